Background: an optimization exercise with open tools, aiming at small area and a short achievable clock period. Do not read the settings as production practice.
RTL that was checked went through simulation tests only; none was proved equivalent to the original.
The runs stand in the order in which they began. Some may have run side by side, so a run need not build on the results above it, and the first need not be the original design.
Not every run is shown, and edits may drop behaviour that the tests do not exercise.
No functional check of the RTL was part of runs 2 to 7, 14 to 17, 20 to 22, 32 to 34 and 43.
The flow treats the clock pin as an ideal source, which a real chip does not have.
No activity file was given, so power comes from the tool's default toggle rates.

File: run.sh
#!/bin/bash
# synth_recipe.tcl (not shown) runs the flow's synth.tcl, then flattens the netlist and writes it again
# the make line also repeats each setting of config.mk as NAME=value (left out here)
make -C /OpenROAD-flow-scripts/flow DESIGN_CONFIG=/design/flow/config.mk WORK_HOME=/design/flow/orfs CLKGATE_MAP_FILE= SYNTH_SCRIPT=/design/flow/synth_recipe.tcl finish
File: config.mk
export PLATFORM = sky130hd
export DESIGN_NAME = FP16_add
export DESIGN_NICKNAME = FP16_add
export VERILOG_FILES = /design/flow/design.v
export SDC_FILE = /design/flow/constraint.sdc
export NUM_CORES = 4
export LEC_CHECK = 0
export CAP_MARGIN = 20
export CORE_MARGIN = 2
export CORE_UTILIZATION = 40
export PLACE_DENSITY = 0.6
export SLEW_MARGIN = 20
File: constraint.sdc
create_clock -name core_clock -period 4.0 [get_ports {clk}]
set_input_delay 0.8000 -clock core_clock [delete_from_list [all_inputs] [get_ports {clk}]]
set_output_delay 0.8000 -clock core_clock [all_outputs]
set_load 0.01 [all_outputs]
File: design.v
`timescale 1ns / 1ps
module FP16_add(
    input wire [15:0]data1,
    input wire [15:0]data2,
    input wire clk,
    input wire rst,
    input wire input_valid,
    output reg [15:0]data_o,
    output reg output_update
    );
    reg pre_over;        
    reg overflow1;
    reg sign_high;
    reg sign_low;
    reg [4:0]exp_high;
    reg [4:0]exp_low;
    reg [22:0]rm_high;
    reg [22:0]rm_low;
    reg align_over;      
    reg overflow2;
    reg sign_high2;
    reg sign_low2;
    reg [4:0]exp_high2;
    reg [4:0]exp_low2;
    reg [22:0]rm_high2;
    reg [22:0]rm_low2;
    reg cal_over;        
    reg overflow3;
    reg sign_cache;
    reg [5:0]exp_cache;
    reg [22:0]rm_cache;
    reg norpre_over;      
    reg overflow4;
    reg sign_new;
    reg [6:0]exp_new;
    reg [11:0]rm_new;
    reg ifround;
    reg norround_over;    
    reg overflow5;
    reg sign_new2;
    reg [6:0]exp_new2;
    reg [11:0]rm_new2;
    reg norcarry_over;       
    reg overflow6;
    reg sign_new3;
    reg [6:0]exp_new3;
    reg [11:0]rm_new3;
    always @ (posedge clk or posedge rst)   begin
        if(rst) begin                    
            pre_over <= 1'b0;
            overflow1 <= 1'b0;
            sign_high <= 1'b0;
            sign_low <= 1'b0;
            exp_high <= 4'd0;
            exp_low <= 4'd0;
            rm_high <= 23'd0;
            rm_low <= 23'd0;
        end
        else if(input_valid)    begin            
            pre_over <= 1'b1;
            if((&data1) || (&data2))    begin
                overflow1 <= 1'b1;
                sign_high <= sign_high;
                sign_low <= sign_low;
                exp_high <= exp_high;
                exp_low <= exp_low;
                rm_high <= rm_high;
                rm_low <= rm_low;
            end
            else begin
                overflow1 <= 1'b0;
                if(data1[14:10] > data2[14:10]) begin
                    exp_high <= data1[14:10];
                    exp_low <= data2[14:10];
                    sign_high <= data1[15];
                    sign_low <= data2[15];
                    rm_high <= {2'b01,data1[9:0],11'd0};
                    if(|data2[14:10])
                        rm_low <= {2'd1,data2[9:0],11'd0};
                    else
                        rm_low <= 23'd0;
                end
                else if(data1[14:10] < data2[14:10])    begin
                    exp_high <= data2[14:10];
                    exp_low <= data1[14:10];
                    sign_high <= data2[15];
                    sign_low <= data1[15];
                    rm_high <= {2'b01,data2[9:0],11'd0};
                    if(|data1[14:10])
                        rm_low <= {2'd1,data1[9:0],11'd0};
                    else
                        rm_low <= 23'd0;
                end
                else if(data1[9:0] > data2[9:0])    begin
                    exp_high <= data1[14:10];
                    exp_low <= data2[14:10];
                    sign_high <= data1[15];
                    sign_low <= data2[15];
                    rm_high <= {2'd1,data1[9:0],11'd0};
                    rm_low <= {2'd1,data2[9:0],11'd0};
                end
                else    begin
                    exp_high <= data2[14:10];
                    exp_low <= data1[14:10];
                    sign_high <= data2[15];
                    sign_low <= data1[15];
                    if(|data1[14:10])   begin
                        rm_high <= {2'b01,data2[9:0],11'd0};
                        rm_low <= {2'b01,data1[9:0],11'd0};
                    end
                    else    begin
                        rm_high <= 23'd0;
                        rm_low <= 23'd0;
                    end
                end
            end
        end
        else    begin                
            pre_over <= 1'b0;
            overflow1 <= overflow1;
            sign_high <= sign_high;
            sign_low <= sign_low;
            exp_high <= exp_high;
            exp_low <= exp_low;
            rm_high <= rm_high;
            rm_low <= rm_low;
        end
    end
    always@(posedge clk or posedge rst) begin
        if(rst) begin                            
            align_over <= 1'b0;
            overflow2 <= 1'b0;
            sign_high2 <= 1'b0;
            sign_low2 <= 1'b0;
            exp_high2 <= 5'd0;
            exp_low2 <= 5'd0;
            rm_high2 <= 23'd0;
            rm_low2 <= 23'd0;
        end
        else if(pre_over)   begin                
            align_over <= 1'b1;
            overflow2 <= overflow1;
            if(overflow1)   begin
                sign_high2 <= sign_high2;
                sign_low2 <= sign_low2;
                exp_high2 <= exp_high2;
                exp_low2 <= exp_low2;
                rm_high2 <= rm_high2;
                rm_low2 <= rm_low2;
            end
            else begin
                sign_high2 <= sign_high;
                sign_low2 <= sign_low;
                exp_high2 <= exp_high;
                exp_low2 <= exp_low;
                rm_high2 <= rm_high;
                case(exp_high - exp_low)
                    5'd0 : rm_low2 <= rm_low;
                    5'd1 : rm_low2 <= rm_low >> 1;
                    5'd2 : rm_low2 <= rm_low >> 2;
                    5'd3 : rm_low2 <= rm_low >> 3;
                    5'd4 : rm_low2 <= rm_low >> 4;
                    5'd5 : rm_low2 <= rm_low >> 5;
                    5'd6 : rm_low2 <= rm_low >> 6;
                    5'd7 : rm_low2 <= rm_low >> 7;
                    5'd8 : rm_low2 <= rm_low >> 8;
                    5'd9 : rm_low2 <= rm_low >> 9;
                    5'd10 : rm_low2 <= rm_low >> 10;
                    5'd11 : rm_low2 <= rm_low >> 11;
                    5'd12 : rm_low2 <= rm_low >> 12;
                    default  : rm_low2 <= 23'd0;
                endcase 
            end
        end
        else    begin                        
            align_over <= 1'b0;
            overflow2 <= overflow2;
            sign_high2 <= sign_high2;
            sign_low2 <= sign_low2;
            exp_high2 <= exp_high2;
            exp_low2 <= exp_low2;
            rm_high2 <= rm_high2;
            rm_low2 <= rm_low2;
        end
    end
    always @(posedge clk or posedge rst)    begin
        if(rst) begin                            
            cal_over <= 1'b0;
            overflow3 <= 1'b0;
            sign_cache <= 1'b0;
            exp_cache <= 6'd0;
            rm_cache <= 23'd0;
        end
        else if(align_over) begin                
            cal_over <= 1'b1;
            overflow3 <= overflow2;
            if(overflow2)   begin
                sign_cache <= sign_cache;
                exp_cache <= exp_cache;
                rm_cache <= rm_cache;
            end
            else    begin
                sign_cache <= sign_high2;
                exp_cache <= exp_high2;
                if(sign_high2 ^ sign_low2)
                    rm_cache <= rm_high2 - rm_low2;
                else
                    rm_cache <= rm_high2 + rm_low2;
            end
        end
        else    begin                            
            cal_over <= 1'b0;
            overflow3 <= overflow3;
            sign_cache <= sign_cache;
            exp_cache <= exp_cache;
            rm_cache <= rm_cache;
        end
    end
    always @(posedge clk or posedge rst)    begin
        if(rst) begin                            
            norpre_over <= 1'b0;
            overflow4 <= 1'b0;
            exp_new <= 7'd0;
            rm_new <= 12'd0;
            sign_new <= 1'b0;
            ifround <= 1'b0;          
        end
        else if(cal_over)   begin                
            norpre_over <= 1'b1;
            overflow4 <= overflow3;
            if(overflow3)   begin
                sign_new <= sign_new;
                exp_new <= exp_new;
                rm_new <= rm_new;
                ifround <= ifround;
            end
            else    begin
                sign_new <= sign_cache;
                casex(rm_cache)
                    23'b1xx_xxxx_xxxx_xxxx_xxxx_xxxx : begin
                        exp_new <= exp_cache + 7'd1;
                        rm_new <= {1'b0,rm_cache[22:12]};
                        ifround <= rm_cache[11] & (rm_cache[12] | (|rm_cache[10:0]));
                    end
                    23'b01x_xxxx_xxxx_xxxx_xxxx_xxxx : begin
                        exp_new <= exp_cache;
                        rm_new <= {1'b0,rm_cache[21:11]};
                        ifround <= rm_cache[10] & (rm_cache[11] | (|rm_cache[9:0]));
                    end
                    23'b001_xxxx_xxxx_xxxx_xxxx_xxxx : begin
                        exp_new <= exp_cache - 7'd1;
                        rm_new <= {1'b0,rm_cache[20:10]};
                        ifround <= rm_cache[9] & (rm_cache[10] | (|rm_cache[8:0]));
                    end
                    23'b000_1xxx_xxxx_xxxx_xxxx_xxxx : begin
                        exp_new <= exp_cache - 7'd2;
                        rm_new <= {1'b0,rm_cache[19:9]};
                        ifround <= rm_cache[8] & (rm_cache[9] | (|rm_cache[7:0]));
                    end
                    23'b000_01xx_xxxx_xxxx_xxxx_xxxx : begin
                        exp_new <= exp_cache - 7'd3;
                        rm_new <= {1'b0,rm_cache[18:8]};
                        ifround <= rm_cache[7] & (rm_cache[8] | (|rm_cache[6:0]));
                    end
                    23'b000_001x_xxxx_xxxx_xxxx_xxxx : begin
                        exp_new <= exp_cache - 7'd4;
                        rm_new <= {1'b0,rm_cache[17:7]};
                        ifround <= rm_cache[6] & (rm_cache[7] | (|rm_cache[5:0]));
                    end
                    23'b000_0001_xxxx_xxxx_xxxx_xxxx : begin
                        exp_new <= exp_cache - 7'd5;
                        rm_new <= {1'b0,rm_cache[16:6]};
                        ifround <= rm_cache[5] & (rm_cache[6] | (|rm_cache[4:0]));
                    end
                    23'b000_0000_1xxx_xxxx_xxxx_xxxx : begin
                        exp_new <= exp_cache - 7'd6;
                        rm_new <= {1'b0,rm_cache[15:5]};
                        ifround <= rm_cache[4] & (rm_cache[5] | (|rm_cache[3:0]));
                    end
                    23'b000_0000_01xx_xxxx_xxxx_xxxx : begin
                        exp_new <= exp_cache - 7'd7;
                        rm_new <= {1'b0,rm_cache[14:4]};
                        ifround <= rm_cache[3] & (rm_cache[4] | (|rm_cache[2:0]));
                    end
                    23'b000_0000_001x_xxxx_xxxx_xxxx : begin
                        exp_new <= exp_cache - 7'd8;
                        rm_new <= {1'b0,rm_cache[13:3]};
                        ifround <= rm_cache[2] & (rm_cache[3] | (|rm_cache[1:0]));
                    end
                    23'b000_0000_0001_xxxx_xxxx_xxxx : begin
                        exp_new <= exp_cache - 7'd9;
                        rm_new <= {1'b0,rm_cache[12:2]};
                        ifround <= rm_cache[1] & (rm_cache[2] | rm_cache[0]);
                    end
                    23'b000_0000_0000_1xxx_xxxx_xxxx : begin
                        exp_new <= exp_cache - 7'd10;
                        rm_new <= {1'b0,rm_cache[11:1]};
                        ifround <= rm_cache[0] & rm_cache[1];
                    end
                    default : begin
                        exp_new <= 12'd0;
                        rm_new <= 7'd0;
                        ifround <= 1'b0;
                    end
                endcase
            end
        end
        else    begin                
            norpre_over <= 1'b0;
            overflow4 <= 1'b0;
            sign_new <= sign_new;
            exp_new <= exp_new;
            rm_new <= rm_new;
            ifround <= ifround;
        end
    end
    always@(posedge clk or posedge rst) begin
        if(rst) begin            
            norround_over <= 1'b0;
            overflow5 <= 1'b0;
            rm_new2 <= 12'd0;
            sign_new2 <= 1'b0;
            exp_new2 <= 7'd0;
        end
        else if(norpre_over)    begin        
            norround_over <= 1'b1;
            overflow5 <= overflow4;
            if(overflow4)   begin
                rm_new2 <= rm_new2;
                sign_new2 <= sign_new2;
                exp_new2 <= exp_new2;
            end
            else    begin
                rm_new2 <= ifround ? rm_new + 12'd1 : rm_new;
                sign_new2 <= sign_new;
                exp_new2 <= exp_new;
            end
        end
        else    begin            
            norround_over <= 1'b0;
            overflow5 <= overflow5;
            rm_new2 <= rm_new2;
            sign_new2 <= sign_new2;
            exp_new2 <= exp_new2;
        end
    end
    always @ (posedge clk or posedge rst)   begin
        if(rst) begin        
            norcarry_over <= 1'b0;
            overflow6 <= 1'b0;
            sign_new3 <= 1'b0;
            exp_new3 <= 7'd0;
            rm_new3 <= 12'd0;
        end
        else if(norround_over)  begin        
            norcarry_over <= 1'b1;
            overflow6 <= overflow5;
            if(overflow5)   begin
                sign_new3 <= sign_new3;
                exp_new3 <= exp_new3;
                rm_new3 <= rm_new3;
            end
            else begin
                sign_new3 <= sign_new2;
                if(rm_new2[11]) begin
                    exp_new3 <= exp_new2 + 7'd1;
                    rm_new3 <= rm_new2 >> 1;
                end
                else begin
                    exp_new3 <= exp_new2;
                    rm_new3 <= rm_new2;
                end
            end
        end
        else    begin                    
            norcarry_over <= 1'b0;
            overflow6 <= overflow6;
            sign_new3 <= sign_new3;
            exp_new3 <= exp_new3;
            rm_new3 <= rm_new3;
        end
    end
    always @(posedge clk or posedge rst)    begin
        if(rst) begin            
            data_o <= 16'd0;
            output_update <= 1'b0;
        end
        else if(norcarry_over)  begin            
            output_update <= 1'b1;
            if(overflow6 | (exp_new3[6:5] == 2'b01))
                data_o <= 16'hffff;
            else if( ~(|rm_new3[11:0]) | (exp_new3[6]))
                data_o <= 16'h0000;
            else
                data_o <= {sign_new3,exp_new3[4:0],rm_new3[9:0]};
        end
        else    begin                
            data_o <= data_o;
            output_update <= 1'b0;
        end
    end
endmodule
==> reports/results.ini, run 1 <==
[die]
row_count = 64
die_w_um = 181
io_pins = 52
fp.dieH_um = 181
initial_core_util_pct = 40.8
die-area_um2 = 32700
core_area_um2 = 30700

[global_routing]
grtUsageTotal_pct = 19.2
grt_pass1_wl_um = 52600
antenna_found_initial = 0
grt_max_degree = 89
grt_pass1_vias = 10200
overflow = 0

[clock_tree]
clock_latency_ns = 0.45
cts_tree = yes
numCtsBuffers = 17
clkSinkCount = 191
clk_pin_slew_ns = 0.08
cts-root-buf = clkbuf_16
htreeDepth = 4
clockBufferDepth = 2

[yosys]
synth_ff_type = dfrtp_1
yosys.area.top_type = dfrtp_1
synth-seq-cells = 191
syn_inst = 1433
syn_area_um2 = 12500
synth_area_leaders = dfrtp_1 38%, nand2_1 6.1%, o21ai_0 5.3%, ha_1 4.9%, a21oi_1 2.9%
syn-num-nets = 1518
synth_edf_count = 0
ys_seq_area_share_pct = 38.2
yosys_warnings = 1
synth_cell_type_count = 83
yosysTopAreaCellShare_pct = 38.2
synthArstFlopShare_pct = 100
synth.avg_cell_area_um2 = 8.72

[timing]
max_freq_ghz = 0.272
rsz0062_at_grt = no
hold_violations = 0
tns_ns = 0
skew_ns = 0.0131
fin_crit_sh_pct = 92.1
slew_viol_final = 0
period_needed_ns = 3.68
worstMarginPinSlew_ns = 1.14
timing.final.setup_violations = 0
relSlewSlack_pct = 23.2

[hold_path]
whs_endpoint = norpre_over$_DFF_PP0_
whs_path_depth = 0
min-delay-start = cal_over$_DFF_PP0_
hp-class = reg -> reg

[detailed_routing]
drtIter0Drc = 1188
drc_errors = 0
num_vias = 10700
avgViaCountPerCell = 5.84
totalWireLength_um = 31200
drtPass1Iterations = 7
wl_per_cell_um = 17.0
ant_nets = 0

[placed_design]
portBuffers = 51
placed_cells = 1802
dpl.hpwl_um = 22500
finalWeightedCongestion = 0.861

[setup_path]
path_max_fanout = 10
r2r-start = rm_low2[0]$_DFFE_PP0P_
endpoint_kind = register
r2r_slack_ns = 0.32
regToRegEndpoint = rm_cache[21]$_DFFE_PP0P_
critical_path_class = reg -> reg
cp-start-kind = register
crit_arrival_ns = 4.00
crit_required_ns = 4.32
worstRegToRegCells = 14

[layout]
layoutNonFillerInstCount = 1833
mostFrequentLayoutCell = nand2_1
antenna_cells = 0
nets = 1510
area_growth_pct = 11.8
final_cell_mix = 203 x nand2_1, 191 x dfrtp_1, 133 x o21ai_0
drive_gt1_share_pct = 9.12

[pwr]
p_seq_share_pct = 31.8
p_switching_mw = 4.70
p_sw_share_pct = 44.6
powerDensity_nw_per_um2 = 754
total_leakage_power_nw = 5.85
vdd_drop_max_v = 0.000424
clockPowerShare_pct = 16.4
p_int_mw = 5.84
comb_power_share_pct = 51.8

[outcome]
outcome = finished clean

[job]
cap_violations = 0

power groups by stage:
| stage | Clock (mW) | Combinational [mW] | Sequential [mW] |
|---|---|---|---|
| 6_report | 1.72 | 5.46 | 3.35 |
| 5_1_grt | 1.86 | 6.13 | 3.46 |
| 4_1_cts | 1.78 | 5.44 | 3.35 |
| 3_5_place_dp | 0 | 5.41 | 3.39 |
| 3_3_place_gp | 0 | 5.36 | 3.37 |
| 2_1_floorplan | 0 | 4.42 | 2.95 |
worst max-delay path, stage by stage (launching register included):
cell,delay [ns]
dfrtp_1,0.47
inv_1,0.19
ha_1,0.39
nor3b_4,0.26
and3_1,0.25
nand2_1,0.11
o21ai_0,0.20
xor2_1,0.22
ha_1,0.35
a21o_1,0.21
a211o_1,0.31
nor2_1,0.09
nor4b_2,0.27
or4_1,0.16
nand3_1,0.07
cell families after synthesis:
kind of cell,share of synthesized area [%]
fa+ha+maj,5.07
compound gates,23.3
flops,38.2
xor+xnor,4.12
buf+inv,5.27
simple gates,18.5
mux,5.44
worst max-delay path by stage:
stage | slack, ns | startpoint | depth (start not counted) | end
3_5_place_dp | 0.27 | rm_low2[0]$_DFFE_PP0P_ | 14 | rm_cache[21]$_DFFE_PP0P_
3_3_place_gp | 0.40 | data2[7] | 12 | rm_low[14]$_DFFE_PP0P_
4_1_cts | 0.24 | rm_low2[0]$_DFFE_PP0P_ | 14 | rm_cache[21]$_DFFE_PP0P_
5_1_grt | 0.06 | rm_low2[0]$_DFFE_PP0P_ | 14 | rm_cache[21]$_DFFE_PP0P_
6_report | 0.32 | rm_low2[0]$_DFFE_PP0P_ | 14 | rm_cache[21]$_DFFE_PP0P_
2_1_floorplan | 0.62 | rm_low2[0]$_DFFE_PP0P_ | 16 | rm_cache[21]$_DFFE_PP0P_
flip-flops by register name, indices dropped and copies added, names as in the netlist, 5 cells and up:
signal / cells
exp_high: 5
rm_cache: 23
data_o: 16
rm_new3: 11
exp_new2: 7
rm_new: 11
exp_new3: 7
exp_high2: 5
exp_low: 5
exp_cache: 5
exp_new: 7
rm_high: 11
rm_low: 11
rm_low2: 22
rm_high2: 11
rm_new2: 12
Yosys cell counts, drive strengths merged (9+ instances only):
| cell type | number |
|---|---|
| nand4 | 32 |
| clkbuf | 99 |
| nand2b | 20 |
| nand2 | 204 |
| xor2 | 23 |
| nor3 | 35 |
| a22o | 17 |
| a31oi | 12 |
| buf | 16 |
| a21o | 24 |
| a21oi | 74 |
| a221oi | 33 |
| nand3 | 22 |
| and2 | 9 |
| mux2i | 33 |
| a22oi | 40 |
| mux2 | 31 |
| nor2 | 78 |
| a222oi | 33 |
| dfrtp | 191 |
| o21ai | 134 |
| nor2b | 11 |
| inv | 53 |
| nor4 | 15 |
| ha | 49 |
| nor3b | 11 |
| xnor2 | 35 |
routing by layer:
| metal | vias up | part of all wire (%) | track usage, % |
|---|---|---|---|
| met2 | 339 | 49 | 32.1 |
| li1 | 5233 | - | - |
| met5 | - | 0 | 0 |
| met1 | 5080 | 45 | 26.0 |
| met3 | 44 | 4.6 | 2.44 |
| met4 | 0 | 1.9 | 6.19 |
cell type report:
cell class	count	area [um^2]
fillers	2922	16700
multi-input cells	1074	7090
flip-flops and latches	191	4780
repair buffers	88	813
well taps	396	495
clock buffers	17	425
inverters	53	203
clock inverters	14	173
timing repair:
action                                 in CTS  in global routing
hold buffers                                0                  0
setup endpoints to repair                   0                  1
gates resized for setup                     0                  1
endpoints found under the hold margin       0                  0
setup buffers                               0                  0
per-stage QoR:
step / utilization (%) / instance area (um^2) / power, mW / setup WS (ns) / hold slack, ns
after floorplan: - / 12500 / 7.37 / 0.617 / 0.352
after global placement: 43.5 / 13400 / 8.73 / 0.396 / 0.375
after detailed placement: 43.5 / 13400 / 8.80 / 0.275 / 0.383
after CTS: 45.5 / 13900 / 10.6 / 0.242 / 0.401
after global routing: 45.6 / 14000 / 11.5 / 0.0616 / 0.415
final: 45.6 / 14000 / 10.5 / 0.317 / 0.396
==> run 2: changes to the inputs <==
==> design.v (replaced) <==
module FP16_add #(
    parameter C0 = 0,    
    parameter C1 = 1,    
    parameter C2 = 0,    
    parameter C3 = 1,    
    parameter C4 = 0,    
    parameter C5 = 1     
)(
    input wire [15:0]data1,
    input wire [15:0]data2,
    input wire clk,
    input wire rst,
    input wire input_valid,
    output reg [15:0]data_o,
    output reg output_update
    );
    localparam NS = C0 + C1 + C2 + C3 + C4 + C5;
    reg [NS-1:0] vld;
    always @(posedge clk or posedge rst) begin
        if (rst) vld <= {NS{1'b0}};
        else     vld <= {vld[NS-2:0], input_valid};
    end
    always @(*) output_update = vld[NS-1];
    wire [15:0] a, b;
    generate if (C0) begin : g0
        reg [15:0] ra, rb;
        always @(posedge clk) begin ra <= data1; rb <= data2; end
        assign a = ra; assign b = rb;
    end else begin : n0
        assign a = data1; assign b = data2;
    end endgenerate
    wire ovf_0 = (&a) | (&b);
    wire gt = a[14:0] > b[14:0];
    wire [4:0] ea = a[14:10], eb = b[14:10];
    wire eq0 = ~(|ea) & ~(|eb);
    wire [4:0] dab = ea - eb, dba = eb - ea;
    wire [4:0] d_0 = gt ? dab : dba;
    wire [4:0] eh_0 = gt ? ea : eb;
    wire [9:0] fh_0 = gt ? a[9:0] : b[9:0];
    wire [9:0] fl_0 = gt ? b[9:0] : a[9:0];
    wire sh_0 = gt ? a[15] : b[15];
    wire sub_0 = a[15] ^ b[15];
    wire lh_0 = (gt ? |eb : |ea) | eq0;    
    wire zall_0 = eq0 & ~gt;
    wire [1:0] kill_0 = {ovf_0, zall_0};
    wire [4:0] d_1, eh_1; wire [9:0] fh_1, fl_1; wire sh_1, sub_1, lh_1; wire [1:0] kill_1;
    generate if (C1) begin : g1
        reg [4:0] r_d, r_eh; reg [9:0] r_fh, r_fl; reg r_sh, r_sub, r_lh; reg [1:0] r_kill;
        always @(posedge clk) begin
            r_d <= d_0; r_eh <= eh_0; r_fh <= fh_0; r_fl <= fl_0;
            r_sh <= sh_0; r_sub <= sub_0; r_lh <= lh_0; r_kill <= kill_0;
        end
        assign d_1 = r_d; assign eh_1 = r_eh; assign fh_1 = r_fh; assign fl_1 = r_fl;
        assign sh_1 = r_sh; assign sub_1 = r_sub; assign lh_1 = r_lh; assign kill_1 = r_kill;
    end else begin : n1
        assign d_1 = d_0; assign eh_1 = eh_0; assign fh_1 = fh_0; assign fl_1 = fl_0;
        assign sh_1 = sh_0; assign sub_1 = sub_0; assign lh_1 = lh_0; assign kill_1 = kill_0;
    end endgenerate
    wire [22:0] low23 = {2'b01, fl_1, 11'd0} >> d_1;
    wire big = (d_1 > 5'd12) | ~lh_1;
    wire [12:0] al_1 = big ? 13'd0 : low23[21:9];
    wire st_1 = big ? 1'b0 : |low23[8:0];
    wire [12:0] al_2; wire st_2; wire [4:0] eh_2; wire [9:0] fh_2; wire sh_2, sub_2; wire [1:0] kill_2;
    generate if (C2) begin : g2
        reg [12:0] r_al; reg r_st; reg [4:0] r_eh; reg [9:0] r_fh; reg r_sh, r_sub; reg [1:0] r_kill;
        always @(posedge clk) begin
            r_al <= al_1; r_st <= st_1; r_eh <= eh_1; r_fh <= fh_1;
            r_sh <= sh_1; r_sub <= sub_1; r_kill <= kill_1;
        end
        assign al_2 = r_al; assign st_2 = r_st; assign eh_2 = r_eh; assign fh_2 = r_fh;
        assign sh_2 = r_sh; assign sub_2 = r_sub; assign kill_2 = r_kill;
    end else begin : n2
        assign al_2 = al_1; assign st_2 = st_1; assign eh_2 = eh_1; assign fh_2 = fh_1;
        assign sh_2 = sh_1; assign sub_2 = sub_1; assign kill_2 = kill_1;
    end endgenerate
    wire [14:0] hf = {2'b01, fh_2, 3'd0};
    wire [14:0] lf = {1'b0, al_2, st_2};
    wire [14:0] s_2 = sub_2 ? hf - lf : hf + lf;
    wire [14:0] s_3; wire [4:0] eh_3; wire sh_3; wire [1:0] kill_3;
    generate if (C3) begin : g3
        reg [14:0] r_s; reg [4:0] r_eh; reg r_sh; reg [1:0] r_kill;
        always @(posedge clk) begin
            r_s <= s_2; r_eh <= eh_2; r_sh <= sh_2; r_kill <= kill_2;
        end
        assign s_3 = r_s; assign eh_3 = r_eh; assign sh_3 = r_sh; assign kill_3 = r_kill;
    end else begin : n3
        assign s_3 = s_2; assign eh_3 = eh_2; assign sh_3 = sh_2; assign kill_3 = kill_2;
    end endgenerate
    reg [3:0] lz;
    integer i;
    always @(*) begin
        lz = 4'd12;
        for (i = 3; i <= 14; i = i + 1)
            if (s_3[i]) lz = 14 - i;
    end
    wire zero_3 = ~(|s_3[14:3]);
    wire [14:0] n_3 = s_3 << lz;
    wire [10:0] m_3 = n_3[14:4];
    wire rnd_3 = n_3[3] & (n_3[4] | (|n_3[2:0]));
    wire [6:0] e_3 = {2'b00, eh_3} + 7'd1 - {3'd0, lz};
    wire [1:0] kill3 = {kill_3[1], kill_3[0] | zero_3};
    wire [10:0] m_4; wire rnd_4; wire [6:0] e_4; wire sh_4; wire [1:0] kill_4;
    generate if (C4) begin : g4
        reg [10:0] r_m; reg r_rnd; reg [6:0] r_e; reg r_sh; reg [1:0] r_kill;
        always @(posedge clk) begin
            r_m <= m_3; r_rnd <= rnd_3; r_e <= e_3; r_sh <= sh_3; r_kill <= kill3;
        end
        assign m_4 = r_m; assign rnd_4 = r_rnd; assign e_4 = r_e; assign sh_4 = r_sh; assign kill_4 = r_kill;
    end else begin : n4
        assign m_4 = m_3; assign rnd_4 = rnd_3; assign e_4 = e_3; assign sh_4 = sh_3; assign kill_4 = kill3;
    end endgenerate
    wire [11:0] mr = {1'b0, m_4} + {11'd0, rnd_4};
    wire [6:0] ef = e_4 + {6'd0, mr[11]};
    wire [15:0] res = kill_4[1] ? 16'hffff :
                      kill_4[0] ? 16'h0000 :
                      (ef[6:5] == 2'b01) ? 16'hffff :
                      ef[6] ? 16'h0000 : {sh_4, ef[4:0], mr[9:0]};
    generate if (C5) begin : g5
        reg [15:0] r_o;
        always @(posedge clk) r_o <= res;
        always @(*) data_o = r_o;
    end else begin : n5
        always @(*) data_o = res;
    end endgenerate
endmodule
==> run 2 against run 1 <==
  * Now fails the layout checks on setup timing
  * Utilization rose by 10 points
  * Sequential share of layout area fell by 14 points
  * Clock skew fell by 0.0036 ns
  * Clock power fell by 51%
  * Area after synthesis fell by 54%
  * Largest cell class unchanged
  * Register-to-register slack got worse by 0.50 ns
  * Via count fell by 47%
  * Combinational power fell by 29%
  * Total power fell by 44%
==> reports/results.ini, run 2 <==
[placed_design]
dp_slack_ns = -0.371
portBuffers = 51
postPlaceCellArea_um2 = 7190
dpl.hpwl_um = 13500
finalWeightedCongestion = 0.980

[clock_tree]
cts-root-buf = clkbuf_16
numCtsBuffers = 9
clockBufferDepth = 2
clk_pin_slew_ns = 0.07
htreeDepth = 3
clkSinkCount = 77
clock_latency_ns = 0.35
cts_tree = yes

[timing]
fin_ws_ns = -0.185
hold_violations = 0
rsz0062_at_grt = yes
fin_crit_sh_pct = 105
slew_viol_final = 0
relSlewSlack_pct = 61.0
worstMarginPinSlew_ns = 0.583
timing.final.setup_violations = 15
max_freq_ghz = 0.239
period_needed_ns = 4.19
skew_ns = 0.00951

[yosys]
synthTopCellsByCount = 74 x dfxtp_1, 66 x inv_1, 53 x nand2_1
synth-seq-cells = 77
synth_ff_type = dfxtp_1
synth_area_leaders = dfxtp_1 26%, ha_1 11%, inv_1 4.3%, a21oi_1 4.2%, o21ai_0 4.2%
synth_cell_type_count = 69
syn-num-nets = 784
synth.avg_cell_area_um2 = 8.22
synthArstFlopShare_pct = 3.90
syn_area_um2 = 5700
yosys.cell_count.top_type = dfxtp_1
yosys.area.top_type = dfxtp_1
syn_inst = 694
synth_edf_count = 0
ys_seq_area_share_pct = 27.3
yosysTopAreaCellShare_pct = 26.0
yosys_warnings = 1

[pwr]
powerDensity_nw_per_um2 = 762
vdd_drop_max_v = 0.000286
total_leakage_power_nw = 3.40

[job]
cap_violations = 0

[die]
die_w_um = 123
core_area_um2 = 13900
die-area_um2 = 15200
fp.dieH_um = 123
row_count = 43
initial_core_util_pct = 41.1
io_pins = 52

[global_routing]
overflow = 0
antenna_found_initial = 0
grt_max_degree = 31
grt_pass1_wl_um = 27400
grt_pass1_vias = 5612
grtUsageTotal_pct = 23.1

[layout]
top_register = g5.r_o
largest_reg_flops = 16
final_cell_mix = 91 x buf_4, 69 x dfxtp_1, 65 x inv_1
drive_gt1_share_pct = 23.1
area_growth_pct = 35.4
nets = 915
antenna_cells = 0
fillers = 1276
largestRegisters = g5.r_o (16), g3.r_s (15)
fin_area_um2 = 7720
mostFrequentLayoutCell = buf_4

[hold_path]
min-delay-start = g1.r_sh$_DFF_P_
hp-class = reg -> reg

[detailed_routing]
wl_met1_um = 7270
top_layer = met4
avgViaCountPerCell = 5.62
wl_per_cell_um = 16.7
wl_met3_um = 750
drtPass1Iterations = 6
drc_errors = 0
dr_wl_met2_um = 8400
totalWireLength_um = 16900
ant_nets = 0
drtIter0Drc = 499
num_vias = 5673

[setup_path]
r2r-start = g3.r_s[4]$_DFF_P_
cpPeakStageDelay_ns = 0.43
path_max_fanout = 6
crit_arrival_ns = 4.44
worstPathCellList = nand2b_4 > a221o_2 > a211o_4 > inv_8 > mux2i_4 > mux2i_4 > a221oi_2 > a211oi_2 > nand3b_1 > fa_2 > inv_2 > ha_4 > fa_2 > a21oi_4 > o21bai_4 > xnor2_4 > nor2_2 > nand2_1 > a21oi_1 > a311oi_1
crit_required_ns = 4.26
slowest_stage = a211o_4
cp-start-kind = register
startpoint = g3.r_s[4]$_DFF_P_
endpoint_kind = register
critical_path_class = reg -> reg

[outcome]
violations = setup timing
outcome = complete, but fails checks

-- run 2: cell count changes after synthesis, moves of 36 or more --
cell	change
a22oi_1	-36
nor2_1	-40
dfrtp_1	-188
dfxtp_1	+74
nand2_1	-150
o21ai_0	-85
clkbuf_1	-82
-- run 2: area by class of cell --
class                      count  area [um^2]  area share, %
clock inverter                 7         86.3           1.12
inverter                      69          267           3.45
multi-input combinational    524         4130           53.6
tap                          180          225           2.92
clock buffer                   9          225           2.92
sequential                    77         1570           20.3
timing repair buffer         144         1220           15.8
-- run 2: path summary, 6_finish.rpt --
path | endpoint | slack [ns] | cells past startpoint
max | g5.r_o[7]$_SDFF_PP1_ | -0.19 | 20
min | g3.r_sh$_DFF_P_ | 0.33 | 0
max reg2reg | g5.r_o[7]$_SDFF_PP1_ | -0.19 | 20
min reg2reg | g3.r_sh$_DFF_P_ | 0.33 | 0
max in group asynchronous | vld[2]$_DFF_PP0_ | 3.26 | 2
min in group asynchronous | vld[1]$_DFF_PP0_ | 0.62 | 2
-- run 2: critical path: cells and delay by family (launching register included) --
kind | cells | cell delay [ns]
AO/OA/AOI/OAI | 8 | 1.74
XOR/XNOR | 1 | 0.25
adder cells (fa/ha/maj) | 3 | 0.73
buffers and inverters | 2 | 0.15
flip-flops | 1 | 0.32
multiplexers | 2 | 0.44
AND/OR/NAND/NOR | 4 | 0.45
-- run 2: layer usage --
metal,vias to the layer above,track usage [%]
met5,-,0
met4,0,10.3
met3,31,3.83
met2,180,40.1
met1,2680,27.9
li1,2782,-
-- run 2: logic make-up (layout without fill, tap and decap cells) --
| group | after synthesis | in the layout | share of synthesized area, % |
|---|---|---|---|
| XOR/XNOR | 23 | 23 | 3.53 |
| adder cells (fa/ha/maj) | 55 | 55 | 12.7 |
| multiplexers | 43 | 43 | 8.87 |
| AO/OA/AOI/OAI | 210 | 211 | 24.4 |
| AND/OR/NAND/NOR | 192 | 192 | 16.6 |
| buffers and inverters | 94 | 229 | 6.50 |
| flip-flops | 77 | 77 | 27.3 |
-- run 2: per-stage QoR --
stage	std cells	setup TNS [ns]	hold slack (ns)	total power, mW	utilization [%]
finish	1010	-2.18	0.327	5.88	55.6
global route	1010	-5.19	0.330	6.28	55.6
CTS	1010	-1.76	0.328	5.81	55.3
detailed placement	986	-4.31	0.312	4.69	51.8
global placement	986	-2.21	0.315	4.65	51.8
floorplan	694	-0.180	0.310	3.32	-
-- run 2: timing repair --
action	in CTS	in global routing
setup endpoints to repair	16	18
pin swaps	20	11
hold endpoints to repair	0	0
hold buffers	0	0
buffers inserted	7	1
cloned	1	0
gates resized for setup	26	10
-- run 2: report_power, final --
| group | total, mW | internal [mW] | switching (mW) |
|---|---|---|---|
| logic | 3.88 | 1.91 | 1.97 |
| registers | 1.16 | 1.00 | 0.156 |
| clock network | 0.847 | 0.498 | 0.349 |
| total | 5.88 | 3.40 | 2.48 |
==> run 3: changes to the inputs <==
--- a/design.v
+++ b/design.v
@@ -3,7 +3,7 @@
     parameter C1 = 1,    
     parameter C2 = 0,    
-    parameter C3 = 1,    
-    parameter C4 = 0,    
-    parameter C5 = 1     
+    parameter C3 = 0,    
+    parameter C4 = 1,    
+    parameter C5 = 0     
 )(
     input wire [15:0]data1,
==> run 3 against run 2 <==
  * The layout still fails its checks (setup timing)
  * Maximum frequency shrank 14%
  * Synthesized cell count increased by 1.7%
  * Clock power decreased by 15%
  * Die area rose by 4.2%
  * First-iteration DRC count decreased by 42%
  * Total power is 1.1% lower
  * Hold slack worse by 0.0012 ns
  * Register-to-register slack worse by 0.66 ns
  * Critical endpoint is now g4.r_e[3]$_DFF_P_
  * Largest cell class unchanged
  * Highest routed layer unchanged
==> reports/results.ini, run 3 <==
[yosys]
syn_inst = 706
yosys_warnings = 1
synth_edf_count = 0
syn-num-nets = 801
yosys.area.top_type = dfxtp_1
synth-seq-cells = 59
ys_seq_area_share_pct = 20.0
synth_cell_type_count = 87
synthTopCellsByCount = 66 x inv_1, 59 x nand2_1, 57 x dfxtp_1
synth.avg_cell_area_um2 = 8.43
yosysTopAreaCellShare_pct = 19.2
syn_area_um2 = 5950
yosys.cell_count.top_type = inv_1
synth_ff_type = dfxtp_1
synth_area_leaders = dfxtp_1 19%, ha_1 12%, mux2i_1 4.9%, inv_1 4.2%, nand2_1 3.7%
synthArstFlopShare_pct = 3.39

[die]
fp.dieH_um = 126
die-area_um2 = 15900
row_count = 44
initial_core_util_pct = 40.9
core_area_um2 = 14500
die_w_um = 126
io_pins = 52

[timing]
relSlewSlack_pct = 51.2
fin_hold_ws_ns = 0.326
tns_ns = -12.87
fin_ws_ns = -0.850
max_freq_ghz = 0.206
period_needed_ns = 4.85
skew_ns = 0.00610
rsz0062_at_grt = yes
fin_crit_sh_pct = 121
timing.final.setup_violations = 20
worstMarginPinSlew_ns = 0.725
hold_violations = 0
slew_viol_final = 0

[hold_path]
hp-class = reg -> reg
min-delay-start = g1.r_kill[1]$_DFF_P_
whs_path_depth = 0
whs_endpoint = g4.r_kill[1]$_DFF_P_

[clock_tree]
clockBufferDepth = 2
numCtsBuffers = 9
clock_latency_ns = 0.33
clk_pin_slew_ns = 0.06
cts-root-buf = clkbuf_16
cts_tree = yes
clkSinkCount = 59
htreeDepth = 3
ctsHoldBuffers = 0

[setup_path]
crit_family = compound AO/OA/AOI/OAI gates
crit_required_ns = 4.22
slowest_stage = mux4_2
crit_buf_inv = 6
worstPathCellList = mux4_2 > mux2i_2 > nand4_1 > a21boi_2 > and2_4 > ha_4 > and3_4 > o211a_4 > o211ai_1 > a21oi_2 > nor2_2 > nor4_4 > buf_4 > nor2_4 > o31a_1 > clkinv_4 > ha_4 > inv_2 > ha_4 > inv_2 > fa_2 > buf_4 > buf_6 > xnor2_2
r2r-start = g1.r_d[0]$_DFF_P_
path_max_fanout = 8
regToRegEndpoint = g4.r_e[3]$_DFF_P_
critical_path_class = reg -> reg
cpMostUsedCell = ha_4
r2r_slack_ns = -0.85
endpoint_kind = register
crit_arrival_ns = 5.07
worstRegToRegCells = 24
cp-start-kind = register
cpPeakStageDelay_ns = 0.55

[pwr]
vdd_drop_max_v = 0.000271
power_mw = 5.81
total_leakage_power_nw = 4.18
powerDensity_nw_per_um2 = 633

[placed_design]
finalWeightedCongestion = 0.938
dpl.hpwl_um = 15400
portBuffers = 51

[detailed_routing]
avgViaCountPerCell = 5.47
ant_nets = 0
drtPass1Iterations = 5
drtIter0Drc = 287
totalWireLength_um = 19800
drc_errors = 0
wl_per_cell_um = 17.0
num_vias = 6359

[global_routing]
grt_max_degree = 30
grt_pass1_vias = 6324
antenna_found_initial = 0
grtUsageTotal_pct = 24.7
overflow = 0
grt_pass1_wl_um = 32000

[layout]
drive_gt1_share_pct = 42.7
top_register = g4.r_m
largest_reg_flops = 11
mostFrequentLayoutCell = buf_4
area_growth_pct = 54.5
final_cell_mix = 214 x buf_4, 58 x inv_1, 53 x nand2_1, 53 x dfxtp_1, 39 x ha_1
nets = 1068
largestRegisters = g4.r_m (11), g1.r_fh (10), g1.r_fl (10)
antenna_cells = 0

[job]
cap_violations = 0

[outcome]
violations = setup timing
outcome = complete, but fails checks

==> run 3: report_power, final <==
part           internal (mW)  switching, mW
clock                  0.428          0.289
sequential             0.745          0.146
combinational           2.17           2.03
total                   3.35           2.47
==> run 3: timing repair <==
item | 4_1_cts | 5_1_grt
endpoints found under the setup margin | 36 | 33
cloned | 1 | 0
gates resized for setup | 140 | 44
setup buffers | 44 | 11
pin swaps | 43 | 30
==> run 3: per-layer routing <==
layer / global-route usage (%) / vias up / wire (um)
li1: - / 3145 / -
met1: 33.4 / 2988 / 8840
met2: 41.9 / 199 / 9520
met3: 3.23 / 27 / 1060
met4: 5.88 / 0 / 346
met5: 0 / - / 0
==> run 3: per-stage QoR <==
| stage | std cells | setup slack (ns) | instance area (um^2) | util (%) |
|---|---|---|---|---|
| floorplan | 706 | -0.927 | 6040 | - |
| global placement | 1094 | -1.09 | 7970 | 54.8 |
| detailed placement | 1094 | -1.12 | 7970 | 54.8 |
| CTS | 1154 | -0.846 | 8960 | 61.6 |
| global route | 1162 | -1.08 | 9190 | 63.2 |
| finish | 1162 | -0.850 | 9190 | 63.2 |
==> run 3: kinds of logic (layout without fill, tap and decap cells) <==
family,count (synthesis),in the layout,synth area share (%)
DFF,59,59,20.0
adders and majority gates,60,60,13.1
and+or+nand+nor,196,196,16.8
xor gates and xnor gates,29,29,4.27
muxes,58,58,12.2
buffers and inverters,96,368,7.43
AOI/OAI and AO/OA,208,208,26.2
==> run 3: final cells by class <==
class                   instances  area, um^2
clock inverters                 7        57.6
fillers                      1239        5340
multi-input cells             551        4940
repair buffers                284        2280
well taps                     184         230
flip-flops and latches         59        1200
clock buffers                   9         225
inverters                      68         263
==> run 3: worst max-delay path by stage <==
stage,startpoint,to,cells past startpoint
after floorplan,g1.r_d[0]$_DFF_P_,g4.r_e[5]$_DFF_P_,28
after global placement,g1.r_d[0]$_DFF_P_,g4.r_e[5]$_DFF_P_,27
after detailed placement,g1.r_d[0]$_DFF_P_,g4.r_e[5]$_DFF_P_,27
after CTS,g1.r_d[0]$_DFF_P_,g4.r_e[3]$_DFF_P_,25
after global routing,g1.r_d[0]$_DFF_P_,g4.r_e[5]$_DFF_P_,24
final,g1.r_d[0]$_DFF_P_,g4.r_e[3]$_DFF_P_,24
==> run 4: changes to the inputs <==
--- a/design.v
+++ b/design.v
@@ -1,9 +1,9 @@
 module FP16_add #(
-    parameter C0 = 0,    
+    parameter C0 = 1,    
     parameter C1 = 1,    
-    parameter C2 = 0,    
-    parameter C3 = 0,    
+    parameter C2 = 1,    
+    parameter C3 = 1,    
     parameter C4 = 1,    
-    parameter C5 = 0     
+    parameter C5 = 1     
 )(
     input wire [15:0]data1,
==> run 4 against run 3 <==
  * Now clean on timing, DRC and antenna
  * Register-to-register slack better by 1.7 ns
  * Largest power group is now registers
  * Non-clock buffer count is 232 lower
  * Combinational power is 53% lower
  * Critical path depth is 11 lower
  * Area after synthesis is 24% higher
==> reports/results.ini, run 4 <==
[yosys]
synth_edf_count = 0
synth_area_leaders = dfxtp_1 44%, ha_1 9.2%, inv_1 3.1%, mux2_1 3.1%, mux2i_1 2.7%
yosys.cell_count.top_type = dfxtp_1
synth_cell_type_count = 69
syn-num-nets = 843
yosys.area.top_type = dfxtp_1
yosys_warnings = 1
synth-compound-area-share_pct = 15.5
synth-seq-cells = 167
yosysTopAreaCellShare_pct = 43.7
syn_area_um2 = 7370
synth_fa_ha_area_share_pct = 10.3
synth.avg_cell_area_um2 = 9.83
syn_inst = 750
synth_top_family_by_area = compound AO/OA/AOI/OAI gates
synth_xor_area_share_pct = 3.80
yosys-mux-area-fraction_pct = 7.45
synthArstFlopShare_pct = 3.59
synthTopCellsByCount = 161 x dfxtp_1, 61 x inv_1, 54 x ha_1
synth-simple-area-share_pct = 12.6
ys_seq_area_share_pct = 45.8
synth_ff_type = dfxtp_1

[setup_path]
critical_path_class = reg -> reg
cp-start-kind = register
r2r_slack_ns = 0.82
regToRegEndpoint = g5.r_o[0]$_SDFF_PP1_
worstRegToRegCells = 13
r2r-start = g4.r_m[0]$_DFF_P_
startpoint = g4.r_m[0]$_DFF_P_
crit_required_ns = 4.36
crit_arrival_ns = 3.54
path_max_fanout = 16
endpoint_kind = register

[timing]
rsz0062_at_grt = no
slew_viol_final = 0
relSlewSlack_pct = 38.7
fin_crit_sh_pct = 79.4
fin_ws_ns = 0.822
period_needed_ns = 3.18
timing.final.setup_violations = 0
fin_hold_ws_ns = 0.325
tns_ns = 0
skew_ns = 0.0143
hold_violations = 0
worstMarginPinSlew_ns = 0.919
max_freq_ghz = 0.315

[hold_path]
whs_endpoint = g4.r_sh$_DFF_P_
hp-class = reg -> reg
min-delay-start = g3.r_sh$_DFF_P_
whs_path_depth = 0

[global_routing]
grtUsageTotal_pct = 15.6
antenna_found_initial = 0
grt_max_degree = 49
overflow = 0
grt_pass1_wl_um = 24600
grt_pass1_vias = 5147

[clock_tree]
ctsHoldBuffers = 0
numCtsBuffers = 17
clk_pin_slew_ns = 0.06
cts_tree = yes
cts_setup_buffers = 0
cts-root-buf = clkbuf_16
cts-resized-gates = 0
clkSinkCount = 167
clockBufferDepth = 2
htreeDepth = 4
clock_latency_ns = 0.42

[placed_design]
dpl.hpwl_um = 11500
finalWeightedCongestion = 0.864
portBuffers = 51
dp_slack_ns = 0.860

[layout]
drive_gt1_share_pct = 6.55
antenna_cells = 0
final_cell_mix = 161 x dfxtp_1, 61 x inv_1, 54 x ha_1
fillers = 1722
nets = 889
area_growth_pct = 18.6
mostFrequentLayoutCell = dfxtp_1
largestRegisters = g0.ra (16), g0.rb (16), g5.r_o (16)

[detailed_routing]
avgViaCountPerCell = 5.18
num_vias = 5382
drtIter0Drc = 455
wl_per_cell_um = 14.6
totalWireLength_um = 15100
drtPass1Iterations = 5
ant_nets = 0
drc_errors = 0

[die]
die-area_um2 = 19500
fp.dieH_um = 140
row_count = 49
core_area_um2 = 18000
initial_core_util_pct = 40.9
die_w_um = 140
io_pins = 52

[outcome]
outcome = finished clean

[pwr]
total_leakage_power_nw = 3.75
powerDensity_nw_per_um2 = 699
vdd_drop_max_v = 0.000362

[job]
cap_violations = 0

run 4: cells by family after synthesis:
kind of cell | after synthesis
buffers and inverters | 89
muxes | 49
AOI/OAI and AO/OA | 172
adders and majority gates | 58
and+or+nand+nor | 183
xor gates and xnor gates | 32
DFF | 167
run 4: layout make-up:
cell class / instances / area, um^2 / share of cell area (%)
multi-input combinational: 494 / 3670 / 42.0
clock inverter: 14 / 213 / 2.43
tap: 229 / 287 / 3.28
clock buffer: 18 / 439 / 5.02
sequential: 167 / 3370 / 38.6
inverter: 64 / 243 / 2.78
timing repair buffer: 52 / 518 / 5.92
run 4: worst max-delay path by stage:
stage	end	slack (ns)	depth (start not counted)
after detailed placement	g5.r_o[1]$_SDFF_PP1_	0.86	13
after global placement	g5.r_o[15]$_SDFF_PP1_	0.97	13
final	g5.r_o[0]$_SDFF_PP1_	0.82	13
after global routing	g5.r_o[0]$_SDFF_PP1_	0.52	13
after floorplan	g5.r_o[15]$_SDFF_PP1_	1.28	14
after CTS	g5.r_o[11]$_SDFF_PP1_	0.82	13
run 4: worst max-delay path, cell delays in order (launching register included):
cell and delay [ns]:
dfxtp_1 0.30, ha_1 0.20, and3_1 0.21, and4_1 0.22, and3_1 0.21, and3_1 0.19
ha_1 0.20, ha_1 0.21, and3_1 0.22, nand3_1 0.10, xnor2_1 0.07, nor2_1 0.66
o21ai_0 0.21, nand2b_1 0.12
run 4: where the power goes:
group | leakage, nW | switching (mW) | internal [mW]
Combinational | 2.01 | 1.01 | 0.942
Clock | 0.317 | 0.676 | 1.08
Sequential | 1.42 | 0.340 | 2.06
run 4: through the flow:
step                      utilization (%)  area (um^2)  instances  total power [mW]
after global placement               44.9         8090       1006              4.36
after detailed placement             44.9         8090       1006              4.38
final                                48.5         8740       1038              6.11
after global routing                 48.5         8740       1038              6.49
after CTS                            48.5         8740       1038              6.16
after floorplan                         -         7370        750              3.77
run 4: routing by layer:
| layer | global-route usage, % | up-vias | part of all wire [%] |
|---|---|---|---|
| met5 | 0 | - | 0 |
| met3 | 2.96 | 34 | 3.5 |
| met1 | 19.2 | 2473 | 45 |
| met4 | 7.21 | 0 | 2.8 |
| li1 | - | 2730 | - |
| met2 | 26.2 | 145 | 49 |
==> run 5: changes to the inputs <==
--- a/design.v
+++ b/design.v
@@ -1,4 +1,4 @@
 module FP16_add #(
-    parameter C0 = 1,    
+    parameter C0 = 0,    
     parameter C1 = 1,    
     parameter C2 = 1,    
==> run 5 against run 4 <==
  * Still clean
  * Clock power fell by 7%
  * Global-route usage grew 1.5 points
  * Critical path depth shrank 1
  * Largest power group is now combinational logic
==> reports/results.ini, run 5 <==
[die]
row_count = 47
core_area_um2 = 16500
die-area_um2 = 18000
io_pins = 52
fp.dieH_um = 134
initial_core_util_pct = 40.9
die_w_um = 134

[global_routing]
grt_pass1_wl_um = 24500
grt_max_degree = 49
grt_pass1_vias = 5147
grtUsageTotal_pct = 17.0
antenna_found_initial = 0
overflow = 0

[setup_path]
regToRegEndpoint = g4.r_e[5]$_DFF_P_
critical_path_class = reg -> reg
crit_required_ns = 4.35
crit_end = g4.r_e[5]$_DFF_P_
r2r_slack_ns = 0.95
path_max_fanout = 18
worstRegToRegCells = 12
cp-start-kind = register
r2r-start = g3.r_s[10]$_DFF_P_
startpoint = g3.r_s[10]$_DFF_P_
crit_arrival_ns = 3.40
endpoint_kind = register

[yosys]
synthArstFlopShare_pct = 3.73
synth_edf_count = 0
synthTopCellsByCount = 129 x dfxtp_1, 62 x inv_1, 54 x ha_1
synth-seq-cells = 134
syn-num-nets = 812
synth_ff_type = dfxtp_1
syn_area_um2 = 6760
yosysTopAreaCellShare_pct = 38.2
yosys_warnings = 1
syn_inst = 719
synth_area_leaders = dfxtp_1 38%, ha_1 10%, o21ai_0 3.9%, inv_1 3.4%, mux2_2 3.0%
yosys.area.top_type = dfxtp_1
synth.avg_cell_area_um2 = 9.40
ys_seq_area_share_pct = 40.1
synth_cell_type_count = 75
yosys.cell_count.top_type = dfxtp_1

[placed_design]
postPlaceCellArea_um2 = 7490
finalWeightedCongestion = 0.898
placed_cells = 970
dpl.hpwl_um = 11400
portBuffers = 51
dp_slack_ns = 0.659

[timing]
rsz0062_at_grt = no
relSlewSlack_pct = 40.5
fin_hold_ws_ns = 0.326
fin_crit_sh_pct = 76.3
tns_ns = 0
fin_ws_ns = 0.949
period_needed_ns = 3.05
hold_violations = 0
max_freq_ghz = 0.328
worstMarginPinSlew_ns = 0.891
slew_viol_final = 0
skew_ns = 0.0105
timing.final.setup_violations = 0

[layout]
layoutNonFillerInstCount = 1002
drive_gt1_share_pct = 9.97
largestRegisters = g5.r_o (16), g3.r_s (15), g2.r_al (13)
area_growth_pct = 20.2
mostFrequentLayoutCell = dfxtp_1
antenna_cells = 0
fin_area_um2 = 8130
top_register = g5.r_o
final_cell_mix = 129 x dfxtp_1, 62 x inv_1, 54 x ha_1
nets = 862
utilization_pct = 49.2
largest_reg_flops = 16

[pwr]
total_leakage_power_nw = 3.48
comb_power_share_pct = 36.0
p_int_mw = 3.71
p_switching_mw = 2.01
p_sw_share_pct = 35.1
vdd_drop_max_v = 0.000367
clockPowerShare_pct = 28.5
power_mw = 5.72
powerDensity_nw_per_um2 = 703
p_seq_share_pct = 35.5

[detailed_routing]
drc_errors = 0
avgViaCountPerCell = 5.15
drtIter0Drc = 333
num_vias = 5156
totalWireLength_um = 14500
wl_per_cell_um = 14.4
ant_nets = 0
drtPass1Iterations = 4

[clock_tree]
clockBufferDepth = 2
cts-root-buf = clkbuf_16
clkSinkCount = 134
cts-resized-gates = 0
ctsHoldBuffers = 0
numCtsBuffers = 17
cts_tree = yes
clk_pin_slew_ns = 0.06
htreeDepth = 4
clock_latency_ns = 0.41
cts_setup_buffers = 0

[job]
cap_violations = 0

[hold_path]
hp-class = reg -> reg
whs_path_depth = 0

[outcome]
outcome = finished clean

-- run 5: cell types whose count changed after synthesis, sizes merged, moves of 4 or more --
cell / previous run / this run
mux2: 27 / 18
clkbuf: 21 / 17
a21oi: 36 / 32
buf: 4 / 8
dfxtp: 161 / 129
o21ai: 47 / 55
-- run 5: power groups by stage --
stage | Combinational (mW) | Sequential, mW | Clock (mW)
after floorplan | 1.51 | 1.97 | 0
after global routing | 2.30 | 2.08 | 1.72
after global placement | 2.04 | 2.05 | 0
final | 2.06 | 2.03 | 1.63
after CTS | 2.06 | 2.03 | 1.66
after detailed placement | 2.04 | 2.06 | 0
-- run 5: cell families after synthesis --
family,synth area share [%]
buf+inv,5.48
mux,7.18
compound gates,18.5
fa+ha+maj,11.2
flops,40.1
simple gates,13.4
xor+xnor,4.15
-- run 5: worst min path at each step --
stage | startpoint | endpoint | slack, ns
global route | g1.r_fh[3]$_DFF_P_ | g2.r_fh[3]$_DFF_P_ | 0.33
finish | g1.r_eh[4]$_DFF_P_ | g2.r_eh[4]$_DFF_P_ | 0.33
global placement | g1.r_eh[1]$_DFF_P_ | g2.r_eh[1]$_DFF_P_ | 0.31
CTS | g1.r_eh[4]$_DFF_P_ | g2.r_eh[4]$_DFF_P_ | 0.33
floorplan | g1.r_eh[0]$_DFF_P_ | g2.r_eh[0]$_DFF_P_ | 0.31
detailed placement | g1.r_kill[0]$_DFF_P_ | g2.r_kill[0]$_DFF_P_ | 0.31
-- run 5: layout make-up --
type,instances,area [um^2]
flip-flops and latches,134,2710
clock buffers,17,425
clock inverters,15,209
fillers,1525,8400
well taps,220,275
inverters,65,245
repair buffers,57,568
multi-input cells,494,3700
-- run 5: worst max-delay path: stages, from the launching register on --
cell,delay (ns)
dfxtp_1,0.48
nor2_1,0.10
o31ai_1,0.26
or2_1,0.55
inv_1,0.18
ha_1,0.32
inv_1,0.04
ha_1,0.22
fa_1,0.41
a21oi_1,0.15
nor2_1,0.05
nor2_1,0.11
xnor2_1,0.12
-- run 5: metal layers --
| layer | global-route usage [%] | part of all wire (%) | up-vias |
|---|---|---|---|
| li1 | - | - | 2647 |
| met1 | 21.3 | 47 | 2368 |
| met2 | 28.7 | 48 | 120 |
| met3 | 3.74 | 3.6 | 21 |
| met4 | 6.68 | 1.7 | 0 |
| met5 | 0 | 0 | - |
==> run 6: changes to the inputs <==
--- a/design.v
+++ b/design.v
@@ -1,4 +1,4 @@
 module FP16_add #(
-    parameter C0 = 0,    
+    parameter C0 = 1,    
     parameter C1 = 1,    
     parameter C2 = 1,    
@@ -76,5 +76,5 @@
     wire [14:0] hf = {2'b01, fh_2, 3'd0};
     wire [14:0] lf = {1'b0, al_2, st_2};
-    wire [14:0] s_2 = sub_2 ? hf - lf : hf + lf;
+    wire [14:0] s_2 = hf + (lf ^ {15{sub_2}}) + {14'd0, sub_2};
     wire [14:0] s_3; wire [4:0] eh_3; wire sh_3; wire [1:0] kill_3;
     generate if (C3) begin : g3
@@ -110,6 +110,13 @@
         assign m_4 = m_3; assign rnd_4 = rnd_3; assign e_4 = e_3; assign sh_4 = sh_3; assign kill_4 = kill3;
     end endgenerate
-    wire [11:0] mr = {1'b0, m_4} + {11'd0, rnd_4};
-    wire [6:0] ef = e_4 + {6'd0, mr[11]};
+    reg [11:0] mr;
+    integer j;
+    always @(*) begin
+        for (j = 0; j < 11; j = j + 1)
+            mr[j] = m_4[j] ^ (rnd_4 & (&(m_4 & ((11'd1 << j) - 11'd1))));
+        mr[11] = rnd_4 & (&m_4);
+    end
+    wire [6:0] e_4p = e_4 + 7'd1;
+    wire [6:0] ef = mr[11] ? e_4p : e_4;
     wire [15:0] res = kill_4[1] ? 16'hffff :
                       kill_4[0] ? 16'h0000 :
--- a/config.mk
+++ b/config.mk
@@ -6,7 +6,9 @@
 export NUM_CORES = 4
 export LEC_CHECK = 0
+export ABC_AREA = 1
 export CAP_MARGIN = 20
 export CORE_MARGIN = 2
 export CORE_UTILIZATION = 40
 export PLACE_DENSITY = 0.6
+export SETUP_SLACK_MARGIN = 1.0
 export SLEW_MARGIN = 20
==> run 6 against run 5 <==
  * Critical path depth grew 5
  * Design area grew 2.6%
  * First-iteration DRC count shrank 4.8%
  * Critical path type unchanged
  * Critical endpoint unchanged
  * Largest power group is now registers
==> reports/results.ini, run 6 <==
[clock_tree]
cts_tree = yes
numCtsBuffers = 17
clk_pin_slew_ns = 0.06
clockBufferDepth = 2
clkSinkCount = 167
ctsHoldBuffers = 0
htreeDepth = 4
cts-root-buf = clkbuf_16
clock_latency_ns = 0.42

[yosys]
synthTopCellsByCount = 181 x nand2_1, 161 x dfxtp_1, 88 x o21ai_0
synth_edf_count = 0
synth_cell_type_count = 47
ys_seq_area_share_pct = 48.3
syn_inst = 825
synthArstFlopShare_pct = 3.59
synth.avg_cell_area_um2 = 8.47
synth_ff_type = dfxtp_1
yosys.area.top_type = dfxtp_1
yosysTopAreaCellShare_pct = 46.1
synth_area_leaders = dfxtp_1 46%, nand2_1 9.7%, ha_1 7.5%, o21ai_0 6.3%, inv_1 4.2%
syn_area_um2 = 6990
yosys.cell_count.top_type = nand2_1
syn-num-nets = 905
yosys_warnings = 1
synth-seq-cells = 167

[hold_path]
hp-class = reg -> reg

[timing]
rsz0062_at_grt = no
period_needed_ns = 2.68
fin_crit_sh_pct = 66.9
tns_ns = 0
worstMarginPinSlew_ns = 0.794
hold_violations = 0
timing.final.setup_violations = 0
skew_ns = 0.00789
relSlewSlack_pct = 47.0
slew_viol_final = 0
max_freq_ghz = 0.374

[job]
cap_violations = 0

[global_routing]
antenna_found_initial = 0
grt_pass1_wl_um = 22900
grt_max_degree = 39
grtUsageTotal_pct = 15.6
grt_pass1_vias = 5076
overflow = 0

[layout]
fillers = 1641
utilization_pct = 48.5
antenna_cells = 0
mostFrequentLayoutCell = nand2_1
area_growth_pct = 19.3
drive_gt1_share_pct = 6.63
final_cell_mix = 181 x nand2_1, 161 x dfxtp_1, 88 x o21ai_0
nets = 957
layoutNonFillerInstCount = 1115
largestRegisters = g0.ra (16), g0.rb (16), g5.r_o (16)

[die]
row_count = 48
initial_core_util_pct = 40.7
die_w_um = 136
io_pins = 52
die-area_um2 = 18500
fp.dieH_um = 136
core_area_um2 = 17200

[placed_design]
dpl.hpwl_um = 10300
finalWeightedCongestion = 0.901
portBuffers = 51
placed_cells = 1079

[setup_path]
crit_arrival_ns = 2.99
critical_path_class = reg -> reg
cp-start-kind = register
endpoint_kind = register
crit_required_ns = 4.31
path_max_fanout = 16

[outcome]
outcome = finished clean

[detailed_routing]
ant_nets = 0
drtIter0Drc = 317
num_vias = 5293
drc_errors = 0
avgViaCountPerCell = 4.75
wl_per_cell_um = 12.0
totalWireLength_um = 13400
drtPass1Iterations = 7

[pwr]
powerDensity_nw_per_um2 = 754
total_leakage_power_nw = 3.80
vdd_drop_max_v = 0.000328

[run 6: worst max-delay path, cell delays in order, from the launching register on]
cell	delay, ns
dfxtp_1	0.36
inv_1	0.09
o211ai_1	0.10
nand3_1	0.10
nand3_1	0.08
nand3_1	0.11
nand2_4	0.19
clkinvlp_4	0.20
ha_1	0.30
inv_1	0.06
ha_1	0.15
inv_1	0.05
fa_1	0.39
inv_1	0.07
a21oi_1	0.05
nor2_1	0.09
nor2_1	0.05
xor2_1	0.13
[run 6: cell families (layout without fill, tap and decap cells)]
kind of cell	Yosys count	count (layout)	synth area share (%)
flops	167	167	48.3
simple gates	315	315	19.8
xor+xnor	37	37	4.64
compound gates	153	153	12.3
mux	3	3	0.430
buf+inv	105	170	6.19
fa+ha+maj	45	45	8.38
[run 6: power by group]
| part | switching (mW) | leakage (nW) | total [mW] | internal, mW |
|---|---|---|---|---|
| Combinational | 1.38 | 2.08 | 2.29 | 0.910 |
| Clock | 0.696 | 0.304 | 1.71 | 1.01 |
| Sequential | 0.215 | 1.42 | 2.29 | 2.08 |
[run 6: cell type report]
cell class	instances	area (um^2)	area share [%]
clock buffers	17	425	5.10
flip-flops and latches	167	3370	40.5
repair buffers	56	548	6.57
well taps	225	282	3.38
multi-input cells	553	3190	38.3
clock inverters	15	208	2.49
inverters	82	312	3.74
[run 6: path summary, 6_finish.rpt]
path	slack [ns]	startpoint	cells after the start	to
setup / recovery	1.32	g3.r_s[6]$_DFF_P_	17	g4.r_e[5]$_DFF_P_
hold / removal	0.33	g1.r_fh[0]$_DFF_P_	0	g2.r_fh[0]$_DFF_P_
setup reg to reg	1.32	g3.r_s[6]$_DFF_P_	17	g4.r_e[5]$_DFF_P_
hold reg to reg	0.33	g1.r_fh[0]$_DFF_P_	0	g2.r_fh[0]$_DFF_P_
max in group asynchronous	3.24	rst	2	vld[0]$_DFF_PP0_
min in group asynchronous	0.58	rst	2	vld[5]$_DFF_PP0_
[run 6: per-layer routing]
layer	up-vias	track usage, %	part of all wire (%)	wire [um]
li1	2821	-	-	-
met1	2341	19.3	46	6230
met2	110	26.5	48	6500
met3	21	3.43	3.1	415
met4	0	6.13	2.1	279
met5	-	0	0	0
[run 6: through the flow]
stage / setup slack, ns / power, mW / hold WS, ns / area, um^2
after floorplan: 1.57 / 3.98 / 0.310 / 6990
after global placement: 1.21 / 4.55 / 0.310 / 7660
after detailed placement: 1.18 / 4.55 / 0.312 / 7660
after CTS: 1.16 / 6.28 / 0.327 / 8300
after global routing: 1.06 / 6.77 / 0.333 / 8340
final: 1.32 / 6.28 / 0.325 / 8340
[run 6: timing repair]
action	in CTS	in global routing
gates resized for setup	0	2
setup endpoints to repair	0	1
setup buffers	0	4
==> run 7: changes to the inputs <==
--- a/config.mk
+++ b/config.mk
@@ -11,4 +11,3 @@
 export CORE_UTILIZATION = 40
 export PLACE_DENSITY = 0.6
-export SETUP_SLACK_MARGIN = 1.0
 export SLEW_MARGIN = 20
==> run 7 against run 6 <==
  * Still clean on timing, DRC and antenna
  * Wire length is 0.78% lower
  * Synthesized cell count stayed put
  * Sequential power hardly changed
  * Non-clock buffer count is 4 lower
  * Hold slack hardly changed
  * Largest cell class unchanged
  * Highest routed layer unchanged
==> reports/results.ini, run 7 <==
[outcome]
outcome = finished clean

[yosys]
yosys.area.top_type = dfxtp_1
yosys_warnings = 1
synth_ff_type = dfxtp_1
synth_cell_type_count = 47
yosysTopAreaCellShare_pct = 46.1
syn_inst = 825
ys_seq_area_share_pct = 48.3
syn_area_um2 = 6990
syn-num-nets = 905
synth_edf_count = 0
yosys.cell_count.top_type = nand2_1
synthArstFlopShare_pct = 3.59
synth-seq-cells = 167
synthTopCellsByCount = 181 x nand2_1, 161 x dfxtp_1, 88 x o21ai_0
synth_area_leaders = dfxtp_1 46%, nand2_1 9.7%, ha_1 7.5%, o21ai_0 6.3%, inv_1 4.2%
synth.avg_cell_area_um2 = 8.47

[timing]
skew_ns = 0.00775
timing.final.setup_violations = 0
fin_crit_sh_pct = 71.0
hold_violations = 0
worstMarginPinSlew_ns = 0.794
tns_ns = 0
max_freq_ghz = 0.352
period_needed_ns = 2.84
rsz0062_at_grt = no
relSlewSlack_pct = 47.0
slew_viol_final = 0
fin_hold_ws_ns = 0.325

[die]
row_count = 48
die-area_um2 = 18500
initial_core_util_pct = 40.7
core_area_um2 = 17200
fp.dieH_um = 136
die_w_um = 136
io_pins = 52

[pwr]
comb_power_share_pct = 35.8
total_leakage_power_nw = 3.79
vdd_drop_max_v = 0.000326
p_switching_mw = 2.27
p_int_mw = 3.96
p_seq_share_pct = 36.8
p_sw_share_pct = 36.4
powerDensity_nw_per_um2 = 750
clockPowerShare_pct = 27.4

[placed_design]
postPlaceCellArea_um2 = 7660
placed_cells = 1079
portBuffers = 51
finalWeightedCongestion = 0.901
dpl.hpwl_um = 10300

[setup_path]
cpPeakStageDelay_ns = 0.39
crit_buf_inv = 5
path_depth = 17
critical_path_class = reg -> reg
r2r-start = g3.r_s[5]$_DFF_P_
crit_family = adder cells
startpoint = g3.r_s[5]$_DFF_P_
r2r_slack_ns = 1.16
endpoint_kind = register
regToRegEndpoint = g4.r_e[5]$_DFF_P_
cp-start-kind = register
slowest_stage = inv_1
crit_required_ns = 4.31
path_max_fanout = 16
worstPathCellList = inv_1 > o211ai_1 > nand3_1 > nand3_1 > nand3_1 > nand2_2 > inv_1 > ha_1 > inv_1 > ha_1 > inv_1 > fa_1 > inv_1 > a21oi_1 > nor2_1 > nor2_1 > xor2_1
crit_end = g4.r_e[5]$_DFF_P_
crit_arrival_ns = 3.15
cpMostUsedCell = inv_1
worstRegToRegCells = 17

[layout]
mostFrequentLayoutCell = nand2_1
final_cell_mix = 181 x nand2_1, 161 x dfxtp_1, 88 x o21ai_0
area_growth_pct = 18.7
fin_area_um2 = 8300
drive_gt1_share_pct = 6.09
layoutNonFillerInstCount = 1111
antenna_cells = 0
fillers = 1643
largestRegisters = g0.ra (16), g0.rb (16), g5.r_o (16)
nets = 953

[detailed_routing]
avgViaCountPerCell = 4.72
ant_nets = 0
wl_per_cell_um = 12.0
totalWireLength_um = 13300
drtIter0Drc = 324
num_vias = 5242
drc_errors = 0
drtPass1Iterations = 5

[clock_tree]
cts-root-buf = clkbuf_16
clock_latency_ns = 0.42
cts_tree = yes
clkSinkCount = 167
cts-resized-gates = 0
cts_setup_buffers = 0
clockBufferDepth = 2
clk_pin_slew_ns = 0.07
htreeDepth = 4
numCtsBuffers = 17
ctsHoldBuffers = 0

[global_routing]
antenna_found_initial = 0
grt_pass1_wl_um = 22900
grt_max_degree = 39
overflow = 0
grt_pass1_vias = 5076
grtUsageTotal_pct = 15.6

[hold_path]
hp-class = reg -> reg
whs_path_depth = 0

[job]
cap_violations = 0

==> run 7: worst min-delay path by stage <==
stage | start | to | slack, ns
3_3_place_gp | g1.r_eh[2]$_DFF_P_ | g2.r_eh[2]$_DFF_P_ | 0.31
5_1_grt | g1.r_eh[0]$_DFF_P_ | g2.r_eh[0]$_DFF_P_ | 0.33
4_1_cts | g1.r_kill[0]$_DFF_P_ | g2.r_kill[0]$_DFF_P_ | 0.33
6_report | g1.r_fh[0]$_DFF_P_ | g2.r_fh[0]$_DFF_P_ | 0.33
3_5_place_dp | g1.r_eh[0]$_DFF_P_ | g2.r_eh[0]$_DFF_P_ | 0.31
2_1_floorplan | g1.r_eh[0]$_DFF_P_ | g2.r_eh[0]$_DFF_P_ | 0.31
==> run 7: power groups by stage <==
stage / clock [mW] / combinational, mW / sequential (mW)
floorplan: 0 / 1.67 / 2.30
CTS: 1.75 / 2.24 / 2.29
finish: 1.71 / 2.23 / 2.29
global placement: 0 / 2.22 / 2.33
global route: 1.83 / 2.54 / 2.34
detailed placement: 0 / 2.22 / 2.33
==> run 7: layout make-up <==
class / instances / area (um^2) / area share [%]
inverters: 82 / 308 / 3.71
clock inverters: 15 / 208 / 2.50
clock buffers: 17 / 425 / 5.13
multi-input cells: 553 / 3180 / 38.4
repair buffers: 52 / 518 / 6.24
well taps: 225 / 282 / 3.39
flip-flops and latches: 167 / 3370 / 40.7
==> run 7: per-layer routing <==
| layer | vias up | track usage, % | wire length [um] |
|---|---|---|---|
| li1 | 2815 | - | - |
| met1 | 2308 | 19.3 | 6230 |
| met2 | 99 | 26.5 | 6390 |
| met3 | 20 | 3.43 | 422 |
| met4 | 0 | 6.13 | 284 |
| met5 | - | 0 | 0 |
==> run 7: per-stage QoR <==
step	utilization (%)	worst slack (ns)	power, mW
after floorplan	-	1.57	3.98
after global placement	44.6	1.21	4.55
after detailed placement	44.6	1.18	4.55
after CTS	48.3	1.16	6.28
after global routing	48.3	0.825	6.71
final	48.3	1.16	6.23
==> run 7: kinds of logic (layout without fill, tap and decap cells) <==
kind of cell | Yosys count | after routing | share of synthesized area [%]
multiplexers | 3 | 3 | 0.430
buffers and inverters | 105 | 166 | 6.19
AND/OR/NAND/NOR | 315 | 315 | 19.8
flip-flops | 167 | 167 | 48.3
adder cells (fa/ha/maj) | 45 | 45 | 8.38
XOR/XNOR | 37 | 37 | 4.64
AO/OA/AOI/OAI | 153 | 153 | 12.3
==> run 8: changes to the inputs <==
==> design.v (replaced) <==
module FP16_add #(
    parameter C0 = 1,    
    parameter C1 = 1,    
    parameter C2 = 1,    
    parameter C3 = 1,    
    parameter C4 = 1,    
    parameter C5 = 1     
)(
    input wire [15:0]data1,
    input wire [15:0]data2,
    input wire clk,
    input wire rst,
    input wire input_valid,
    output reg [15:0]data_o,
    output reg output_update
    );
    localparam NS = C0 + C1 + C2 + C3 + C4 + C5;
    reg [NS-1:0] vld;
    always @(posedge clk or posedge rst) begin
        if (rst) vld <= {NS{1'b0}};
        else     vld <= {vld[NS-2:0], input_valid};
    end
    always @(*) output_update = vld[NS-1];
    wire [15:0] a, b;
    generate if (C0) begin : g0
        reg [15:0] ra, rb;
        always @(posedge clk) begin ra <= data1; rb <= data2; end
        assign a = ra; assign b = rb;
    end else begin : p0
        assign a = data1; assign b = data2;
    end endgenerate
    wire [4:0] ea = a[14:10], eb = b[14:10];
    wire ovf_0 = (&a) | (&b);                  
    wire gt_0 = a[14:0] > b[14:0];             
    wire egt = ea > eb;
    wire [4:0] dab = ea - eb, dba = eb - ea;
    wire [4:0] d = egt ? dab : dba;            
    wire [4:0] eh_0 = egt ? ea : eb;           
    wire eq0 = ~(|ea) & ~(|eb);
    wire lowz_0 = ~eq0 & ~((|ea) & (|eb));
    wire [4:0] sh_0 = d;
    wire zall_0 = eq0 & ~gt_0;                 
    wire [1:0] kill_0 = {ovf_0, zall_0};       
    wire sub_0 = a[15] ^ b[15];
    wire [9:0] fa_1, fb_1; wire gt_1, sa_1, sb_1, lowz_1; wire [4:0] sh_1; wire [4:0] eh_1; wire [1:0] kill_1;
    generate if (C1) begin : g1
        reg [9:0] r_fa, r_fb; reg r_gt, r_sa, r_sb, r_lowz; reg [4:0] r_sh; reg [4:0] r_eh; reg [1:0] r_kill;
        always @(posedge clk) begin
            r_fa <= a[9:0]; r_fb <= b[9:0]; r_gt <= gt_0; r_sa <= a[15]; r_sb <= b[15];
            r_lowz <= lowz_0; r_sh <= sh_0; r_eh <= eh_0; r_kill <= kill_0;
        end
        assign fa_1 = r_fa; assign fb_1 = r_fb; assign gt_1 = r_gt; assign sa_1 = r_sa; assign sb_1 = r_sb;
        assign lowz_1 = r_lowz; assign sh_1 = r_sh; assign eh_1 = r_eh; assign kill_1 = r_kill;
    end else begin : p1
        assign fa_1 = a[9:0]; assign fb_1 = b[9:0]; assign gt_1 = gt_0; assign sa_1 = a[15]; assign sb_1 = b[15];
        assign lowz_1 = lowz_0; assign sh_1 = sh_0; assign eh_1 = eh_0; assign kill_1 = kill_0;
    end endgenerate
    wire [9:0] fh_1 = gt_1 ? fa_1 : fb_1;
    wire [9:0] fl_1 = gt_1 ? fb_1 : fa_1;
    wire sgn_1 = gt_1 ? sa_1 : sb_1;
    wire sub_1 = sa_1 ^ sb_1;
    wire [22:0] low23 = {2'b01, fl_1, 11'd0} >> sh_1[3:0];
    wire drop = lowz_1 | (sh_1 > 5'd12);
    wire [12:0] al_1 = drop ? 13'd0 : low23[21:9];
    wire st_1 = ~drop & (|low23[8:0]);
    wire [13:0] lx_1 = {al_1, st_1} ^ {14{sub_1}};
    wire [5:0] eh1_1 = {1'b0, eh_1} + 6'd1;    
    wire [13:0] lx_2; wire [5:0] eh_2; wire [9:0] fh_2; wire sgn_2, sub_2; wire [1:0] kill_2;
    generate if (C2) begin : g2
        reg [13:0] r_lx; reg [5:0] r_eh; reg [9:0] r_fh; reg r_sgn, r_sub; reg [1:0] r_kill;
        always @(posedge clk) begin
            r_lx <= lx_1; r_eh <= eh1_1; r_fh <= fh_1;
            r_sgn <= sgn_1; r_sub <= sub_1; r_kill <= kill_1;
        end
        assign lx_2 = r_lx; assign eh_2 = r_eh; assign fh_2 = r_fh;
        assign sgn_2 = r_sgn; assign sub_2 = r_sub; assign kill_2 = r_kill;
    end else begin : p2
        assign lx_2 = lx_1; assign eh_2 = eh1_1; assign fh_2 = fh_1;
        assign sgn_2 = sgn_1; assign sub_2 = sub_1; assign kill_2 = kill_1;
    end endgenerate
    wire [14:0] hf = {2'b01, fh_2, 3'd0};
    wire [14:0] s_2 = hf + {sub_2, lx_2} + {14'd0, sub_2};
    wire [14:0] s_3; wire [5:0] eh_3; wire sgn_3; wire [1:0] kill_3;
    generate if (C3) begin : g3
        reg [14:0] r_s; reg [5:0] r_eh; reg r_sgn; reg [1:0] r_kill;
        always @(posedge clk) begin
            r_s <= s_2; r_eh <= eh_2; r_sgn <= sgn_2; r_kill <= kill_2;
        end
        assign s_3 = r_s; assign eh_3 = r_eh; assign sgn_3 = r_sgn; assign kill_3 = r_kill;
    end else begin : p3
        assign s_3 = s_2; assign eh_3 = eh_2; assign sgn_3 = sgn_2; assign kill_3 = kill_2;
    end endgenerate
    wire [11:0] t = s_3[14:3];
    wire z8 = ~(|t[11:4]);
    wire [7:0] t1 = z8 ? {t[3:0], 4'd0} : t[11:4];
    wire z4 = ~(|t1[7:4]);
    wire [3:0] t2 = z4 ? t1[3:0] : t1[7:4];
    wire z2 = ~(|t2[3:2]);
    wire [1:0] t3 = z2 ? t2[1:0] : t2[3:2];
    wire z1 = ~t3[1];
    wire [3:0] lz = {z8, z4, z2, z1};
    wire zero_3 = ~(|t);
    wire [14:0] n1 = z8 ? {s_3[6:0], 8'd0} : s_3;
    wire [14:0] n2 = z4 ? {n1[10:0], 4'd0} : n1;
    wire [14:0] n3 = z2 ? {n2[12:0], 2'd0} : n2;
    wire [14:0] n4 = z1 ? {n3[13:0], 1'd0} : n3;
    wire [9:0] m_3 = n4[13:4];                 
    wire rnd_3 = n4[3] & (n4[4] | (|n4[2:0]));
    wire c_3 = rnd_3 & (&m_3);                 
    wire [6:0] e0_3 = {1'b0, eh_3} - {3'd0, lz};
    wire [1:0] kill3 = {kill_3[1], kill_3[0] | zero_3};
    wire [9:0] m_4; wire rnd_4, c_4; wire [6:0] e0_4; wire sgn_4; wire [1:0] kill_4;
    generate if (C4) begin : g4
        reg [9:0] r_m; reg r_rnd, r_c; reg [6:0] r_e0; reg r_sgn; reg [1:0] r_kill;
        always @(posedge clk) begin
            r_m <= m_3; r_rnd <= rnd_3; r_c <= c_3; r_e0 <= e0_3; r_sgn <= sgn_3; r_kill <= kill3;
        end
        assign m_4 = r_m; assign rnd_4 = r_rnd; assign c_4 = r_c; assign e0_4 = r_e0;
        assign sgn_4 = r_sgn; assign kill_4 = r_kill;
    end else begin : p4
        assign m_4 = m_3; assign rnd_4 = rnd_3; assign c_4 = c_3; assign e0_4 = e0_3;
        assign sgn_4 = sgn_3; assign kill_4 = kill3;
    end endgenerate
    reg [9:0] mr;
    integer j;
    always @(*)
        for (j = 0; j < 10; j = j + 1)
            mr[j] = m_4[j] ^ (rnd_4 & (&(m_4 | ~((10'd1 << j) - 10'd1))));
    wire ones = &e0_4[4:0];
    wire ovf = (e0_4[6:5] == 2'b01) | (c_4 & ones & (e0_4[6:5] == 2'b00));
    wire neg = e0_4[6] & ~(c_4 & ones);
    wire [4:0] ef = e0_4[4:0] + {4'd0, c_4};
    wire f1 = kill_4[1] | ovf;
    wire f0 = kill_4[0] | neg;
    wire [15:0] res = f1 ? 16'hffff : f0 ? 16'h0000 : {sgn_4, ef, mr};
    generate if (C5) begin : g5
        reg [15:0] r_o;
        always @(posedge clk) r_o <= res;
        always @(*) data_o = r_o;
    end else begin : p5
        always @(*) data_o = res;
    end endgenerate
endmodule
==> run 8 against run 7 <==
  * Critical path depth is the same
  * Global-route usage shrank 0.98 points
  * Synthesized cell count grew 0.61%
  * Critical path type unchanged
  * Highest routed layer unchanged
  * Sequential share of layout area grew 0.96 points
  * Sequential power grew 3%
  * Clock-buffer cell count grew 3
  * Wire length shrank 4.5%
  * Setup slack gained 0.23 ns
  * Largest power group unchanged
  * Still clean on timing, DRC and antenna
  * Design area shrank 0.57%
==> reports/results.ini, run 8 <==
[outcome]
outcome = finished clean

[setup_path]
endpoint_kind = register
r2r_slack_ns = 1.39
cpPeakStageDelay_ns = 0.41
critical_path_class = reg -> reg
crit_family = simple AND/OR/NAND/NOR gates
path_depth = 17
r2r-start = g3.r_s[9]$_DFF_P_
worstPathCellList = nor2_1 > nand2_2 > nor2_4 > nand2_1 > nand2_2 > nor2_8 > nand3_2 > nand2_4 > inv_4 > nand2_4 > nand2_4 > nor2_1 > fa_1 > o21ai_0 > nor2_1 > nand2_1 > inv_1
crit_arrival_ns = 2.92
crit_buf_inv = 2
regToRegEndpoint = g4.r_e0[6]$_DFF_P_
cp-start-kind = register
crit_required_ns = 4.31
path_max_fanout = 14
worstRegToRegCells = 17
slowest_stage = fa_1

[clock_tree]
clkSinkCount = 170
cts_setup_buffers = 0
htreeDepth = 4
clock_latency_ns = 0.42
cts_tree = yes
clk_pin_slew_ns = 0.06
numCtsBuffers = 17
ctsHoldBuffers = 0
cts-resized-gates = 0
cts-root-buf = clkbuf_16
clockBufferDepth = 2

[layout]
drive_gt1_share_pct = 6.92
layoutNonFillerInstCount = 1121
fillers = 1662
largestRegisters = g0.ra (16), g0.rb (16), g5.r_o (16)
antenna_cells = 0
multiInputGateArea_um2 = 3110
utilization_pct = 47.9
nets = 961
final_cell_mix = 213 x nand2_1, 164 x dfxtp_1, 91 x inv_1
seq_area_um2 = 3430
area_growth_pct = 17.3
fin_area_um2 = 8250
mostFrequentLayoutCell = nand2_1

[yosys]
ys_seq_area_share_pct = 48.8
synth_ff_type = dfxtp_1
synthArstFlopShare_pct = 3.53
syn-num-nets = 908
syn_inst = 830
synth_cell_type_count = 44
synth.avg_cell_area_um2 = 8.47
synth-seq-cells = 170
yosysTopAreaCellShare_pct = 46.7
yosys_warnings = 1
synth_area_leaders = dfxtp_1 47%, nand2_1 11%, ha_1 7.1%, inv_1 4.9%, xor2_1 4.1%
yosys.cell_count.top_type = nand2_1
yosys.area.top_type = dfxtp_1
synth_edf_count = 0
syn_area_um2 = 7030
synthTopCellsByCount = 213 x nand2_1, 164 x dfxtp_1, 91 x inv_1

[timing]
slew_viol_final = 0
fin_hold_ws_ns = 0.326
hold_violations = 0
skew_ns = 0.0158
rsz0062_at_grt = no
fin_crit_sh_pct = 65.3
max_freq_ghz = 0.383
timing.final.setup_violations = 0
worstMarginPinSlew_ns = 0.899
tns_ns = 0
relSlewSlack_pct = 39.8
period_needed_ns = 2.61

[detailed_routing]
ant_nets = 0
num_vias = 5075
totalWireLength_um = 12700
wl_per_cell_um = 11.3
avgViaCountPerCell = 4.53
drc_errors = 0
drtPass1Iterations = 6
drtIter0Drc = 287

[hold_path]
whs_endpoint = g3.r_eh[0]$_DFF_P_
whs_path_depth = 0
min-delay-start = g2.r_eh[0]$_DFF_P_
hp-class = reg -> reg

[pwr]
p_int_mw = 3.78
powerDensity_nw_per_um2 = 713
total_leakage_power_nw = 3.92
p_seq_share_pct = 39.9
clockPowerShare_pct = 24.8
comb_power_share_pct = 35.3
p_switching_mw = 2.11
vdd_drop_max_v = 0.000344
p_sw_share_pct = 35.8

[job]
cap_violations = 0

[die]
initial_core_util_pct = 40.8
core_area_um2 = 17200
io_pins = 52
row_count = 48
die_w_um = 137
die-area_um2 = 18700
fp.dieH_um = 137

[placed_design]
postPlaceCellArea_um2 = 7720
placed_cells = 1089
portBuffers = 51
finalWeightedCongestion = 0.868
dpl.hpwl_um = 10000

[global_routing]
overflow = 0
grt_max_degree = 27
grt_pass1_vias = 4795
grtUsageTotal_pct = 14.7
grt_pass1_wl_um = 21600
antenna_found_initial = 0

## run 8: cell types whose count changed after synthesis, sizes merged, moves of 4 or more
| cell | change |
|---|---|
| xor2 | +9 |
| nand4 | -5 |
| xnor2 | -4 |
| o21ai | -34 |
| o211ai | -4 |
| nor2 | +6 |
| buf | -4 |
| nor3 | +4 |
| nand3 | -10 |
| inv | +13 |
| nand2 | +33 |
## run 8: worst max-delay path by stage
stage	from	to
6_report	g3.r_s[9]$_DFF_P_	g4.r_e0[6]$_DFF_P_
5_1_grt	g3.r_s[9]$_DFF_P_	g4.r_e0[6]$_DFF_P_
4_1_cts	g3.r_s[9]$_DFF_P_	g4.r_e0[6]$_DFF_P_
3_5_place_dp	g3.r_s[9]$_DFF_P_	g4.r_e0[6]$_DFF_P_
3_3_place_gp	g3.r_s[9]$_DFF_P_	g4.r_e0[6]$_DFF_P_
2_1_floorplan	g3.r_s[9]$_DFF_P_	g4.r_e0[6]$_DFF_P_
## run 8: cells by family after synthesis
family	after synthesis	synth area share [%]
fa+ha+maj	43	7.97
mux	2	0.285
simple gates	338	21.2
xor+xnor	42	5.23
flops	170	48.8
compound gates	119	9.48
buf+inv	116	6.96
## run 8: area by class of cell
cell class              count  area share [%]
inverters                  96            4.43
repair buffers             54            6.46
well taps                 225            3.41
clock buffers              20            5.29
clock inverters            12            1.11
multi-input cells         544            37.7
flip-flops and latches    170            41.6
## run 8: per-layer routing
metal / track usage (%) / share of wire [%] / wire [um]
met4: 5.56 / 1.2 / 150
met3: 3.41 / 3.4 / 432
met1: 18.1 / 46 / 5910
met2: 24.9 / 49 / 6230
met5: 0 / 0 / 0
## run 8: per-stage QoR
step | worst slack, ns | power (mW)
final | 1.39 | 5.89
after global routing | 1.13 | 6.34
after CTS | 1.38 | 5.96
after detailed placement | 1.39 | 4.48
after global placement | 1.43 | 4.48
after floorplan | 1.77 | 3.95
## run 8: power groups by stage
stage,registers [mW],logic [mW],clock network [mW]
2_1_floorplan,2.36,1.60,0
3_3_place_gp,2.38,2.10,0
3_5_place_dp,2.39,2.09,0
4_1_cts,2.35,2.10,1.51
5_1_grt,2.40,2.38,1.57
6_report,2.35,2.08,1.46
==> run 9: changes to the inputs <==
--- a/config.mk
+++ b/config.mk
@@ -11,3 +11,4 @@
 export CORE_UTILIZATION = 40
 export PLACE_DENSITY = 0.6
+export SETUP_SLACK_MARGIN = 1.4
 export SLEW_MARGIN = 20
==> run 9 against run 8 <==
  * Non-clock buffer count rose by 5
  * Combinational power up 2%
  * Global-route usage unchanged
==> reports/results.ini, run 9 <==
[layout]
drive_gt1_share_pct = 7.87
largestRegisters = g0.ra (16), g0.rb (16), g5.r_o (16)
utilization_pct = 48.3
mostFrequentLayoutCell = nand2_1
nets = 967
area_growth_pct = 18.4
fillers = 1665
final_cell_mix = 213 x nand2_1, 164 x dfxtp_1, 90 x inv_1
layoutNonFillerInstCount = 1127
antenna_cells = 0

[die]
initial_core_util_pct = 40.8
fp.dieH_um = 137
core_area_um2 = 17200
row_count = 48
die_w_um = 137
io_pins = 52
die-area_um2 = 18700

[yosys]
synth_top_family_by_area = simple AND/OR/NAND/NOR gates
yosys_warnings = 1
synth-compound-area-share_pct = 9.48
synth_ff_type = dfxtp_1
syn-num-nets = 908
synth_fa_ha_area_share_pct = 7.97
yosys-mux-area-fraction_pct = 0.285
yosys.cell_count.top_type = nand2_1
synthTopCellsByCount = 213 x nand2_1, 164 x dfxtp_1, 91 x inv_1
synthArstFlopShare_pct = 3.53
yosys.area.top_type = dfxtp_1
synth-simple-area-share_pct = 21.2
synth_xor_area_share_pct = 5.23
synth_area_leaders = dfxtp_1 47%, nand2_1 11%, ha_1 7.1%, inv_1 4.9%, xor2_1 4.1%
synth_cell_type_count = 44
syn_area_um2 = 7030
synth.avg_cell_area_um2 = 8.47
synth-seq-cells = 170
yosysTopAreaCellShare_pct = 46.7
ys_seq_area_share_pct = 48.8
synth_edf_count = 0
syn_inst = 830

[setup_path]
cpMostUsedCell = nand2_4
worstRegToRegCells = 18
startpoint = g3.r_s[9]$_DFF_P_
r2r-start = g3.r_s[9]$_DFF_P_
critical_path_class = reg -> reg
crit_end = g4.r_e0[6]$_DFF_P_
crit_required_ns = 4.31
cp-start-kind = register
endpoint_kind = register
worstPathCellList = nor2_1 > nand2_2 > nor2_4 > buf_4 > nand2_4 > nand2_4 > nor2_8 > nand3_2 > nand2_4 > inv_4 > nand2_4 > nand2_8 > nor2_1 > fa_1 > o21ai_2 > nor2_1 > nand2_1 > inv_1
crit_arrival_ns = 2.74
r2r_slack_ns = 1.57
path_max_fanout = 14
cpPeakStageDelay_ns = 0.42
regToRegEndpoint = g4.r_e0[6]$_DFF_P_
slowest_stage = fa_1

[timing]
tns_ns = 0
relSlewSlack_pct = 39.8
period_needed_ns = 2.43
rsz0062_at_grt = yes
timing.final.setup_violations = 0
fin_ws_ns = 1.57
slew_viol_final = 0
hold_violations = 0
worstMarginPinSlew_ns = 0.900
max_freq_ghz = 0.411
fin_crit_sh_pct = 60.8
skew_ns = 0.0155

[clock_tree]
clk_pin_slew_ns = 0.06
htreeDepth = 4
clock_latency_ns = 0.42
clkSinkCount = 170
numCtsBuffers = 17
clockBufferDepth = 2
ctsHoldBuffers = 0
cts-root-buf = clkbuf_16
cts_tree = yes

[detailed_routing]
totalWireLength_um = 12900
drtPass1Iterations = 4
num_vias = 5126
drc_errors = 0
ant_nets = 0
avgViaCountPerCell = 4.55
wl_per_cell_um = 11.4
drtIter0Drc = 310

[pwr]
clockPowerShare_pct = 24.6
total_leakage_power_nw = 3.95
p_seq_share_pct = 39.6
p_switching_mw = 2.14
p_sw_share_pct = 36.0
power_mw = 5.94
vdd_drop_max_v = 0.000345
p_int_mw = 3.80
powerDensity_nw_per_um2 = 713
comb_power_share_pct = 35.8

[global_routing]
antenna_found_initial = 0
grtUsageTotal_pct = 14.7
overflow = 0
grt_max_degree = 27
grt_pass1_wl_um = 21600
grt_pass1_vias = 4795

[placed_design]
dp_slack_ns = 1.39
portBuffers = 51
finalWeightedCongestion = 0.868
dpl.hpwl_um = 10000
placed_cells = 1089

[outcome]
outcome = finished clean

[hold_path]
hp-class = reg -> reg

[job]
cap_violations = 0

==> run 9: cell counts after synthesis <==
Identical to the previous run, type by type.
==> run 9: power groups by stage <==
stage	clock network (mW)	logic (mW)	registers, mW
3_5_place_dp	0	2.09	2.39
2_1_floorplan	0	1.60	2.36
3_3_place_gp	0	2.10	2.38
6_report	1.46	2.13	2.35
5_1_grt	1.57	2.42	2.40
4_1_cts	1.51	2.11	2.35
==> run 9: worst max-delay path: cells and delay by family, from the launching register on <==
family,cells,cell delay (ns)
AND/OR/NAND/NOR,13,1.10
adder cells (fa/ha/maj),1,0.42
flip-flops,1,0.34
buffers and inverters,3,0.27
AO/OA/AOI/OAI,1,0.19
==> run 9: cell type report <==
cell class	instances	area (um^2)	area share (%)
sequential	170	3430	41.2
clock inverter	12	91.3	1.10
clock buffer	20	437	5.24
timing repair inverter	1	7.51	0.0902
multi-input combinational	544	3130	37.6
tap	225	282	3.38
timing repair buffer	59	574	6.90
inverter	96	369	4.43
==> run 9: timing repair <==
item                       CTS  global route
pin swaps                    0             2
setup endpoints to repair    1             5
gates resized for setup      1             7
buffers inserted             0             5
gates cloned                 0             1
==> run 9: how the worst min path moves through the flow <==
stage	startpoint	end	cells past startpoint
after global routing	g3.r_sgn$_DFF_P_	g4.r_sgn$_DFF_P_	0
after floorplan	g1.r_kill[0]$_DFF_P_	g2.r_kill[0]$_DFF_P_	0
after global placement	g2.r_eh[4]$_DFF_P_	g3.r_eh[4]$_DFF_P_	0
after CTS	g2.r_eh[0]$_DFF_P_	g3.r_eh[0]$_DFF_P_	0
final	g2.r_kill[0]$_DFF_P_	g3.r_kill[0]$_DFF_P_	0
after detailed placement	g2.r_eh[0]$_DFF_P_	g3.r_eh[0]$_DFF_P_	0
==> run 9: cell families (layout without fill, tap and decap cells) <==
kind of cell	Yosys count	after routing
muxes	2	2
AOI/OAI and AO/OA	119	119
adders and majority gates	43	43
buffers and inverters	116	188
and+or+nand+nor	338	338
xor gates and xnor gates	42	42
DFF	170	170
==> run 9: per-stage QoR <==
step	hold WS, ns	area, um^2
2_1_floorplan	0.310	7030
3_3_place_gp	0.311	7720
3_5_place_dp	0.312	7720
4_1_cts	0.327	8250
5_1_grt	0.329	8330
6_report	0.325	8330
==> run 9: per-layer routing <==
layer / vias to the layer above / share of wire, % / global-route usage, %
li1: 2771 / - / -
met1: 2262 / 47 / 18.1
met2: 81 / 49 / 24.9
met3: 12 / 2.7 / 3.41
met4: 0 / 1.2 / 5.56
met5: - / 0 / 0
==> run 10: changes to the inputs <==
--- a/config.mk
+++ b/config.mk
@@ -11,4 +11,4 @@
 export CORE_UTILIZATION = 40
 export PLACE_DENSITY = 0.6
-export SETUP_SLACK_MARGIN = 1.4
+export SETUP_SLACK_MARGIN = 1.8
 export SLEW_MARGIN = 20
==> run 10 against run 9 <==
  * Flip-flop and latch count unchanged
  * Critical endpoint is now g4.r_e0[5]$_DFF_P_
  * Combinational power increased by 15%
  * First-iteration DRC count decreased by 21%
==> reports/results.ini, run 10 <==
[outcome]
outcome = finished clean

[timing]
timing.final.setup_violations = 0
slew_viol_final = 0
hold_violations = 0
worstMarginPinSlew_ns = 0.912
fin_crit_sh_pct = 56.1
tns_ns = 0
relSlewSlack_pct = 39.0
skew_ns = 0.0115
max_freq_ghz = 0.446
rsz0062_at_grt = yes
period_needed_ns = 2.24

[global_routing]
antenna_found_initial = 0
grt_pass1_wl_um = 22500
overflow = 0
grt_pass1_vias = 4980
grt_max_degree = 28
grtUsageTotal_pct = 15.4

[yosys]
synth_edf_count = 0
syn_inst = 830
yosysTopAreaCellShare_pct = 46.7
synth_cell_type_count = 44
synth-seq-cells = 170
synth_ff_type = dfxtp_1
yosys_warnings = 1
ys_seq_area_share_pct = 48.8
synth_area_leaders = dfxtp_1 47%, nand2_1 11%, ha_1 7.1%, inv_1 4.9%, xor2_1 4.1%
syn-num-nets = 908
syn_area_um2 = 7030
synth.avg_cell_area_um2 = 8.47
yosys.cell_count.top_type = nand2_1
synthTopCellsByCount = 213 x nand2_1, 164 x dfxtp_1, 91 x inv_1
synthArstFlopShare_pct = 3.53
yosys.area.top_type = dfxtp_1

[layout]
area_growth_pct = 24.6
mostFrequentLayoutCell = nand2_1
drive_gt1_share_pct = 15.2
nets = 993
fillers = 1637
largestRegisters = g0.ra (16), g0.rb (16), g5.r_o (16)
antenna_cells = 0
final_cell_mix = 206 x nand2_1, 156 x dfxtp_1, 89 x inv_1
fin_area_um2 = 8760

[die]
row_count = 48
core_area_um2 = 17200
initial_core_util_pct = 40.8
io_pins = 52
die-area_um2 = 18700
die_w_um = 137
fp.dieH_um = 137

[setup_path]
critical_path_class = reg -> reg
path_max_fanout = 11
crit_required_ns = 4.31
slowest_stage = dfxtp_2
worstPathCellList = nor2_2 > nand2_2 > nor2_4 > buf_6 > nand2_4 > nand2_4 > nor2_8 > nand3_2 > nand2_4 > inv_6 > nand2_4 > ha_1 > nand2_1 > o21ai_2 > nand2_1 > nand4_1 > nand2_1
crit_arrival_ns = 2.55
endpoint_kind = register
cp-start-kind = register
cpPeakStageDelay_ns = 0.32
cpMostUsedCell = nand2_4

[detailed_routing]
ant_nets = 0
drc_errors = 0
avgViaCountPerCell = 4.62
wl_per_cell_um = 11.8
drtPass1Iterations = 5
drtIter0Drc = 244
num_vias = 5323
totalWireLength_um = 13600

[pwr]
total_leakage_power_nw = 4.13
powerDensity_nw_per_um2 = 724
vdd_drop_max_v = 0.000368
power_mw = 6.34

[placed_design]
postPlaceCellArea_um2 = 7720
portBuffers = 51
dpl.hpwl_um = 10100
finalWeightedCongestion = 0.848

[clock_tree]
cts_tree = yes
clockBufferDepth = 2
clkSinkCount = 170
htreeDepth = 4
numCtsBuffers = 17
clk_pin_slew_ns = 0.06
clock_latency_ns = 0.42
ctsHoldBuffers = 0
cts-root-buf = clkbuf_16

[job]
cap_violations = 0

[hold_path]
hp-class = reg -> reg

-- run 10: worst paths after layout --
path / startpoint / endpoint / slack [ns] / depth (start not counted)
max in group asynchronous: rst / vld[0]$_DFF_PP0_ / 3.24 / 2
min in group asynchronous: rst / vld[5]$_DFF_PP0_ / 0.58 / 2
min reg2reg: g2.r_eh[0]$_DFF_P_ / g3.r_eh[0]$_DFF_P_ / 0.32 / 0
max reg2reg: g3.r_s[12]$_DFF_P_ / g4.r_e0[5]$_DFF_P_ / 1.76 / 17
min: g2.r_eh[0]$_DFF_P_ / g3.r_eh[0]$_DFF_P_ / 0.32 / 0
max: g3.r_s[12]$_DFF_P_ / g4.r_e0[5]$_DFF_P_ / 1.76 / 17
-- run 10: per-layer routing --
metal	global-route usage, %	vias up	part of all wire [%]
met4	5.67	0	1.8
li1	-	2831	-
met5	0	-	0
met2	26.3	81	48
met1	18.8	2390	47
met3	3.59	21	2.9
-- run 10: what timing repair did --
item | 4_1_cts | 5_1_grt
endpoints found under the setup margin | 13 | 21
gates resized for setup | 35 | 50
buffers inserted | 18 | 11
pin swaps | 13 | 20
cloned | 1 | 2
-- run 10: report_power, final --
part           internal (mW)  switching [mW]  total (mW)
sequential              2.13           0.230        2.36
combinational           1.07            1.38        2.44
clock                  0.892           0.639        1.53
-- run 10: area by class of cell --
cell class,instances,area (um^2),area share (%)
multi-input combinational,545,3270,37.4
clock inverter,9,91.3,1.04
timing repair buffer,84,820,9.35
tap,225,282,3.21
timing repair inverter,1,7.51,0.0857
clock buffer,23,468,5.34
sequential,170,3450,39.3
inverter,96,374,4.27
-- run 10: through the flow --
step,util (%),worst slack [ns],cells,hold WS [ns]
after floorplan,-,1.84,830,0.310
after global placement,44.8,1.53,1089,0.310
after detailed placement,44.8,1.46,1089,0.312
after CTS,49.4,1.76,1140,0.326
after global routing,50.8,1.62,1153,0.329
final,50.8,1.76,1153,0.324
-- run 10: kinds of logic after synthesis --
kind of cell	Yosys count	share of synthesized area (%)
compound gates	119	9.48
xor+xnor	42	5.23
fa+ha+maj	43	7.97
buf+inv	116	6.96
flops	170	48.8
mux	2	0.285
simple gates	338	21.2
-- run 10: critical path, delay by kind of cell, from the launching register on --
| kind | cells | cell delay, ns |
|---|---|---|
| flops | 1 | 0.32 |
| fa+ha+maj | 1 | 0.29 |
| simple gates | 13 | 1.13 |
| compound gates | 1 | 0.16 |
| buf+inv | 2 | 0.23 |
==> run 11: changes to the inputs <==
--- a/config.mk
+++ b/config.mk
@@ -10,5 +10,6 @@
 export CORE_MARGIN = 2
 export CORE_UTILIZATION = 40
+export CTS_BUF_LIST = sky130_fd_sc_hd__clkbuf_4 sky130_fd_sc_hd__clkbuf_8
 export PLACE_DENSITY = 0.6
-export SETUP_SLACK_MARGIN = 1.8
+export SETUP_SLACK_MARGIN = 1.4
 export SLEW_MARGIN = 20
==> run 11 against run 10 <==
  * Still clean on timing, DRC and antenna
  * Design area shrank 7.1%
  * Hold slack improved by 0.0071 ns
  * First-iteration DRC count up 32%
  * Combinational power down 13%
  * Utilization decreased by 3.6 points
  * Non-clock buffer count shrank 25
  * Largest power group is now registers
==> reports/results.ini, run 11 <==
[outcome]
outcome = finished clean

[timing]
fin_crit_sh_pct = 60.9
rsz0062_at_grt = yes
timing.final.setup_violations = 0
hold_violations = 0
period_needed_ns = 2.44
relSlewSlack_pct = 40.6
skew_ns = 0.0185
worstMarginPinSlew_ns = 0.888
tns_ns = 0
slew_viol_final = 0
max_freq_ghz = 0.410

[job]
cap_violations = 0

[setup_path]
startpoint = g3.r_s[9]$_DFF_P_
path_max_fanout = 17
crit_required_ns = 4.34
r2r_slack_ns = 1.56
cpMostUsedCell = nand2_4
worstRegToRegCells = 17
r2r-start = g3.r_s[9]$_DFF_P_
slowest_stage = fa_1
worstPathCellList = nor2_1 > nand2_2 > nor2_4 > buf_4 > nand2_4 > nand2_4 > nor2_8 > nand2_4 > o21bai_2 > nand2_4 > nand2_8 > nor2_1 > fa_1 > o21ai_2 > nor2_1 > nand2_1 > inv_1
path_depth = 17
crit_end = g4.r_e0[6]$_DFF_P_
critical_path_class = reg -> reg
cpPeakStageDelay_ns = 0.42
endpoint_kind = register
crit_buf_inv = 2
regToRegEndpoint = g4.r_e0[6]$_DFF_P_
crit_family = simple AND/OR/NAND/NOR gates
cp-start-kind = register
crit_arrival_ns = 2.78

[layout]
multiInputGateArea_um2 = 3130
drive_gt1_share_pct = 8.31
layoutNonFillerInstCount = 1127
fillers = 1693
final_cell_mix = 212 x nand2_1, 164 x dfxtp_1, 90 x inv_1
largestRegisters = g0.ra (16), g0.rb (16), g5.r_o (16)
area_growth_pct = 15.8
antenna_cells = 0
mostFrequentLayoutCell = nand2_1
seq_area_um2 = 3430
nets = 967

[yosys]
synth_area_leaders = dfxtp_1 47%, nand2_1 11%, ha_1 7.1%, inv_1 4.9%, xor2_1 4.1%
synth_cell_type_count = 44
synth_edf_count = 0
synth_ff_type = dfxtp_1
syn_area_um2 = 7030
yosys_warnings = 1
yosys.cell_count.top_type = nand2_1
yosys.area.top_type = dfxtp_1
synth-seq-cells = 170
syn_inst = 830
synthTopCellsByCount = 213 x nand2_1, 164 x dfxtp_1, 91 x inv_1
syn-num-nets = 908
yosysTopAreaCellShare_pct = 46.7
synth.avg_cell_area_um2 = 8.47
ys_seq_area_share_pct = 48.8
synthArstFlopShare_pct = 3.53

[clock_tree]
htreeDepth = 4
clockBufferDepth = 2
cts_tree = yes
clk_pin_slew_ns = 0.08
ctsHoldBuffers = 0
cts-root-buf = clkbuf_8
clock_latency_ns = 0.45
numCtsBuffers = 17
clkSinkCount = 170

[detailed_routing]
wl_per_cell_um = 11.4
avgViaCountPerCell = 4.52
num_vias = 5099
drc_errors = 0
ant_nets = 0
totalWireLength_um = 12800
drtPass1Iterations = 5
drtIter0Drc = 322

[die]
fp.dieH_um = 137
die_w_um = 137
core_area_um2 = 17200
initial_core_util_pct = 40.8
io_pins = 52
row_count = 48
die-area_um2 = 18700

[global_routing]
grt_pass1_vias = 4820
overflow = 0
antenna_found_initial = 0
grt_max_degree = 27
grtUsageTotal_pct = 14.6
grt_pass1_wl_um = 21500

[placed_design]
portBuffers = 51
placed_cells = 1089
dpl.hpwl_um = 10000
finalWeightedCongestion = 0.868

[pwr]
vdd_drop_max_v = 0.000246
total_leakage_power_nw = 3.87
powerDensity_nw_per_um2 = 679

[hold_path]
min-delay-start = g2.r_eh[0]$_DFF_P_
hp-class = reg -> reg

run 11: changes by cell type in the layout (fill, tap and decap cells not counted), moves of 8 or more:
cell	before	now
buf_4	25	6
o21ai_2	14	2
clkbuf_16	18	0
dfxtp_1	156	164
clkbuf_8	2	17
o21ai_0	32	51
run 11: power by group:
| part | total (mW) | internal, mW | switching [mW] |
|---|---|---|---|
| combinational | 2.12 | 0.868 | 1.25 |
| clock | 1.06 | 0.456 | 0.607 |
| sequential | 2.34 | 2.12 | 0.220 |
run 11: how the worst min path moves through the flow:
stage	cells after the start	to	slack, ns
final	0	g3.r_eh[0]$_DFF_P_	0.33
after global routing	0	g4.r_sgn$_DFF_P_	0.33
after CTS	0	g3.r_kill[1]$_DFF_P_	0.33
after detailed placement	0	g3.r_eh[0]$_DFF_P_	0.31
after global placement	0	g3.r_eh[4]$_DFF_P_	0.31
after floorplan	0	g2.r_kill[0]$_DFF_P_	0.31
run 11: timing repair:
action | in CTS | in global routing
hold endpoints to repair | 0 | 0
gates resized for setup | 1 | 7
buffers inserted | 0 | 5
pin swaps | 0 | 2
gates cloned | 0 | 1
endpoints found under the setup margin | 1 | 7
run 11: cell type report:
class                           count  share of cell area [%]
Sequential cell                   170                    42.2
Multi-Input combinational cell    544                    38.4
Timing Repair Buffer               59                    7.05
Inverter                           96                    4.53
Tap cell                          225                    3.46
Clock buffer                       20                    3.15
Clock inverter                     12                    1.12
Timing Repair inverter              1                  0.0922
run 11: layer usage:
| metal | share of wire (%) | track usage (%) |
|---|---|---|
| met3 | 3.0 | 3.63 |
| met1 | 46 | 17.7 |
| met4 | 1.7 | 5.96 |
| met5 | 0 | 0 |
| met2 | 49 | 24.6 |
run 11: kinds of logic after synthesis:
logic type	count (synthesis)	synth area share, %
XOR/XNOR	42	5.23
buffers and inverters	116	6.96
AO/OA/AOI/OAI	119	9.48
AND/OR/NAND/NOR	338	21.2
flip-flops	170	48.8
multiplexers	2	0.285
adder cells (fa/ha/maj)	43	7.97
run 11: through the flow:
stage / area, um^2 / hold slack, ns / setup slack [ns] / utilization, % / power, mW
2_1_floorplan: 7030 / 0.310 / 1.77 / - / 3.95
3_3_place_gp: 7720 / 0.311 / 1.43 / 44.8 / 4.48
3_5_place_dp: 7720 / 0.312 / 1.39 / 44.8 / 4.48
4_1_cts: 8070 / 0.332 / 1.46 / 46.8 / 5.56
5_1_grt: 8140 / 0.335 / 1.38 / 47.2 / 5.97
6_report: 8140 / 0.331 / 1.56 / 47.2 / 5.53
==> run 12: changes to the inputs <==
--- a/config.mk
+++ b/config.mk
@@ -12,4 +12,4 @@
 export CTS_BUF_LIST = sky130_fd_sc_hd__clkbuf_4 sky130_fd_sc_hd__clkbuf_8
 export PLACE_DENSITY = 0.6
-export SETUP_SLACK_MARGIN = 1.4
+export SETUP_SLACK_MARGIN = 1.8
 export SLEW_MARGIN = 20
==> run 12 against run 11 <==
  * Wire length increased by 4.5%
  * Hold slack got worse by 0.0023 ns
  * Sequential share of layout area decreased by 1.8 points
  * Still clean
==> reports/results.ini, run 12 <==
[detailed_routing]
ant_nets = 0
wl_per_cell_um = 11.7
num_vias = 5292
drtPass1Iterations = 4
drtIter0Drc = 218
totalWireLength_um = 13400
drc_errors = 0
avgViaCountPerCell = 4.61

[yosys]
synthArstFlopShare_pct = 3.53
syn_area_um2 = 7030
synth_cell_type_count = 44
syn-num-nets = 908
synth_edf_count = 0
yosys.area.top_type = dfxtp_1
synthTopCellsByCount = 213 x nand2_1, 164 x dfxtp_1, 91 x inv_1
syn_inst = 830
yosys_warnings = 1
synth.avg_cell_area_um2 = 8.47
yosys.cell_count.top_type = nand2_1
synth-seq-cells = 170
synth_ff_type = dfxtp_1
yosysTopAreaCellShare_pct = 46.7
synth_area_leaders = dfxtp_1 47%, nand2_1 11%, ha_1 7.1%, inv_1 4.9%, xor2_1 4.1%
ys_seq_area_share_pct = 48.8

[placed_design]
portBuffers = 51
dpl.hpwl_um = 10100
finalWeightedCongestion = 0.848

[timing]
timing.final.setup_violations = 0
tns_ns = 0
relSlewSlack_pct = 38.3
hold_violations = 0
rsz0062_at_grt = yes
max_freq_ghz = 0.444
fin_crit_sh_pct = 56.3
slew_viol_final = 0
period_needed_ns = 2.25
skew_ns = 0.0198
worstMarginPinSlew_ns = 0.922

[global_routing]
grt_pass1_vias = 4910
grtUsageTotal_pct = 15.0
antenna_found_initial = 0
overflow = 0
grt_max_degree = 28
grt_pass1_wl_um = 22100

[clock_tree]
cts_tree = yes
numCtsBuffers = 17
clock_latency_ns = 0.44
clk_pin_slew_ns = 0.08
clkSinkCount = 170
ctsHoldBuffers = 0
clockBufferDepth = 2
htreeDepth = 4
cts-root-buf = clkbuf_8

[die]
die-area_um2 = 18700
fp.dieH_um = 137
core_area_um2 = 17200
die_w_um = 137
io_pins = 52
initial_core_util_pct = 40.8
row_count = 48

[setup_path]
critical_path_class = reg -> reg
path_max_fanout = 7
cp-start-kind = register
endpoint_kind = register
crit_required_ns = 4.34
crit_arrival_ns = 2.59

[layout]
utilization_pct = 49.5
nets = 989
area_growth_pct = 21.4
largestRegisters = g0.ra (16), g0.rb (16), g5.r_o (16)
drive_gt1_share_pct = 15.2
antenna_cells = 0
mostFrequentLayoutCell = nand2_1
final_cell_mix = 206 x nand2_1, 156 x dfxtp_1, 90 x inv_1

[job]
cap_violations = 0

[pwr]
vdd_drop_max_v = 0.000313
powerDensity_nw_per_um2 = 689
total_leakage_power_nw = 4.03

[hold_path]
hp-class = reg -> reg

[outcome]
outcome = finished clean

## run 12: power breakdown
| part | leakage [nW] | switching, mW | internal, mW |
|---|---|---|---|
| logic | 2.40 | 1.36 | 1.02 |
| clock network | 0.186 | 0.583 | 0.556 |
| registers | 1.45 | 0.233 | 2.13 |
## run 12: cell type report
class                   instances  area (um^2)
fillers                      1657         8700
flip-flops and latches        170         3450
multi-input cells             544         3270
repair buffers                 81          777
inverters                      96          377
clock buffers                  23          292
well taps                     225          282
clock inverters                 9         91.3
repair inverters                1         7.51
## run 12: kinds of logic (layout without fill, tap and decap cells)
family                     after synthesis  count (layout)  share of synthesized area [%]
AOI/OAI and AO/OA                      119             119                           9.48
adders and majority gates               43              43                           7.97
and+or+nand+nor                        338             338                           21.2
xor gates and xnor gates                42              42                           5.23
muxes                                    2               2                          0.285
DFF                                    170             170                           48.8
buffers and inverters                  116             210                           6.96
## run 12: metrics by stage
stage / setup WS, ns / cells / hold slack, ns / total power [mW] / area, um^2
floorplan: 1.84 / 830 / 0.310 / 3.96 / 7030
global placement: 1.53 / 1089 / 0.310 / 4.47 / 7720
detailed placement: 1.46 / 1089 / 0.312 / 4.47 / 7720
CTS: 1.79 / 1138 / 0.331 / 5.75 / 8300
global route: 1.60 / 1149 / 0.335 / 6.36 / 8540
finish: 1.75 / 1149 / 0.329 / 5.89 / 8540
## run 12: layer usage
layer	part of all wire, %	routed length, um	global-route usage (%)	vias up
li1	-	-	-	2822
met1	46	6220	18.6	2380
met2	49	6620	25.6	78
met3	3.1	411	2.81	12
met4	1.3	177	5.90	0
met5	0	0	0	-
## run 12: worst paths after layout
path / slack [ns] / endpoint / cells past startpoint / startpoint
worst min-delay path: 0.33 / g3.r_eh[0]$_DFF_P_ / 0 / g2.r_eh[0]$_DFF_P_
worst max register to register: 1.75 / g4.r_e0[6]$_DFF_P_ / 18 / g3.r_s[12]$_DFF_P_
worst min register to register: 0.33 / g3.r_eh[0]$_DFF_P_ / 0 / g2.r_eh[0]$_DFF_P_
min in group asynchronous: 0.55 / vld[5]$_DFF_PP0_ / 2 / rst
max in group asynchronous: 3.27 / vld[2]$_DFF_PP0_ / 2 / rst
worst max-delay path: 1.75 / g4.r_e0[6]$_DFF_P_ / 18 / g3.r_s[12]$_DFF_P_
## run 12: timing repair
action / in CTS / in global routing
setup endpoints to repair: 13 / 21
pin swaps: 10 / 20
buffers inserted: 16 / 10
gates resized for setup: 30 / 52
gates cloned: 1 / 1
## run 12: worst max-delay path: stages, from the launching register on
cell	delay, ns
dfxtp_2	0.33
nor2_2	0.11
nand2_2	0.07
nor2_4	0.20
buf_6	0.13
nand2_4	0.04
nand2_4	0.09
nor2_8	0.05
nand3_4	0.06
nand2_4	0.08
inv_4	0.09
nand2_4	0.06
nand2_8	0.09
nor2_4	0.05
fa_2	0.36
o21ai_2	0.18
nor2_1	0.06
nand2_1	0.05
inv_1	0.03
==> run 13: changes to the inputs <==
==> flow/run.sh (new file) <==
#!/bin/bash
# Standard ORFS layout, with the port buffers made from the smallest buffer
# cell instead of the delay cell buffer_ports picks by default.
set -euo pipefail
export BUFFER_PORTS_ARGS="-buffer_cell sky130_fd_sc_hd__buf_1"
bash standard.sh finish > standard_flow.log 2>&1
==> standard.sh (new file) <==
#!/bin/bash
# synth_recipe.tcl (not shown) runs the flow's synth.tcl, then flattens the netlist and writes it again
# the make line also repeats each setting of config.mk as NAME=value (left out here)
make -C /OpenROAD-flow-scripts/flow DESIGN_CONFIG=/design/flow/config.mk WORK_HOME=/design/flow/orfs CLKGATE_MAP_FILE= SYNTH_SCRIPT=/design/flow/synth_recipe.tcl "${@:-finish}"
removed: run.sh
==> run 13 against run 12 <==
  * Flip-flop and latch count is the same
  * Maximum frequency shrank 1.3%
  * Critical path depth shrank 1
  * Design area shrank 2.1%
  * First-iteration DRC count grew 9.6%
  * Largest cell class unchanged
  * Largest power group is now registers
==> reports/results.ini, run 13 <==
[layout]
utilization_pct = 48.5
layoutNonFillerInstCount = 1156
antenna_cells = 0
mostFrequentLayoutCell = nand2_1
final_cell_mix = 206 x nand2_1, 156 x dfxtp_1, 87 x inv_1
nets = 996
fin_area_um2 = 8360
area_growth_pct = 18.8
largestRegisters = g0.ra (16), g0.rb (16), g5.r_o (16)
drive_gt1_share_pct = 15.8
fillers = 1648

[pwr]
power_mw = 5.99
total_leakage_power_nw = 3.96
powerDensity_nw_per_um2 = 717
vdd_drop_max_v = 0.000316

[timing]
rsz0062_at_grt = yes
max_freq_ghz = 0.438
hold_violations = 0
timing.final.setup_violations = 0
worstMarginPinSlew_ns = 0.937
relSlewSlack_pct = 37.3
skew_ns = 0.0142
period_needed_ns = 2.28
slew_viol_final = 0
tns_ns = 0
fin_crit_sh_pct = 57.1

[yosys]
syn_inst = 830
synth.avg_cell_area_um2 = 8.47
synth_area_leaders = dfxtp_1 47%, nand2_1 11%, ha_1 7.1%, inv_1 4.9%, xor2_1 4.1%
yosysTopAreaCellShare_pct = 46.7
synth_cell_type_count = 44
synth_ff_type = dfxtp_1
synth-seq-cells = 170
synthArstFlopShare_pct = 3.53
synthTopCellsByCount = 213 x nand2_1, 164 x dfxtp_1, 91 x inv_1
syn_area_um2 = 7030
synth_edf_count = 0
syn-num-nets = 908
yosys.cell_count.top_type = nand2_1
yosys.area.top_type = dfxtp_1
yosys_warnings = 1
ys_seq_area_share_pct = 48.8

[die]
io_pins = 52
initial_core_util_pct = 40.8
die-area_um2 = 18700
core_area_um2 = 17200
die_w_um = 137
fp.dieH_um = 137
row_count = 48

[placed_design]
finalWeightedCongestion = 0.874
portBuffers = 51
placed_cells = 1089
postPlaceCellArea_um2 = 7400
dpl.hpwl_um = 9930

[clock_tree]
htreeDepth = 4
clock_latency_ns = 0.46
clkSinkCount = 170
cts-root-buf = clkbuf_8
clockBufferDepth = 2
clk_pin_slew_ns = 0.10
numCtsBuffers = 17
cts_tree = yes

[setup_path]
cpPeakStageDelay_ns = 0.40
crit_arrival_ns = 2.65
crit_required_ns = 4.36
crit_family = simple AND/OR/NAND/NOR gates
critical_path_class = reg -> reg
path_max_fanout = 7
endpoint_kind = register
cp-start-kind = register
slowest_stage = fa_2
crit_buf_inv = 2
r2r_slack_ns = 1.72
startpoint = g3.r_s[12]$_DFF_P_
r2r-start = g3.r_s[12]$_DFF_P_
worstPathCellList = nor2_2 > nand2_2 > nor2_4 > nand2_2 > nand2_2 > nor2_4 > nand3_2 > nand2_4 > inv_4 > nand2_4 > nand2_8 > nor2_4 > fa_2 > o21ai_2 > nor2_1 > nand2_1 > inv_1
regToRegEndpoint = g4.r_e0[6]$_DFF_P_
worstRegToRegCells = 17

[job]
cap_violations = 0

[detailed_routing]
drtIter0Drc = 239
totalWireLength_um = 13800
wl_per_cell_um = 12.0
avgViaCountPerCell = 4.59
ant_nets = 0
drtPass1Iterations = 5
drc_errors = 0
num_vias = 5301

[global_routing]
grt_pass1_vias = 4950
grt_use_met3_pct = 3.30
grt_max_degree = 28
grtUsageTotal_pct = 15.2
overflow = 0
met2_usage_pct = 25.6
grt_use_met1_pct = 18.5
grt.busiest_layer = met2
antenna_found_initial = 0
grt_pass1_wl_um = 22300

[hold_path]
hp-class = in -> async

[outcome]
outcome = finished clean

## run 13: metal layers
metal  up-vias  wire length, um
met1      2349             6420
met4         0              306
met3        21              402
met2        88             6700
met5         -                0
li1       2843                -
## run 13: how the worst max path moves through the flow
| stage | end | slack (ns) | depth (start not counted) |
|---|---|---|---|
| detailed placement | g4.r_e0[6]$_DFF_P_ | 1.47 | 17 |
| global route | g4.r_e0[6]$_DFF_P_ | 1.57 | 17 |
| finish | g4.r_e0[6]$_DFF_P_ | 1.72 | 17 |
| CTS | g4.r_e0[6]$_DFF_P_ | 1.76 | 17 |
| floorplan | g4.r_e0[6]$_DFF_P_ | 1.84 | 18 |
| global placement | g4.r_e0[6]$_DFF_P_ | 1.52 | 17 |
## run 13: metrics by stage
| step | hold WS [ns] | setup slack [ns] |
|---|---|---|
| floorplan | 0.310 | 1.84 |
| global placement | 0.310 | 1.52 |
| detailed placement | 0.312 | 1.47 |
| CTS | 0.178 | 1.76 |
| global route | 0.202 | 1.57 |
| finish | 0.199 | 1.72 |
## run 13: where the power goes
group          switching, mW  internal, mW
clock                  0.691         0.592
combinational           1.38         0.965
sequential             0.233          2.13
## run 13: cell families (layout without fill, tap and decap cells)
group / Yosys count / count (layout) / synth area share (%)
AOI/OAI and AO/OA: 119 / 119 / 9.48
xor gates and xnor gates: 42 / 42 / 5.23
adders and majority gates: 43 / 43 / 7.97
buffers and inverters: 116 / 216 / 6.96
DFF: 170 / 170 / 48.8
muxes: 2 / 2 / 0.285
and+or+nand+nor: 338 / 339 / 21.2
## run 13: repair_timing
item / in CTS / in global routing
endpoints found under the setup margin: 13 / 22
gates resized for setup: 34 / 48
hold buffers: 0 / 0
cloned: 1 / 2
setup buffers: 18 / 14
hold endpoints to repair: 0 / 0
pin swaps: 13 / 24
## run 13: cell type report
class | instances | area [um^2] | area share, %
Tap cell | 225 | 282 | 3.37
Timing Repair Buffer | 87 | 541 | 6.47
Clock inverter | 15 | 206 | 2.47
Inverter | 96 | 382 | 4.57
Multi-Input combinational cell | 545 | 3260 | 39.0
Sequential cell | 170 | 3450 | 41.2
Clock buffer | 17 | 234 | 2.80
Timing Repair inverter | 1 | 7.51 | 0.0898
## run 13: worst register-to-register path, cell delays in order (launching register included)
cell     delay (ns)
dfxtp_2        0.33
nor2_2         0.11
nand2_2        0.08
nor2_4         0.24
nand2_2        0.10
nand2_2        0.11
nor2_4         0.06
nand3_2        0.09
nand2_4        0.07
inv_4          0.08
nand2_4        0.07
nand2_8        0.09
nor2_4         0.05
fa_2           0.40
o21ai_2        0.17
nor2_1         0.07
nand2_1        0.06
inv_1          0.03
==> run 14: changes to the inputs <==
==> design.v (replaced) <==
module FP16_add #(
    parameter C0 = 1,    
    parameter C1 = 1,    
    parameter C2 = 1,    
    parameter C3 = 1,    
    parameter C4 = 1,    
    parameter C5 = 1     
)(
    input wire [15:0]data1,
    input wire [15:0]data2,
    input wire clk,
    input wire rst,
    input wire input_valid,
    output reg [15:0]data_o,
    output reg output_update
    );
    localparam NS = C0 + C1 + C2 + C3 + C4 + C5;
    reg [NS-1:0] vld;
    always @(posedge clk or posedge rst) begin
        if (rst) vld <= {NS{1'b0}};
        else     vld <= {vld[NS-2:0], input_valid};
    end
    always @(*) output_update = vld[NS-1];
    wire [15:0] a, b;
    generate if (C0) begin : g0
        reg [15:0] ra, rb;
        always @(posedge clk) begin ra <= data1; rb <= data2; end
        assign a = ra; assign b = rb;
    end else begin : p0
        assign a = data1; assign b = data2;
    end endgenerate
    wire [4:0] ea = a[14:10], eb = b[14:10];
    wire ovf_0 = (&a) | (&b);                  
    wire gt_0 = a[14:0] > b[14:0];             
    wire egt = ea > eb;
    wire [4:0] dab = ea - eb, dba = eb - ea;
    wire [4:0] d = egt ? dab : dba;            
    wire [4:0] eh_0 = egt ? ea : eb;           
    wire eq0 = ~(|ea) & ~(|eb);
    wire drop_0 = (~eq0 & ~((|ea) & (|eb))) | (d > 5'd12);
    wire zall_0 = eq0 & ~gt_0;                 
    wire [9:0] fa_1, fb_1; wire gt_1, sa_1, sb_1, drop_1, ovf_1, zall_1; wire [3:0] sh_1; wire [4:0] eh_1;
    generate if (C1) begin : g1
        reg [9:0] r_fa, r_fb; reg r_gt, r_sa, r_sb, r_drop, r_ovf, r_zall; reg [3:0] r_sh; reg [4:0] r_eh;
        always @(posedge clk) begin
            r_fa <= a[9:0]; r_fb <= b[9:0]; r_gt <= gt_0; r_sa <= a[15]; r_sb <= b[15];
            r_drop <= drop_0; r_sh <= d[3:0]; r_eh <= eh_0; r_ovf <= ovf_0; r_zall <= zall_0;
        end
        assign fa_1 = r_fa; assign fb_1 = r_fb; assign gt_1 = r_gt; assign sa_1 = r_sa; assign sb_1 = r_sb;
        assign drop_1 = r_drop; assign sh_1 = r_sh; assign eh_1 = r_eh; assign ovf_1 = r_ovf; assign zall_1 = r_zall;
    end else begin : p1
        assign fa_1 = a[9:0]; assign fb_1 = b[9:0]; assign gt_1 = gt_0; assign sa_1 = a[15]; assign sb_1 = b[15];
        assign drop_1 = drop_0; assign sh_1 = d[3:0]; assign eh_1 = eh_0; assign ovf_1 = ovf_0; assign zall_1 = zall_0;
    end endgenerate
    wire [9:0] fh_1 = gt_1 ? fa_1 : fb_1;
    wire [9:0] fl_1 = gt_1 ? fb_1 : fa_1;
    wire sgn_1 = gt_1 ? sa_1 : sb_1;
    wire sub_1 = sa_1 ^ sb_1;
    wire [22:0] low23 = {2'b01, fl_1, 11'd0} >> sh_1;
    wire [12:0] al_1 = drop_1 ? 13'd0 : low23[21:9];
    wire st_1 = ~drop_1 & (|low23[8:0]);
    wire [13:0] lx_1 = {al_1, st_1} ^ {14{sub_1}};
    wire [5:0] eh1_1 = ({1'b0, eh_1} + 6'd1) | {6{ovf_1}};
    wire [13:0] lx_2; wire [5:0] eh1_2; wire [9:0] fh_2; wire sgn_2, sub_2, zall_2;
    generate if (C2) begin : g2
        reg [13:0] r_lx; reg [5:0] r_eh1; reg [9:0] r_fh; reg r_sgn, r_sub, r_zall;
        always @(posedge clk) begin
            r_lx <= lx_1; r_eh1 <= eh1_1; r_fh <= fh_1; r_sgn <= sgn_1; r_sub <= sub_1; r_zall <= zall_1;
        end
        assign lx_2 = r_lx; assign eh1_2 = r_eh1; assign fh_2 = r_fh;
        assign sgn_2 = r_sgn; assign sub_2 = r_sub; assign zall_2 = r_zall;
    end else begin : p2
        assign lx_2 = lx_1; assign eh1_2 = eh1_1; assign fh_2 = fh_1;
        assign sgn_2 = sgn_1; assign sub_2 = sub_1; assign zall_2 = zall_1;
    end endgenerate
    wire [14:0] hf = {2'b01, fh_2, 3'd0};
    wire [14:0] s_2 = hf + {sub_2, lx_2} + {14'd0, sub_2};
    wire [14:0] s_3; wire [5:0] eh1_3; wire sgn_3, zall_3;
    generate if (C3) begin : g3
        reg [14:0] r_s; reg [5:0] r_eh1; reg r_sgn, r_zall;
        always @(posedge clk) begin
            r_s <= s_2; r_eh1 <= eh1_2; r_sgn <= sgn_2; r_zall <= zall_2;
        end
        assign s_3 = r_s; assign eh1_3 = r_eh1; assign sgn_3 = r_sgn; assign zall_3 = r_zall;
    end else begin : p3
        assign s_3 = s_2; assign eh1_3 = eh1_2; assign sgn_3 = sgn_2; assign zall_3 = zall_2;
    end endgenerate
    wire [11:0] t = s_3[14:3];
    wire z8 = ~(|t[11:4]);
    wire [7:0] t1 = z8 ? {t[3:0], 4'd0} : t[11:4];
    wire z4 = ~(|t1[7:4]);
    wire [3:0] t2 = z4 ? t1[3:0] : t1[7:4];
    wire z2 = ~(|t2[3:2]);
    wire [1:0] t3 = z2 ? t2[1:0] : t2[3:2];
    wire z1 = ~t3[1];
    wire [3:0] lz = {z8, z4, z2, z1};
    wire [14:0] n1 = z8 ? {s_3[6:0], 8'd0} : s_3;
    wire [14:0] n2 = z4 ? {n1[10:0], 4'd0} : n1;
    wire [14:0] n3 = z2 ? {n2[12:0], 2'd0} : n2;
    wire [14:0] n4 = z1 ? {n3[13:0], 1'd0} : n3;
    wire [9:0] m_3 = n4[13:4];                 
    wire rnd_3 = n4[3] & (n4[4] | (|n4[2:0]));
    wire [6:0] e0_3 = {1'b0, eh1_3} - {3'd0, lz};
    wire z_3 = zall_3 | ~(|t);                 
    wire [9:0] m_4; wire rnd_4, z_4; wire [6:0] e0_4; wire sgn_4;
    generate if (C4) begin : g4
        reg [9:0] r_m; reg r_rnd, r_z; reg [6:0] r_e0; reg r_sgn;
        always @(posedge clk) begin
            r_m <= m_3; r_rnd <= rnd_3; r_e0 <= e0_3; r_sgn <= sgn_3; r_z <= z_3;
        end
        assign m_4 = r_m; assign rnd_4 = r_rnd; assign e0_4 = r_e0; assign sgn_4 = r_sgn; assign z_4 = r_z;
    end else begin : p4
        assign m_4 = m_3; assign rnd_4 = rnd_3; assign e0_4 = e0_3; assign sgn_4 = sgn_3; assign z_4 = z_3;
    end endgenerate
    reg [9:0] mr;
    integer j;
    always @(*)
        for (j = 0; j < 10; j = j + 1)
            mr[j] = m_4[j] ^ (rnd_4 & (&(m_4 | ~((10'd1 << j) - 10'd1))));
    wire c = rnd_4 & (&m_4);                   
    wire ones = &e0_4[4:0];
    wire ovf = (e0_4[6:5] == 2'b01) | (c & ones & (e0_4[6:5] == 2'b00));
    wire neg = e0_4[6] & ~(c & ones);
    wire [4:0] ef = e0_4[4:0] + {4'd0, c};
    wire [15:0] res = ovf ? 16'hffff : (z_4 | neg) ? 16'h0000 : {sgn_4, ef, mr};
    generate if (C5) begin : g5
        reg [15:0] r_o;
        always @(posedge clk) r_o <= res;
        always @(*) data_o = r_o;
    end else begin : p5
        always @(*) data_o = res;
    end endgenerate
endmodule
--- a/config.mk
+++ b/config.mk
@@ -11,4 +11,6 @@
 export CORE_UTILIZATION = 40
 export CTS_BUF_LIST = sky130_fd_sc_hd__clkbuf_4 sky130_fd_sc_hd__clkbuf_8
+export CTS_CLUSTER_DIAMETER = 100
+export CTS_CLUSTER_SIZE = 40
 export PLACE_DENSITY = 0.6
 export SETUP_SLACK_MARGIN = 1.8
==> run 14 against run 13 <==
  * Still clean on timing, DRC and antenna
  * Design area decreased by 2.7%
  * Clock power shrank 13%
  * Sequential share of layout area decreased by 0.061 points
  * Critical path depth up 4
  * Largest cell class is now multi-input gates
==> reports/results.ini, run 14 <==
[setup_path]
endpoint_kind = register
critical_path_class = reg -> reg
crit_arrival_ns = 2.55
crit_required_ns = 4.34
path_max_fanout = 7
cp-start-kind = register

[yosys]
synth-seq-cells = 165
syn-num-nets = 896
syn_area_um2 = 6990
synthArstFlopShare_pct = 3.64
synthTopCellsByCount = 196 x nand2_1, 159 x dfxtp_1, 86 x inv_1
synth.avg_cell_area_um2 = 8.54
yosys.area.top_type = dfxtp_1
synth_cell_type_count = 48
yosys_warnings = 1
yosysTopAreaCellShare_pct = 45.6
synth_area_leaders = dfxtp_1 46%, nand2_1 11%, ha_1 7.3%, o21ai_0 4.7%, inv_1 4.6%
yosys.cell_count.top_type = nand2_1
synth_ff_type = dfxtp_1
syn_inst = 818
ys_seq_area_share_pct = 47.7
synth_edf_count = 0

[clock_tree]
clock_latency_ns = 0.46
clk_pin_slew_ns = 0.09
clockBufferDepth = 2
cts_tree = yes
numCtsBuffers = 17
htreeDepth = 4
clkSinkCount = 165
cts-root-buf = clkbuf_8
ctsHoldBuffers = 0

[layout]
fillers = 1694
antenna_cells = 0
layoutNonFillerInstCount = 1133
drive_gt1_share_pct = 14.3
largestRegisters = g0.ra (16), g0.rb (16), g5.r_o (16)
multiInputGateArea_um2 = 3370
fin_area_um2 = 8130
seq_area_um2 = 3350
final_cell_mix = 188 x nand2_1, 150 x dfxtp_1, 81 x inv_1
area_growth_pct = 16.4
mostFrequentLayoutCell = nand2_1
nets = 973

[detailed_routing]
totalWireLength_um = 13300
avgViaCountPerCell = 4.59
ant_nets = 0
num_vias = 5203
drc_errors = 0
wl_per_cell_um = 11.8
drtPass1Iterations = 4
drtIter0Drc = 181

[pwr]
power_mw = 5.58
vdd_drop_max_v = 0.000283
total_leakage_power_nw = 3.74
powerDensity_nw_per_um2 = 686

[timing]
rsz0062_at_grt = yes
tns_ns = 0
relSlewSlack_pct = 67.7
worstMarginPinSlew_ns = 0.478
fin_crit_sh_pct = 55.2
skew_ns = 0.0193
max_freq_ghz = 0.453
slew_viol_final = 0
hold_violations = 0
fin_hold_ws_ns = 0.216
period_needed_ns = 2.21
timing.final.setup_violations = 0

[placed_design]
postPlaceCellArea_um2 = 7370
portBuffers = 51
placed_cells = 1077
finalWeightedCongestion = 0.901
dpl.hpwl_um = 10100

[outcome]
outcome = finished clean

[global_routing]
grtUsageTotal_pct = 15.5
grt_pass1_vias = 5002
grt_max_degree = 27
grt_pass1_wl_um = 22400
overflow = 0
antenna_found_initial = 0

[job]
cap_violations = 0

[die]
fp.dieH_um = 136
initial_core_util_pct = 40.7
row_count = 48
die-area_um2 = 18500
core_area_um2 = 17200
io_pins = 52
die_w_um = 136

[hold_path]
hp-class = in -> async

-- run 14: changes by cell type in the layout (fill, tap and decap cells not counted), moves of 6 or more --
cell     change
nand2_1     -18
dfxtp_1      -6
o21ai_2     -11
inv_1        -6
o21ai_0     +28
-- run 14: path summary, 6_finish.rpt --
path,end,cells after the start,startpoint,slack [ns]
setup reg to reg,g4.r_e0[2]$_DFF_P_,21,g3.r_s[13]$_DFF_P_,1.79
setup / recovery,g4.r_e0[2]$_DFF_P_,21,g3.r_s[13]$_DFF_P_,1.79
min in group core_clock,g3.r_eh1[0]$_DFF_P_,0,g2.r_eh1[0]$_DFF_P_,0.33
hold reg to reg,g3.r_eh1[0]$_DFF_P_,0,g2.r_eh1[0]$_DFF_P_,0.33
hold / removal,vld[1]$_DFF_PP0_,2,rst,0.22
max in group asynchronous,vld[3]$_DFF_PP0_,2,rst,3.61
-- run 14: per-stage QoR --
| step | util [%] | setup WS [ns] |
|---|---|---|
| global route | 47.3 | 1.64 |
| floorplan | - | 1.83 |
| finish | 47.3 | 1.79 |
| detailed placement | 42.9 | 1.08 |
| CTS | 46.2 | 1.78 |
| global placement | 42.9 | 1.18 |
-- run 14: what timing repair did --
item / CTS / global route
endpoints found under the setup margin: 17 / 27
cloned: 0 / 0
pin swaps: 12 / 17
resized for setup: 26 / 38
buffers inserted: 14 / 10
-- run 14: critical path, cell delays in order, from the launching register on --
cell and delay, ns:
dfxtp_2 0.33, nor2_2 0.12, nand2_2 0.07, nor2_4 0.20, buf_6 0.13, nand2_4 0.04
nand2_4 0.08, nor2_8 0.05, nand2_8 0.08, inv_8 0.03, nand2_4 0.05, nand2_4 0.05
nand2_4 0.07, nand2_4 0.05, inv_4 0.06, ha_4 0.13, inv_2 0.04, ha_4 0.14
inv_2 0.05, nand2_2 0.06, buf_4 0.13, xor2_1 0.13
-- run 14: metal layers --
layer / GRT usage [%] / up-vias / part of all wire [%]
met5: 0 / - / 0
met4: 7.58 / 0 / 2.5
met3: 3.43 / 26 / 2.7
met2: 27.9 / 77 / 51
met1: 17.1 / 2291 / 44
li1: - / 2809 / -
-- run 14: report_power, final --
part / leakage [nW] / internal, mW / switching [mW]
Clock: 0.181 / 0.482 / 0.634
Sequential: 1.41 / 2.08 / 0.249
Combinational: 2.15 / 0.855 / 1.28
-- run 14: kinds of logic after synthesis --
group,Yosys count,share of synthesized area [%]
simple gates,324,21.7
compound gates,127,9.99
fa+ha+maj,43,7.92
buf+inv,110,6.43
mux,7,1.00
xor+xnor,42,5.27
flops,165,47.7
-- run 14: layout make-up --
| class | count | share of cell area, % |
|---|---|---|
| Inverter | 91 | 4.42 |
| Sequential cell | 165 | 41.2 |
| Timing Repair Buffer | 77 | 4.85 |
| Clock inverter | 13 | 1.43 |
| Clock buffer | 19 | 3.22 |
| Multi-Input combinational cell | 543 | 41.4 |
| Tap cell | 225 | 3.46 |
==> run 15: changes to the inputs <==
--- a/design.v
+++ b/design.v
@@ -1,4 +1,4 @@
 module FP16_add #(
-    parameter C0 = 1,    
+    parameter C0 = 0,    
     parameter C1 = 1,    
     parameter C2 = 1,    
--- a/config.mk
+++ b/config.mk
@@ -11,6 +11,4 @@
 export CORE_UTILIZATION = 40
 export CTS_BUF_LIST = sky130_fd_sc_hd__clkbuf_4 sky130_fd_sc_hd__clkbuf_8
-export CTS_CLUSTER_DIAMETER = 100
-export CTS_CLUSTER_SIZE = 40
 export PLACE_DENSITY = 0.6
 export SETUP_SLACK_MARGIN = 1.8
==> run 15 against run 14 <==
  * Sequential share of layout area down 5.8 points
  * Still clean
  * Register-to-register slack worse by 0.02 ns
  * Combinational power is essentially flat
  * Total power fell by 4.1%
  * Sequential power fell by 16%
  * Non-clock buffer count decreased by 1
  * Design area is 6.9% lower
  * Maximum frequency shrank 0.94%
  * Final cell count fell by 4.1%
  * Wire length fell by 5.2%
==> reports/results.ini, run 15 <==
[outcome]
outcome = finished clean

[setup_path]
endpoint_kind = register
startpoint = g3.r_s[11]$_DFF_P_
critical_path_class = reg -> reg
cp-start-kind = register
crit_required_ns = 4.32
crit_arrival_ns = 2.55
r2r-start = g3.r_s[11]$_DFF_P_
path_max_fanout = 8

[yosys]
synthTopCellsByCount = 196 x nand2_1, 127 x dfxtp_1, 86 x inv_1
ys_seq_area_share_pct = 42.2
synth-seq-cells = 132
syn_area_um2 = 6320
syn_inst = 786
yosys.area.top_type = dfxtp_1
syn-num-nets = 864
synth.avg_cell_area_um2 = 8.04
synth_ff_type = dfxtp_1
synthArstFlopShare_pct = 3.79
synth_edf_count = 0
yosys_warnings = 1
synth_area_leaders = dfxtp_1 40%, nand2_1 12%, ha_1 8.1%, o21ai_0 5.2%, inv_1 5.1%
yosys.cell_count.top_type = nand2_1
yosysTopAreaCellShare_pct = 40.2
synth_cell_type_count = 48

[clock_tree]
htreeDepth = 4
clockBufferDepth = 2
clkSinkCount = 132
ctsHoldBuffers = 0
cts_tree = yes
cts-root-buf = clkbuf_8
numCtsBuffers = 17
clock_latency_ns = 0.44
clk_pin_slew_ns = 0.07

[timing]
relSlewSlack_pct = 62.7
hold_violations = 0
worstMarginPinSlew_ns = 0.552
max_freq_ghz = 0.449
timing.final.setup_violations = 0
period_needed_ns = 2.23
fin_hold_ws_ns = 0.222
tns_ns = 0
fin_crit_sh_pct = 55.7
rsz0062_at_grt = yes
skew_ns = 0.0103
slew_viol_final = 0

[pwr]
powerDensity_nw_per_um2 = 707
total_leakage_power_nw = 3.52
vdd_drop_max_v = 0.000288

[layout]
fillers = 1503
largestRegisters = g5.r_o (16), g3.r_s (15), g2.r_lx (14)
multiInputGateArea_um2 = 3400
top_register = g5.r_o
largest_reg_flops = 16
seq_area_um2 = 2680
mostFrequentLayoutCell = nand2_1
drive_gt1_share_pct = 15.5
layoutNonFillerInstCount = 1086
final_cell_mix = 187 x nand2_1, 120 x dfxtp_1, 78 x inv_1
antenna_cells = 0
utilization_pct = 49.4
area_growth_pct = 19.7
nets = 940

[global_routing]
grt_max_degree = 27
antenna_found_initial = 0
overflow = 0
grt_pass1_vias = 4734
grtUsageTotal_pct = 16.2
grt_pass1_wl_um = 21400

[die]
row_count = 45
die-area_um2 = 16800
fp.dieH_um = 130
io_pins = 52
core_area_um2 = 15300
die_w_um = 130
initial_core_util_pct = 41.3

[detailed_routing]
drtIter0Drc = 211
totalWireLength_um = 12600
wl_per_cell_um = 11.6
num_vias = 5007
ant_nets = 0
avgViaCountPerCell = 4.61
drc_errors = 0
drtPass1Iterations = 5

[hold_path]
hp-class = in -> async

[job]
cap_violations = 0

[placed_design]
placed_cells = 1031
dpl.hpwl_um = 10000
portBuffers = 51
finalWeightedCongestion = 0.861

==> run 15: cell types whose count changed in the layout (fill, tap and decap cells not counted), sizes merged <==
cell | before | now
clkinvlp | 4 | 2
nand3 | 38 | 39
nor4 | 1 | 3
nand4 | 16 | 14
bufinv | 0 | 4
nor2 | 49 | 50
inv | 97 | 93
buf | 77 | 74
or4 | 2 | 1
dfrtp | 6 | 5
dfxtp | 159 | 127
clkbuf | 19 | 23
==> run 15: logic make-up after synthesis <==
family / count (synthesis) / synth area share, %
simple gates: 325 / 24.0
xor+xnor: 42 / 5.82
compound gates: 127 / 11.0
buf+inv: 110 / 7.11
fa+ha+maj: 43 / 8.75
mux: 7 / 1.11
flops: 132 / 42.2
==> run 15: layout make-up <==
cell class | count | share of cell area [%]
inverter | 91 | 4.75
tap | 211 | 3.49
multi-input combinational | 544 | 45.0
timing repair buffer | 76 | 5.29
clock buffer | 21 | 3.82
sequential | 132 | 35.4
clock inverter | 11 | 2.27
==> run 15: critical path, stage by stage (launching register included) <==
cell,delay [ns]
dfxtp_2,0.32
nor2_2,0.12
nand2_2,0.08
nor2_4,0.18
buf_6,0.13
nand2_4,0.04
nand2_4,0.09
nor2_8,0.05
nand2_8,0.09
inv_8,0.05
nand2_4,0.06
nand2_4,0.05
nand2_4,0.07
nand2_4,0.05
inv_4,0.06
ha_4,0.13
inv_2,0.04
ha_4,0.14
inv_2,0.05
nand2_2,0.05
buf_4,0.13
xor2_1,0.13
==> run 15: final timing paths <==
path | end | slack, ns | cells after the start
max | g4.r_e0[2]$_DFF_P_ | 1.77 | 21
min | vld[2]$_DFF_PP0_ | 0.22 | 2
max in group asynchronous | vld[1]$_DFF_PP0_ | 3.62 | 2
max reg2reg | g4.r_e0[2]$_DFF_P_ | 1.77 | 21
min reg2reg | g3.r_eh1[4]$_DFF_P_ | 0.32 | 0
min in group core_clock | g3.r_eh1[4]$_DFF_P_ | 0.32 | 0
==> run 15: per-stage QoR <==
step / cell area, um^2 / total power [mW] / worst slack (ns)
floorplan: 6360 / 3.49 / 1.62
global placement: 6730 / 3.88 / 1.05
detailed placement: 6730 / 3.90 / 0.984
CTS: 7350 / 5.26 / 1.80
global route: 7560 / 5.81 / 1.62
finish: 7560 / 5.35 / 1.77
==> run 15: what timing repair did <==
action                     in CTS  in global routing
pin swaps                       7                 26
setup buffers                  13                 10
setup endpoints to repair      20                 23
gates resized for setup        17                 52
==> run 15: power by group <==
| part | switching, mW | leakage (nW) | internal [mW] |
|---|---|---|---|
| Sequential | 0.228 | 1.13 | 1.73 |
| Clock | 0.488 | 0.229 | 0.749 |
| Combinational | 1.28 | 2.16 | 0.871 |
==> run 15: layer usage <==
layer	global-route usage (%)	up-vias	share of wire, %
met5	0	-	0
met4	6.64	0	1.9
met3	5.08	23	3.4
met2	28.1	85	51
met1	18.7	2199	44
li1	-	2700	-
==> run 16: changes to the inputs <==
==> flow/run.sh (replaced) <==
#!/bin/bash
# Standard ORFS layout (standard.sh) with two changes:
#  - port buffers use the smallest buffer cell instead of the delay cell
#    that buffer_ports picks by default;
#  - clock tree built from clkbuf_4 cells, without dummy loads.
set -euo pipefail
export BUFFER_PORTS_ARGS="-buffer_cell sky130_fd_sc_hd__buf_1"
export CTS_ARGS="-sink_clustering_enable -repair_clock_nets -buf_list sky130_fd_sc_hd__clkbuf_4 -dont_use_dummy_load"
bash standard.sh finish > standard_flow.log 2>&1
--- a/config.mk
+++ b/config.mk
@@ -10,5 +10,4 @@
 export CORE_MARGIN = 2
 export CORE_UTILIZATION = 40
-export CTS_BUF_LIST = sky130_fd_sc_hd__clkbuf_4 sky130_fd_sc_hd__clkbuf_8
 export PLACE_DENSITY = 0.6
 export SETUP_SLACK_MARGIN = 1.8
==> run 16 against run 15 <==
  * Non-clock buffer count is 1 lower
  * Maximum frequency is essentially flat
  * Area after synthesis stayed put
  * Setup slack better by 0.0010 ns
  * Combinational power is essentially flat
  * Largest cell class unchanged
  * Design area down 4.7%
  * Critical endpoint unchanged
  * Critical path type unchanged
  * Total power is 13% lower
  * Final cell count fell by 1.4%
  * First-iteration DRC count grew 4.7%
  * Critical path depth did not move
  * Utilization shrank 2.3 points
  * Largest power group unchanged
  * Clock-buffer cell count is 4 lower
==> reports/results.ini, run 16 <==
[outcome]
outcome = finished clean

[die]
initial_core_util_pct = 41.3
io_pins = 52
row_count = 45
die_w_um = 130
core_area_um2 = 15300
fp.dieH_um = 130
die-area_um2 = 16800

[clock_tree]
clk_pin_slew_ns = 0.08
clkSinkCount = 132
numCtsBuffers = 17
cts-root-buf = clkbuf_4
clockBufferDepth = 2
htreeDepth = 4
clock_latency_ns = 0.52
cts_tree = yes

[timing]
period_needed_ns = 2.23
relSlewSlack_pct = 68.9
worstMarginPinSlew_ns = 0.461
fin_hold_ws_ns = 0.168
skew_ns = 0.0527
rsz0062_at_grt = yes
slew_viol_final = 0
hold_violations = 0
max_freq_ghz = 0.449
timing.final.setup_violations = 0
tns_ns = 0
fin_crit_sh_pct = 55.7

[layout]
final_cell_mix = 188 x nand2_1, 115 x dfxtp_1, 80 x inv_1
top_register = g5.r_o
fin_area_um2 = 7210
mostFrequentLayoutCell = nand2_1
utilization_pct = 47.1
fillers = 1557
multiInputGateArea_um2 = 3360
largest_reg_flops = 16
area_growth_pct = 14.1
seq_area_um2 = 2690
largestRegisters = g5.r_o (16), g3.r_s (15), g2.r_lx (14)
drive_gt1_share_pct = 13.9
layoutNonFillerInstCount = 1071
nets = 939

[yosys]
syn_inst = 786
synth.avg_cell_area_um2 = 8.04
yosys.area.top_type = dfxtp_1
synth_ff_type = dfxtp_1
synthArstFlopShare_pct = 3.79
syn_area_um2 = 6320
synth_area_leaders = dfxtp_1 40%, nand2_1 12%, ha_1 8.1%, o21ai_0 5.2%, inv_1 5.1%
syn-num-nets = 864
synth-seq-cells = 132
synthTopCellsByCount = 196 x nand2_1, 127 x dfxtp_1, 86 x inv_1
yosysTopAreaCellShare_pct = 40.2
ys_seq_area_share_pct = 42.2
synth_cell_type_count = 48
yosys.cell_count.top_type = nand2_1
yosys_warnings = 1
synth_edf_count = 0

[global_routing]
grtUsageTotal_pct = 16.1
overflow = 0
grt_pass1_vias = 4714
grt_max_degree = 27
antenna_found_initial = 0
grt_pass1_wl_um = 21300

[detailed_routing]
wl_per_cell_um = 11.9
avgViaCountPerCell = 4.63
wl_met3_um = 380
totalWireLength_um = 12700
drc_errors = 0
drtIter0Drc = 221
top_layer = met4
ant_nets = 0
wl_met1_um = 5690
num_vias = 4958
dr_wl_met2_um = 6400
drtPass1Iterations = 5

[pwr]
powerDensity_nw_per_um2 = 646
total_leakage_power_nw = 3.36
vdd_drop_max_v = 0.000222

[setup_path]
regToRegEndpoint = g4.r_e0[2]$_DFF_P_
slowest_stage = dfxtp_2
crit_required_ns = 4.38
cp-start-kind = register
r2r-start = g3.r_s[11]$_DFF_P_
critical_path_class = reg -> reg
crit_buf_inv = 6
cpPeakStageDelay_ns = 0.33
worstRegToRegCells = 21
path_max_fanout = 9
crit_arrival_ns = 2.61
crit_end = g4.r_e0[2]$_DFF_P_
worstPathCellList = nor2_2 > nand2_2 > nor2_4 > buf_6 > nand2_4 > nand2_4 > nor2_8 > nand2_8 > inv_6 > nand2_2 > nand2_2 > nand2_4 > nand2_4 > inv_4 > ha_4 > inv_2 > ha_4 > inv_2 > nand2_2 > buf_4 > xor2_1
path_depth = 21
endpoint_kind = register
startpoint = g3.r_s[11]$_DFF_P_
r2r_slack_ns = 1.77
crit_family = simple AND/OR/NAND/NOR gates

[hold_path]
hp-class = in -> async

[placed_design]
placed_cells = 1031
postPlaceCellArea_um2 = 6730
finalWeightedCongestion = 0.861
portBuffers = 51
dpl.hpwl_um = 10000

[job]
cap_violations = 0

## run 16: stage by stage
step                      power [mW]  worst slack, ns
final                           4.66             1.77
after global routing            5.10             1.61
after CTS                       4.56             1.78
after detailed placement        3.90            0.984
after global placement          3.88             1.05
after floorplan                 3.49             1.62
## run 16: kinds of logic (layout without fill, tap and decap cells)
group / after synthesis / after routing / synth area share [%]
AND/OR/NAND/NOR: 325 / 325 / 24.0
flip-flops: 132 / 132 / 42.2
AO/OA/AOI/OAI: 127 / 127 / 11.0
buffers and inverters: 110 / 183 / 7.11
adder cells (fa/ha/maj): 43 / 43 / 8.75
XOR/XNOR: 42 / 42 / 5.82
multiplexers: 7 / 7 / 1.11
other: 0 / 1 / 0
## run 16: worst min-delay path by stage
stage                         from             endpoint  depth (start not counted)
4_1_cts                        rst     vld[0]$_DFF_PP0_                          2
2_1_floorplan    g1.r_zall$_DFF_P_    g2.r_zall$_DFF_P_                          0
3_5_place_dp   g2.r_eh1[3]$_DFF_P_  g3.r_eh1[3]$_DFF_P_                          0
6_report                       rst     vld[2]$_DFF_PP0_                          2
5_1_grt                        rst     vld[0]$_DFF_PP0_                          2
3_3_place_gp   g2.r_eh1[0]$_DFF_P_  g3.r_eh1[0]$_DFF_P_                          0
## run 16: layout make-up
class,count,share of cell area (%)
Antenna cell,1,0.0347
Clock buffer,17,1.77
Inverter,91,4.95
Multi-Input combinational cell,544,46.6
Sequential cell,132,37.2
Tap cell,211,3.66
Timing Repair Buffer,75,5.73
## run 16: layer usage
metal	track usage [%]	vias up
met3	4.51	17
met5	0	-
met2	28.1	77
met1	18.6	2175
li1	-	2689
met4	6.58	0
## run 16: power breakdown
part           internal, mW  switching [mW]
Sequential             1.74           0.231
Combinational         0.865            1.26
Clock                 0.194           0.366
Total                  2.80            1.86
## run 16: what timing repair did
item                                    4_1_cts  5_1_grt
hold buffers                                  0        0
gates resized for setup                      14       53
setup buffers                                13        8
gates cloned                                  0        1
pin swaps                                     6       23
endpoints found under the setup margin       15       24
==> run 17: changes to the inputs <==
--- a/config.mk
+++ b/config.mk
@@ -9,6 +9,6 @@
 export CAP_MARGIN = 20
 export CORE_MARGIN = 2
-export CORE_UTILIZATION = 40
-export PLACE_DENSITY = 0.6
-export SETUP_SLACK_MARGIN = 1.8
+export CORE_UTILIZATION = 55
+export PLACE_DENSITY = 0.7
+export SETUP_SLACK_MARGIN = 2.1
 export SLEW_MARGIN = 20
==> run 17 against run 16 <==
  * Global-route usage up 6.6 points
  * Clock skew fell by 0.011 ns
  * Utilization grew 22 points
  * Critical path depth shrank 1
  * Sequential share of layout area shrank 2.9 points
  * Critical path type unchanged
  * Largest power group unchanged
  * Highest routed layer unchanged
==> reports/results.ini, run 17 <==
[outcome]
outcome = finished clean

[layout]
utilization_pct = 69.4
mostFrequentLayoutCell = nand2_1
top_register = g5.r_o
largestRegisters = g5.r_o (16), g3.r_s (15), g2.r_lx (14)
area_growth_pct = 24.2
largest_reg_flops = 16
nets = 974
final_cell_mix = 176 x nand2_1, 109 x dfxtp_1, 71 x inv_1
drive_gt1_share_pct = 26.0
antenna_cells = 0

[setup_path]
crit_end = g4.r_e0[4]$_DFF_P_
startpoint = g3.r_s[12]$_DFF_P_
crit_required_ns = 4.40
critical_path_class = reg -> reg
r2r-start = g3.r_s[12]$_DFF_P_
r2r_slack_ns = 1.84
cp-start-kind = register
regToRegEndpoint = g4.r_e0[4]$_DFF_P_
crit_arrival_ns = 2.55
path_max_fanout = 5
worstRegToRegCells = 20
endpoint_kind = register

[timing]
period_needed_ns = 2.16
worstMarginPinSlew_ns = 0.520
relSlewSlack_pct = 64.9
hold_violations = 0
timing.final.setup_violations = 0
rsz0062_at_grt = yes
slew_viol_final = 0
skew_ns = 0.0415
fin_crit_sh_pct = 53.9
max_freq_ghz = 0.464
tns_ns = 0

[clock_tree]
clk_pin_slew_ns = 0.09
cts_tree = yes
ctsHoldBuffers = 0
clock_latency_ns = 0.51
clkSinkCount = 132
clockBufferDepth = 2
cts-root-buf = clkbuf_4
numCtsBuffers = 17
htreeDepth = 4

[yosys]
synth-seq-cells = 132
yosys.cell_count.top_type = nand2_1
syn_area_um2 = 6320
yosysTopAreaCellShare_pct = 40.2
ys_seq_area_share_pct = 42.2
synth_area_leaders = dfxtp_1 40%, nand2_1 12%, ha_1 8.1%, o21ai_0 5.2%, inv_1 5.1%
synth_edf_count = 0
yosys_warnings = 1
synth.avg_cell_area_um2 = 8.04
synthTopCellsByCount = 196 x nand2_1, 127 x dfxtp_1, 86 x inv_1
yosys.area.top_type = dfxtp_1
syn-num-nets = 864
synthArstFlopShare_pct = 3.79
synth_cell_type_count = 48
synth_ff_type = dfxtp_1
syn_inst = 786

[hold_path]
hp-class = in -> async

[detailed_routing]
ant_nets = 0
drc_errors = 0
drtIter0Drc = 208
wl_per_cell_um = 13.7
num_vias = 5415
avgViaCountPerCell = 5.22
totalWireLength_um = 14200
drtPass1Iterations = 5

[placed_design]
finalWeightedCongestion = 0.911
portBuffers = 51
dpl.hpwl_um = 10400

[die]
io_pins = 52
die_w_um = 111
core_area_um2 = 11300
die-area_um2 = 12400
fp.dieH_um = 111
row_count = 39
initial_core_util_pct = 55.8

[global_routing]
antenna_found_initial = 0
grtUsageTotal_pct = 22.6
grt_pass1_vias = 5137
grt_pass1_wl_um = 22700
grt_max_degree = 18
overflow = 0

[pwr]
power_mw = 5.17
vdd_drop_max_v = 0.000597
total_leakage_power_nw = 3.62
powerDensity_nw_per_um2 = 659

[job]
cap_violations = 0

## run 17: final cells by class
class	count	area (um^2)
Inverter	91	402
Tap cell	143	179
Timing Repair inverter	1	5.00
Multi-Input combinational cell	544	3700
Fill cell	912	3470
Clock buffer	17	128
Sequential cell	132	2700
Timing Repair Buffer	109	738
## run 17: logic make-up (layout without fill, tap and decap cells)
family                     Yosys count  count (layout)  synth area share [%]
AOI/OAI and AO/OA                  127             127                  11.0
xor gates and xnor gates            42              42                  5.82
adders and majority gates           43              43                  8.75
buffers and inverters              110             218                  7.11
DFF                                132             132                  42.2
muxes                                7               7                  1.11
and+or+nand+nor                    325             325                  24.0
## run 17: stage by stage
step	setup WS, ns	area [um^2]	instances	hold WS, ns
floorplan	1.68	6480	786	0.310
CTS	1.79	7280	1005	0.113
global placement	0.962	6750	963	0.312
finish	1.84	7850	1037	0.160
global route	1.69	7850	1037	0.116
detailed placement	0.881	6750	963	0.312
## run 17: timing repair
action / in CTS / in global routing
endpoints found under the setup margin: 52 / 48
pin swaps: 34 / 53
buffers inserted: 24 / 30
gates cloned: 1 / 2
resized for setup: 70 / 106
## run 17: per-layer routing
layer / GRT usage, % / share of wire (%)
met1: 25.8 / 42
met2: 41.5 / 53
met5: 0 / 0
met3: 5.19 / 3.7
met4: 7.49 / 2.1
## run 17: how the worst min path moves through the flow
| stage | from | endpoint | slack [ns] | cells past startpoint |
|---|---|---|---|---|
| 6_report | rst | vld[2]$_DFF_PP0_ | 0.16 | 2 |
| 5_1_grt | rst | vld[4]$_DFF_PP0_ | 0.12 | 2 |
| 4_1_cts | rst | vld[3]$_DFF_PP0_ | 0.11 | 2 |
| 3_5_place_dp | g2.r_eh1[3]$_DFF_P_ | g3.r_eh1[3]$_DFF_P_ | 0.31 | 0 |
| 3_3_place_gp | g2.r_eh1[5]$_DFF_P_ | g3.r_eh1[5]$_DFF_P_ | 0.31 | 0 |
| 2_1_floorplan | g1.r_zall$_DFF_P_ | g2.r_zall$_DFF_P_ | 0.31 | 0 |
## run 17: critical path, cell delays in order (launching register included)
cell and delay [ns]:
dfxtp_1 0.35, nor2_2 0.11, nand2_2 0.08, nor2_4 0.18
nand2_2 0.10, nand2_4 0.11, nor2_8 0.05, nand2_8 0.09
nand2_4 0.07, nand2_8 0.09, nand2_4 0.07, nand2_8 0.08
inv_8 0.03, ha_4 0.15, inv_4 0.05, ha_4 0.11
inv_2 0.03, nand2_2 0.07, nand3_2 0.07, nand3b_1 0.11
nand2_1 0.06
## run 17: where the power goes
part,internal (mW),switching (mW),total [mW]
sequential,1.75,0.271,2.02
clock,0.194,0.370,0.564
combinational,1.11,1.48,2.59
==> run 18: changes to the inputs <==
--- a/design.v
+++ b/design.v
@@ -87,20 +87,16 @@
     end endgenerate
     wire [11:0] t = s_3[14:3];
-    wire z8 = ~(|t[11:4]);
-    wire [7:0] t1 = z8 ? {t[3:0], 4'd0} : t[11:4];
-    wire z4 = ~(|t1[7:4]);
-    wire [3:0] t2 = z4 ? t1[3:0] : t1[7:4];
-    wire z2 = ~(|t2[3:2]);
-    wire [1:0] t3 = z2 ? t2[1:0] : t2[3:2];
-    wire z1 = ~t3[1];
-    wire [3:0] lz = {z8, z4, z2, z1};
-    wire [14:0] n1 = z8 ? {s_3[6:0], 8'd0} : s_3;
-    wire [14:0] n2 = z4 ? {n1[10:0], 4'd0} : n1;
-    wire [14:0] n3 = z2 ? {n2[12:0], 2'd0} : n2;
-    wire [14:0] n4 = z1 ? {n3[13:0], 1'd0} : n3;
+    wire nz2 = |t[11:8], nz1 = |t[7:4], nz0 = |t[3:0];
+    wire [1:0] q2 = {~t[11] & ~t[10], ~t[11] & (t[10] | ~t[9])};
+    wire [1:0] q1 = {~t[7] & ~t[6], ~t[7] & (t[6] | ~t[5])};
+    wire [1:0] q0 = {~t[3] & ~t[2], ~t[3] & (t[2] | ~t[1])};
+    wire [1:0] qf = nz2 ? q2 : nz1 ? q1 : q0;
+    wire [3:0] lz = {~nz2 & ~nz1, ~nz2 & nz1, qf};
+    wire [14:0] n1 = nz2 ? s_3 : nz1 ? {s_3[10:0], 4'd0} : {s_3[6:0], 8'd0};
+    wire [14:0] n4 = n1 << qf;
     wire [9:0] m_3 = n4[13:4];                 
     wire rnd_3 = n4[3] & (n4[4] | (|n4[2:0]));
     wire [6:0] e0_3 = {1'b0, eh1_3} - {3'd0, lz};
-    wire z_3 = zall_3 | ~(|t);                 
+    wire z_3 = zall_3 | ~(nz2 | nz1 | nz0);                 
     wire [9:0] m_4; wire rnd_4, z_4; wire [6:0] e0_4; wire sgn_4;
     generate if (C4) begin : g4
--- a/config.mk
+++ b/config.mk
@@ -9,6 +9,6 @@
 export CAP_MARGIN = 20
 export CORE_MARGIN = 2
-export CORE_UTILIZATION = 55
-export PLACE_DENSITY = 0.7
-export SETUP_SLACK_MARGIN = 2.1
+export CORE_UTILIZATION = 40
+export PLACE_DENSITY = 0.6
+export SETUP_SLACK_MARGIN = 1.8
 export SLEW_MARGIN = 20
==> run 18 against run 17 <==
  * Clock skew fell by 0.0055 ns
  * Area after synthesis rose by 0.18%
  * Die area rose by 36%
  * Final cell count rose by 1.9%
  * Synthesized cell count rose by 0.51%
  * Largest power group is now registers
  * Setup slack improved by 0.079 ns
  * Utilization fell by 24 points
  * Hold slack improved by 0.012 ns
  * Total power fell by 13%
  * Still clean on timing, DRC and antenna
  * Global-route usage fell by 6.2 points
==> reports/results.ini, run 18 <==
[outcome]
outcome = finished clean

[pwr]
powerDensity_nw_per_um2 = 646
comb_power_share_pct = 43.6
p_seq_share_pct = 43.8
clockPowerShare_pct = 12.6
p_int_mw = 2.66
p_sw_share_pct = 40.6
total_leakage_power_nw = 3.23
vdd_drop_max_v = 0.000220
p_switching_mw = 1.82

[timing]
max_freq_ghz = 0.482
worstMarginPinSlew_ns = 0.502
skew_ns = 0.0360
period_needed_ns = 2.08
tns_ns = 0
rsz0062_at_grt = yes
relSlewSlack_pct = 66.5
fin_crit_sh_pct = 51.9
timing.final.setup_violations = 0
hold_violations = 0
slew_viol_final = 0

[global_routing]
grt_max_degree = 23
overflow = 0
grt_pass1_wl_um = 21900
grtUsageTotal_pct = 16.5
grt_pass1_vias = 4829
antenna_found_initial = 1

[clock_tree]
clkSinkCount = 132
cts-root-buf = clkbuf_4
cts_tree = yes
numCtsBuffers = 17
clockBufferDepth = 2
clock_latency_ns = 0.50
clk_pin_slew_ns = 0.10
htreeDepth = 4

[die]
row_count = 45
io_pins = 52
initial_core_util_pct = 41.3
fp.dieH_um = 130
core_area_um2 = 15300
die-area_um2 = 16900
die_w_um = 130

[detailed_routing]
wl_per_cell_um = 12.4
num_vias = 5080
drtPass1Iterations = 5
totalWireLength_um = 13100
drtIter0Drc = 243
drc_errors = 0
ant_nets = 0
avgViaCountPerCell = 4.81

[yosys]
syn_area_um2 = 6330
synth-seq-cells = 132
yosys.area.top_type = dfxtp_1
synth_edf_count = 0
syn-num-nets = 869
synth_cell_type_count = 53
yosys_warnings = 1
syn_inst = 790
synthArstFlopShare_pct = 3.79
synth.avg_cell_area_um2 = 8.02
synth_ff_type = dfxtp_1
synth_area_leaders = dfxtp_1 40%, nand2_1 11%, ha_1 8.1%, nand3_1 7.2%, inv_1 4.9%
ys_seq_area_share_pct = 42.1
yosys.cell_count.top_type = nand2_1
synthTopCellsByCount = 180 x nand2_1, 127 x dfxtp_1, 91 x nand3_1
yosysTopAreaCellShare_pct = 40.2

[setup_path]
crit_arrival_ns = 2.50
crit_buf_inv = 3
crit_end = g4.r_e0[5]$_DFF_P_
slowest_stage = dfxtp_2
cpPeakStageDelay_ns = 0.37
path_max_fanout = 7
startpoint = g3.r_s[14]$_DFF_P_
endpoint_kind = register
worstPathCellList = nor2_4 > nand3_4 > clkinvlp_4 > buf_4 > nand2_4 > ha_4 > a21oi_1 > and2_1 > inv_1 > a211oi_1 > xor2_1
crit_family = simple AND/OR/NAND/NOR gates
r2r-start = g3.r_s[14]$_DFF_P_
r2r_slack_ns = 1.92
worstRegToRegCells = 11
path_depth = 11
cp-start-kind = register
regToRegEndpoint = g4.r_e0[5]$_DFF_P_
critical_path_class = reg -> reg
crit_required_ns = 4.42

[placed_design]
finalWeightedCongestion = 0.867
portBuffers = 51
dpl.hpwl_um = 10500

[layout]
largestRegisters = g5.r_o (16), g3.r_s (15), g2.r_lx (14)
drive_gt1_share_pct = 8.28
top_register = g5.r_o
mostFrequentLayoutCell = nand2_1
final_cell_mix = 179 x nand2_1, 126 x dfxtp_1, 89 x nand3_1
nets = 926
largest_reg_flops = 16
area_growth_pct = 9.78
utilization_pct = 45.4

[hold_path]
hp-class = in -> async

[job]
cap_violations = 0

## run 18: worst min-delay path by stage
| stage | cells after the start | end | slack, ns |
|---|---|---|---|
| after floorplan | 0 | g2.r_zall$_DFF_P_ | 0.31 |
| after global placement | 0 | g3.r_zall$_DFF_P_ | 0.31 |
| after detailed placement | 0 | g4.r_sgn$_DFF_P_ | 0.31 |
| after CTS | 2 | vld[4]$_DFF_PP0_ | 0.11 |
| after global routing | 2 | vld[3]$_DFF_PP0_ | 0.11 |
| final | 2 | vld[3]$_DFF_PP0_ | 0.17 |
## run 18: metal layers
layer | global-route usage, % | part of all wire [%] | up-vias
li1 | - | - | 2715
met1 | 20.4 | 47 | 2264
met2 | 27.9 | 48 | 89
met3 | 4.55 | 3.6 | 12
met4 | 5.31 | 1.2 | 0
met5 | 0 | 0 | -
## run 18: final cells by class
type | count | area (um^2)
multi-input cells | 549 | 3300
repair buffers | 58 | 244
diodes | 1 | 2.50
inverters | 89 | 345
clock buffers | 17 | 128
fillers | 1588 | 8360
flip-flops and latches | 132 | 2670
well taps | 211 | 264
## run 18: logic make-up after synthesis
group	synth area share (%)
flops	42.1
mux	0.158
simple gates	25.2
xor+xnor	5.95
compound gates	10.2
fa+ha+maj	9.05
buf+inv	7.31
## run 18: stage by stage
| stage | worst slack, ns | instances | instance area, um^2 | power (mW) | hold WS [ns] |
|---|---|---|---|---|---|
| 6_report | 1.92 | 1057 | 6950 | 4.49 | 0.172 |
| 5_1_grt | 1.77 | 1057 | 6950 | 4.90 | 0.113 |
| 4_1_cts | 1.80 | 1054 | 6880 | 4.48 | 0.108 |
| 3_5_place_dp | 1.33 | 1034 | 6680 | 3.84 | 0.312 |
| 3_3_place_gp | 1.37 | 1034 | 6680 | 3.85 | 0.310 |
| 2_1_floorplan | 1.81 | 790 | 6350 | 3.42 | 0.310 |
## run 18: worst reg2reg max path: cells and delay by family, from the launching register on
| family | cells | cell delay [ns] |
|---|---|---|
| DFF | 1 | 0.37 |
| and+or+nand+nor | 4 | 0.54 |
| buffers and inverters | 3 | 0.33 |
| AOI/OAI and AO/OA | 2 | 0.34 |
| adders and majority gates | 1 | 0.25 |
| xor gates and xnor gates | 1 | 0.16 |
## run 18: power by group through the flow
stage	registers (mW)	logic (mW)	clock network, mW
finish	1.96	1.96	0.565
CTS	1.97	1.91	0.603
detailed placement	1.99	1.84	0
global route	2.01	2.23	0.651
floorplan	1.96	1.45	0
global placement	1.99	1.86	0
## run 18: repair_timing
item	CTS	global route
endpoints found under the hold margin	0	0
buffers inserted	3	2
gates cloned	0	0
setup endpoints to repair	6	6
hold buffers	0	0
gates resized for setup	10	15
pin swaps	1	3
==> run 19: changes to the inputs <==
--- a/config.mk
+++ b/config.mk
@@ -11,4 +11,4 @@
 export CORE_UTILIZATION = 40
 export PLACE_DENSITY = 0.6
-export SETUP_SLACK_MARGIN = 1.8
+export SETUP_SLACK_MARGIN = 2.0
 export SLEW_MARGIN = 20
==> run 19 against run 18 <==
  * Still clean on timing, DRC and antenna
  * Non-clock buffer count rose by 20
  * Sequential power barely moved
  * Critical path depth rose by 1
  * Clock skew rose by 0.015 ns
  * Synthesized cell count did not move
  * Setup slack improved by 0.069 ns
  * Critical endpoint unchanged
==> reports/results.ini, run 19 <==
[outcome]
outcome = finished clean

[timing]
slew_viol_final = 0
skew_ns = 0.0508
worstMarginPinSlew_ns = 0.478
max_freq_ghz = 0.498
hold_violations = 0
relSlewSlack_pct = 68.1
fin_ws_ns = 1.99
rsz0062_at_grt = yes
period_needed_ns = 2.01
timing.final.setup_violations = 0
tns_ns = 0
fin_crit_sh_pct = 50.2

[yosys]
synthArstFlopShare_pct = 3.79
synth-seq-cells = 132
synthTopCellsByCount = 180 x nand2_1, 127 x dfxtp_1, 91 x nand3_1
yosys.cell_count.top_type = nand2_1
synth.avg_cell_area_um2 = 8.02
yosys.area.top_type = dfxtp_1
yosysTopAreaCellShare_pct = 40.2
syn_area_um2 = 6330
ys_seq_area_share_pct = 42.1
synth_area_leaders = dfxtp_1 40%, nand2_1 11%, ha_1 8.1%, nand3_1 7.2%, inv_1 4.9%
synth_ff_type = dfxtp_1
synth_edf_count = 0
syn-num-nets = 869
yosys_warnings = 1
synth_cell_type_count = 53
syn_inst = 790

[global_routing]
grt_max_degree = 23
grt_pass1_vias = 4854
overflow = 0
grtUsageTotal_pct = 16.8
grt_pass1_wl_um = 22400
antenna_found_initial = 0

[setup_path]
worstPathCellList = nor2_4 > nand3_4 > o21ai_4 > a21oi_4 > buf_6 > clkinv_8 > ha_1 > nand3_1 > and2_4 > inv_1 > a211oi_2 > xor2_1
cp-start-kind = register
critical_path_class = reg -> reg
crit_arrival_ns = 2.42
cpPeakStageDelay_ns = 0.36
endpoint_kind = register
slowest_stage = dfxtp_4
crit_buf_inv = 3
path_max_fanout = 6
crit_required_ns = 4.41
crit_family = simple AND/OR/NAND/NOR gates

[detailed_routing]
avgViaCountPerCell = 4.89
drtPass1Iterations = 5
drc_errors = 0
wl_per_cell_um = 12.5
drtIter0Drc = 299
num_vias = 5259
ant_nets = 0
totalWireLength_um = 13400

[clock_tree]
cts-root-buf = clkbuf_4
cts_tree = yes
clkSinkCount = 132
numCtsBuffers = 17
htreeDepth = 4
clk_pin_slew_ns = 0.09
clock_latency_ns = 0.50
ctsHoldBuffers = 0
clockBufferDepth = 2

[layout]
layoutNonFillerInstCount = 1076
largest_reg_flops = 16
utilization_pct = 47.4
final_cell_mix = 177 x nand2_1, 118 x dfxtp_1, 89 x nand3_1
largestRegisters = g5.r_o (16), g3.r_s (15), g2.r_lx (14)
mostFrequentLayoutCell = nand2_1
nets = 946
top_register = g5.r_o
area_growth_pct = 14.6
antenna_cells = 0
drive_gt1_share_pct = 13.6

[placed_design]
portBuffers = 51
placed_cells = 1035
finalWeightedCongestion = 0.864
dpl.hpwl_um = 10500
dp_slack_ns = 1.34

[pwr]
p_int_mw = 2.82
vdd_drop_max_v = 0.000221
comb_power_share_pct = 45.8
clockPowerShare_pct = 12.1
p_seq_share_pct = 42.1
p_sw_share_pct = 40.1
powerDensity_nw_per_um2 = 650
power_mw = 4.72
total_leakage_power_nw = 3.36
p_switching_mw = 1.89

[die]
initial_core_util_pct = 41.3
core_area_um2 = 15300
row_count = 45
fp.dieH_um = 130
io_pins = 52
die-area_um2 = 16900
die_w_um = 130

[hold_path]
hp-class = in -> async

[job]
cap_violations = 0

## run 19: layout make-up
type                    count  area [um^2]
inverters                  89          373
well taps                 211          264
clock buffers              17          128
fillers                  1528         8060
multi-input cells         549         3390
flip-flops and latches    132         2680
repair buffers             78          415
## run 19: layer usage
layer | global-route usage, % | share of wire [%]
met1 | 21.5 | 47
met2 | 28.5 | 48
met3 | 4.31 | 4.1
met4 | 4.17 | 0.69
met5 | 0 | 0
## run 19: path summary, 6_finish.rpt
kind	start	slack, ns	cells after the start	end
min in group core_clock	g2.r_eh1[0]$_DFF_P_	0.33	0	g3.r_eh1[0]$_DFF_P_
hold / removal	rst	0.16	2	vld[4]$_DFF_PP0_
max in group asynchronous	rst	3.67	2	vld[1]$_DFF_PP0_
hold reg to reg	g2.r_eh1[0]$_DFF_P_	0.33	0	g3.r_eh1[0]$_DFF_P_
setup reg to reg	g3.r_s[13]$_DFF_P_	1.99	12	g4.r_e0[5]$_DFF_P_
setup / recovery	g3.r_s[13]$_DFF_P_	1.99	12	g4.r_e0[5]$_DFF_P_
## run 19: logic make-up (layout without fill, tap and decap cells)
kind of cell             after synthesis  count (layout)  share of synthesized area (%)
flip-flops                           132             132                           42.1
buffers and inverters                109             184                           7.31
multiplexers                           1               1                          0.158
AND/OR/NAND/NOR                      353             353                           25.2
XOR/XNOR                              43              43                           5.95
adder cells (fa/ha/maj)               44              44                           9.05
AO/OA/AOI/OAI                        108             108                           10.2
## run 19: stage by stage
step | hold slack [ns] | instance area, um^2
floorplan | 0.310 | 6420
global placement | 0.310 | 6750
detailed placement | 0.312 | 6750
CTS | 0.104 | 6990
global route | 0.0900 | 7250
finish | 0.155 | 7250
## run 19: what timing repair did
item	in CTS	in global routing
setup endpoints to repair	9	13
buffers inserted	6	17
resized for setup	21	40
pin swaps	3	9
gates cloned	0	1
## run 19: power by group through the flow
stage	sequential [mW]	clock [mW]	combinational, mW
after global routing	2.04	0.665	2.45
after global placement	1.99	0	1.85
final	1.99	0.569	2.16
after floorplan	1.96	0	1.46
after CTS	1.97	0.605	1.94
after detailed placement	2.00	0	1.85
==> run 20: changes to the inputs <==
--- a/design.v
+++ b/design.v
@@ -39,17 +39,16 @@
     wire eq0 = ~(|ea) & ~(|eb);
     wire drop_0 = (~eq0 & ~((|ea) & (|eb))) | (d > 5'd12);
-    wire zall_0 = eq0 & ~gt_0;                 
-    wire [9:0] fa_1, fb_1; wire gt_1, sa_1, sb_1, drop_1, ovf_1, zall_1; wire [3:0] sh_1; wire [4:0] eh_1;
+    wire [9:0] fa_1, fb_1; wire gt_1, sa_1, sb_1, drop_1, ovf_1; wire [3:0] sh_1; wire [4:0] eh_1;
     generate if (C1) begin : g1
-        reg [9:0] r_fa, r_fb; reg r_gt, r_sa, r_sb, r_drop, r_ovf, r_zall; reg [3:0] r_sh; reg [4:0] r_eh;
+        reg [9:0] r_fa, r_fb; reg r_gt, r_sa, r_sb, r_drop, r_ovf; reg [3:0] r_sh; reg [4:0] r_eh;
         always @(posedge clk) begin
             r_fa <= a[9:0]; r_fb <= b[9:0]; r_gt <= gt_0; r_sa <= a[15]; r_sb <= b[15];
-            r_drop <= drop_0; r_sh <= d[3:0]; r_eh <= eh_0; r_ovf <= ovf_0; r_zall <= zall_0;
+            r_drop <= drop_0; r_sh <= d[3:0]; r_eh <= eh_0; r_ovf <= ovf_0;
         end
         assign fa_1 = r_fa; assign fb_1 = r_fb; assign gt_1 = r_gt; assign sa_1 = r_sa; assign sb_1 = r_sb;
-        assign drop_1 = r_drop; assign sh_1 = r_sh; assign eh_1 = r_eh; assign ovf_1 = r_ovf; assign zall_1 = r_zall;
+        assign drop_1 = r_drop; assign sh_1 = r_sh; assign eh_1 = r_eh; assign ovf_1 = r_ovf;
     end else begin : p1
         assign fa_1 = a[9:0]; assign fb_1 = b[9:0]; assign gt_1 = gt_0; assign sa_1 = a[15]; assign sb_1 = b[15];
-        assign drop_1 = drop_0; assign sh_1 = d[3:0]; assign eh_1 = eh_0; assign ovf_1 = ovf_0; assign zall_1 = zall_0;
+        assign drop_1 = drop_0; assign sh_1 = d[3:0]; assign eh_1 = eh_0; assign ovf_1 = ovf_0;
     end endgenerate
     wire [9:0] fh_1 = gt_1 ? fa_1 : fb_1;
@@ -57,4 +56,5 @@
     wire sgn_1 = gt_1 ? sa_1 : sb_1;
     wire sub_1 = sa_1 ^ sb_1;
+    wire zall_1 = ~(|eh_1) & ~gt_1;
     wire [22:0] low23 = {2'b01, fl_1, 11'd0} >> sh_1;
     wire [12:0] al_1 = drop_1 ? 13'd0 : low23[21:9];
@@ -98,5 +98,5 @@
     wire rnd_3 = n4[3] & (n4[4] | (|n4[2:0]));
     wire [6:0] e0_3 = {1'b0, eh1_3} - {3'd0, lz};
-    wire z_3 = zall_3 | ~(nz2 | nz1 | nz0);                 
+    wire z_3 = zall_3 | ~(nz2 | nz1 | nz0);    
     wire [9:0] m_4; wire rnd_4, z_4; wire [6:0] e0_4; wire sgn_4;
     generate if (C4) begin : g4
--- a/config.mk
+++ b/config.mk
@@ -11,4 +11,4 @@
 export CORE_UTILIZATION = 40
 export PLACE_DENSITY = 0.6
-export SETUP_SLACK_MARGIN = 2.0
+export SETUP_SLACK_MARGIN = 1.8
 export SLEW_MARGIN = 20
==> run 20 against run 19 <==
  * Still clean on timing, DRC and antenna
  * Via count decreased by 1.2%
  * Design area fell by 3.8%
  * Sequential share of layout area is 1.0 points higher
  * Clock-buffer cell count is the same
  * Clock skew shrank 0.021 ns
==> reports/results.ini, run 20 <==
[layout]
utilization_pct = 45.7
drive_gt1_share_pct = 9.26
seq_area_um2 = 2650
mostFrequentLayoutCell = nand2_1
area_growth_pct = 10.9
layoutNonFillerInstCount = 1065
multiInputGateArea_um2 = 3300
largest_reg_flops = 16
largestRegisters = g5.r_o (16), g3.r_s (15), g2.r_lx (14)
top_register = g5.r_o
fillers = 1561
nets = 934
final_cell_mix = 188 x nand2_1, 124 x dfxtp_1, 87 x nand3_1

[yosys]
yosysTopAreaCellShare_pct = 40.1
ys_seq_area_share_pct = 42.1
synth-seq-cells = 131
synth.avg_cell_area_um2 = 7.95
syn_inst = 791
synthTopCellsByCount = 190 x nand2_1, 126 x dfxtp_1, 90 x nand3_1
syn-num-nets = 870
syn_area_um2 = 6290
synthArstFlopShare_pct = 3.82
synth_cell_type_count = 49
synth_edf_count = 0
yosys.area.top_type = dfxtp_1
synth_area_leaders = dfxtp_1 40%, nand2_1 11%, ha_1 8.2%, nand3_1 7.2%, xor2_1 5.2%
synth_ff_type = dfxtp_1
yosys_warnings = 1
yosys.cell_count.top_type = nand2_1

[die]
die_w_um = 129
initial_core_util_pct = 41.2
fp.dieH_um = 129
die-area_um2 = 16700
row_count = 45
io_pins = 52
core_area_um2 = 15300

[global_routing]
grt_max_degree = 24
antenna_found_initial = 1
overflow = 0
grt_pass1_vias = 4797
grtUsageTotal_pct = 16.3
grt_pass1_wl_um = 21500

[timing]
slew_viol_final = 0
timing.final.setup_violations = 0
hold_violations = 0
worstMarginPinSlew_ns = 0.581
max_freq_ghz = 0.474
rsz0062_at_grt = yes
fin_crit_sh_pct = 52.8
skew_ns = 0.0294
period_needed_ns = 2.11
relSlewSlack_pct = 60.8
tns_ns = 0
fin_hold_ws_ns = 0.145

[pwr]
total_leakage_power_nw = 3.26
power_mw = 4.48
vdd_drop_max_v = 0.000220
powerDensity_nw_per_um2 = 643

[clock_tree]
ctsHoldBuffers = 0
clock_latency_ns = 0.50
htreeDepth = 4
cts_tree = yes
cts-root-buf = clkbuf_4
clockBufferDepth = 2
clkSinkCount = 131
clk_pin_slew_ns = 0.10
numCtsBuffers = 17

[setup_path]
crit_family = simple AND/OR/NAND/NOR gates
worstPathCellList = nor2_2 > nand3_4 > o21ai_1 > a21oi_4 > clkinv_2 > ha_1 > nand3_1 > and2_1 > inv_1 > a211oi_1 > xor2_1
endpoint_kind = register
r2r_slack_ns = 1.89
critical_path_class = reg -> reg
path_max_fanout = 10
crit_buf_inv = 2
slowest_stage = dfxtp_2
crit_required_ns = 4.44
cp-start-kind = register
cpPeakStageDelay_ns = 0.35
crit_arrival_ns = 2.55

[hold_path]
hp-class = in -> async

[placed_design]
portBuffers = 51
dpl.hpwl_um = 10200
placed_cells = 1035
finalWeightedCongestion = 0.863

[detailed_routing]
wl_per_cell_um = 12.5
totalWireLength_um = 13300
avgViaCountPerCell = 4.88
drtPass1Iterations = 5
num_vias = 5194
drc_errors = 0
ant_nets = 0
drtIter0Drc = 202

[outcome]
outcome = finished clean

[job]
cap_violations = 0

-- run 20: cell types whose count changed in the layout (fill, tap and decap cells not counted), moves of 6 or more --
cell     change
buf_4       -13
dfxtp_1      +6
dfxtp_2      -6
inv_1        +8
inv_2        -9
nand2_1     +11
nor2_1       -8
o21ai_0     +12
o21ai_1     -12
-- run 20: timing repair --
| action | in CTS | in global routing |
|---|---|---|
| buffers inserted | 3 | 6 |
| pin swaps | 0 | 4 |
| gates resized for setup | 13 | 16 |
| cloned | 0 | 3 |
| setup endpoints to repair | 14 | 13 |
-- run 20: worst paths after layout --
path / to / cells after the start / from
max: g4.r_e0[5]$_DFF_P_ / 11 / g3.r_s[14]$_DFF_P_
min: vld[4]$_DFF_PP0_ / 2 / rst
max reg2reg: g4.r_e0[5]$_DFF_P_ / 11 / g3.r_s[14]$_DFF_P_
min reg2reg: g3.r_eh1[2]$_DFF_P_ / 0 / g2.r_eh1[2]$_DFF_P_
max in group asynchronous: vld[1]$_DFF_PP0_ / 2 / rst
min in group core_clock: g3.r_eh1[2]$_DFF_P_ / 0 / g2.r_eh1[2]$_DFF_P_
-- run 20: report_power, final --
group / internal (mW) / switching [mW] / leakage [nW]
logic: 0.756 / 1.21 / 2.06
registers: 1.72 / 0.234 / 1.12
clock network: 0.194 / 0.369 / 0.0782
-- run 20: kinds of logic after synthesis --
family	Yosys count	synth area share (%)
muxes	1	0.159
AOI/OAI and AO/OA	103	9.81
buffers and inverters	106	6.79
xor gates and xnor gates	47	6.55
and+or+nand+nor	359	25.5
adders and majority gates	44	9.11
DFF	131	42.1
-- run 20: final cells by class --
type | count | area share [%]
timing repair buffer | 62 | 4.00
clock buffer | 17 | 1.83
antenna | 1 | 0.0359
inverter | 86 | 4.83
tap | 211 | 3.78
sequential | 131 | 38.0
multi-input combinational | 555 | 47.4
timing repair inverter | 2 | 0.179
-- run 20: routing by layer --
layer  track usage, %  wire length (um)
met1             19.1              5940
met2             28.7              6580
met3             4.46               597
met4             5.63               212
met5                0                 0
-- run 20: metrics by stage --
stage	setup WS, ns	cell area (um^2)
after detailed placement	0.985	6660
after global routing	1.68	6980
after floorplan	1.80	6310
final	1.89	6980
after global placement	1.05	6660
after CTS	1.79	6860
==> run 21: changes to the inputs <==
--- a/config.mk
+++ b/config.mk
@@ -6,5 +6,6 @@
 export NUM_CORES = 4
 export LEC_CHECK = 0
-export ABC_AREA = 1
+export ABC_AREA = 0
+export ABC_CLOCK_PERIOD_IN_PS = 2000
 export CAP_MARGIN = 20
 export CORE_MARGIN = 2
==> run 21 against run 20 <==
  * Hold slack got worse by 0.0018 ns
  * Clock skew rose by 0.0094 ns
  * Synthesized cell count fell by 20%
  * Sequential share of layout area fell by 1.5 points
  * Highest routed layer unchanged
  * Die area rose by 1.7%
  * Via count fell by 8.2%
==> reports/results.ini, run 21 <==
[yosys]
synth.avg_cell_area_um2 = 10.1
ys_seq_area_share_pct = 41.4
synthTopCellsByCount = 126 x dfxtp_1, 51 x inv_1, 41 x ha_1
yosysTopAreaCellShare_pct = 39.4
yosys_warnings = 1
synth_ff_type = dfxtp_1
syn-num-nets = 710
syn_area_um2 = 6400
syn_inst = 631
synth_cell_type_count = 65
synth_area_leaders = dfxtp_1 39%, ha_1 8.0%, mux2i_1 5.0%, xor2_1 4.4%, mux2_2 3.9%
synthArstFlopShare_pct = 3.82
yosys.area.top_type = dfxtp_1
synth_edf_count = 0
yosys.cell_count.top_type = dfxtp_1
synth-seq-cells = 131

[layout]
fillers = 1559
layoutNonFillerInstCount = 917
drive_gt1_share_pct = 19.3
seq_area_um2 = 2670
largest_reg_flops = 16
top_register = g5.r_o
mostFrequentLayoutCell = dfxtp_1
final_cell_mix = 117 x dfxtp_1, 48 x buf_1, 46 x inv_1
nets = 781
area_growth_pct = 14.4
multiInputGateArea_um2 = 3640
largestRegisters = g5.r_o (16), g3.r_s (15), g2.r_lx (14)

[clock_tree]
cts-root-buf = clkbuf_4
htreeDepth = 4
clkSinkCount = 131
cts_tree = yes
clockBufferDepth = 2
numCtsBuffers = 17
ctsHoldBuffers = 0
clock_latency_ns = 0.51
clk_pin_slew_ns = 0.10

[placed_design]
dpl.hpwl_um = 10500
dp_slack_ns = 0.644
placed_cells = 878
finalWeightedCongestion = 0.908
portBuffers = 51

[pwr]
powerDensity_nw_per_um2 = 641
total_leakage_power_nw = 3.05
vdd_drop_max_v = 0.000216

[outcome]
outcome = finished clean

[timing]
hold_violations = 0
worstMarginPinSlew_ns = 0.843
relSlewSlack_pct = 43.7
skew_ns = 0.0388
fin_crit_sh_pct = 57.5
tns_ns = 0
period_needed_ns = 2.30
fin_hold_ws_ns = 0.143
fin_ws_ns = 1.70
timing.final.setup_violations = 0
rsz0062_at_grt = yes
slew_viol_final = 0
max_freq_ghz = 0.434

[setup_path]
cp-start-kind = primary input
crit_required_ns = 4.37
endpoint_kind = register
worstPathCellList = buf_1 > inv_2 > ha_4 > and4_2 > and2_4 > o21ai_4 > mux2i_1 > xnor2_1 > a311o_1
slowest_stage = a311o_1
crit_arrival_ns = 2.67
cpPeakStageDelay_ns = 0.32
path_max_fanout = 6
critical_path_class = in -> reg
crit_family = compound AO/OA/AOI/OAI gates
crit_buf_inv = 2

[die]
io_pins = 52
die-area_um2 = 17000
initial_core_util_pct = 40.6
die_w_um = 130
row_count = 46
fp.dieH_um = 130
core_area_um2 = 15800

[global_routing]
grt_pass1_wl_um = 22300
grt_max_degree = 26
overflow = 0
grtUsageTotal_pct = 16.9
grt_pass1_vias = 4742
antenna_found_initial = 1

[hold_path]
hp-class = in -> async

[detailed_routing]
ant_nets = 0
totalWireLength_um = 13700
avgViaCountPerCell = 5.20
drtPass1Iterations = 5
wl_per_cell_um = 15.0
drc_errors = 0
drtIter0Drc = 200
num_vias = 4769

[job]
cap_violations = 0

run 21: changes by cell type after synthesis, moves of 7 or more:
cell	change
mux2_2	+22
mux2i_1	+31
mux4_2	+10
nand4_1	-9
o21ai_0	-19
xnor2_1	+8
nand2_2	-7
nand3_1	-75
nand2_1	-151
inv_1	-32
a21o_1	+11
run 21: final cells by class:
type,instances,share of cell area [%]
Antenna cell,1,0.0342
Multi-Input combinational cell,423,49.7
Clock buffer,17,1.74
Sequential cell,131,36.5
Tap cell,216,3.69
Inverter,53,2.86
Timing Repair Buffer,76,5.42
run 21: final timing paths:
| check | endpoint | from | cells past startpoint | slack, ns |
|---|---|---|---|---|
| max | g1.r_drop$_DFF_P_ | data1[13] | 9 | 1.70 |
| min | vld[4]$_DFF_PP0_ | rst | 2 | 0.14 |
| max reg2reg | g4.r_e0[6]$_DFF_P_ | g3.r_s[9]$_DFF_P_ | 10 | 1.73 |
| min reg2reg | g3.r_eh1[0]$_DFF_P_ | g2.r_eh1[0]$_DFF_P_ | 0 | 0.31 |
| max in group asynchronous | vld[0]$_DFF_PP0_ | rst | 2 | 3.69 |
| min in group core_clock | g3.r_eh1[0]$_DFF_P_ | g2.r_eh1[0]$_DFF_P_ | 0 | 0.31 |
run 21: cells by family after synthesis:
group                      count (synthesis)  share of synthesized area, %
xor gates and xnor gates                  50                          6.85
and+or+nand+nor                          130                          10.8
muxes                                     64                          12.4
adders and majority gates                 44                          8.96
buffers and inverters                     77                          5.03
DFF                                      131                          41.4
AOI/OAI and AO/OA                        135                          14.6
run 21: per-layer routing:
metal / part of all wire (%) / track usage [%]
met4: 3.4 / 8.32
met1: 43 / 19.5
met5: 0 / 0
met3: 3.9 / 3.99
met2: 50 / 29.5
run 21: per-stage QoR:
| step | area, um^2 | total power [mW] | utilization [%] |
|---|---|---|---|
| 6_report | 7320 | 4.69 | 46.4 |
| 5_1_grt | 7320 | 5.05 | 46.4 |
| 4_1_cts | 7140 | 4.57 | 45.3 |
| 3_5_place_dp | 6900 | 3.92 | 43.7 |
| 3_3_place_gp | 6900 | 3.87 | 43.7 |
| 2_1_floorplan | 6550 | 3.49 | - |
run 21: worst register-to-register path, stage by stage, from the launching register on:
cell	delay (ns)
dfxtp_4	0.39
nor4_4	0.08
a311o_1	0.40
a221oi_4	0.23
buf_6	0.15
ha_4	0.12
inv_2	0.04
fa_2	0.33
a21o_1	0.17
a21oi_2	0.14
nor3b_2	0.19
run 21: timing repair:
action | CTS | global route
setup buffers | 7 | 14
endpoints found under the hold margin | 0 | 0
endpoints found under the setup margin | 44 | 20
pin swaps | 7 | 9
gates resized for setup | 20 | 19
run 21: report_power, final:
group | internal (mW) | switching, mW
combinational | 1.00 | 1.01
sequential | 1.73 | 0.379
clock | 0.194 | 0.375
==> run 22: changes to the inputs <==
==> config.mk (replaced) <==
export PLATFORM = sky130hd
export DESIGN_NAME = FP16_add
export DESIGN_NICKNAME = FP16_add
export VERILOG_FILES = /design/flow/design.v
export SDC_FILE = /design/flow/constraint.sdc
export NUM_CORES = 4
export LEC_CHECK = 0
export ABC_AREA = 1
export CAP_MARGIN = 20
export CORE_MARGIN = 2
export CORE_UTILIZATION = 50
export PLACE_DENSITY = 0.65
export SETUP_SLACK_MARGIN = 2.0
export SLEW_MARGIN = 20
==> run 22 against run 21 <==
  * Maximum frequency rose by 17%
  * Utilization increased by 13 points
  * Non-clock buffer count up 1
  * Critical path type is now reg -> reg
  * Sequential share of layout area rose by 0.15 points
  * Via count up 14%
==> reports/results.ini, run 22 <==
[outcome]
outcome = finished clean

[global_routing]
grt_max_degree = 25
grtUsageTotal_pct = 21.3
antenna_found_initial = 0
overflow = 0
grt_pass1_vias = 5144
grt_pass1_wl_um = 22600

[timing]
fin_crit_sh_pct = 49.2
skew_ns = 0.0261
worstMarginPinSlew_ns = 0.477
slew_viol_final = 0
fin_ws_ns = 2.03
period_needed_ns = 1.97
hold_violations = 0
fin_hold_ws_ns = 0.136
max_freq_ghz = 0.508
relSlewSlack_pct = 68.2
timing.final.setup_violations = 0
rsz0062_at_grt = yes
tns_ns = 0

[yosys]
synth_edf_count = 0
syn-num-nets = 870
synth_ff_type = dfxtp_1
synth_area_leaders = dfxtp_1 40%, nand2_1 11%, ha_1 8.2%, nand3_1 7.2%, xor2_1 5.2%
synth-simple-area-share_pct = 25.5
synth.avg_cell_area_um2 = 7.95
yosys-mux-area-fraction_pct = 0.159
syn_inst = 791
synthArstFlopShare_pct = 3.82
synth-compound-area-share_pct = 9.81
synth_cell_type_count = 49
yosys.area.top_type = dfxtp_1
ys_seq_area_share_pct = 42.1
synth_fa_ha_area_share_pct = 9.11
synth_top_family_by_area = simple AND/OR/NAND/NOR gates
syn_area_um2 = 6290
yosys.cell_count.top_type = nand2_1
synth_xor_area_share_pct = 6.55
yosysTopAreaCellShare_pct = 40.1
yosys_warnings = 1
synthTopCellsByCount = 190 x nand2_1, 126 x dfxtp_1, 90 x nand3_1
synth-seq-cells = 131

[placed_design]
portBuffers = 51
placed_cells = 992
dp_slack_ns = 1.22
finalWeightedCongestion = 0.909
postPlaceCellArea_um2 = 6660
dpl.hpwl_um = 10300

[job]
cap_violations = 0

[detailed_routing]
wl_per_cell_um = 13.3
drc_errors = 0
num_vias = 5416
ant_nets = 0
avgViaCountPerCell = 5.22
drtIter0Drc = 356
totalWireLength_um = 13800
drtPass1Iterations = 5

[die]
core_area_um2 = 12200
initial_core_util_pct = 51.7
io_pins = 52
die_w_um = 116
fp.dieH_um = 116
die-area_um2 = 13500
row_count = 40

[layout]
antenna_cells = 0
largest_reg_flops = 16
mostFrequentLayoutCell = nand2_1
drive_gt1_share_pct = 15.8
seq_area_um2 = 2660
final_cell_mix = 183 x nand2_1, 113 x dfxtp_1, 84 x nand3_1
layoutNonFillerInstCount = 1037
fillers = 1108
fin_area_um2 = 7260
nets = 950
area_growth_pct = 15.5
largestRegisters = g5.r_o (16), g3.r_s (15), g2.r_lx (14)
top_register = g5.r_o
multiInputGateArea_um2 = 3470

[clock_tree]
cts-root-buf = clkbuf_4
htreeDepth = 4
clockBufferDepth = 2
cts_tree = yes
clk_pin_slew_ns = 0.09
numCtsBuffers = 17
clock_latency_ns = 0.52
ctsHoldBuffers = 0
clkSinkCount = 131

[setup_path]
r2r_slack_ns = 2.03
crit_arrival_ns = 2.42
cp-start-kind = register
r2r-start = g3.r_s[14]$_DFF_P_
worstRegToRegCells = 11
crit_end = g4.r_e0[5]$_DFF_P_
path_max_fanout = 6
critical_path_class = reg -> reg
endpoint_kind = register
crit_required_ns = 4.45
startpoint = g3.r_s[14]$_DFF_P_
regToRegEndpoint = g4.r_e0[5]$_DFF_P_

[hold_path]
hp-class = in -> async

[pwr]
powerDensity_nw_per_um2 = 659
vdd_drop_max_v = 0.000214
total_leakage_power_nw = 3.37

-- run 22: cell types whose count changed in the layout (fill, tap and decap cells not counted), sizes merged, moves of 10 or more --
cell	change
nand2	+160
mux2i	-31
inv	+35
nand3	+75
mux2	-22
a21o	-11
mux4	-10
o21ai	+18
-- run 22: cell type report --
class                   count  area share (%)
multi-input cells         556            47.7
flip-flops and latches    131            36.7
repair buffers             77            5.96
inverters                  86            4.81
well taps                 168            2.89
clock buffers              17            1.76
repair inverters            2           0.172
-- run 22: worst min-delay path by stage --
stage / end / slack (ns) / depth (start not counted)
3_3_place_gp: g3.r_sgn$_DFF_P_ / 0.31 / 0
5_1_grt: vld[4]$_DFF_PP0_ / 0.09 / 2
3_5_place_dp: g3.r_eh1[1]$_DFF_P_ / 0.31 / 0
6_report: vld[4]$_DFF_PP0_ / 0.14 / 2
4_1_cts: vld[2]$_DFF_PP0_ / 0.09 / 2
2_1_floorplan: g3.r_eh1[0]$_DFF_P_ / 0.31 / 0
-- run 22: stage by stage --
step	power [mW]	utilization [%]
floorplan	3.42	-
global placement	3.84	54.8
detailed placement	3.86	54.8
CTS	4.56	57.2
global route	5.20	59.7
finish	4.78	59.7
-- run 22: power breakdown --
group	internal (mW)	switching, mW	total [mW]
Sequential	1.73	0.256	1.99
Clock	0.194	0.376	0.570
Combinational	0.919	1.31	2.23
-- run 22: worst max-delay path, stage by stage, from the launching register on --
cell and delay [ns]:
dfxtp_2 0.37, nor2_4 0.15, nand3_4 0.15, o21ai_2 0.20
a21oi_4 0.06, inv_4 0.09, ha_1 0.23, nand3_1 0.08
and2_1 0.16, inv_1 0.06, a211oi_2 0.20, xor2_1 0.16
-- run 22: cells by family (layout without fill, tap and decap cells) --
family | count (synthesis) | in the layout
AO/OA/AOI/OAI | 103 | 103
XOR/XNOR | 47 | 47
adder cells (fa/ha/maj) | 44 | 44
buffers and inverters | 106 | 182
flip-flops | 131 | 131
multiplexers | 1 | 1
AND/OR/NAND/NOR | 359 | 361
-- run 22: layer usage --
| metal | up-vias | routed length (um) | GRT usage, % |
|---|---|---|---|
| li1 | 2765 | - | - |
| met1 | 2448 | 5760 | 24.4 |
| met2 | 168 | 7010 | 37.5 |
| met3 | 35 | 642 | 5.14 |
| met4 | 0 | 397 | 10.1 |
| met5 | - | 0 | 0 |
-- run 22: repair_timing --
item                                    4_1_cts  5_1_grt
pin swaps                                     5        9
gates resized for setup                      32       41
gates cloned                                  1        4
endpoints found under the setup margin       22       22
setup buffers                                 9       14
==> run 23: changes to the inputs <==
--- a/design.v
+++ b/design.v
@@ -38,17 +38,17 @@
     wire [4:0] eh_0 = egt ? ea : eb;           
     wire eq0 = ~(|ea) & ~(|eb);
-    wire drop_0 = (~eq0 & ~((|ea) & (|eb))) | (d > 5'd12);
-    wire [9:0] fa_1, fb_1; wire gt_1, sa_1, sb_1, drop_1, ovf_1; wire [3:0] sh_1; wire [4:0] eh_1;
+    wire lowz_0 = ~eq0 & ~((|ea) & (|eb));
+    wire [9:0] fa_1, fb_1; wire gt_1, sa_1, sb_1, lowz_1, ovf_1; wire [4:0] sh_1; wire [4:0] eh_1;
     generate if (C1) begin : g1
-        reg [9:0] r_fa, r_fb; reg r_gt, r_sa, r_sb, r_drop, r_ovf; reg [3:0] r_sh; reg [4:0] r_eh;
+        reg [9:0] r_fa, r_fb; reg r_gt, r_sa, r_sb, r_lowz, r_ovf; reg [4:0] r_sh; reg [4:0] r_eh;
         always @(posedge clk) begin
             r_fa <= a[9:0]; r_fb <= b[9:0]; r_gt <= gt_0; r_sa <= a[15]; r_sb <= b[15];
-            r_drop <= drop_0; r_sh <= d[3:0]; r_eh <= eh_0; r_ovf <= ovf_0;
+            r_lowz <= lowz_0; r_sh <= d; r_eh <= eh_0; r_ovf <= ovf_0;
         end
         assign fa_1 = r_fa; assign fb_1 = r_fb; assign gt_1 = r_gt; assign sa_1 = r_sa; assign sb_1 = r_sb;
-        assign drop_1 = r_drop; assign sh_1 = r_sh; assign eh_1 = r_eh; assign ovf_1 = r_ovf;
+        assign lowz_1 = r_lowz; assign sh_1 = r_sh; assign eh_1 = r_eh; assign ovf_1 = r_ovf;
     end else begin : p1
         assign fa_1 = a[9:0]; assign fb_1 = b[9:0]; assign gt_1 = gt_0; assign sa_1 = a[15]; assign sb_1 = b[15];
-        assign drop_1 = drop_0; assign sh_1 = d[3:0]; assign eh_1 = eh_0; assign ovf_1 = ovf_0;
+        assign lowz_1 = lowz_0; assign sh_1 = d; assign eh_1 = eh_0; assign ovf_1 = ovf_0;
     end endgenerate
     wire [9:0] fh_1 = gt_1 ? fa_1 : fb_1;
@@ -57,5 +57,6 @@
     wire sub_1 = sa_1 ^ sb_1;
     wire zall_1 = ~(|eh_1) & ~gt_1;
-    wire [22:0] low23 = {2'b01, fl_1, 11'd0} >> sh_1;
+    wire [22:0] low23 = {2'b01, fl_1, 11'd0} >> sh_1[3:0];
+    wire drop_1 = lowz_1 | (sh_1 > 5'd12);
     wire [12:0] al_1 = drop_1 ? 13'd0 : low23[21:9];
     wire st_1 = ~drop_1 & (|low23[8:0]);
--- a/config.mk
+++ b/config.mk
@@ -9,6 +9,6 @@
 export CAP_MARGIN = 20
 export CORE_MARGIN = 2
-export CORE_UTILIZATION = 50
-export PLACE_DENSITY = 0.65
-export SETUP_SLACK_MARGIN = 2.0
+export CORE_UTILIZATION = 40
+export PLACE_DENSITY = 0.6
+export SETUP_SLACK_MARGIN = 1.8
 export SLEW_MARGIN = 20
==> run 23 against run 22 <==
  * Still clean on timing, DRC and antenna
  * Area after synthesis grew 0.40%
  * Clock-buffer cell count is the same
  * Final cell count grew 1.4%
  * Flip-flop and latch count grew 1
  * Register-to-register slack lost 0.09 ns
  * Die area grew 25%
  * Design area shrank 4.6%
  * First-iteration DRC count shrank 39%
  * Sequential power is essentially flat
  * Critical endpoint is now g4.r_e0[6]$_DFF_P_
==> reports/results.ini, run 23 <==
[yosys]
synth_cell_type_count = 49
ys_seq_area_share_pct = 42.3
syn_area_um2 = 6310
synth_edf_count = 0
yosys_warnings = 1
yosys.cell_count.top_type = nand2_1
syn_inst = 782
synth_area_leaders = dfxtp_1 40%, nand2_1 11%, ha_1 8.1%, nand3_1 6.8%, xor2_1 5.3%
synthTopCellsByCount = 184 x nand2_1, 127 x dfxtp_1, 86 x nand3_1
synthArstFlopShare_pct = 3.79
synth_ff_type = dfxtp_1
synth-seq-cells = 132
syn-num-nets = 861
yosys.area.top_type = dfxtp_1
synth.avg_cell_area_um2 = 8.07
yosysTopAreaCellShare_pct = 40.3

[job]
cap_violations = 0

[die]
initial_core_util_pct = 41.2
die_w_um = 130
die-area_um2 = 16800
fp.dieH_um = 130
core_area_um2 = 15300
io_pins = 52
row_count = 45

[timing]
relSlewSlack_pct = 60.9
tns_ns = 0
fin_crit_sh_pct = 51.5
max_freq_ghz = 0.485
slew_viol_final = 0
period_needed_ns = 2.06
worstMarginPinSlew_ns = 0.579
skew_ns = 0.0465
fin_hold_ws_ns = 0.173
rsz0062_at_grt = yes
hold_violations = 0
timing.final.setup_violations = 0

[detailed_routing]
totalWireLength_um = 12700
wl_per_cell_um = 12.1
drtIter0Drc = 218
drtPass1Iterations = 5
num_vias = 5060
ant_nets = 0
drc_errors = 0
avgViaCountPerCell = 4.81

[placed_design]
placed_cells = 1027
finalWeightedCongestion = 0.908
portBuffers = 51
dpl.hpwl_um = 10200

[layout]
drive_gt1_share_pct = 9.65
area_growth_pct = 9.79
nets = 920
layoutNonFillerInstCount = 1051
largestRegisters = g5.r_o (16), g3.r_s (15), g2.r_lx (14)
largest_reg_flops = 16
mostFrequentLayoutCell = nand2_1
final_cell_mix = 183 x nand2_1, 120 x dfxtp_1, 86 x nand3_1
top_register = g5.r_o

[clock_tree]
clockBufferDepth = 2
cts-root-buf = clkbuf_4
clock_latency_ns = 0.51
numCtsBuffers = 17
ctsHoldBuffers = 0
clk_pin_slew_ns = 0.09
clkSinkCount = 132
htreeDepth = 4
cts_tree = yes

[setup_path]
path_max_fanout = 15
cp-start-kind = register
endpoint_kind = register
critical_path_class = reg -> reg
crit_required_ns = 4.40
crit_arrival_ns = 2.46

[pwr]
total_leakage_power_nw = 3.24
power_mw = 4.44
powerDensity_nw_per_um2 = 641
vdd_drop_max_v = 0.000200

[global_routing]
antenna_found_initial = 1
grt_max_degree = 24
met2_usage_pct = 27.2
overflow = 0
grt_pass1_vias = 4749
grt_pass1_wl_um = 21400
grt.busiest_layer = met2
grt_use_met1_pct = 19.7
grtUsageTotal_pct = 16.1
grt_use_met3_pct = 4.29

[outcome]
outcome = finished clean

[hold_path]
hp-class = in -> async

[run 23: cell types whose count changed after synthesis, sizes merged, moves of 2 or more]
cell	before	now
a21o	2	0
a21oi	30	27
clkinv	2	0
nand3	90	88
nand4	20	16
o21ai	51	53
o21bai	1	3
o221ai	3	0
o22ai	5	8
o31ai	1	3
or2	5	2
xnor2	10	7
[run 23: worst max-delay path, stage by stage (launching register included)]
cell and delay [ns]:
dfxtp_1 0.35, nor2_4 0.14, nand3_4 0.11, o21ai_2 0.14, nand2_2 0.12, nand2_8 0.12
inv_2 0.10, ha_1 0.22, fa_2 0.36, o21ai_2 0.16, nor2_1 0.06, nand2_1 0.05
inv_1 0.03
[run 23: layer usage]
| metal | up-vias | share of wire, % |
|---|---|---|
| met5 | - | 0 |
| met2 | 89 | 48 |
| met4 | 0 | 2.1 |
| li1 | 2699 | - |
| met3 | 19 | 3.4 |
| met1 | 2253 | 47 |
[run 23: worst paths after layout]
check | cells past startpoint | start | endpoint | slack, ns
max | 12 | g3.r_s[9]$_DFF_P_ | g4.r_e0[6]$_DFF_P_ | 1.94
min reg2reg | 0 | g2.r_eh1[3]$_DFF_P_ | g3.r_eh1[3]$_DFF_P_ | 0.32
min | 2 | rst | vld[1]$_DFF_PP0_ | 0.17
min in group core_clock | 0 | g2.r_eh1[3]$_DFF_P_ | g3.r_eh1[3]$_DFF_P_ | 0.32
max reg2reg | 12 | g3.r_s[9]$_DFF_P_ | g4.r_e0[6]$_DFF_P_ | 1.94
max in group asynchronous | 2 | rst | vld[3]$_DFF_PP0_ | 3.66
[run 23: repair_timing]
item                       in CTS  in global routing
resized for setup              10                 24
pin swaps                       2                  6
setup endpoints to repair      10                  8
buffers inserted                1                  5
[run 23: where the power goes]
| group | internal (mW) | switching (mW) |
|---|---|---|
| sequential | 1.73 | 0.244 |
| combinational | 0.734 | 1.16 |
| clock | 0.194 | 0.378 |
[run 23: cell type report]
class / count / area (um^2)
fillers: 1604 / 8380
multi-input cells: 548 / 3280
flip-flops and latches: 132 / 2680
inverters: 83 / 322
well taps: 211 / 264
repair buffers: 59 / 253
clock buffers: 17 / 128
diodes: 1 / 2.50
[run 23: stage by stage]
| stage | worst slack (ns) | util [%] | cell area, um^2 |
|---|---|---|---|
| final | 1.94 | 45.3 | 6930 |
| after detailed placement | 1.15 | 43.5 | 6660 |
| after floorplan | 1.83 | - | 6310 |
| after global routing | 1.79 | 45.3 | 6930 |
| after CTS | 1.74 | 44.5 | 6820 |
| after global placement | 1.22 | 43.5 | 6660 |
[run 23: logic make-up after synthesis]
logic type / share of synthesized area [%]
simple gates: 25.0
flops: 42.3
compound gates: 10.3
buf+inv: 7.00
xor+xnor: 6.24
fa+ha+maj: 9.08
mux: 0.159
==> run 24: changes to the inputs <==
==> flow/run.sh (replaced) <==
#!/bin/bash
# Standard ORFS layout (standard.sh) with three changes:
#  - port buffers use the smallest buffer cell instead of the delay cell
#    that buffer_ports picks by default;
#  - the clock tree is built from clkbuf_4 cells, without dummy loads;
#  - after CTS, flow/post_cts.tcl upsizes to clkbuf_8 the clock buffers
#    whose flip-flop clock pins see a slow slew.
# Each tool's full output stays in orfs/logs; make's output goes to
# standard_flow.log.
set -euo pipefail
export BUFFER_PORTS_ARGS="-buffer_cell sky130_fd_sc_hd__buf_1"
export CTS_ARGS="-sink_clustering_enable -repair_clock_nets -buf_list sky130_fd_sc_hd__clkbuf_4 -dont_use_dummy_load"
export POST_CTS_TCL="$PWD/flow/post_cts.tcl"
bash standard.sh finish > standard_flow.log 2>&1
==> flow/post_cts.tcl (new file) <==
estimate_parasitics -placement
set my_up [dict create]
foreach pin [all_registers -clock_pins -edge_triggered] {
  set worst 0
  foreach edge {rise fall} {
    foreach an {min max} {
      set s [expr {[sta::time_ui_sta [get_property $pin slew_${an}_$edge]] * 1e12}]
      if {$s > $worst} { set worst $s }
    }
  }
  if {$worst > 100} {
    set net [get_nets -of_objects $pin]
    foreach drv [get_pins -of_objects $net -filter "direction==output"] {
      set inst [get_cells -of_objects $drv]
      if {[get_property $inst ref_name] eq "sky130_fd_sc_hd__clkbuf_4"} {
        dict set my_up [get_full_name $inst] 1
      }
    }
  }
}
foreach name [dict keys $my_up] {
  replace_cell [get_cells $name] sky130_fd_sc_hd__clkbuf_8
}
puts "post_cts: upsized [dict size $my_up] clock buffers"
if {[dict size $my_up] > 0} {
  detailed_placement
  check_placement -verbose
  estimate_parasitics -placement
}
--- a/config.mk
+++ b/config.mk
@@ -11,4 +11,4 @@
 export CORE_UTILIZATION = 40
 export PLACE_DENSITY = 0.6
-export SETUP_SLACK_MARGIN = 1.8
+export SETUP_SLACK_MARGIN = 2.0
 export SLEW_MARGIN = 20
==> run 24 against run 23 <==
  * Sequential power about the same
  * Maximum frequency increased by 3.9%
  * Die area unchanged
  * Flip-flop and latch count unchanged
  * Clock-buffer cell count unchanged
  * Setup slack improved by 0.078 ns
  * Utilization increased by 2.4 points
==> reports/results.ini, run 24 <==
[outcome]
outcome = finished clean

[pwr]
clockPowerShare_pct = 12.9
total_leakage_power_nw = 3.40
power_mw = 4.69
p_switching_mw = 1.86
comb_power_share_pct = 44.7
p_seq_share_pct = 42.4
powerDensity_nw_per_um2 = 642
p_sw_share_pct = 39.6
p_int_mw = 2.83
vdd_drop_max_v = 0.000206

[global_routing]
grt_pass1_vias = 4885
antenna_found_initial = 0
grt_pass1_wl_um = 22300
overflow = 0
grt_max_degree = 23
grtUsageTotal_pct = 16.9

[setup_path]
crit_family = simple AND/OR/NAND/NOR gates
path_max_fanout = 3
crit_buf_inv = 1
cpMostUsedCell = nand4_1
cp-start-kind = register
endpoint_kind = register
regToRegEndpoint = g5.r_o[14]$_SDFF_PP1_
crit_required_ns = 4.40
worstPathCellList = nand4_1 > inv_2 > nand4_1 > or2_4 > nor4b_4 > ha_2 > ha_4 > nand3_4 > xor2_2 > o21ai_2
worstRegToRegCells = 10
cpPeakStageDelay_ns = 0.35
critical_path_class = reg -> reg
r2r_slack_ns = 2.02
crit_arrival_ns = 2.39
slowest_stage = dfxtp_2
r2r-start = g4.r_m[2]$_DFF_P_

[yosys]
yosys_warnings = 1
yosys.area.top_type = dfxtp_1
syn_area_um2 = 6310
yosysTopAreaCellShare_pct = 40.3
synth-seq-cells = 132
syn_inst = 782
synth_edf_count = 0
synthArstFlopShare_pct = 3.79
synth.avg_cell_area_um2 = 8.07
syn-num-nets = 861
synth_ff_type = dfxtp_1
yosys.cell_count.top_type = nand2_1
ys_seq_area_share_pct = 42.3
synth_cell_type_count = 49
synth_area_leaders = dfxtp_1 40%, nand2_1 11%, ha_1 8.1%, nand3_1 6.8%, xor2_1 5.3%
synthTopCellsByCount = 184 x nand2_1, 127 x dfxtp_1, 86 x nand3_1

[layout]
largestRegisters = g5.r_o (16), g3.r_s (15), g2.r_lx (14)
largest_reg_flops = 16
fillers = 1594
drive_gt1_share_pct = 15.4
top_register = g5.r_o
multiInputGateArea_um2 = 3390
antenna_cells = 0
final_cell_mix = 180 x nand2_1, 115 x dfxtp_1, 84 x nand3_1
utilization_pct = 47.7
area_growth_pct = 15.7
nets = 946
fin_area_um2 = 7300
mostFrequentLayoutCell = nand2_1
seq_area_um2 = 2690

[clock_tree]
clkSinkCount = 132
clock_latency_ns = 0.52
cts_tree = yes
clk_pin_slew_ns = 0.09

[timing]
fin_hold_ws_ns = 0.153
worstMarginPinSlew_ns = 0.530
period_needed_ns = 1.98
relSlewSlack_pct = 64.2
tns_ns = 0
timing.final.setup_violations = 0
hold_violations = 0
slew_viol_final = 0
fin_crit_sh_pct = 49.6
max_freq_ghz = 0.505
skew_ns = 0.0260
rsz0062_at_grt = yes

[placed_design]
finalWeightedCongestion = 0.880
portBuffers = 51
dpl.hpwl_um = 10400
postPlaceCellArea_um2 = 6710

[die]
fp.dieH_um = 130
die_w_um = 130
io_pins = 52
die-area_um2 = 16800
row_count = 45
initial_core_util_pct = 41.2
core_area_um2 = 15300

[detailed_routing]
totalWireLength_um = 13400
num_vias = 5257
drc_errors = 0
ant_nets = 0
avgViaCountPerCell = 4.89
drtIter0Drc = 240
drtPass1Iterations = 5
wl_per_cell_um = 12.5

[hold_path]
hp-class = in -> async

[job]
cap_violations = 0

[run 24: cell count changes in the layout (fill, tap and decap cells not counted), moves of 5 or more]
cell,delta
dfxtp_1,-5
ha_4,+5
buf_4,+23
ha_1,-5
dfxtp_2,+6
[run 24: layout make-up]
type	instances	area share, %
Timing Repair Buffer	85	6.49
Clock buffer	17	2.00
Tap cell	211	3.61
Inverter	83	4.73
Sequential cell	132	36.8
Multi-Input combinational cell	548	46.4
[run 24: per-layer routing]
| layer | GRT usage (%) | routed length, um |
|---|---|---|
| met3 | 4.46 | 473 |
| met2 | 29.3 | 6810 |
| met5 | 0 | 0 |
| met1 | 20.5 | 6010 |
| met4 | 5.25 | 149 |
[run 24: worst register-to-register path, delay by kind of cell, from the launching register on]
| family | cells | cell delay, ns |
|---|---|---|
| fa+ha+maj | 2 | 0.43 |
| buf+inv | 1 | 0.07 |
| xor+xnor | 1 | 0.15 |
| flops | 1 | 0.35 |
| compound gates | 1 | 0.06 |
| simple gates | 5 | 0.79 |
[run 24: logic make-up (layout without fill, tap and decap cells)]
logic type | after synthesis | in the layout | share of synthesized area [%]
adder cells (fa/ha/maj) | 44 | 44 | 9.08
buffers and inverters | 102 | 185 | 7.00
multiplexers | 1 | 1 | 0.159
XOR/XNOR | 45 | 45 | 6.24
AO/OA/AOI/OAI | 110 | 110 | 10.3
flip-flops | 132 | 132 | 42.3
AND/OR/NAND/NOR | 348 | 348 | 25.0
[run 24: per-stage QoR]
step	setup WS, ns	std cells
3_5_place_dp	1.28	1027
5_1_grt	1.89	1076
3_3_place_gp	1.34	1027
2_1_floorplan	1.95	782
6_report	2.02	1076
[run 24: worst max path at each step]
stage	startpoint	endpoint	slack, ns	cells past startpoint
global route	g3.r_s[13]$_DFF_P_	g4.r_e0[5]$_DFF_P_	1.89	14
global placement	data1[11]	g1.r_sh[2]$_DFF_P_	1.34	10
floorplan	data1[12]	g1.r_sh[4]$_DFF_P_	1.95	12
finish	g4.r_m[2]$_DFF_P_	g5.r_o[14]$_SDFF_PP1_	2.02	10
detailed placement	data1[11]	g1.r_sh[2]$_DFF_P_	1.28	10
[run 24: power by group through the flow]
stage / Combinational, mW / Clock, mW / Sequential [mW]
2_1_floorplan: 1.45 / 0 / 1.97
3_3_place_gp: 1.80 / 0 / 2.00
3_5_place_dp: 1.80 / 0 / 2.00
5_1_grt: 2.40 / 0.692 / 2.04
6_report: 2.10 / 0.603 / 1.99
==> run 25: changes to the inputs <==
--- a/config.mk
+++ b/config.mk
@@ -11,4 +11,4 @@
 export CORE_UTILIZATION = 40
 export PLACE_DENSITY = 0.6
-export SETUP_SLACK_MARGIN = 2.0
+export SETUP_SLACK_MARGIN = 1.8
 export SLEW_MARGIN = 20
==> run 25 against run 24 <==
  * Still clean
  * Clock-buffer cell count unchanged
  * Synthesized cell count unchanged
  * Die area is the same
  * Maximum frequency shrank 4.9%
  * Global-route usage fell by 0.71 points
  * Via count shrank 4.8%
  * First-iteration DRC count fell by 1.3%
  * Hold slack got worse by 0.0096 ns
  * Combinational power decreased by 11%
  * Critical path type is now in -> reg
  * Highest routed layer unchanged
==> reports/results.ini, run 25 <==
[outcome]
outcome = finished clean

[placed_design]
finalWeightedCongestion = 0.908
portBuffers = 51
dpl.hpwl_um = 10200
placed_cells = 1027

[clock_tree]
cts_tree = yes
clkSinkCount = 132
clk_pin_slew_ns = 0.08
clock_latency_ns = 0.52

[pwr]
total_leakage_power_nw = 3.23
powerDensity_nw_per_um2 = 645
vdd_drop_max_v = 0.000210

[timing]
tns_ns = 0
hold_violations = 0
rsz0062_at_grt = yes
max_freq_ghz = 0.480
fin_crit_sh_pct = 52.1
period_needed_ns = 2.08
skew_ns = 0.0297
relSlewSlack_pct = 60.6
worstMarginPinSlew_ns = 0.584
timing.final.setup_violations = 0
slew_viol_final = 0

[detailed_routing]
wl_per_cell_um = 12.1
avgViaCountPerCell = 4.78
num_vias = 5005
ant_nets = 0
drtIter0Drc = 237
totalWireLength_um = 12600
drc_errors = 0
drtPass1Iterations = 4

[die]
die_w_um = 130
fp.dieH_um = 130
die-area_um2 = 16800
initial_core_util_pct = 41.2
core_area_um2 = 15300
io_pins = 52
row_count = 45

[yosys]
synth_edf_count = 0
syn_area_um2 = 6310
yosys.cell_count.top_type = nand2_1
synth-seq-cells = 132
synth_ff_type = dfxtp_1
synthTopCellsByCount = 184 x nand2_1, 127 x dfxtp_1, 86 x nand3_1
synth_cell_type_count = 49
synth_area_leaders = dfxtp_1 40%, nand2_1 11%, ha_1 8.1%, nand3_1 6.8%, xor2_1 5.3%
yosys.area.top_type = dfxtp_1
yosys_warnings = 1
syn-num-nets = 861
ys_seq_area_share_pct = 42.3
synth.avg_cell_area_um2 = 8.07
syn_inst = 782
yosysTopAreaCellShare_pct = 40.3
synthArstFlopShare_pct = 3.79

[setup_path]
endpoint_kind = register
regToRegEndpoint = g4.r_e0[6]$_DFF_P_
cp-start-kind = primary input
crit_arrival_ns = 2.47
worstRegToRegCells = 12
critical_path_class = in -> reg
r2r-start = g3.r_s[9]$_DFF_P_
crit_required_ns = 4.39
r2r_slack_ns = 1.93
path_max_fanout = 12

[job]
cap_violations = 0

[layout]
largestRegisters = g5.r_o (16), g3.r_s (15), g2.r_lx (14)
final_cell_mix = 182 x nand2_1, 122 x dfxtp_1, 86 x nand3_1
nets = 915
mostFrequentLayoutCell = nand2_1
area_growth_pct = 9.63
drive_gt1_share_pct = 8.99
layoutNonFillerInstCount = 1046
top_register = g5.r_o
largest_reg_flops = 16

[global_routing]
grt_pass1_wl_um = 21400
antenna_found_initial = 1
grt_max_degree = 24
overflow = 0
grt_pass1_vias = 4765
grtUsageTotal_pct = 16.2

[hold_path]
hp-class = in -> async

run 25: cell count changes in the layout (fill, tap and decap cells not counted), sizes merged:
| cell | previous run | this run |
|---|---|---|
| diode | 0 | 1 |
| clkinv | 1 | 0 |
| buf | 82 | 53 |
| clkbuf | 20 | 18 |
| inv | 81 | 83 |
| clkinvlp | 1 | 0 |
run 25: worst max-delay path, cell delays in order:
cell,delay (ns)
buf_1,0.12
inv_1,0.09
ha_1,0.39
nand2_1,0.16
o31ai_2,0.33
nand2_4,0.15
inv_1,0.17
nand2_1,0.08
a21oi_1,0.13
nor2_1,0.06
run 25: area by class of cell:
type	count	area, um^2
clock buffer	17	159
antenna	1	2.50
tap	211	264
fill	1599	8390
timing repair buffer	54	215
sequential	132	2670
multi-input combinational	548	3290
inverter	83	319
run 25: kinds of logic after synthesis:
family	share of synthesized area, %
adders and majority gates	9.08
xor gates and xnor gates	6.24
muxes	0.159
and+or+nand+nor	25.0
AOI/OAI and AO/OA	10.3
DFF	42.3
buffers and inverters	7.00
run 25: report_power, final:
group	switching, mW	total, mW	internal, mW
Sequential	0.247	1.97	1.73
Clock	0.386	0.632	0.246
Combinational	1.15	1.86	0.714
run 25: metal layers:
layer	share of wire (%)	GRT usage, %
met5	0	0
met1	47	19.7
met4	1.8	6.39
met2	48	27.2
met3	3.7	4.50
run 25: worst max path at each step:
stage                 startpoint            endpoint  slack [ns]
2_1_floorplan          data1[12]  g1.r_sh[4]$_DFF_P_        1.83
3_3_place_gp           data1[11]  g1.r_sh[3]$_DFF_P_        1.22
3_5_place_dp           data1[11]  g1.r_sh[3]$_DFF_P_        1.15
5_1_grt        g3.r_s[9]$_DFF_P_  g4.r_e0[6]$_DFF_P_        1.77
6_report               data1[12]  g1.r_sh[2]$_DFF_P_        1.92
run 25: per-stage QoR:
step	cell area [um^2]	util, %	total power, mW	worst slack, ns	hold WS, ns
after floorplan	6310	-	3.41	1.83	0.310
after global placement	6660	43.5	3.79	1.22	0.310
after detailed placement	6660	43.5	3.80	1.15	0.312
after global routing	6920	45.2	4.89	1.77	0.110
final	6920	45.2	4.47	1.92	0.144
==> run 26: changes to the inputs <==
--- a/config.mk
+++ b/config.mk
@@ -11,4 +11,5 @@
 export CORE_UTILIZATION = 40
 export PLACE_DENSITY = 0.6
-export SETUP_SLACK_MARGIN = 1.8
+export SETUP_SLACK_MARGIN = 2.0
 export SLEW_MARGIN = 20
+export TNS_END_PERCENT = 0
==> run 26 against run 25 <==
  * Maximum frequency grew 3.7%
  * Critical path depth grew 4
  * Setup slack improved by 0.074 ns
  * Non-clock buffer count rose by 10
  * First-iteration DRC count is 4.6% lower
  * Largest cell class unchanged
  * Largest power group unchanged
  * Sequential share of layout area fell by 0.83 points
  * Highest routed layer unchanged
  * Register-to-register slack improved by 0.06 ns
==> reports/results.ini, run 26 <==
[outcome]
outcome = finished clean

[pwr]
comb_power_share_pct = 42.5
clockPowerShare_pct = 14.2
p_switching_mw = 1.82
power_mw = 4.57
p_sw_share_pct = 39.8
powerDensity_nw_per_um2 = 645
total_leakage_power_nw = 3.28
p_seq_share_pct = 43.3
vdd_drop_max_v = 0.000220
p_int_mw = 2.75

[setup_path]
endpoint_kind = register
cpPeakStageDelay_ns = 0.39
cpMostUsedCell = nor2_4
regToRegEndpoint = g4.r_e0[6]$_DFF_P_
path_depth = 14
slowest_stage = fa_2
crit_arrival_ns = 2.42
r2r_slack_ns = 1.99
critical_path_class = reg -> reg
r2r-start = g3.r_s[13]$_DFF_P_
crit_buf_inv = 5
path_max_fanout = 15
cp-start-kind = register
crit_family = simple AND/OR/NAND/NOR gates
worstPathCellList = inv_1 > nand2_1 > inv_2 > nand2_8 > nor2_4 > inv_4 > nor2_4 > nor2_4 > buf_4 > fa_2 > o21ai_2 > nor2_1 > nand2_1 > inv_1
worstRegToRegCells = 14
crit_required_ns = 4.41

[detailed_routing]
drtIter0Drc = 226
ant_nets = 0
drc_errors = 0
totalWireLength_um = 12800
num_vias = 5078
avgViaCountPerCell = 4.81
wl_per_cell_um = 12.1
drtPass1Iterations = 4

[timing]
timing.final.setup_violations = 0
period_needed_ns = 2.01
slew_viol_final = 0
worstMarginPinSlew_ns = 0.558
max_freq_ghz = 0.498
rsz0062_at_grt = yes
hold_violations = 0
tns_ns = 0
fin_crit_sh_pct = 50.2
relSlewSlack_pct = 62.8
skew_ns = 0.0262

[layout]
mostFrequentLayoutCell = nand2_1
drive_gt1_share_pct = 11.3
nets = 925
largest_reg_flops = 16
final_cell_mix = 181 x nand2_1, 121 x dfxtp_1, 86 x nand3_1
utilization_pct = 46.2
top_register = g5.r_o
area_growth_pct = 12.1
largestRegisters = g5.r_o (16), g3.r_s (15), g2.r_lx (14)

[global_routing]
grt_pass1_vias = 4698
grt_pass1_wl_um = 21500
grt_max_degree = 23
antenna_found_initial = 1
grtUsageTotal_pct = 16.2
overflow = 0

[die]
initial_core_util_pct = 41.2
io_pins = 52
core_area_um2 = 15300
die-area_um2 = 16800
row_count = 45
die_w_um = 130
fp.dieH_um = 130

[clock_tree]
clkSinkCount = 132
clk_pin_slew_ns = 0.08
cts_tree = yes
clock_latency_ns = 0.52

[yosys]
syn_inst = 782
synth.avg_cell_area_um2 = 8.07
synth_edf_count = 0
yosys.cell_count.top_type = nand2_1
synth-seq-cells = 132
synth_ff_type = dfxtp_1
synth_cell_type_count = 49
yosys_warnings = 1
synthTopCellsByCount = 184 x nand2_1, 127 x dfxtp_1, 86 x nand3_1
synthArstFlopShare_pct = 3.79
syn-num-nets = 861
syn_area_um2 = 6310
yosysTopAreaCellShare_pct = 40.3
synth_area_leaders = dfxtp_1 40%, nand2_1 11%, ha_1 8.1%, nand3_1 6.8%, xor2_1 5.3%
yosys.area.top_type = dfxtp_1
ys_seq_area_share_pct = 42.3

[job]
cap_violations = 0

[placed_design]
dpl.hpwl_um = 10100
portBuffers = 51
finalWeightedCongestion = 0.954

[hold_path]
hp-class = in -> async

## run 26: layer usage
| layer | share of wire [%] | global-route usage [%] |
|---|---|---|
| met1 | 47 | 20.0 |
| met2 | 48 | 27.4 |
| met3 | 4.1 | 4.21 |
| met4 | 1.5 | 5.57 |
| met5 | 0 | 0 |
## run 26: power groups by stage
stage	registers [mW]	logic [mW]	clock network, mW
floorplan	1.97	1.44	0
global placement	1.99	1.80	0
detailed placement	2.00	1.80	0
global route	2.02	2.23	0.735
finish	1.98	1.94	0.649
## run 26: logic make-up (layout without fill, tap and decap cells)
kind of cell    after synthesis  after routing  share of synthesized area [%]
flops                       132            132                           42.3
buf+inv                     102            164                           7.00
mux                           1              1                          0.159
xor+xnor                     45             45                           6.24
other cells                   0              1                              0
fa+ha+maj                    44             44                           9.08
simple gates                348            348                           25.0
compound gates              110            110                           10.3
## run 26: layout make-up
class | count | area (um^2)
fill | 1607 | 8240
timing repair buffer | 64 | 290
inverter | 83 | 329
multi-input combinational | 548 | 3350
tap | 211 | 264
clock buffer | 17 | 165
antenna | 1 | 2.50
sequential | 132 | 2680
## run 26: metrics by stage
step / std cells / setup WS, ns / hold slack [ns] / area (um^2)
2_1_floorplan: 782 / 1.93 / 0.310 / 6360
3_3_place_gp: 1027 / 1.36 / 0.310 / 6700
6_report: 1056 / 1.99 / 0.131 / 7080
3_5_place_dp: 1027 / 1.31 / 0.312 / 6700
5_1_grt: 1056 / 1.88 / 0.105 / 7080
## run 26: how the worst max path moves through the flow
stage | endpoint | start
3_3_place_gp | g1.r_sh[3]$_DFF_P_ | data1[11]
2_1_floorplan | g1.r_sh[4]$_DFF_P_ | data1[12]
6_report | g4.r_e0[6]$_DFF_P_ | g3.r_s[13]$_DFF_P_
5_1_grt | g4.r_e0[6]$_DFF_P_ | g3.r_s[13]$_DFF_P_
3_5_place_dp | g1.r_sh[3]$_DFF_P_ | data1[11]
==> run 27: changes to the inputs <==
--- a/config.mk
+++ b/config.mk
@@ -11,5 +11,5 @@
 export CORE_UTILIZATION = 40
 export PLACE_DENSITY = 0.6
-export SETUP_SLACK_MARGIN = 2.0
+export SETUP_SLACK_MARGIN = 2.4
 export SLEW_MARGIN = 20
 export TNS_END_PERCENT = 0
==> run 27 against run 26 <==
  * Non-clock buffer count rose by 12
  * Combinational power up 4%
  * Die area unchanged
  * Critical path depth is the same
  * Highest routed layer unchanged
  * Synthesized cell count unchanged
  * Final cell count grew 1.1%
  * First-iteration DRC count down 26%
  * Setup slack improved by 0.064 ns
  * Largest cell class unchanged
  * Area after synthesis did not move
  * Sequential power about the same
==> reports/results.ini, run 27 <==
[outcome]
outcome = finished clean

[detailed_routing]
num_vias = 5134
avgViaCountPerCell = 4.81
ant_nets = 0
totalWireLength_um = 13100
wl_per_cell_um = 12.3
drtIter0Drc = 168
drtPass1Iterations = 5
drc_errors = 0

[hold_path]
hp-class = in -> async

[clock_tree]
cts_tree = yes
clkSinkCount = 132
clock_latency_ns = 0.52
clk_pin_slew_ns = 0.08

[layout]
mostFrequentLayoutCell = nand2_1
nets = 937
drive_gt1_share_pct = 13.7
largestRegisters = g5.r_o (16), g3.r_s (15), g2.r_lx (14)
fillers = 1611
top_register = g5.r_o
largest_reg_flops = 16
area_growth_pct = 14.3
final_cell_mix = 180 x nand2_1, 117 x dfxtp_1, 85 x nand3_1

[timing]
period_needed_ns = 1.94
rsz0062_at_grt = yes
max_freq_ghz = 0.514
tns_ns = 0
fin_crit_sh_pct = 48.6
fin_hold_ws_ns = 0.132
hold_violations = 0
skew_ns = 0.0287
timing.final.setup_violations = 0
worstMarginPinSlew_ns = 0.552
relSlewSlack_pct = 63.1
slew_viol_final = 0

[global_routing]
grt_pass1_vias = 4731
overflow = 0
antenna_found_initial = 1
grt_max_degree = 23
grt_pass1_wl_um = 21700
grtUsageTotal_pct = 16.3

[setup_path]
endpoint_kind = register
critical_path_class = reg -> reg
worstPathCellList = inv_1 > nand2_1 > inv_2 > nand2_8 > nor2_4 > inv_4 > nor2_4 > nor2_4 > buf_8 > fa_2 > o21ai_2 > nor2_1 > nand2_1 > inv_1
r2r-start = g3.r_s[13]$_DFF_P_
startpoint = g3.r_s[13]$_DFF_P_
cpMostUsedCell = nor2_4
cpPeakStageDelay_ns = 0.39
crit_arrival_ns = 2.36
crit_required_ns = 4.41
slowest_stage = fa_2
crit_family = simple AND/OR/NAND/NOR gates
path_max_fanout = 8
cp-start-kind = register
crit_buf_inv = 5

[yosys]
yosys-mux-area-fraction_pct = 0.159
ys_seq_area_share_pct = 42.3
synth-simple-area-share_pct = 25.0
syn-num-nets = 861
synthTopCellsByCount = 184 x nand2_1, 127 x dfxtp_1, 86 x nand3_1
syn_area_um2 = 6310
yosysTopAreaCellShare_pct = 40.3
yosys.cell_count.top_type = nand2_1
yosys_warnings = 1
yosys.area.top_type = dfxtp_1
synth.avg_cell_area_um2 = 8.07
synth-seq-cells = 132
synth_edf_count = 0
synth_cell_type_count = 49
synth_top_family_by_area = simple AND/OR/NAND/NOR gates
syn_inst = 782
synth_ff_type = dfxtp_1
synth_area_leaders = dfxtp_1 40%, nand2_1 11%, ha_1 8.1%, nand3_1 6.8%, xor2_1 5.3%
synth-compound-area-share_pct = 10.3
synth_fa_ha_area_share_pct = 9.08
synthArstFlopShare_pct = 3.79
synth_xor_area_share_pct = 6.24

[pwr]
vdd_drop_max_v = 0.000220
powerDensity_nw_per_um2 = 646
total_leakage_power_nw = 3.34

[placed_design]
portBuffers = 51
finalWeightedCongestion = 0.954
dpl.hpwl_um = 10100

[die]
row_count = 45
initial_core_util_pct = 41.2
fp.dieH_um = 130
core_area_um2 = 15300
die-area_um2 = 16800
die_w_um = 130
io_pins = 52

[job]
cap_violations = 0

## run 27: cell counts after synthesis
No cell type changed its count.
## run 27: final timing paths
check	endpoint	slack (ns)	depth (start not counted)
setup / recovery	g4.r_e0[6]$_DFF_P_	2.06	14
hold / removal	vld[0]$_DFF_PP0_	0.13	2
setup reg to reg	g4.r_e0[6]$_DFF_P_	2.06	14
hold reg to reg	g3.r_eh1[3]$_DFF_P_	0.33	0
max in group asynchronous	vld[4]$_DFF_PP0_	3.70	2
min in group core_clock	g3.r_eh1[3]$_DFF_P_	0.33	0
## run 27: area by class of cell
| cell class | instances | area, um^2 | area share (%) |
|---|---|---|---|
| Timing Repair Buffer | 76 | 389 | 5.40 |
| Antenna cell | 1 | 2.50 | 0.0347 |
| Sequential cell | 132 | 2680 | 37.2 |
| Clock buffer | 17 | 165 | 2.29 |
| Inverter | 83 | 329 | 4.56 |
| Multi-Input combinational cell | 548 | 3380 | 46.9 |
| Tap cell | 211 | 264 | 3.66 |
## run 27: cells by family (layout without fill, tap and decap cells)
logic type	after synthesis	in the layout
buf+inv	102	176
fa+ha+maj	44	44
flops	132	132
simple gates	348	348
mux	1	1
other cells	0	1
compound gates	110	110
xor+xnor	45	45
## run 27: per-stage QoR
stage                     instance area (um^2)  instances  utilization (%)  worst slack [ns]  power [mW]
after floorplan                           6360        782                -              1.93        3.41
after global placement                    6700       1027             43.7              1.36        3.79
after detailed placement                  6700       1027             43.7              1.31        3.80
after global routing                      7210       1068             47.1              1.95        5.07
final                                     7210       1068             47.1              2.06        4.66
## run 27: metal layers
layer | GRT usage (%) | part of all wire, %
met1 | 20.1 | 46
met2 | 27.7 | 49
met3 | 4.25 | 3.6
met4 | 5.50 | 1.3
met5 | 0 | 0
## run 27: report_power, final
part	switching [mW]	internal [mW]
clock	0.394	0.256
sequential	0.254	1.73
combinational	1.21	0.815
total	1.85	2.80
==> run 28: changes to the inputs <==
--- a/config.mk
+++ b/config.mk
@@ -11,5 +11,5 @@
 export CORE_UTILIZATION = 40
 export PLACE_DENSITY = 0.6
-export SETUP_SLACK_MARGIN = 2.4
+export SETUP_SLACK_MARGIN = 2.7
 export SLEW_MARGIN = 20
 export TNS_END_PERCENT = 0
==> run 28 against run 27 <==
  * Via count unchanged
  * Area after synthesis stayed put
  * Critical path depth is the same
  * Setup slack unchanged
  * Non-clock buffer count did not move
  * Critical endpoint unchanged
  * Clock skew is the same
==> reports/results.ini, run 28 <==
[timing]
hold_violations = 0
slew_viol_final = 0
rsz0062_at_grt = yes
period_needed_ns = 1.94
relSlewSlack_pct = 63.1
skew_ns = 0.0287
fin_crit_sh_pct = 48.6
max_freq_ghz = 0.514
worstMarginPinSlew_ns = 0.552
timing.final.setup_violations = 0
tns_ns = 0

[global_routing]
grt_pass1_wl_um = 21700
grtUsageTotal_pct = 16.3
antenna_found_initial = 1
grt_pass1_vias = 4731
overflow = 0
grt_max_degree = 23

[clock_tree]
clock_latency_ns = 0.52
cts_tree = yes
clkSinkCount = 132
clk_pin_slew_ns = 0.08

[placed_design]
finalWeightedCongestion = 0.954
placed_cells = 1027
portBuffers = 51
dpl.hpwl_um = 10100

[detailed_routing]
drc_errors = 0
drtPass1Iterations = 5
totalWireLength_um = 13100
num_vias = 5134
ant_nets = 0
wl_per_cell_um = 12.3
drtIter0Drc = 168
avgViaCountPerCell = 4.81

[setup_path]
critical_path_class = reg -> reg
crit_arrival_ns = 2.36
cp-start-kind = register
path_max_fanout = 8
endpoint_kind = register
crit_required_ns = 4.41

[yosys]
syn-num-nets = 861
yosys.area.top_type = dfxtp_1
synth.avg_cell_area_um2 = 8.07
syn_area_um2 = 6310
synth_area_leaders = dfxtp_1 40%, nand2_1 11%, ha_1 8.1%, nand3_1 6.8%, xor2_1 5.3%
yosys_warnings = 1
yosysTopAreaCellShare_pct = 40.3
yosys.cell_count.top_type = nand2_1
ys_seq_area_share_pct = 42.3
synth_ff_type = dfxtp_1
synth_edf_count = 0
synthArstFlopShare_pct = 3.79
syn_inst = 782
synthTopCellsByCount = 184 x nand2_1, 127 x dfxtp_1, 86 x nand3_1
synth-seq-cells = 132
synth_cell_type_count = 49

[pwr]
powerDensity_nw_per_um2 = 646
vdd_drop_max_v = 0.000220
total_leakage_power_nw = 3.34

[layout]
drive_gt1_share_pct = 13.7
final_cell_mix = 180 x nand2_1, 117 x dfxtp_1, 85 x nand3_1
nets = 937
layoutNonFillerInstCount = 1068
largestRegisters = g5.r_o (16), g3.r_s (15), g2.r_lx (14)
mostFrequentLayoutCell = nand2_1
largest_reg_flops = 16
top_register = g5.r_o
area_growth_pct = 14.3

[job]
cap_violations = 0

[die]
core_area_um2 = 15300
die-area_um2 = 16800
row_count = 45
die_w_um = 130
fp.dieH_um = 130
initial_core_util_pct = 41.2
io_pins = 52

[hold_path]
hp-class = in -> async

[outcome]
outcome = finished clean

[run 28: cell counts after synthesis]
No cell type changed its count.
[run 28: area by class of cell]
class / instances / area [um^2]
Tap cell: 211 / 264
Antenna cell: 1 / 2.50
Clock buffer: 17 / 165
Timing Repair Buffer: 76 / 389
Fill cell: 1611 / 8100
Sequential cell: 132 / 2680
Multi-Input combinational cell: 548 / 3380
Inverter: 83 / 329
[run 28: worst paths after layout]
path,startpoint,end,slack (ns),cells past startpoint
hold reg to reg,g2.r_eh1[3]$_DFF_P_,g3.r_eh1[3]$_DFF_P_,0.33,0
max in group asynchronous,rst,vld[4]$_DFF_PP0_,3.70,2
setup reg to reg,g3.r_s[13]$_DFF_P_,g4.r_e0[6]$_DFF_P_,2.06,14
hold / removal,rst,vld[0]$_DFF_PP0_,0.13,2
min in group core_clock,g2.r_eh1[3]$_DFF_P_,g3.r_eh1[3]$_DFF_P_,0.33,0
setup / recovery,g3.r_s[13]$_DFF_P_,g4.r_e0[6]$_DFF_P_,2.06,14
[run 28: cells by family after synthesis]
kind of cell | Yosys count | synth area share [%]
and+or+nand+nor | 348 | 25.0
DFF | 132 | 42.3
AOI/OAI and AO/OA | 110 | 10.3
buffers and inverters | 102 | 7.00
xor gates and xnor gates | 45 | 6.24
adders and majority gates | 44 | 9.08
muxes | 1 | 0.159
[run 28: per-layer routing]
layer,vias to the layer above,global-route usage [%],routed length (um)
met1,2290,20.1,6070
met4,0,5.50,177
met2,99,27.7,6390
met5,-,0,0
li1,2729,-,-
met3,16,4.25,471
[run 28: through the flow]
stage          hold WS [ns]  setup slack (ns)  utilization, %  area (um^2)  power [mW]
2_1_floorplan         0.310              1.93               -         6360        3.41
3_3_place_gp          0.310              1.36            43.7         6700        3.79
3_5_place_dp          0.312              1.31            43.7         6700        3.80
5_1_grt               0.105              1.95            47.1         7210        5.07
6_report              0.132              2.06            47.1         7210        4.66
[run 28: critical path, cell delays in order (launching register included)]
cell and delay [ns]:
dfxtp_2 0.34, inv_1 0.05, nand2_1 0.05, inv_2 0.10, nand2_8 0.09, nor2_4 0.17
inv_4 0.06, nor2_4 0.10, nor2_4 0.06, buf_8 0.14, fa_2 0.39, o21ai_2 0.16
nor2_1 0.05, nand2_1 0.05, inv_1 0.03
[run 28: where the power goes]
part / internal [mW] / switching (mW)
Clock: 0.256 / 0.394
Sequential: 1.73 / 0.254
Combinational: 0.815 / 1.21
Total: 2.80 / 1.85
==> run 29: changes to the inputs <==
--- a/config.mk
+++ b/config.mk
@@ -11,5 +11,5 @@
 export CORE_UTILIZATION = 40
 export PLACE_DENSITY = 0.6
-export SETUP_SLACK_MARGIN = 2.7
+export SETUP_SLACK_MARGIN = 2.2
 export SLEW_MARGIN = 20
 export TNS_END_PERCENT = 0
==> run 29 against run 28 <==
  * Via count stayed put
  * Utilization stayed put
  * Sequential power hardly changed
  * Largest cell class unchanged
  * Synthesized cell count did not move
  * Non-clock buffer count unchanged
  * Die area did not move
  * Design area unchanged
  * Maximum frequency stayed put
  * Clock-buffer cell count unchanged
  * Combinational power is essentially flat
  * Sequential share of layout area stayed put
==> reports/results.ini, run 29 <==
[clock_tree]
clk_pin_slew_ns = 0.08
clock_latency_ns = 0.52
clkSinkCount = 132
cts_tree = yes

[pwr]
power_mw = 4.66
vdd_drop_max_v = 0.000220
total_leakage_power_nw = 3.34
powerDensity_nw_per_um2 = 646

[setup_path]
cpMostUsedCell = nor2_4
crit_required_ns = 4.41
cpPeakStageDelay_ns = 0.39
crit_arrival_ns = 2.36
worstPathCellList = inv_1 > nand2_1 > inv_2 > nand2_8 > nor2_4 > inv_4 > nor2_4 > nor2_4 > buf_8 > fa_2 > o21ai_2 > nor2_1 > nand2_1 > inv_1
cp-start-kind = register
endpoint_kind = register
slowest_stage = fa_2
critical_path_class = reg -> reg
path_max_fanout = 8

[layout]
multiInputGateArea_um2 = 3380
seq_area_um2 = 2680
nets = 937
final_cell_mix = 180 x nand2_1, 117 x dfxtp_1, 85 x nand3_1
top_register = g5.r_o
fillers = 1611
fin_area_um2 = 7210
area_growth_pct = 14.3
drive_gt1_share_pct = 13.7
mostFrequentLayoutCell = nand2_1
largestRegisters = g5.r_o (16), g3.r_s (15), g2.r_lx (14)
largest_reg_flops = 16

[yosys]
yosysTopAreaCellShare_pct = 40.3
synth_ff_type = dfxtp_1
synth_edf_count = 0
synthArstFlopShare_pct = 3.79
syn_inst = 782
synth-seq-cells = 132
syn-num-nets = 861
synth_area_leaders = dfxtp_1 40%, nand2_1 11%, ha_1 8.1%, nand3_1 6.8%, xor2_1 5.3%
synth_cell_type_count = 49
synthTopCellsByCount = 184 x nand2_1, 127 x dfxtp_1, 86 x nand3_1
yosys_warnings = 1
yosys.cell_count.top_type = nand2_1
yosys.area.top_type = dfxtp_1
syn_area_um2 = 6310
synth.avg_cell_area_um2 = 8.07
ys_seq_area_share_pct = 42.3

[die]
io_pins = 52
die-area_um2 = 16800
die_w_um = 130
core_area_um2 = 15300
row_count = 45
fp.dieH_um = 130
initial_core_util_pct = 41.2

[timing]
tns_ns = 0
fin_ws_ns = 2.06
relSlewSlack_pct = 63.1
slew_viol_final = 0
timing.final.setup_violations = 0
period_needed_ns = 1.94
skew_ns = 0.0287
worstMarginPinSlew_ns = 0.552
fin_hold_ws_ns = 0.132
rsz0062_at_grt = yes
max_freq_ghz = 0.514
hold_violations = 0
fin_crit_sh_pct = 48.6

[outcome]
outcome = finished clean

[detailed_routing]
totalWireLength_um = 13100
avgViaCountPerCell = 4.81
ant_nets = 0
drtPass1Iterations = 5
drc_errors = 0
wl_per_cell_um = 12.3
num_vias = 5134
drtIter0Drc = 168

[global_routing]
grt_max_degree = 23
overflow = 0
grt_pass1_wl_um = 21700
grtUsageTotal_pct = 16.3
grt_pass1_vias = 4731
antenna_found_initial = 1

[hold_path]
hp-class = in -> async

[job]
cap_violations = 0

[placed_design]
postPlaceCellArea_um2 = 6700
portBuffers = 51
dp_slack_ns = 1.31
finalWeightedCongestion = 0.954
dpl.hpwl_um = 10100

-- run 29: critical path, delay by kind of cell, from the launching register on --
family / cells / cell delay, ns
simple gates: 7 / 0.57
compound gates: 1 / 0.16
buf+inv: 5 / 0.38
flops: 1 / 0.34
fa+ha+maj: 1 / 0.39
-- run 29: layout make-up --
class / instances / area share, %
Timing Repair Buffer: 76 / 5.40
Sequential cell: 132 / 37.2
Antenna cell: 1 / 0.0347
Multi-Input combinational cell: 548 / 46.9
Inverter: 83 / 4.56
Tap cell: 211 / 3.66
Clock buffer: 17 / 2.29
-- run 29: kinds of logic (layout without fill, tap and decap cells) --
logic type / Yosys count / in the layout / synth area share (%)
simple gates: 348 / 348 / 25.0
mux: 1 / 1 / 0.159
xor+xnor: 45 / 45 / 6.24
buf+inv: 102 / 176 / 7.00
flops: 132 / 132 / 42.3
fa+ha+maj: 44 / 44 / 9.08
compound gates: 110 / 110 / 10.3
other cells: 0 / 1 / 0
-- run 29: where the power goes --
part | internal [mW] | total (mW) | switching [mW]
registers | 1.73 | 1.99 | 0.254
clock network | 0.256 | 0.650 | 0.394
logic | 0.815 | 2.02 | 1.21
total | 2.80 | 4.66 | 1.85
-- run 29: final timing paths --
kind                                          start                   to  slack, ns  depth (start not counted)
worst max-delay path             g3.r_s[13]$_DFF_P_   g4.r_e0[6]$_DFF_P_       2.06                         14
worst max register to register   g3.r_s[13]$_DFF_P_   g4.r_e0[6]$_DFF_P_       2.06                         14
max in group asynchronous                       rst     vld[4]$_DFF_PP0_       3.70                          2
worst min-delay path                            rst     vld[0]$_DFF_PP0_       0.13                          2
min in group core_clock         g2.r_eh1[3]$_DFF_P_  g3.r_eh1[3]$_DFF_P_       0.33                          0
worst min register to register  g2.r_eh1[3]$_DFF_P_  g3.r_eh1[3]$_DFF_P_       0.33                          0
-- run 29: per-stage QoR --
step,utilization [%],instances
after floorplan,-,782
after global placement,43.7,1027
after detailed placement,43.7,1027
after global routing,47.1,1068
final,47.1,1068
-- run 29: routing by layer --
layer | GRT usage, % | vias to the layer above | share of wire, %
met1 | 20.1 | 2290 | 46
li1 | - | 2729 | -
met5 | 0 | - | 0
met2 | 27.7 | 99 | 49
met4 | 5.50 | 0 | 1.3
met3 | 4.25 | 16 | 3.6
==> run 30: changes to the inputs <==
--- a/config.mk
+++ b/config.mk
@@ -9,6 +9,6 @@
 export CAP_MARGIN = 20
 export CORE_MARGIN = 2
-export CORE_UTILIZATION = 40
-export PLACE_DENSITY = 0.6
+export CORE_UTILIZATION = 60
+export PLACE_DENSITY = 0.7
 export SETUP_SLACK_MARGIN = 2.2
 export SLEW_MARGIN = 20
==> run 30 against run 29 <==
  * Die area down 32%
  * Maximum frequency down 4.4%
  * Register-to-register slack worse by 0.09 ns
  * First-iteration DRC count up 130%
  * Largest power group unchanged
  * Clock-buffer cell count unchanged
  * Highest routed layer unchanged
  * Critical path depth down 2
  * Sequential power about the same
==> reports/results.ini, run 30 <==
[timing]
slew_viol_final = 0
period_needed_ns = 2.03
hold_violations = 0
relSlewSlack_pct = 65.7
fin_hold_ws_ns = 0.134
max_freq_ghz = 0.492
worstMarginPinSlew_ns = 0.513
rsz0062_at_grt = yes
timing.final.setup_violations = 0
skew_ns = 0.0302
fin_crit_sh_pct = 50.9
tns_ns = 0

[die]
io_pins = 52
initial_core_util_pct = 61.4
die-area_um2 = 11400
die_w_um = 107
row_count = 37
core_area_um2 = 10300
fp.dieH_um = 107

[yosys]
yosys.cell_count.top_type = nand2_1
synthArstFlopShare_pct = 3.79
synth_cell_type_count = 49
syn_inst = 782
synth.avg_cell_area_um2 = 8.07
yosysTopAreaCellShare_pct = 40.3
synth_area_leaders = dfxtp_1 40%, nand2_1 11%, ha_1 8.1%, nand3_1 6.8%, xor2_1 5.3%
synth_edf_count = 0
ys_seq_area_share_pct = 42.3
syn_area_um2 = 6310
yosys_warnings = 1
yosys.area.top_type = dfxtp_1
syn-num-nets = 861
synth_ff_type = dfxtp_1
synth-seq-cells = 132
synthTopCellsByCount = 184 x nand2_1, 127 x dfxtp_1, 86 x nand3_1

[layout]
drive_gt1_share_pct = 13.2
antenna_cells = 0
largestRegisters = g5.r_o (16), g3.r_s (15), g2.r_lx (14)
utilization_pct = 68.6
layoutNonFillerInstCount = 991
final_cell_mix = 181 x nand2_1, 118 x dfxtp_1, 84 x nand3_1
fillers = 878
largest_reg_flops = 16
mostFrequentLayoutCell = nand2_1
seq_area_um2 = 2680
top_register = g5.r_o
nets = 936
area_growth_pct = 11.7
multiInputGateArea_um2 = 3360

[hold_path]
hp-class = in -> async

[setup_path]
r2r_slack_ns = 1.97
crit_arrival_ns = 2.44
endpoint_kind = register
critical_path_class = reg -> reg
r2r-start = g3.r_s[10]$_DFF_P_
path_max_fanout = 10
crit_required_ns = 4.40
cp-start-kind = register
worstRegToRegCells = 12
regToRegEndpoint = g4.r_e0[6]$_DFF_P_

[pwr]
power_mw = 4.64
powerDensity_nw_per_um2 = 658
total_leakage_power_nw = 3.33
vdd_drop_max_v = 0.000378

[detailed_routing]
avgViaCountPerCell = 5.40
wl_per_cell_um = 13.7
totalWireLength_um = 13600
drc_errors = 0
ant_nets = 0
drtPass1Iterations = 5
num_vias = 5352
drtIter0Drc = 385

[placed_design]
placed_cells = 952
dpl.hpwl_um = 10500
finalWeightedCongestion = 0.932
portBuffers = 51

[clock_tree]
cts_tree = yes
clk_pin_slew_ns = 0.09
clock_latency_ns = 0.53
clkSinkCount = 132

[global_routing]
grt_max_degree = 24
antenna_found_initial = 0
grt_pass1_vias = 5033
overflow = 0
grtUsageTotal_pct = 24.8
grt_pass1_wl_um = 22200

[job]
cap_violations = 0

[outcome]
outcome = finished clean

==> run 30: logic make-up (layout without fill, tap and decap cells) <==
family / Yosys count / count (layout) / share of synthesized area (%)
xor gates and xnor gates: 45 / 45 / 6.24
and+or+nand+nor: 348 / 348 / 25.0
adders and majority gates: 44 / 44 / 9.08
muxes: 1 / 1 / 0.159
DFF: 132 / 132 / 42.3
AOI/OAI and AO/OA: 110 / 110 / 10.3
buffers and inverters: 102 / 175 / 7.00
==> run 30: through the flow <==
step	cell area, um^2	worst slack, ns
floorplan	6360	1.93
global placement	6600	1.31
detailed placement	6600	1.24
global route	7050	1.83
finish	7050	1.97
==> run 30: per-layer routing <==
metal	vias up	global-route usage [%]	routed length (um)
met3	31	5.96	656
met5	-	0	0
met1	2443	29.3	5780
met2	157	42.3	6780
met4	0	11.8	346
li1	2721	-	-
==> run 30: worst max-delay path by stage <==
stage	start	endpoint	slack, ns	depth (start not counted)
2_1_floorplan	data1[12]	g1.r_sh[4]$_DFF_P_	1.93	12
5_1_grt	g3.r_s[8]$_DFF_P_	g4.r_e0[6]$_DFF_P_	1.83	12
3_3_place_gp	data1[11]	g1.r_sh[3]$_DFF_P_	1.31	11
3_5_place_dp	data1[11]	g1.r_sh[3]$_DFF_P_	1.24	11
6_report	g3.r_s[10]$_DFF_P_	g4.r_e0[6]$_DFF_P_	1.97	12
==> run 30: final cells by class <==
cell class	count	area share, %
Multi-Input combinational cell	548	47.6
Sequential cell	132	38.0
Timing Repair Buffer	75	5.34
Inverter	83	4.63
Tap cell	136	2.41
Clock buffer	17	1.99
==> run 30: critical path: stages, from the launching register on <==
cell and delay [ns]:
dfxtp_2 0.35, nor2_4 0.13, nand3_4 0.11, o21ai_4 0.15, nand2_2 0.10, nand2_4 0.08, inv_4 0.06, ha_4 0.17
fa_2 0.40, o21ai_2 0.19, nor2_1 0.06, nand2_1 0.06, inv_1 0.04
==> run 30: power breakdown <==
group,internal [mW],switching (mW)
Combinational,0.812,1.24
Sequential,1.73,0.256
Clock,0.214,0.381
==> run 31: changes to the inputs <==
--- a/config.mk
+++ b/config.mk
@@ -7,9 +7,9 @@
 export LEC_CHECK = 0
 export ABC_AREA = 1
-export CAP_MARGIN = 20
+export CAP_MARGIN = 0
 export CORE_MARGIN = 2
-export CORE_UTILIZATION = 60
-export PLACE_DENSITY = 0.7
+export CORE_UTILIZATION = 40
+export PLACE_DENSITY = 0.6
 export SETUP_SLACK_MARGIN = 2.2
-export SLEW_MARGIN = 20
+export SLEW_MARGIN = 0
 export TNS_END_PERCENT = 0
==> run 31 against run 30 <==
  * Still clean on timing, DRC and antenna
  * Critical path depth grew 2
  * Global-route usage fell by 8.5 points
  * Utilization down 22 points
  * Combinational power down 2%
  * Via count decreased by 4.1%
  * Critical path type unchanged
  * Largest cell class unchanged
  * Largest power group unchanged
  * Highest routed layer unchanged
==> reports/results.ini, run 31 <==
[timing]
period_needed_ns = 1.94
timing.final.setup_violations = 0
skew_ns = 0.0287
fin_hold_ws_ns = 0.132
hold_violations = 0
fin_ws_ns = 2.06
max_freq_ghz = 0.514
fin_crit_sh_pct = 48.6
rsz0062_at_grt = yes
slew_viol_final = 0
relSlewSlack_pct = 63.1
tns_ns = 0
worstMarginPinSlew_ns = 0.552

[placed_design]
dpl.hpwl_um = 10100
finalWeightedCongestion = 0.954
postPlaceCellArea_um2 = 6700
dp_slack_ns = 1.31
portBuffers = 51
placed_cells = 1027

[yosys]
yosys-mux-area-fraction_pct = 0.159
syn-num-nets = 861
synthTopCellsByCount = 184 x nand2_1, 127 x dfxtp_1, 86 x nand3_1
synth_xor_area_share_pct = 6.24
syn_inst = 782
synth_top_family_by_area = simple AND/OR/NAND/NOR gates
ys_seq_area_share_pct = 42.3
yosysTopAreaCellShare_pct = 40.3
synthArstFlopShare_pct = 3.79
synth_edf_count = 0
yosys_warnings = 1
syn_area_um2 = 6310
synth-seq-cells = 132
synth.avg_cell_area_um2 = 8.07
synth-compound-area-share_pct = 10.3
synth_fa_ha_area_share_pct = 9.08
synth_ff_type = dfxtp_1
yosys.cell_count.top_type = nand2_1
synth-simple-area-share_pct = 25.0
synth_area_leaders = dfxtp_1 40%, nand2_1 11%, ha_1 8.1%, nand3_1 6.8%, xor2_1 5.3%
yosys.area.top_type = dfxtp_1
synth_cell_type_count = 49

[layout]
largestRegisters = g5.r_o (16), g3.r_s (15), g2.r_lx (14)
fin_area_um2 = 7210
mostFrequentLayoutCell = nand2_1
area_growth_pct = 14.3
nets = 937
drive_gt1_share_pct = 13.7
final_cell_mix = 180 x nand2_1, 117 x dfxtp_1, 85 x nand3_1
layoutNonFillerInstCount = 1068
top_register = g5.r_o
largest_reg_flops = 16

[setup_path]
crit_required_ns = 4.41
path_max_fanout = 8
crit_buf_inv = 5
cpMostUsedCell = nor2_4
critical_path_class = reg -> reg
worstPathCellList = inv_1 > nand2_1 > inv_2 > nand2_8 > nor2_4 > inv_4 > nor2_4 > nor2_4 > buf_8 > fa_2 > o21ai_2 > nor2_1 > nand2_1 > inv_1
crit_family = simple AND/OR/NAND/NOR gates
endpoint_kind = register
crit_arrival_ns = 2.36
cp-start-kind = register
cpPeakStageDelay_ns = 0.39
slowest_stage = fa_2

[die]
initial_core_util_pct = 41.2
row_count = 45
io_pins = 52
die_w_um = 130
fp.dieH_um = 130
core_area_um2 = 15300
die-area_um2 = 16800

[hold_path]
hp-class = in -> async

[detailed_routing]
drc_errors = 0
avgViaCountPerCell = 4.81
wl_per_cell_um = 12.3
drtIter0Drc = 168
totalWireLength_um = 13100
drtPass1Iterations = 5
num_vias = 5134
ant_nets = 0

[global_routing]
grtUsageTotal_pct = 16.3
grt_max_degree = 23
grt_use_met3_pct = 4.25
grt_pass1_vias = 4731
antenna_found_initial = 1
grt.busiest_layer = met2
overflow = 0
grt_pass1_wl_um = 21700
grt_use_met1_pct = 20.1
met2_usage_pct = 27.7

[clock_tree]
clock_latency_ns = 0.52
cts_tree = yes
clk_pin_slew_ns = 0.08
clkSinkCount = 132

[pwr]
p_seq_share_pct = 42.7
powerDensity_nw_per_um2 = 646
p_int_mw = 2.80
total_leakage_power_nw = 3.34
comb_power_share_pct = 43.4
clockPowerShare_pct = 14.0
vdd_drop_max_v = 0.000220
p_switching_mw = 1.85
p_sw_share_pct = 39.8

[job]
cap_violations = 0

[outcome]
outcome = finished clean

run 31: cell counts after synthesis:
Identical to the previous run, type by type.
run 31: path summary, 6_finish.rpt:
check                      slack (ns)  cells past startpoint                 from                  end
max                              2.06                     14   g3.r_s[13]$_DFF_P_   g4.r_e0[6]$_DFF_P_
min                              0.13                      2                  rst     vld[0]$_DFF_PP0_
max reg2reg                      2.06                     14   g3.r_s[13]$_DFF_P_   g4.r_e0[6]$_DFF_P_
min reg2reg                      0.33                      0  g2.r_eh1[3]$_DFF_P_  g3.r_eh1[3]$_DFF_P_
max in group asynchronous        3.70                      2                  rst     vld[4]$_DFF_PP0_
min in group core_clock          0.33                      0  g2.r_eh1[3]$_DFF_P_  g3.r_eh1[3]$_DFF_P_
run 31: stage by stage:
step	utilization (%)	power (mW)
3_3_place_gp	43.7	3.79
6_report	47.1	4.66
2_1_floorplan	-	3.41
3_5_place_dp	43.7	3.80
5_1_grt	47.1	5.07
run 31: kinds of logic after synthesis:
family                   Yosys count
adder cells (fa/ha/maj)           44
XOR/XNOR                          45
AO/OA/AOI/OAI                    110
buffers and inverters            102
AND/OR/NAND/NOR                  348
flip-flops                       132
multiplexers                       1
run 31: layout make-up:
class,instances,area (um^2)
fill,1611,8100
multi-input combinational,548,3380
sequential,132,2680
timing repair buffer,76,389
inverter,83,329
tap,211,264
clock buffer,17,165
antenna,1,2.50
run 31: metal layers:
metal | wire length (um) | part of all wire [%]
met1 | 6070 | 46
met3 | 471 | 3.6
met5 | 0 | 0
met2 | 6390 | 49
met4 | 177 | 1.3
run 31: power groups by stage:
stage	registers [mW]	clock network (mW)	logic, mW
6_report	1.99	0.650	2.02
5_1_grt	2.03	0.735	2.31
3_5_place_dp	2.00	0	1.80
3_3_place_gp	1.99	0	1.80
2_1_floorplan	1.97	0	1.44
==> run 32: changes to the inputs <==
--- a/design.v
+++ b/design.v
@@ -110,15 +110,8 @@
         assign m_4 = m_3; assign rnd_4 = rnd_3; assign e0_4 = e0_3; assign sgn_4 = sgn_3; assign z_4 = z_3;
     end endgenerate
-    reg [9:0] mr;
-    integer j;
-    always @(*)
-        for (j = 0; j < 10; j = j + 1)
-            mr[j] = m_4[j] ^ (rnd_4 & (&(m_4 | ~((10'd1 << j) - 10'd1))));
-    wire c = rnd_4 & (&m_4);                   
-    wire ones = &e0_4[4:0];
-    wire ovf = (e0_4[6:5] == 2'b01) | (c & ones & (e0_4[6:5] == 2'b00));
-    wire neg = e0_4[6] & ~(c & ones);
-    wire [4:0] ef = e0_4[4:0] + {4'd0, c};
-    wire [15:0] res = ovf ? 16'hffff : (z_4 | neg) ? 16'h0000 : {sgn_4, ef, mr};
+    wire [16:0] er = {e0_4, m_4} + {16'd0, rnd_4};
+    wire ovf = (er[16:15] == 2'b01);
+    wire neg = er[16];
+    wire [15:0] res = ovf ? 16'hffff : (z_4 | neg) ? 16'h0000 : {sgn_4, er[14:0]};
     generate if (C5) begin : g5
         reg [15:0] r_o;
--- a/config.mk
+++ b/config.mk
@@ -7,9 +7,9 @@
 export LEC_CHECK = 0
 export ABC_AREA = 1
-export CAP_MARGIN = 0
+export CAP_MARGIN = 20
 export CORE_MARGIN = 2
 export CORE_UTILIZATION = 40
 export PLACE_DENSITY = 0.6
 export SETUP_SLACK_MARGIN = 2.2
-export SLEW_MARGIN = 0
+export SLEW_MARGIN = 20
 export TNS_END_PERCENT = 0
==> run 32 against run 31 <==
  * Still clean
  * Clock skew fell by 0.0028 ns
  * Non-clock buffer count increased by 9
  * Synthesized cell count grew 1.3%
  * Clock power is 0.8% lower
  * Global-route usage up 1.2 points
  * Critical path type unchanged
  * Largest cell class unchanged
==> reports/results.ini, run 32 <==
[outcome]
outcome = finished clean

[timing]
fin_hold_ws_ns = 0.142
skew_ns = 0.0259
period_needed_ns = 1.92
worstMarginPinSlew_ns = 0.487
fin_crit_sh_pct = 48.1
timing.final.setup_violations = 0
tns_ns = 0
relSlewSlack_pct = 67.1
fin_ws_ns = 2.08
max_freq_ghz = 0.520
slew_viol_final = 0
hold_violations = 0
rsz0062_at_grt = yes

[setup_path]
startpoint = g3.r_s[13]$_DFF_P_
r2r-start = g3.r_s[13]$_DFF_P_
crit_required_ns = 4.41
critical_path_class = reg -> reg
path_max_fanout = 4
endpoint_kind = register
crit_arrival_ns = 2.33
cp-start-kind = register

[yosys]
synth_top_family_by_area = simple AND/OR/NAND/NOR gates
synth_edf_count = 0
synthTopCellsByCount = 199 x nand2_1, 127 x dfxtp_1, 86 x nand3_1
yosys-mux-area-fraction_pct = 0.320
synth-seq-cells = 132
syn_inst = 792
synth_area_leaders = dfxtp_1 41%, nand2_1 12%, ha_1 8.0%, nand3_1 6.9%, xor2_1 5.3%
yosys_warnings = 1
synth.avg_cell_area_um2 = 7.91
synthArstFlopShare_pct = 3.79
syn_area_um2 = 6260
syn-num-nets = 870
synth-compound-area-share_pct = 9.41
yosys.area.top_type = dfxtp_1
synth_xor_area_share_pct = 6.71
synth_fa_ha_area_share_pct = 8.95
ys_seq_area_share_pct = 42.6
yosys.cell_count.top_type = nand2_1
synth_ff_type = dfxtp_1
yosysTopAreaCellShare_pct = 40.6
synth_cell_type_count = 46
synth-simple-area-share_pct = 25.4

[layout]
nets = 960
final_cell_mix = 185 x nand2_1, 119 x dfxtp_1, 71 x inv_1
drive_gt1_share_pct = 17.7
utilization_pct = 49.8
layoutNonFillerInstCount = 1092
largestRegisters = g5.r_o (16), g3.r_s (15), g2.r_lx (14)
area_growth_pct = 21.4
largest_reg_flops = 16
mostFrequentLayoutCell = nand2_1
top_register = g5.r_o
fin_area_um2 = 7600

[placed_design]
postPlaceCellArea_um2 = 6720
dp_slack_ns = 1.18
dpl.hpwl_um = 10500
portBuffers = 51
finalWeightedCongestion = 0.874
placed_cells = 1038

[die]
row_count = 45
initial_core_util_pct = 41.0
core_area_um2 = 15300
fp.dieH_um = 129
die-area_um2 = 16700
die_w_um = 129
io_pins = 52

[detailed_routing]
ant_nets = 0
drtIter0Drc = 239
avgViaCountPerCell = 4.93
drtPass1Iterations = 5
totalWireLength_um = 14400
drc_errors = 0
num_vias = 5387
wl_per_cell_um = 13.1

[pwr]
p_switching_mw = 1.95
power_mw = 4.82
p_seq_share_pct = 41.7
clockPowerShare_pct = 13.4
total_leakage_power_nw = 3.48
p_sw_share_pct = 40.6
p_int_mw = 2.86
powerDensity_nw_per_um2 = 634
vdd_drop_max_v = 0.000245
comb_power_share_pct = 44.9

[clock_tree]
clock_latency_ns = 0.52
clk_pin_slew_ns = 0.08
clkSinkCount = 132
cts_tree = yes

[global_routing]
antenna_found_initial = 1
grt_pass1_wl_um = 23200
overflow = 0
grt_pass1_vias = 4987
grtUsageTotal_pct = 17.5
grt_max_degree = 26

[hold_path]
hp-class = in -> async

[job]
cap_violations = 0

run 32: layer usage:
metal / up-vias / global-route usage [%] / routed length (um)
li1: 2788 / - / -
met1: 2444 / 21.0 / 6320
met2: 136 / 30.3 / 7230
met3: 19 / 4.17 / 571
met4: 0 / 6.78 / 225
met5: - / 0 / 0
run 32: cell families after synthesis:
group / Yosys count
flops: 132
buf+inv: 103
fa+ha+maj: 43
xor+xnor: 48
mux: 2
compound gates: 102
simple gates: 362
run 32: layout make-up:
type | instances | area (um^2)
antenna | 1 | 2.50
clock buffer | 17 | 165
fill | 1466 | 7660
inverter | 85 | 344
multi-input combinational | 559 | 3640
sequential | 132 | 2680
tap | 211 | 264
timing repair buffer | 85 | 487
timing repair inverter | 2 | 12.5
run 32: worst paths after layout:
path	to	slack [ns]	depth (start not counted)
max in group asynchronous	vld[1]$_DFF_PP0_	3.69	2
min reg2reg	g3.r_eh1[4]$_DFF_P_	0.33	0
min	vld[4]$_DFF_PP0_	0.14	2
max reg2reg	g4.r_e0[6]$_DFF_P_	2.08	11
min in group core_clock	g3.r_eh1[4]$_DFF_P_	0.33	0
max	g4.r_e0[6]$_DFF_P_	2.08	11
run 32: power groups by stage:
stage               combinational, mW  clock, mW  sequential, mW
finish                           2.16      0.645            2.01
global route                     2.43      0.731            2.05
detailed placement               1.79          0            1.99
global placement                 1.79          0            1.99
floorplan                        1.38          0            1.96
run 32: critical path, stage by stage, from the launching register on:
cell	delay, ns
dfxtp_2	0.35
nor2_4	0.14
nand3_4	0.14
buf_6	0.15
o21ai_4	0.14
a21oi_4	0.06
buf_4	0.15
fa_2	0.37
o21ai_2	0.18
nor2_1	0.06
nand2_1	0.05
inv_1	0.03
==> run 33: changes to the inputs <==
--- a/config.mk
+++ b/config.mk
@@ -11,5 +11,5 @@
 export CORE_UTILIZATION = 40
 export PLACE_DENSITY = 0.6
-export SETUP_SLACK_MARGIN = 2.2
+export SETUP_SLACK_MARGIN = 2.0
 export SLEW_MARGIN = 20
 export TNS_END_PERCENT = 0
==> run 33 against run 32 <==
  * Still clean
  * First-iteration DRC count rose by 6.3%
  * Clock skew grew 0.0061 ns
  * Via count decreased by 1.3%
  * Register-to-register slack got worse by 0.05 ns
  * Die area stayed put
==> reports/results.ini, run 33 <==
[outcome]
outcome = finished clean

[global_routing]
grt_max_degree = 25
antenna_found_initial = 1
overflow = 0
grt_pass1_wl_um = 22300
grtUsageTotal_pct = 16.8
grt_pass1_vias = 4780

[layout]
multiInputGateArea_um2 = 3540
fillers = 1497
utilization_pct = 48.0
seq_area_um2 = 2680
final_cell_mix = 191 x nand2_1, 121 x dfxtp_1, 83 x nand3_1
layoutNonFillerInstCount = 1073
fin_area_um2 = 7330
mostFrequentLayoutCell = nand2_1
top_register = g5.r_o
area_growth_pct = 17.1
largestRegisters = g5.r_o (16), g3.r_s (15), g2.r_lx (14)
drive_gt1_share_pct = 12.7
largest_reg_flops = 16
nets = 941

[detailed_routing]
drc_errors = 0
drtPass1Iterations = 5
avgViaCountPerCell = 4.96
wl_met1_um = 6150
wl_met3_um = 559
top_layer = met4
totalWireLength_um = 14000
wl_per_cell_um = 13.0
drtIter0Drc = 254
num_vias = 5317
ant_nets = 0
dr_wl_met2_um = 6970

[timing]
relSlewSlack_pct = 64.9
rsz0062_at_grt = yes
fin_crit_sh_pct = 49.2
slew_viol_final = 0
max_freq_ghz = 0.508
period_needed_ns = 1.97
skew_ns = 0.0320
hold_violations = 0
tns_ns = 0
timing.final.setup_violations = 0
worstMarginPinSlew_ns = 0.520

[setup_path]
critical_path_class = reg -> reg
crit_arrival_ns = 2.36
r2r-start = g4.r_rnd$_DFF_P_
worstPathCellList = ha_4 > ha_4 > nand3_4 > inv_2 > nand3_4 > nor2_4 > nand2_4 > or3_4 > nand3_4 > o21ai_1
crit_end = g5.r_o[8]$_SDFF_PN1_
crit_required_ns = 4.39
r2r_slack_ns = 2.03
cpPeakStageDelay_ns = 0.47
slowest_stage = or3_4
endpoint_kind = register
cpMostUsedCell = nand3_4
crit_buf_inv = 1
regToRegEndpoint = g5.r_o[8]$_SDFF_PN1_
worstRegToRegCells = 10
cp-start-kind = register
path_depth = 10
path_max_fanout = 8
startpoint = g4.r_rnd$_DFF_P_
crit_family = simple AND/OR/NAND/NOR gates

[die]
die_w_um = 129
row_count = 45
fp.dieH_um = 129
io_pins = 52
die-area_um2 = 16700
core_area_um2 = 15300
initial_core_util_pct = 41.0

[yosys]
yosys.area.top_type = dfxtp_1
synthTopCellsByCount = 199 x nand2_1, 127 x dfxtp_1, 86 x nand3_1
yosysTopAreaCellShare_pct = 40.6
syn-num-nets = 870
syn_inst = 792
yosys.cell_count.top_type = nand2_1
synth_edf_count = 0
synthArstFlopShare_pct = 3.79
synth_area_leaders = dfxtp_1 41%, nand2_1 12%, ha_1 8.0%, nand3_1 6.9%, xor2_1 5.3%
synth_ff_type = dfxtp_1
yosys_warnings = 1
synth-seq-cells = 132
synth_cell_type_count = 46
syn_area_um2 = 6260
ys_seq_area_share_pct = 42.6
synth.avg_cell_area_um2 = 7.91

[placed_design]
finalWeightedCongestion = 0.874
postPlaceCellArea_um2 = 6720
placed_cells = 1038
portBuffers = 51
dpl.hpwl_um = 10500

[hold_path]
hp-class = in -> async

[clock_tree]
cts_tree = yes
clkSinkCount = 132
clock_latency_ns = 0.52
clk_pin_slew_ns = 0.08

[pwr]
total_leakage_power_nw = 3.37
vdd_drop_max_v = 0.000248
powerDensity_nw_per_um2 = 641
power_mw = 4.70

[job]
cap_violations = 0

[run 33: area by class of cell]
| type | count | area share, % |
|---|---|---|
| Multi-Input combinational cell | 559 | 48.3 |
| Antenna cell | 1 | 0.0341 |
| Inverter | 85 | 4.56 |
| Tap cell | 211 | 3.60 |
| Timing Repair inverter | 2 | 0.171 |
| Sequential cell | 132 | 36.6 |
| Clock buffer | 17 | 2.17 |
| Timing Repair Buffer | 66 | 4.64 |
[run 33: worst min-delay path by stage]
stage	slack (ns)	depth (start not counted)	startpoint	endpoint
final	0.15	2	rst	vld[4]$_DFF_PP0_
after global routing	0.12	2	rst	vld[4]$_DFF_PP0_
after floorplan	0.31	0	g2.r_eh1[0]$_DFF_P_	g3.r_eh1[0]$_DFF_P_
after detailed placement	0.31	0	g2.r_eh1[1]$_DFF_P_	g3.r_eh1[1]$_DFF_P_
after global placement	0.31	0	g2.r_eh1[5]$_DFF_P_	g3.r_eh1[5]$_DFF_P_
[run 33: per-stage QoR]
stage	hold WS, ns	worst slack (ns)
after detailed placement	0.312	1.18
after global routing	0.120	1.94
final	0.151	2.03
after floorplan	0.310	1.92
after global placement	0.311	1.25
[run 33: routing by layer]
metal | vias up | GRT usage [%]
met5 | - | 0
met4 | 0 | 7.54
met3 | 27 | 3.63
met2 | 153 | 28.8
met1 | 2388 | 20.4
li1 | 2749 | -
[run 33: cell families (layout without fill, tap and decap cells)]
family	after synthesis	after routing	synth area share, %
buffers and inverters	103	170	6.63
adders and majority gates	43	43	8.95
other	0	1	0
and+or+nand+nor	362	364	25.4
muxes	2	2	0.320
AOI/OAI and AO/OA	102	102	9.41
xor gates and xnor gates	48	48	6.71
DFF	132	132	42.6
[run 33: report_power, final]
group | total, mW | internal, mW | switching [mW] | leakage, nW
Combinational | 2.06 | 0.817 | 1.24 | 2.15
Clock | 0.633 | 0.246 | 0.387 | 0.0912
Sequential | 2.00 | 1.73 | 0.276 | 1.13
==> run 34: changes to the inputs <==
--- a/flow/run.sh
+++ b/flow/run.sh
@@ -1,4 +1,7 @@
 #!/bin/bash
-# Standard ORFS layout (standard.sh) with three changes:
+# Standard ORFS layout (standard.sh) with these changes:
+#  - synthesis leaves adders to ABC instead of mapping them onto the
+#    library's ripple full/half-adder cells (ADDER_MAP_FILE left empty);
+#    registers are mapped exactly as in the standard synthesis;
 #  - port buffers use the smallest buffer cell instead of the delay cell
 #    that buffer_ports picks by default;
@@ -12,3 +15,3 @@
 export CTS_ARGS="-sink_clustering_enable -repair_clock_nets -buf_list sky130_fd_sc_hd__clkbuf_4 -dont_use_dummy_load"
 export POST_CTS_TCL="$PWD/flow/post_cts.tcl"
-bash standard.sh finish > standard_flow.log 2>&1
+bash standard.sh ADDER_MAP_FILE= finish > standard_flow.log 2>&1
--- a/config.mk
+++ b/config.mk
@@ -11,5 +11,5 @@
 export CORE_UTILIZATION = 40
 export PLACE_DENSITY = 0.6
-export SETUP_SLACK_MARGIN = 2.0
+export SETUP_SLACK_MARGIN = 2.2
 export SLEW_MARGIN = 20
 export TNS_END_PERCENT = 0
==> run 34 against run 33 <==
  * Highest routed layer unchanged
  * Synthesized cell count is 11% higher
  * Utilization fell by 3.3 points
  * First-iteration DRC count is 1.2% lower
  * Setup slack improved by 0.13 ns
  * Maximum frequency up 7.3%
==> reports/results.ini, run 34 <==
[timing]
period_needed_ns = 1.84
tns_ns = 0
slew_viol_final = 0
skew_ns = 0.0301
max_freq_ghz = 0.545
rsz0062_at_grt = yes
hold_violations = 0
fin_crit_sh_pct = 45.9
timing.final.setup_violations = 0
worstMarginPinSlew_ns = 0.428
relSlewSlack_pct = 71.3

[setup_path]
crit_arrival_ns = 1.04
endpoint_kind = primary output
crit_family = flip-flops
r2r_slack_ns = 2.25
cp-start-kind = register
worstPathCellList = clkbuf_2
critical_path_class = reg -> out
cpPeakStageDelay_ns = 0.36
crit_buf_inv = 1
crit_required_ns = 3.20
slowest_stage = dfrtp_1
path_max_fanout = 1

[clock_tree]
clock_latency_ns = 0.56
clkSinkCount = 132
cts_tree = yes
clk_pin_slew_ns = 0.09

[pwr]
vdd_drop_max_v = 0.000203
powerDensity_nw_per_um2 = 637
comb_power_share_pct = 41.6
p_int_mw = 2.64
p_seq_share_pct = 43.9
total_leakage_power_nw = 3.36
clockPowerShare_pct = 14.6
power_mw = 4.48
p_sw_share_pct = 41.2
p_switching_mw = 1.84

[detailed_routing]
num_vias = 5540
totalWireLength_um = 13500
ant_nets = 0
drtIter0Drc = 251
wl_per_cell_um = 11.7
drtPass1Iterations = 5
drc_errors = 0
avgViaCountPerCell = 4.82

[global_routing]
grt_pass1_wl_um = 22600
grt_max_degree = 23
grt_pass1_vias = 4977
overflow = 0
antenna_found_initial = 1
grtUsageTotal_pct = 16.9

[placed_design]
placed_cells = 1129
dpl.hpwl_um = 10800
portBuffers = 51
finalWeightedCongestion = 0.851

[layout]
top_register = g5.r_o
final_cell_mix = 247 x nand2_1, 124 x dfxtp_1, 88 x nand3_1
largestRegisters = g5.r_o (16), g3.r_s (15), g2.r_lx (14)
mostFrequentLayoutCell = nand2_1
largest_reg_flops = 16
layoutNonFillerInstCount = 1150
nets = 970
fillers = 1648
area_growth_pct = 10.2
drive_gt1_share_pct = 10.9

[die]
initial_core_util_pct = 40.6
die-area_um2 = 17000
fp.dieH_um = 130
row_count = 46
io_pins = 52
core_area_um2 = 15700
die_w_um = 130

[yosys]
synth-seq-cells = 132
yosys_warnings = 1
yosys.area.top_type = dfxtp_1
synthArstFlopShare_pct = 3.79
synthTopCellsByCount = 252 x nand2_1, 127 x dfxtp_1, 89 x inv_1
synth_ff_type = dfxtp_1
synth.avg_cell_area_um2 = 7.28
yosys.cell_count.top_type = nand2_1
synth_area_leaders = dfxtp_1 40%, nand2_1 15%, nand3_1 6.9%, inv_1 5.2%, xor2_1 5.2%
syn_area_um2 = 6380
synth_cell_type_count = 53
ys_seq_area_share_pct = 41.8
yosysTopAreaCellShare_pct = 39.8
syn-num-nets = 912
synth_edf_count = 0
syn_inst = 877

[job]
cap_violations = 0

[outcome]
outcome = finished clean

[hold_path]
hp-class = in -> async

-- run 34: routing by layer --
metal,part of all wire [%],track usage (%),vias up
met4,1.5,6.07,0
met3,3.8,4.55,15
met5,0,0,-
met2,49,29.4,116
met1,46,20.2,2459
li1,-,-,2950
-- run 34: cell families after synthesis --
family | Yosys count | share of synthesized area, %
buffers and inverters | 120 | 7.59
flip-flops | 132 | 41.8
multiplexers | 1 | 0.157
AND/OR/NAND/NOR | 475 | 34.2
XOR/XNOR | 46 | 6.31
AO/OA/AOI/OAI | 103 | 9.94
-- run 34: through the flow --
step                utilization (%)  setup slack, ns  hold WS, ns  cell area (um^2)
floorplan                         -             2.14        0.310              6430
global placement               43.4             1.60        0.310              6820
detailed placement             43.4             1.57        0.312              6820
global route                   44.8             2.07       0.0698              7030
finish                         44.8             2.16       0.0883              7030
-- run 34: path summary, 6_finish.rpt --
kind	to	depth (start not counted)	start
max	output_update	1	vld[4]$_DFF_PP0_
min	vld[0]$_DFF_PP0_	2	rst
max reg2reg	g2.r_lx[9]$_DFF_P_	7	g1.r_sh[1]$_DFF_P_
min reg2reg	g3.r_eh1[4]$_DFF_P_	0	g2.r_eh1[4]$_DFF_P_
max in group asynchronous	vld[4]$_DFF_PP0_	2	rst
min in group core_clock	g3.r_eh1[4]$_DFF_P_	0	g2.r_eh1[4]$_DFF_P_
-- run 34: worst reg2reg max path: stages, from the launching register on --
cell	delay, ns
dfxtp_2	0.41
inv_4	0.15
nand2_1	0.12
a211oi_2	0.31
nand2_2	0.20
inv_1	0.14
nand3_1	0.09
xor2_1	0.22
-- run 34: power by group through the flow --
stage,clock (mW),combinational [mW],sequential (mW)
detailed placement,0,1.85,2.00
global placement,0,1.83,1.99
global route,0.745,2.14,2.02
finish,0.652,1.86,1.96
floorplan,0,1.47,1.96
-- run 34: area by class of cell --
type	instances	area (um^2)	share of cell area [%]
Inverter	104	425	6.05
Antenna cell	1	2.50	0.0356
Multi-Input combinational cell	625	3270	46.5
Tap cell	216	270	3.84
Sequential cell	132	2670	38.0
Clock buffer	17	165	2.35
Timing Repair Buffer	55	224	3.18
==> run 35: changes to the inputs <==
--- a/design.v
+++ b/design.v
@@ -110,8 +110,15 @@
         assign m_4 = m_3; assign rnd_4 = rnd_3; assign e0_4 = e0_3; assign sgn_4 = sgn_3; assign z_4 = z_3;
     end endgenerate
-    wire [16:0] er = {e0_4, m_4} + {16'd0, rnd_4};
-    wire ovf = (er[16:15] == 2'b01);
-    wire neg = er[16];
-    wire [15:0] res = ovf ? 16'hffff : (z_4 | neg) ? 16'h0000 : {sgn_4, er[14:0]};
+    reg [9:0] mr;
+    integer j;
+    always @(*)
+        for (j = 0; j < 10; j = j + 1)
+            mr[j] = m_4[j] ^ (rnd_4 & (&(m_4 | ~((10'd1 << j) - 10'd1))));
+    wire c = rnd_4 & (&m_4);                   
+    wire ones = &e0_4[4:0];
+    wire ovf = (e0_4[6:5] == 2'b01) | (c & ones & (e0_4[6:5] == 2'b00));
+    wire neg = e0_4[6] & ~(c & ones);
+    wire [4:0] ef = e0_4[4:0] + {4'd0, c};
+    wire [15:0] res = ovf ? 16'hffff : (z_4 | neg) ? 16'h0000 : {sgn_4, ef, mr};
     generate if (C5) begin : g5
         reg [15:0] r_o;
--- a/config.mk
+++ b/config.mk
@@ -11,5 +11,5 @@
 export CORE_UTILIZATION = 40
 export PLACE_DENSITY = 0.6
-export SETUP_SLACK_MARGIN = 2.2
+export SETUP_SLACK_MARGIN = 2.0
 export SLEW_MARGIN = 20
 export TNS_END_PERCENT = 0
==> run 35 against run 34 <==
  * Hold slack improved by 0.057 ns
  * Utilization fell by 0.054 points
  * Die area shrank 1.3%
  * Critical endpoint is now g1.r_sh[1]$_DFF_P_
  * Area after synthesis down 1.4%
  * Flip-flop and latch count unchanged
  * Final cell count up 0.35%
  * Register-to-register slack worse by 0.10 ns
  * Still clean
  * Critical path depth rose by 8
==> reports/results.ini, run 35 <==
[global_routing]
grt_pass1_wl_um = 22000
overflow = 0
grt_pass1_vias = 4971
grt_max_degree = 23
antenna_found_initial = 1
grtUsageTotal_pct = 16.4

[detailed_routing]
avgViaCountPerCell = 4.76
drc_errors = 0
drtIter0Drc = 278
drtPass1Iterations = 5
totalWireLength_um = 13000
wl_per_cell_um = 11.3
num_vias = 5495
ant_nets = 0

[layout]
largestRegisters = g5.r_o (16), g3.r_s (15), g2.r_lx (14)
nets = 979
largest_reg_flops = 16
top_register = g5.r_o
fillers = 1630
final_cell_mix = 262 x nand2_1, 125 x dfxtp_1, 97 x inv_1
drive_gt1_share_pct = 6.79
mostFrequentLayoutCell = nand2_1
area_growth_pct = 8.74
layoutNonFillerInstCount = 1154

[clock_tree]
clkSinkCount = 132
clk_pin_slew_ns = 0.09
cts_tree = yes
clock_latency_ns = 0.54

[yosys]
synth_edf_count = 0
synthArstFlopShare_pct = 3.79
syn_inst = 892
ys_seq_area_share_pct = 42.4
synthTopCellsByCount = 263 x nand2_1, 127 x dfxtp_1, 98 x inv_1
synth_ff_type = dfxtp_1
synth-seq-cells = 132
synth.avg_cell_area_um2 = 7.06
yosys_warnings = 1
synth_area_leaders = dfxtp_1 40%, nand2_1 16%, nand3_1 7.6%, inv_1 5.8%, xor2_1 4.3%
synth_cell_type_count = 47
yosys.area.top_type = dfxtp_1
yosysTopAreaCellShare_pct = 40.4
syn-num-nets = 927
syn_area_um2 = 6300
yosys.cell_count.top_type = nand2_1

[setup_path]
cp-start-kind = primary input
slowest_stage = o21ai_2
path_max_fanout = 12
critical_path_class = in -> reg
endpoint_kind = register
r2r_slack_ns = 2.15
crit_arrival_ns = 2.30
crit_required_ns = 4.43
worstPathCellList = buf_1 > nor2_1 > or2_1 > nor2_4 > nand3_2 > o21ai_2 > inv_1 > o21ai_0 > nand2_1
cpPeakStageDelay_ns = 0.41

[placed_design]
placed_cells = 1136
dp_slack_ns = 1.59
dpl.hpwl_um = 10500
finalWeightedCongestion = 0.869
portBuffers = 51

[die]
core_area_um2 = 15300
fp.dieH_um = 129
die_w_um = 129
die-area_um2 = 16800
io_pins = 52
row_count = 45
initial_core_util_pct = 41.1

[timing]
max_freq_ghz = 0.534
slew_viol_final = 0
rsz0062_at_grt = yes
worstMarginPinSlew_ns = 0.531
tns_ns = 0
hold_violations = 0
relSlewSlack_pct = 64.6
skew_ns = 0.0319
timing.final.setup_violations = 0
fin_hold_ws_ns = 0.145
period_needed_ns = 1.87
fin_crit_sh_pct = 46.8
fin_ws_ns = 2.13

[pwr]
powerDensity_nw_per_um2 = 625
power_mw = 4.28
total_leakage_power_nw = 3.37
vdd_drop_max_v = 0.000224

[job]
cap_violations = 0

[outcome]
outcome = finished clean

[hold_path]
hp-class = in -> async

-- run 35: worst paths after layout --
path | startpoint | to | cells past startpoint
min in group core_clock | g2.r_eh1[2]$_DFF_P_ | g3.r_eh1[2]$_DFF_P_ | 0
worst max-delay path | data2[14] | g1.r_sh[1]$_DFF_P_ | 9
worst min register to register | g2.r_eh1[2]$_DFF_P_ | g3.r_eh1[2]$_DFF_P_ | 0
worst max register to register | g1.r_sh[1]$_DFF_P_ | g2.r_lx[5]$_DFF_P_ | 8
max in group asynchronous | rst | vld[2]$_DFF_PP0_ | 2
worst min-delay path | rst | vld[3]$_DFF_PP0_ | 2
-- run 35: per-stage QoR --
stage	utilization, %	instance area, um^2
floorplan	-	6300
global placement	43.5	6660
detailed placement	43.5	6660
global route	44.7	6850
finish	44.7	6850
-- run 35: cell families (layout without fill, tap and decap cells) --
logic type                count (synthesis)  after routing  share of synthesized area [%]
AOI/OAI and AO/OA                        97             97                           9.32
xor gates and xnor gates                 38             38                           5.29
buffers and inverters                   131            181                           8.25
DFF                                     132            132                           42.4
muxes                                     1              1                          0.159
other                                     0              1                              0
and+or+nand+nor                         493            493                           34.6
-- run 35: power breakdown --
group	total [mW]	internal, mW	leakage (nW)	switching, mW
registers	1.95	1.70	1.13	0.245
logic	1.71	0.621	2.15	1.08
clock network	0.630	0.245	0.0912	0.385
-- run 35: worst max-delay path, delay by kind of cell --
kind,cells,cell delay [ns]
and+or+nand+nor,5,0.69
AOI/OAI and AO/OA,2,0.51
buffers and inverters,2,0.30
-- run 35: layout make-up --
class                   count  area (um^2)  area share [%]
multi-input cells         629         3120            45.6
diodes                      1         2.50          0.0365
repair buffers             52          199            2.91
clock buffers              17          159            2.32
inverters                 112          427            6.23
flip-flops and latches    132         2670            39.0
well taps                 211          264            3.86
-- run 35: per-layer routing --
layer	global-route usage [%]	vias to the layer above	share of wire, %
li1	-	2967	-
met1	20.0	2416	47
met2	28.1	95	48
met3	4.17	17	3.0
met4	6.20	0	1.9
met5	0	-	0
==> run 36: changes to the inputs <==
--- a/config.mk
+++ b/config.mk
@@ -11,5 +11,5 @@
 export CORE_UTILIZATION = 40
 export PLACE_DENSITY = 0.6
-export SETUP_SLACK_MARGIN = 2.0
+export SETUP_SLACK_MARGIN = 2.4
 export SLEW_MARGIN = 20
 export TNS_END_PERCENT = 0
==> run 36 against run 35 <==
  * Critical path type is now reg -> out
  * Non-clock buffer count is 8 higher
  * Clock-buffer cell count is the same
  * Flip-flop and latch count is the same
  * Design area increased by 2.3%
  * Synthesized cell count did not move
  * Clock skew is 0.0016 ns lower
  * Register-to-register slack improved by 0.07 ns
==> reports/results.ini, run 36 <==
[outcome]
outcome = finished clean

[layout]
drive_gt1_share_pct = 10.3
fillers = 1616
utilization_pct = 45.7
mostFrequentLayoutCell = nand2_1
largest_reg_flops = 16
top_register = g5.r_o
nets = 988
area_growth_pct = 11.2
final_cell_mix = 262 x nand2_1, 122 x dfxtp_1, 96 x inv_1, 96 x nand3_1, 67 x nor2_1
largestRegisters = g5.r_o (16), g3.r_s (15), g2.r_lx (14)

[yosys]
syn_inst = 892
synth-seq-cells = 132
synth_ff_type = dfxtp_1
ys_seq_area_share_pct = 42.4
yosysTopAreaCellShare_pct = 40.4
synth.avg_cell_area_um2 = 7.06
yosys_warnings = 1
yosys.cell_count.top_type = nand2_1
syn_area_um2 = 6300
synthTopCellsByCount = 263 x nand2_1, 127 x dfxtp_1, 98 x inv_1
syn-num-nets = 927
synthArstFlopShare_pct = 3.79
synth_edf_count = 0
yosys.area.top_type = dfxtp_1
synth_area_leaders = dfxtp_1 40%, nand2_1 16%, nand3_1 7.6%, inv_1 5.8%, xor2_1 4.3%
synth_cell_type_count = 47

[timing]
tns_ns = 0
max_freq_ghz = 0.554
rsz0062_at_grt = yes
relSlewSlack_pct = 73.3
period_needed_ns = 1.81
fin_crit_sh_pct = 45.1
timing.final.setup_violations = 0
worstMarginPinSlew_ns = 0.395
hold_violations = 0
slew_viol_final = 0
skew_ns = 0.0303

[setup_path]
r2r-start = g1.r_sh[0]$_DFF_P_
path_max_fanout = 1
endpoint_kind = primary output
cpPeakStageDelay_ns = 0.38
crit_required_ns = 3.20
worstPathCellList = buf_6
startpoint = vld[4]$_DFF_PP0_
cp-start-kind = register
r2r_slack_ns = 2.22
crit_buf_inv = 1
regToRegEndpoint = g2.r_lx[3]$_DFF_P_
worstRegToRegCells = 7
slowest_stage = dfrtp_1
crit_family = flip-flops
critical_path_class = reg -> out
crit_arrival_ns = 1.01

[clock_tree]
clock_latency_ns = 0.52
cts_tree = yes
clkSinkCount = 132
clk_pin_slew_ns = 0.07

[hold_path]
hp-class = in -> async

[die]
initial_core_util_pct = 41.1
io_pins = 52
row_count = 45
core_area_um2 = 15300
die-area_um2 = 16800
die_w_um = 129
fp.dieH_um = 129

[placed_design]
finalWeightedCongestion = 0.885
portBuffers = 51
dpl.hpwl_um = 10400

[global_routing]
grt_pass1_vias = 5017
antenna_found_initial = 1
grt_max_degree = 23
grtUsageTotal_pct = 16.7
overflow = 0
grt_pass1_wl_um = 22400

[pwr]
total_leakage_power_nw = 3.47
powerDensity_nw_per_um2 = 622
vdd_drop_max_v = 0.000223

[detailed_routing]
num_vias = 5550
avgViaCountPerCell = 4.77
drtPass1Iterations = 5
drc_errors = 0
totalWireLength_um = 13300
drtIter0Drc = 317
ant_nets = 0
wl_per_cell_um = 11.5

[job]
cap_violations = 0

==> run 36: cell counts after synthesis <==
No cell type changed its count.
==> run 36: worst max-delay path by stage <==
stage / slack, ns / end / cells after the start
5_1_grt: 2.09 / g2.r_lx[11]$_DFF_P_ / 6
6_report: 2.19 / output_update / 1
3_3_place_gp: 1.66 / g1.r_sh[1]$_DFF_P_ / 10
2_1_floorplan: 2.09 / g1.r_sh[1]$_DFF_P_ / 10
3_5_place_dp: 1.63 / g1.r_sh[1]$_DFF_P_ / 10
==> run 36: through the flow <==
step / total power [mW] / hold slack (ns) / setup WS, ns / std cells / area (um^2)
after detailed placement: 3.68 / 0.312 / 1.63 / 1136 / 6660
after global routing: 4.79 / 0.104 / 2.09 / 1163 / 7010
after global placement: 3.67 / 0.310 / 1.66 / 1136 / 6660
final: 4.36 / 0.138 / 2.19 / 1163 / 7010
after floorplan: 3.29 / 0.310 / 2.09 / 892 / 6300
==> run 36: cell families (layout without fill, tap and decap cells) <==
logic type | Yosys count | in the layout | share of synthesized area, %
flops | 132 | 132 | 42.4
mux | 1 | 1 | 0.159
buf+inv | 131 | 189 | 8.25
xor+xnor | 38 | 38 | 5.29
other cells | 0 | 1 | 0
simple gates | 493 | 494 | 34.6
compound gates | 97 | 97 | 9.32
==> run 36: power breakdown <==
part | internal (mW) | leakage [nW] | switching [mW]
combinational | 0.672 | 2.25 | 1.12
sequential | 1.70 | 1.13 | 0.241
clock | 0.245 | 0.0912 | 0.377
==> run 36: cell type report <==
cell class | instances | area (um^2) | area share, %
Tap cell | 211 | 264 | 3.77
Sequential cell | 132 | 2680 | 38.2
Multi-Input combinational cell | 630 | 3170 | 45.3
Clock buffer | 17 | 159 | 2.27
Antenna cell | 1 | 2.50 | 0.0357
Timing Repair Buffer | 60 | 297 | 4.23
Inverter | 112 | 433 | 6.18
==> run 36: per-layer routing <==
| layer | up-vias | part of all wire (%) | global-route usage, % |
|---|---|---|---|
| li1 | 2996 | - | - |
| met2 | 109 | 48 | 28.7 |
| met5 | - | 0 | 0 |
| met1 | 2427 | 47 | 20.4 |
| met4 | 0 | 1.7 | 5.76 |
| met3 | 18 | 3.9 | 4.25 |
==> run 37: changes to the inputs <==
--- a/flow/run.sh
+++ b/flow/run.sh
@@ -6,5 +6,6 @@
 #  - port buffers use the smallest buffer cell instead of the delay cell
 #    that buffer_ports picks by default;
-#  - the clock tree is built from clkbuf_4 cells, without dummy loads;
+#  - the clock tree is built from clkbuf_4 cells below a clkbuf_8 root,
+#    without dummy loads;
 #  - after CTS, flow/post_cts.tcl upsizes to clkbuf_8 the clock buffers
 #    whose flip-flop clock pins see a slow slew.
@@ -13,5 +14,5 @@
 set -euo pipefail
 export BUFFER_PORTS_ARGS="-buffer_cell sky130_fd_sc_hd__buf_1"
-export CTS_ARGS="-sink_clustering_enable -repair_clock_nets -buf_list sky130_fd_sc_hd__clkbuf_4 -dont_use_dummy_load"
+export CTS_ARGS="-sink_clustering_enable -repair_clock_nets -buf_list sky130_fd_sc_hd__clkbuf_4 -root_buf sky130_fd_sc_hd__clkbuf_8 -dont_use_dummy_load"
 export POST_CTS_TCL="$PWD/flow/post_cts.tcl"
 bash standard.sh ADDER_MAP_FILE= finish > standard_flow.log 2>&1
==> run 37 against run 36 <==
  * Setup slack better by 0.090 ns
  * Area after synthesis unchanged
  * Final cell count grew 1.7%
  * Critical path depth increased by 7
  * Via count grew 3.5%
  * Wire length rose by 7.3%
  * Utilization rose by 3.6 points
  * Total power up 5.8%
  * Die area stayed put
  * Design area is 7.9% higher
  * Critical endpoint is now g1.r_sh[4]$_DFF_P_
  * Largest cell class unchanged
==> reports/results.ini, run 37 <==
[outcome]
outcome = finished clean

[setup_path]
critical_path_class = in -> reg
regToRegEndpoint = g4.r_rnd$_DFF_P_
endpoint_kind = register
r2r_slack_ns = 2.35
path_max_fanout = 4
cp-start-kind = primary input
r2r-start = g3.r_s[9]$_DFF_P_
crit_arrival_ns = 2.01
worstRegToRegCells = 10
crit_required_ns = 4.29

[yosys]
synthArstFlopShare_pct = 3.79
synthTopCellsByCount = 263 x nand2_1, 127 x dfxtp_1, 98 x inv_1
syn_area_um2 = 6300
synth_cell_type_count = 47
yosys.cell_count.top_type = nand2_1
syn_inst = 892
yosys.area.top_type = dfxtp_1
yosys_warnings = 1
yosysTopAreaCellShare_pct = 40.4
synth.avg_cell_area_um2 = 7.06
synth_edf_count = 0
synth-seq-cells = 132
synth_ff_type = dfxtp_1
synth_area_leaders = dfxtp_1 40%, nand2_1 16%, nand3_1 7.6%, inv_1 5.8%, xor2_1 4.3%
ys_seq_area_share_pct = 42.4
syn-num-nets = 927

[placed_design]
finalWeightedCongestion = 0.885
placed_cells = 1136
dpl.hpwl_um = 10400
portBuffers = 51

[layout]
top_register = g5.r_o
mostFrequentLayoutCell = nand2_1
area_growth_pct = 20.1
layoutNonFillerInstCount = 1183
drive_gt1_share_pct = 21.5
utilization_pct = 49.4
final_cell_mix = 240 x nand2_1, 118 x dfxtp_1, 87 x inv_1
antenna_cells = 0
largestRegisters = g5.r_o (16), g3.r_s (15), g2.r_lx (14)
nets = 1009
largest_reg_flops = 16

[global_routing]
grt_pass1_vias = 5203
overflow = 0
grt_pass1_wl_um = 23500
grt_max_degree = 23
antenna_found_initial = 0
grtUsageTotal_pct = 17.6

[pwr]
vdd_drop_max_v = 0.000236
power_mw = 4.61
total_leakage_power_nw = 3.69
powerDensity_nw_per_um2 = 610

[timing]
max_freq_ghz = 0.583
timing.final.setup_violations = 0
fin_crit_sh_pct = 42.9
worstMarginPinSlew_ns = 0.505
rsz0062_at_grt = yes
hold_violations = 0
skew_ns = 0.0341
period_needed_ns = 1.72
fin_hold_ws_ns = 0.251
slew_viol_final = 0
tns_ns = 0
relSlewSlack_pct = 66.1

[detailed_routing]
drtIter0Drc = 347
num_vias = 5743
totalWireLength_um = 14300
drtPass1Iterations = 4
drc_errors = 0
ant_nets = 0
avgViaCountPerCell = 4.85
wl_per_cell_um = 12.1

[die]
core_area_um2 = 15300
io_pins = 52
row_count = 45
die-area_um2 = 16800
fp.dieH_um = 129
initial_core_util_pct = 41.1
die_w_um = 129

[clock_tree]
clkSinkCount = 132
clk_pin_slew_ns = 0.07
cts_tree = yes
clock_latency_ns = 0.41

[job]
cap_violations = 0

[hold_path]
hp-class = in -> async

-- run 37: cell count changes in the layout (fill, tap and decap cells not counted), sizes merged --
cell / previous run / this run
buf: 60 / 78
clkbuf: 17 / 18
clkinv: 0 / 2
clkinvlp: 0 / 1
diode: 1 / 0
inv: 112 / 110
nand2: 269 / 270
-- run 37: how the worst max path moves through the flow --
stage                      startpoint            endpoint  slack (ns)  cells past startpoint
floorplan                   data1[14]  g1.r_sh[1]$_DFF_P_        2.09                     10
global placement            data1[14]  g1.r_sh[1]$_DFF_P_        1.66                     10
detailed placement          data1[14]  g1.r_sh[1]$_DFF_P_        1.63                     10
global route        g3.r_s[9]$_DFF_P_    g4.r_rnd$_DFF_P_        2.22                     10
finish                      data1[11]  g1.r_sh[4]$_DFF_P_        2.28                      8
-- run 37: logic make-up (layout without fill, tap and decap cells) --
kind of cell    count (synthesis)  count (layout)  synth area share [%]
flops                         132             132                  42.4
xor+xnor                       38              38                  5.29
simple gates                  493             495                  34.6
compound gates                 97              97                  9.32
mux                             1               1                 0.159
buf+inv                       131             209                  8.25
-- run 37: worst max-delay path: stages --
cell     delay, ns
buf_1         0.13
nor2_2        0.25
inv_1         0.10
a21oi_1       0.27
o21ai_0       0.18
xnor2_1       0.16
nand2_1       0.07
nand2_1       0.05
-- run 37: through the flow --
step | worst slack, ns | instance area (um^2)
final | 2.28 | 7560
after detailed placement | 1.63 | 6660
after global placement | 1.66 | 6660
after floorplan | 2.09 | 6300
after global routing | 2.22 | 7560
-- run 37: area by class of cell --
type / instances / area, um^2
timing repair inverter: 1 / 5.00
inverter: 112 / 444
clock buffer: 17 / 159
tap: 211 / 264
sequential: 132 / 2690
multi-input combinational: 631 / 3530
timing repair buffer: 79 / 470
fill: 1552 / 7750
-- run 37: metal layers --
metal  up-vias  share of wire, %  global-route usage, %  wire (um)
met5         -                 0                      0          0
met4         0               2.3                   6.33        323
met3        33               3.7                   4.58        536
met2       125                49                   30.3       7020
met1      2539                45                   21.1       6420
li1       3046                 -                      -          -
-- run 37: report_power, final --
group          switching [mW]  total (mW)  internal (mW)
sequential              0.254        1.96           1.71
clock                   0.380       0.629          0.249
combinational            1.23        2.02          0.787
total                    1.86        4.61           2.74
==> run 38: changes to the inputs <==
--- a/flow/run.sh
+++ b/flow/run.sh
@@ -6,5 +6,5 @@
 #  - port buffers use the smallest buffer cell instead of the delay cell
 #    that buffer_ports picks by default;
-#  - the clock tree is built from clkbuf_4 cells below a clkbuf_8 root,
+#  - the clock tree is built from clkbuf_4 cells below a clkbuf_16 root,
 #    without dummy loads;
 #  - after CTS, flow/post_cts.tcl upsizes to clkbuf_8 the clock buffers
@@ -14,5 +14,5 @@
 set -euo pipefail
 export BUFFER_PORTS_ARGS="-buffer_cell sky130_fd_sc_hd__buf_1"
-export CTS_ARGS="-sink_clustering_enable -repair_clock_nets -buf_list sky130_fd_sc_hd__clkbuf_4 -root_buf sky130_fd_sc_hd__clkbuf_8 -dont_use_dummy_load"
+export CTS_ARGS="-sink_clustering_enable -repair_clock_nets -buf_list sky130_fd_sc_hd__clkbuf_4 -root_buf sky130_fd_sc_hd__clkbuf_16 -dont_use_dummy_load"
 export POST_CTS_TCL="$PWD/flow/post_cts.tcl"
 bash standard.sh ADDER_MAP_FILE= finish > standard_flow.log 2>&1
==> run 38 against run 37 <==
  * Non-clock buffer count increased by 16
  * First-iteration DRC count decreased by 12%
  * Largest power group unchanged
  * Highest routed layer unchanged
  * Critical path depth increased by 2
  * Still clean on timing, DRC and antenna
  * Flip-flop and latch count unchanged
  * Clock skew about the same
  * Critical path type unchanged
  * Total power increased by 0.38%
  * Final cell count increased by 1.4%
  * Utilization increased by 0.70 points
==> reports/results.ini, run 38 <==
[placed_design]
dpl.hpwl_um = 10400
portBuffers = 51
finalWeightedCongestion = 0.885

[setup_path]
cp-start-kind = primary input
critical_path_class = in -> reg
crit_arrival_ns = 1.96
path_max_fanout = 4
r2r_slack_ns = 2.35
crit_required_ns = 4.25
endpoint_kind = register

[die]
row_count = 45
initial_core_util_pct = 41.1
die_w_um = 129
io_pins = 52
fp.dieH_um = 129
die-area_um2 = 16800
core_area_um2 = 15300

[yosys]
yosysTopAreaCellShare_pct = 40.4
synth_cell_type_count = 47
synth.avg_cell_area_um2 = 7.06
synthArstFlopShare_pct = 3.79
synth_area_leaders = dfxtp_1 40%, nand2_1 16%, nand3_1 7.6%, inv_1 5.8%, xor2_1 4.3%
yosys_warnings = 1
synth-seq-cells = 132
synth_edf_count = 0
syn_area_um2 = 6300
syn-num-nets = 927
yosys.cell_count.top_type = nand2_1
syn_inst = 892
synth_ff_type = dfxtp_1
yosys.area.top_type = dfxtp_1
synthTopCellsByCount = 263 x nand2_1, 127 x dfxtp_1, 98 x inv_1
ys_seq_area_share_pct = 42.4

[timing]
timing.final.setup_violations = 0
hold_violations = 0
period_needed_ns = 1.71
fin_crit_sh_pct = 42.7
tns_ns = 0
max_freq_ghz = 0.585
worstMarginPinSlew_ns = 0.500
fin_hold_ws_ns = 0.309
skew_ns = 0.0339
slew_viol_final = 0
rsz0062_at_grt = yes
relSlewSlack_pct = 66.4

[global_routing]
grt_pass1_vias = 5328
grtUsageTotal_pct = 17.9
overflow = 0
grt_pass1_wl_um = 23900
grt_max_degree = 23
antenna_found_initial = 0

[detailed_routing]
ant_nets = 0
drtIter0Drc = 305
wl_per_cell_um = 12.1
totalWireLength_um = 14500
num_vias = 5845
avgViaCountPerCell = 4.87
drc_errors = 0
drtPass1Iterations = 5

[layout]
largest_reg_flops = 16
drive_gt1_share_pct = 21.7
largestRegisters = g5.r_o (16), g3.r_s (15), g2.r_lx (14)
area_growth_pct = 21.8
antenna_cells = 0
nets = 1025
mostFrequentLayoutCell = nand2_1
top_register = g5.r_o
final_cell_mix = 235 x nand2_1, 119 x dfxtp_1, 85 x inv_1
utilization_pct = 50.1

[pwr]
vdd_drop_max_v = 0.000272
powerDensity_nw_per_um2 = 603
total_leakage_power_nw = 3.72

[job]
cap_violations = 0

[clock_tree]
clock_latency_ns = 0.36
cts_tree = yes
clkSinkCount = 132
clk_pin_slew_ns = 0.08

[outcome]
outcome = finished clean

[hold_path]
hp-class = in -> async

## run 38: worst paths after layout
kind | start | to | depth (start not counted)
worst max register to register | g3.r_s[9]$_DFF_P_ | g4.r_rnd$_DFF_P_ | 10
min in group core_clock | g2.r_eh1[0]$_DFF_P_ | g3.r_eh1[0]$_DFF_P_ | 0
worst max-delay path | data1[11] | g1.r_sh[1]$_DFF_P_ | 10
worst min register to register | g2.r_eh1[0]$_DFF_P_ | g3.r_eh1[0]$_DFF_P_ | 0
worst min-delay path | rst | vld[0]$_DFF_PP0_ | 2
max in group asynchronous | rst | vld[2]$_DFF_PP0_ | 2
## run 38: kinds of logic after synthesis
| family | share of synthesized area (%) |
|---|---|
| and+or+nand+nor | 34.6 |
| DFF | 42.4 |
| buffers and inverters | 8.25 |
| AOI/OAI and AO/OA | 9.32 |
| xor gates and xnor gates | 5.29 |
| muxes | 0.159 |
## run 38: worst max-delay path: stages
cell,delay (ns)
clkbuf_2,0.13
nor2_2,0.22
nor2_4,0.07
buf_4,0.15
buf_4,0.14
buf_4,0.13
inv_1,0.06
nor2_1,0.04
o21ai_0,0.15
nand2_1,0.06
## run 38: report_power, final
| group | switching [mW] | total, mW | internal (mW) |
|---|---|---|---|
| logic | 1.23 | 2.01 | 0.777 |
| registers | 0.260 | 1.97 | 1.71 |
| clock network | 0.379 | 0.653 | 0.274 |
| total | 1.87 | 4.63 | 2.76 |
## run 38: through the flow
| stage | worst slack, ns | std cells | area (um^2) | total power [mW] |
|---|---|---|---|---|
| floorplan | 2.09 | 892 | 6300 | 3.29 |
| global placement | 1.66 | 1136 | 6660 | 3.67 |
| detailed placement | 1.63 | 1136 | 6660 | 3.68 |
| global route | 2.20 | 1199 | 7670 | 5.06 |
| finish | 2.29 | 1199 | 7670 | 4.63 |
## run 38: cell type report
class,instances,area (um^2)
Timing Repair Buffer,95,587
Inverter,112,452
Clock buffer,17,170
Timing Repair inverter,1,5.00
Multi-Input combinational cell,631,3510
Fill cell,1561,7650
Sequential cell,132,2690
Tap cell,211,264
## run 38: per-layer routing
metal,wire [um],global-route usage (%)
met4,401,7.21
met5,0,0
met1,6460,21.1
met2,7100,30.9
met3,568,4.62
==> run 39: changes to the inputs <==
--- a/flow/run.sh
+++ b/flow/run.sh
@@ -6,6 +6,5 @@
 #  - port buffers use the smallest buffer cell instead of the delay cell
 #    that buffer_ports picks by default;
-#  - the clock tree is built from clkbuf_4 cells below a clkbuf_16 root,
-#    without dummy loads;
+#  - the clock tree is built from clkbuf_4 cells, without dummy loads;
 #  - after CTS, flow/post_cts.tcl upsizes to clkbuf_8 the clock buffers
 #    whose flip-flop clock pins see a slow slew.
@@ -14,5 +13,5 @@
 set -euo pipefail
 export BUFFER_PORTS_ARGS="-buffer_cell sky130_fd_sc_hd__buf_1"
-export CTS_ARGS="-sink_clustering_enable -repair_clock_nets -buf_list sky130_fd_sc_hd__clkbuf_4 -root_buf sky130_fd_sc_hd__clkbuf_16 -dont_use_dummy_load"
+export CTS_ARGS="-sink_clustering_enable -repair_clock_nets -buf_list sky130_fd_sc_hd__clkbuf_4 -dont_use_dummy_load"
 export POST_CTS_TCL="$PWD/flow/post_cts.tcl"
 bash standard.sh ADDER_MAP_FILE= finish > standard_flow.log 2>&1
--- a/config.mk
+++ b/config.mk
@@ -11,5 +11,5 @@
 export CORE_UTILIZATION = 40
 export PLACE_DENSITY = 0.6
-export SETUP_SLACK_MARGIN = 2.4
+export SETUP_SLACK_MARGIN = 2.2
 export SLEW_MARGIN = 20
 export TNS_END_PERCENT = 0
==> run 39 against run 38 <==
  * Still clean on timing, DRC and antenna
  * Critical path depth fell by 9
  * Non-clock buffer count fell by 35
  * Setup slack got worse by 0.097 ns
  * Global-route usage fell by 1.1 points
  * Area after synthesis did not move
  * Utilization fell by 4.5 points
  * Sequential power barely moved
==> reports/results.ini, run 39 <==
[job]
cap_violations = 0

[detailed_routing]
ant_nets = 0
drc_errors = 0
totalWireLength_um = 13300
drtPass1Iterations = 7
wl_per_cell_um = 11.4
num_vias = 5555
avgViaCountPerCell = 4.78
drtIter0Drc = 290

[setup_path]
slowest_stage = dfrtp_1
crit_end = output_update
crit_arrival_ns = 1.01
worstPathCellList = buf_6
cp-start-kind = register
r2r_slack_ns = 2.22
crit_family = flip-flops
regToRegEndpoint = g2.r_lx[3]$_DFF_P_
path_depth = 1
path_max_fanout = 1
worstRegToRegCells = 7
endpoint_kind = primary output
crit_buf_inv = 1
crit_required_ns = 3.20
r2r-start = g1.r_sh[0]$_DFF_P_
startpoint = vld[4]$_DFF_PP0_
cpPeakStageDelay_ns = 0.38
critical_path_class = reg -> out

[pwr]
powerDensity_nw_per_um2 = 621
vdd_drop_max_v = 0.000222
total_leakage_power_nw = 3.43

[clock_tree]
cts_tree = yes
clkSinkCount = 132
clk_pin_slew_ns = 0.07
clock_latency_ns = 0.52

[timing]
tns_ns = 0
slew_viol_final = 0
hold_violations = 0
period_needed_ns = 1.81
relSlewSlack_pct = 72.8
skew_ns = 0.0299
max_freq_ghz = 0.554
timing.final.setup_violations = 0
fin_hold_ws_ns = 0.137
fin_crit_sh_pct = 45.2
worstMarginPinSlew_ns = 0.405
rsz0062_at_grt = yes

[yosys]
yosys.area.top_type = dfxtp_1
syn_inst = 892
synth_edf_count = 0
synth.avg_cell_area_um2 = 7.06
synth_area_leaders = dfxtp_1 40%, nand2_1 16%, nand3_1 7.6%, inv_1 5.8%, xor2_1 4.3%
synthTopCellsByCount = 263 x nand2_1, 127 x dfxtp_1, 98 x inv_1
synth-seq-cells = 132
yosys_warnings = 1
yosysTopAreaCellShare_pct = 40.4
syn_area_um2 = 6300
synth_cell_type_count = 47
synthArstFlopShare_pct = 3.79
syn-num-nets = 927
ys_seq_area_share_pct = 42.4
yosys.cell_count.top_type = nand2_1
synth_ff_type = dfxtp_1

[layout]
fillers = 1625
mostFrequentLayoutCell = nand2_1
drive_gt1_share_pct = 8.73
top_register = g5.r_o
area_growth_pct = 10.9
utilization_pct = 45.6
multiInputGateArea_um2 = 3170
largest_reg_flops = 16
nets = 988
final_cell_mix = 262 x nand2_1, 123 x dfxtp_1, 96 x inv_1, 96 x nand3_1, 67 x nor2_1
seq_area_um2 = 2680
largestRegisters = g5.r_o (16), g3.r_s (15), g2.r_lx (14)

[global_routing]
grt_pass1_vias = 5024
grt_max_degree = 23
overflow = 0
grt_pass1_wl_um = 22400
antenna_found_initial = 1
grtUsageTotal_pct = 16.7

[hold_path]
hp-class = in -> async

[die]
row_count = 45
die-area_um2 = 16800
die_w_um = 129
io_pins = 52
initial_core_util_pct = 41.1
fp.dieH_um = 129
core_area_um2 = 15300

[placed_design]
finalWeightedCongestion = 0.885
portBuffers = 51
dpl.hpwl_um = 10400

[outcome]
outcome = finished clean

-- run 39: metrics by stage --
step                setup slack, ns  cells  power (mW)  cell area, um^2
floorplan                      2.09    892        3.29             6300
global placement               1.66   1136        3.67             6660
detailed placement             1.63   1136        3.68             6660
global route                   2.09   1163        4.77             6990
finish                         2.19   1163        4.34             6990
-- run 39: per-layer routing --
metal | GRT usage (%) | wire length [um] | up-vias
met4 | 5.76 | 223 | 0
li1 | - | - | 2994
met2 | 28.7 | 6380 | 124
met3 | 4.25 | 540 | 17
met5 | 0 | 0 | -
met1 | 20.4 | 6160 | 2420
-- run 39: power breakdown --
group,internal (mW),switching (mW),leakage (nW)
Combinational,0.654,1.12,2.21
Sequential,1.70,0.242,1.13
Clock,0.245,0.377,0.0912
Total,2.60,1.73,3.43
-- run 39: logic make-up after synthesis --
group | count (synthesis) | share of synthesized area [%]
AND/OR/NAND/NOR | 493 | 34.6
XOR/XNOR | 38 | 5.29
buffers and inverters | 131 | 8.25
multiplexers | 1 | 0.159
AO/OA/AOI/OAI | 97 | 9.32
flip-flops | 132 | 42.4
-- run 39: layout make-up --
type	count	area share, %
diodes	1	0.0358
well taps	211	3.78
repair buffers	60	3.99
inverters	112	6.20
multi-input cells	630	45.4
clock buffers	17	2.27
flip-flops and latches	132	38.3
-- run 39: worst min-delay path by stage --
stage	to	from	slack [ns]
finish	vld[0]$_DFF_PP0_	rst	0.14
global route	vld[0]$_DFF_PP0_	rst	0.10
detailed placement	g3.r_eh1[5]$_DFF_P_	g2.r_eh1[5]$_DFF_P_	0.31
global placement	g3.r_eh1[4]$_DFF_P_	g2.r_eh1[4]$_DFF_P_	0.31
floorplan	g3.r_eh1[0]$_DFF_P_	g2.r_eh1[0]$_DFF_P_	0.31
==> run 40: changes to the inputs <==
--- a/config.mk
+++ b/config.mk
@@ -10,5 +10,5 @@
 export CORE_MARGIN = 2
 export CORE_UTILIZATION = 40
-export PLACE_DENSITY = 0.6
+export PLACE_DENSITY = 0.8
 export SETUP_SLACK_MARGIN = 2.2
 export SLEW_MARGIN = 20
==> run 40 against run 39 <==
  * Still clean
  * Synthesized cell count is the same
  * Area after synthesis unchanged
  * Setup slack improved by 0.0079 ns
  * Final cell count is essentially flat
  * Utilization is 0.35 points higher
  * Clock power about the same
  * Via count up 0.27%
  * Critical path type unchanged
  * Largest power group unchanged
  * Highest routed layer unchanged
==> reports/results.ini, run 40 <==
[outcome]
outcome = finished clean

[setup_path]
crit_family = flip-flops
slowest_stage = dfrtp_1
cpPeakStageDelay_ns = 0.36
crit_buf_inv = 1
path_max_fanout = 1
r2r-start = g1.r_sh[1]$_DFF_P_
endpoint_kind = primary output
regToRegEndpoint = g2.r_lx[5]$_DFF_P_
worstRegToRegCells = 8
crit_arrival_ns = 1.00
crit_required_ns = 3.20
cp-start-kind = register
critical_path_class = reg -> out
r2r_slack_ns = 2.23
worstPathCellList = clkbuf_2

[timing]
worstMarginPinSlew_ns = 0.438
slew_viol_final = 0
relSlewSlack_pct = 70.4
period_needed_ns = 1.80
max_freq_ghz = 0.556
timing.final.setup_violations = 0
hold_violations = 0
rsz0062_at_grt = yes
skew_ns = 0.0332
fin_crit_sh_pct = 45.0
tns_ns = 0

[die]
io_pins = 52
die_w_um = 129
initial_core_util_pct = 41.1
die-area_um2 = 16800
core_area_um2 = 15300
row_count = 45
fp.dieH_um = 129

[global_routing]
grtUsageTotal_pct = 15.9
grt_max_degree = 23
grt_pass1_vias = 4828
grt_pass1_wl_um = 21300
grt.busiest_layer = met2
met2_usage_pct = 26.7
grt_use_met1_pct = 19.2
overflow = 0
antenna_found_initial = 0
grt_use_met3_pct = 4.54

[placed_design]
postPlaceCellArea_um2 = 6670
dpl.hpwl_um = 9890
finalWeightedCongestion = 0.954
portBuffers = 51

[detailed_routing]
ant_nets = 0
drtIter0Drc = 323
wl_per_cell_um = 11.1
totalWireLength_um = 12900
drc_errors = 0
num_vias = 5570
avgViaCountPerCell = 4.79
drtPass1Iterations = 5

[pwr]
p_sw_share_pct = 40.2
powerDensity_nw_per_um2 = 621
p_int_mw = 2.61
vdd_drop_max_v = 0.000218
total_leakage_power_nw = 3.47
comb_power_share_pct = 41.3
p_switching_mw = 1.76
p_seq_share_pct = 44.5
power_mw = 4.37
clockPowerShare_pct = 14.2

[yosys]
synth-seq-cells = 132
syn_area_um2 = 6300
yosysTopAreaCellShare_pct = 40.4
yosys.cell_count.top_type = nand2_1
yosys.area.top_type = dfxtp_1
syn_inst = 892
synth_cell_type_count = 47
synthTopCellsByCount = 263 x nand2_1, 127 x dfxtp_1, 98 x inv_1
synth_ff_type = dfxtp_1
ys_seq_area_share_pct = 42.4
synth_edf_count = 0
synthArstFlopShare_pct = 3.79
syn-num-nets = 927
synth_area_leaders = dfxtp_1 40%, nand2_1 16%, nand3_1 7.6%, inv_1 5.8%, xor2_1 4.3%
yosys_warnings = 1
synth.avg_cell_area_um2 = 7.06

[hold_path]
hp-class = in -> async

[layout]
top_register = g5.r_o
area_growth_pct = 11.8
nets = 988
largestRegisters = g5.r_o (16), g3.r_s (15), g2.r_lx (14)
drive_gt1_share_pct = 9.99
fin_area_um2 = 7040
final_cell_mix = 258 x nand2_1, 123 x dfxtp_1, 97 x inv_1
mostFrequentLayoutCell = nand2_1
antenna_cells = 0
largest_reg_flops = 16

[clock_tree]
clock_latency_ns = 0.54
clk_pin_slew_ns = 0.07
cts_tree = yes
clkSinkCount = 132

[job]
cap_violations = 0

run 40: how the worst max path moves through the flow:
| stage | slack [ns] | to | depth (start not counted) | startpoint |
|---|---|---|---|---|
| 2_1_floorplan | 2.09 | g1.r_sh[1]$_DFF_P_ | 10 | data1[14] |
| 6_report | 2.20 | output_update | 1 | vld[4]$_DFF_PP0_ |
| 3_5_place_dp | 1.56 | g1.r_sh[1]$_DFF_P_ | 9 | data2[14] |
| 5_1_grt | 2.06 | g2.r_lx[0]$_DFF_P_ | 14 | g1.r_gt$_DFF_P_ |
| 3_3_place_gp | 1.62 | g1.r_sh[1]$_DFF_P_ | 9 | data2[14] |
run 40: metal layers:
layer  wire [um]  vias to the layer above
met2        6210                      143
met5           0                        -
met3         610                       24
li1            -                     2997
met4         283                        0
met1        5830                     2406
run 40: per-stage QoR:
step                util, %  cells  setup WS (ns)  hold slack [ns]
floorplan                 -    892           2.09            0.310
global placement       43.6   1137           1.62            0.311
detailed placement     43.6   1137           1.56            0.312
global route           46.0   1162           2.06           0.0936
finish                 46.0   1162           2.20            0.136
run 40: cell type report:
| type | instances | area (um^2) |
|---|---|---|
| inverter | 112 | 435 |
| tap | 211 | 264 |
| clock buffer | 17 | 153 |
| sequential | 132 | 2680 |
| fill | 1564 | 8270 |
| timing repair buffer | 61 | 303 |
| multi-input combinational | 629 | 3210 |
run 40: power groups by stage:
| stage | logic (mW) | clock network (mW) | registers [mW] |
|---|---|---|---|
| global route | 2.07 | 0.702 | 1.99 |
| floorplan | 1.35 | 0 | 1.94 |
| finish | 1.81 | 0.621 | 1.94 |
| global placement | 1.67 | 0 | 1.95 |
| detailed placement | 1.70 | 0 | 1.96 |
run 40: logic make-up (layout without fill, tap and decap cells):
family                    Yosys count  in the layout  share of synthesized area [%]
and+or+nand+nor                   493            493                           34.6
muxes                               1              1                          0.159
xor gates and xnor gates           38             38                           5.29
DFF                               132            132                           42.4
buffers and inverters             131            190                           8.25
AOI/OAI and AO/OA                  97             97                           9.32
==> run 41: changes to the inputs <==
--- a/config.mk
+++ b/config.mk
@@ -10,5 +10,6 @@
 export CORE_MARGIN = 2
 export CORE_UTILIZATION = 40
-export PLACE_DENSITY = 0.8
+export GPL_TIMING_DRIVEN = 0
+export PLACE_DENSITY = 0.6
 export SETUP_SLACK_MARGIN = 2.2
 export SLEW_MARGIN = 20
==> run 41 against run 40 <==
  * Still clean
  * Critical path depth is the same
  * Non-clock buffer count grew 10
  * Global-route usage grew 1.3 points
  * Clock power grew 7.6%
  * Combinational power is essentially flat
  * Synthesized cell count is the same
  * Sequential power is essentially flat
  * Sequential share of layout area grew 0.33 points
  * Critical endpoint unchanged
  * Highest routed layer unchanged
==> reports/results.ini, run 41 <==
[pwr]
total_leakage_power_nw = 3.47
power_mw = 4.37
vdd_drop_max_v = 0.000216
powerDensity_nw_per_um2 = 627

[timing]
slew_viol_final = 0
rsz0062_at_grt = yes
relSlewSlack_pct = 63.1
worstMarginPinSlew_ns = 0.552
hold_violations = 0
fin_crit_sh_pct = 45.6
timing.final.setup_violations = 0
tns_ns = 0
skew_ns = 0.0317
max_freq_ghz = 0.548
fin_ws_ns = 2.18
period_needed_ns = 1.82

[global_routing]
grt_max_degree = 17
grtUsageTotal_pct = 17.2
grt_pass1_wl_um = 22800
overflow = 0
antenna_found_initial = 1
grt_pass1_vias = 4983

[layout]
fin_area_um2 = 6970
drive_gt1_share_pct = 8.95
top_register = g5.r_o
nets = 998
mostFrequentLayoutCell = nand2_1
multiInputGateArea_um2 = 3120
largestRegisters = g5.r_o (16), g3.r_s (15), g2.r_lx (14)
largest_reg_flops = 16
fillers = 1638
area_growth_pct = 10.7
final_cell_mix = 262 x nand2_1, 125 x dfxtp_1, 98 x inv_1
seq_area_um2 = 2670

[yosys]
syn-num-nets = 927
synth_cell_type_count = 47
synth_ff_type = dfxtp_1
synth-seq-cells = 132
synth_edf_count = 0
synthArstFlopShare_pct = 3.79
synth_top_family_by_area = simple AND/OR/NAND/NOR gates
synth-simple-area-share_pct = 34.6
yosysTopAreaCellShare_pct = 40.4
yosys_warnings = 1
syn_inst = 892
ys_seq_area_share_pct = 42.4
syn_area_um2 = 6300
synth-compound-area-share_pct = 9.32
synth_area_leaders = dfxtp_1 40%, nand2_1 16%, nand3_1 7.6%, inv_1 5.8%, xor2_1 4.3%
synth_fa_ha_area_share_pct = 0
synthTopCellsByCount = 263 x nand2_1, 127 x dfxtp_1, 98 x inv_1
yosys.cell_count.top_type = nand2_1
yosys-mux-area-fraction_pct = 0.159
yosys.area.top_type = dfxtp_1
synth_xor_area_share_pct = 5.29
synth.avg_cell_area_um2 = 7.06

[setup_path]
worstRegToRegCells = 12
path_depth = 1
crit_required_ns = 3.20
slowest_stage = dfrtp_1
crit_arrival_ns = 1.02
worstPathCellList = buf_6
endpoint_kind = primary output
crit_family = flip-flops
r2r-start = g3.r_s[8]$_DFF_P_
path_max_fanout = 1
cp-start-kind = register
crit_buf_inv = 1
startpoint = vld[4]$_DFF_PP0_
cpPeakStageDelay_ns = 0.37
critical_path_class = reg -> out

[detailed_routing]
totalWireLength_um = 13400
num_vias = 5573
drc_errors = 0
wl_per_cell_um = 11.5
avgViaCountPerCell = 4.75
drtIter0Drc = 230
drtPass1Iterations = 5
ant_nets = 0

[clock_tree]
cts_tree = yes
clk_pin_slew_ns = 0.07
clock_latency_ns = 0.56
clkSinkCount = 132

[hold_path]
hp-class = in -> async

[die]
core_area_um2 = 15300
fp.dieH_um = 129
die_w_um = 129
initial_core_util_pct = 41.1
die-area_um2 = 16800
io_pins = 52
row_count = 45

[job]
cap_violations = 0

[placed_design]
dpl.hpwl_um = 10900
portBuffers = 51
finalWeightedCongestion = 0.904
postPlaceCellArea_um2 = 6760
dp_slack_ns = 1.79

[outcome]
outcome = finished clean

-- run 41: cell counts after synthesis --
No cell type changed its count.
-- run 41: worst paths after layout --
path,to,slack [ns]
max in group asynchronous,vld[1]$_DFF_PP0_,3.71
min reg2reg,g3.r_eh1[0]$_DFF_P_,0.32
min,vld[0]$_DFF_PP0_,0.12
max reg2reg,g4.r_e0[5]$_DFF_P_,2.25
max,output_update,2.18
min in group core_clock,g3.r_eh1[0]$_DFF_P_,0.32
-- run 41: area by class of cell --
class	count	area share, %
clock buffers	17	2.46
well taps	211	3.79
diodes	1	0.0359
inverters	112	6.03
flip-flops and latches	132	38.3
multi-input cells	629	44.8
plain buffers	19	1.45
repair buffers	52	3.10
-- run 41: power breakdown --
group,internal [mW],switching (mW)
clock,0.266,0.402
sequential,1.70,0.224
combinational,0.657,1.12
-- run 41: routing by layer --
metal / share of wire (%) / wire length (um) / up-vias / global-route usage, %
li1: - / - / 3010 / -
met3: 3.9 / 524 / 24 / 4.29
met2: 47 / 6350 / 105 / 28.8
met1: 47 / 6330 / 2434 / 21.6
met4: 1.7 / 234 / 0 / 6.26
met5: 0 / 0 / - / 0
-- run 41: logic make-up (layout without fill, tap and decap cells) --
kind of cell,Yosys count,count (layout)
simple gates,493,493
flops,132,132
buf+inv,131,200
compound gates,97,97
xor+xnor,38,38
mux,1,1
other cells,0,1
-- run 41: metrics by stage --
stage                     hold slack [ns]  utilization, %  std cells
after global routing               0.0930            45.5       1173
final                               0.122            45.5       1173
after detailed placement            0.312            44.1       1154
after global placement              0.310            44.1       1154
after floorplan                     0.310               -        892
==> run 42: changes to the inputs <==
--- a/config.mk
+++ b/config.mk
@@ -10,4 +10,5 @@
 export CORE_MARGIN = 2
 export CORE_UTILIZATION = 40
+export GPL_ROUTABILITY_DRIVEN = 0
 export GPL_TIMING_DRIVEN = 0
 export PLACE_DENSITY = 0.6
==> run 42 against run 41 <==
  * Still clean
  * Sequential share of layout area unchanged
  * Flip-flop and latch count is the same
  * Via count unchanged
  * Hold slack did not move
  * Utilization is the same
  * Clock-buffer cell count unchanged
  * Die area did not move
  * Non-clock buffer count did not move
  * Clock power barely moved
  * Total power did not move
  * First-iteration DRC count stayed put
  * Clock skew unchanged
==> reports/results.ini, run 42 <==
[detailed_routing]
totalWireLength_um = 13400
wl_per_cell_um = 11.5
avgViaCountPerCell = 4.75
num_vias = 5573
drtIter0Drc = 230
ant_nets = 0
drtPass1Iterations = 5
drc_errors = 0

[setup_path]
cpPeakStageDelay_ns = 0.37
crit_buf_inv = 1
crit_arrival_ns = 1.02
cp-start-kind = register
crit_family = flip-flops
critical_path_class = reg -> out
r2r-start = g3.r_s[8]$_DFF_P_
r2r_slack_ns = 2.25
worstPathCellList = buf_6
startpoint = vld[4]$_DFF_PP0_
endpoint_kind = primary output
crit_end = output_update
path_depth = 1
worstRegToRegCells = 12
path_max_fanout = 1
slowest_stage = dfrtp_1
crit_required_ns = 3.20
regToRegEndpoint = g4.r_e0[5]$_DFF_P_

[yosys]
synth_area_leaders = dfxtp_1 40%, nand2_1 16%, nand3_1 7.6%, inv_1 5.8%, xor2_1 4.3%
synth_cell_type_count = 47
syn_area_um2 = 6300
synthArstFlopShare_pct = 3.79
syn-num-nets = 927
synth.avg_cell_area_um2 = 7.06
synth_ff_type = dfxtp_1
synth-seq-cells = 132
syn_inst = 892
synth_edf_count = 0
yosys.cell_count.top_type = nand2_1
yosys.area.top_type = dfxtp_1
synthTopCellsByCount = 263 x nand2_1, 127 x dfxtp_1, 98 x inv_1
ys_seq_area_share_pct = 42.4
yosysTopAreaCellShare_pct = 40.4
yosys_warnings = 1

[timing]
tns_ns = 0
period_needed_ns = 1.82
relSlewSlack_pct = 63.1
timing.final.setup_violations = 0
skew_ns = 0.0317
hold_violations = 0
fin_crit_sh_pct = 45.6
worstMarginPinSlew_ns = 0.552
rsz0062_at_grt = yes
max_freq_ghz = 0.548
slew_viol_final = 0

[die]
row_count = 45
io_pins = 52
initial_core_util_pct = 41.1
core_area_um2 = 15300
fp.dieH_um = 129
die_w_um = 129
die-area_um2 = 16800

[clock_tree]
clock_latency_ns = 0.56
cts_tree = yes
clkSinkCount = 132
clk_pin_slew_ns = 0.07

[layout]
utilization_pct = 45.5
largestRegisters = g5.r_o (16), g3.r_s (15), g2.r_lx (14)
drive_gt1_share_pct = 8.95
multiInputGateArea_um2 = 3120
fillers = 1638
mostFrequentLayoutCell = nand2_1
area_growth_pct = 10.7
seq_area_um2 = 2670
final_cell_mix = 262 x nand2_1, 125 x dfxtp_1, 98 x inv_1
top_register = g5.r_o
nets = 998
largest_reg_flops = 16

[global_routing]
grt.busiest_layer = met2
grt_use_met1_pct = 21.6
overflow = 0
grt_max_degree = 17
grt_use_met3_pct = 4.29
grtUsageTotal_pct = 17.2
antenna_found_initial = 1
grt_pass1_wl_um = 22800
grt_pass1_vias = 4983
met2_usage_pct = 28.8

[hold_path]
hp-class = in -> async

[pwr]
p_seq_share_pct = 44.1
clockPowerShare_pct = 15.3
vdd_drop_max_v = 0.000216
p_switching_mw = 1.75
comb_power_share_pct = 40.7
total_leakage_power_nw = 3.47
p_int_mw = 2.63
p_sw_share_pct = 39.9
powerDensity_nw_per_um2 = 627

[placed_design]
portBuffers = 51
dpl.hpwl_um = 10900

[outcome]
outcome = finished clean

[job]
cap_violations = 0

run 42: cell type report:
type                    count  share of cell area [%]
flip-flops and latches    132                    38.3
repair buffers             52                    3.10
clock buffers              17                    2.46
plain buffers              19                    1.45
inverters                 112                    6.03
diodes                      1                  0.0359
multi-input cells         629                    44.8
well taps                 211                    3.79
run 42: kinds of logic after synthesis:
kind of cell / Yosys count / synth area share (%)
simple gates: 493 / 34.6
flops: 132 / 42.4
buf+inv: 131 / 8.25
compound gates: 97 / 9.32
xor+xnor: 38 / 5.29
mux: 1 / 0.159
run 42: routing by layer:
layer,vias up,share of wire (%)
li1,3010,-
met1,2434,47
met2,105,47
met3,24,3.9
met4,0,1.7
met5,-,0
run 42: how the worst min path moves through the flow:
stage                              startpoint             endpoint  slack, ns  cells past startpoint
after global placement    g2.r_eh1[4]$_DFF_P_  g3.r_eh1[4]$_DFF_P_       0.31                      0
after detailed placement  g2.r_eh1[5]$_DFF_P_  g3.r_eh1[5]$_DFF_P_       0.31                      0
after global routing                      rst     vld[4]$_DFF_PP0_       0.09                      2
final                                     rst     vld[0]$_DFF_PP0_       0.12                      2
after floorplan           g2.r_eh1[0]$_DFF_P_  g3.r_eh1[0]$_DFF_P_       0.31                      0
run 42: through the flow:
step	std cells	area, um^2	power (mW)	worst slack (ns)	hold WS [ns]
2_1_floorplan	892	6300	3.29	2.09	0.310
3_3_place_gp	1154	6760	3.71	1.79	0.310
3_5_place_dp	1154	6760	3.72	1.79	0.312
5_1_grt	1173	6970	4.78	2.10	0.0930
6_report	1173	6970	4.37	2.18	0.122
run 42: power groups by stage:
stage / Combinational (mW) / Clock [mW] / Sequential (mW)
6_report: 1.78 / 0.668 / 1.93
5_1_grt: 2.06 / 0.754 / 1.97
3_5_place_dp: 1.76 / 0 / 1.96
3_3_place_gp: 1.75 / 0 / 1.96
2_1_floorplan: 1.35 / 0 / 1.94
==> run 43: changes to the inputs <==
--- a/design.v
+++ b/design.v
@@ -110,15 +110,8 @@
         assign m_4 = m_3; assign rnd_4 = rnd_3; assign e0_4 = e0_3; assign sgn_4 = sgn_3; assign z_4 = z_3;
     end endgenerate
-    reg [9:0] mr;
-    integer j;
-    always @(*)
-        for (j = 0; j < 10; j = j + 1)
-            mr[j] = m_4[j] ^ (rnd_4 & (&(m_4 | ~((10'd1 << j) - 10'd1))));
-    wire c = rnd_4 & (&m_4);                   
-    wire ones = &e0_4[4:0];
-    wire ovf = (e0_4[6:5] == 2'b01) | (c & ones & (e0_4[6:5] == 2'b00));
-    wire neg = e0_4[6] & ~(c & ones);
-    wire [4:0] ef = e0_4[4:0] + {4'd0, c};
-    wire [15:0] res = ovf ? 16'hffff : (z_4 | neg) ? 16'h0000 : {sgn_4, ef, mr};
+    wire [16:0] er = {e0_4, m_4} + {16'd0, rnd_4};
+    wire ovf = (er[16:15] == 2'b01);
+    wire neg = er[16];
+    wire [15:0] res = ovf ? 16'hffff : (z_4 | neg) ? 16'h0000 : {sgn_4, er[14:0]};
     generate if (C5) begin : g5
         reg [15:0] r_o;
--- a/config.mk
+++ b/config.mk
@@ -10,5 +10,4 @@
 export CORE_MARGIN = 2
 export CORE_UTILIZATION = 40
-export GPL_ROUTABILITY_DRIVEN = 0
 export GPL_TIMING_DRIVEN = 0
 export PLACE_DENSITY = 0.6
==> run 43 against run 42 <==
  * Die area up 1.3%
  * Maximum frequency up 1.2%
  * Via count down 1.1%
  * Design area up 2.4%
  * Utilization down 0.070 points
  * Wire length up 1.9%
  * First-iteration DRC count up 21%
  * Flip-flop and latch count unchanged
  * Total power up 4.4%
  * Critical path type unchanged
  * Critical endpoint unchanged
  * Largest power group unchanged
==> reports/results.ini, run 43 <==
[timing]
slew_viol_final = 0
timing.final.setup_violations = 0
tns_ns = 0
worstMarginPinSlew_ns = 0.482
fin_crit_sh_pct = 45.1
relSlewSlack_pct = 67.7
hold_violations = 0
period_needed_ns = 1.80
fin_hold_ws_ns = 0.125
max_freq_ghz = 0.555
fin_ws_ns = 2.20
skew_ns = 0.0289
rsz0062_at_grt = yes

[placed_design]
dp_slack_ns = 1.49
dpl.hpwl_um = 11100
postPlaceCellArea_um2 = 6900
finalWeightedCongestion = 0.894
portBuffers = 51

[yosys]
yosys.area.top_type = dfxtp_1
synth-compound-area-share_pct = 9.94
yosysTopAreaCellShare_pct = 39.8
synth-seq-cells = 132
synth_area_leaders = dfxtp_1 40%, nand2_1 15%, nand3_1 6.9%, inv_1 5.2%, xor2_1 5.2%
synthArstFlopShare_pct = 3.79
syn_area_um2 = 6380
synth.avg_cell_area_um2 = 7.28
synth-simple-area-share_pct = 34.2
synth_xor_area_share_pct = 6.31
synth_fa_ha_area_share_pct = 0
synth_ff_type = dfxtp_1
synthTopCellsByCount = 252 x nand2_1, 127 x dfxtp_1, 89 x inv_1
ys_seq_area_share_pct = 41.8
syn-num-nets = 912
synth_cell_type_count = 53
yosys_warnings = 1
yosys.cell_count.top_type = nand2_1
yosys-mux-area-fraction_pct = 0.157
syn_inst = 877
synth_edf_count = 0
synth_top_family_by_area = simple AND/OR/NAND/NOR gates

[clock_tree]
clkSinkCount = 132
clk_pin_slew_ns = 0.06
clock_latency_ns = 0.56
cts_tree = yes

[setup_path]
crit_required_ns = 3.20
endpoint_kind = primary output
cp-start-kind = register
slowest_stage = dfrtp_1
critical_path_class = reg -> out
cpPeakStageDelay_ns = 0.35
crit_arrival_ns = 1.00
startpoint = vld[4]$_DFF_PP0_
r2r-start = g3.r_s[9]$_DFF_P_
crit_family = flip-flops
path_max_fanout = 1
crit_buf_inv = 1
worstPathCellList = clkbuf_2

[pwr]
total_leakage_power_nw = 3.45
powerDensity_nw_per_um2 = 639
vdd_drop_max_v = 0.000230

[global_routing]
grt_pass1_vias = 5119
overflow = 0
grtUsageTotal_pct = 17.6
grt_max_degree = 17
grt_pass1_wl_um = 23400
antenna_found_initial = 1

[layout]
nets = 984
fin_area_um2 = 7140
area_growth_pct = 11.9
mostFrequentLayoutCell = nand2_1
top_register = g5.r_o
largestRegisters = g5.r_o (16), g3.r_s (15), g2.r_lx (14)
largest_reg_flops = 16
drive_gt1_share_pct = 13.1
utilization_pct = 45.5
final_cell_mix = 248 x nand2_1, 123 x dfxtp_1, 88 x nand3_1

[detailed_routing]
totalWireLength_um = 13700
avgViaCountPerCell = 4.74
drtPass1Iterations = 5
wl_per_cell_um = 11.8
top_layer = met4
wl_met1_um = 6170
wl_met3_um = 498
drtIter0Drc = 279
num_vias = 5514
dr_wl_met2_um = 6730
drc_errors = 0
ant_nets = 0

[die]
die-area_um2 = 17000
row_count = 46
io_pins = 52
core_area_um2 = 15700
die_w_um = 130
initial_core_util_pct = 40.6
fp.dieH_um = 130

[hold_path]
hp-class = in -> async

[outcome]
outcome = finished clean

[job]
cap_violations = 0

[run 43: cell type report]
| type | count | area [um^2] |
|---|---|---|
| Tap cell | 216 | 270 |
| Antenna cell | 1 | 2.50 |
| Buffer | 16 | 86.3 |
| Timing Repair Buffer | 53 | 234 |
| Sequential cell | 132 | 2670 |
| Clock buffer | 17 | 171 |
| Inverter | 104 | 418 |
| Fill cell | 1652 | 8570 |
| Multi-Input combinational cell | 625 | 3290 |
[run 43: through the flow]
stage / std cells / power [mW]
6_report: 1164 / 4.57
2_1_floorplan: 877 / 3.42
5_1_grt: 1164 / 5.00
3_3_place_gp: 1144 / 3.87
3_5_place_dp: 1144 / 3.88
[run 43: logic make-up (layout without fill, tap and decap cells)]
group,after synthesis,count (layout)
AO/OA/AOI/OAI,103,103
XOR/XNOR,46,46
buffers and inverters,120,190
flip-flops,132,132
multiplexers,1,1
other,0,1
AND/OR/NAND/NOR,475,475
[run 43: power breakdown]
part | switching (mW) | internal (mW)
clock | 0.403 | 0.266
sequential | 0.235 | 1.71
combinational | 1.23 | 0.719
total | 1.87 | 2.70
[run 43: final timing paths]
path                            depth (start not counted)                 end  slack [ns]
worst max register to register                         11  g4.r_e0[5]$_DFF_P_        2.28
worst min register to register                          0   g3.r_zall$_DFF_P_        0.32
worst min-delay path                                    2    vld[4]$_DFF_PP0_        0.12
max in group asynchronous                               2    vld[1]$_DFF_PP0_        3.71
min in group core_clock                                 0   g3.r_zall$_DFF_P_        0.32
worst max-delay path                                    1       output_update        2.20
[run 43: routing by layer]
layer	global-route usage [%]	up-vias
met1	20.5	2422
li1	-	2971
met5	0	-
met4	6.70	0
met2	31.0	100
met3	4.39	21

## afterwards: timing with drivers on the ports
In the flow no input, the clock included, has a driving cell. The finished layouts below were timed again as built, in two steps. Step 1, drivers: a clkbuf_16 drives clk and a buf_2 each remaining input, both assumed. Step 2 moves the port delays by t, midway between the first and last clock arrival at a register: inputs arrive t later, outputs are due t later. That takes back most of the time a late clock gives input paths. Three values: ideal ports, drivers, drivers and shift; two values: the first two.
run	t, ns	setup WS [ns]	clock arrival spread, ns	slew at the worst register clock pin (ns)	pins driven straight from the clock port
run 1	0.490	0.317 / 0.317 / 0.317	0.013 / 0.013	0.08 / 0.08	1
run 2	0.387	-0.185 / -0.185 / -0.185	0.009 / 0.010	0.07 / 0.07	1
run 3	0.357	-0.850 / -0.850 / -0.850	0.007 / 0.006	0.06 / 0.06	1
run 4	0.457	0.822 / 0.822 / 0.822	0.016 / 0.017	0.07 / 0.07	1
run 5	0.452	0.949 / 0.949 / 0.680	0.012 / 0.012	0.06 / 0.06	1
run 6	0.463	1.324 / 1.324 / 1.324	0.011 / 0.011	0.07 / 0.07	1
run 7	0.461	1.159 / 1.159 / 1.159	0.010 / 0.010	0.07 / 0.07	1
run 8	0.457	1.389 / 1.389 / 1.389	0.016 / 0.016	0.07 / 0.07	1
run 9	0.456	1.568 / 1.568 / 1.568	0.015 / 0.016	0.07 / 0.07	1
run 10	0.457	1.757 / 1.757 / 1.757	0.014 / 0.014	0.07 / 0.07	1
run 11	0.479	1.564 / 1.564 / 1.564	0.018 / 0.019	0.10 / 0.10	1
run 12	0.473	1.747 / 1.747 / 1.747	0.022 / 0.022	0.09 / 0.09	1
run 13	0.491	1.718 / 1.718 / 1.718	0.016 / 0.015	0.10 / 0.10	1
run 14	0.482	1.794 / 1.794 / 1.794	0.021 / 0.021	0.10 / 0.10	1
run 15	0.468	1.773 / 1.773 / 1.417	0.011 / 0.010	0.08 / 0.08	1
run 16	0.530	1.774 / 1.774 / 1.388	0.052 / 0.053	0.12 / 0.12	1
run 17	0.524	1.844 / 1.844 / 1.461	0.045 / 0.045	0.11 / 0.11	1
run 18	0.513	1.924 / 1.924 / 1.430	0.037 / 0.036	0.11 / 0.11	1
run 19	0.508	1.993 / 1.993 / 1.569	0.052 / 0.052	0.11 / 0.11	1
run 20	0.522	1.889 / 1.889 / 1.474	0.031 / 0.031	0.10 / 0.10	1
run 21	0.530	1.698 / 1.706 / 1.176	0.043 / 0.042	0.12 / 0.12	1
run 22	0.540	2.030 / 2.030 / 1.510	0.026 / 0.026	0.10 / 0.10	1
run 23	0.526	1.940 / 1.940 / 1.450	0.051 / 0.050	0.12 / 0.12	1
run 24	0.546	2.018 / 2.018 / 1.545	0.026 / 0.026	0.09 / 0.09	1
run 25	0.541	1.917 / 1.927 / 1.391	0.030 / 0.030	0.09 / 0.09	1
run 26	0.548	1.991 / 1.991 / 1.544	0.028 / 0.027	0.09 / 0.09	1
run 27	0.549	2.055 / 2.055 / 1.564	0.029 / 0.029	0.09 / 0.09	1
run 28	0.549	2.055 / 2.055 / 1.564	0.029 / 0.029	0.09 / 0.09	1
run 29	0.549	2.055 / 2.055 / 1.564	0.029 / 0.029	0.09 / 0.09	1
run 30	0.544	1.966 / 1.966 / 1.572	0.031 / 0.031	0.09 / 0.09	1
run 31	0.549	2.055 / 2.055 / 1.564	0.029 / 0.029	0.09 / 0.09	1
run 32	0.544	2.075 / 2.075 / 1.556	0.027 / 0.027	0.09 / 0.09	1
run 33	0.539	2.030 / 2.030 / 1.539	0.033 / 0.032	0.10 / 0.10	1
run 34	0.578	2.164 / 2.129 / 1.682	0.032 / 0.032	0.09 / 0.09	1
run 35	0.556	2.128 / 2.141 / 1.585	0.034 / 0.034	0.10 / 0.10	1
run 36	0.544	2.195 / 2.159 / 1.744	0.036 / 0.036	0.09 / 0.09	1
run 37	0.435	2.284 / 2.272 / 1.866	0.036 / 0.036	0.09 / 0.09	1
run 38	0.382	2.291 / 2.302 / 1.921	0.035 / 0.035	0.09 / 0.09	1
run 39	0.546	2.194 / 2.158 / 1.744	0.036 / 0.036	0.09 / 0.09	1
run 40	0.557	2.202 / 2.170 / 1.693	0.034 / 0.033	0.10 / 0.10	1
run 41	0.582	2.176 / 2.141 / 1.778	0.032 / 0.032	0.09 / 0.09	1
run 42	0.582	2.176 / 2.141 / 1.778	0.032 / 0.032	0.09 / 0.09	1
run 43	0.579	2.198 / 2.161 / 1.716	0.029 / 0.029	0.09 / 0.09	1
For run 35, which loses most, drivers alone change the setup slack by +0.013 ns; drivers and shift together by -0.543 ns.
